From an optimization exercise on the open Yosys and OpenROAD flow, aimed at small area; shortcuts taken in it are not production practice.
RTL that was checked went through simulation tests only; none was proved equivalent to the original.
The runs stand in the order in which they began. Some may have run side by side, so a run need not build on the results above it, and the first need not be the original design.
Some runs may be left out. An edit can pass the tests and still lose a function that they never use.
No functional check of the RTL was part of runs 1, 2, 6, 7, 10, 13, 14, 20, 25, 26 and 38.
Power is estimated from default activity; no workload was simulated.

`flow/design.v`:
```
`timescale 1ns / 1ps
module ICMP(readmode,sendmode,hardreset,inputdata,typeoficmpin,codein,restofheaderin,clock,outputmessage,outputvalid,restofheaderout,typeoficmpout,codeout);  
input hardreset;
output [31:0]restofheaderout;
reg [31:0] restofheaderout;
 output [7:0] typeoficmpout;
 reg [7:0] typeoficmpout;
input [31:0] inputdata;  
input [31:0] restofheaderin; 
input [7:0] typeoficmpin;  
input [7:0] codein;  
output [7:0] codeout;
reg [7:0] codeout;
input clock;  
input readmode;
input sendmode;
output outputvalid;
output [31:0] outputmessage;  
reg [15:0] checksum;
reg [31:0] outputmessage;  
reg outputvalid;  
parameter SIZE=5;
parameter icmptypecode=5'b00000;
parameter roh=5'b00001;
parameter inpd1=5'b00010;
parameter inpd2=5'b00011;
parameter inpd3=5'b00100;
parameter csgen1=5'b00101;
parameter csgen2=5'b00110;
parameter opmsg1=5'b00111;
parameter opmsg2=5'b01000;
parameter opmsg3=5'b01001;
parameter opmsg4=5'b01010;
parameter opmsg5=5'b01011;
parameter icmptcrd=5'b01100;
parameter rohrd=5'b01101;
parameter d1rd=5'b01110;
parameter d2rd=5'b01111;
parameter d3rd=5'b10000;
parameter ord=5'b10001;
parameter IDLE=5'b11111;
reg [15:0] m0;
reg [31:0] m1;
reg [31:0] m2;
reg [31:0] m3;
reg [31:0] m4;
reg sendtrap;
reg readtrap;
reg [SIZE-1:0] state;  
always @ (posedge clock)
begin
	if (hardreset==1)
		begin
		end
	else
		begin
		end
	end
always @ (posedge clock)
begin
	if (hardreset==1)
		begin
		state<=IDLE;
		end
	else
		begin
			case(state)
			IDLE :   begin
			         if(sendmode&&~readmode)
			         begin
			         sendtrap<=1;
			         state<=icmptypecode;
			         end
			         if(readmode)
			         begin
			         readtrap<=1;
			         state<=icmptcrd;
			         end
			         end
			icmptypecode : state<=roh;
			roh : state<=inpd1;
			inpd1 : state<=inpd2;
			inpd2 : state<=inpd3;
			inpd3 : state<=csgen1;
			csgen1 : state<=csgen2;
			csgen2 : state<=opmsg1;
			opmsg1 : state<=opmsg2;
			opmsg2 : state<=opmsg3;
			opmsg3 : state<=opmsg4;
			opmsg4 : state<=opmsg5;
			opmsg5 : state<=IDLE;
			icmptcrd: state<=rohrd;
			rohrd: state<=d1rd;
			d1rd: state<=d2rd;
			d2rd: state<=d3rd;
			d3rd: state<=ord;
			default : state<=IDLE;
			endcase
		end
	end
always @(posedge clock)
begin
	if(hardreset)
	begin
	sendtrap<=0;
	readtrap<=0;
	m0<=0;
	m1<=0;
	m2<=0;
	m3<=0;
	m4<=0;
	checksum<=0;
	outputmessage<=0;
	outputvalid<=0;
	restofheaderout<=0;
	typeoficmpout<=0;
	codeout<=0;
	end
	else
	begin
	case(state)
	IDLE : begin
	       outputmessage<=0;
	       outputvalid<=0;
	       end
icmptypecode : begin
				m0<={typeoficmpin,codein};
				m1<=restofheaderin;
				m2<=inputdata;
				checksum<=16'b0;
				end
roh :			begin
                m3<=inputdata;
				checksum<=~m0;
				end
inpd1 :         begin
                m4<=inputdata;
                checksum<=checksum+(~(m1[31:16])+(~(m1[15:0])));
                end
inpd2 :         begin
                checksum<=checksum+(~(m2[31:16])+(~(m2[15:0])));
                end
inpd3 :         begin
                checksum<=checksum+(~(m3[31:16])+(~(m3[15:0])));
                end
csgen1 :        begin
                checksum<=checksum+(~(m4[31:16])+(~(m4[15:0])));
                end
csgen2 :        begin
                checksum<=~checksum;
                end
opmsg1 :        begin
                outputmessage<={m0,checksum};
                outputvalid<=1;
                end
opmsg2 :        begin
                outputmessage<=m1;
                end
opmsg3 :        begin
                outputmessage<=m2;
                end
opmsg4 :        begin
                outputmessage<=m3;
                end
opmsg5 :        begin
                outputmessage<=m4;
               sendtrap<=0;
                end
icmptcrd :      	        begin
                            m0<=inputdata[31:16];
                            checksum<=inputdata[15:0];
                            end
rohrd :                     begin
                            m1<=inputdata;
                            typeoficmpout<=m0[15:8];
                            codeout<=m0[7:0];
                            end
d1rd :                  begin
                        m2<=inputdata;
                        restofheaderout<=m1;
                        end
d2rd :                  begin
                        m3<=inputdata;
                        outputmessage<=m2;
                        end
d3rd :                  begin
                        m4<=inputdata;
                        outputmessage<=m3;
                        end
ord :                   begin
                        readtrap<=0;
                        outputmessage<=m4;
                        end
default : begin
end
endcase
end
end
endmodule  
```
`flow/run.sh`:
```
#!/bin/bash
# synth_recipe.tcl (not shown) runs the flow's synth.tcl, then flattens the netlist and writes it again
# the make line also repeats each setting of config.mk as NAME=value (left out here)
make -C /OpenROAD-flow-scripts/flow DESIGN_CONFIG=/design/flow/config.mk WORK_HOME=/design/flow/orfs CLKGATE_MAP_FILE= SYNTH_SCRIPT=/design/flow/synth_recipe.tcl finish
```
`flow/config.mk`:
```
export PLATFORM = sky130hd
export DESIGN_NAME = ICMP
export DESIGN_NICKNAME = ICMP
export VERILOG_FILES = /design/flow/design.v
export SDC_FILE = /design/flow/constraint.sdc
export NUM_CORES = 4
export LEC_CHECK = 0
export CAP_MARGIN = 20
export CORE_MARGIN = 2
export CORE_UTILIZATION = 40
export SLEW_MARGIN = 20
```
`flow/constraint.sdc`:
```
create_clock -name core_clock -period 5.0 [get_ports {clock}]
set_input_delay 1.0000 -clock core_clock [delete_from_list [all_inputs] [get_ports {clock}]]
set_output_delay 1.0000 -clock core_clock [all_outputs]
set_load 0.01 [all_outputs]
```
==> metrics.yaml, run 1 <==
combPwrFrac_pct: 46.3
crit_fanout: 7
multi_input_area_um2: 8424
portBuffers: 164
final_nets: 2107
synth_top_cell_by_area: "dfxtp_1"
drc: 0
swShare_pct: 41.73
syn_avg_cell_area_um2: 7.900
tightest_slew_ns: 1.116
grt_util_met2_pct: 48.24
slew_headroom_pct: 25.40
synth_cells: 1791
grt_use_total_pct: 30.97
min_period_ns: 3.606
core_area_um2: 34710
grt-busiest-layer: "met2"
setup_slack_ns: 1.394
yosysWarnings: 1
areaGrowthSynthToFinish_pct: 21.62
critPathLaunchType: "register"
synthDistinctLibCells: 60
synthArstFlopShare_pct: 0
setup_viol: 0
worstPathCellList: "fa_1 > ha_1 > fa_1 > a211oi_1 > o21bai_1 > a41oi_1 > a21o_1 > xnor2_1 > a22oi_1 > a31oi_1"
initial_utilization_pct: 40.76
p_switching_mw: 3.483
post_cts_buffers: 0
antenna_cells: 0
drive_gt1_share_pct: 5.094
cts_resized: 0
drt_iter0_drc: 1445
synth-edff-count: 0
hold_buffers: 0
synth.top_cell.area_share_pct: 34.81
synth-main-ff-cell: "dfxtp_1"
grt_pass1_wl_um: 84800
p_seq_share_pct: 28.1
p_clk_share_pct: 25.6
critPathKind: "reg -> reg"
grt_pass1_vias: 13420
clk_pin_slew_worst_paths_ns: 0.07
utilization_pct: 49.57
fillerInstances: 3457
synth_fp_nets: 1995
use_met3_pct: 7.400
fmax_mhz: 277.3
dr.pass1.iters: 6
syn_area_um2: 14150
period_share_pct: 72.12
grt_overflow: 0
numClockSinks: 246
max-cap-violations: 0
path_common_cell: "fa_1"
post-dp-hpwl_um: 41620
gp_congestion: 0.9573
hold_viol_final: 0
yosysSeqAreaShare_pct: 34.81
io_pins: 165
die_h_um: 192.1
synthTopCellsByArea: "dfxtp_1, nand2_1, fa_1"
chipWidth_um: 192.1
slew_violations: 0
crit_path_end_kind: "register"
grtUsageMet1_pct: 42.24
p_int_mw: 4.864
clk_path_buf_depth: 3
slowest_delay_ns: 0.56
cts_tree: "yes"
ys_seq_elements: 246
grt_start_max_net_pins: 101
fin_worst_skew_ns: 0.04140
powerDensity_nw_per_um2: 485.1
status: "no timing/DRC/antenna violations"
vias: 13820
grt_setup_unrepaired: "false"
ant_nets: 0
numCtsBuffers: 28
tns_ns: 0
crit_required_ns: 5.41
wirelength_um: 57260
vias_per_cell: 5.810
die_area_um2: 36890
slowest_stage: "dfxtp_1"
h-tree-depth: 1
regArea_um2: 4925
antenna_found_initial: 0
cts_root_buf: "clkbuf_16"
power_leakage_nw: 5.776
dp_slack_ns: 1.461
irDropWorstVdd_uv: 282.6
cp.arrival_ns: 4.01
rows: 68
clock_latency_ns: 0.58
hp-class: "reg -> reg"
routedWlPerCell_um: 24.07
worst paths after layout:
| check | from | slack [ns] | cells after the start | end |
|---|---|---|---|---|
| hold reg to reg | restofheaderout[17] | 0.46 | 2 | restofheaderout[17] |
| setup / recovery | checksum[1] | 1.39 | 10 | checksum[15] |
| setup reg to reg | checksum[1] | 1.39 | 10 | checksum[15] |
| hold / removal | restofheaderout[17] | 0.46 | 2 | restofheaderout[17] |
layout by cell type, fill, tap and decap left out, drive strengths merged, types with 5 or more instances in the layout:
cell type,instances
xnor2,35
ha,56
a311oi,11
o211ai,11
fa,64
inv,132
a211oi,13
buf,24
nand3,15
a222oi,32
or3,6
o22ai,26
o21bai,11
or2,5
nor2,81
clkbuf,46
dfxtp,246
clkdlybuf4s50,163
o21ai,34
o21a,10
nand2,425
nor3,34
a221oi,13
a21oi,231
a21o,11
o221ai,6
a22oi,56
a31oi,48
xor2,22
Yosys cell counts (6+ instances only):
cell	instances
a211oi_1	13
a21o_1	11
a21oi_1	231
a221oi_1	12
a222oi_1	32
a22oi_1	56
a311oi_1	11
a31oi_1	47
buf_1	10
clkbuf_1	89
dfxtp_1	246
fa_1	64
ha_1	56
inv_1	131
nand2_1	425
nand3_1	15
nor2_1	81
nor3_1	34
o211ai_1	11
o21a_1	10
o21ai_0	29
o21bai_1	11
o221ai_1	6
o22ai_1	26
or3_1	6
xnor2_1	35
xor2_1	22
power by group through the flow:
stage	logic, mW	registers (mW)	clock network [mW]
2_1_floorplan	2.76	2.25	0
3_3_place_gp	3.77	2.38	0
3_5_place_dp	3.77	2.38	0
4_1_cts	3.80	2.34	2.17
5_1_grt	4.24	2.37	2.25
6_report	3.87	2.35	2.13
through the flow:
step	hold slack [ns]	cells	total power, mW	area [um^2]
after CTS	0.4551	2379	8.308	17210
after global routing	0.4705	2379	8.852	17210
after floorplan	0.4442	1791	5.004	14150
final	0.4566	2379	8.347	17210
after global placement	0.4463	2328	6.148	16230
after detailed placement	0.4469	2328	6.152	16240
critical path: cells and delay by family (launching register included):
family	cells	cell delay [ns]
AOI/OAI and AO/OA	6	1.57
xor gates and xnor gates	1	0.07
adders and majority gates	3	1.22
DFF	1	0.56
cell families after synthesis:
family / synth area share (%)
fa+ha+maj: 14.01
simple gates: 17.04
flops: 34.81
mux: 0.2830
buf+inv: 6.358
compound gates: 23.97
xor+xnor: 3.528
flip-flops by register name, summed over array words and instances (netlist names):
| signal | count |
|---|---|
| checksum | 16 |
| codeout | 8 |
| m0 | 16 |
| m1 | 32 |
| m2 | 32 |
| m3 | 32 |
| m4 | 32 |
| outputmessage | 32 |
| outputvalid | 1 |
| restofheaderout | 32 |
| state | 5 |
| typeoficmpout | 8 |
layer usage:
metal | part of all wire (%) | vias up
li1 | - | 6453
met1 | 44 | 6664
met2 | 44 | 603
met3 | 8.6 | 101
met4 | 3.7 | 0
met5 | 0 | -
cell type report:
class / count / share of cell area [%]
well taps: 455 / 3.308
clock buffers: 46 / 5.162
repair buffers: 187 / 10.62
flip-flops and latches: 246 / 28.62
multi-input cells: 1308 / 48.96
inverters: 132 / 2.879
clock inverters: 5 / 0.4508
==> inputs of run 2 (changes only) <==
==> flow/design.v (replaced) <==
`timescale 1ns / 1ps
module ICMP(readmode,sendmode,hardreset,inputdata,typeoficmpin,codein,restofheaderin,clock,outputmessage,outputvalid,restofheaderout,typeoficmpout,codeout);
input hardreset;
input [31:0] inputdata;
input [31:0] restofheaderin;
input [7:0] typeoficmpin;
input [7:0] codein;
input clock;
input readmode;
input sendmode;
output [31:0] outputmessage;
output outputvalid;
output reg [31:0] restofheaderout;
output reg [7:0] typeoficmpout;
output reg [7:0] codeout;
reg [3:0] cnt;
reg ms, mr;
reg [31:0] p0, p1, p2, p3, p4;
reg [15:0] acc;
wire idle   = (cnt == 4'd0);
wire s_e1   = ms & (cnt == 4'd1);
wire rot    = ms & (cnt >= 4'd4) & (cnt <= 4'd8);
wire first  = ms & (cnt == 4'd4);
wire ins    = ms & (cnt == 4'd8);
wire swin   = ms & (idle | (cnt >= 4'd9));
wire rwin   = mr & (idle | (cnt >= 4'd5));
always @(posedge clock) begin
  if (hardreset) begin
    cnt <= 4'd0;
    ms <= 1'b0;
    mr <= 1'b0;
  end else if (idle) begin
    mr <= readmode;
    ms <= sendmode & ~readmode;
    cnt <= {3'b000, readmode | sendmode};
  end else if ((ms & (cnt == 4'd12)) | (mr & (cnt == 4'd6))) begin
    cnt <= 4'd0;
  end else begin
    cnt <= cnt + 4'd1;
  end
end
wire [15:0] acc_op = first ? 16'd8 : acc;
wire [15:0] sum = acc_op + p0[31:16] + p0[15:0];
always @(posedge clock) begin
  acc <= sum;
  p4 <= rot ? p0 : inputdata;
  p3 <= s_e1 ? restofheaderin : p4;
  p2 <= s_e1 ? {typeoficmpin, codein, 16'd0} : p3;
  p1 <= p2;
  p0 <= {p1[31:16], ins ? sum : p1[15:0]};
end
always @(posedge clock) begin
  if (hardreset) begin
    restofheaderout <= 32'd0;
    typeoficmpout <= 8'd0;
    codeout <= 8'd0;
  end else begin
    if (mr & (cnt == 4'd2)) begin
      typeoficmpout <= p4[31:24];
      codeout <= p4[23:16];
    end
    if (mr & (cnt == 4'd3))
      restofheaderout <= p4;
  end
end
assign outputvalid = swin;
assign outputmessage = ({32{swin}} & p0) | ({32{rwin}} & p3);
endmodule
==> run 2 against run 1 <==
  * Die area decreased by 41%
  * Critical endpoint is now outputmessage[3]
  * Final area is 37% lower
  * Still clean on timing, DRC and antenna
  * Sequential power fell by 5%
  * Clock skew fell by 0.031 ns
  * Largest cell class is now sequential cells
  * Sequential cell count decreased by 16
  * Via count fell by 59%
  * Sequential share of layout area increased by 14 points
  * Highest routed layer unchanged
  * Core utilization rose by 4.1 points
  * Fmax decreased by 19%
  * Register-to-register slack got worse by 0.42 ns
  * Clock power fell by 17%
==> metrics.yaml, run 2 <==
status: "no timing/DRC/antenna violations"
vias: 5724  # -59%
crit_required_ns: 4.00  # -1.41 ns
slew_headroom_pct: 26.85  # +1.4 points
synth-main-ff-cell: "dfxtp_1"
syn_avg_cell_area_um2: 11.17  # +41%
hp-class: "reg -> reg"
numCtsBuffers: 24  # -14%
grt_setup_unrepaired: "false"
final_cell_mix: "dfxtp_1, clkdlybuf4s50_1, nand2_1"
dr_wl_met2_um: 9355  # -63%
hold-path-endpoint: "p1[3]"
antenna_cells: 0  # unchanged
power_leakage_nw: 4.209  # -27%
antenna_found_initial: 0  # unchanged
slew_violations: 0  # unchanged
h-tree-depth: 1  # unchanged
drc: 0  # unchanged
hold_buffers: 0  # unchanged
critPathLaunchType: "register"
yosys-top-cells-count: "dfxtp_1, nand2_1, mux2_2, a21oi_1, a22o_1"
dp_slack_ns: 0.9463  # -0.5147 ns
cts_root_buf: "clkbuf_16"
rows: 52  # -24%
vias_per_cell: 4.867  # -16%
holdCritStartpoint: "p2[3]"
grt_use_total_pct: 19.22  # -12 points
hold_viol_final: 0  # unchanged
fin_worst_skew_ns: 0.009939  # -0.03146 ns
reg2reg_slack_ns: 0.97  # -0.42 ns
routedWlPerCell_um: 17.64  # -27%
r2r_start: "cnt[0]"
tightest_slew_ns: 1.095  # -0.02175 ns
ys_seq_elements: 230  # -6.5%
synthTopCellsByArea: "dfxtp_1, mux2_2, nand2_1"
layout_commonest_cell: "dfxtp_1"
grt_pass1_wl_um: 32910  # -61%
grt_pass1_vias: 6053  # -55%
yosysWarnings: 1  # unchanged
dr.pass1.iters: 4  # -2
wl_met3_um: 1622  # -67%
wirelength_um: 20750  # -64%
final_nets: 1010  # -52%
powerDensity_nw_per_um2: 544.5  # +12%
numClockSinks: 230  # -6.5%
power_mw: 5.915  # -29%
hold_depth: 0  # -2
synth.top_cell.area_share_pct: 56.00  # +21 points
initial_utilization_pct: 40.63  # -0.13 points
setup_slack_ns: 0.5237  # -0.8702 ns
setup_viol: 0  # unchanged
synthArstFlopShare_pct: 0  # unchanged
gp_congestion: 0.8280  # -14%
synth-edff-count: 0  # unchanged
grt_overflow: 0  # unchanged
clk_pin_slew_worst_paths_ns: 0.06  # about the same
synth_cells: 736  # -59%
slowest_delay_ns: 0.63  # +0.07 ns
portBuffers: 164  # unchanged
chipWidth_um: 147.4  # -23%
crit_path_end_kind: "output pin"
cts_tree: "yes"
synth_top_cell_by_area: "dfxtp_1"
irDropWorstVdd_uv: 248.8  # -12%
grt_start_max_net_pins: 53  # -48%
post-dp-hpwl_um: 15000  # -64%
ant_nets: 0  # unchanged
syn_area_um2: 8222  # -42%
die_area_um2: 21720  # -41%
core_area_um2: 20230  # -42%
rr_worst_depth: 12  # +2
yosysMostFrequentCell: "dfxtp_1"
areaGrowthSynthToFinish_pct: 32.14
slowest_stage: "nor2b_2"
yosysSeqAreaShare_pct: 56.00  # +21 points
die_h_um: 147.4  # -23%
cts_resized: 0  # unchanged
worstPathCellList: "inv_1 > ha_1 > nor2b_1 > a211oi_1 > nor2b_2 > buf_4 > a22o_1 > clkdlybuf4s50_1"
crit_fanout: 18  # +11
drive_gt1_share_pct: 15.34  # +10 points
synthDistinctLibCells: 43  # -28%
wl_met1_um: 9298  # -63%
fmax_mhz: 223.4  # -19%
synth_fp_nets: 855  # -57%
clk_path_buf_depth: 3  # unchanged
period_share_pct: 89.53  # +17 points
clock_latency_ns: 0.50  # -0.08 ns
r2r_end: "p0[12]"
io_pins: 165  # unchanged
critPathKind: "reg -> out"
max-cap-violations: 0  # unchanged
min_period_ns: 4.476  # +0.8702 ns
drt_iter0_drc: 201  # -86%
cp.arrival_ns: 3.48  # -0.53 ns
top_layer: "met4"
tns_ns: 0  # unchanged
post_cts_buffers: 0  # unchanged
run 2: per-stage QoR:
stage	instance area, um^2	hold slack (ns)	utilization, %	instances
finish	10860	0.3192	53.69	1176
CTS	10860	0.3237	53.69	1176
detailed placement	10070	0.3121	49.78	1135
global placement	10070	0.3102	49.78	1135
floorplan	8222	0.3096	-	736
global route	10860	0.3290	53.69	1176
run 2: where the power goes:
group,switching (mW),internal (mW),total (mW)
Combinational,1.00,0.910,1.91
Clock,0.678,1.09,1.76
Sequential,0.132,2.11,2.24
run 2: how the worst max path moves through the flow:
stage / start / endpoint / depth (start not counted)
4_1_cts: cnt[0] / outputmessage[3] / 8
6_report: cnt[0] / outputmessage[3] / 8
3_3_place_gp: cnt[0] / p0[12] / 12
3_5_place_dp: cnt[0] / p0[12] / 12
5_1_grt: cnt[0] / outputmessage[3] / 8
2_1_floorplan: cnt[0] / p0[12] / 13
run 2: area by class of cell:
cell class              count  area, um^2
clock buffers              36       716.9
clock inverters             5       75.07
fillers                  1760        9370
inverters                   8       30.03
multi-input cells         458        3426
flip-flops and latches    230        4604
well taps                 270       337.8
repair buffers            169        1674
run 2: worst max-delay path: cells and delay by family, from the launching register on:
kind | cells | cell delay, ns
AO/OA/AOI/OAI | 2 | 0.34
adder cells (fa/ha/maj) | 1 | 0.25
buffers and inverters | 3 | 1.07
flip-flops | 1 | 0.35
AND/OR/NAND/NOR | 2 | 0.96
run 2: cell families (layout without fill, tap and decap cells):
logic type / count (synthesis) / count (layout) / synth area share, %
flops: 230 / 230 / 56.00
simple gates: 195 / 195 / 10.70
compound gates: 121 / 121 / 9.831
mux: 90 / 90 / 12.36
buf+inv: 48 / 218 / 2.511
fa+ha+maj: 35 / 35 / 6.787
xor+xnor: 17 / 17 / 1.811
run 2: per-layer routing:
metal / vias up / GRT usage, %
met5: - / 0
met2: 186 / 31.00
met4: 0 / 5.577
met3: 30 / 5.093
li1: 2816 / -
met1: 2692 / 25.50
==> inputs of run 3 (changes only) <==
--- a/flow/design.v
+++ b/flow/design.v
@@ -17,9 +17,10 @@
 reg ms, mr;
-reg [31:0] p0, p1, p2, p3, p4;
-reg [15:0] acc;
+reg [15:0] h0, h1, h2, h3, h4;
+reg [15:0] l1, l2, l3, l4;
+reg [15:0] lo;
 wire idle   = (cnt == 4'd0);
 wire s_e1   = ms & (cnt == 4'd1);
-wire rot    = ms & (cnt >= 4'd4) & (cnt <= 4'd8);
+wire rot    = ms & (cnt >= 4'd4);
+wire accum  = ms & (cnt >= 4'd4) & (cnt <= 4'd8);
 wire first  = ms & (cnt == 4'd4);
-wire ins    = ms & (cnt == 4'd8);
 wire swin   = ms & (idle | (cnt >= 4'd9));
@@ -41,11 +42,16 @@
 end
-wire [15:0] acc_op = first ? 16'd8 : acc;
-wire [15:0] sum = acc_op + p0[31:16] + p0[15:0];
+wire [15:0] acc_op = first ? 16'd8 : lo;
+wire [15:0] lo_op  = first ? 16'd0 : l1;
+wire [15:0] sum = acc_op + h0 + lo_op;
 always @(posedge clock) begin
-  acc <= sum;
-  p4 <= rot ? p0 : inputdata;
-  p3 <= s_e1 ? restofheaderin : p4;
-  p2 <= s_e1 ? {typeoficmpin, codein, 16'd0} : p3;
-  p1 <= p2;
-  p0 <= {p1[31:16], ins ? sum : p1[15:0]};
+  h4 <= rot ? h0 : inputdata[31:16];
+  h3 <= s_e1 ? restofheaderin[31:16] : h4;
+  h2 <= s_e1 ? {typeoficmpin, codein} : h3;
+  h1 <= h2;
+  h0 <= h1;
+  l1 <= rot ? l2 : inputdata[15:0];
+  l2 <= l3;
+  l3 <= l4;
+  l4 <= s_e1 ? restofheaderin[15:0] : l1;
+  lo <= accum ? sum : l1;
 end
@@ -58,7 +64,7 @@
     if (mr & (cnt == 4'd2)) begin
-      typeoficmpout <= p4[31:24];
-      codeout <= p4[23:16];
+      typeoficmpout <= h4[15:8];
+      codeout <= h4[7:0];
     end
     if (mr & (cnt == 4'd3))
-      restofheaderout <= p4;
+      restofheaderout <= {h4, l1};
   end
@@ -66,3 +72,3 @@
 assign outputvalid = swin;
-assign outputmessage = ({32{swin}} & p0) | ({32{rwin}} & p3);
+assign outputmessage = ({32{swin}} & {h0, lo}) | ({32{rwin}} & {h3, l4});
 endmodule
==> run 3 against run 2 <==
  * Final area decreased by 2.7%
  * Sequential share of layout area fell by 1.9 points
  * Largest power group unchanged
  * Largest cell class unchanged
  * Combinational power fell by 52%
  * Clock-buffer cell count down 8
==> metrics.yaml, run 3 <==
vias: 5581  # -2.5%
areaGrowthSynthToFinish_pct: 34.67
gp_congestion: 0.9099  # +9.9%
setup_slack_ns: 0.6474  # +0.1236 ns
yosysSeqAreaShare_pct: 54.56  # -1.4 points
chipWidth_um: 144.1  # -2.2%
tightest_slew_ns: 0.9164  # -0.1782 ns
dr.pass1.iters: 4  # unchanged
grt_start_max_net_pins: 53  # unchanged
cp.arrival_ns: 4.75  # +1.27 ns
combPwrFrac_pct: 19.7  # -13 points
drc: 0  # unchanged
max-cap-violations: 0  # unchanged
synthDistinctLibCells: 46  # +7.0%
hold_depth: 0  # unchanged
crit_required_ns: 5.40  # +1.40 ns
grt_setup_unrepaired: "false"
wl_met3_um: 1184  # -27%
synth_fp_nets: 844  # -1.3%
numClockSinks: 214  # -7.0%
reg2reg_slack_ns: 0.65  # -0.32 ns
ant_nets: 0  # unchanged
fillerInstances: 1712  # -2.7%
post-dp-hpwl_um: 14120  # -5.9%
r2r_end: "lo[15]"
cts_resized: 0  # unchanged
ys_seq_elements: 214  # -7.0%
critPathLaunchType: "register"
post_cts_buffers: 0  # unchanged
slowest_stage: "fa_1"
die_area_um2: 20770  # -4.4%
synthArstFlopShare_pct: 0  # unchanged
yosysWarnings: 1  # unchanged
cts_tree: "yes"
drive_gt1_share_pct: 8.909  # -6.4 points
placed_area_um2: 9742  # -3.3%
final_cell_mix: "dfxtp_1, clkdlybuf4s50_1, nand2_1"
crit_start: "cnt[0]"
crit_path_end_kind: "register"
cts_root_buf: "clkbuf_16"
hold_slack_ns: 0.3216  # +0.002430 ns
grt_pass1_wl_um: 30920  # -6.1%
h-tree-depth: 1  # unchanged
powerDensity_nw_per_um2: 445.1  # -18%
final_nets: 1000  # -0.99%
drt_iter0_drc: 215  # +7.0%
r2r_start: "cnt[0]"
status: "no timing/DRC/antenna violations"
slew_headroom_pct: 38.84  # +12 points
worstPathCellList: "inv_1 > ha_1 > nand4_1 > buf_4 > and2_1 > fa_1 > ha_1 > inv_1 > fa_1 > nor2b_1 > o2111ai_1 > nand2_1 > a211oi_2 > xnor2_1 > o21bai_1 > a211o_1"
grt_pass1_vias: 5846  # -3.4%
routedWlPerCell_um: 17.23  # -2.3%
slew_violations: 0  # unchanged
synth-main-ff-cell: "dfxtp_1"
syn_area_um2: 7853  # -4.5%
wl_met1_um: 8879  # -4.5%
vias_per_cell: 4.799  # -1.4%
synth_top_cell_by_area: "dfxtp_1"
largest_register: "restofheaderout"
core_area_um2: 19330  # -4.4%
io_pins: 165  # unchanged
antenna_found_initial: 0  # unchanged
holdCritStartpoint: "h1[1]"
power_leakage_nw: 4.116  # -2.2%
crit_fanout: 18  # unchanged
tns_ns: 0  # unchanged
top_layer: "met4"
yosys-top-cells-count: "dfxtp_1, nand2_1, mux2_1, a21oi_1, a22o_1"
synth.top_cell.area_share_pct: 54.56  # -1.4 points
final_cell_area_um2: 10580  # -2.7%
clk_path_buf_depth: 3  # unchanged
hold-path-endpoint: "h0[1]"
irDropWorstVdd_uv: 246.9  # -0.73%
swShare_pct: 26.56  # -4.1 points
synth-edff-count: 0  # unchanged
hold_viol_final: 0  # unchanged
p_int_mw: 3.457  # -16%
fin_worst_skew_ns: 0.01234  # +0.002400 ns
dp_slack_ns: 0.6883  # -0.2580 ns
antenna_cells: 0  # unchanged
die_h_um: 144.1  # -2.2%
setup_viol: 0  # unchanged
initial_utilization_pct: 40.61  # about the same
hp-class: "reg -> reg"
rows: 51  # -1.9%
min_period_ns: 4.353  # -0.1236 ns
portBuffers: 164  # unchanged
synthTopCellsByArea: "dfxtp_1, mux2_1, nand2_1"
hold_buffers: 0  # unchanged
critPathKind: "reg -> reg"
clock_latency_ns: 0.51  # about the same
clk_pin_slew_worst_paths_ns: 0.07  # about the same
grt_overflow: 0  # unchanged
period_share_pct: 87.05  # -2.5 points
numCtsBuffers: 23  # -4.2%
dr_wl_met2_um: 9452  # +1.0%
p_seq_share_pct: 41.8  # +3.9 points
layout_commonest_cell: "dfxtp_1"
largest_reg_flops: 32
p_clk_share_pct: 38.6  # +8.8 points
yosysMostFrequentCell: "dfxtp_1"
synth_cells: 725  # -1.5%
wirelength_um: 20040  # -3.4%
rr_worst_depth: 16  # +4
syn_avg_cell_area_um2: 10.83  # -3.0%
p_switching_mw: 1.250  # -31%
grt_use_total_pct: 19.32  # +0.092 points
fmax_mhz: 229.7  # +2.8%
slowest_delay_ns: 0.52  # -0.11 ns
run 3: logic make-up (layout without fill, tap and decap cells):
kind of cell | after synthesis | after routing | synth area share (%)
xor+xnor | 15 | 15 | 1.673
simple gates | 186 | 186 | 10.58
flops | 214 | 214 | 54.56
buf+inv | 54 | 227 | 2.964
fa+ha+maj | 35 | 35 | 7.106
mux | 81 | 81 | 11.58
compound gates | 140 | 140 | 11.54
run 3: worst max-delay path by stage:
stage,to,cells after the start,slack [ns]
after floorplan,lo[15],16,1.47
after global placement,lo[15],16,0.85
after detailed placement,lo[15],16,0.69
after CTS,lo[15],16,0.69
after global routing,lo[15],16,0.24
final,lo[15],16,0.65
run 3: final cells by class:
type / count / area, um^2 / area share, %
Sequential cell: 214 / 4284 / 40.51
Clock inverter: 14 / 187.7 / 1.775
Timing Repair Buffer: 172 / 1697 / 16.04
Multi-Input combinational cell: 457 / 3382 / 31.98
Inverter: 13 / 48.80 / 0.4614
Tap cell: 265 / 331.6 / 3.135
Clock buffer: 28 / 644.4 / 6.093
run 3: worst max-delay path: cells and delay by family (launching register included):
family                     cells  cell delay [ns]
AOI/OAI and AO/OA              4             0.63
DFF                            1             0.36
buffers and inverters          3             0.57
adders and majority gates      4             1.38
and+or+nand+nor                4             1.02
xor gates and xnor gates       1             0.27
run 3: per-layer routing:
metal	track usage, %	vias to the layer above
met5	0	-
met4	5.676	0
met3	4.669	40
met2	32.76	146
met1	24.49	2616
li1	-	2779
run 3: power by group through the flow:
| stage | clock, mW | sequential, mW | combinational [mW] |
|---|---|---|---|
| global placement | 0 | 2.00 | 0.912 |
| finish | 1.82 | 1.97 | 0.926 |
| floorplan | 0 | 1.96 | 0.583 |
| CTS | 1.85 | 1.97 | 0.933 |
| global route | 1.92 | 1.98 | 1.01 |
| detailed placement | 0 | 2.01 | 0.924 |
run 3: metrics by stage:
| step | utilization (%) | total power [mW] | cells |
|---|---|---|---|
| final | 54.69 | 4.707 | 1163 |
| after global placement | 50.39 | 2.910 | 1121 |
| after global routing | 54.69 | 4.922 | 1163 |
| after detailed placement | 50.39 | 2.930 | 1121 |
| after floorplan | - | 2.542 | 725 |
| after CTS | 54.69 | 4.754 | 1163 |
==> inputs of run 4 (changes only) <==
--- a/flow/config.mk
+++ b/flow/config.mk
@@ -10,2 +10,5 @@
 export CORE_UTILIZATION = 40
+export CTS_BUF_LIST = sky130_fd_sc_hd__clkbuf_8
+export CTS_CLUSTER_DIAMETER = 60
+export CTS_CLUSTER_SIZE = 20
 export SLEW_MARGIN = 20
==> run 4 against run 3 <==
  * Sequential cell count unchanged
  * Final area decreased by 5.1%
  * Non-clock buffer count unchanged
  * Via count decreased by 0.84%
  * Fmax decreased by 0.25%
  * Clock skew increased by 0.0084 ns
  * Critical path depth unchanged
  * Worst setup slack got worse by 0.011 ns
  * Combinational power about the same
  * Largest power group unchanged
  * Final cell count decreased by 1.5%
  * Die area unchanged
  * Still clean
==> metrics.yaml, run 4 <==
status: "no timing/DRC/antenna violations"
h-tree-depth: 1  # unchanged
die_h_um: 144.1  # unchanged
tightest_slew_ns: 0.9157  # -0.0006945 ns
clk_pin_slew_worst_paths_ns: 0.11  # +0.04 ns
layout_commonest_cell: "dfxtp_1"
numCtsBuffers: 16  # -30%
crit_required_ns: 5.41  # about the same
dr_wl_met2_um: 9510  # +0.61%
post_cts_buffers: 0  # unchanged
cp_num_buf_inv: 3  # unchanged
hold_buffers: 0  # unchanged
fin_worst_skew_ns: 0.02076  # +0.008419 ns
synthArstFlopShare_pct: 0  # unchanged
utilization_pct: 51.93  # -2.8 points
power_leakage_nw: 3.877  # -5.8%
crit_path_end_kind: "register"
numClockSinks: 214  # unchanged
synth_fp_nets: 844  # unchanged
synth.top_cell.area_share_pct: 54.56  # unchanged
post-dp-hpwl_um: 14120  # unchanged
cp.arrival_ns: 4.78  # +0.03 ns
wl_met1_um: 8891  # +0.14%
grt_pass1_vias: 5768  # -1.3%
crit_fanout: 18  # unchanged
setup_viol: 0  # unchanged
synth-edff-count: 0  # unchanged
yosys-top-cells-count: "dfxtp_1, nand2_1, mux2_1, a21oi_1, a22o_1"
drt_iter0_drc: 195  # -9.3%
initial_utilization_pct: 40.61  # unchanged
slowest_stage: "fa_1"
rows: 51  # unchanged
final_cell_mix: "dfxtp_1, clkdlybuf4s50_1, nand2_1"
synth_cells: 725  # unchanged
largest_register: "restofheaderout"
core_area_um2: 19330  # unchanged
top_layer: "met4"
vias_per_cell: 4.829  # +0.63%
holdCritStartpoint: "l3[7]"
irDropWorstVdd_uv: 151.3  # -39%
ant_nets: 0  # unchanged
critPathLaunchType: "register"
yosysSeqAreaShare_pct: 54.56  # unchanged
chipWidth_um: 144.1  # unchanged
path_delay_family: "adder cells"
drive_gt1_share_pct: 6.924  # -2.0 points
grt_pass1_wl_um: 30680  # -0.76%
dr.pass1.iters: 4  # unchanged
fin_cells: 1146  # -1.5%
grt_setup_unrepaired: "false"
reg2reg_slack_ns: 0.64  # about the same
cts_resized: 0  # unchanged
slew_violations: 0  # unchanged
portBuffers: 164  # unchanged
r2r_start: "cnt[0]"
io_pins: 165  # unchanged
syn_avg_cell_area_um2: 10.83  # unchanged
power_mw: 3.800  # -19%
cts_tree: "yes"
ys_seq_elements: 214  # unchanged
routedWlPerCell_um: 17.37  # +0.80%
grt_use_total_pct: 19.16  # -0.16 points
period_share_pct: 87.27  # +0.22 points
synthDistinctLibCells: 46  # unchanged
areaGrowthSynthToFinish_pct: 27.87
final_cell_area_um2: 10040  # -5.1%
wl_met3_um: 1179  # -0.42%
final_nets: 993  # -0.70%
critPathKind: "reg -> reg"
synth_top_cell_by_area: "dfxtp_1"
synth-main-ff-cell: "dfxtp_1"
dp_slack_ns: 0.6883  # unchanged
max-cap-violations: 0  # unchanged
gp_congestion: 0.9099  # unchanged
slew_headroom_pct: 38.88  # +0.046 points
clock_latency_ns: 0.51  # about the same
r2r_end: "lo[15]"
wirelength_um: 19910  # -0.67%
rr_worst_depth: 16  # unchanged
hold_viol_final: 0  # unchanged
hp-class: "reg -> reg"
drc: 0  # unchanged
vias: 5534  # -0.84%
placed_area_um2: 9742  # unchanged
fmax_mhz: 229.2  # -0.25%
tns_ns: 0  # unchanged
min_period_ns: 4.364  # +0.01107 ns
grt_start_max_net_pins: 53  # unchanged
yosysMostFrequentCell: "dfxtp_1"
hold_depth: 0  # unchanged
powerDensity_nw_per_um2: 378.5  # -15%
hold_slack_ns: 0.3353  # +0.01366 ns
worstPathCellList: "inv_1 > ha_1 > nand4_1 > buf_4 > and2_1 > fa_1 > ha_1 > inv_1 > fa_1 > nor2b_1 > o2111ai_1 > nand2_1 > a211oi_2 > xnor2_1 > o21bai_1 > a211o_1"
largest_reg_flops: 32  # unchanged
setup_slack_ns: 0.6363  # -0.01107 ns
dp.cells: 1121  # unchanged
hold-path-endpoint: "l2[7]"
grt_overflow: 0  # unchanged
clk_path_buf_depth: 3  # unchanged
die_area_um2: 20770  # unchanged
slowest_delay_ns: 0.52  # about the same
cts_root_buf: "clkbuf_8"
antenna_cells: 0  # unchanged
yosysWarnings: 1  # unchanged
syn_area_um2: 7853  # unchanged
antenna_found_initial: 0  # unchanged
synthTopCellsByArea: "dfxtp_1, mux2_1, nand2_1"
## run 4: cell counts after synthesis
Identical to the previous run, type by type.
## run 4: how the worst max path moves through the flow
| stage | end | slack (ns) | start | cells after the start |
|---|---|---|---|---|
| 2_1_floorplan | lo[15] | 1.47 | cnt[0] | 16 |
| 5_1_grt | lo[15] | 0.24 | cnt[0] | 16 |
| 4_1_cts | lo[15] | 0.68 | cnt[0] | 16 |
| 6_report | lo[15] | 0.64 | cnt[0] | 16 |
| 3_3_place_gp | lo[15] | 0.85 | cnt[0] | 16 |
| 3_5_place_dp | lo[15] | 0.69 | cnt[0] | 16 |
## run 4: cells by family after synthesis
group / after synthesis / synth area share [%]
DFF: 214 / 54.56
adders and majority gates: 35 / 7.106
AOI/OAI and AO/OA: 140 / 11.54
and+or+nand+nor: 186 / 10.58
muxes: 81 / 11.58
xor gates and xnor gates: 15 / 1.673
buffers and inverters: 54 / 2.964
## run 4: layout make-up
class	instances	area, um^2
repair buffers	172	1697
clock inverters	8	63.81
multi-input cells	457	3382
flip-flops and latches	214	4284
inverters	13	48.80
fillers	1770	9294
clock buffers	17	234.0
well taps	265	331.6
## run 4: where the power goes
group	internal [mW]	switching, mW
clock	0.336	0.577
combinational	0.467	0.459
sequential	1.86	0.103
total	2.66	1.14
## run 4: per-layer routing
layer | track usage [%] | up-vias
met5 | 0 | -
met4 | 4.799 | 0
met1 | 24.45 | 2608
met2 | 32.81 | 147
met3 | 4.503 | 24
li1 | - | 2755
## run 4: worst reg2reg max path, cell delays in order (launching register included)
cell,delay (ns)
dfxtp_1,0.37
inv_1,0.12
ha_1,0.30
nand4_1,0.50
buf_4,0.39
and2_1,0.19
fa_1,0.52
ha_1,0.17
inv_1,0.06
fa_1,0.40
nor2b_1,0.17
o2111ai_1,0.15
nand2_1,0.16
a211oi_2,0.09
xnor2_1,0.27
o21bai_1,0.12
a211o_1,0.29
==> inputs of run 5 (changes only) <==
==> flow/flow/run.sh (new file) <==
#!/bin/bash
# Layout: the standard flow (standard.sh) with two changes:
#  - the port buffers buffer_ports inserts are buf_1 cells
#  - CTS inserts no dummy loads
# make's full output goes to standard.log in the work folder; ORFS's per-step
# logs stay under orfs/logs.
set -euo pipefail
export BUFFER_PORTS_ARGS="-buffer_cell sky130_fd_sc_hd__buf_1"
export CTS_ARGS="-sink_clustering_enable -repair_clock_nets -dont_use_dummy_load"
bash standard.sh > standard.log 2>&1
==> flow/standard.sh (new file) <==
#!/bin/bash
# synth_recipe.tcl (not shown) runs the flow's synth.tcl, then flattens the netlist and writes it again
# the make line also repeats each setting of config.mk as NAME=value (left out here)
make -C /OpenROAD-flow-scripts/flow DESIGN_CONFIG=/design/flow/config.mk WORK_HOME=/design/flow/orfs CLKGATE_MAP_FILE= SYNTH_SCRIPT=/design/flow/synth_recipe.tcl "${@:-finish}"
--- a/flow/config.mk
+++ b/flow/config.mk
@@ -10,5 +10,2 @@
 export CORE_UTILIZATION = 40
-export CTS_BUF_LIST = sky130_fd_sc_hd__clkbuf_8
-export CTS_CLUSTER_DIAMETER = 60
-export CTS_CLUSTER_SIZE = 20
 export SLEW_MARGIN = 20
removed: flow/run.sh
==> run 5 against run 4 <==
  * Critical path type unchanged
  * Clock-buffer cell count rose by 6
  * Highest routed layer unchanged
  * Global-route usage fell by 0.62 points
  * Core utilization decreased by 3.8 points
==> metrics.yaml, run 5 <==
numClockSinks: 214  # unchanged
holdCritStartpoint: "l3[13]"
period_share_pct: 83.69  # -3.6 points
post-dp-hpwl_um: 13590  # -3.7%
numCtsBuffers: 23  # +7
drc: 0  # unchanged
min_period_ns: 4.184  # -0.1793 ns
gp_congestion: 0.8701  # -4.4%
p_seq_share_pct: 47.3  # -4.3 points
cts_root_buf: "clkbuf_16"
vias_per_cell: 4.823  # -0.11%
worstPathCellList: "inv_1 > ha_1 > nand4_1 > buf_4 > and2_1 > fa_1 > ha_1 > a21o_1 > a21o_1 > a21o_1 > a211oi_2 > xnor2_1 > o21bai_1 > a211o_1"
top_layer: "met4"
dr.pass1.iters: 4  # unchanged
chipWidth_um: 144.1  # unchanged
dp_slack_ns: 0.7913  # +0.1030 ns
p_clk_share_pct: 33.6  # +9.6 points
clk_path_buf_depth: 3  # unchanged
clk_pin_slew_worst_paths_ns: 0.06  # -0.05 ns
hold-path-endpoint: "l2[13]"
core_area_um2: 19330  # unchanged
largest_reg_flops: 32  # unchanged
wirelength_um: 19120  # -3.9%
vias: 5518  # -0.29%
areaGrowthSynthToFinish_pct: 18.40
combPwrFrac_pct: 19.1  # -5.3 points
clock_latency_ns: 0.50  # about the same
grt_overflow: 0  # unchanged
grt_setup_unrepaired: "false"
ant_nets: 0  # unchanged
dp.cells: 1121  # unchanged
drt_iter0_drc: 188  # -3.6%
ys_seq_elements: 214  # unchanged
post_cts_buffers: 0  # unchanged
synth-main-ff-cell: "dfxtp_1"
hold_depth: 0  # unchanged
irDropWorstVdd_uv: 237.8  # +57%
synth_top_cell_by_area: "dfxtp_1"
cp.arrival_ns: 4.57  # -0.21 ns
layout_commonest_cell: "dfxtp_1"
synth-edff-count: 0  # unchanged
yosysWarnings: 1  # unchanged
yosysMostFrequentCell: "dfxtp_1"
wl_met3_um: 1252  # +6.2%
yosys-top-cells-count: "dfxtp_1, nand2_1, mux2_1, a21oi_1, a22o_1"
tns_ns: 0  # unchanged
synth_fp_nets: 844  # unchanged
syn_area_um2: 7853  # unchanged
synth_top_family_by_area: "multiplexers"
portBuffers: 164  # unchanged
synthDistinctLibCells: 46  # unchanged
grt_pass1_vias: 5563  # -3.6%
synth_simple_gate_area_share_pct: 10.58  # unchanged
p_switching_mw: 1.148  # +0.81%
grt_use_total_pct: 18.54  # -0.62 points
fin_cells: 1144  # -0.17%
synth_compound_area_share_pct: 11.54  # unchanged
synth_xor_area_share_pct: 1.673  # unchanged
crit_fanout: 17  # -1
synth_mux_area_share_pct: 11.58  # unchanged
antenna_cells: 0  # unchanged
crit_path_end_kind: "register"
slowest_delay_ns: 0.52  # about the same
grt_start_max_net_pins: 40  # -25%
cts_resized: 0  # unchanged
setup_slack_ns: 0.8156  # +0.1793 ns
die_area_um2: 20770  # unchanged
grt_pass1_wl_um: 29510  # -3.8%
reg2reg_slack_ns: 0.82  # +0.18 ns
slew_headroom_pct: 39.25  # +0.37 points
slew_violations: 0  # unchanged
synth_cells: 725  # unchanged
powerDensity_nw_per_um2: 447.1  # +18%
h-tree-depth: 1  # unchanged
r2r_end: "lo[15]"
final_nets: 1000  # +0.70%
largest_register: "restofheaderout"
path_common_cell: "a21o_1"
dr_wl_met2_um: 8925  # -6.2%
status: "no timing/DRC/antenna violations"
fmax_mhz: 239.0  # +4.3%
critPathLaunchType: "register"
critPathKind: "reg -> reg"
power_leakage_nw: 3.593  # -7.3%
swShare_pct: 27.61  # -2.3 points
fin_worst_skew_ns: 0.03537  # +0.01461 ns
initial_utilization_pct: 40.61  # unchanged
io_pins: 165  # unchanged
yosys.area_share.adder_pct: 7.106  # unchanged
hold_viol_final: 0  # unchanged
routedWlPerCell_um: 16.72  # -3.8%
synthArstFlopShare_pct: 0  # unchanged
cts_tree: "yes"
p_int_mw: 3.009  # +13%
rows: 51  # unchanged
final_cell_mix: "dfxtp_1, buf_1, nand2_1"
hp-class: "reg -> reg"
synthTopCellsByArea: "dfxtp_1, mux2_1, nand2_1"
hold_buffers: 0  # unchanged
yosysSeqAreaShare_pct: 54.56  # unchanged
die_h_um: 144.1  # unchanged
syn_avg_cell_area_um2: 10.83  # unchanged
synth.top_cell.area_share_pct: 54.56  # unchanged
crit_required_ns: 5.39  # -0.02 ns
antenna_found_initial: 0  # unchanged
tightest_slew_ns: 0.9102  # -0.005496 ns
rr_worst_depth: 14  # -2
max-cap-violations: 0  # unchanged
wl_met1_um: 8556  # -3.8%
drive_gt1_share_pct: 6.826  # -0.098 points
slowest_stage: "nand4_1"
setup_viol: 0  # unchanged
r2r_start: "cnt[0]"
run 5: cell counts after synthesis:
Identical to the previous run, type by type.
run 5: per-layer routing:
metal  track usage [%]  up-vias
met5                 0        -
met4             4.334        0
met3             4.404       26
met2             31.53      135
met1             23.94     2583
li1                  -     2774
run 5: cells by family after synthesis:
family	Yosys count
AND/OR/NAND/NOR	186
buffers and inverters	54
adder cells (fa/ha/maj)	35
XOR/XNOR	15
multiplexers	81
AO/OA/AOI/OAI	140
flip-flops	214
run 5: layout make-up:
cell class | count | area [um^2]
Clock buffer | 23 | 575.6
Timing Repair Buffer | 172 | 676.9
Tap cell | 265 | 331.6
Inverter | 13 | 48.80
Multi-Input combinational cell | 457 | 3381
Fill cell | 1868 | 10040
Sequential cell | 214 | 4284
run 5: how the worst max path moves through the flow:
stage	endpoint	cells after the start	startpoint
after floorplan	lo[15]	16	cnt[0]
after global placement	lo[15]	14	cnt[0]
after detailed placement	lo[15]	14	cnt[0]
after CTS	lo[15]	14	cnt[0]
after global routing	lo[15]	15	cnt[0]
final	lo[15]	14	cnt[0]
run 5: critical path, delay by kind of cell (launching register included):
family,cells,cell delay [ns]
buffers and inverters,2,0.51
and+or+nand+nor,2,0.71
AOI/OAI and AO/OA,6,1.17
DFF,1,0.35
adders and majority gates,3,1.14
xor gates and xnor gates,1,0.20
run 5: power groups by stage:
stage / Combinational [mW] / Clock [mW] / Sequential [mW]
3_5_place_dp: 0.801 / 0 / 2.00
3_3_place_gp: 0.796 / 0 / 2.00
2_1_floorplan: 0.583 / 0 / 1.96
6_report: 0.794 / 1.40 / 1.96
4_1_cts: 0.806 / 1.44 / 1.97
5_1_grt: 0.894 / 1.50 / 1.98
run 5: stage by stage:
| stage | utilization [%] | hold slack, ns | total power, mW | cell area, um^2 |
|---|---|---|---|---|
| 3_3_place_gp | 45.11 | 0.3097 | 2.796 | 8722 |
| 2_1_floorplan | - | 0.3096 | 2.542 | 7853 |
| 5_1_grt | 48.09 | 0.3232 | 4.377 | 9298 |
| 4_1_cts | 48.09 | 0.3185 | 4.209 | 9298 |
| 3_5_place_dp | 45.11 | 0.3121 | 2.805 | 8722 |
| 6_report | 48.09 | 0.3190 | 4.157 | 9298 |
==> inputs of run 6 (changes only) <==
--- a/flow/design.v
+++ b/flow/design.v
@@ -44,3 +44,14 @@
 wire [15:0] lo_op  = first ? 16'd0 : l1;
-wire [15:0] sum = acc_op + h0 + lo_op;
+wire [15:0] cs_s = acc_op ^ h0 ^ lo_op;
+wire [15:0] cs_c = (acc_op & h0) | (acc_op & lo_op) | (h0 & lo_op);
+wire [15:0] rc_b = {cs_c[14:0], 1'b0};
+wire [16:0] rc_c;
+assign rc_c[0] = 1'b0;
+genvar gi;
+generate
+  for (gi = 0; gi < 16; gi = gi + 1) begin : rca
+    assign rc_c[gi+1] = (cs_s[gi] & rc_b[gi]) | (rc_c[gi] & (cs_s[gi] ^ rc_b[gi]));
+  end
+endgenerate
+wire [15:0] sum = cs_s ^ rc_b ^ rc_c[15:0];
 always @(posedge clock) begin
--- a/flow/flow/run.sh
+++ b/flow/flow/run.sh
@@ -8,3 +8,3 @@
 export BUFFER_PORTS_ARGS="-buffer_cell sky130_fd_sc_hd__buf_1"
-export CTS_ARGS="-sink_clustering_enable -repair_clock_nets -dont_use_dummy_load"
+export CTS_ARGS="-sink_clustering_enable -repair_clock_nets -dont_use_dummy_load -buf_list sky130_fd_sc_hd__clkbuf_16 -sink_clustering_size 30 -sink_clustering_max_diameter 80"
 bash standard.sh > standard.log 2>&1
==> run 6 against run 5 <==
  * Now fails the layout checks on negative setup slack
  * Highest routed layer unchanged
  * Register-to-register slack got worse by 2.4 ns
  * Worst setup slack got worse by 2.4 ns
  * Critical path type unchanged
  * Synthesized cell count fell by 10%
==> metrics.yaml, run 6 <==
grt_pass1_vias: 5189  # -6.7%
yosysWarnings: 1  # unchanged
crit_required_ns: 5.34  # -0.05 ns
hold_buffers: 0  # unchanged
irDropWorstVdd_uv: 202.4  # -15%
rows: 50  # -2.0%
initial_utilization_pct: 41.05  # +0.44 points
synth-main-ff-cell: "dfxtp_1"
critPathLaunchType: "register"
yosys-top-cells-count: "dfxtp_1, nand2_1, mux2_2, a21oi_1, a22o_1"
yosysMostFrequentCell: "dfxtp_1"
io_pins: 165  # unchanged
syn_avg_cell_area_um2: 11.93  # +10%
vias: 5132  # -7.0%
status: "failed layout checks"
ant_nets: 0  # unchanged
drt_iter0_drc: 148  # -21%
die_area_um2: 20520  # -1.2%
cts_root_buf: "clkbuf_16"
hold_viol_final: 0  # unchanged
die_h_um: 143.3  # -0.60%
slowest_stage: "fa_1"
slowest_delay_ns: 0.43  # -0.09 ns
drive_gt1_share_pct: 19.68  # +13 points
tns_ns: -4.729  # -4.729 ns
power_mw: 3.192  # -23%
cp_num_buf_inv: 6  # +4
grt_setup_unrepaired: "true"
fin_cells: 1078  # -5.8%
synth_top_cell_by_area: "dfxtp_1"
synth-edff-count: 0  # unchanged
fmax_mhz: 151.0  # -37%
crit_fanout: 8  # -9
numCtsBuffers: 12  # -48%
max-cap-violations: 0  # unchanged
power_leakage_nw: 3.443  # -4.2%
final_cell_mix: "dfxtp_1, buf_1, nand2_1"
tightest_slew_ns: 0.9894  # +0.07919 ns
slew_violations: 0  # unchanged
dp.cells: 1065  # -5.0%
antenna_found_initial: 0  # unchanged
numClockSinks: 214  # unchanged
critPathKind: "reg -> reg"
layout_commonest_cell: "dfxtp_1"
wirelength_um: 18600  # -2.7%
path_common_cell: "fa_2"
drc: 0  # unchanged
dr.pass1.iters: 4  # unchanged
setup_slack_ns: -1.624  # -2.440 ns
check.faults: "negative setup slack"
powerDensity_nw_per_um2: 352.0  # -21%
clk_pin_slew_worst_paths_ns: 0.11  # +0.05 ns
antenna_cells: 0  # unchanged
synth_fp_nets: 768  # -9.0%
largest_reg_flops: 32  # unchanged
core_area_um2: 18890  # -2.3%
path_delay_family: "adder cells"
cp.arrival_ns: 6.96  # +2.39 ns
clock_latency_ns: 0.47  # -0.03 ns
portBuffers: 164  # unchanged
post-dp-hpwl_um: 13110  # -3.5%
slew_headroom_pct: 33.90  # -5.3 points
routedWlPerCell_um: 17.26  # +3.2%
grt_overflow: 0  # unchanged
clk_path_buf_depth: 3  # unchanged
synth.top_cell.area_share_pct: 55.23  # +0.68 points
final_cell_area_um2: 9069  # -2.5%
setup_viol: 5  # +5
synth_cells: 650  # -10%
gp_congestion: 0.8241  # -5.3%
hp-class: "reg -> reg"
grt_start_max_net_pins: 49  # +23%
h-tree-depth: 1  # unchanged
reg2reg_slack_ns: -1.62  # -2.44 ns
chipWidth_um: 143.3  # -0.60%
utilization_pct: 48.00  # -0.088 points
period_share_pct: 132.5  # +49 points
placed_area_um2: 8737  # +0.17%
dp_slack_ns: -1.678  # -2.469 ns
ys_seq_elements: 214  # unchanged
grt_pass1_wl_um: 28540  # -3.3%
fillerInstances: 1801  # -3.6%
grt_use_total_pct: 18.07  # -0.47 points
crit_path_end_kind: "register"
hold_slack_ns: 0.3127  # -0.006322 ns
largest_register: "restofheaderout"
min_period_ns: 6.624  # +2.440 ns
synthDistinctLibCells: 41  # -11%
syn_area_um2: 7756  # -1.2%
areaGrowthSynthToFinish_pct: 16.92
synthTopCellsByArea: "dfxtp_1, mux2_2, fa_1"
final_nets: 938  # -6.2%
fin_worst_skew_ns: 0.04158  # +0.006216 ns
cts_tree: "yes"
vias_per_cell: 4.761  # -1.3%
yosysSeqAreaShare_pct: 55.23  # +0.68 points
synthArstFlopShare_pct: 0  # unchanged
## run 6: worst paths after layout
check | startpoint | endpoint | cells after the start
worst max-delay path | cnt[1] | lo[15] | 28
worst min register to register | h1[9] | h0[9] | 0
worst min-delay path | h1[9] | h0[9] | 0
worst max register to register | cnt[1] | lo[15] | 28
## run 6: layer usage
metal  share of wire, %  track usage (%)  vias to the layer above
met5                  0                0                        -
met4                1.9            3.509                        0
met3                6.7            4.561                       19
met2                 46            30.50                      139
met1                 45            23.65                     2466
li1                   -                -                     2508
## run 6: repair_timing
| action | CTS | global route |
|---|---|---|
| gates cloned | 0 | 0 |
| gates resized for setup | 4 | 4 |
| setup buffers | 0 | 1 |
| pin swaps | 4 | 1 |
| endpoints found under the setup margin | 6 | 6 |
## run 6: report_power, final
group / internal, mW / switching, mW / total (mW) / leakage [nW]
Combinational: 0.192 / 0.183 / 0.375 / 1.51
Sequential: 1.80 / 0.0580 / 1.86 / 1.79
Clock: 0.432 / 0.523 / 0.955 / 0.148
## run 6: cell families after synthesis
logic type / after synthesis / share of synthesized area (%)
buf+inv: 53 / 4.065
xor+xnor: 3 / 0.5323
mux: 91 / 14.18
compound gates: 96 / 8.179
flops: 214 / 55.23
fa+ha+maj: 34 / 8.195
simple gates: 159 / 9.615
## run 6: worst register-to-register path, delay by kind of cell, from the launching register on
kind | cells | cell delay [ns]
AO/OA/AOI/OAI | 3 | 0.38
XOR/XNOR | 1 | 0.27
adder cells (fa/ha/maj) | 16 | 4.82
buffers and inverters | 6 | 0.42
flip-flops | 1 | 0.34
AND/OR/NAND/NOR | 2 | 0.25
## run 6: layout make-up
| class | count | area, um^2 | share of cell area, % |
|---|---|---|---|
| clock buffers | 12 | 300.3 | 3.311 |
| flip-flops and latches | 214 | 4287 | 47.27 |
| multi-input cells | 383 | 3251 | 35.84 |
| repair buffers | 195 | 853.3 | 9.409 |
| inverters | 14 | 52.55 | 0.5795 |
| well taps | 260 | 325.3 | 3.587 |
==> inputs of run 7 (changes only) <==
--- a/flow/flow/run.sh
+++ b/flow/flow/run.sh
@@ -8,3 +8,3 @@
 export BUFFER_PORTS_ARGS="-buffer_cell sky130_fd_sc_hd__buf_1"
-export CTS_ARGS="-sink_clustering_enable -repair_clock_nets -dont_use_dummy_load -buf_list sky130_fd_sc_hd__clkbuf_16 -sink_clustering_size 30 -sink_clustering_max_diameter 80"
+export CTS_ARGS="-sink_clustering_enable -repair_clock_nets -dont_use_dummy_load -buf_list sky130_fd_sc_hd__clkbuf_8 -sink_clustering_size 18 -sink_clustering_max_diameter 60"
 bash standard.sh > standard.log 2>&1
==> run 7 against run 6 <==
  * The layout still fails its checks (negative setup slack)
  * Sequential share of layout area increased by 0.28 points
  * First-iteration DRC count grew 13%
  * Global-route usage grew 0.32 points
  * Combinational power is essentially flat
  * Highest routed layer unchanged
==> metrics.yaml, run 7 <==
yosysMostFrequentCell: "dfxtp_1"
ys_seq_elements: 214  # unchanged
numClockSinks: 214  # unchanged
fillerInstances: 1805  # +0.22%
slowest_delay_ns: 0.43  # about the same
numCtsBuffers: 18  # +6
slew_violations: 0  # unchanged
crit_required_ns: 5.38  # +0.04 ns
drive_gt1_share_pct: 20.27  # +0.58 points
slew_headroom_pct: 33.63  # -0.27 points
drt_iter0_drc: 167  # +13%
clock_latency_ns: 0.52  # +0.05 ns
wirelength_um: 18690  # +0.46%
grt_pass1_vias: 5252  # +1.2%
clk_pin_slew_worst_paths_ns: 0.11  # about the same
h-tree-depth: 1  # unchanged
use_met3_pct: 5.600  # +1.0 points
hold_viol_final: 0  # unchanged
cts_tree: "yes"
portBuffers: 164  # unchanged
grt_pass1_wl_um: 28870  # +1.2%
synthTopCellsByArea: "dfxtp_1, mux2_2, fa_1"
slowest_stage: "fa_1"
rows: 50  # unchanged
setup_viol: 5  # unchanged
fmax_mhz: 150.9  # about the same
tns_ns: -4.680  # +0.04896 ns
grt_use_total_pct: 18.40  # +0.32 points
yosysWarnings: 1  # unchanged
power_leakage_nw: 3.424  # -0.54%
period_share_pct: 132.5  # about the same
vias: 5131  # -0.019%
setup_slack_ns: -1.627  # -0.003100 ns
post-dp-hpwl_um: 13110  # unchanged
io_pins: 165  # unchanged
synthArstFlopShare_pct: 0  # unchanged
critPathLaunchType: "register"
syn_avg_cell_area_um2: 11.93  # unchanged
vias_per_cell: 4.733  # -0.57%
routedWlPerCell_um: 17.24  # about the same
grt-busiest-layer: "met2"
ant_nets: 0  # unchanged
crit_fanout: 8  # unchanged
yosys-top-cells-count: "dfxtp_1, nand2_1, mux2_2, a21oi_1, a22o_1"
synthDistinctLibCells: 41  # unchanged
drc: 0  # unchanged
synth_top_cell_by_area: "dfxtp_1"
final_nets: 944  # +0.64%
powerDensity_nw_per_um2: 341.6  # -3.0%
grt_start_max_net_pins: 49  # unchanged
yosysSeqAreaShare_pct: 55.23  # unchanged
cp.arrival_ns: 7.01  # +0.05 ns
check.faults: "negative setup slack"
synth-main-ff-cell: "dfxtp_1"
final_cell_mix: "dfxtp_1, buf_1, nand2_1"
grtUsageMet1_pct: 23.58  # -0.070 points
syn_area_um2: 7756  # unchanged
die_area_um2: 20520  # unchanged
layout_commonest_cell: "dfxtp_1"
largest_register: "restofheaderout"
synth.top_cell.area_share_pct: 55.23  # unchanged
max-cap-violations: 0  # unchanged
path_delay_family: "adder cells"
hold_slack_ns: 0.2896  # -0.02311 ns
min_period_ns: 6.627  # +0.003100 ns
synth_cells: 650  # unchanged
core_area_um2: 18890  # unchanged
crit_path_end_kind: "register"
irDropWorstVdd_uv: 236.9  # +17%
dr.pass1.iters: 4  # unchanged
tightest_slew_ns: 0.9934  # +0.003989 ns
grt_overflow: 0  # unchanged
gp_congestion: 0.8241  # unchanged
grt_util_met2_pct: 30.75  # +0.25 points
synth_fp_nets: 768  # unchanged
status: "failed layout checks"
areaGrowthSynthToFinish_pct: 16.24
hold_buffers: 0  # unchanged
largest_reg_flops: 32  # unchanged
path_common_cell: "fa_2"
cp_num_buf_inv: 6  # unchanged
chipWidth_um: 143.3  # unchanged
critPathKind: "reg -> reg"
initial_utilization_pct: 41.05  # unchanged
grt_setup_unrepaired: "true"
dp_slack_ns: -1.678  # unchanged
clk_path_buf_depth: 3  # unchanged
fin_worst_skew_ns: 0.06640  # +0.02482 ns
die_h_um: 143.3  # unchanged
antenna_found_initial: 0  # unchanged
hp-class: "reg -> reg"
cts_root_buf: "clkbuf_8"
synth-edff-count: 0  # unchanged
antenna_cells: 0  # unchanged
-- run 7: cell counts after synthesis --
No cell type changed its count.
-- run 7: repair_timing --
item	in CTS	in global routing
setup buffers	0	1
setup endpoints to repair	6	6
gates resized for setup	4	4
pin swaps	4	1
-- run 7: final timing paths --
kind / start / to / slack [ns] / cells past startpoint
worst max-delay path: cnt[1] / lo[15] / -1.63 / 28
worst min register to register: h1[9] / h0[9] / 0.29 / 0
worst min-delay path: h1[9] / h0[9] / 0.29 / 0
worst max register to register: cnt[1] / lo[15] / -1.63 / 28
-- run 7: per-layer routing --
metal / part of all wire (%) / vias to the layer above
met5: 0 / -
met4: 2.1 / 0
met2: 46 / 150
met1: 45 / 2443
li1: - / 2514
met3: 7.3 / 24
-- run 7: cell type report --
class                   instances  area [um^2]  area share [%]
inverters                      14        52.55          0.5828
well taps                     260        325.3           3.608
multi-input cells             383         3251           36.05
repair buffers                195        853.3           9.464
clock buffers                  18        247.7           2.748
flip-flops and latches        214         4287           47.54
-- run 7: logic make-up (layout without fill, tap and decap cells) --
logic type	after synthesis	count (layout)	share of synthesized area (%)
AO/OA/AOI/OAI	96	96	8.179
XOR/XNOR	3	3	0.5323
adder cells (fa/ha/maj)	34	34	8.195
buffers and inverters	53	227	4.065
flip-flops	214	214	55.23
multiplexers	91	91	14.18
AND/OR/NAND/NOR	159	159	9.615
-- run 7: power breakdown --
group          switching [mW]  internal (mW)
combinational           0.184          0.192
clock                   0.518          0.324
sequential             0.0581           1.80
total                   0.760           2.32
-- run 7: metrics by stage --
step | power [mW] | instance area (um^2) | std cells | util [%]
6_report | 3.080 | 9016 | 1084 | 47.72
5_1_grt | 3.258 | 9016 | 1084 | 47.72
4_1_cts | 3.129 | 8996 | 1083 | 47.62
3_5_place_dp | 2.276 | 8737 | 1065 | 46.25
3_3_place_gp | 2.270 | 8737 | 1065 | 46.25
2_1_floorplan | 2.132 | 7807 | 650 | -
==> inputs of run 8 (changes only) <==
--- a/flow/design.v
+++ b/flow/design.v
@@ -44,14 +44,3 @@
 wire [15:0] lo_op  = first ? 16'd0 : l1;
-wire [15:0] cs_s = acc_op ^ h0 ^ lo_op;
-wire [15:0] cs_c = (acc_op & h0) | (acc_op & lo_op) | (h0 & lo_op);
-wire [15:0] rc_b = {cs_c[14:0], 1'b0};
-wire [16:0] rc_c;
-assign rc_c[0] = 1'b0;
-genvar gi;
-generate
-  for (gi = 0; gi < 16; gi = gi + 1) begin : rca
-    assign rc_c[gi+1] = (cs_s[gi] & rc_b[gi]) | (rc_c[gi] & (cs_s[gi] ^ rc_b[gi]));
-  end
-endgenerate
-wire [15:0] sum = cs_s ^ rc_b ^ rc_c[15:0];
+wire [15:0] sum = acc_op + h0 + lo_op;
 always @(posedge clock) begin
==> flow/flow/run.sh (replaced) <==
#!/bin/bash
# Layout: the standard flow (standard.sh) with these changes:
#  - synthesis is ORFS's synth.tcl run through synth_recipe.tcl as standard.sh
#    does, except that ABC maps the logic with flow/area.abc (area mapping)
#    instead of ORFS's speed script; registers are mapped before ABC runs, so
#    they are the standard synthesis's
#  - the port buffers buffer_ports inserts are buf_1 cells
#  - CTS uses clkbuf_8 with smaller sink clusters and inserts no dummy loads
# make's full output goes to standard.log in the work folder; ORFS's per-step
# logs stay under orfs/logs.
set -euo pipefail
W=$(pwd)
export BUFFER_PORTS_ARGS="-buffer_cell sky130_fd_sc_hd__buf_1"
export CTS_ARGS="-sink_clustering_enable -repair_clock_nets -dont_use_dummy_load -buf_list sky130_fd_sc_hd__clkbuf_8 -sink_clustering_size 18 -sink_clustering_max_diameter 60"
awk -v s="$W/flow/area.abc" '{print} /source .*synth_preamble.tcl/ {print "set abc_args [lreplace $abc_args 1 1 " s "]"}' \
  "$FLOW_HOME/scripts/synth.tcl" > "$W/flow_synth.tcl"
grep -q "lreplace" "$W/flow_synth.tcl"
sed "s#source \$::env(SCRIPTS_DIR)/synth.tcl#source $W/flow_synth.tcl#" "$W/synth_recipe.tcl" > "$W/flow_synth_recipe.tcl"
grep -q "flow_synth.tcl" "$W/flow_synth_recipe.tcl"
sed "s#SYNTH_SCRIPT=$W/synth_recipe.tcl#SYNTH_SCRIPT=$W/flow_synth_recipe.tcl#" "$W/standard.sh" > "$W/flow_standard.sh"
grep -q "flow_synth_recipe.tcl" "$W/flow_standard.sh"
bash "$W/flow_standard.sh" > standard.log 2>&1
==> flow/flow/area.abc (new file) <==
&get -n
&st
&dch
&nf
&st
&syn2
&if -g -K 6
&synch2
&nf
&st
&syn2
&if -g -K 6
&synch2
&nf
&st
&syn2
&if -g -K 6
&synch2
&nf
&st
&syn2
&if -g -K 6
&synch2
&nf
&st
&syn2
&if -g -K 6
&synch2
&nf
&put
buffer -c
topo
stime -c
upsize -c
dnsize -c
==> run 8 against run 7 <==
  * Now clean on timing, DRC and antenna
  * Sequential cell count unchanged
  * Worst setup slack better by 2.4 ns
  * Clock power is 2% lower
  * Sequential share of layout area up 0.29 points
  * Register-to-register slack improved by 2.4 ns
  * Fmax increased by 56%
  * Core utilization is 1.4 points lower
  * Global-route usage rose by 0.075 points
  * First-iteration DRC count increased by 7.8%
  * Critical endpoint unchanged
  * Final area fell by 0.67%
  * Combinational power increased by 110%
  * Clock-buffer cell count shrank 1
==> metrics.yaml, run 8 <==
status: "no timing/DRC/antenna violations"
cp.arrival_ns: 4.61  # -2.40 ns
die_area_um2: 20770  # +1.2%
synth_top_cell_by_area: "dfxtp_1"
hold_viol_final: 0  # unchanged
slew_headroom_pct: 39.15  # +5.5 points
crit_required_ns: 5.37  # about the same
critPathKind: "reg -> reg"
yosysSeqAreaShare_pct: 54.56  # -0.68 points
numClockSinks: 214  # unchanged
setup_viol: 0  # -5
grt_overflow: 0  # unchanged
crit_fanout: 17  # +9
die_h_um: 144.1  # +0.60%
synth_cells: 725  # +12%
synthTopCellsByArea: "dfxtp_1, mux2_1, nand2_1"
clock_latency_ns: 0.52  # about the same
drive_gt1_share_pct: 6.186  # -14 points
rr_worst_depth: 14  # -50%
largest_register: "restofheaderout"
reg2reg_slack_ns: 0.76  # +2.39 ns
syn_area_um2: 7853  # +1.2%
r2r_end: "lo[15]"
tns_ns: 0  # +4.680 ns
r2r_start: "cnt[0]"
routedWlPerCell_um: 16.75  # -2.8%
ys_seq_elements: 214  # unchanged
areaGrowthSynthToFinish_pct: 14.05
period_share_pct: 84.78  # -48 points
vias: 5418  # +5.6%
grt_pass1_vias: 5504  # +4.8%
irDropWorstVdd_uv: 191.1  # -19%
tightest_slew_ns: 0.9118  # -0.08164 ns
drt_iter0_drc: 180  # +7.8%
rows: 51  # +2.0%
gp_congestion: 0.8701  # +5.6%
clk_path_buf_depth: 3  # unchanged
yosys-top-cells-count: "dfxtp_1, nand2_1, mux2_1, a21oi_1, a22o_1"
antenna_cells: 0  # unchanged
antenna_found_initial: 0  # unchanged
min_period_ns: 4.239  # -2.388 ns
portBuffers: 164  # unchanged
cts_tree: "yes"
synthArstFlopShare_pct: 0  # unchanged
layout_commonest_cell: "dfxtp_1"
grt_setup_unrepaired: "false"
h-tree-depth: 1  # unchanged
largest_reg_flops: 32  # unchanged
ant_nets: 0  # unchanged
fin_worst_skew_ns: 0.04024  # -0.02616 ns
dr.pass1.iters: 4  # unchanged
post-dp-hpwl_um: 13590  # +3.7%
yosysMostFrequentCell: "dfxtp_1"
hold_slack_ns: 0.2893  # -0.0002720 ns
wirelength_um: 19060  # +2.0%
syn_avg_cell_area_um2: 10.83  # -9.2%
final_cell_mix: "dfxtp_1, buf_1, nand2_1"
initial_utilization_pct: 40.61  # -0.44 points
cts_resized: 0  # -4
synth.top_cell.area_share_pct: 54.56  # -0.68 points
yosysWarnings: 1  # unchanged
crit_start: "cnt[0]"
crit_path_end_kind: "register"
cts_root_buf: "clkbuf_8"
synth-edff-count: 0  # unchanged
grt_start_max_net_pins: 40  # -18%
cp-endpoint: "lo[15]"
hp-class: "reg -> reg"
grt_use_total_pct: 18.47  # +0.075 points
clk_pin_slew_worst_paths_ns: 0.11  # about the same
synth_fp_nets: 844  # +9.9%
core_area_um2: 19330  # +2.3%
hold_buffers: 0  # unchanged
numCtsBuffers: 17  # -1
drc: 0  # unchanged
powerDensity_nw_per_um2: 400.1  # +17%
max-cap-violations: 0  # unchanged
synth-main-ff-cell: "dfxtp_1"
critPathLaunchType: "register"
utilization_pct: 46.32  # -1.4 points
synthDistinctLibCells: 46  # +12%
final_nets: 994  # +5.3%
grt_pass1_wl_um: 29380  # +1.8%
post_cts_buffers: 0  # unchanged
vias_per_cell: 4.761  # +0.58%
io_pins: 165  # unchanged
slew_violations: 0  # unchanged
chipWidth_um: 144.1  # +0.60%
fmax_mhz: 235.9  # +56%
power_leakage_nw: 3.432  # +0.23%
-- run 8: worst min path at each step --
stage,endpoint,startpoint,cells past startpoint
after floorplan,h0[0],h1[0],0
after global placement,l2[7],l3[7],0
after detailed placement,h0[10],h1[10],0
after CTS,l2[15],l3[15],0
after global routing,l2[15],l3[15],0
final,l2[15],l3[15],0
-- run 8: cell families after synthesis --
kind of cell,count (synthesis),share of synthesized area (%)
adders and majority gates,35,7.106
muxes,81,11.58
AOI/OAI and AO/OA,140,11.54
and+or+nand+nor,186,10.58
xor gates and xnor gates,15,1.673
buffers and inverters,54,2.964
DFF,214,54.56
-- run 8: area by class of cell --
type / count / area (um^2)
Fill cell: 1901 / 10380
Sequential cell: 214 / 4284
Multi-Input combinational cell: 457 / 3381
Timing Repair Buffer: 172 / 676.9
Tap cell: 265 / 331.6
Clock buffer: 17 / 234.0
Inverter: 13 / 48.80
-- run 8: per-stage QoR --
step	worst slack [ns]	area, um^2	instances	power (mW)
6_report	0.7609	8956	1138	3.583
5_1_grt	0.3994	8956	1138	3.796
3_5_place_dp	0.7913	8722	1121	2.805
4_1_cts	0.7618	8956	1138	3.630
2_1_floorplan	1.471	7853	725	2.542
3_3_place_gp	0.9352	8722	1121	2.796
-- run 8: worst max-delay path, cell delays in order (launching register included) --
cell and delay, ns:
dfxtp_1 0.37, inv_1 0.12, ha_1 0.28, nand4_1 0.52, buf_4 0.40, and2_1 0.19
fa_1 0.45, ha_1 0.40, a21o_1 0.19, a21o_1 0.17, a21o_1 0.18, a211oi_2 0.22
xnor2_1 0.20, o21bai_1 0.12, a211o_1 0.29
-- run 8: metal layers --
metal  up-vias  track usage (%)  part of all wire [%]
met3        25            4.205                   5.7
met2       127            31.30                    46
li1       2749                -                     -
met4         0            4.180                   2.1
met1      2517            24.11                    46
met5         -                0                     0
-- run 8: where the power goes --
part	internal [mW]	switching, mW
combinational	0.342	0.450
clock	0.307	0.522
sequential	1.86	0.102
total	2.51	1.07
==> inputs of run 9 (changes only) <==
==> flow/flow/area.abc (replaced) <==
strash
dc2
dch
amap
==> run 9 against run 8 <==
  * Sequential cell count unchanged
  * Final cell count is 7.6% lower
  * Sequential power increased by 3%
  * Synthesized area down 7.2%
  * Core utilization is 1.4 points higher
  * Global-route usage is 2.4 points higher
  * Fmax is 8.1% lower
  * Clock-buffer cell count shrank 1
  * Die area shrank 7.0%
  * Non-clock buffer count is 1 higher
  * Via count is 5.4% higher
  * Critical endpoint unchanged
  * Highest routed layer unchanged
==> metrics.yaml, run 9 <==
synth-main-ff-cell: "dfxtp_1"
cts_tree: "yes"
synth_fp_nets: 752  # -11%
drt_iter0_drc: 250  # +39%
setup_viol: 0  # unchanged
crit_fanout: 7  # -10
final_cell_mix: "dfxtp_1, buf_1, o22a_1"
grt_setup_unrepaired: "false"
routedWlPerCell_um: 19.58  # +17%
vias_per_cell: 5.431  # +14%
critPathKind: "reg -> reg"
layout_commonest_cell: "dfxtp_1"
power_mw: 3.691  # +3.0%
slowest_stage: "fa_1"
dr.pass1.iters: 4  # unchanged
path_common_cell: "nor2_1"
numClockSinks: 214  # unchanged
utilization_pct: 47.74  # +1.4 points
yosysWarnings: 1  # unchanged
synth-edff-count: 0  # unchanged
fmax_mhz: 216.9  # -8.1%
drive_gt1_share_pct: 4.501  # -1.7 points
initial_utilization_pct: 40.70  # +0.091 points
synth.top_cell.area_share_pct: 58.79  # +4.2 points
core_area_um2: 17900  # -7.4%
largest_register: "restofheaderout"
slew_headroom_pct: 29.29  # -9.9 points
slew_violations: 0  # unchanged
clk_pin_slew_worst_paths_ns: 0.11  # about the same
holdCritStartpoint: "h1[9]"
setup_slack_ns: 0.3885  # -0.3724 ns
grt_use_total_pct: 20.85  # +2.4 points
grt_pass1_wl_um: 32110  # +9.3%
post-dp-hpwl_um: 13720  # +0.92%
drc: 0  # unchanged
synthTopCellsByArea: "dfxtp_1, o22a_1, o221a_1"
h-tree-depth: 1  # unchanged
crit_start: "cnt[1]"
wirelength_um: 20580  # +8.0%
syn_avg_cell_area_um2: 11.51  # +6.3%
yosys-top-cells-count: "dfxtp_1, o22a_1, clkinv_1, nor2_1, o221a_1"
die_h_um: 139.0  # -3.6%
crit_required_ns: 5.44  # +0.07 ns
clk_path_buf_depth: 3  # unchanged
synthDistinctLibCells: 25  # -46%
numCtsBuffers: 16  # -1
slowest_delay_ns: 0.43  # -0.09 ns
gp_congestion: 0.8197  # -5.8%
hold_viol_final: 0  # unchanged
die_area_um2: 19310  # -7.0%
yosysMostFrequentCell: "dfxtp_1"
tns_ns: 0  # unchanged
dp_slack_ns: 0.2902  # -0.5011 ns
largest_reg_flops: 32  # unchanged
cp_num_buf_inv: 4  # +2
max-cap-violations: 0  # unchanged
final_nets: 943  # -5.1%
dp.cells: 1035  # -7.7%
io_pins: 165  # unchanged
tightest_slew_ns: 1.061  # +0.1489 ns
synth_cells: 633  # -13%
fin_cells: 1051  # -7.6%
grt_overflow: 0  # unchanged
chipWidth_um: 139.0  # -3.6%
irDropWorstVdd_uv: 224.2  # +17%
ys_seq_elements: 214  # unchanged
antenna_cells: 0  # unchanged
powerDensity_nw_per_um2: 431.9  # +7.9%
portBuffers: 164  # unchanged
synth_top_cell_by_area: "dfxtp_1"
cp.arrival_ns: 5.05  # +0.44 ns
cts_root_buf: "clkbuf_8"
grt_pass1_vias: 5832  # +6.0%
clock_latency_ns: 0.48  # -0.04 ns
hp-class: "reg -> reg"
fin_worst_skew_ns: 0.03070  # -0.009545 ns
syn_area_um2: 7287  # -7.2%
synthArstFlopShare_pct: 0  # unchanged
period_share_pct: 92.23  # +7.4 points
path_delay_family: "compound AO/OA/AOI/OAI gates"
critPathLaunchType: "register"
ant_nets: 0  # unchanged
areaGrowthSynthToFinish_pct: 17.27
rows: 49  # -3.9%
vias: 5708  # +5.4%
power_leakage_nw: 3.144  # -8.4%
min_period_ns: 4.611  # +0.3724 ns
crit_path_end_kind: "register"
grt_start_max_net_pins: 55  # +38%
status: "no timing/DRC/antenna violations"
r2r_start: "cnt[1]"
antenna_found_initial: 0  # unchanged
yosysSeqAreaShare_pct: 58.79  # +4.2 points
==> run 9: cell count changes after synthesis, sizes merged, moves of 11 or more <==
cell    delta
and2      -26
mux2      -79
o221a     +43
a21o      -11
inv       -13
a21oi     -32
buf       -16
o22a      +78
nand2     -99
clkinv    +60
clkbuf    -25
a22o      -17
nor2      +52
==> run 9: area by class of cell <==
class	count	area [um^2]
inverter	60	225.2
tap	229	286.5
clock buffer	16	220.2
timing repair buffer	173	703.2
fill	1714	9356
multi-input combinational	359	2826
sequential	214	4284
==> run 9: timing repair <==
action	CTS	global route
buffers inserted	0	0
hold buffers	0	0
resized for setup	0	4
endpoints found under the setup margin	0	1
==> run 9: layer usage <==
metal / vias to the layer above / GRT usage, % / routed length [um]
met5: - / 0 / 0
li1: 2701 / - / -
met1: 2781 / 27.59 / 8983
met2: 196 / 35.49 / 9931
met3: 30 / 3.626 / 1318
met4: 0 / 5.476 / 349
==> run 9: where the power goes <==
group / switching [mW] / internal (mW) / total [mW]
sequential: 0.106 / 1.90 / 2.01
combinational: 0.529 / 0.350 / 0.879
clock: 0.513 / 0.290 / 0.804
==> run 9: final timing paths <==
kind,to,slack [ns],depth (start not counted)
worst min register to register,h0[9],0.31,0
worst max register to register,lo[15],0.39,29
worst min-delay path,h0[9],0.31,0
worst max-delay path,lo[15],0.39,29
==> run 9: cell families after synthesis <==
kind of cell | share of synthesized area [%]
compound gates | 24.26
fa+ha+maj | 7.658
flops | 58.79
buf+inv | 3.091
simple gates | 6.199
==> run 9: metrics by stage <==
| step | cell area [um^2] | hold WS [ns] |
|---|---|---|
| floorplan | 7295 | 0.3096 |
| global route | 8546 | 0.3076 |
| detailed placement | 8312 | 0.3121 |
| finish | 8546 | 0.3078 |
| global placement | 8284 | 0.3104 |
| CTS | 8532 | 0.3086 |
==> inputs of run 10 (changes only) <==
--- a/flow/design.v
+++ b/flow/design.v
@@ -23,3 +23,2 @@
 wire rot    = ms & (cnt >= 4'd4);
-wire accum  = ms & (cnt >= 4'd4) & (cnt <= 4'd8);
 wire first  = ms & (cnt == 4'd4);
@@ -27,2 +26,4 @@
 wire rwin   = mr & (idle | (cnt >= 4'd5));
+wire lwin   = ms & (cnt == 4'd9);
+wire l4win  = (ms & (idle | (cnt >= 4'd10))) | rwin;
 always @(posedge clock) begin
@@ -55,3 +56,3 @@
   l4 <= s_e1 ? restofheaderin[15:0] : l1;
-  lo <= accum ? sum : l1;
+  lo <= sum;
 end
@@ -72,3 +73,4 @@
 assign outputvalid = swin;
-assign outputmessage = ({32{swin}} & {h0, lo}) | ({32{rwin}} & {h3, l4});
+assign outputmessage = {({16{swin}} & h0) | ({16{rwin}} & h3),
+                        ({16{lwin}} & lo) | ({16{l4win}} & l4)};
 endmodule
==> run 10 against run 9 <==
  * Largest power group unchanged
  * Highest routed layer unchanged
  * First-iteration DRC count decreased by 7.2%
  * Synthesized cell count up 13%
  * Synthesized area is 0.24% higher
  * Clock skew rose by 0.0049 ns
  * Non-clock buffer count up 6
  * Clock-buffer cell count rose by 1
  * Still clean
  * Sequential power hardly changed
  * Sequential share of layout area down 0.46 points
  * Via count shrank 0.42%
==> metrics.yaml, run 10 <==
status: "no timing/DRC/antenna violations"
vias_per_cell: 4.982  # -8.3%
yosysWarnings: 1  # unchanged
grt-busiest-layer: "met2"
reg2reg_slack_ns: 0.34  # -0.05 ns
combPwrFrac_pct: 29.2  # +5.4 points
clk_pin_slew_worst_paths_ns: 0.11  # about the same
dp_slack_ns: 0.03986  # -0.2503 ns
synth-main-ff-cell: "dfxtp_1"
yosys-top-cells-count: "dfxtp_1, nor2_1, clkinv_1, o22a_1, nor3_1"
cts_tree: "yes"
max-cap-violations: 0  # unchanged
slew_headroom_pct: 31.87  # +2.6 points
tightest_slew_ns: 1.021  # -0.04006 ns
dr.pass1.iters: 6  # +2
die_h_um: 139.1  # +0.12%
drc: 0  # unchanged
hold_viol_final: 0  # unchanged
wirelength_um: 19680  # -4.4%
die_area_um2: 19360  # +0.24%
min_period_ns: 4.659  # +0.04717 ns
portBuffers: 164  # unchanged
hp-class: "reg -> reg"
period_share_pct: 93.17  # +0.94 points
core_area_um2: 17960  # +0.34%
grt_start_max_net_pins: 53  # -3.6%
clk_path_buf_depth: 3  # unchanged
power_leakage_nw: 3.310  # +5.3%
slowest_delay_ns: 0.45  # +0.02 ns
crit_path_end_kind: "register"
crit_fanout: 7  # unchanged
areaGrowthSynthToFinish_pct: 18.11
drive_gt1_share_pct: 4.830  # +0.33 points
drt_iter0_drc: 232  # -7.2%
synth_top_cell_by_area: "dfxtp_1"
syn_area_um2: 7305  # +0.24%
grt_use_total_pct: 19.97  # -0.88 points
ys_seq_elements: 214  # unchanged
path_common_cell: "nor2_1"
syn_avg_cell_area_um2: 10.22  # -11%
cp.arrival_ns: 5.09  # +0.04 ns
regArea_um2: 4285  # about the same
critPathLaunchType: "register"
slowest_stage: "fa_1"
use_met3_pct: 3.557  # -0.069 points
grtUsageMet1_pct: 27.65  # +0.058 points
cts_root_buf: "clkbuf_8"
numClockSinks: 214  # unchanged
synthDistinctLibCells: 26  # +4.0%
numCtsBuffers: 17  # +1
crit_required_ns: 5.44  # about the same
utilization_pct: 48.03  # +0.29 points
final_nets: 1032  # +9.4%
p_int_mw: 2.756  # +8.4%
synth-edff-count: 0  # unchanged
fillerInstances: 1784  # +4.1%
fin_worst_skew_ns: 0.03564  # +0.004946 ns
io_pins: 165  # unchanged
tns_ns: 0  # unchanged
irDropWorstVdd_uv: 213.7  # -4.7%
critPathKind: "reg -> reg"
slew_violations: 0  # unchanged
hold_buffers: 0  # unchanged
grt_pass1_wl_um: 30030  # -6.5%
setup_slack_ns: 0.3414  # -0.04717 ns
synth_fp_nets: 834  # +11%
rows: 49  # unchanged
powerDensity_nw_per_um2: 471.1  # +9.1%
largest_register: "restofheaderout"
swShare_pct: 32.19  # +1.1 points
antenna_found_initial: 1  # +1
setup_viol: 0  # unchanged
ant_nets: 0  # unchanged
grt_util_met2_pct: 33.39  # -2.1 points
chipWidth_um: 139.1  # +0.12%
vias: 5684  # -0.42%
clock_latency_ns: 0.50  # +0.02 ns
yosysMostFrequentCell: "dfxtp_1"
grt_overflow: 0  # unchanged
synthArstFlopShare_pct: 0  # unchanged
grt_setup_unrepaired: "false"
grt_pass1_vias: 5424  # -7.0%
gp_congestion: 0.8651  # +5.5%
largest_reg_flops: 32  # unchanged
p_switching_mw: 1.308  # +14%
synth.top_cell.area_share_pct: 58.65  # -0.14 points
final_cell_mix: "dfxtp_1, buf_1, nor2_1"
initial_utilization_pct: 40.66  # -0.041 points
routedWlPerCell_um: 17.24  # -12%
multi_input_area_um2: 2770  # -2.0%
p_seq_share_pct: 50.2  # -4.2 points
synthTopCellsByArea: "dfxtp_1, o22a_1, nor2_1"
h-tree-depth: 1  # unchanged
layout_commonest_cell: "dfxtp_1"
synth_cells: 715  # +13%
post-dp-hpwl_um: 12900  # -5.9%
yosysSeqAreaShare_pct: 58.65  # -0.14 points
p_clk_share_pct: 20.6  # -1.2 points
fmax_mhz: 214.7  # -1.0%
==> run 10: cell count changes after synthesis, sizes merged, moves of 8 or more <==
cell	before	now
o221a	43	0
a22o	15	0
nor3	8	53
nand3	0	8
a32o	0	10
o22ai	3	19
o21ai	28	6
nand2	28	15
clkinv	60	75
nor2	60	148
==> run 10: layout make-up <==
type	count	share of cell area, %
Tap cell	229	3.321
Antenna cell	1	0.02901
Timing Repair Buffer	179	8.861
Sequential cell	214	49.67
Clock buffer	17	2.712
Multi-Input combinational cell	426	32.11
Inverter	75	3.292
==> run 10: power by group through the flow <==
stage / clock network (mW) / logic, mW / registers [mW]
3_5_place_dp: 0 / 1.19 / 2.08
2_1_floorplan: 0 / 0.895 / 2.05
3_3_place_gp: 0 / 1.17 / 2.08
6_report: 0.838 / 1.19 / 2.04
5_1_grt: 0.928 / 1.38 / 2.07
4_1_cts: 0.870 / 1.20 / 2.04
==> run 10: path summary, 6_finish.rpt <==
kind,cells past startpoint,startpoint,endpoint
worst min-delay path,0,h1[10],h0[10]
worst max register to register,29,cnt[1],lo[15]
worst max-delay path,29,cnt[1],lo[15]
worst min register to register,0,h1[10],h0[10]
==> run 10: critical path: cells and delay by family, from the launching register on <==
family | cells | cell delay (ns)
AO/OA/AOI/OAI | 7 | 1.10
adder cells (fa/ha/maj) | 4 | 1.25
buffers and inverters | 4 | 0.36
flip-flops | 1 | 0.35
AND/OR/NAND/NOR | 14 | 1.53
==> run 10: what timing repair did <==
item,CTS,global route
gates cloned,0,0
gates resized for setup,1,9
setup endpoints to repair,1,1
hold endpoints to repair,0,0
buffers inserted,0,1
pin swaps,0,1
==> run 10: cells by family (layout without fill, tap and decap cells) <==
family | count (synthesis) | in the layout | synth area share (%)
other | 0 | 1 | 0
DFF | 214 | 214 | 58.65
and+or+nand+nor | 244 | 244 | 14.27
AOI/OAI and AO/OA | 147 | 147 | 15.59
adders and majority gates | 35 | 35 | 7.640
buffers and inverters | 75 | 271 | 3.854
==> run 10: metrics by stage <==
step | hold WS, ns | std cells | area (um^2) | power [mW]
3_3_place_gp | 0.3097 | 1120 | 8322 | 3.250
3_5_place_dp | 0.3121 | 1120 | 8322 | 3.270
4_1_cts | 0.2867 | 1137 | 8557 | 4.109
5_1_grt | 0.2772 | 1140 | 8625 | 4.369
6_report | 0.2862 | 1141 | 8627 | 4.064
2_1_floorplan | 0.3096 | 715 | 7310 | 2.943
==> run 10: metal layers <==
layer  vias up  part of all wire, %
met5         -                    0
met4         0                  1.6
met3        23                  5.1
met2       157                   45
met1      2652                   48
li1       2852                    -
==> inputs of run 11 (changes only) <==
--- a/flow/design.v
+++ b/flow/design.v
@@ -23,2 +23,3 @@
 wire rot    = ms & (cnt >= 4'd4);
+wire accum  = ms & (cnt >= 4'd4) & (cnt <= 4'd8);
 wire first  = ms & (cnt == 4'd4);
@@ -26,4 +27,2 @@
 wire rwin   = mr & (idle | (cnt >= 4'd5));
-wire lwin   = ms & (cnt == 4'd9);
-wire l4win  = (ms & (idle | (cnt >= 4'd10))) | rwin;
 always @(posedge clock) begin
@@ -56,3 +55,3 @@
   l4 <= s_e1 ? restofheaderin[15:0] : l1;
-  lo <= sum;
+  lo <= accum ? sum : l1;
 end
@@ -73,4 +72,3 @@
 assign outputvalid = swin;
-assign outputmessage = {({16{swin}} & h0) | ({16{rwin}} & h3),
-                        ({16{lwin}} & lo) | ({16{l4win}} & l4)};
+assign outputmessage = ({32{swin}} & {h0, lo}) | ({32{rwin}} & {h3, l4});
 endmodule
--- a/flow/flow/run.sh
+++ b/flow/flow/run.sh
@@ -13,3 +13,3 @@
 export BUFFER_PORTS_ARGS="-buffer_cell sky130_fd_sc_hd__buf_1"
-export CTS_ARGS="-sink_clustering_enable -repair_clock_nets -dont_use_dummy_load -buf_list sky130_fd_sc_hd__clkbuf_8 -sink_clustering_size 18 -sink_clustering_max_diameter 60"
+export CTS_ARGS="-sink_clustering_enable -repair_clock_nets -dont_use_dummy_load -buf_list sky130_fd_sc_hd__clkbuf_4 -sink_clustering_size 10 -sink_clustering_max_diameter 40"
 awk -v s="$W/flow/area.abc" '{print} /source .*synth_preamble.tcl/ {print "set abc_args [lreplace $abc_args 1 1 " s "]"}' \
==> run 11 against run 10 <==
  * Largest power group unchanged
  * Via count rose by 1.9%
  * Die area fell by 0.24%
  * First-iteration DRC count rose by 9.5%
  * Final area is 0.71% lower
  * Register-to-register slack improved by 0.02 ns
  * Still clean on timing, DRC and antenna
  * Highest routed layer unchanged
  * Largest cell class unchanged
==> metrics.yaml, run 11 <==
hold_viol_final: 0  # unchanged
final_nets: 957  # -7.3%
tns_ns: 0  # unchanged
r2r_start: "cnt[0]"
largest_register: "restofheaderout"
grt_use_total_pct: 20.96  # +0.99 points
fin_worst_skew_ns: 0.05792  # +0.02228 ns
post-dp-hpwl_um: 13720  # +6.3%
final_cell_mix: "dfxtp_1, buf_1, o22a_1"
areaGrowthSynthToFinish_pct: 17.55
synthArstFlopShare_pct: 0  # unchanged
dr.pass1.iters: 4  # -2
tightest_slew_ns: 1.085  # +0.06441 ns
synthDistinctLibCells: 25  # -3.8%
hold_buffers: 0  # unchanged
dp_slack_ns: 0.2902  # +0.2503 ns
vias: 5790  # +1.9%
yosys-top-cells-count: "dfxtp_1, o22a_1, clkinv_1, nor2_1, o221a_1"
slew_headroom_pct: 27.66  # -4.2 points
hold_depth: 0  # unchanged
drc: 0  # unchanged
fillerInstances: 1705  # -4.4%
dp.cells: 1035  # -7.6%
rows: 49  # unchanged
r2r_end: "lo[15]"
crit_required_ns: 5.52  # +0.08 ns
combPwrFrac_pct: 24.0  # -5.2 points
yosysWarnings: 1  # unchanged
synth_cells: 633  # -11%
cts_root_buf: "clkbuf_4"
power_leakage_nw: 3.170  # -4.2%
core_area_um2: 17900  # -0.34%
largest_reg_flops: 32  # unchanged
reg2reg_slack_ns: 0.36  # +0.02 ns
critPathLaunchType: "register"
cp.arrival_ns: 5.16  # +0.07 ns
drive_gt1_share_pct: 6.459  # +1.6 points
syn_area_um2: 7287  # -0.24%
clk_pin_slew_worst_paths_ns: 0.11  # about the same
clock_latency_ns: 0.64  # +0.14 ns
period_share_pct: 92.85  # -0.32 points
hold-path-endpoint: "h0[5]"
grt_setup_unrepaired: "false"
yosysMostFrequentCell: "dfxtp_1"
holdCritStartpoint: "h1[5]"
irDropWorstVdd_uv: 211.7  # -0.93%
crit_path_end_kind: "register"
max-cap-violations: 0  # unchanged
powerDensity_nw_per_um2: 430.8  # -8.5%
die_h_um: 139.0  # -0.12%
p_switching_mw: 1.167  # -11%
p_int_mw: 2.523  # -8.4%
clk_path_buf_depth: 3  # unchanged
grt_start_max_net_pins: 55  # +3.8%
portBuffers: 164  # unchanged
drt_iter0_drc: 254  # +9.5%
synth.top_cell.area_share_pct: 58.79  # +0.14 points
ant_nets: 0  # unchanged
setup_viol: 0  # unchanged
p_clk_share_pct: 21.5  # +0.9 points
power_mw: 3.690  # -9.2%
gp_congestion: 0.8197  # -5.2%
numClockSinks: 214  # unchanged
wirelength_um: 20670  # +5.0%
layout_commonest_cell: "dfxtp_1"
rr_worst_depth: 27  # -6.9%
syn_avg_cell_area_um2: 11.51  # +13%
slew_violations: 0  # unchanged
fin_cells: 1066  # -6.6%
ys_seq_elements: 214  # unchanged
io_pins: 165  # unchanged
synth-main-ff-cell: "dfxtp_1"
chipWidth_um: 139.0  # -0.12%
fmax_mhz: 215.4  # +0.35%
synthTopCellsByArea: "dfxtp_1, o22a_1, o221a_1"
swShare_pct: 31.62  # -0.57 points
grt_pass1_vias: 5935  # +9.4%
grt_pass1_wl_um: 32310  # +7.6%
hp-class: "reg -> reg"
critPathKind: "reg -> reg"
synth-edff-count: 0  # unchanged
grt_overflow: 0  # unchanged
initial_utilization_pct: 40.70  # +0.041 points
vias_per_cell: 5.432  # +9.0%
p_seq_share_pct: 54.4  # +4.2 points
cts_tree: "yes"
yosysSeqAreaShare_pct: 58.79  # +0.14 points
setup_slack_ns: 0.3576  # +0.01622 ns
status: "no timing/DRC/antenna violations"
min_period_ns: 4.642  # -0.01621 ns
synth_fp_nets: 752  # -9.8%
antenna_found_initial: 1  # unchanged
die_area_um2: 19310  # -0.24%
routedWlPerCell_um: 19.39  # +12%
h-tree-depth: 1  # unchanged
crit_fanout: 22  # +15
numCtsBuffers: 29  # +12
synth_top_cell_by_area: "dfxtp_1"
-- run 11: area by class of cell --
type                    count  area [um^2]  share of cell area (%)
flip-flops and latches    214         4284                   50.01
multi-input cells         359         2839                   33.14
repair buffers            174        710.7                   8.297
well taps                 229        286.5                   3.345
inverters                  60        225.2                   2.629
clock buffers              29        217.7                   2.542
diodes                      1        2.502                 0.02921
-- run 11: power groups by stage --
stage	Clock [mW]	Combinational (mW)	Sequential, mW
6_report	0.795	0.887	2.01
5_1_grt	0.887	0.996	2.03
2_1_floorplan	0	0.586	2.02
3_3_place_gp	0	0.847	2.04
3_5_place_dp	0	0.871	2.05
4_1_cts	0.823	0.876	2.01
-- run 11: timing repair --
action / in CTS / in global routing
resized for setup: 0 / 8
setup endpoints to repair: 0 / 1
setup buffers: 0 / 1
-- run 11: layer usage --
metal	global-route usage, %	vias to the layer above	routed length [um]
li1	-	2740	-
met1	27.24	2819	9072
met2	35.18	185	9780
met3	4.316	46	1263
met4	6.699	0	550
met5	0	-	0
-- run 11: how the worst max path moves through the flow --
stage	cells after the start	end	from	slack, ns
after global routing	29	lo[15]	cnt[0]	0.0006
after floorplan	29	lo[15]	cnt[0]	0.38
after global placement	29	lo[15]	cnt[0]	0.47
after detailed placement	29	lo[15]	cnt[0]	0.29
final	27	lo[15]	cnt[0]	0.36
after CTS	29	lo[15]	cnt[0]	0.18
-- run 11: per-stage QoR --
stage | cell area, um^2 | hold WS (ns) | util (%)
global placement | 8284 | 0.3104 | 46.27
detailed placement | 8312 | 0.3121 | 46.43
floorplan | 7295 | 0.3096 | -
finish | 8566 | 0.2924 | 47.85
CTS | 8529 | 0.2929 | 47.64
global route | 8566 | 0.3065 | 47.85
-- run 11: logic make-up (layout without fill, tap and decap cells) --
logic type | after synthesis | after routing | share of synthesized area (%)
adder cells (fa/ha/maj) | 35 | 35 | 7.658
other | 0 | 1 | 0
buffers and inverters | 60 | 263 | 3.091
flip-flops | 214 | 214 | 58.79
AND/OR/NAND/NOR | 109 | 109 | 6.199
AO/OA/AOI/OAI | 215 | 215 | 24.26
-- run 11: worst max-delay path: stages, from the launching register on --
cell and delay [ns]:
dfxtp_1 0.36, inv_2 0.12, ha_4 0.16, nand2_1 0.10
nor2_4 0.23, buf_4 0.30, nor2_1 0.09, fa_1 0.46
ha_1 0.33, clkinv_1 0.06, nor2_1 0.05, nor2_1 0.09
nor2_1 0.06, o21a_1 0.17, nor2_1 0.09, nor2_1 0.06
o21a_1 0.17, nor2_1 0.12, nor2_1 0.07, nor2_1 0.10
nor2_1 0.05, nor2_1 0.15, clkinv_1 0.12, a221oi_2 0.28
nor2_1 0.09, o21a_1 0.18, o311a_1 0.33, a21oi_1 0.11
==> inputs of run 12 (changes only) <==
--- a/flow/flow/run.sh
+++ b/flow/flow/run.sh
@@ -13,3 +13,3 @@
 export BUFFER_PORTS_ARGS="-buffer_cell sky130_fd_sc_hd__buf_1"
-export CTS_ARGS="-sink_clustering_enable -repair_clock_nets -dont_use_dummy_load -buf_list sky130_fd_sc_hd__clkbuf_4 -sink_clustering_size 10 -sink_clustering_max_diameter 40"
+export CTS_ARGS="-sink_clustering_enable -repair_clock_nets -dont_use_dummy_load -buf_list sky130_fd_sc_hd__clkbuf_16 -sink_clustering_size 30 -sink_clustering_max_diameter 80"
 awk -v s="$W/flow/area.abc" '{print} /source .*synth_preamble.tcl/ {print "set abc_args [lreplace $abc_args 1 1 " s "]"}' \
==> run 12 against run 11 <==
  * Still clean
  * Critical path depth up 2
  * Hold slack gained 0.0066 ns
  * Register-to-register slack better by 0.03 ns
  * Clock skew is 0.011 ns lower
  * Sequential cell count did not move
  * First-iteration DRC count grew 3.5%
  * Worst setup slack better by 0.033 ns
  * Largest power group unchanged
==> metrics.yaml, run 12 <==
hold-path-endpoint: "h0[11]"
layout_commonest_cell: "dfxtp_1"
critPathLaunchType: "register"
initial_utilization_pct: 40.70  # unchanged
syn_area_um2: 7287  # unchanged
chipWidth_um: 139.0  # unchanged
gp_congestion: 0.8197  # unchanged
numCtsBuffers: 12  # -59%
dr.pass1.iters: 5  # +1
synth_compound_area_share_pct: 24.26  # unchanged
status: "no timing/DRC/antenna violations"
routedWlPerCell_um: 19.51  # +0.63%
slew_headroom_pct: 28.43  # +0.77 points
final_cell_mix: "dfxtp_1, buf_1, o22a_1"
synth_top_family_by_area: "compound AO/OA/AOI/OAI gates"
clock_latency_ns: 0.47  # -0.17 ns
clk_pin_slew_worst_paths_ns: 0.10  # about the same
drive_gt1_share_pct: 4.034  # -2.4 points
numClockSinks: 214  # unchanged
reg2reg_slack_ns: 0.39  # +0.03 ns
synthTopCellsByArea: "dfxtp_1, o22a_1, o221a_1"
period_share_pct: 92.19  # -0.65 points
hp-class: "reg -> reg"
cp.arrival_ns: 5.02  # -0.14 ns
yosysMostFrequentCell: "dfxtp_1"
path_common_cell: "nor2_1"
hold_buffers: 0  # unchanged
drt_iter0_drc: 263  # +3.5%
slowest_delay_ns: 0.43  # -0.03 ns
grt_pass1_vias: 5797  # -2.3%
holdCritStartpoint: "h1[11]"
fillerInstances: 1698  # -0.41%
fin_worst_skew_ns: 0.04652  # -0.01140 ns
yosys-top-cells-count: "dfxtp_1, o22a_1, clkinv_1, nor2_1, o221a_1"
synth-edff-count: 0  # unchanged
synth_fp_nets: 752  # unchanged
r2r_end: "lo[15]"
post-dp-hpwl_um: 13720  # unchanged
clk_path_buf_depth: 3  # unchanged
power_leakage_nw: 3.177  # +0.22%
synthDistinctLibCells: 25  # unchanged
ant_nets: 0  # unchanged
rr_worst_depth: 29  # +7.4%
post_cts_buffers: 0  # unchanged
grt_overflow: 0  # unchanged
synth_simple_gate_area_share_pct: 6.198  # unchanged
h-tree-depth: 1  # unchanged
die_h_um: 139.0  # unchanged
min_period_ns: 4.610  # -0.03272 ns
rows: 49  # unchanged
setup_viol: 0  # unchanged
critPathKind: "reg -> reg"
synth_cells: 633  # unchanged
r2r_start: "cnt[1]"
largest_reg_flops: 32  # unchanged
synth.top_cell.area_share_pct: 58.79  # unchanged
crit_fanout: 7  # -68%
grt_use_total_pct: 20.72  # -0.24 points
irDropWorstVdd_uv: 309.8  # +46%
slew_violations: 0  # unchanged
hold_viol_final: 0  # unchanged
max-cap-violations: 0  # unchanged
final_nets: 939  # -1.9%
tns_ns: 0  # unchanged
vias: 5690  # -1.7%
areaGrowthSynthToFinish_pct: 18.37
wirelength_um: 20430  # -1.2%
dp_slack_ns: 0.2902  # unchanged
synth_xor_area_share_pct: 0  # unchanged
setup_slack_ns: 0.3903  # +0.03272 ns
core_area_um2: 17900  # unchanged
synthArstFlopShare_pct: 0  # unchanged
crit_path_end_kind: "register"
yosysWarnings: 1  # unchanged
synth-main-ff-cell: "dfxtp_1"
vias_per_cell: 5.435  # about the same
grt_pass1_wl_um: 31870  # -1.3%
die_area_um2: 19310  # unchanged
portBuffers: 164  # unchanged
hold_depth: 0  # unchanged
antenna_found_initial: 0  # -1
power_mw: 3.831  # +3.8%
largest_register: "restofheaderout"
cts_root_buf: "clkbuf_16"
tightest_slew_ns: 1.074  # -0.01151 ns
antenna_cells: 0  # -1
io_pins: 165  # unchanged
crit_required_ns: 5.41  # -0.11 ns
synth_top_cell_by_area: "dfxtp_1"
fmax_mhz: 216.9  # +0.71%
yosysSeqAreaShare_pct: 58.79  # unchanged
grt_setup_unrepaired: "false"
synth_mux_area_share_pct: 0  # unchanged
ys_seq_elements: 214  # unchanged
powerDensity_nw_per_um2: 444.1  # +3.1%
slowest_stage: "fa_1"
syn_avg_cell_area_um2: 11.51  # unchanged
drc: 0  # unchanged
yosys.area_share.adder_pct: 7.658  # unchanged
cts_tree: "yes"
grt_start_max_net_pins: 55  # unchanged
-- run 12: cell counts after synthesis --
Identical to the previous run, type by type.
-- run 12: what timing repair did --
item | in CTS | in global routing
hold endpoints to repair | 0 | 0
gates resized for setup | 0 | 4
setup endpoints to repair | 0 | 2
-- run 12: metal layers --
layer | up-vias | track usage [%] | routed length (um) | share of wire [%]
li1 | 2692 | - | - | -
met1 | 2777 | 27.42 | 8956 | 44
met2 | 186 | 35.21 | 9796 | 48
met3 | 35 | 3.764 | 1206 | 5.9
met4 | 0 | 5.316 | 466 | 2.3
met5 | - | 0 | 0 | 0
-- run 12: area by class of cell --
class / count / area, um^2 / area share (%)
sequential: 214 / 4284 / 49.67
clock buffer: 12 / 300.3 / 3.481
tap: 229 / 286.5 / 3.322
timing repair buffer: 173 / 703.2 / 8.152
inverter: 60 / 225.2 / 2.611
multi-input combinational: 359 / 2826 / 32.77
-- run 12: logic make-up after synthesis --
group                      after synthesis
and+or+nand+nor                        109
buffers and inverters                   60
AOI/OAI and AO/OA                      215
adders and majority gates               35
DFF                                    214
-- run 12: worst max-delay path by stage --
stage            from     end  slack [ns]  depth (start not counted)
6_report       cnt[1]  lo[15]        0.39                         29
3_5_place_dp   cnt[0]  lo[15]        0.29                         29
4_1_cts        cnt[0]  lo[15]        0.25                         29
5_1_grt        cnt[0]  lo[15]       0.007                         31
3_3_place_gp   cnt[0]  lo[15]        0.47                         29
2_1_floorplan  cnt[0]  lo[15]        0.38                         29
-- run 12: through the flow --
step | hold slack, ns | area (um^2) | std cells | util [%]
floorplan | 0.3096 | 7295 | 633 | -
global placement | 0.3104 | 8284 | 1034 | 46.27
detailed placement | 0.3121 | 8312 | 1035 | 46.43
CTS | 0.3041 | 8612 | 1047 | 48.11
global route | 0.3029 | 8626 | 1047 | 48.18
finish | 0.2990 | 8626 | 1047 | 48.18
-- run 12: critical path, delay by kind of cell (launching register included) --
kind / cells / cell delay (ns)
compound gates: 7 / 1.37
flops: 1 / 0.37
buf+inv: 4 / 0.39
fa+ha+maj: 4 / 1.10
simple gates: 14 / 1.34
-- run 12: power breakdown --
group / total [mW] / leakage [nW] / switching, mW / internal, mW
Sequential: 2.01 / 1.79 / 0.107 / 1.90
Clock: 0.944 / 0.148 / 0.512 / 0.432
Combinational: 0.878 / 1.24 / 0.528 / 0.350
==> inputs of run 13 (changes only) <==
--- a/flow/design.v
+++ b/flow/design.v
@@ -23,3 +23,2 @@
 wire rot    = ms & (cnt >= 4'd4);
-wire accum  = ms & (cnt >= 4'd4) & (cnt <= 4'd8);
 wire first  = ms & (cnt == 4'd4);
@@ -27,2 +26,4 @@
 wire rwin   = mr & (idle | (cnt >= 4'd5));
+wire lwin   = ms & (cnt == 4'd9);
+wire l4win  = (ms & (idle | (cnt >= 4'd10))) | rwin;
 always @(posedge clock) begin
@@ -55,3 +56,3 @@
   l4 <= s_e1 ? restofheaderin[15:0] : l1;
-  lo <= accum ? sum : l1;
+  lo <= sum;
 end
@@ -72,3 +73,4 @@
 assign outputvalid = swin;
-assign outputmessage = ({32{swin}} & {h0, lo}) | ({32{rwin}} & {h3, l4});
+assign outputmessage = {({16{swin}} & h0) | ({16{rwin}} & h3),
+                        ({16{lwin}} & lo) | ({16{l4win}} & l4)};
 endmodule
--- a/flow/flow/run.sh
+++ b/flow/flow/run.sh
@@ -13,3 +13,3 @@
 export BUFFER_PORTS_ARGS="-buffer_cell sky130_fd_sc_hd__buf_1"
-export CTS_ARGS="-sink_clustering_enable -repair_clock_nets -dont_use_dummy_load -buf_list sky130_fd_sc_hd__clkbuf_16 -sink_clustering_size 30 -sink_clustering_max_diameter 80"
+export CTS_ARGS="-sink_clustering_enable -repair_clock_nets -dont_use_dummy_load -buf_list sky130_fd_sc_hd__clkbuf_8 -sink_clustering_size 18 -sink_clustering_max_diameter 60"
 awk -v s="$W/flow/area.abc" '{print} /source .*synth_preamble.tcl/ {print "set abc_args [lreplace $abc_args 1 1 " s "]"}' \
==> flow/flow/area.abc (replaced) <==
strash
dc2
dc2
dch -f
amap
==> run 13 against run 12 <==
  * Non-clock buffer count is 8 higher
  * Total power is 13% higher
  * Clock-buffer cell count rose by 5
  * Clock skew is 0.0030 ns higher
  * Critical path type unchanged
  * Critical endpoint unchanged
  * Highest routed layer unchanged
==> metrics.yaml, run 13 <==
status: "no timing/DRC/antenna violations"
slowest_delay_ns: 0.47  # +0.04 ns
synthTopCellsByArea: "dfxtp_1, o22a_1, o221a_1"
tightest_slew_ns: 1.012  # -0.06194 ns
slew_violations: 0  # unchanged
ant_nets: 0  # unchanged
vias: 5563  # -2.2%
areaGrowthSynthToFinish_pct: 18.37  # about the same
fmax_mhz: 214.8  # -0.97%
grt_use_total_pct: 20.07  # -0.65 points
ys_seq_elements: 214  # unchanged
critPathLaunchType: "register"
hold_viol_final: 0  # unchanged
numClockSinks: 214  # unchanged
syn_area_um2: 7233  # -0.74%
clk_pin_slew_worst_paths_ns: 0.10  # about the same
period_share_pct: 93.10  # +0.91 points
power_leakage_nw: 3.194  # +0.53%
setup_viol: 0  # unchanged
antenna_found_initial: 0  # unchanged
crit_path_end_kind: "register"
chipWidth_um: 138.5  # -0.36%
crit_fanout: 7  # unchanged
antenna_cells: 0  # unchanged
dr_wl_met2_um: 9448  # -3.6%
p_int_mw: 2.874  # +7.0%
clock_latency_ns: 0.50  # +0.03 ns
cp_num_buf_inv: 1  # -3
core_area_um2: 17840  # -0.34%
yosysMostFrequentCell: "dfxtp_1"
drt_iter0_drc: 288  # +9.5%
post-dp-hpwl_um: 13310  # -3.0%
gp_congestion: 0.8650  # +5.5%
wl_met3_um: 1290  # +7.0%
top_layer: "met4"
synth_cells: 632  # -0.16%
portBuffers: 164  # unchanged
fin_worst_skew_ns: 0.04957  # +0.003048 ns
dp_slack_ns: 0.1201  # -0.1701 ns
p_switching_mw: 1.472  # +28%
synth.top_cell.area_share_pct: 59.23  # +0.44 points
drive_gt1_share_pct: 5.904  # +1.9 points
layout_commonest_cell: "dfxtp_1"
slowest_stage: "fa_1"
critPathKind: "reg -> reg"
synthArstFlopShare_pct: 0  # unchanged
dr.pass1.iters: 5  # unchanged
cp.arrival_ns: 5.05  # +0.03 ns
path_common_cell: "nor2_1"
routedWlPerCell_um: 18.67  # -4.3%
final_nets: 951  # +1.3%
yosysSeqAreaShare_pct: 59.23  # +0.44 points
p_clk_share_pct: 18.9  # -5.7 points
rows: 49  # unchanged
numCtsBuffers: 17  # +5
grt_pass1_wl_um: 31040  # -2.6%
min_period_ns: 4.655  # +0.04526 ns
wl_met1_um: 8536  # -4.7%
synthDistinctLibCells: 27  # +8.0%
die_area_um2: 19170  # -0.72%
crit_required_ns: 5.39  # -0.02 ns
p_seq_share_pct: 48.9  # -3.6 points
synth_fp_nets: 751  # -0.13%
irDropWorstVdd_uv: 248.5  # -20%
wirelength_um: 19780  # -3.2%
drc: 0  # unchanged
synth-main-ff-cell: "dfxtp_1"
slew_headroom_pct: 32.46  # +4.0 points
utilization_pct: 47.99  # -0.19 points
synth-edff-count: 0  # unchanged
setup_slack_ns: 0.3450  # -0.04526 ns
largest_register: "restofheaderout"
die_h_um: 138.5  # -0.36%
largest_reg_flops: 32  # unchanged
h-tree-depth: 1  # unchanged
powerDensity_nw_per_um2: 507.6  # +14%
path_delay_family: "simple AND/OR/NAND/NOR gates"
swShare_pct: 33.87  # +3.9 points
cts_root_buf: "clkbuf_8"
grt_pass1_vias: 5942  # +2.5%
vias_per_cell: 5.253  # -3.3%
synth_top_cell_by_area: "dfxtp_1"
hp-class: "reg -> reg"
grt_overflow: 0  # unchanged
cts_tree: "yes"
clk_path_buf_depth: 3  # unchanged
yosysWarnings: 1  # unchanged
syn_avg_cell_area_um2: 11.44  # -0.58%
io_pins: 165  # unchanged
grt_start_max_net_pins: 51  # -7.3%
initial_utilization_pct: 40.54  # -0.16 points
yosys-top-cells-count: "dfxtp_1, clkinv_1, o22a_1, nor2_1, o221a_1"
max-cap-violations: 0  # unchanged
final_cell_mix: "dfxtp_1, buf_1, o22a_1"
combPwrFrac_pct: 32.2  # +9.3 points
hold_buffers: 0  # unchanged
-- run 13: cell type report --
cell class | count | area [um^2]
multi-input cells | 345 | 2726
fillers | 1689 | 9279
clock buffers | 17 | 234.0
well taps | 229 | 286.5
repair buffers | 181 | 750.7
inverters | 73 | 277.8
flip-flops and latches | 214 | 4287
-- run 13: logic make-up after synthesis --
group                    Yosys count  share of synthesized area [%]
flip-flops                       214                          59.23
AO/OA/AOI/OAI                    196                          22.51
AND/OR/NAND/NOR                  114                          6.764
buffers and inverters             73                          3.788
adder cells (fa/ha/maj)           35                          7.715
-- run 13: power groups by stage --
stage          sequential (mW)  clock [mW]  combinational [mW]
2_1_floorplan             2.12           0               0.994
3_3_place_gp              2.16           0                1.34
3_5_place_dp              2.17           0                1.39
4_1_cts                   2.13       0.861                1.40
5_1_grt                   2.15       0.919                1.60
6_report                  2.13       0.820                1.40
-- run 13: final timing paths --
kind,startpoint,end,slack (ns),depth (start not counted)
setup / recovery,cnt[0],lo[15],0.35,26
hold / removal,h2[14],h1[14],0.29,0
setup reg to reg,cnt[0],lo[15],0.35,26
hold reg to reg,h2[14],h1[14],0.29,0
-- run 13: repair_timing --
| item | 4_1_cts | 5_1_grt |
|---|---|---|
| setup buffers | 0 | 5 |
| setup endpoints to repair | 0 | 2 |
| gates resized for setup | 0 | 13 |
-- run 13: per-stage QoR --
stage | setup TNS (ns) | std cells | power [mW] | hold WS [ns] | cell area [um^2]
finish | 0 | 1059 | 4.346 | 0.2914 | 8562
global route | -0.04135 | 1059 | 4.672 | 0.2907 | 8562
CTS | 0 | 1054 | 4.388 | 0.2944 | 8491
detailed placement | 0 | 1037 | 3.558 | 0.3121 | 8257
global placement | 0 | 1037 | 3.495 | 0.3101 | 8257
floorplan | 0 | 632 | 3.113 | 0.3096 | 7241
-- run 13: per-layer routing --
layer	up-vias	GRT usage (%)
met5	-	0
met4	0	6.713
met3	35	4.157
met2	166	34.37
met1	2685	25.39
li1	2677	-
==> inputs of run 14 (changes only) <==
--- a/flow/design.v
+++ b/flow/design.v
@@ -23,3 +23,3 @@
 wire rot    = ms & (cnt >= 4'd4);
-wire first  = ms & (cnt == 4'd4);
+wire first  = ms & (cnt == 4'd5);
 wire swin   = ms & (idle | (cnt >= 4'd9));
@@ -43,5 +43,4 @@
 end
-wire [15:0] acc_op = first ? 16'd8 : lo;
-wire [15:0] lo_op  = first ? 16'd0 : l1;
-wire [15:0] sum = acc_op + h0 + lo_op;
+wire [15:0] acc_op = first ? h4 : lo;
+wire [15:0] sum = acc_op + h0 + l1 + 16'd2;
 always @(posedge clock) begin
==> run 14 against run 13 <==
  * Sequential share of layout area increased by 0.29 points
  * Combinational power barely moved
  * Die area decreased by 0.38%
  * Clock-buffer cell count is 1 lower
  * Largest power group unchanged
==> metrics.yaml, run 14 <==
r2r_end: "lo[15]"
vias: 5435  # -2.3%
max-cap-violations: 0  # unchanged
slew_violations: 0  # unchanged
slowest_stage: "fa_1"
antenna_cells: 0  # unchanged
synthDistinctLibCells: 26  # -3.7%
ys_seq_elements: 214  # unchanged
r2r_start: "cnt[1]"
final_nets: 948  # -0.32%
rr_worst_depth: 28  # +7.7%
portBuffers: 164  # unchanged
die_h_um: 138.2  # -0.19%
synth-main-ff-cell: "dfxtp_1"
h-tree-depth: 1  # unchanged
cts_tree: "yes"
slew_headroom_pct: 30.09  # -2.4 points
critPathKind: "reg -> reg"
reg2reg_slack_ns: 0.50  # +0.15 ns
min_period_ns: 4.504  # -0.1509 ns
initial_utilization_pct: 40.38  # -0.16 points
grt_start_max_net_pins: 53  # +3.9%
dp.cells: 1038  # +0.096%
largest_reg_flops: 32  # unchanged
core_area_um2: 17840  # unchanged
post-dp-hpwl_um: 12560  # -5.6%
synth_top_cell_by_area: "dfxtp_1"
powerDensity_nw_per_um2: 504.2  # -0.67%
slowest_delay_ns: 0.50  # +0.03 ns
antenna_found_initial: 0  # unchanged
synth.top_cell.area_share_pct: 59.47  # +0.24 points
hp-class: "reg -> reg"
synthTopCellsByArea: "dfxtp_1, o22a_1, o221a_1"
layout_commonest_cell: "dfxtp_1"
crit_fanout: 4  # -3
syn_area_um2: 7204  # -0.40%
die_area_um2: 19100  # -0.38%
yosysWarnings: 1  # unchanged
fin_worst_skew_ns: 0.05355  # +0.003980 ns
period_share_pct: 90.08  # -3.0 points
fmax_mhz: 222.0  # +3.4%
largest_register: "restofheaderout"
chipWidth_um: 138.2  # -0.19%
hold_viol_final: 0  # unchanged
holdCritStartpoint: "l4[14]"
setup_viol: 0  # unchanged
cts_root_buf: "clkbuf_8"
fin_cells: 1057  # -0.19%
gp_congestion: 0.8175  # -5.5%
power_leakage_nw: 3.161  # -1.0%
hold_depth: 0  # unchanged
numClockSinks: 214  # unchanged
utilization_pct: 47.69  # -0.30 points
wirelength_um: 19280  # -2.5%
synth_fp_nets: 752  # +0.13%
synth-edff-count: 0  # unchanged
fillerInstances: 1719  # +1.8%
irDropWorstVdd_uv: 289.0  # +16%
status: "no timing/DRC/antenna violations"
final_cell_mix: "dfxtp_1, buf_1, clkinv_1"
drc: 0  # unchanged
drive_gt1_share_pct: 5.314  # -0.59 points
synthArstFlopShare_pct: 0  # unchanged
synth_cells: 634  # +0.32%
tightest_slew_ns: 1.047  # +0.03557 ns
yosys-top-cells-count: "dfxtp_1, clkinv_1, o22a_1, nor2_1, a21oi_1"
yosysMostFrequentCell: "dfxtp_1"
clock_latency_ns: 0.52  # +0.02 ns
dr.pass1.iters: 4  # -1
clk_path_buf_depth: 3  # unchanged
grt_use_total_pct: 19.34  # -0.73 points
grt_overflow: 0  # unchanged
crit_path_end_kind: "register"
clk_pin_slew_worst_paths_ns: 0.10  # about the same
vias_per_cell: 5.142  # -2.1%
hold_buffers: 0  # unchanged
ant_nets: 0  # unchanged
cp.arrival_ns: 4.92  # -0.13 ns
grt_pass1_vias: 5352  # -9.9%
yosysSeqAreaShare_pct: 59.47  # +0.24 points
critPathLaunchType: "register"
hold-path-endpoint: "l3[14]"
routedWlPerCell_um: 18.24  # -2.3%
rows: 49  # unchanged
grt_pass1_wl_um: 29330  # -5.5%
syn_avg_cell_area_um2: 11.36  # -0.71%
path_common_cell: "nor2_1"
multi_input_area_um2: 2711  # -0.55%
regArea_um2: 4284  # about the same
areaGrowthSynthToFinish_pct: 18.10
numCtsBuffers: 16  # -1
crit_required_ns: 5.41  # +0.02 ns
io_pins: 165  # unchanged
drt_iter0_drc: 298  # +3.5%
-- run 14: cell count changes in the layout (fill, tap and decap cells not counted), sizes merged, moves of 3 or more --
cell / change
a21oi: +16
a22o: +11
a32o: -11
nor2b: -10
nand2: -8
nor2: +4
o22ai: +4
buf: -3
nand3: -3
-- run 14: area by class of cell --
type / count / area share (%)
clock buffers: 16 / 2.588
inverters: 75 / 3.353
multi-input cells: 345 / 31.87
flip-flops and latches: 214 / 50.35
well taps: 229 / 3.368
repair buffers: 178 / 8.471
-- run 14: cell families (layout without fill, tap and decap cells) --
logic type / Yosys count / count (layout) / synth area share (%)
AOI/OAI and AO/OA: 217 / 217 / 23.91
DFF: 214 / 214 / 59.47
and+or+nand+nor: 94 / 94 / 5.245
buffers and inverters: 75 / 269 / 3.908
adders and majority gates: 34 / 34 / 7.468
-- run 14: worst max-delay path by stage --
stage / startpoint / to / slack, ns / cells past startpoint
after floorplan: cnt[1] / lo[15] / 0.36 / 28
after global placement: cnt[0] / lo[15] / 0.36 / 27
after detailed placement: cnt[1] / lo[15] / 0.18 / 28
after CTS: cnt[1] / lo[15] / 0.16 / 28
after global routing: cnt[1] / lo[15] / -0.02 / 29
final: cnt[1] / lo[15] / 0.50 / 28
-- run 14: what timing repair did --
action	4_1_cts	5_1_grt
setup endpoints to repair	0	2
gates resized for setup	0	7
buffers inserted	0	3
-- run 14: through the flow --
stage	power (mW)	TNS, ns	hold WS [ns]	area [um^2]	setup WS, ns
after CTS	4.325	0	0.3278	8466	0.1583
after detailed placement	3.524	0	0.3121	8245	0.1846
after global routing	4.594	-0.02117	0.3321	8508	-0.02117
after global placement	3.511	0	0.3099	8245	0.3557
after floorplan	3.095	0	0.3096	7204	0.3643
final	4.290	0	0.3280	8508	0.4960
-- run 14: where the power goes --
part / total, mW / switching (mW) / internal (mW) / leakage (nW)
Clock: 0.808 / 0.518 / 0.290 / 0.115
Sequential: 2.10 / 0.124 / 1.97 / 1.79
Combinational: 1.38 / 0.795 / 0.588 / 1.26
-- run 14: critical path: cells and delay by family (launching register included) --
family	cells	cell delay [ns]
AO/OA/AOI/OAI	9	1.38
AND/OR/NAND/NOR	12	1.19
adder cells (fa/ha/maj)	3	1.05
buffers and inverters	4	0.42
flip-flops	1	0.35
-- run 14: per-layer routing --
layer | GRT usage (%) | share of wire [%] | up-vias
li1 | - | - | 2684
met1 | 27.38 | 47 | 2564
met2 | 31.19 | 45 | 162
met3 | 3.741 | 5.5 | 25
met4 | 3.813 | 1.8 | 0
met5 | 0 | 0 | -
==> inputs of run 15 (changes only) <==
--- a/flow/design.v
+++ b/flow/design.v
@@ -23,3 +23,3 @@
 wire rot    = ms & (cnt >= 4'd4);
-wire first  = ms & (cnt == 4'd5);
+wire hsel   = (cnt <= 4'd5);
 wire swin   = ms & (idle | (cnt >= 4'd9));
@@ -43,6 +43,9 @@
 end
-wire [15:0] acc_op = first ? h4 : lo;
-wire [15:0] sum = acc_op + h0 + l1 + 16'd2;
+wire [15:0] h4_d = rot ? h0 : inputdata[31:16];
+wire [15:0] l1_d = rot ? l2 : inputdata[15:0];
+wire [15:0] acc_op = s_e1 ? l1_d : lo;
+wire [15:0] add_op = hsel ? h4_d : l1_d;
+wire [15:0] sum = acc_op + add_op + 16'd1;
 always @(posedge clock) begin
-  h4 <= rot ? h0 : inputdata[31:16];
+  h4 <= h4_d;
   h3 <= s_e1 ? restofheaderin[31:16] : h4;
@@ -51,3 +54,3 @@
   h0 <= h1;
-  l1 <= rot ? l2 : inputdata[15:0];
+  l1 <= l1_d;
   l2 <= l3;
==> run 15 against run 14 <==
  * Global-route usage is 2.8 points higher
  * Hold slack better by 0.0011 ns
  * Total power is 7.4% lower
  * Die area down 3.0%
  * Critical path depth rose by 2
  * Largest cell class unchanged
  * Register-to-register slack about the same
  * Synthesized cell count is 0.95% lower
  * Worst setup slack worse by 0.011 ns
  * Final area decreased by 2.0%
  * Critical path type unchanged
  * Clock skew is 0.0087 ns lower
==> metrics.yaml, run 15 <==
io_pins: 165  # unchanged
path_common_cell: "nor2_1"
fmax_mhz: 221.5  # -0.24%
post_cts_buffers: 0  # unchanged
hp-class: "reg -> reg"
drive_gt1_share_pct: 6.780  # +1.5 points
cp.arrival_ns: 4.95  # +0.03 ns
core_area_um2: 17180  # -3.7%
portBuffers: 164  # unchanged
slew_violations: 0  # unchanged
slew_headroom_pct: 38.07  # +8.0 points
fin_worst_skew_ns: 0.04480  # -0.008749 ns
numClockSinks: 214  # unchanged
slowest_delay_ns: 0.39  # -0.11 ns
die_h_um: 136.1  # -1.5%
grt_pass1_wl_um: 31600  # +7.7%
placed_area_um2: 8108  # -1.7%
p_clk_share_pct: 20.2  # +1.4 points
p_int_mw: 2.701  # -5.3%
multi_input_area_um2: 2444  # -9.9%
swShare_pct: 32.01  # -1.5 points
irDropWorstVdd_uv: 234.2  # -19%
final_nets: 933  # -1.6%
grt_overflow: 0  # unchanged
synthArstFlopShare_pct: 0  # unchanged
layout_commonest_cell: "dfxtp_1"
vias_per_cell: 5.448  # +6.0%
synth-main-ff-cell: "dfxtp_1"
gp_congestion: 0.8654  # +5.9%
power_mw: 3.973  # -7.4%
yosysMostFrequentCell: "dfxtp_1"
syn_avg_cell_area_um2: 11.12  # -2.1%
slowest_stage: "dfxtp_2"
critPathLaunchType: "register"
p_seq_share_pct: 52.2  # +3.3 points
regArea_um2: 4288  # about the same
yosys-top-cells-count: "dfxtp_1, clkinv_1, o22ai_1, o22a_1, nor2_1"
clk_pin_slew_worst_paths_ns: 0.11  # about the same
powerDensity_nw_per_um2: 476.7  # -5.5%
final_cell_area_um2: 8334  # -2.0%
post-dp-hpwl_um: 14020  # +12%
areaGrowthSynthToFinish_pct: 19.33
period_share_pct: 90.30  # +0.22 points
largest_register: "restofheaderout"
synth-edff-count: 0  # unchanged
synth_fp_nets: 733  # -2.5%
numCtsBuffers: 16  # unchanged
synthDistinctLibCells: 25  # -3.8%
antenna_found_initial: 0  # unchanged
fillerInstances: 1653  # -3.8%
antenna_cells: 0  # unchanged
clk_path_buf_depth: 3  # unchanged
combPwrFrac_pct: 27.5  # -4.7 points
ys_seq_elements: 214  # unchanged
synthTopCellsByArea: "dfxtp_1, o22ai_1, o22a_1"
dr.pass1.iters: 4  # unchanged
path_delay_family: "compound AO/OA/AOI/OAI gates"
yosysWarnings: 1  # unchanged
drt_iter0_drc: 348  # +17%
hold_viol_final: 0  # unchanged
setup_viol: 0  # unchanged
grt_pass1_vias: 5914  # +11%
crit_fanout: 11  # +7
crit_required_ns: 5.44  # +0.03 ns
max-cap-violations: 0  # unchanged
routedWlPerCell_um: 19.77  # +8.4%
clock_latency_ns: 0.51  # about the same
final_cell_mix: "dfxtp_1, buf_1, clkinv_1"
crit_path_end_kind: "register"
vias: 5726  # +5.4%
synth_top_cell_by_area: "dfxtp_1"
grt_start_max_net_pins: 35  # -34%
p_switching_mw: 1.272  # -11%
yosysSeqAreaShare_pct: 61.34  # +1.9 points
status: "no timing/DRC/antenna violations"
drc: 0  # unchanged
power_leakage_nw: 3.083  # -2.5%
largest_reg_flops: 32  # unchanged
die_area_um2: 18530  # -3.0%
rows: 48  # -2.0%
cts_tree: "yes"
min_period_ns: 4.515  # +0.01100 ns
wirelength_um: 20780  # +7.8%
syn_area_um2: 6984  # -3.1%
cts_root_buf: "clkbuf_8"
ant_nets: 0  # unchanged
synth.top_cell.area_share_pct: 61.34  # +1.9 points
cp_num_buf_inv: 5  # +1
h-tree-depth: 1  # unchanged
initial_utilization_pct: 40.66  # +0.28 points
critPathKind: "reg -> reg"
synth_cells: 628  # -0.95%
grt_use_total_pct: 22.12  # +2.8 points
chipWidth_um: 136.1  # -1.5%
tightest_slew_ns: 0.9259  # -0.1212 ns
-- run 15: cell families after synthesis --
| kind of cell | count (synthesis) | synth area share [%] |
|---|---|---|
| AND/OR/NAND/NOR | 70 | 4.156 |
| adder cells (fa/ha/maj) | 21 | 3.870 |
| flip-flops | 214 | 61.34 |
| buffers and inverters | 91 | 4.891 |
| AO/OA/AOI/OAI | 232 | 25.74 |
-- run 15: repair_timing --
| item | 4_1_cts | 5_1_grt |
|---|---|---|
| hold buffers | 0 | 0 |
| gates resized for setup | 0 | 2 |
| endpoints found under the setup margin | 0 | 1 |
-- run 15: area by class of cell --
cell class / instances / area share (%)
tap: 225 / 3.378
clock buffer: 16 / 2.642
inverter: 91 / 4.159
sequential: 214 / 51.45
timing repair buffer: 182 / 9.053
multi-input combinational: 323 / 29.32
-- run 15: routing by layer --
metal | track usage, % | vias to the layer above | share of wire, %
li1 | - | 2706 | -
met1 | 28.99 | 2755 | 44
met2 | 36.68 | 228 | 47
met3 | 3.654 | 37 | 6.9
met4 | 8.218 | 0 | 2.5
met5 | 0 | - | 0
-- run 15: worst paths after layout --
| kind | end | cells past startpoint | slack [ns] | from |
|---|---|---|---|---|
| setup reg to reg | lo[14] | 30 | 0.48 | cnt[0] |
| setup / recovery | lo[14] | 30 | 0.48 | cnt[0] |
| hold / removal | h1[14] | 0 | 0.33 | h2[14] |
| hold reg to reg | h1[14] | 0 | 0.33 | h2[14] |
-- run 15: power groups by stage --
| stage | sequential [mW] | combinational, mW | clock (mW) |
|---|---|---|---|
| 3_3_place_gp | 2.10 | 1.05 | 0 |
| 6_report | 2.08 | 1.09 | 0.804 |
| 2_1_floorplan | 2.09 | 0.735 | 0 |
| 3_5_place_dp | 2.11 | 1.08 | 0 |
| 5_1_grt | 2.10 | 1.21 | 0.888 |
| 4_1_cts | 2.08 | 1.09 | 0.832 |
-- run 15: through the flow --
step,TNS (ns),setup WS [ns],std cells,hold WS [ns],util (%)
after floorplan,-8.841,-1.497,628,0.3096,-
after global placement,0,0.6269,1035,0.3104,47.20
after detailed placement,0,0.4475,1035,0.3121,47.20
after CTS,0,0.4915,1051,0.3284,48.48
after global routing,-0.004548,-0.004548,1051,0.3386,48.52
final,0,0.4850,1051,0.3291,48.52
==> inputs of run 16 (changes only) <==
--- a/flow/flow/run.sh
+++ b/flow/flow/run.sh
@@ -13,2 +13,3 @@
 export BUFFER_PORTS_ARGS="-buffer_cell sky130_fd_sc_hd__buf_1"
+export REMOVE_ABC_BUFFERS=1
 export CTS_ARGS="-sink_clustering_enable -repair_clock_nets -dont_use_dummy_load -buf_list sky130_fd_sc_hd__clkbuf_8 -sink_clustering_size 18 -sink_clustering_max_diameter 60"
==> run 16 against run 15 <==
  * Final area stayed put
  * Non-clock buffer count grew 5
  * Final cell count is 0.48% higher
  * First-iteration DRC count is 20% lower
  * Die area is the same
  * Critical path depth down 2
  * Via count decreased by 1.4%
  * Sequential share of layout area about the same
  * Critical path type unchanged
  * Largest power group unchanged
==> metrics.yaml, run 16 <==
areaGrowthSynthToFinish_pct: 19.33  # unchanged
dp.cells: 1033  # -0.19%
fin_cells: 1056  # +0.48%
r2r_start: "cnt[0]"
slew_headroom_pct: 35.26  # -2.8 points
core_area_um2: 17180  # unchanged
io_pins: 165  # unchanged
utilization_pct: 48.52  # unchanged
cts_tree: "yes"
combPwrFrac_pct: 27.0  # -0.5 points
grt_pass1_wl_um: 30710  # -2.8%
largest_reg_flops: 32  # unchanged
slew_violations: 0  # unchanged
h-tree-depth: 1  # unchanged
drive_gt1_share_pct: 6.017  # -0.76 points
grt_pass1_vias: 5743  # -2.9%
numCtsBuffers: 16  # unchanged
syn_area_um2: 6984  # unchanged
vias: 5648  # -1.4%
cp.arrival_ns: 5.04  # +0.09 ns
antenna_found_initial: 0  # unchanged
use_met3_pct: 4.325  # +0.67 points
rr_worst_depth: 28  # -6.7%
die_area_um2: 18530  # unchanged
clock_latency_ns: 0.50  # about the same
largest_register: "restofheaderout"
slowest_delay_ns: 0.42  # +0.03 ns
status: "no timing/DRC/antenna violations"
tns_ns: 0  # unchanged
yosysSeqAreaShare_pct: 61.34  # unchanged
clk_path_buf_depth: 3  # unchanged
synth.top_cell.area_share_pct: 61.34  # unchanged
grt_overflow: 0  # unchanged
hold_buffers: 0  # unchanged
tightest_slew_ns: 0.9679  # +0.04201 ns
swShare_pct: 31.86  # -0.15 points
grt_use_total_pct: 21.43  # -0.69 points
yosysMostFrequentCell: "dfxtp_1"
ys_seq_elements: 214  # unchanged
p_switching_mw: 1.257  # -1.2%
initial_utilization_pct: 40.66  # unchanged
p_seq_share_pct: 52.5  # +0.3 points
antenna_cells: 0  # unchanged
syn_avg_cell_area_um2: 11.12  # unchanged
critPathKind: "reg -> reg"
regArea_um2: 4284  # about the same
hold_viol_final: 0  # unchanged
crit_path_end_kind: "register"
fillerInstances: 1692  # +2.4%
numClockSinks: 214  # unchanged
yosysWarnings: 1  # unchanged
post-dp-hpwl_um: 13830  # -1.3%
critPathLaunchType: "register"
synth-edff-count: 0  # unchanged
chipWidth_um: 136.1  # unchanged
irDropWorstVdd_uv: 201.1  # -14%
layout_commonest_cell: "dfxtp_1"
drc: 0  # unchanged
synth_top_cell_by_area: "dfxtp_1"
synthTopCellsByArea: "dfxtp_1, o22ai_1, o22a_1"
synthDistinctLibCells: 25  # unchanged
min_period_ns: 4.635  # +0.1204 ns
fmax_mhz: 215.7  # -2.6%
period_share_pct: 92.71  # +2.4 points
routedWlPerCell_um: 19.31  # -2.3%
grtUsageMet1_pct: 27.75  # -1.2 points
power_leakage_nw: 3.102  # +0.61%
powerDensity_nw_per_um2: 473.4  # -0.70%
drt_iter0_drc: 279  # -20%
yosys-top-cells-count: "dfxtp_1, clkinv_1, o22ai_1, o22a_1, nor2_1"
multi_input_area_um2: 2415  # -1.2%
p_int_mw: 2.688  # -0.47%
clk_pin_slew_worst_paths_ns: 0.12  # about the same
die_h_um: 136.1  # unchanged
hp-class: "reg -> reg"
crit_fanout: 4  # -7
synth_cells: 628  # unchanged
final_nets: 938  # +0.54%
vias_per_cell: 5.348  # -1.8%
fin_worst_skew_ns: 0.02472  # -0.02008 ns
grt_start_max_net_pins: 39  # +11%
grt_util_met2_pct: 35.87  # -0.81 points
cp_num_buf_inv: 4  # -1
wirelength_um: 20390  # -1.9%
portBuffers: 164  # unchanged
synthArstFlopShare_pct: 0  # unchanged
grt-busiest-layer: "met2"
reg2reg_slack_ns: 0.36  # -0.12 ns
p_clk_share_pct: 20.5  # +0.3 points
hold-path-endpoint: "h0[10]"
grt_setup_unrepaired: "true"
rows: 48  # unchanged
cts_root_buf: "clkbuf_8"
path_delay_family: "compound AO/OA/AOI/OAI gates"
max-cap-violations: 0  # unchanged
crit_required_ns: 5.41  # -0.03 ns
r2r_end: "lo[14]"
ant_nets: 0  # unchanged
gp_congestion: 0.9081  # +4.9%
final_cell_mix: "dfxtp_1, buf_1, clkinv_1"
path_common_cell: "nor2_1"
synth-main-ff-cell: "dfxtp_1"
dr.pass1.iters: 4  # unchanged
holdCritStartpoint: "h1[10]"
setup_viol: 0  # unchanged
slowest_stage: "fa_1"
hold_depth: 0  # unchanged
[run 16: cell counts after synthesis]
Identical to the previous run, type by type.
[run 16: worst register-to-register path: cells and delay by family, from the launching register on]
kind                     cells  cell delay (ns)
AO/OA/AOI/OAI               10             1.49
adder cells (fa/ha/maj)      3             0.84
buffers and inverters        4             0.47
flip-flops                   1             0.41
AND/OR/NAND/NOR             11             1.33
[run 16: how the worst max path moves through the flow]
| stage | from | endpoint | slack, ns | cells past startpoint |
|---|---|---|---|---|
| 2_1_floorplan | cnt[1] | lo[14] | -4.96 | 27 |
| 3_3_place_gp | inputdata[0] | lo[14] | 0.54 | 24 |
| 6_report | cnt[0] | lo[14] | 0.36 | 28 |
| 5_1_grt | cnt[0] | lo[14] | -0.05 | 29 |
| 4_1_cts | ms | lo[14] | 0.32 | 25 |
| 3_5_place_dp | ms | lo[14] | 0.33 | 25 |
[run 16: logic make-up (layout without fill, tap and decap cells)]
family / Yosys count / count (layout) / share of synthesized area (%)
and+or+nand+nor: 70 / 70 / 4.156
AOI/OAI and AO/OA: 232 / 232 / 25.74
buffers and inverters: 91 / 294 / 4.891
DFF: 214 / 214 / 61.34
adders and majority gates: 21 / 21 / 3.870
[run 16: power by group through the flow]
stage	Combinational (mW)	Clock [mW]	Sequential, mW
floorplan	0.719	0	2.09
global placement	1.03	0	2.11
detailed placement	1.05	0	2.11
CTS	1.06	0.834	2.07
global route	1.19	0.896	2.10
finish	1.06	0.809	2.07
[run 16: cell type report]
type	instances	share of cell area, %
Timing Repair Buffer	187	9.503
Sequential cell	214	51.40
Tap cell	225	3.378
Clock buffer	16	2.642
Multi-Input combinational cell	323	28.97
Inverter	91	4.098
[run 16: routing by layer]
layer,vias to the layer above,share of wire [%]
li1,2710,-
met1,2720,44
met2,182,47
met3,36,6.5
met4,0,2.4
met5,-,0
[run 16: timing repair]
action,in CTS,in global routing
setup endpoints to repair,0,2
setup buffers,0,7
gates resized for setup,0,3
[run 16: stage by stage]
stage                     hold slack, ns  total power [mW]  area (um^2)  setup WS, ns
after floorplan                   0.3096             2.804         6984        -4.959
after global placement            0.3104             3.137         8049        0.5443
after detailed placement          0.3121             3.163         8049        0.3343
after CTS                         0.3152             3.967         8269        0.3162
after global routing              0.3139             4.179         8334      -0.05046
final                             0.3115             3.945         8334        0.3645
==> inputs of run 17 (changes only) <==
--- a/flow/flow/run.sh
+++ b/flow/flow/run.sh
@@ -13,3 +13,2 @@
 export BUFFER_PORTS_ARGS="-buffer_cell sky130_fd_sc_hd__buf_1"
-export REMOVE_ABC_BUFFERS=1
 export CTS_ARGS="-sink_clustering_enable -repair_clock_nets -dont_use_dummy_load -buf_list sky130_fd_sc_hd__clkbuf_8 -sink_clustering_size 18 -sink_clustering_max_diameter 60"
--- a/flow/config.mk
+++ b/flow/config.mk
@@ -7,5 +7,5 @@
 export LEC_CHECK = 0
-export CAP_MARGIN = 20
+export CAP_MARGIN = 5
 export CORE_MARGIN = 2
 export CORE_UTILIZATION = 40
-export SLEW_MARGIN = 20
+export SLEW_MARGIN = 5
==> run 17 against run 16 <==
  * Largest cell class unchanged
  * Synthesized cell count unchanged
  * Global-route usage up 0.69 points
  * Largest power group unchanged
  * Core utilization unchanged
  * Die area unchanged
  * First-iteration DRC count up 25%
  * Synthesized area unchanged
  * Still clean on timing, DRC and antenna
  * Clock skew up 0.020 ns
  * Sequential share of layout area about the same
==> metrics.yaml, run 17 <==
status: "no timing/DRC/antenna violations"
io_pins: 165  # unchanged
grt_pass1_vias: 5914  # +3.0%
hp-class: "reg -> reg"
yosysSeqAreaShare_pct: 61.34  # unchanged
yosysWarnings: 1  # unchanged
clk_path_buf_depth: 3  # unchanged
clock_latency_ns: 0.51  # about the same
vias: 5726  # +1.4%
rows: 48  # unchanged
crit_fanout: 11  # +7
irDropWorstVdd_uv: 234.2  # +16%
synth-edff-count: 0  # unchanged
synth_top_cell_by_area: "dfxtp_1"
yosys-top-cells-count: "dfxtp_1, clkinv_1, o22ai_1, o22a_1, nor2_1"
p_seq_share_pct: 52.2  # -0.3 points
p_clk_share_pct: 20.2  # -0.3 points
drc: 0  # unchanged
crit_required_ns: 5.44  # +0.03 ns
p_int_mw: 2.701  # +0.47%
critPathLaunchType: "register"
final_nets: 933  # -0.53%
tns_ns: 0  # unchanged
fin_worst_skew_ns: 0.04480  # +0.02008 ns
placed_area_um2: 8108  # +0.73%
fmax_mhz: 221.5  # +2.7%
final_cell_mix: "dfxtp_1, buf_1, clkinv_1"
path_common_cell: "nor2_1"
holdCritStartpoint: "h2[14]"
p_switching_mw: 1.272  # +1.2%
largest_reg_flops: 32  # unchanged
min_period_ns: 4.515  # -0.1204 ns
regArea_um2: 4288  # about the same
synth.top_cell.area_share_pct: 61.34  # unchanged
grt_start_max_net_pins: 35  # -10%
die_h_um: 136.1  # unchanged
die_area_um2: 18530  # unchanged
largest_register: "restofheaderout"
areaGrowthSynthToFinish_pct: 19.33  # unchanged
fillerInstances: 1653  # -2.3%
synth_fp_nets: 733
crit_start: "cnt[0]"
dp_slack_ns: 0.4475  # +0.1133 ns
cp.arrival_ns: 4.95  # -0.09 ns
fin_cells: 1051  # -0.47%
h-tree-depth: 1  # unchanged
synthTopCellsByArea: "dfxtp_1, o22ai_1, o22a_1"
synth-main-ff-cell: "dfxtp_1"
syn_area_um2: 6984  # unchanged
grt_use_total_pct: 22.12  # +0.69 points
critPathKind: "reg -> reg"
dr.pass1.iters: 4  # unchanged
slew_headroom_pct: 38.07  # +2.8 points
antenna_found_initial: 0  # unchanged
clk_pin_slew_worst_paths_ns: 0.11  # about the same
tightest_slew_ns: 0.9259  # -0.04201 ns
chipWidth_um: 136.1  # unchanged
layout_commonest_cell: "dfxtp_1"
slowest_delay_ns: 0.39  # -0.03 ns
hold_slack_ns: 0.3291  # +0.01753 ns
r2r_start: "cnt[0]"
portBuffers: 164  # unchanged
syn_avg_cell_area_um2: 11.12  # unchanged
ant_nets: 0  # unchanged
powerDensity_nw_per_um2: 476.7  # +0.70%
dp.cells: 1035  # +0.19%
wirelength_um: 20780  # +1.9%
slew_violations: 0  # unchanged
hold_buffers: 0  # unchanged
numCtsBuffers: 16  # unchanged
crit_path_end_kind: "register"
cts_root_buf: "clkbuf_8"
numClockSinks: 214  # unchanged
swShare_pct: 32.01  # +0.15 points
vias_per_cell: 5.448  # +1.9%
synth_cells: 628  # unchanged
combPwrFrac_pct: 27.5  # +0.5 points
setup_slack_ns: 0.4850  # +0.1204 ns
initial_utilization_pct: 40.66  # unchanged
power_leakage_nw: 3.083  # -0.61%
final_cell_area_um2: 8334  # unchanged
cts_tree: "yes"
drive_gt1_share_pct: 6.780  # +0.76 points
post-dp-hpwl_um: 14020  # +1.4%
grt_overflow: 0  # unchanged
yosysMostFrequentCell: "dfxtp_1"
core_area_um2: 17180  # unchanged
gp_congestion: 0.8654  # -4.7%
hold_viol_final: 0  # unchanged
synthDistinctLibCells: 25  # unchanged
routedWlPerCell_um: 19.77  # +2.4%
synthArstFlopShare_pct: 0  # unchanged
period_share_pct: 90.30  # -2.4 points
antenna_cells: 0  # unchanged
ys_seq_elements: 214  # unchanged
multi_input_area_um2: 2444  # +1.2%
grt_pass1_wl_um: 31600  # +2.9%
setup_viol: 0  # unchanged
slowest_stage: "dfxtp_2"
drt_iter0_drc: 348  # +25%
max-cap-violations: 0  # unchanged
[run 17: cell counts after synthesis]
Identical to the previous run, type by type.
[run 17: logic make-up (layout without fill, tap and decap cells)]
group / count (synthesis) / in the layout / share of synthesized area (%)
AND/OR/NAND/NOR: 70 / 70 / 4.156
adder cells (fa/ha/maj): 21 / 21 / 3.870
flip-flops: 214 / 214 / 61.34
buffers and inverters: 91 / 289 / 4.891
AO/OA/AOI/OAI: 232 / 232 / 25.74
[run 17: worst max-delay path, delay by kind of cell, from the launching register on]
kind                       cells  cell delay (ns)
buffers and inverters          5             0.52
DFF                            1             0.39
AOI/OAI and AO/OA             10             1.47
and+or+nand+nor               12             1.28
adders and majority gates      3             0.79
[run 17: stage by stage]
stage	power, mW	util [%]
global route	4.205	48.52
finish	3.973	48.52
global placement	3.157	47.20
CTS	3.996	48.48
detailed placement	3.196	47.20
floorplan	2.824	-
[run 17: timing repair]
action,in CTS,in global routing
resized for setup,0,2
setup endpoints to repair,0,1
buffers inserted,0,0
[run 17: cell type report]
class                           instances  share of cell area (%)
Clock buffer                           16                   2.642
Inverter                               91                   4.159
Multi-Input combinational cell        323                   29.32
Sequential cell                       214                   51.45
Tap cell                              225                   3.378
Timing Repair Buffer                  182                   9.053
[run 17: layer usage]
layer  wire [um]  part of all wire [%]  GRT usage, %
met1        9117                    44         28.99
met2        9709                    47         36.68
met3        1434                   6.9         3.654
met4         517                   2.5         8.218
met5           0                     0             0
[run 17: path summary, 6_finish.rpt]
check	slack, ns	cells past startpoint	to
setup / recovery	0.48	30	lo[14]
setup reg to reg	0.48	30	lo[14]
hold reg to reg	0.33	0	h1[14]
hold / removal	0.33	0	h1[14]
[run 17: power groups by stage]
stage,Sequential [mW],Combinational (mW),Clock (mW)
3_5_place_dp,2.11,1.08,0
2_1_floorplan,2.09,0.735,0
3_3_place_gp,2.10,1.05,0
5_1_grt,2.10,1.21,0.888
6_report,2.08,1.09,0.804
4_1_cts,2.08,1.09,0.832
==> inputs of run 18 (changes only) <==
--- a/flow/config.mk
+++ b/flow/config.mk
@@ -7,5 +7,5 @@
 export LEC_CHECK = 0
-export CAP_MARGIN = 5
+export CAP_MARGIN = 20
 export CORE_MARGIN = 2
-export CORE_UTILIZATION = 40
-export SLEW_MARGIN = 5
+export CORE_UTILIZATION = 75
+export SLEW_MARGIN = 20
==> run 18 against run 17 <==
  * Final cell count fell by 11%
  * Clock skew decreased by 0.021 ns
  * Core utilization rose by 41 points
  * Synthesized cell count unchanged
  * Wire length down 6.0%
  * Via count grew 4.7%
  * Die area decreased by 46%
==> metrics.yaml, run 18 <==
status: "no timing/DRC/antenna violations"
h-tree-depth: 1  # unchanged
fillerInstances: 441  # -73%
holdCritStartpoint: "l3[9]"
drt_iter0_drc: 355  # +2.0%
power_leakage_nw: 3.071  # -0.39%
yosysSeqAreaShare_pct: 61.34  # unchanged
tns_ns: 0  # unchanged
die_h_um: 100.5  # -26%
power_mw: 3.960  # -0.33%
layout_commonest_cell: "dfxtp_1"
cp.arrival_ns: 4.96  # about the same
routedWlPerCell_um: 20.90  # +5.7%
synth_top_family_by_area: "compound AO/OA/AOI/OAI gates"
clk_path_buf_depth: 3  # unchanged
yosys.area_share.adder_pct: 3.870  # unchanged
synth-edff-count: 0  # unchanged
largest_register: "restofheaderout"
final_cell_mix: "dfxtp_1, buf_1, clkinv_1"
setup_viol: 0  # unchanged
post-dp-hpwl_um: 13290  # -5.2%
initial_utilization_pct: 76.31  # +36 points
final_nets: 931  # -0.21%
ys_seq_elements: 214  # unchanged
areaGrowthSynthToFinish_pct: 16.97
grt_overflow: 0  # unchanged
hold_buffers: 0  # unchanged
yosysMostFrequentCell: "dfxtp_1"
critPathLaunchType: "register"
slew_headroom_pct: 43.37  # +5.3 points
vias: 5995  # +4.7%
synth.top_cell.area_share_pct: 61.34  # unchanged
slowest_delay_ns: 0.39  # about the same
core_area_um2: 9153  # -47%
numClockSinks: 214  # unchanged
yosysWarnings: 1  # unchanged
crit_required_ns: 5.37  # -0.07 ns
cts_root_buf: "clkbuf_8"
critPathKind: "reg -> reg"
utilization_pct: 89.26  # +41 points
antenna_cells: 0  # unchanged
synthDistinctLibCells: 25  # unchanged
wirelength_um: 19540  # -6.0%
grt_use_total_pct: 38.27  # +16 points
slew_violations: 0  # unchanged
drc: 0  # unchanged
synthArstFlopShare_pct: 0  # unchanged
synth_top_cell_by_area: "dfxtp_1"
synth_fp_nets: 733  # unchanged
slowest_stage: "dfxtp_2"
numCtsBuffers: 15  # -1
fin_worst_skew_ns: 0.02419  # -0.02062 ns
gp_congestion: 0.9649  # +11%
grt_start_max_net_pins: 33  # -5.7%
synth_simple_gate_area_share_pct: 4.156  # unchanged
max-cap-violations: 0  # unchanged
path_common_cell: "nand2_1"
hp-class: "reg -> reg"
cts_tree: "yes"
synth_cells: 628  # unchanged
grt_pass1_vias: 6118  # +3.4%
crit_start: "cnt[0]"
die_area_um2: 10100  # -46%
fmax_mhz: 217.8  # -1.7%
dr.pass1.iters: 6  # +2
crit_path_end_kind: "register"
vias_per_cell: 6.412  # +18%
portBuffers: 164  # unchanged
ant_nets: 0  # unchanged
antenna_found_initial: 0  # unchanged
tightest_slew_ns: 0.8471  # -0.07884 ns
synth_xor_area_share_pct: 0  # unchanged
syn_area_um2: 6984  # unchanged
min_period_ns: 4.592  # +0.07658 ns
clk_pin_slew_worst_paths_ns: 0.11  # about the same
powerDensity_nw_per_um2: 484.7  # +1.7%
synthTopCellsByArea: "dfxtp_1, o22ai_1, o22a_1"
io_pins: 165  # unchanged
syn_avg_cell_area_um2: 11.12  # unchanged
synth_mux_area_share_pct: 0  # unchanged
grt_setup_unrepaired: "false"
crit_fanout: 15  # +4
synth-main-ff-cell: "dfxtp_1"
period_share_pct: 91.83  # +1.5 points
synth_compound_area_share_pct: 25.74  # unchanged
hold_viol_final: 0  # unchanged
irDropWorstVdd_uv: 403.9  # +72%
clock_latency_ns: 0.49  # -0.02 ns
largest_reg_flops: 32  # unchanged
r2r_start: "cnt[0]"
chipWidth_um: 100.5  # -26%
grt_pass1_wl_um: 30090  # -4.8%
yosys-top-cells-count: "dfxtp_1, clkinv_1, o22ai_1, o22a_1, nor2_1"
drive_gt1_share_pct: 6.796  # +0.016 points
hold_slack_ns: 0.3222  # -0.006862 ns
rows: 35  # -27%
==> run 18: cell types whose count changed in the layout (fill, tap and decap cells not counted) <==
| cell | delta |
|---|---|
| buf_4 | -1 |
| clkinv_1 | -1 |
| a211oi_4 | -1 |
| o22ai_2 | +1 |
| clkbuf_8 | -1 |
| a211oi_2 | +1 |
| inv_2 | +1 |
| o22ai_1 | -1 |
==> run 18: worst paths after layout <==
kind | to | slack [ns] | cells past startpoint
max | lo[15] | 0.41 | 31
min | l2[9] | 0.32 | 0
max reg2reg | lo[15] | 0.41 | 31
min reg2reg | l2[9] | 0.32 | 0
==> run 18: cell type report <==
type                       instances  area [um^2]  share of cell area [%]
multi-input combinational        323         2442                   29.90
tap                              111        138.9                   1.700
clock buffer                      15        206.4                   2.527
inverter                          91        346.6                   4.243
timing repair buffer             181        747.0                   9.144
sequential                       214         4288                   52.49
==> run 18: through the flow <==
stage,instances,instance area [um^2],setup slack [ns]
floorplan,628,7033,-1.497
global placement,919,7943,0.5918
detailed placement,919,7943,0.3524
CTS,934,8149,0.2855
global route,935,8169,0.03435
finish,935,8169,0.4084
==> run 18: what timing repair did <==
action | 4_1_cts | 5_1_grt
setup endpoints to repair | 0 | 2
buffers inserted | 0 | 1
hold endpoints to repair | 0 | 0
gates resized for setup | 0 | 3
==> run 18: critical path: cells and delay by family, from the launching register on <==
kind | cells | cell delay [ns]
adder cells (fa/ha/maj) | 2 | 0.50
AND/OR/NAND/NOR | 13 | 1.05
AO/OA/AOI/OAI | 11 | 1.82
flip-flops | 1 | 0.39
buffers and inverters | 5 | 0.70
==> run 18: where the power goes <==
part	switching (mW)	total [mW]	internal, mW
clock	0.491	0.764	0.273
sequential	0.118	2.09	1.97
combinational	0.661	1.11	0.449
total	1.27	3.96	2.69
==> run 18: metal layers <==
metal,GRT usage (%),part of all wire (%)
met1,45.63,38
met2,68.15,50
met3,6.449,8.0
met4,16.54,3.7
met5,0,0
==> run 18: logic make-up after synthesis <==
kind of cell / after synthesis
AO/OA/AOI/OAI: 232
adder cells (fa/ha/maj): 21
AND/OR/NAND/NOR: 70
flip-flops: 214
buffers and inverters: 91
==> inputs of run 19 (changes only) <==
--- a/flow/config.mk
+++ b/flow/config.mk
@@ -9,3 +9,3 @@
 export CORE_MARGIN = 2
-export CORE_UTILIZATION = 75
+export CORE_UTILIZATION = 60
 export SLEW_MARGIN = 20
==> run 19 against run 18 <==
  * Critical path type unchanged
  * Register-to-register slack better by 0.19 ns
  * Critical endpoint is now lo[14]
  * Sequential cell count is the same
  * Wire length shrank 0.95%
  * Die area grew 24%
  * Final area is 0.58% higher
  * Non-clock buffer count unchanged
  * Global-route usage decreased by 7.8 points
==> metrics.yaml, run 19 <==
hold_buffers: 0  # unchanged
syn_area_um2: 6984  # unchanged
cts_root_buf: "clkbuf_8"
cp-endpoint: "lo[14]"
synth_cells: 628  # unchanged
cts_tree: "yes"
antenna_cells: 0  # unchanged
gp_congestion: 0.8763  # -9.2%
rows: 39  # +11%
r2r_start: "cnt[0]"
synth_top_cell_by_area: "dfxtp_1"
ys_seq_elements: 214  # unchanged
hold_viol_final: 0  # unchanged
final_nets: 931  # unchanged
crit_required_ns: 5.40  # +0.03 ns
status: "no timing/DRC/antenna violations"
cp.arrival_ns: 4.81  # -0.15 ns
wirelength_um: 19360  # -0.95%
grt_pass1_vias: 5840  # -4.5%
p_clk_share_pct: 19.7  # +0.4 points
yosysWarnings: 1  # unchanged
slowest_stage: "dfxtp_2"
core_area_um2: 11370  # +24%
slew_violations: 0  # unchanged
p_int_mw: 2.687  # -0.11%
post_cts_buffers: 0  # unchanged
p_switching_mw: 1.251  # -1.5%
numClockSinks: 214  # unchanged
grt_pass1_wl_um: 30440  # +1.1%
die_area_um2: 12520  # +24%
combPwrFrac_pct: 27.6  # -0.4 points
antenna_found_initial: 0  # unchanged
slowest_delay_ns: 0.37  # -0.02 ns
grt_start_max_net_pins: 49  # +48%
yosys-top-cells-count: "dfxtp_1, clkinv_1, o22ai_1, o22a_1, nor2_1"
synth.top_cell.area_share_pct: 61.34  # unchanged
synth-main-ff-cell: "dfxtp_1"
final_cell_area_um2: 8217  # +0.58%
min_period_ns: 4.405  # -0.1866 ns
syn_avg_cell_area_um2: 11.12  # unchanged
placed_area_um2: 8010  # +0.85%
fin_cells: 967  # +3.4%
yosys.area_share.adder_pct: 3.870  # unchanged
grt_overflow: 0  # unchanged
yosysMostFrequentCell: "dfxtp_1"
drc: 0  # unchanged
dr.pass1.iters: 7  # +1
fillerInstances: 896  # +100%
rr_worst_depth: 28  # -9.7%
layout_commonest_cell: "dfxtp_1"
crit_fanout: 16  # +1
powerDensity_nw_per_um2: 479.3  # -1.1%
critPathLaunchType: "register"
drt_iter0_drc: 406  # +14%
portBuffers: 164  # unchanged
drive_gt1_share_pct: 6.432  # -0.36 points
largest_register: "restofheaderout"
post-dp-hpwl_um: 12710  # -4.3%
critPathKind: "reg -> reg"
dp.cells: 952  # +3.6%
grt_use_total_pct: 30.42  # -7.8 points
power_mw: 3.938  # -0.55%
grt_setup_unrepaired: "false"
synth_simple_gate_area_share_pct: 4.156  # unchanged
initial_utilization_pct: 61.43  # -15 points
power_leakage_nw: 3.076  # +0.17%
synth_top_family_by_area: "compound AO/OA/AOI/OAI gates"
vias_per_cell: 5.941  # -7.3%
routedWlPerCell_um: 20.02  # -4.2%
synth-edff-count: 0  # unchanged
h-tree-depth: 1  # unchanged
cts_resized: 0  # unchanged
slew_headroom_pct: 40.98  # -2.4 points
synth_mux_area_share_pct: 0  # unchanged
die_h_um: 111.9  # +11%
irDropWorstVdd_uv: 350.8  # -13%
final_cell_mix: "dfxtp_1, buf_1, clkinv_1"
tightest_slew_ns: 0.8829  # +0.03579 ns
r2r_end: "lo[14]"
path_common_cell: "nor2_1"
vias: 5745  # -4.2%
synthTopCellsByArea: "dfxtp_1, o22ai_1, o22a_1"
setup_viol: 0  # unchanged
synth_fp_nets: 733  # unchanged
fmax_mhz: 227.0  # +4.2%
yosysSeqAreaShare_pct: 61.34  # unchanged
max-cap-violations: 0  # unchanged
io_pins: 165  # unchanged
synthDistinctLibCells: 25  # unchanged
synth_xor_area_share_pct: 0  # unchanged
crit_path_end_kind: "register"
largest_reg_flops: 32  # unchanged
fin_worst_skew_ns: 0.05398  # +0.02980 ns
synthArstFlopShare_pct: 0  # unchanged
swShare_pct: 31.76  # -0.30 points
crit_start: "cnt[0]"
period_share_pct: 88.10  # -3.7 points
p_seq_share_pct: 52.7  # about the same
chipWidth_um: 111.9  # +11%
reg2reg_slack_ns: 0.60  # +0.19 ns
clk_path_buf_depth: 3  # unchanged
regArea_um2: 4288  # unchanged
clock_latency_ns: 0.51  # +0.02 ns
clk_pin_slew_worst_paths_ns: 0.12  # about the same
multi_input_area_um2: 2434  # -0.36%
synth_compound_area_share_pct: 25.74  # unchanged
ant_nets: 0  # unchanged
numCtsBuffers: 15  # unchanged
holdCritStartpoint: "h2[2]"
areaGrowthSynthToFinish_pct: 17.65
hp-class: "reg -> reg"
## run 19: changes by cell type in the layout (fill, tap and decap cells not counted), sizes merged
| cell | before | now |
|---|---|---|
| clkinv | 89 | 90 |
| inv | 2 | 1 |
## run 19: how the worst min path moves through the flow
stage,endpoint,cells after the start
global route,h1[2],0
CTS,l2[15],0
global placement,h1[8],0
floorplan,h0[0],0
detailed placement,h1[14],0
finish,h1[2],0
## run 19: cell type report
| type | count | area share [%] |
|---|---|---|
| flip-flops and latches | 214 | 52.19 |
| multi-input cells | 323 | 29.62 |
| repair buffers | 181 | 9.289 |
| inverters | 91 | 4.218 |
| clock buffers | 15 | 2.513 |
| well taps | 143 | 2.178 |
## run 19: power groups by stage
| stage | logic (mW) | clock network, mW | registers (mW) |
|---|---|---|---|
| after CTS | 1.08 | 0.788 | 2.08 |
| after global routing | 1.20 | 0.841 | 2.10 |
| after detailed placement | 1.07 | 0 | 2.11 |
| after global placement | 1.03 | 0 | 2.10 |
| after floorplan | 0.735 | 0 | 2.09 |
| final | 1.09 | 0.777 | 2.08 |
## run 19: layer usage
metal / share of wire, % / GRT usage, % / routed length, um
met2: 47 / 51.39 / 9153
met4: 2.5 / 10.53 / 490
met1: 43 / 39.96 / 8415
met5: 0 / 0 / 0
met3: 6.7 / 4.790 / 1296
## run 19: critical path: cells and delay by family, from the launching register on
kind,cells,cell delay (ns)
buffers and inverters,4,0.45
AND/OR/NAND/NOR,11,1.11
AO/OA/AOI/OAI,10,1.64
flip-flops,1,0.37
adder cells (fa/ha/maj),3,0.73
## run 19: cells by family (layout without fill, tap and decap cells)
logic type               count (synthesis)  in the layout
AO/OA/AOI/OAI                          232            232
flip-flops                             214            214
buffers and inverters                   91            287
AND/OR/NAND/NOR                         70             70
adder cells (fa/ha/maj)                 21             21
## run 19: per-stage QoR
step	hold slack [ns]	TNS (ns)	utilization, %	worst slack, ns
after floorplan	0.3096	-8.841	-	-1.497
after global placement	0.3102	0	70.21	0.6499
after detailed placement	0.3128	0	70.45	0.5361
after CTS	0.2970	0	72.27	0.6195
after global routing	0.2923	0	72.27	0.2103
final	0.2857	0	72.27	0.5950
==> inputs of run 20 (changes only) <==
--- a/flow/design.v
+++ b/flow/design.v
@@ -18,4 +18,7 @@
 reg [15:0] h0, h1, h2, h3, h4;
-reg [15:0] l1, l2, l3, l4;
-reg [15:0] lo;
+reg [15:0] l1, l2, l3;
+reg [15:0] l4_n;    
+reg [15:0] lo_n;    
+wire [15:0] l4 = ~l4_n;
+wire [15:0] lo = ~lo_n;
 wire idle   = (cnt == 4'd0);
@@ -57,4 +60,4 @@
   l3 <= l4;
-  l4 <= s_e1 ? restofheaderin[15:0] : l1;
-  lo <= sum;
+  l4_n <= ~(s_e1 ? restofheaderin[15:0] : l1);
+  lo_n <= ~sum;
 end
==> run 20 against run 19 <==
  * Still clean
  * Clock power is 1% lower
  * Register-to-register slack worse by 0.15 ns
  * Synthesized cell count shrank 2.1%
  * Total power fell by 1.7%
  * Final cell count shrank 1.1%
  * Die area down 1.2%
  * Critical path type unchanged
  * Largest cell class unchanged
==> metrics.yaml, run 20 <==
grt_use_total_pct: 29.78  # -0.64 points
initial_utilization_pct: 60.95  # -0.48 points
slew_violations: 0  # unchanged
path_common_cell: "nor2_1"
crit_fanout: 20  # +4
clk_path_buf_depth: 3  # unchanged
hold_viol_final: 0  # unchanged
largest_register: "restofheaderout"
clk_pin_slew_worst_paths_ns: 0.11  # about the same
rows: 39  # unchanged
numClockSinks: 214  # unchanged
vias_per_cell: 5.946  # about the same
powerDensity_nw_per_um2: 472.9  # -1.3%
yosys.area_share.adder_pct: 4.098  # +0.23 points
critPathLaunchType: "register"
setup_slack_ns: 0.4436  # -0.1515 ns
ys_seq_elements: 214  # unchanged
layout_commonest_cell: "dfxtp_1"
rr_worst_depth: 28  # unchanged
synth_simple_gate_area_share_pct: 4.587  # +0.43 points
synth_cells: 615  # -2.1%
post-dp-hpwl_um: 12500  # -1.7%
crit_required_ns: 5.38  # -0.02 ns
drc: 0  # unchanged
fmax_mhz: 219.5  # -3.3%
clock_latency_ns: 0.49  # -0.02 ns
crit_path_end_kind: "register"
synth_mux_area_share_pct: 0  # unchanged
core_area_um2: 11320  # -0.43%
status: "no timing/DRC/antenna violations"
drt_iter0_drc: 473  # +17%
critPathKind: "reg -> reg"
portBuffers: 164  # unchanged
yosys-top-cells-count: "dfxtp_1, o22ai_1, clkinv_1, nor2_1, o22a_1"
chipWidth_um: 111.2  # -0.58%
antenna_cells: 0  # unchanged
io_pins: 165  # unchanged
fin_cells: 956  # -1.1%
cp-endpoint: "lo_n[15]"
tightest_slew_ns: 0.9977  # +0.1148 ns
crit_start: "ms"
fin_worst_skew_ns: 0.03159  # -0.02240 ns
fillerInstances: 896  # unchanged
period_share_pct: 91.13  # +3.0 points
drive_gt1_share_pct: 7.503  # +1.1 points
grt_pass1_vias: 5723  # -2.0%
synth_xor_area_share_pct: 0  # unchanged
synth_fp_nets: 721  # -1.6%
cp.arrival_ns: 4.94  # +0.13 ns
dp.cells: 937  # -1.6%
ant_nets: 0  # unchanged
antenna_found_initial: 0  # unchanged
die_area_um2: 12370  # -1.2%
final_nets: 921  # -1.1%
cp_num_buf_inv: 4  # unchanged
final_cell_mix: "dfxtp_1, buf_1, o22ai_1"
grt_pass1_wl_um: 29850  # -1.9%
syn_avg_cell_area_um2: 11.22  # +0.89%
slowest_stage: "dfxtp_1"
max-cap-violations: 0  # unchanged
r2r_end: "lo_n[15]"
synth-edff-count: 0  # unchanged
slew_headroom_pct: 33.29  # -7.7 points
r2r_start: "ms"
path_delay_family: "simple AND/OR/NAND/NOR gates"
yosysWarnings: 1  # unchanged
syn_area_um2: 6900  # -1.2%
hp-class: "reg -> reg"
synth_top_family_by_area: "compound AO/OA/AOI/OAI gates"
cp_num_cells: 28  # unchanged
dp_slack_ns: 0.1999  # -0.3362 ns
reg2reg_slack_ns: 0.44  # -0.15 ns
grt_setup_unrepaired: "false"
cts_root_buf: "clkbuf_8"
slowest_delay_ns: 0.37  # about the same
die_h_um: 111.2  # -0.58%
synth-main-ff-cell: "dfxtp_1"
vias: 5684  # -1.1%
grt_start_max_net_pins: 53  # +8.2%
wirelength_um: 18830  # -2.7%
synth.top_cell.area_share_pct: 62.09  # +0.75 points
synth_top_cell_by_area: "dfxtp_1"
yosysSeqAreaShare_pct: 62.09  # +0.75 points
routedWlPerCell_um: 19.69  # -1.6%
synth_compound_area_share_pct: 25.26  # -0.49 points
irDropWorstVdd_uv: 313.0  # -11%
gp_congestion: 0.9312  # +6.3%
synthTopCellsByArea: "dfxtp_1, o22ai_1, o221a_1"
h-tree-depth: 1  # unchanged
numCtsBuffers: 15  # unchanged
areaGrowthSynthToFinish_pct: 18.64
synthDistinctLibCells: 26  # +4.0%
yosysMostFrequentCell: "dfxtp_1"
cts_tree: "yes"
grt_overflow: 0  # unchanged
min_period_ns: 4.556  # +0.1515 ns
power_leakage_nw: 3.088  # +0.36%
synthArstFlopShare_pct: 0  # unchanged
setup_viol: 0  # unchanged
largest_reg_flops: 32  # unchanged
dr.pass1.iters: 7  # unchanged
[run 20: routing by layer]
layer	vias to the layer above	wire, um	track usage (%)
li1	2681	-	-
met1	2702	8036	39.57
met2	267	8944	50.85
met3	34	1413	5.249
met4	0	430	7.325
met5	-	0	0
[run 20: cell families (layout without fill, tap and decap cells)]
family,Yosys count,after routing
AO/OA/AOI/OAI,231,231
flip-flops,214,214
adder cells (fa/ha/maj),22,22
AND/OR/NAND/NOR,75,75
buffers and inverters,73,271
[run 20: through the flow]
stage	power, mW	hold slack, ns	cell area, um^2	utilization [%]	TNS (ns)
after floorplan	2.773	0.3096	6934	-	-9.128
after global placement	3.066	0.3099	7855	69.39	0
after detailed placement	3.106	0.3121	7884	69.64	0
after CTS	3.854	0.3310	8090	71.46	0
after global routing	4.083	0.3395	8187	72.31	0
final	3.871	0.3324	8187	72.31	0
[run 20: worst min path at each step]
stage / startpoint / end / slack, ns / depth (start not counted)
floorplan: h1[0] / h0[0] / 0.31 / 0
global placement: h2[12] / h1[12] / 0.31 / 0
detailed placement: h2[9] / h1[9] / 0.31 / 0
CTS: h1[6] / h0[6] / 0.33 / 0
global route: h1[13] / h0[13] / 0.34 / 0
finish: h1[6] / h0[6] / 0.33 / 0
[run 20: final cells by class]
cell class	instances	area (um^2)	share of cell area, %
repair inverters	1	5.005	0.06113
repair buffers	182	770.7	9.415
clock buffers	15	206.4	2.522
well taps	143	178.9	2.186
flip-flops and latches	214	4289	52.39
inverters	73	282.8	3.454
multi-input cells	328	2454	29.97
[run 20: what timing repair did]
| action | CTS | global route |
|---|---|---|
| setup buffers | 0 | 3 |
| resized for setup | 0 | 16 |
| endpoints found under the setup margin | 0 | 3 |
| hold buffers | 0 | 0 |
[run 20: power by group]
| group | switching [mW] | leakage, nW | internal (mW) |
|---|---|---|---|
| clock network | 0.493 | 0.108 | 0.273 |
| registers | 0.131 | 1.79 | 1.97 |
| logic | 0.584 | 1.19 | 0.425 |
[run 20: worst reg2reg max path, delay by kind of cell (launching register included)]
kind	cells	cell delay, ns
buffers and inverters	4	0.94
AND/OR/NAND/NOR	14	1.53
adder cells (fa/ha/maj)	1	0.26
AO/OA/AOI/OAI	9	1.37
flip-flops	1	0.37
==> inputs of run 21 (changes only) <==
--- a/flow/design.v
+++ b/flow/design.v
@@ -18,4 +18,6 @@
 reg [15:0] h0, h1, h2, h3, h4;
-reg [15:0] l1, l2, l3;
-reg [15:0] l4_n;    
+reg [15:0] l1;
+reg [15:0] l2_n, l3_n, l4_n;    
+wire [15:0] l2 = ~l2_n;
+wire [15:0] l3 = ~l3_n;
 reg [15:0] lo_n;    
@@ -58,4 +60,4 @@
   l1 <= l1_d;
-  l2 <= l3;
-  l3 <= l4;
+  l2_n <= l3_n;
+  l3_n <= l4_n;
   l4_n <= ~(s_e1 ? restofheaderin[15:0] : l1);
==> run 21 against run 20 <==
  * Critical endpoint unchanged
  * Sequential share of layout area rose by 0.65 points
  * Still clean on timing, DRC and antenna
  * Hold slack got worse by 0.032 ns
  * Combinational power fell by 4%
==> metrics.yaml, run 21 <==
yosysMostFrequentCell: "dfxtp_1"
multi_input_area_um2: 2422  # -1.3%
grt_pass1_wl_um: 28060  # -6.0%
synth.top_cell.area_share_pct: 62.40  # +0.32 points
grt_use_total_pct: 28.22  # -1.6 points
cp.arrival_ns: 5.09  # +0.15 ns
grt_pass1_vias: 5577  # -2.6%
final_cell_mix: "dfxtp_1, buf_1, o22ai_1"
hold_buffers: 0  # unchanged
vias: 5622  # -1.1%
irDropWorstVdd_uv: 369.8  # +18%
ant_nets: 0  # unchanged
hold_slack_ns: 0.2999  # -0.03247 ns
p_clk_share_pct: 19.8  # about the same
status: "no timing/DRC/antenna violations"
synth_cells: 610  # -0.81%
clk_path_buf_depth: 3  # unchanged
fmax_mhz: 215.0  # -2.0%
power_leakage_nw: 3.105  # +0.57%
critPathKind: "reg -> reg"
yosys-top-cells-count: "dfxtp_1, o22ai_1, clkinv_1, nor2_1"
setup_viol: 0  # unchanged
cts_root_buf: "clkbuf_8"
drive_gt1_share_pct: 6.180  # -1.3 points
grt_overflow: 0  # unchanged
synth_top_cell_by_area: "dfxtp_1"
post-dp-hpwl_um: 12120  # -3.0%
cts_tree: "yes"
rows: 39  # unchanged
gp_congestion: 0.8756  # -6.0%
critPathLaunchType: "register"
regArea_um2: 4287  # about the same
chipWidth_um: 111.0  # -0.24%
period_share_pct: 93.02  # +1.9 points
die_h_um: 111.0  # -0.24%
combPwrFrac_pct: 25.4  # -0.7 points
clk_pin_slew_worst_paths_ns: 0.11  # about the same
initial_utilization_pct: 60.91  # about the same
power_mw: 3.825  # -1.2%
fin_worst_skew_ns: 0.05770  # +0.02611 ns
slowest_stage: "dfxtp_1"
numCtsBuffers: 15  # unchanged
path_delay_family: "compound AO/OA/AOI/OAI gates"
drt_iter0_drc: 351  # -26%
slowest_delay_ns: 0.40  # +0.03 ns
synth_fp_nets: 716  # -0.69%
p_switching_mw: 1.176  # -2.7%
synth-main-ff-cell: "dfxtp_1"
wirelength_um: 17930  # -4.7%
largest_register: "restofheaderout"
p_int_mw: 2.648  # -0.54%
drc: 0  # unchanged
io_pins: 165  # unchanged
setup_slack_ns: 0.3490  # -0.09451 ns
areaGrowthSynthToFinish_pct: 17.71
crit_path_end_kind: "register"
tightest_slew_ns: 0.9755  # -0.02216 ns
die_area_um2: 12310  # -0.48%
cp_num_cells: 30  # +7.1%
synthArstFlopShare_pct: 0  # unchanged
crit_fanout: 8  # -60%
h-tree-depth: 1  # unchanged
max-cap-violations: 0  # unchanged
yosysWarnings: 1  # unchanged
largest_reg_flops: 32  # unchanged
slew_violations: 0  # unchanged
synthDistinctLibCells: 27  # +3.8%
layout_commonest_cell: "dfxtp_1"
portBuffers: 164  # unchanged
syn_area_um2: 6865  # -0.51%
numClockSinks: 214  # unchanged
synth-edff-count: 0  # unchanged
clock_latency_ns: 0.50  # about the same
final_nets: 917  # -0.43%
syn_avg_cell_area_um2: 11.25  # +0.31%
cp_num_buf_inv: 4  # unchanged
hold_viol_final: 0  # unchanged
grt_start_max_net_pins: 37  # -30%
routedWlPerCell_um: 18.84  # -4.3%
dp_slack_ns: 0.2512  # +0.05134 ns
tns_ns: 0  # unchanged
hold_depth: 0  # unchanged
antenna_found_initial: 0  # unchanged
antenna_cells: 0  # unchanged
hp-class: "reg -> reg"
path_common_cell: "nor2_1"
yosysSeqAreaShare_pct: 62.40  # +0.32 points
min_period_ns: 4.651  # +0.09451 ns
rr_worst_depth: 30  # +7.1%
swShare_pct: 30.75  # -0.46 points
vias_per_cell: 5.905  # -0.68%
crit_required_ns: 5.44  # +0.06 ns
p_seq_share_pct: 54.8  # +0.6 points
slew_headroom_pct: 34.77  # +1.5 points
core_area_um2: 11270  # -0.43%
ys_seq_elements: 214  # unchanged
fillerInstances: 899  # +0.33%
dr.pass1.iters: 4  # -3
synthTopCellsByArea: "dfxtp_1, o22ai_1, o221a_1"
powerDensity_nw_per_um2: 473.3  # about the same
==> run 21: what timing repair did <==
| action | 4_1_cts | 5_1_grt |
|---|---|---|
| buffers inserted | 0 | 4 |
| setup endpoints to repair | 0 | 2 |
| resized for setup | 0 | 4 |
==> run 21: metrics by stage <==
stage	utilization (%)	instance area, um^2	cells
5_1_grt	71.70	8082	952
3_3_place_gp	69.45	7829	933
2_1_floorplan	-	6903	610
3_5_place_dp	69.45	7829	933
4_1_cts	71.28	8035	948
6_report	71.70	8082	952
==> run 21: layout make-up <==
cell class              count  share of cell area, %
flip-flops and latches    214                  53.04
multi-input cells         339                  29.97
repair buffers            184                  9.475
inverters                  57                  2.740
clock buffers              15                  2.555
well taps                 143                  2.214
==> run 21: cells by family after synthesis <==
kind of cell	synth area share (%)
AO/OA/AOI/OAI	25.42
adder cells (fa/ha/maj)	4.119
buffers and inverters	3.117
flip-flops	62.40
AND/OR/NAND/NOR	4.939
==> run 21: path summary, 6_finish.rpt <==
check	startpoint	end	slack, ns
max reg2reg	ms	lo_n[15]	0.35
min reg2reg	l4_n[12]	l3_n[12]	0.30
max	ms	lo_n[15]	0.35
min	l4_n[12]	l3_n[12]	0.30
==> run 21: worst reg2reg max path: cells and delay by family, from the launching register on <==
kind	cells	cell delay, ns
compound gates	11	1.75
fa+ha+maj	1	0.31
simple gates	14	1.49
flops	1	0.40
buf+inv	4	0.69
==> run 21: power by group through the flow <==
stage	Clock (mW)	Sequential, mW	Combinational (mW)
floorplan	0	2.10	0.668
global placement	0	2.13	0.924
detailed placement	0	2.13	0.956
CTS	0.774	2.09	0.963
global route	0.838	2.12	1.08
finish	0.759	2.10	0.971
==> run 21: layer usage <==
metal	GRT usage, %	part of all wire [%]	vias up
met1	36.58	42	2701
met4	8.667	2.4	0
met3	4.975	7.0	33
li1	-	-	2672
met5	0	0	-
met2	48.43	48	216
==> inputs of run 22 (changes only) <==
--- a/flow/config.mk
+++ b/flow/config.mk
@@ -9,3 +9,4 @@
 export CORE_MARGIN = 2
-export CORE_UTILIZATION = 60
+export CORE_UTILIZATION = 70
+export PLACE_DENSITY = 0.8
 export SLEW_MARGIN = 20
==> run 22 against run 21 <==
  * Total power is 0.53% higher
  * Die area is 14% lower
  * Fmax is 2.1% higher
  * Wire length is 2.8% higher
  * Synthesized cell count stayed put
  * Hold slack better by 0.015 ns
  * Clock power is 0.9% higher
  * Via count is 3.3% higher
  * Combinational power is 0.4% higher
  * Critical path type unchanged
  * Largest power group unchanged
==> metrics.yaml, run 22 <==
status: "no timing/DRC/antenna violations"
cp.arrival_ns: 5.00  # -0.09 ns
numCtsBuffers: 15  # unchanged
holdCritStartpoint: "l3_n[6]"
vias_per_cell: 6.176  # +4.6%
synth.top_cell.area_share_pct: 62.40  # unchanged
power_leakage_nw: 3.094  # -0.35%
combPwrFrac_pct: 25.3  # about the same
max-cap-violations: 0  # unchanged
synthTopCellsByArea: "dfxtp_1, o22ai_1, o221a_1"
synth_top_family_by_area: "compound AO/OA/AOI/OAI gates"
path_common_cell: "nor2_1"
core_area_um2: 9639  # -14%
p_switching_mw: 1.197  # +1.8%
irDropWorstVdd_uv: 326.3  # -12%
h-tree-depth: 1  # unchanged
gp_congestion: 0.8768  # +0.14%
grt_start_max_net_pins: 61  # +65%
cp_num_buf_inv: 4  # unchanged
yosysMostFrequentCell: "dfxtp_1"
p_seq_share_pct: 54.7  # about the same
min_period_ns: 4.557  # -0.09420 ns
synth_fp_nets: 716  # unchanged
vias: 5805  # +3.3%
synth-edff-count: 0  # unchanged
dr.pass1.iters: 6  # +2
yosysWarnings: 1  # unchanged
grt_overflow: 0  # unchanged
r2r_end: "lo_n[15]"
synth_cells: 610  # unchanged
rows: 36  # -7.7%
synth_mux_area_share_pct: 0  # unchanged
grt_use_total_pct: 33.11  # +4.9 points
synth-main-ff-cell: "dfxtp_1"
ant_nets: 0  # unchanged
hp-class: "reg -> reg"
dp.cells: 921  # -1.3%
portBuffers: 164  # unchanged
syn_avg_cell_area_um2: 11.25  # unchanged
path_delay_family: "compound AO/OA/AOI/OAI gates"
slowest_delay_ns: 0.39  # about the same
cts_tree: "yes"
powerDensity_nw_per_um2: 477.8  # +0.96%
crit_path_end_kind: "register"
initial_utilization_pct: 71.22  # +10 points
synthArstFlopShare_pct: 0  # unchanged
clk_pin_slew_worst_paths_ns: 0.11  # about the same
antenna_cells: 0  # unchanged
grt-busiest-layer: "met2"
slew_headroom_pct: 40.28  # +5.5 points
grt_util_met2_pct: 57.34  # +8.9 points
p_clk_share_pct: 19.9  # about the same
hold_depth: 0  # unchanged
layout_commonest_cell: "dfxtp_1"
clock_latency_ns: 0.50  # about the same
synthDistinctLibCells: 27  # unchanged
tightest_slew_ns: 0.8931  # -0.08241 ns
fmax_mhz: 219.5  # +2.1%
p_int_mw: 2.648  # about the same
hold_viol_final: 0  # unchanged
numClockSinks: 214  # unchanged
final_cell_mix: "dfxtp_1, buf_1, o22ai_1"
yosys.area_share.adder_pct: 4.119  # unchanged
fin_cells: 940  # -1.3%
slew_violations: 0  # unchanged
synth_top_cell_by_area: "dfxtp_1"
largest_reg_flops: 32  # unchanged
slowest_stage: "dfxtp_1"
post-dp-hpwl_um: 12110  # about the same
io_pins: 165  # unchanged
placed_area_um2: 7801  # -0.35%
cts_root_buf: "clkbuf_8"
r2r_start: "ms"
grt_pass1_wl_um: 27330  # -2.6%
grt_pass1_vias: 5518  # -1.1%
grtUsageMet1_pct: 40.85  # +4.3 points
wirelength_um: 18430  # +2.8%
hold_slack_ns: 0.3153  # +0.01539 ns
final_nets: 915  # -0.22%
setup_viol: 0  # unchanged
areaGrowthSynthToFinish_pct: 17.22
critPathKind: "reg -> reg"
chipWidth_um: 103.0  # -7.2%
rr_worst_depth: 30  # unchanged
crit_required_ns: 5.44  # about the same
clk_path_buf_depth: 3  # unchanged
syn_area_um2: 6865  # unchanged
critPathLaunchType: "register"
synth_xor_area_share_pct: 0  # unchanged
swShare_pct: 31.14  # +0.38 points
synth_compound_area_share_pct: 25.42  # unchanged
final_cell_area_um2: 8048  # -0.42%
use_met3_pct: 6.915  # +1.9 points
drt_iter0_drc: 346  # -1.4%
hold-path-endpoint: "l2_n[6]"
ys_seq_elements: 214  # unchanged
drive_gt1_share_pct: 5.948  # -0.23 points
yosys-top-cells-count: "dfxtp_1, o22ai_1, clkinv_1, nor2_1"
largest_register: "restofheaderout"
crit_fanout: 7  # -1
period_share_pct: 91.14  # -1.9 points
routedWlPerCell_um: 19.61  # +4.1%
yosysSeqAreaShare_pct: 62.40  # unchanged
hold_buffers: 0  # unchanged
synth_simple_gate_area_share_pct: 4.939  # unchanged
die_h_um: 103.0  # -7.2%
antenna_found_initial: 0  # unchanged
fin_worst_skew_ns: 0.04516  # -0.01254 ns
crit_start: "ms"
reg2reg_slack_ns: 0.44  # +0.09 ns
drc: 0  # unchanged
die_area_um2: 10620  # -14%
==> run 22: changes by cell type in the layout (fill, tap and decap cells not counted), sizes merged <==
cell,change
buf,-2
inv,+1
clkinv,-1
==> run 22: repair_timing <==
item                                   4_1_cts  5_1_grt
endpoints found under the hold margin        0        0
setup buffers                                0        4
setup endpoints to repair                    0        1
gates resized for setup                      0        3
==> run 22: power by group through the flow <==
stage               Sequential, mW  Clock (mW)  Combinational [mW]
floorplan                     2.10           0               0.668
global placement              2.12           0               0.923
detailed placement            2.13           0               0.953
CTS                           2.10       0.765               0.966
global route                  2.12       0.827                1.07
finish                        2.10       0.766               0.975
==> run 22: how the worst max path moves through the flow <==
stage | endpoint | depth (start not counted)
final | lo_n[15] | 30
after global routing | lo_n[15] | 30
after CTS | lo_n[15] | 30
after detailed placement | lo_n[15] | 30
after global placement | lo_n[15] | 30
after floorplan | lo_n[15] | 29
==> run 22: layout make-up <==
class / instances / area, um^2
inverters: 57 / 221.5
fillers: 574 / 1592
flip-flops and latches: 214 / 4287
well taps: 133 / 166.4
clock buffers: 15 / 206.4
multi-input cells: 339 / 2416
repair buffers: 182 / 750.7
==> run 22: per-stage QoR <==
stage	power (mW)	worst slack, ns	util [%]	setup TNS [ns]
CTS	3.831	0.3276	83.07	0
finish	3.845	0.4432	83.49	0
detailed placement	3.088	0.3058	80.93	0
global route	4.025	-0.01352	83.49	-0.01352
global placement	3.045	0.4681	80.93	0
floorplan	2.764	-1.585	-	-9.096
==> run 22: cells by family (layout without fill, tap and decap cells) <==
logic type,Yosys count,in the layout
compound gates,233,233
fa+ha+maj,22,22
buf+inv,57,254
flops,214,214
simple gates,84,84
==> run 22: per-layer routing <==
| metal | wire [um] | vias to the layer above |
|---|---|---|
| met1 | 7316 | 2792 |
| li1 | - | 2671 |
| met3 | 1434 | 52 |
| met2 | 9125 | 290 |
| met4 | 557 | 0 |
| met5 | 0 | - |
==> inputs of run 23 (changes only) <==
--- a/flow/design.v
+++ b/flow/design.v
@@ -15,4 +15,6 @@
 output reg [7:0] codeout;
-reg [3:0] cnt;
-reg ms, mr;
+reg [4:0] st;
+wire ms = ~st[4];
+wire mr = st[4];
+wire [3:0] cnt = st[3:0];
 reg [15:0] h0, h1, h2, h3, h4;
@@ -25,24 +27,17 @@
 wire [15:0] lo = ~lo_n;
-wire idle   = (cnt == 4'd0);
-wire s_e1   = ms & (cnt == 4'd1);
+wire idle   = (st == 5'd0) | (st == 5'd13) | (st == 5'd23);
+wire s_e1   = (st == 5'd1);
 wire rot    = ms & (cnt >= 4'd4);
 wire hsel   = (cnt <= 4'd5);
-wire swin   = ms & (idle | (cnt >= 4'd9));
-wire rwin   = mr & (idle | (cnt >= 4'd5));
-wire lwin   = ms & (cnt == 4'd9);
-wire l4win  = (ms & (idle | (cnt >= 4'd10))) | rwin;
+wire swin   = ms & (cnt >= 4'd9);
+wire rwin   = mr & (cnt >= 4'd5);
+wire lwin   = (st == 5'd9);
+wire l4win  = (ms & (cnt >= 4'd10)) | rwin;
 always @(posedge clock) begin
-  if (hardreset) begin
-    cnt <= 4'd0;
-    ms <= 1'b0;
-    mr <= 1'b0;
-  end else if (idle) begin
-    mr <= readmode;
-    ms <= sendmode & ~readmode;
-    cnt <= {3'b000, readmode | sendmode};
-  end else if ((ms & (cnt == 4'd12)) | (mr & (cnt == 4'd6))) begin
-    cnt <= 4'd0;
-  end else begin
-    cnt <= cnt + 4'd1;
-  end
+  if (hardreset)
+    st <= 5'd0;
+  else if (idle)
+    st <= readmode ? 5'd17 : (sendmode ? 5'd1 : 5'd0);
+  else
+    st <= st + 5'd1;
 end
==> run 23 against run 22 <==
  * Worst setup slack got worse by 0.023 ns
  * Critical path type unchanged
  * Via count is 0.91% lower
  * Clock power fell by 0.5%
==> metrics.yaml, run 23 <==
status: "no timing/DRC/antenna violations"
crit_path_end_kind: "register"
largest_reg_flops: 32  # unchanged
power_mw: 4.019  # +4.5%
synth_cells: 602  # -1.3%
dp_slack_ns: 0.05794  # -0.2479 ns
holdCritStartpoint: "l3_n[5]"
vias: 5752  # -0.91%
hold_depth: 0  # unchanged
hp-class: "reg -> reg"
hold_viol_final: 0  # unchanged
slowest_stage: "dfxtp_4"
critPathLaunchType: "register"
chipWidth_um: 102.7  # -0.28%
r2r_start: "st[0]"
hold_buffers: 0  # unchanged
antenna_found_initial: 0  # unchanged
largest_register: "restofheaderout"
slowest_delay_ns: 0.40  # about the same
max-cap-violations: 0  # unchanged
cts_tree: "yes"
die_h_um: 102.7  # -0.28%
path_common_cell: "nor2_1"
period_share_pct: 91.60  # +0.47 points
min_period_ns: 4.580  # +0.02344 ns
post-dp-hpwl_um: 12510  # +3.3%
final_cell_area_um2: 8055  # about the same
ant_nets: 0  # unchanged
p_seq_share_pct: 57.8  # +3.1 points
clock_latency_ns: 0.48  # -0.02 ns
h-tree-depth: 1  # unchanged
yosysSeqAreaShare_pct: 62.47  # +0.073 points
p_switching_mw: 1.223  # +2.2%
vias_per_cell: 6.192  # +0.26%
yosysWarnings: 1  # unchanged
gp_congestion: 0.9601  # +9.5%
syn_avg_cell_area_um2: 11.34  # +0.74%
critPathKind: "reg -> reg"
cp.arrival_ns: 5.00  # about the same
powerDensity_nw_per_um2: 499.0  # +4.4%
synthDistinctLibCells: 24  # -11%
synth-edff-count: 0  # unchanged
hold-path-endpoint: "l2_n[5]"
r2r_end: "lo_n[15]"
setup_slack_ns: 0.4198  # -0.02343 ns
tightest_slew_ns: 0.9138  # +0.02070 ns
synthArstFlopShare_pct: 0  # unchanged
wirelength_um: 18900  # +2.5%
rr_worst_depth: 28  # -6.7%
core_area_um2: 9639  # unchanged
grt_pass1_wl_um: 28430  # +4.0%
p_clk_share_pct: 19.0  # -0.9 points
dr.pass1.iters: 5  # -1
slew_violations: 0  # unchanged
final_nets: 904  # -1.2%
routedWlPerCell_um: 20.34  # +3.7%
synth.top_cell.area_share_pct: 62.47  # +0.073 points
swShare_pct: 30.43  # -0.70 points
setup_viol: 0  # unchanged
grt_start_max_net_pins: 36  # -41%
synth-main-ff-cell: "dfxtp_1"
fmax_mhz: 218.3  # -0.51%
clk_path_buf_depth: 3  # unchanged
synth_fp_nets: 708  # -1.1%
die_area_um2: 10560  # -0.56%
fin_worst_skew_ns: 0.02084  # -0.02432 ns
final_cell_mix: "dfxtp_1, buf_1, o22ai_1"
clk_pin_slew_worst_paths_ns: 0.11  # about the same
yosys-top-cells-count: "dfxtp_1, o22ai_1, clkinv_1, nor2_1, o22a_1"
syn_area_um2: 6825  # -0.58%
grt_use_total_pct: 34.98  # +1.9 points
crit_required_ns: 5.42  # -0.02 ns
synthTopCellsByArea: "dfxtp_1, o22ai_1, o221a_1"
irDropWorstVdd_uv: 372.5  # +14%
placed_area_um2: 7792  # -0.11%
crit_start: "st[0]"
synth_top_cell_by_area: "dfxtp_1"
combPwrFrac_pct: 23.3  # -2.0 points
reg2reg_slack_ns: 0.42  # -0.02 ns
slew_headroom_pct: 38.91  # -1.4 points
crit_fanout: 11  # +4
numClockSinks: 213  # -0.47%
io_pins: 165  # unchanged
areaGrowthSynthToFinish_pct: 18.02
hold_slack_ns: 0.3224  # +0.007114 ns
ys_seq_elements: 213  # -0.47%
drive_gt1_share_pct: 6.784  # +0.84 points
drc: 0  # unchanged
path_delay_family: "compound AO/OA/AOI/OAI gates"
rows: 36  # unchanged
numCtsBuffers: 15  # unchanged
drt_iter0_drc: 296  # -14%
initial_utilization_pct: 70.81  # -0.42 points
grt_overflow: 0  # unchanged
cts_root_buf: "clkbuf_8"
grt_setup_unrepaired: "false"
antenna_cells: 0  # unchanged
portBuffers: 164  # unchanged
p_int_mw: 2.796  # +5.6%
cp_num_buf_inv: 2  # -2
layout_commonest_cell: "dfxtp_1"
power_leakage_nw: 3.092  # about the same
grt_pass1_vias: 5679  # +2.9%
yosysMostFrequentCell: "dfxtp_1"
[run 23: routing by layer]
layer	global-route usage, %	part of all wire, %	up-vias
met4	13.77	2.9	0
met3	7.254	8.9	47
li1	-	-	2648
met2	59.93	49	323
met1	43.61	39	2734
met5	0	0	-
[run 23: stage by stage]
stage,instances,util [%],TNS (ns)
floorplan,602,-,-9.205
global placement,914,80.75,0
detailed placement,914,80.84,0
CTS,929,82.98,0
global route,929,83.57,0
finish,929,83.57,0
[run 23: cells by family after synthesis]
kind of cell,Yosys count,synth area share (%)
compound gates,233,25.66
buf+inv,55,3.025
fa+ha+maj,22,4.143
flops,213,62.47
simple gates,79,4.693
[run 23: power groups by stage]
stage	Combinational [mW]	Clock, mW	Sequential (mW)
global route	1.03	0.831	2.36
detailed placement	0.899	0	2.35
finish	0.935	0.762	2.32
CTS	0.913	0.765	2.32
global placement	0.852	0	2.33
floorplan	0.657	0	2.29
[run 23: layout make-up]
cell class	instances	area, um^2
Tap cell	133	166.4
Clock buffer	15	206.4
Inverter	55	227.7
Sequential cell	213	4272
Timing Repair Buffer	179	728.2
Multi-Input combinational cell	334	2455
Fill cell	579	1584
[run 23: worst max path at each step]
| stage | end | slack [ns] | depth (start not counted) |
|---|---|---|---|
| 3_5_place_dp | lo_n[15] | 0.06 | 30 |
| 5_1_grt | lo_n[15] | 0.04 | 29 |
| 2_1_floorplan | lo_n[15] | -1.60 | 30 |
| 3_3_place_gp | lo_n[15] | 0.47 | 29 |
| 6_report | lo_n[15] | 0.42 | 28 |
| 4_1_cts | lo_n[15] | 0.03 | 30 |
[run 23: what timing repair did]
item / CTS / global route
hold endpoints to repair: 0 / 0
gates resized for setup: 0 / 16
endpoints found under the setup margin: 0 / 3
setup buffers: 0 / 0
[run 23: worst register-to-register path: cells and delay by family, from the launching register on]
family / cells / cell delay (ns)
flops: 1 / 0.40
fa+ha+maj: 2 / 0.55
compound gates: 11 / 1.87
buf+inv: 2 / 0.35
simple gates: 13 / 1.35
==> inputs of run 24 (changes only) <==
--- a/flow/config.mk
+++ b/flow/config.mk
@@ -10,2 +10,3 @@
 export CORE_UTILIZATION = 70
+export GPL_TIMING_DRIVEN = 0
 export PLACE_DENSITY = 0.8
==> run 24 against run 23 <==
  * Hold slack got worse by 0.0048 ns
  * Largest cell class unchanged
  * Largest power group unchanged
  * Global-route usage increased by 0.50 points
  * Final cell count increased by 0.54%
==> metrics.yaml, run 24 <==
portBuffers: 164  # unchanged
status: "no timing/DRC/antenna violations"
fmax_mhz: 209.6  # -4.0%
fin_worst_skew_ns: 0.03354  # +0.01270 ns
powerDensity_nw_per_um2: 498.0  # -0.19%
path_common_cell: "nor2_1"
gp_congestion: 0.8821  # -8.1%
critPathLaunchType: "register"
antenna_cells: 0  # unchanged
antenna_found_initial: 0  # unchanged
numCtsBuffers: 15  # unchanged
crit_required_ns: 5.44  # +0.02 ns
largest_register: "restofheaderout"
dr_wl_met2_um: 9918  # +6.7%
crit_path_end_kind: "register"
drive_gt1_share_pct: 7.740  # +0.96 points
hold_buffers: 0  # unchanged
routedWlPerCell_um: 21.27  # +4.5%
combPwrFrac_pct: 24.5  # +1.2 points
final_nets: 909  # +0.55%
grt_pass1_vias: 5738  # +1.0%
grt_start_max_net_pins: 47  # +31%
grt_use_total_pct: 35.48  # +0.50 points
slew_headroom_pct: 27.55  # -11 points
reg2reg_slack_ns: 0.23  # -0.19 ns
min_period_ns: 4.770  # +0.1897 ns
holdCritStartpoint: "l3_n[3]"
synth-main-ff-cell: "dfxtp_1"
slowest_delay_ns: 0.41  # about the same
synthTopCellsByArea: "dfxtp_1, o22ai_1, o221a_1"
p_seq_share_pct: 56.8  # -1.0 points
initial_utilization_pct: 70.81  # unchanged
wl_met1_um: 7391  # about the same
synthArstFlopShare_pct: 0  # unchanged
p_int_mw: 2.840  # +1.6%
synthDistinctLibCells: 24  # unchanged
tightest_slew_ns: 1.087  # +0.1729 ns
slew_violations: 0  # unchanged
dp.cells: 908  # -0.66%
ys_seq_elements: 213  # unchanged
layout_commonest_cell: "dfxtp_1"
vias_per_cell: 6.345  # +2.5%
swShare_pct: 30.55  # +0.11 points
crit_fanout: 16  # +5
r2r_start: "st[0]"
yosysMostFrequentCell: "dfxtp_1"
cp.arrival_ns: 5.21  # +0.21 ns
final_cell_area_um2: 8212  # +1.9%
largest_reg_flops: 32  # unchanged
grt_overflow: 0  # unchanged
p_switching_mw: 1.249  # +2.1%
hp-class: "reg -> reg"
synth_fp_nets: 708  # unchanged
syn_area_um2: 6825  # unchanged
r2r_end: "lo_n[15]"
clock_latency_ns: 0.50  # +0.02 ns
rows: 36  # unchanged
yosysSeqAreaShare_pct: 62.47  # unchanged
h-tree-depth: 1  # unchanged
grt_pass1_wl_um: 28660  # +0.80%
top_layer: "met4"
wl_met3_um: 1875  # +12%
numClockSinks: 213  # unchanged
die_area_um2: 10560  # unchanged
path_delay_family: "compound AO/OA/AOI/OAI gates"
yosysWarnings: 1  # unchanged
setup_viol: 0  # unchanged
rr_worst_depth: 31  # +11%
synth_cells: 602  # unchanged
core_area_um2: 9639  # unchanged
vias: 5926  # +3.0%
cts_root_buf: "clkbuf_8"
cp_num_buf_inv: 4  # +2
hold_depth: 0  # unchanged
max-cap-violations: 0  # unchanged
final_cell_mix: "dfxtp_1, buf_1, o22ai_1"
die_h_um: 102.7  # unchanged
chipWidth_um: 102.7  # unchanged
placed_area_um2: 7848  # +0.71%
irDropWorstVdd_uv: 347.5  # -6.7%
synth.top_cell.area_share_pct: 62.47  # unchanged
ant_nets: 0  # unchanged
drc: 0  # unchanged
cts_tree: "yes"
syn_avg_cell_area_um2: 11.34  # unchanged
clk_path_buf_depth: 3  # unchanged
period_share_pct: 95.40  # +3.8 points
power_leakage_nw: 3.153  # +2.0%
synth_top_cell_by_area: "dfxtp_1"
post-dp-hpwl_um: 12640  # +1.0%
fin_cells: 934  # +0.54%
clk_pin_slew_worst_paths_ns: 0.11  # about the same
synth-edff-count: 0  # unchanged
hold_viol_final: 0  # unchanged
areaGrowthSynthToFinish_pct: 20.31
yosys-top-cells-count: "dfxtp_1, o22ai_1, clkinv_1, nor2_1, o22a_1"
wirelength_um: 19870  # +5.1%
critPathKind: "reg -> reg"
hold-path-endpoint: "l2_n[3]"
slowest_stage: "dfxtp_2"
tns_ns: 0  # unchanged
dr.pass1.iters: 7  # +2
drt_iter0_drc: 373  # +26%
fillerInstances: 569  # -1.7%
p_clk_share_pct: 18.6  # -0.4 points
io_pins: 165  # unchanged
run 24: worst max-delay path by stage:
| stage | startpoint | to | slack, ns | cells past startpoint |
|---|---|---|---|---|
| after CTS | st[3] | lo_n[15] | 0.03 | 31 |
| after global routing | st[2] | lo_n[15] | -0.09 | 30 |
| after floorplan | st[1] | lo_n[15] | -1.60 | 30 |
| final | st[0] | lo_n[15] | 0.23 | 31 |
| after global placement | st[1] | lo_n[15] | -4.14 | 30 |
| after detailed placement | st[2] | lo_n[15] | -0.62 | 30 |
run 24: what timing repair did:
action / 4_1_cts / 5_1_grt
gates resized for setup: 8 / 12
setup endpoints to repair: 3 / 3
setup buffers: 1 / 8
cloned: 0 / 2
pin swaps: 1 / 4
run 24: logic make-up (layout without fill, tap and decap cells):
family	count (synthesis)	in the layout	synth area share [%]
simple gates	79	79	4.693
flops	213	213	62.47
buf+inv	55	254	3.025
fa+ha+maj	22	22	4.143
compound gates	233	233	25.66
run 24: through the flow:
| stage | setup slack (ns) | hold WS, ns | utilization, % | power [mW] |
|---|---|---|---|---|
| 6_report | 0.2301 | 0.3176 | 85.19 | 4.090 |
| 5_1_grt | -0.08764 | 0.3280 | 85.19 | 4.273 |
| 4_1_cts | 0.02857 | 0.3301 | 83.97 | 4.035 |
| 3_5_place_dp | -0.6197 | 0.3121 | 81.41 | 3.283 |
| 3_3_place_gp | -4.137 | 0.3098 | 79.41 | 3.148 |
| 2_1_floorplan | -1.595 | 0.3096 | - | 2.943 |
run 24: metal layers:
metal / global-route usage, % / up-vias
li1: - / 2661
met1: 43.30 / 2832
met2: 61.04 / 378
met3: 6.644 / 55
met4: 16.60 / 0
met5: 0 / -
run 24: area by class of cell:
type | instances | area, um^2 | share of cell area [%]
Sequential cell | 213 | 4269 | 51.99
Multi-Input combinational cell | 334 | 2466 | 30.03
Timing Repair Buffer | 182 | 837.1 | 10.19
Inverter | 55 | 249.0 | 3.032
Clock buffer | 15 | 206.4 | 2.514
Tap cell | 133 | 166.4 | 2.027
Timing Repair inverter | 2 | 17.52 | 0.2133
run 24: power groups by stage:
stage	clock network [mW]	logic (mW)	registers, mW
2_1_floorplan	0	0.657	2.29
3_3_place_gp	0	0.832	2.32
3_5_place_dp	0	0.939	2.34
4_1_cts	0.767	0.955	2.31
5_1_grt	0.822	1.09	2.36
6_report	0.762	1.00	2.32
==> inputs of run 25 (changes only) <==
--- a/flow/design.v
+++ b/flow/design.v
@@ -28,4 +28,8 @@
 wire idle   = (st == 5'd0) | (st == 5'd13) | (st == 5'd23);
-wire s_e1   = (st == 5'd1);
-wire rot    = ms & (cnt >= 4'd4);
+wire sel_h3 = (st == 5'd1);
+wire sel_l4 = (cnt == 4'd1);
+wire sel_h2 = (st <= 5'd1);
+wire sel_a  = (cnt <= 4'd1);
+wire rot_h  = ms & (cnt >= 4'd4) & (cnt <= 4'd8);
+wire rot_l  = ms & (cnt >= 4'd4);
 wire hsel   = (cnt <= 4'd5);
@@ -43,5 +47,5 @@
 end
-wire [15:0] h4_d = rot ? h0 : inputdata[31:16];
-wire [15:0] l1_d = rot ? l2 : inputdata[15:0];
-wire [15:0] acc_op = s_e1 ? l1_d : lo;
+wire [15:0] h4_d = rot_h ? h0 : inputdata[31:16];
+wire [15:0] l1_d = rot_l ? l2 : inputdata[15:0];
+wire [15:0] acc_op = sel_a ? l1_d : lo;
 wire [15:0] add_op = hsel ? h4_d : l1_d;
@@ -50,4 +54,4 @@
   h4 <= h4_d;
-  h3 <= s_e1 ? restofheaderin[31:16] : h4;
-  h2 <= s_e1 ? {typeoficmpin, codein} : h3;
+  h3 <= sel_h3 ? restofheaderin[31:16] : h4;
+  h2 <= sel_h2 ? {typeoficmpin, codein} : h3;
   h1 <= h2;
@@ -57,3 +61,3 @@
   l3_n <= l4_n;
-  l4_n <= ~(s_e1 ? restofheaderin[15:0] : l1);
+  l4_n <= ~(sel_l4 ? restofheaderin[15:0] : l1);
   lo_n <= ~sum;
--- a/flow/flow/run.sh
+++ b/flow/flow/run.sh
@@ -13,2 +13,3 @@
 export BUFFER_PORTS_ARGS="-buffer_cell sky130_fd_sc_hd__buf_1"
+export REMOVE_ABC_BUFFERS=1
 export CTS_ARGS="-sink_clustering_enable -repair_clock_nets -dont_use_dummy_load -buf_list sky130_fd_sc_hd__clkbuf_8 -sink_clustering_size 18 -sink_clustering_max_diameter 60"
--- a/flow/config.mk
+++ b/flow/config.mk
@@ -10,3 +10,2 @@
 export CORE_UTILIZATION = 70
-export GPL_TIMING_DRIVEN = 0
 export PLACE_DENSITY = 0.8
==> run 25 against run 24 <==
  * Clock skew down 0.0078 ns
  * Final area shrank 2.0%
  * Register-to-register slack hardly changed
  * Critical path depth is 2 lower
  * Largest cell class unchanged
==> metrics.yaml, run 25 <==
status: "no timing/DRC/antenna violations"
crit_fanout: 10  # -6
synth_compound_area_share_pct: 25.69  # about the same
synthTopCellsByArea: "dfxtp_1, o22ai_1, o221a_1"
chipWidth_um: 102.9  # +0.16%
slowest_stage: "fa_1"
crit_path_end_kind: "register"
layout_commonest_cell: "dfxtp_1"
largest_reg_flops: 32  # unchanged
core_area_um2: 9639  # unchanged
critPathLaunchType: "register"
yosysMostFrequentCell: "dfxtp_1"
synth-main-ff-cell: "dfxtp_1"
wirelength_um: 19060  # -4.1%
slew_violations: 0  # unchanged
tightest_slew_ns: 0.9334  # -0.1533 ns
hp-class: "reg -> reg"
clk_pin_slew_worst_paths_ns: 0.12  # about the same
slew_headroom_pct: 37.70  # +10 points
syn_area_um2: 6848  # +0.33%
vias: 5831  # -1.6%
final_cell_mix: "dfxtp_1, buf_1, o22ai_1"
crit_required_ns: 5.42  # -0.02 ns
yosysSeqAreaShare_pct: 62.27  # -0.21 points
final_nets: 913  # +0.44%
largest_register: "restofheaderout"
powerDensity_nw_per_um2: 586.5  # +18%
syn_avg_cell_area_um2: 11.24  # -0.82%
cp_num_buf_inv: 3  # -1
cts_tree: "yes"
synth_top_cell_by_area: "dfxtp_1"
slowest_delay_ns: 0.41  # about the same
gp_congestion: 1.001  # +13%
critPathKind: "reg -> reg"
hold_viol_final: 0  # unchanged
max-cap-violations: 0  # unchanged
drc: 0  # unchanged
dp.cells: 924  # +1.8%
rows: 36  # unchanged
grt_pass1_wl_um: 28330  # -1.2%
clk_path_buf_depth: 3  # unchanged
synth-edff-count: 0  # unchanged
synth_mux_area_share_pct: 0  # unchanged
ant_nets: 0  # unchanged
cp.arrival_ns: 5.17  # -0.04 ns
period_share_pct: 95.17  # -0.23 points
numClockSinks: 213  # unchanged
h-tree-depth: 1  # unchanged
vias_per_cell: 6.210  # -2.1%
synth_simple_gate_area_share_pct: 4.970  # +0.28 points
ys_seq_elements: 213  # unchanged
post-dp-hpwl_um: 12720  # +0.62%
power_mw: 4.722  # +15%
fmax_mhz: 210.2  # +0.24%
fin_cells: 939  # +0.54%
initial_utilization_pct: 71.04  # +0.23 points
yosys.area_share.adder_pct: 3.947  # -0.20 points
routedWlPerCell_um: 20.29  # -4.6%
setup_viol: 0  # unchanged
drt_iter0_drc: 430  # +15%
synthDistinctLibCells: 26  # +8.3%
cts_root_buf: "clkbuf_8"
min_period_ns: 4.758  # -0.01149 ns
die_area_um2: 10590  # +0.31%
antenna_cells: 0  # unchanged
io_pins: 165  # unchanged
yosysWarnings: 1  # unchanged
synth_xor_area_share_pct: 0  # unchanged
yosys-top-cells-count: "dfxtp_1, o22ai_1, clkinv_1, nor2_1, o22a_1"
grt_start_max_net_pins: 34  # -28%
synth.top_cell.area_share_pct: 62.27  # -0.21 points
path_delay_family: "compound AO/OA/AOI/OAI gates"
portBuffers: 164  # unchanged
dr.pass1.iters: 5  # -2
grt_pass1_vias: 5718  # -0.35%
drive_gt1_share_pct: 6.452  # -1.3 points
grt_use_total_pct: 35.13  # -0.35 points
post_cts_buffers: 0  # -1
clock_latency_ns: 0.49  # about the same
antenna_found_initial: 0  # unchanged
synth_cells: 609  # +1.2%
synth_top_family_by_area: "compound AO/OA/AOI/OAI gates"
areaGrowthSynthToFinish_pct: 17.58
numCtsBuffers: 15  # unchanged
synthArstFlopShare_pct: 0  # unchanged
fin_worst_skew_ns: 0.02576  # -0.007773 ns
power_leakage_nw: 3.108  # -1.4%
die_h_um: 102.9  # +0.16%
grt_overflow: 0  # unchanged
irDropWorstVdd_uv: 394.8  # +14%
hold_buffers: 0  # unchanged
-- run 25: where the power goes --
group          internal [mW]  switching (mW)
Combinational          0.572           0.831
Clock                  0.273           0.494
Sequential              2.29           0.266
-- run 25: final cells by class --
class / count / area (um^2)
Fill cell: 588 / 1588
Inverter: 57 / 230.2
Multi-Input combinational cell: 339 / 2424
Clock buffer: 15 / 206.4
Sequential cell: 213 / 4267
Timing Repair Buffer: 182 / 758.2
Tap cell: 133 / 166.4
-- run 25: worst paths after layout --
kind | from | to | slack, ns | depth (start not counted)
hold / removal | h2[1] | h1[1] | 0.32 | 0
setup reg to reg | st[1] | lo_n[14] | 0.24 | 29
hold reg to reg | h2[1] | h1[1] | 0.32 | 0
setup / recovery | st[1] | lo_n[14] | 0.24 | 29
-- run 25: metal layers --
layer / track usage [%] / routed length (um) / part of all wire [%]
met5: 0 / 0 / 0
met4: 13.06 / 535 / 2.8
met3: 5.966 / 1577 / 8.3
met2: 59.24 / 9464 / 50
met1: 45.72 / 7478 / 39
-- run 25: metrics by stage --
step           setup slack (ns)  util (%)  instance area (um^2)  TNS [ns]  hold WS [ns]
5_1_grt                -0.05870     83.53                  8051  -0.05870        0.3302
3_5_place_dp            0.03679     80.84                  7792         0        0.3121
3_3_place_gp             0.2717     80.66                  7775         0        0.3103
2_1_floorplan           -0.6583         -                  6848    -1.873        0.3096
4_1_cts                 0.06437     83.02                  8003         0        0.3221
6_report                 0.2416     83.53                  8051         0        0.3230
-- run 25: cells by family after synthesis --
logic type	count (synthesis)
compound gates	235
fa+ha+maj	21
buf+inv	57
flops	213
simple gates	83
-- run 25: timing repair --
item	CTS	global route
gates cloned	0	0
setup endpoints to repair	1	3
gates resized for setup	3	14
==> inputs of run 26 (changes only) <==
--- a/flow/flow/run.sh
+++ b/flow/flow/run.sh
@@ -13,3 +13,2 @@
 export BUFFER_PORTS_ARGS="-buffer_cell sky130_fd_sc_hd__buf_1"
-export REMOVE_ABC_BUFFERS=1
 export CTS_ARGS="-sink_clustering_enable -repair_clock_nets -dont_use_dummy_load -buf_list sky130_fd_sc_hd__clkbuf_8 -sink_clustering_size 18 -sink_clustering_max_diameter 60"
==> run 26 against run 25 <==
  * Final area up 0.48%
  * Synthesized cell count unchanged
  * Total power down 0.55%
  * Global-route usage down 0.74 points
  * Clock skew up 0.0016 ns
  * Via count up 0.62%
  * Sequential power about the same
  * Fmax up 2.8%
  * Critical path type unchanged
==> metrics.yaml, run 26 <==
gp_congestion: 0.8687  # -13%
dp_slack_ns: 0.1144  # +0.07760 ns
yosysMostFrequentCell: "dfxtp_1"
tightest_slew_ns: 0.9391  # +0.005687 ns
synthArstFlopShare_pct: 0  # unchanged
largest_register: "restofheaderout"
holdCritStartpoint: "l3_n[7]"
vias_per_cell: 6.248  # +0.62%
r2r_start: "st[1]"
wirelength_um: 18710  # -1.8%
synth-edff-count: 0  # unchanged
portBuffers: 164  # unchanged
post-dp-hpwl_um: 12790  # +0.59%
hold_depth: 0  # unchanged
clk_path_buf_depth: 3  # unchanged
irDropWorstVdd_uv: 379.3  # -3.9%
drc: 0  # unchanged
slowest_stage: "dfxtp_2"
hold_buffers: 0  # unchanged
grt_overflow: 0  # unchanged
final_nets: 913  # unchanged
grt_use_total_pct: 34.39  # -0.74 points
yosys-top-cells-count: "dfxtp_1, o22ai_1, clkinv_1, nor2_1, o22a_1"
numCtsBuffers: 15  # unchanged
reg2reg_slack_ns: 0.37  # +0.13 ns
initial_utilization_pct: 71.04  # unchanged
synth_fp_nets: 714
fmax_mhz: 216.0  # +2.8%
r2r_end: "lo_n[15]"
areaGrowthSynthToFinish_pct: 18.14
rows: 36  # unchanged
cts_resized: 0  # -3
powerDensity_nw_per_um2: 580.5  # -1.0%
antenna_found_initial: 0  # unchanged
synth_cells: 609  # unchanged
yosysWarnings: 1  # unchanged
hold_viol_final: 0  # unchanged
grt_pass1_vias: 5571  # -2.6%
slowest_delay_ns: 0.37  # -0.04 ns
period_share_pct: 92.60  # -2.6 points
critPathLaunchType: "register"
crit_required_ns: 5.42  # about the same
slew_violations: 0  # unchanged
die_area_um2: 10590  # unchanged
final_cell_mix: "dfxtp_1, buf_1, o22ai_1"
min_period_ns: 4.630  # -0.1282 ns
hp-class: "reg -> reg"
synthDistinctLibCells: 26  # unchanged
crit_fanout: 8  # -2
synth.top_cell.area_share_pct: 62.27  # unchanged
setup_slack_ns: 0.3698  # +0.1282 ns
rr_worst_depth: 30  # +3.4%
antenna_cells: 0  # unchanged
fillerInstances: 562  # -4.4%
synth-main-ff-cell: "dfxtp_1"
max-cap-violations: 0  # unchanged
ys_seq_elements: 213  # unchanged
synthTopCellsByArea: "dfxtp_1, o22ai_1, o221a_1"
critPathKind: "reg -> reg"
clk_pin_slew_worst_paths_ns: 0.10  # -0.02 ns
drive_gt1_share_pct: 6.700  # +0.25 points
setup_viol: 0  # unchanged
ant_nets: 0  # unchanged
yosysSeqAreaShare_pct: 62.27  # unchanged
drt_iter0_drc: 432  # +0.47%
chipWidth_um: 102.9  # unchanged
h-tree-depth: 1  # unchanged
hold-path-endpoint: "l2_n[7]"
layout_commonest_cell: "dfxtp_1"
numClockSinks: 213  # unchanged
syn_avg_cell_area_um2: 11.24  # unchanged
post_cts_buffers: 0  # unchanged
power_leakage_nw: 3.109  # about the same
cts_root_buf: "clkbuf_8"
crit_path_end_kind: "register"
slew_headroom_pct: 37.39  # -0.31 points
cp_num_buf_inv: 4  # +1
die_h_um: 102.9  # unchanged
grt_pass1_wl_um: 28010  # -1.1%
routedWlPerCell_um: 19.93  # -1.8%
vias: 5867  # +0.62%
hold_slack_ns: 0.3258  # +0.002808 ns
syn_area_um2: 6848  # unchanged
dr.pass1.iters: 5  # unchanged
fin_worst_skew_ns: 0.02731  # +0.001552 ns
path_delay_family: "compound AO/OA/AOI/OAI gates"
status: "no timing/DRC/antenna violations"
tns_ns: 0  # unchanged
cts_tree: "yes"
clock_latency_ns: 0.49  # about the same
core_area_um2: 9639  # unchanged
largest_reg_flops: 32  # unchanged
io_pins: 165  # unchanged
grt_start_max_net_pins: 33  # -2.9%
cp.arrival_ns: 5.05  # -0.12 ns
path_common_cell: "nor2_1"
synth_top_cell_by_area: "dfxtp_1"
[run 26: how the worst max path moves through the flow]
| stage | slack, ns | to | from | cells after the start |
|---|---|---|---|---|
| floorplan | 0.12 | lo_n[15] | st[1] | 30 |
| global placement | 0.43 | lo_n[15] | st[3] | 32 |
| detailed placement | 0.11 | lo_n[15] | st[3] | 32 |
| CTS | 0.08 | lo_n[15] | st[3] | 32 |
| global route | -0.001 | lo_n[15] | st[1] | 31 |
| finish | 0.37 | lo_n[15] | st[1] | 30 |
[run 26: report_power, final]
| part | total, mW | switching [mW] | internal (mW) |
|---|---|---|---|
| combinational | 1.39 | 0.817 | 0.578 |
| sequential | 2.55 | 0.261 | 2.29 |
| clock | 0.754 | 0.481 | 0.273 |
[run 26: area by class of cell]
type / instances / area, um^2 / share of cell area, %
flip-flops and latches: 213 / 4270 / 52.78
inverters: 57 / 214.0 / 2.645
repair buffers: 182 / 789.5 / 9.759
well taps: 133 / 166.4 / 2.057
clock buffers: 15 / 206.4 / 2.552
multi-input cells: 339 / 2444 / 30.20
[run 26: per-layer routing]
layer / vias to the layer above / wire length (um) / global-route usage (%)
met5: - / 0 / 0
met4: 0 / 743 / 14.78
met3: 67 / 2003 / 5.695
met2: 390 / 8896 / 57.14
met1: 2735 / 7066 / 44.68
li1: 2675 / - / -
[run 26: kinds of logic (layout without fill, tap and decap cells)]
| family | after synthesis | count (layout) | share of synthesized area (%) |
|---|---|---|---|
| AO/OA/AOI/OAI | 235 | 235 | 25.69 |
| adder cells (fa/ha/maj) | 21 | 21 | 3.947 |
| buffers and inverters | 57 | 254 | 3.124 |
| flip-flops | 213 | 213 | 62.27 |
| AND/OR/NAND/NOR | 83 | 83 | 4.970 |
[run 26: stage by stage]
stage / power (mW) / util [%] / std cells / cell area [um^2]
after global routing: 4.950 / 83.93 / 939 / 8090
final: 4.697 / 83.93 / 939 / 8090
after floorplan: 3.421 / - / 609 / 6852
after CTS: 4.656 / 83.27 / 939 / 8026
after detailed placement: 3.919 / 81.13 / 924 / 7820
after global placement: 3.837 / 80.69 / 922 / 7777
[run 26: worst reg2reg max path: cells and delay by family (launching register included)]
family                     cells  cell delay, ns
AOI/OAI and AO/OA             10            1.75
adders and majority gates      2            0.54
buffers and inverters          4            0.44
DFF                            1            0.37
and+or+nand+nor               14            1.45
==> inputs of run 27 (changes only) <==
--- a/flow/design.v
+++ b/flow/design.v
@@ -15,6 +15,4 @@
 output reg [7:0] codeout;
-reg [4:0] st;
-wire ms = ~st[4];
-wire mr = st[4];
-wire [3:0] cnt = st[3:0];
+reg [3:0] cnt;
+reg ms, mr;
 reg [15:0] h0, h1, h2, h3, h4;
@@ -27,25 +25,28 @@
 wire [15:0] lo = ~lo_n;
-wire idle   = (st == 5'd0) | (st == 5'd13) | (st == 5'd23);
-wire sel_h3 = (st == 5'd1);
-wire sel_l4 = (cnt == 4'd1);
-wire sel_h2 = (st <= 5'd1);
-wire sel_a  = (cnt <= 4'd1);
-wire rot_h  = ms & (cnt >= 4'd4) & (cnt <= 4'd8);
-wire rot_l  = ms & (cnt >= 4'd4);
+wire idle   = (cnt == 4'd0);
+wire s_e1   = ms & (cnt == 4'd1);
+wire rot    = ms & (cnt >= 4'd4);
 wire hsel   = (cnt <= 4'd5);
-wire swin   = ms & (cnt >= 4'd9);
-wire rwin   = mr & (cnt >= 4'd5);
-wire lwin   = (st == 5'd9);
-wire l4win  = (ms & (cnt >= 4'd10)) | rwin;
+wire swin   = ms & (idle | (cnt >= 4'd9));
+wire rwin   = mr & (idle | (cnt >= 4'd5));
+wire lwin   = ms & (cnt == 4'd9);
+wire l4win  = (ms & (idle | (cnt >= 4'd10))) | rwin;
 always @(posedge clock) begin
-  if (hardreset)
-    st <= 5'd0;
-  else if (idle)
-    st <= readmode ? 5'd17 : (sendmode ? 5'd1 : 5'd0);
-  else
-    st <= st + 5'd1;
+  if (hardreset) begin
+    cnt <= 4'd0;
+    ms <= 1'b0;
+    mr <= 1'b0;
+  end else if (idle) begin
+    mr <= readmode;
+    ms <= sendmode & ~readmode;
+    cnt <= {3'b000, readmode | sendmode};
+  end else if ((ms & (cnt == 4'd12)) | (mr & (cnt == 4'd6))) begin
+    cnt <= 4'd0;
+  end else begin
+    cnt <= cnt + 4'd1;
+  end
 end
-wire [15:0] h4_d = rot_h ? h0 : inputdata[31:16];
-wire [15:0] l1_d = rot_l ? l2 : inputdata[15:0];
-wire [15:0] acc_op = sel_a ? l1_d : lo;
+wire [15:0] h4_d = rot ? h0 : inputdata[31:16];
+wire [15:0] l1_d = rot ? l2 : inputdata[15:0];
+wire [15:0] acc_op = s_e1 ? l1_d : lo;
 wire [15:0] add_op = hsel ? h4_d : l1_d;
@@ -54,4 +55,4 @@
   h4 <= h4_d;
-  h3 <= sel_h3 ? restofheaderin[31:16] : h4;
-  h2 <= sel_h2 ? {typeoficmpin, codein} : h3;
+  h3 <= s_e1 ? restofheaderin[31:16] : h4;
+  h2 <= s_e1 ? {typeoficmpin, codein} : h3;
   h1 <= h2;
@@ -61,3 +62,3 @@
   l3_n <= l4_n;
-  l4_n <= ~(sel_l4 ? restofheaderin[15:0] : l1);
+  l4_n <= ~(s_e1 ? restofheaderin[15:0] : l1);
   lo_n <= ~sum;
--- a/flow/flow/run.sh
+++ b/flow/flow/run.sh
@@ -13,2 +13,3 @@
 export BUFFER_PORTS_ARGS="-buffer_cell sky130_fd_sc_hd__buf_1"
+export REMOVE_ABC_BUFFERS=1
 export CTS_ARGS="-sink_clustering_enable -repair_clock_nets -dont_use_dummy_load -buf_list sky130_fd_sc_hd__clkbuf_8 -sink_clustering_size 18 -sink_clustering_max_diameter 60"
==> run 27 against run 26 <==
  * Still clean
  * Sequential share of layout area is 0.44 points higher
  * Register-to-register slack about the same
  * Total power decreased by 18%
  * Via count decreased by 2.1%
  * Wire length shrank 2.6%
  * Critical path depth shrank 1
  * Fmax grew 0.20%
  * Clock-buffer cell count unchanged
  * Die area increased by 0.25%
  * Sequential power fell by 18%
  * Global-route usage fell by 1.3 points
  * Clock power barely moved
  * Largest cell class unchanged
  * Highest routed layer unchanged
==> metrics.yaml, run 27 <==
status: "no timing/DRC/antenna violations"
cts_root_buf: "clkbuf_8"
crit_required_ns: 5.42  # about the same
numClockSinks: 214  # +0.47%
core_area_um2: 9639  # unchanged
synthTopCellsByArea: "dfxtp_1, o22ai_1, o221a_1"
numCtsBuffers: 15  # unchanged
synth-edff-count: 0  # unchanged
die_h_um: 103.0  # +0.13%
drc: 0  # unchanged
syn_area_um2: 6865  # +0.26%
slew_headroom_pct: 33.27  # -4.1 points
vias: 5746  # -2.1%
dr.pass1.iters: 5  # unchanged
fin_worst_skew_ns: 0.01432  # -0.01299 ns
routedWlPerCell_um: 19.34  # -2.9%
vias_per_cell: 6.100  # -2.4%
synthDistinctLibCells: 27  # +3.8%
yosysSeqAreaShare_pct: 62.40  # +0.13 points
grt_pass1_vias: 5488  # -1.5%
largest_register: "restofheaderout"
dp_slack_ns: 0.2211  # +0.1067 ns
final_nets: 917  # +0.44%
grt_pass1_wl_um: 27080  # -3.3%
io_pins: 165  # unchanged
antenna_cells: 0  # unchanged
crit_fanout: 15  # +7
post-dp-hpwl_um: 12380  # -3.2%
synth-main-ff-cell: "dfxtp_1"
layout_commonest_cell: "dfxtp_1"
slowest_delay_ns: 0.44  # +0.07 ns
max-cap-violations: 0  # unchanged
path_common_cell: "nor2_1"
drive_gt1_share_pct: 6.304  # -0.40 points
antenna_found_initial: 0  # unchanged
grt_use_total_pct: 33.08  # -1.3 points
ant_nets: 0  # unchanged
period_share_pct: 92.42  # -0.18 points
yosysWarnings: 1  # unchanged
slowest_stage: "dfxtp_1"
setup_viol: 0  # unchanged
yosysMostFrequentCell: "dfxtp_1"
syn_avg_cell_area_um2: 11.25  # about the same
gp_congestion: 0.8689  # about the same
powerDensity_nw_per_um2: 475.6  # -18%
critPathLaunchType: "register"
synth_top_cell_by_area: "dfxtp_1"
tightest_slew_ns: 1.001  # +0.06175 ns
initial_utilization_pct: 71.22  # +0.18 points
die_area_um2: 10620  # +0.25%
slew_violations: 0  # unchanged
final_cell_mix: "dfxtp_1, buf_1, o22ai_1"
fillerInstances: 577  # +2.7%
drt_iter0_drc: 286  # -34%
synth.top_cell.area_share_pct: 62.40  # +0.13 points
yosys-top-cells-count: "dfxtp_1, o22ai_1, clkinv_1, nor2_1"
synth_cells: 610  # +0.16%
cts_tree: "yes"
ys_seq_elements: 214  # +0.47%
chipWidth_um: 103.0  # +0.13%
wirelength_um: 18220  # -2.6%
hp-class: "reg -> reg"
critPathKind: "reg -> reg"
h-tree-depth: 1  # unchanged
rows: 36  # unchanged
synthArstFlopShare_pct: 0  # unchanged
fmax_mhz: 216.4  # +0.20%
clk_path_buf_depth: 3  # unchanged
clk_pin_slew_worst_paths_ns: 0.10  # about the same
hold_viol_final: 0  # unchanged
crit_path_end_kind: "register"
min_period_ns: 4.621  # -0.009049 ns
clock_latency_ns: 0.48  # about the same
grt_overflow: 0  # unchanged
setup_slack_ns: 0.3788  # +0.009049 ns
portBuffers: 164  # unchanged
cp.arrival_ns: 5.04  # about the same
tns_ns: 0  # unchanged
areaGrowthSynthToFinish_pct: 17.31
power_leakage_nw: 3.098  # -0.34%
grt_start_max_net_pins: 44  # +33%
largest_reg_flops: 32  # unchanged
irDropWorstVdd_uv: 319.4  # -16%
run 27: metrics by stage:
stage / hold slack [ns] / area [um^2] / power (mW) / std cells / utilization [%]
2_1_floorplan: 0.3096 / 6865 / 2.753 / 610 / -
6_report: 0.3225 / 8054 / 3.830 / 942 / 83.55
3_3_place_gp: 0.3096 / 7776 / 3.033 / 922 / 80.67
3_5_place_dp: 0.3132 / 7776 / 3.082 / 922 / 80.67
4_1_cts: 0.3259 / 7983 / 3.814 / 937 / 82.81
5_1_grt: 0.3385 / 8054 / 4.022 / 942 / 83.55
run 27: what timing repair did:
action                     in CTS  in global routing
setup buffers                   0                  5
hold buffers                    0                  0
resized for setup               0                 13
setup endpoints to repair       0                  4
run 27: worst max-delay path: cells and delay by family, from the launching register on:
family                     cells  cell delay [ns]
and+or+nand+nor               16             1.75
AOI/OAI and AO/OA              9             1.50
buffers and inverters          3             0.58
DFF                            1             0.44
adders and majority gates      1             0.29
run 27: worst paths after layout:
kind / startpoint / endpoint / slack (ns) / depth (start not counted)
max: cnt[2] / lo_n[15] / 0.38 / 29
min: l3_n[12] / l2_n[12] / 0.32 / 0
max reg2reg: cnt[2] / lo_n[15] / 0.38 / 29
min reg2reg: l3_n[12] / l2_n[12] / 0.32 / 0
run 27: logic make-up after synthesis:
family / after synthesis / synth area share, %
simple gates: 84 / 4.939
fa+ha+maj: 22 / 4.119
flops: 214 / 62.40
buf+inv: 57 / 3.117
compound gates: 233 / 25.42
run 27: area by class of cell:
cell class	instances	area, um^2	area share, %
clock buffers	15	206.4	2.563
inverters	57	217.7	2.703
multi-input cells	339	2411	29.94
flip-flops and latches	214	4287	53.22
well taps	133	166.4	2.066
repair buffers	184	765.7	9.508
run 27: power breakdown:
| group | switching [mW] | internal, mW |
|---|---|---|
| Combinational | 0.574 | 0.407 |
| Sequential | 0.129 | 1.97 |
| Clock | 0.480 | 0.272 |
run 27: per-layer routing:
| metal | vias to the layer above | global-route usage [%] | wire length [um] |
|---|---|---|---|
| li1 | 2677 | - | - |
| met1 | 2749 | 42.01 | 7353 |
| met2 | 277 | 56.84 | 8983 |
| met3 | 43 | 5.627 | 1410 |
| met4 | 0 | 12.35 | 471 |
| met5 | - | 0 | 0 |
==> inputs of run 28 (changes only) <==
--- a/flow/design.v
+++ b/flow/design.v
@@ -15,4 +15,6 @@
 output reg [7:0] codeout;
-reg [3:0] cnt;
-reg ms, mr;
+reg [4:0] st;
+wire ms = ~st[4];
+wire mr = st[4];
+wire [3:0] cnt = st[3:0];
 reg [15:0] h0, h1, h2, h3, h4;
@@ -25,24 +27,17 @@
 wire [15:0] lo = ~lo_n;
-wire idle   = (cnt == 4'd0);
-wire s_e1   = ms & (cnt == 4'd1);
+wire idle   = (st == 5'd0) | (st == 5'd13) | (st == 5'd23);
+wire s_e1   = (st == 5'd1);
 wire rot    = ms & (cnt >= 4'd4);
 wire hsel   = (cnt <= 4'd5);
-wire swin   = ms & (idle | (cnt >= 4'd9));
-wire rwin   = mr & (idle | (cnt >= 4'd5));
-wire lwin   = ms & (cnt == 4'd9);
-wire l4win  = (ms & (idle | (cnt >= 4'd10))) | rwin;
+wire swin   = ms & (cnt >= 4'd9);
+wire rwin   = mr & (cnt >= 4'd5);
+wire lwin   = (st == 5'd9);
+wire l4win  = (ms & (cnt >= 4'd10)) | rwin;
 always @(posedge clock) begin
-  if (hardreset) begin
-    cnt <= 4'd0;
-    ms <= 1'b0;
-    mr <= 1'b0;
-  end else if (idle) begin
-    mr <= readmode;
-    ms <= sendmode & ~readmode;
-    cnt <= {3'b000, readmode | sendmode};
-  end else if ((ms & (cnt == 4'd12)) | (mr & (cnt == 4'd6))) begin
-    cnt <= 4'd0;
-  end else begin
-    cnt <= cnt + 4'd1;
-  end
+  if (hardreset)
+    st <= 5'd0;
+  else if (idle)
+    st <= readmode ? 5'd17 : (sendmode ? 5'd1 : 5'd0);
+  else
+    st <= st + 5'd1;
 end
==> run 28 against run 27 <==
  * Still clean on timing, DRC and antenna
  * Sequential share of layout area about the same
  * Global-route usage up 0.47 points
  * Synthesized area down 0.58%
  * Via count down 1.3%
  * Critical path type unchanged
  * Critical endpoint unchanged
==> metrics.yaml, run 28 <==
final_nets: 906  # -1.2%
drive_gt1_share_pct: 5.890  # -0.41 points
yosysSeqAreaShare_pct: 62.47  # +0.073 points
holdCritStartpoint: "l3_n[4]"
fmax_mhz: 216.3  # about the same
routedWlPerCell_um: 19.54  # +1.0%
yosysMostFrequentCell: "dfxtp_1"
die_h_um: 102.7  # -0.28%
cts_root_buf: "clkbuf_8"
hold_viol_final: 0  # unchanged
utilization_pct: 83.20  # -0.35 points
max-cap-violations: 0  # unchanged
rows: 36  # unchanged
synth-edff-count: 0  # unchanged
fin_cells: 931  # -1.2%
layout_commonest_cell: "dfxtp_1"
min_period_ns: 4.623  # +0.001803 ns
period_share_pct: 92.46  # about the same
chipWidth_um: 102.7  # -0.28%
crit_required_ns: 5.40  # -0.02 ns
gp_congestion: 0.9306  # +7.1%
areaGrowthSynthToFinish_pct: 17.51
synthDistinctLibCells: 24  # -11%
crit_path_end_kind: "register"
slowest_stage: "dfxtp_1"
rr_worst_depth: 30  # +3.4%
hp-class: "reg -> reg"
critPathKind: "reg -> reg"
antenna_cells: 0  # unchanged
largest_register: "restofheaderout"
final_cell_mix: "dfxtp_1, buf_1, o22ai_1"
post-dp-hpwl_um: 12160  # -1.8%
critPathLaunchType: "register"
core_area_um2: 9639  # unchanged
drt_iter0_drc: 299  # +4.5%
tightest_slew_ns: 1.065  # +0.06452 ns
largest_reg_flops: 32  # unchanged
setup_viol: 0  # unchanged
slew_violations: 0  # unchanged
cp.arrival_ns: 5.02  # -0.02 ns
dp.cells: 914  # -0.87%
power_leakage_nw: 3.093  # -0.15%
fin_worst_skew_ns: 0.06540  # +0.05107 ns
synth_top_cell_by_area: "dfxtp_1"
dr.pass1.iters: 6  # +1
syn_area_um2: 6825  # -0.58%
drc: 0  # unchanged
portBuffers: 164  # unchanged
synth_cells: 602  # -1.3%
cts_tree: "yes"
yosys-top-cells-count: "dfxtp_1, o22ai_1, clkinv_1, nor2_1, o22a_1"
vias: 5672  # -1.3%
synthArstFlopShare_pct: 0  # unchanged
status: "no timing/DRC/antenna violations"
hold_buffers: 0  # unchanged
grt_use_total_pct: 33.55  # +0.47 points
r2r_start: "st[3]"
numCtsBuffers: 15  # unchanged
slew_headroom_pct: 28.80  # -4.5 points
path_common_cell: "nor2_1"
ys_seq_elements: 213  # -0.47%
clk_path_buf_depth: 3  # unchanged
slowest_delay_ns: 0.42  # -0.02 ns
numClockSinks: 213  # -0.47%
io_pins: 165  # unchanged
initial_utilization_pct: 70.81  # -0.42 points
hold_depth: 0  # unchanged
tns_ns: 0  # unchanged
grt_overflow: 0  # unchanged
die_area_um2: 10560  # -0.56%
grt_pass1_wl_um: 27610  # +1.9%
irDropWorstVdd_uv: 363.9  # +14%
hold-path-endpoint: "l2_n[4]"
h-tree-depth: 1  # unchanged
power_mw: 3.995  # +4.3%
r2r_end: "lo_n[15]"
synthTopCellsByArea: "dfxtp_1, o22ai_1, o221a_1"
reg2reg_slack_ns: 0.38  # about the same
grt_start_max_net_pins: 38  # -14%
clk_pin_slew_worst_paths_ns: 0.11  # about the same
antenna_found_initial: 0  # unchanged
synth-main-ff-cell: "dfxtp_1"
grt_pass1_vias: 5674  # +3.4%
vias_per_cell: 6.092  # -0.12%
clock_latency_ns: 0.51  # +0.03 ns
yosysWarnings: 1  # unchanged
synth.top_cell.area_share_pct: 62.47  # +0.073 points
ant_nets: 0  # unchanged
powerDensity_nw_per_um2: 498.1  # +4.7%
crit_fanout: 9  # -6
syn_avg_cell_area_um2: 11.34  # +0.74%
wirelength_um: 18190  # -0.15%
-- run 28: kinds of logic (layout without fill, tap and decap cells) --
group           count (synthesis)  after routing  synth area share, %
compound gates                233            233                25.66
flops                         213            213                62.47
simple gates                   79             79                4.693
buf+inv                        55            251                3.025
fa+ha+maj                      22             22                4.143
-- run 28: critical path, delay by kind of cell (launching register included) --
kind | cells | cell delay [ns]
AO/OA/AOI/OAI | 11 | 1.74
flip-flops | 1 | 0.42
adder cells (fa/ha/maj) | 1 | 0.30
buffers and inverters | 3 | 0.52
AND/OR/NAND/NOR | 15 | 1.51
-- run 28: worst max-delay path by stage --
stage / from / to / slack, ns / cells past startpoint
3_3_place_gp: st[2] / lo_n[15] / 0.45 / 29
4_1_cts: st[2] / lo_n[15] / 0.1 / 29
6_report: st[3] / lo_n[15] / 0.38 / 30
5_1_grt: st[3] / lo_n[15] / -0.08 / 30
3_5_place_dp: st[2] / lo_n[15] / 0.18 / 29
2_1_floorplan: st[1] / lo_n[15] / -4.96 / 30
-- run 28: cell type report --
class | instances | area, um^2
multi-input combinational | 334 | 2414
fill | 628 | 1619
clock buffer | 15 | 206.4
inverter | 55 | 212.7
sequential | 213 | 4265
timing repair buffer | 181 | 755.7
tap | 133 | 166.4
-- run 28: layer usage --
metal / vias up / routed length (um) / GRT usage [%]
li1: 2653 / - / -
met1: 2719 / 7308 / 42.86
met2: 254 / 8981 / 57.67
met3: 46 / 1481 / 6.305
met4: 0 / 420 / 11.44
met5: - / 0 / 0
-- run 28: power breakdown --
group,internal (mW),switching [mW],leakage [nW]
combinational,0.404,0.513,1.21
clock,0.272,0.493,0.108
sequential,2.12,0.191,1.78
total,2.80,1.20,3.09
-- run 28: through the flow --
stage	hold slack (ns)	setup WS, ns	instance area (um^2)
after CTS	0.2849	0.09628	7948
after global placement	0.3097	0.4484	7741
after global routing	0.2993	-0.08189	8020
after detailed placement	0.3136	0.1849	7741
after floorplan	0.3096	-4.961	6825
final	0.2763	0.3770	8020
-- run 28: timing repair --
action	in CTS	in global routing
endpoints found under the setup margin	0	3
buffers inserted	0	2
hold endpoints to repair	0	0
gates resized for setup	0	20
==> inputs of run 29 (changes only) <==
--- a/flow/flow/run.sh
+++ b/flow/flow/run.sh
@@ -6,2 +6,4 @@
 #    they are the standard synthesis's
+#  - the floorplan step removes synthesis buffers (REMOVE_ABC_BUFFERS=1)
+#    instead of running repair_timing on wire-load estimates
 #  - the port buffers buffer_ports inserts are buf_1 cells
==> run 29 against run 28 <==
  * Clock-buffer cell count unchanged
  * Die area stayed put
  * Non-clock buffer count unchanged
  * Sequential share of layout area unchanged
  * Sequential cell count did not move
  * Fmax is the same
  * Core utilization stayed put
  * Via count unchanged
  * Final cell count unchanged
  * First-iteration DRC count is the same
==> metrics.yaml, run 29 <==
numClockSinks: 213  # unchanged
chipWidth_um: 102.7  # unchanged
cts_tree: "yes"
irDropWorstVdd_uv: 363.9  # unchanged
syn_avg_cell_area_um2: 11.34  # unchanged
die_h_um: 102.7  # unchanged
synthArstFlopShare_pct: 0  # unchanged
crit_required_ns: 5.40  # about the same
grt_pass1_vias: 5674  # unchanged
slew_violations: 0  # unchanged
grt_start_max_net_pins: 38  # unchanged
dr.pass1.iters: 6  # unchanged
crit_path_end_kind: "register"
die_area_um2: 10560  # unchanged
critPathKind: "reg -> reg"
ys_seq_elements: 213  # unchanged
gp_congestion: 0.9306  # unchanged
fin_worst_skew_ns: 0.06540  # unchanged
layout_commonest_cell: "dfxtp_1"
critPathLaunchType: "register"
period_share_pct: 92.46  # unchanged
dp_slack_ns: 0.1849  # unchanged
setup_viol: 0  # unchanged
min_period_ns: 4.623  # unchanged
hp-class: "reg -> reg"
power_leakage_nw: 3.093  # unchanged
post-dp-hpwl_um: 12160  # unchanged
crit_fanout: 9  # unchanged
synthTopCellsByArea: "dfxtp_1, o22ai_1, o221a_1"
slowest_delay_ns: 0.42  # about the same
synth_xor_area_share_pct: 0  # unchanged
max-cap-violations: 0  # unchanged
antenna_cells: 0  # unchanged
cp.arrival_ns: 5.02  # about the same
synth-main-ff-cell: "dfxtp_1"
wirelength_um: 18190  # unchanged
cts_root_buf: "clkbuf_8"
clk_path_buf_depth: 3  # unchanged
synthDistinctLibCells: 24  # unchanged
tightest_slew_ns: 1.065  # unchanged
final_nets: 906  # unchanged
yosysWarnings: 1  # unchanged
fillerInstances: 628  # unchanged
path_common_cell: "nor2_1"
h-tree-depth: 1  # unchanged
slowest_stage: "dfxtp_1"
synth_mux_area_share_pct: 0  # unchanged
grt_use_total_pct: 33.55  # unchanged
yosysMostFrequentCell: "dfxtp_1"
portBuffers: 164  # unchanged
synth_cells: 602  # unchanged
grt_overflow: 0  # unchanged
rows: 36  # unchanged
synth-edff-count: 0  # unchanged
yosys.area_share.adder_pct: 4.143  # unchanged
vias_per_cell: 6.092  # unchanged
drc: 0  # unchanged
synth.top_cell.area_share_pct: 62.47  # unchanged
grt_pass1_wl_um: 27610  # unchanged
ant_nets: 0  # unchanged
setup_slack_ns: 0.3770  # unchanged
antenna_found_initial: 0  # unchanged
hold_depth: 0  # unchanged
io_pins: 165  # unchanged
drt_iter0_drc: 299  # unchanged
vias: 5672  # unchanged
final_cell_mix: "dfxtp_1, buf_1, o22ai_1"
synth_simple_gate_area_share_pct: 4.693  # unchanged
synth_top_cell_by_area: "dfxtp_1"
clk_pin_slew_worst_paths_ns: 0.11  # about the same
powerDensity_nw_per_um2: 498.1  # unchanged
largest_reg_flops: 32  # unchanged
areaGrowthSynthToFinish_pct: 17.51  # unchanged
synth_compound_area_share_pct: 25.66  # unchanged
slew_headroom_pct: 28.80  # unchanged
drive_gt1_share_pct: 5.890  # unchanged
yosysSeqAreaShare_pct: 62.47  # unchanged
status: "no timing/DRC/antenna violations"
core_area_um2: 9639  # unchanged
hold_viol_final: 0  # unchanged
routedWlPerCell_um: 19.54  # unchanged
rr_worst_depth: 30  # unchanged
yosys-top-cells-count: "dfxtp_1, o22ai_1, clkinv_1, nor2_1, o22a_1"
syn_area_um2: 6825  # unchanged
hold_buffers: 0  # unchanged
numCtsBuffers: 15  # unchanged
fmax_mhz: 216.3  # unchanged
final_cell_area_um2: 8020  # unchanged
placed_area_um2: 7741  # unchanged
initial_utilization_pct: 70.81  # unchanged
clock_latency_ns: 0.51  # about the same
synth_top_family_by_area: "compound AO/OA/AOI/OAI gates"
largest_register: "restofheaderout"
## run 29: cell counts after synthesis
Identical to the previous run, type by type.
## run 29: critical path, delay by kind of cell (launching register included)
family,cells,cell delay [ns]
AOI/OAI and AO/OA,11,1.74
adders and majority gates,1,0.30
buffers and inverters,3,0.52
DFF,1,0.42
and+or+nand+nor,15,1.51
## run 29: cell families after synthesis
group           count (synthesis)
simple gates                   79
compound gates                233
fa+ha+maj                      22
buf+inv                        55
flops                         213
## run 29: cell type report
cell class / instances / area [um^2] / share of cell area, %
clock buffers: 15 / 206.4 / 2.574
flip-flops and latches: 213 / 4265 / 53.18
inverters: 55 / 212.7 / 2.652
multi-input cells: 334 / 2414 / 30.09
repair buffers: 181 / 755.7 / 9.423
well taps: 133 / 166.4 / 2.075
## run 29: where the power goes
group          internal (mW)  total [mW]  leakage, nW  switching [mW]
logic                  0.404       0.917         1.21           0.513
clock network          0.272       0.765        0.108           0.493
registers               2.12        2.31         1.78           0.191
## run 29: path summary, 6_finish.rpt
path	from	to	slack (ns)
hold reg to reg	l3_n[4]	l2_n[4]	0.28
setup reg to reg	st[3]	lo_n[15]	0.38
setup / recovery	st[3]	lo_n[15]	0.38
hold / removal	l3_n[4]	l2_n[4]	0.28
## run 29: per-stage QoR
step	cells	TNS (ns)	util, %	total power, mW	hold slack (ns)
global placement	914	0	80.31	3.166	0.3097
CTS	929	0	82.45	3.957	0.2849
detailed placement	914	0	80.31	3.216	0.3136
global route	931	-0.08189	83.20	4.213	0.2993
finish	931	0	83.20	3.995	0.2763
floorplan	602	-165.89	-	2.936	0.3096
## run 29: timing repair
action / CTS / global route
buffers inserted: 0 / 2
gates resized for setup: 0 / 20
endpoints found under the setup margin: 0 / 3
## run 29: metal layers
metal	part of all wire (%)	routed length, um	global-route usage (%)
met2	49	8981	57.67
met1	40	7308	42.86
met4	2.3	420	11.44
met3	8.1	1481	6.305
met5	0	0	0
==> inputs of run 30 (changes only) <==
--- a/flow/config.mk
+++ b/flow/config.mk
@@ -9,4 +9,4 @@
 export CORE_MARGIN = 2
-export CORE_UTILIZATION = 70
-export PLACE_DENSITY = 0.8
+export CORE_UTILIZATION = 80
+export PLACE_DENSITY = 0.9
 export SLEW_MARGIN = 20
==> run 30 against run 29 <==
  * The flow now stops in clock tree synthesis (4_1_cts)
  * Synthesized area unchanged
  * Synthesized cell count unchanged
==> metrics.yaml, run 30 <==
cts_resized: 35  # +35
hold_buffers: 0  # unchanged
rows: 33  # -8.3%
chipWidth_um: 96.37  # -6.2%
placed_area_um2: 7696  # -0.58%
status: "aborted with a tool error"
post_cts_buffers: 6  # +6
h-tree-depth: 1  # unchanged
syn_avg_cell_area_um2: 11.34  # unchanged
synth_cells: 602  # unchanged
haltStage: "clock tree synthesis (4_1_cts)"
gp_congestion: 1.023  # +9.9%
initial_utilization_pct: 82.65  # +12 points
io_pins: 165  # unchanged
synth-main-ff-cell: "dfxtp_1"
yosysSeqAreaShare_pct: 62.47  # unchanged
clk_path_buf_depth: 3  # unchanged
ys_seq_elements: 213  # unchanged
synthTopCellsByArea: "dfxtp_1, o22ai_1, o221a_1"
yosysWarnings: 1  # unchanged
dp.cells: 885  # -3.2%
numCtsBuffers: 15  # unchanged
syn_area_um2: 6825  # unchanged
synthArstFlopShare_pct: 0  # unchanged
synth.top_cell.area_share_pct: 62.47  # unchanged
synthDistinctLibCells: 24  # unchanged
die_h_um: 96.37  # -6.2%
tool.error: "[ERROR DPL-0033] detailed placement checks failed during check placement."
portBuffers: 164  # unchanged
yosysMostFrequentCell: "dfxtp_1"
yosys-top-cells-count: "dfxtp_1, o22ai_1, clkinv_1, nor2_1, o22a_1"
cts_root_buf: "clkbuf_8"
synth-edff-count: 0  # unchanged
post-dp-hpwl_um: 14060  # +16%
numClockSinks: 213  # unchanged
synth_top_cell_by_area: "dfxtp_1"
-- run 30: cell counts after synthesis --
Identical to the previous run, type by type.
-- run 30: worst min-delay path by stage --
stage | endpoint | slack [ns]
detailed placement | l2_n[4] | 0.31
floorplan | h0[0] | 0.31
global placement | h1[12] | 0.31
-- run 30: power by group through the flow --
stage               Clock [mW]  Sequential (mW)  Combinational, mW
detailed placement           0             2.36              0.919
global placement             0             2.32              0.834
floorplan                    0             2.28              0.654
-- run 30: stage by stage --
stage	utilization, %	hold WS, ns	power, mW	worst slack [ns]
floorplan	-	0.3096	2.936	-4.961
global placement	93.20	0.3097	3.154	0.5299
detailed placement	93.20	0.3121	3.277	0.1348
-- run 30: cell families after synthesis --
group	synth area share [%]
and+or+nand+nor	4.693
AOI/OAI and AO/OA	25.66
DFF	62.47
buffers and inverters	3.025
adders and majority gates	4.143
==> inputs of run 31 (changes only) <==
--- a/flow/flow/run.sh
+++ b/flow/flow/run.sh
@@ -16,3 +16,3 @@
 export REMOVE_ABC_BUFFERS=1
-export CTS_ARGS="-sink_clustering_enable -repair_clock_nets -dont_use_dummy_load -buf_list sky130_fd_sc_hd__clkbuf_8 -sink_clustering_size 18 -sink_clustering_max_diameter 60"
+export CTS_ARGS="-sink_clustering_enable -repair_clock_nets -dont_use_dummy_load -buf_list sky130_fd_sc_hd__clkbuf_8 -sink_clustering_size 20 -sink_clustering_max_diameter 45"
 awk -v s="$W/flow/area.abc" '{print} /source .*synth_preamble.tcl/ {print "set abc_args [lreplace $abc_args 1 1 " s "]"}' \
--- a/flow/config.mk
+++ b/flow/config.mk
@@ -9,4 +9,4 @@
 export CORE_MARGIN = 2
-export CORE_UTILIZATION = 80
-export PLACE_DENSITY = 0.9
+export CORE_UTILIZATION = 70
+export PLACE_DENSITY = 0.8
 export SLEW_MARGIN = 20
==> run 31 against run 30 <==
  * Now clean on timing, DRC and antenna
  * Synthesized cell count unchanged
  * Synthesized area is the same
==> metrics.yaml, run 31 <==
status: "no timing/DRC/antenna violations"
holdCritStartpoint: "l3_n[4]"
power_leakage_nw: 3.105
ys_seq_elements: 213  # unchanged
antenna_cells: 0
portBuffers: 164  # unchanged
post-dp-hpwl_um: 12160  # -14%
areaGrowthSynthToFinish_pct: 17.84
clk_pin_slew_worst_paths_ns: 0.12
reg2reg_slack_ns: 0.42
yosysSeqAreaShare_pct: 62.47  # unchanged
r2r_end: "lo_n[15]"
hp-class: "reg -> reg"
h-tree-depth: 1  # unchanged
dr_wl_met2_um: 9199
rows: 36  # +9.1%
yosysMostFrequentCell: "dfxtp_1"
tns_ns: 0
fin_worst_skew_ns: 0.08546
period_share_pct: 91.52
syn_avg_cell_area_um2: 11.34  # unchanged
synthTopCellsByArea: "dfxtp_1, o22ai_1, o221a_1"
min_period_ns: 4.576
largest_reg_flops: 32
slew_violations: 0
layout_commonest_cell: "dfxtp_1"
synth_cells: 602  # unchanged
clk_path_buf_depth: 3  # unchanged
crit_required_ns: 5.40
path_common_cell: "nor2_1"
vias_per_cell: 6.094
die_h_um: 102.7  # +6.6%
hold_viol_final: 0
chipWidth_um: 102.7  # +6.6%
drive_gt1_share_pct: 6.250
synthDistinctLibCells: 24  # unchanged
critPathLaunchType: "register"
top_layer: "met4"
numCtsBuffers: 16  # +1
crit_path_end_kind: "register"
grt_overflow: 0
slew_headroom_pct: 29.19
powerDensity_nw_per_um2: 501.2
core_area_um2: 9639
slowest_stage: "dfxtp_1"
gp_congestion: 0.9306  # -9.0%
grt_pass1_vias: 5705
final_nets: 908
wl_met1_um: 7382
tightest_slew_ns: 1.060
yosysWarnings: 1  # unchanged
wirelength_um: 18630
synth_top_cell_by_area: "dfxtp_1"
hold-path-endpoint: "l2_n[4]"
synth-edff-count: 0  # unchanged
setup_viol: 0
fmax_mhz: 218.5
final_cell_mix: "dfxtp_1, buf_1, o22ai_1"
antenna_found_initial: 0
rr_worst_depth: 30
crit_fanout: 9
cts_tree: "yes"
synth.top_cell.area_share_pct: 62.47  # unchanged
ant_nets: 0
slowest_delay_ns: 0.43
synth-main-ff-cell: "dfxtp_1"
clock_latency_ns: 0.51
critPathKind: "reg -> reg"
die_area_um2: 10560
power_mw: 4.031
synthArstFlopShare_pct: 0  # unchanged
dr.pass1.iters: 5
drc: 0
io_pins: 165  # unchanged
max-cap-violations: 0
numClockSinks: 213  # unchanged
largest_register: "restofheaderout"
hold_depth: 0
irDropWorstVdd_uv: 334.1
cts_root_buf: "clkbuf_8"
initial_utilization_pct: 70.81  # -12 points
routedWlPerCell_um: 19.96
grt_use_total_pct: 34.05
yosys-top-cells-count: "dfxtp_1, o22ai_1, clkinv_1, nor2_1, o22a_1"
r2r_start: "st[3]"
vias: 5686
wl_met3_um: 1571
grt_pass1_wl_um: 27880
grt_start_max_net_pins: 38
drt_iter0_drc: 311
cp.arrival_ns: 4.97
syn_area_um2: 6825  # unchanged
-- run 31: cell counts after synthesis --
Identical to the previous run, type by type.
-- run 31: cell families after synthesis --
group / Yosys count / synth area share (%)
DFF: 213 / 62.47
adders and majority gates: 22 / 4.143
buffers and inverters: 55 / 3.025
AOI/OAI and AO/OA: 233 / 25.66
and+or+nand+nor: 79 / 4.693
-- run 31: worst max-delay path by stage --
stage | from | endpoint | slack (ns) | cells after the start
floorplan | st[1] | lo_n[15] | -4.96 | 30
global route | st[3] | lo_n[15] | -0.07 | 30
CTS | st[2] | lo_n[15] | 0.08 | 29
detailed placement | st[2] | lo_n[15] | 0.18 | 29
global placement | st[2] | lo_n[15] | 0.45 | 29
finish | st[3] | lo_n[15] | 0.42 | 30
-- run 31: critical path, delay by kind of cell (launching register included) --
kind                       cells  cell delay, ns
DFF                            1            0.43
and+or+nand+nor               15            1.50
AOI/OAI and AO/OA             11            1.73
buffers and inverters          3            0.49
adders and majority gates      1            0.30
-- run 31: per-stage QoR --
stage	hold WS, ns	cells	util (%)	instance area, um^2	setup WS (ns)
after floorplan	0.3096	602	-	6825	-4.961
after global placement	0.3097	914	80.31	7741	0.4484
after detailed placement	0.3136	914	80.31	7741	0.1849
after CTS	0.2809	930	82.59	7961	0.08213
after global routing	0.2817	933	83.44	8043	-0.07221
final	0.2806	933	83.44	8043	0.4240
-- run 31: power by group --
part / internal [mW] / switching (mW) / leakage (nW)
Clock: 0.290 / 0.501 / 0.115
Sequential: 2.12 / 0.192 / 1.78
Combinational: 0.405 / 0.520 / 1.21
-- run 31: final cells by class --
cell class | count | area [um^2]
Clock buffer | 16 | 220.2
Sequential cell | 213 | 4267
Tap cell | 133 | 166.4
Fill cell | 622 | 1597
Multi-Input combinational cell | 334 | 2414
Inverter | 55 | 212.7
Timing Repair Buffer | 182 | 763.2
-- run 31: routing by layer --
layer	vias up	GRT usage, %
li1	2653	-
met1	2701	43.39
met2	295	58.02
met3	37	6.780
met4	0	12.25
met5	-	0
-- run 31: timing repair --
| action | CTS | global route |
|---|---|---|
| resized for setup | 0 | 22 |
| hold endpoints to repair | 0 | 0 |
| setup buffers | 0 | 3 |
| endpoints found under the setup margin | 0 | 3 |
| hold buffers | 0 | 0 |
==> inputs of run 32 (changes only) <==
--- a/flow/flow/run.sh
+++ b/flow/flow/run.sh
@@ -16,3 +16,3 @@
 export REMOVE_ABC_BUFFERS=1
-export CTS_ARGS="-sink_clustering_enable -repair_clock_nets -dont_use_dummy_load -buf_list sky130_fd_sc_hd__clkbuf_8 -sink_clustering_size 20 -sink_clustering_max_diameter 45"
+export CTS_ARGS="-sink_clustering_enable -repair_clock_nets -dont_use_dummy_load -buf_list sky130_fd_sc_hd__clkbuf_8 -sink_clustering_size 18 -sink_clustering_max_diameter 60"
 awk -v s="$W/flow/area.abc" '{print} /source .*synth_preamble.tcl/ {print "set abc_args [lreplace $abc_args 1 1 " s "]"}' \
--- a/flow/config.mk
+++ b/flow/config.mk
@@ -10,3 +10,3 @@
 export CORE_UTILIZATION = 70
-export PLACE_DENSITY = 0.8
+export PLACE_DENSITY = 0.9
 export SLEW_MARGIN = 20
==> run 32 against run 31 <==
  * Still clean
  * Final area grew 1.1%
  * Total power up 1.5%
  * First-iteration DRC count increased by 14%
  * Synthesized area did not move
  * Clock-buffer cell count fell by 1
  * Combinational power is 7.7% higher
  * Wire length rose by 5.6%
  * Worst setup slack worse by 0.10 ns
  * Hold slack gained 0.042 ns
  * Core utilization is 0.95 points higher
  * Fmax down 2.2%
  * Clock skew fell by 0.039 ns
  * Largest cell class unchanged
  * Highest routed layer unchanged
==> metrics.yaml, run 32 <==
grt_start_max_net_pins: 64  # +68%
synth_cells: 602  # unchanged
vias: 5899  # +3.7%
grt_pass1_wl_um: 28540  # +2.4%
drc: 0  # unchanged
layout_commonest_cell: "dfxtp_1"
largest_register: "restofheaderout"
hp-class: "reg -> reg"
initial_utilization_pct: 70.81  # unchanged
ant_nets: 0  # unchanged
chipWidth_um: 102.7  # unchanged
power_mw: 4.092  # +1.5%
portBuffers: 164  # unchanged
vias_per_cell: 6.269  # +2.9%
crit_fanout: 16  # +7
core_area_um2: 9639  # unchanged
critPathLaunchType: "register"
largest_reg_flops: 32  # unchanged
slew_violations: 0  # unchanged
power_leakage_nw: 3.160  # +1.8%
drt_iter0_drc: 355  # +14%
synthDistinctLibCells: 24  # unchanged
cts_root_buf: "clkbuf_8"
slew_headroom_pct: 36.75  # +7.6 points
h-tree-depth: 1  # unchanged
numCtsBuffers: 15  # -1
period_share_pct: 93.61  # +2.1 points
clk_pin_slew_worst_paths_ns: 0.11  # about the same
yosysWarnings: 1  # unchanged
slowest_delay_ns: 0.35  # -0.08 ns
min_period_ns: 4.681  # +0.1047 ns
synth-main-ff-cell: "dfxtp_1"
grt_overflow: 0  # unchanged
tns_ns: 0  # unchanged
wirelength_um: 19680  # +5.6%
synthArstFlopShare_pct: 0  # unchanged
tightest_slew_ns: 0.9461  # -0.1136 ns
powerDensity_nw_per_um2: 503.1  # +0.38%
post-dp-hpwl_um: 12220  # +0.48%
synth-edff-count: 0  # unchanged
grt_pass1_vias: 5819  # +2.0%
die_area_um2: 10560  # unchanged
antenna_found_initial: 0  # unchanged
cp.arrival_ns: 5.08  # +0.11 ns
rows: 36  # unchanged
path_common_cell: "nor2_1"
synth_top_cell_by_area: "dfxtp_1"
status: "no timing/DRC/antenna violations"
hold_viol_final: 0  # unchanged
syn_avg_cell_area_um2: 11.34  # unchanged
yosysSeqAreaShare_pct: 62.47  # unchanged
dr.pass1.iters: 5  # unchanged
fin_worst_skew_ns: 0.04611  # -0.03936 ns
cts_tree: "yes"
syn_area_um2: 6825  # unchanged
routedWlPerCell_um: 20.91  # +4.7%
areaGrowthSynthToFinish_pct: 19.18
max-cap-violations: 0  # unchanged
final_cell_mix: "dfxtp_1, buf_1, o22ai_1"
fmax_mhz: 213.6  # -2.2%
critPathKind: "reg -> reg"
irDropWorstVdd_uv: 386.0  # +16%
ys_seq_elements: 213  # unchanged
crit_required_ns: 5.40  # about the same
gp_congestion: 0.9174  # -1.4%
clock_latency_ns: 0.50  # about the same
synthTopCellsByArea: "dfxtp_1, o22ai_1, o221a_1"
setup_viol: 0  # unchanged
crit_path_end_kind: "register"
drive_gt1_share_pct: 7.673  # +1.4 points
final_nets: 916  # +0.88%
grt_use_total_pct: 34.48  # +0.43 points
hold_buffers: 0  # unchanged
slowest_stage: "dfxtp_1"
clk_path_buf_depth: 3  # unchanged
numClockSinks: 213  # unchanged
io_pins: 165  # unchanged
hold_depth: 0  # unchanged
synth.top_cell.area_share_pct: 62.47  # unchanged
rr_worst_depth: 31  # +3.3%
die_h_um: 102.7  # unchanged
antenna_cells: 0  # unchanged
yosys-top-cells-count: "dfxtp_1, o22ai_1, clkinv_1, nor2_1, o22a_1"
yosysMostFrequentCell: "dfxtp_1"
## run 32: kinds of logic after synthesis
kind of cell    after synthesis  share of synthesized area [%]
compound gates              233                          25.66
fa+ha+maj                    22                          4.143
buf+inv                      55                          3.025
flops                       213                          62.47
simple gates                 79                          4.693
## run 32: area by class of cell
| type | count | area, um^2 |
|---|---|---|
| inverters | 55 | 216.5 |
| repair buffers | 191 | 863.3 |
| well taps | 133 | 166.4 |
| clock buffers | 15 | 206.4 |
| fillers | 544 | 1505 |
| multi-input cells | 334 | 2416 |
| flip-flops and latches | 213 | 4265 |
## run 32: per-layer routing
metal	GRT usage [%]	share of wire [%]	wire length, um
met1	44.44	38	7555
met2	59.28	48	9509
met3	6.169	11	2134
met4	11.23	2.4	477
met5	0	0	0
## run 32: report_power, final
part / switching (mW) / leakage, nW / internal [mW] / total, mW
Sequential: 0.201 / 1.78 / 2.12 / 2.32
Clock: 0.500 / 0.108 / 0.273 / 0.773
Combinational: 0.557 / 1.27 / 0.439 / 0.996
Total: 1.26 / 3.16 / 2.83 / 4.09
## run 32: worst paths after layout
check        start  endpoint  slack, ns
min reg2reg  h2[9]     h1[9]       0.32
max reg2reg  st[1]  lo_n[15]       0.32
max          st[1]  lo_n[15]       0.32
min          h2[9]     h1[9]       0.32
## run 32: what timing repair did
item | in CTS | in global routing
buffers inserted | 0 | 10
endpoints found under the setup margin | 0 | 2
gates resized for setup | 0 | 24
## run 32: worst max-delay path, delay by kind of cell, from the launching register on
family	cells	cell delay [ns]
simple gates	14	1.53
flops	1	0.35
fa+ha+maj	2	0.58
compound gates	10	1.49
buf+inv	5	0.62
## run 32: stage by stage
step	area [um^2]	cells	setup WS (ns)	utilization [%]	hold slack, ns
6_report	8134	941	0.3194	84.38	0.3227
4_1_cts	7961	929	0.2427	82.59	0.3315
3_5_place_dp	7755	914	0.3186	80.45	0.3121
3_3_place_gp	7754	914	0.4851	80.44	0.3095
5_1_grt	8134	941	-0.09939	84.38	0.3347
2_1_floorplan	6825	602	-4.961	-	0.3096
==> inputs of run 33 (changes only) <==
--- a/flow/flow/run.sh
+++ b/flow/flow/run.sh
@@ -16,3 +16,3 @@
 export REMOVE_ABC_BUFFERS=1
-export CTS_ARGS="-sink_clustering_enable -repair_clock_nets -dont_use_dummy_load -buf_list sky130_fd_sc_hd__clkbuf_8 -sink_clustering_size 18 -sink_clustering_max_diameter 60"
+export CTS_ARGS="-sink_clustering_enable -repair_clock_nets -dont_use_dummy_load -buf_list \"sky130_fd_sc_hd__clkbuf_4 sky130_fd_sc_hd__clkbuf_8\" -sink_clustering_size 18 -sink_clustering_max_diameter 60"
 awk -v s="$W/flow/area.abc" '{print} /source .*synth_preamble.tcl/ {print "set abc_args [lreplace $abc_args 1 1 " s "]"}' \
--- a/flow/config.mk
+++ b/flow/config.mk
@@ -10,3 +10,3 @@
 export CORE_UTILIZATION = 70
-export PLACE_DENSITY = 0.9
+export PLACE_DENSITY = 0.8
 export SLEW_MARGIN = 20
==> run 33 against run 32 <==
  * Critical endpoint unchanged
  * Core utilization fell by 1.2 points
  * Highest routed layer unchanged
  * Hold slack got worse by 0.046 ns
  * Clock-buffer cell count did not move
  * Critical path type unchanged
  * Fmax rose by 1.2%
==> metrics.yaml, run 33 <==
portBuffers: 164  # unchanged
synth-edff-count: 0  # unchanged
powerDensity_nw_per_um2: 498.1  # -0.99%
cp.arrival_ns: 5.02  # -0.06 ns
grt_use_total_pct: 33.55  # -0.92 points
regArea_um2: 4265  # unchanged
largest_register: "restofheaderout"
grt_pass1_wl_um: 27610  # -3.3%
synth_cells: 602  # unchanged
setup_viol: 0  # unchanged
final_nets: 906  # -1.1%
slew_violations: 0  # unchanged
utilization_pct: 83.20  # -1.2 points
min_period_ns: 4.623  # -0.05762 ns
tightest_slew_ns: 1.065  # +0.1193 ns
final_cell_mix: "dfxtp_1, buf_1, o22ai_1"
h-tree-depth: 1  # unchanged
antenna_found_initial: 0  # unchanged
fmax_mhz: 216.3  # +1.2%
die_h_um: 102.7  # unchanged
path_common_cell: "nor2_1"
synth.top_cell.area_share_pct: 62.47  # unchanged
synth_top_cell_by_area: "dfxtp_1"
period_share_pct: 92.46  # -1.2 points
status: "no timing/DRC/antenna violations"
crit_fanout: 9  # -7
holdCritStartpoint: "l3_n[4]"
numClockSinks: 213  # unchanged
reg2reg_slack_ns: 0.38  # +0.06 ns
fin_worst_skew_ns: 0.06540  # +0.01929 ns
syn_avg_cell_area_um2: 11.34  # unchanged
drive_gt1_share_pct: 5.890  # -1.8 points
synthDistinctLibCells: 24  # unchanged
antenna_cells: 0  # unchanged
vias: 5672  # -3.8%
io_pins: 165  # unchanged
routedWlPerCell_um: 19.54  # -6.6%
crit_required_ns: 5.40  # about the same
cp_num_buf_inv: 3  # -2
yosys-top-cells-count: "dfxtp_1, o22ai_1, clkinv_1, nor2_1, o22a_1"
syn_area_um2: 6825  # unchanged
dp.cells: 914  # unchanged
numCtsBuffers: 15  # unchanged
clk_path_buf_depth: 3  # unchanged
vias_per_cell: 6.092  # -2.8%
path_delay_family: "compound AO/OA/AOI/OAI gates"
yosysWarnings: 1  # unchanged
wirelength_um: 18190  # -7.6%
slew_headroom_pct: 28.80  # -7.9 points
largest_reg_flops: 32  # unchanged
synthTopCellsByArea: "dfxtp_1, o22ai_1, o221a_1"
dr.pass1.iters: 6  # +1
initial_utilization_pct: 70.81  # unchanged
grt_start_max_net_pins: 38  # -41%
final_cell_area_um2: 8020  # -1.4%
multi_input_area_um2: 2414  # -0.10%
clock_latency_ns: 0.51  # about the same
gp_congestion: 0.9306  # +1.4%
slowest_stage: "dfxtp_1"
fillerInstances: 628  # +15%
layout_commonest_cell: "dfxtp_1"
r2r_start: "st[3]"
drt_iter0_drc: 299  # -16%
irDropWorstVdd_uv: 363.9  # -5.7%
drc: 0  # unchanged
synthArstFlopShare_pct: 0  # unchanged
areaGrowthSynthToFinish_pct: 17.51
yosysSeqAreaShare_pct: 62.47  # unchanged
post-dp-hpwl_um: 12160  # -0.48%
critPathKind: "reg -> reg"
power_leakage_nw: 3.093  # -2.1%
synth-main-ff-cell: "dfxtp_1"
grt_overflow: 0  # unchanged
critPathLaunchType: "register"
placed_area_um2: 7741  # -0.18%
chipWidth_um: 102.7  # unchanged
cts_root_buf: "clkbuf_8"
rows: 36  # unchanged
grt_pass1_vias: 5674  # -2.5%
slowest_delay_ns: 0.42  # +0.07 ns
fin_cells: 931  # -1.1%
ant_nets: 0  # unchanged
crit_start: "st[3]"
max-cap-violations: 0  # unchanged
core_area_um2: 9639  # unchanged
tns_ns: 0  # unchanged
clk_pin_slew_worst_paths_ns: 0.11  # about the same
crit_path_end_kind: "register"
yosysMostFrequentCell: "dfxtp_1"
hold_viol_final: 0  # unchanged
hp-class: "reg -> reg"
die_area_um2: 10560  # unchanged
cts_tree: "yes"
ys_seq_elements: 213  # unchanged
power_mw: 3.995  # -2.4%
-- run 33: cell count changes in the layout (fill, tap and decap cells not counted), moves of 2 or more --
cell,delta
buf_4,-6
buf_6,-2
clkinv_1,+2
o21ai_2,-2
-- run 33: what timing repair did --
item                                    CTS  global route
resized for setup                         0            20
buffers inserted                          0             2
hold buffers                              0             0
endpoints found under the setup margin    0             3
-- run 33: through the flow --
step / setup slack (ns) / hold slack [ns]
2_1_floorplan: -4.961 / 0.3096
3_3_place_gp: 0.4484 / 0.3097
3_5_place_dp: 0.1849 / 0.3136
4_1_cts: 0.09628 / 0.2849
5_1_grt: -0.08189 / 0.2993
6_report: 0.3770 / 0.2763
-- run 33: path summary, 6_finish.rpt --
check	endpoint	depth (start not counted)
worst max-delay path	lo_n[15]	30
worst min-delay path	l2_n[4]	0
worst max register to register	lo_n[15]	30
worst min register to register	l2_n[4]	0
-- run 33: routing by layer --
layer	share of wire [%]	vias to the layer above	GRT usage [%]
met5	0	-	0
met1	40	2719	42.86
met3	8.1	46	6.305
li1	-	2653	-
met4	2.3	0	11.44
met2	49	254	57.67
-- run 33: final cells by class --
class	instances	share of cell area [%]
inverter	55	2.652
timing repair buffer	181	9.423
tap	133	2.075
clock buffer	15	2.574
multi-input combinational	334	30.09
sequential	213	53.18
-- run 33: logic make-up (layout without fill, tap and decap cells) --
logic type / after synthesis / in the layout / synth area share, %
AOI/OAI and AO/OA: 233 / 233 / 25.66
adders and majority gates: 22 / 22 / 4.143
buffers and inverters: 55 / 251 / 3.025
DFF: 213 / 213 / 62.47
and+or+nand+nor: 79 / 79 / 4.693
-- run 33: worst register-to-register path: cells and delay by family (launching register included) --
kind / cells / cell delay [ns]
flops: 1 / 0.42
compound gates: 11 / 1.74
buf+inv: 3 / 0.52
fa+ha+maj: 1 / 0.30
simple gates: 15 / 1.52
-- run 33: report_power, final --
part	internal (mW)	leakage [nW]	switching, mW
Combinational	0.404	1.21	0.513
Sequential	2.12	1.78	0.191
Clock	0.272	0.108	0.493
==> inputs of run 34 (changes only) <==
--- a/flow/flow/run.sh
+++ b/flow/flow/run.sh
@@ -16,3 +16,3 @@
 export REMOVE_ABC_BUFFERS=1
-export CTS_ARGS="-sink_clustering_enable -repair_clock_nets -dont_use_dummy_load -buf_list \"sky130_fd_sc_hd__clkbuf_4 sky130_fd_sc_hd__clkbuf_8\" -sink_clustering_size 18 -sink_clustering_max_diameter 60"
+export CTS_ARGS="-sink_clustering_enable -repair_clock_nets -dont_use_dummy_load -buf_list sky130_fd_sc_hd__clkbuf_8 -sink_clustering_size 18 -sink_clustering_max_diameter 60"
 awk -v s="$W/flow/area.abc" '{print} /source .*synth_preamble.tcl/ {print "set abc_args [lreplace $abc_args 1 1 " s "]"}' \
--- a/flow/config.mk
+++ b/flow/config.mk
@@ -11,2 +11,3 @@
 export PLACE_DENSITY = 0.8
+export SETUP_SLACK_MARGIN = -0.15
 export SLEW_MARGIN = 20
==> run 34 against run 33 <==
  * Still clean
  * Core utilization is 0.091 points lower
  * Critical path depth unchanged
  * Non-clock buffer count unchanged
  * Global-route usage did not move
  * Die area did not move
  * Fmax down 1.3%
  * Final area is 0.11% lower
  * Largest cell class unchanged
  * Highest routed layer unchanged
==> metrics.yaml, run 34 <==
slew_headroom_pct: 29.14  # +0.34 points
synthTopCellsByArea: "dfxtp_1, o22ai_1, o221a_1"
vias_per_cell: 6.112  # +0.32%
irDropWorstVdd_uv: 363.7  # about the same
crit_path_end_kind: "register"
dp.cells: 914  # unchanged
post-dp-hpwl_um: 12160  # unchanged
status: "no timing/DRC/antenna violations"
utilization_pct: 83.11  # -0.091 points
areaGrowthSynthToFinish_pct: 17.38
multi_input_area_um2: 2406  # -0.31%
initial_utilization_pct: 70.81  # unchanged
die_area_um2: 10560  # unchanged
rows: 36  # unchanged
grt_overflow: 0  # unchanged
portBuffers: 164  # unchanged
cp-endpoint: "lo_n[15]"
die_h_um: 102.7  # unchanged
power_leakage_nw: 3.085  # -0.27%
h-tree-depth: 1  # unchanged
clk_path_buf_depth: 3  # unchanged
crit_fanout: 9  # unchanged
max-cap-violations: 0  # unchanged
yosysSeqAreaShare_pct: 62.47  # unchanged
power_mw: 3.987  # -0.19%
setup_viol: 0  # unchanged
min_period_ns: 4.683  # +0.06049 ns
path_delay_family: "compound AO/OA/AOI/OAI gates"
synth_top_cell_by_area: "dfxtp_1"
tightest_slew_ns: 1.060  # -0.005070 ns
synthArstFlopShare_pct: 0  # unchanged
rr_worst_depth: 30  # unchanged
reg2reg_slack_ns: 0.32  # -0.06 ns
setup_slack_ns: 0.3165  # -0.06049 ns
yosysWarnings: 1  # unchanged
crit_start: "st[2]"
synth-edff-count: 0  # unchanged
hold_buffers: 0  # unchanged
antenna_found_initial: 0  # unchanged
dp_slack_ns: 0.1849  # unchanged
grt_pass1_vias: 5674  # unchanged
grt_use_total_pct: 33.55  # unchanged
wirelength_um: 18160  # -0.20%
syn_area_um2: 6825  # unchanged
r2r_end: "lo_n[15]"
fmax_mhz: 213.5  # -1.3%
core_area_um2: 9639  # unchanged
synthDistinctLibCells: 24  # unchanged
grt_pass1_wl_um: 27610  # unchanged
io_pins: 165  # unchanged
cp_num_buf_inv: 3  # unchanged
hold_viol_final: 0  # unchanged
yosys-top-cells-count: "dfxtp_1, o22ai_1, clkinv_1, nor2_1, o22a_1"
final_cell_mix: "dfxtp_1, buf_1, o22ai_1"
drc: 0  # unchanged
crit_required_ns: 5.40  # about the same
syn_avg_cell_area_um2: 11.34  # unchanged
drt_iter0_drc: 286  # -4.3%
clock_latency_ns: 0.51  # about the same
dr.pass1.iters: 5  # -1
cp_num_cells: 30  # unchanged
gp_congestion: 0.9306  # unchanged
routedWlPerCell_um: 19.50  # -0.20%
yosysMostFrequentCell: "dfxtp_1"
cts_root_buf: "clkbuf_8"
final_nets: 906  # unchanged
chipWidth_um: 102.7  # unchanged
slew_violations: 0  # unchanged
period_share_pct: 93.67  # +1.2 points
layout_commonest_cell: "dfxtp_1"
r2r_start: "st[2]"
numClockSinks: 213  # unchanged
hp-class: "reg -> reg"
cts_tree: "yes"
clk_pin_slew_worst_paths_ns: 0.11  # about the same
synth.top_cell.area_share_pct: 62.47  # unchanged
drive_gt1_share_pct: 5.388  # -0.50 points
slowest_stage: "dfxtp_1"
fin_worst_skew_ns: 0.06287  # -0.002531 ns
path_common_cell: "nor2_1"
ys_seq_elements: 213  # unchanged
critPathKind: "reg -> reg"
antenna_cells: 0  # unchanged
vias: 5690  # +0.32%
ant_nets: 0  # unchanged
synth_cells: 602  # unchanged
critPathLaunchType: "register"
fin_cells: 931  # unchanged
powerDensity_nw_per_um2: 497.7  # about the same
cp.arrival_ns: 5.08  # +0.06 ns
regArea_um2: 4264  # about the same
largest_register: "restofheaderout"
grt_start_max_net_pins: 38  # unchanged
fillerInstances: 631  # +0.48%
synth-main-ff-cell: "dfxtp_1"
slowest_delay_ns: 0.46  # +0.04 ns
numCtsBuffers: 15  # unchanged
largest_reg_flops: 32  # unchanged
-- run 34: logic make-up (layout without fill, tap and decap cells) --
| group | after synthesis | after routing | share of synthesized area [%] |
|---|---|---|---|
| AND/OR/NAND/NOR | 79 | 79 | 4.693 |
| buffers and inverters | 55 | 251 | 3.025 |
| flip-flops | 213 | 213 | 62.47 |
| adder cells (fa/ha/maj) | 22 | 22 | 4.143 |
| AO/OA/AOI/OAI | 233 | 233 | 25.66 |
-- run 34: repair_timing --
| action | in CTS | in global routing |
|---|---|---|
| gates resized for setup | 0 | 14 |
| buffers inserted | 0 | 2 |
| setup endpoints to repair | 0 | 1 |
-- run 34: worst min path at each step --
stage / startpoint / endpoint / slack, ns / cells after the start
2_1_floorplan: h1[0] / h0[0] / 0.31 / 0
3_3_place_gp: l3_n[2] / l2_n[2] / 0.31 / 0
3_5_place_dp: h2[6] / h1[6] / 0.31 / 0
4_1_cts: l3_n[4] / l2_n[4] / 0.28 / 0
5_1_grt: l3_n[4] / l2_n[4] / 0.30 / 0
6_report: l3_n[4] / l2_n[4] / 0.28 / 0
-- run 34: per-stage QoR --
step	setup TNS, ns	hold slack (ns)	cell area, um^2
after floorplan	-165.89	0.3096	6825
after global placement	0	0.3097	7741
after detailed placement	0	0.3136	7741
after CTS	0	0.2849	7948
after global routing	-0.1770	0.2993	8011
final	0	0.2788	8011
-- run 34: area by class of cell --
cell class | count | area share [%]
Sequential cell | 213 | 53.23
Timing Repair Buffer | 181 | 9.433
Multi-Input combinational cell | 334 | 30.03
Clock buffer | 15 | 2.577
Inverter | 55 | 2.655
Tap cell | 133 | 2.077
-- run 34: power by group --
part,switching [mW],leakage (nW),internal (mW)
Combinational,0.512,1.20,0.400
Clock,0.491,0.108,0.272
Sequential,0.190,1.78,2.12
-- run 34: layer usage --
metal  global-route usage (%)  up-vias  share of wire, %
met5                        0        -                 0
met4                    11.44        0               2.3
met3                    6.305       39               8.1
met2                    57.67      273                49
met1                    42.86     2729                41
li1                         -     2649                 -
==> inputs of run 35 (changes only) <==
--- a/flow/config.mk
+++ b/flow/config.mk
@@ -11,3 +11,3 @@
 export PLACE_DENSITY = 0.8
-export SETUP_SLACK_MARGIN = -0.15
+export SETUP_SLACK_MARGIN = -0.3
 export SLEW_MARGIN = 20
==> run 35 against run 34 <==
  * Core utilization fell by 0.36 points
  * First-iteration DRC count fell by 5.6%
  * Final cell count fell by 0.21%
  * Global-route usage did not move
  * Critical endpoint unchanged
==> metrics.yaml, run 35 <==
hold_buffers: 0  # unchanged
cts_tree: "yes"
layout_commonest_cell: "dfxtp_1"
crit_path_end_kind: "register"
slew_violations: 0  # unchanged
status: "no timing/DRC/antenna violations"
fmax_mhz: 208.5  # -2.4%
yosys.area_share.adder_pct: 4.143  # unchanged
hp-class: "reg -> reg"
synth-edff-count: 0  # unchanged
yosysMostFrequentCell: "dfxtp_1"
post_cts_buffers: 0  # unchanged
irDropWorstVdd_uv: 364.4  # +0.18%
final_nets: 904  # -0.22%
rows: 36  # unchanged
synth.top_cell.area_share_pct: 62.47  # unchanged
dp_slack_ns: 0.1849  # unchanged
synth_compound_area_share_pct: 25.66  # unchanged
dp.cells: 914  # unchanged
grtUsageMet1_pct: 42.86  # unchanged
max-cap-violations: 0  # unchanged
cts_resized: 0  # unchanged
synthDistinctLibCells: 24  # unchanged
post-dp-hpwl_um: 12160  # unchanged
grt_overflow: 0  # unchanged
grt_pass1_wl_um: 27610  # unchanged
min_period_ns: 4.797  # +0.1130 ns
yosysSeqAreaShare_pct: 62.47  # unchanged
initial_utilization_pct: 70.81  # unchanged
tns_ns: 0  # unchanged
setup_viol: 0  # unchanged
tightest_slew_ns: 1.056  # -0.004023 ns
setup_slack_ns: 0.2035  # -0.1130 ns
largest_register: "restofheaderout"
fin_worst_skew_ns: 0.05771  # -0.005156 ns
clk_pin_slew_worst_paths_ns: 0.11  # about the same
die_area_um2: 10560  # unchanged
power_mw: 3.974  # -0.33%
chipWidth_um: 102.7  # unchanged
routedWlPerCell_um: 19.50  # about the same
grt-busiest-layer: "met2"
h-tree-depth: 1  # unchanged
synth_simple_gate_area_share_pct: 4.693  # unchanged
path_common_cell: "nor2_1"
yosys-top-cells-count: "dfxtp_1, o22ai_1, clkinv_1, nor2_1, o22a_1"
drive_gt1_share_pct: 4.899  # -0.49 points
power_leakage_nw: 3.070  # -0.48%
core_area_um2: 9639  # unchanged
syn_avg_cell_area_um2: 11.34  # unchanged
crit_fanout: 37  # +28
grt_use_total_pct: 33.55  # unchanged
ys_seq_elements: 213  # unchanged
grt_util_met2_pct: 57.67  # unchanged
clock_latency_ns: 0.51  # about the same
final_cell_area_um2: 7976  # -0.44%
drt_iter0_drc: 270  # -5.6%
clk_path_buf_depth: 3  # unchanged
synth-main-ff-cell: "dfxtp_1"
grt_start_max_net_pins: 38  # unchanged
wirelength_um: 18120  # -0.19%
synth_mux_area_share_pct: 0  # unchanged
numClockSinks: 213  # unchanged
cts_root_buf: "clkbuf_8"
largest_reg_flops: 32  # unchanged
period_share_pct: 95.93  # +2.3 points
critPathKind: "reg -> reg"
io_pins: 165  # unchanged
drc: 0  # unchanged
gp_congestion: 0.9306  # unchanged
grt_pass1_vias: 5674  # unchanged
synthArstFlopShare_pct: 0  # unchanged
ant_nets: 0  # unchanged
synthTopCellsByArea: "dfxtp_1, o22ai_1, o221a_1"
antenna_found_initial: 0  # unchanged
powerDensity_nw_per_um2: 498.3  # +0.11%
syn_area_um2: 6825  # unchanged
dr.pass1.iters: 6  # +1
fillerInstances: 640  # +1.4%
slew_headroom_pct: 29.41  # +0.27 points
areaGrowthSynthToFinish_pct: 16.87
die_h_um: 102.7  # unchanged
numCtsBuffers: 15  # unchanged
vias: 5664  # -0.46%
crit_required_ns: 5.40  # about the same
fin_cells: 929  # -0.21%
slowest_stage: "dfxtp_1"
final_cell_mix: "dfxtp_1, buf_1, o22ai_1"
synth_top_family_by_area: "compound AO/OA/AOI/OAI gates"
slowest_delay_ns: 0.38  # -0.08 ns
synth_xor_area_share_pct: 0  # unchanged
antenna_cells: 0  # unchanged
use_met3_pct: 6.305  # unchanged
hold_viol_final: 0  # unchanged
critPathLaunchType: "register"
vias_per_cell: 6.097  # -0.24%
placed_area_um2: 7741  # unchanged
synth_cells: 602  # unchanged
portBuffers: 164  # unchanged
yosysWarnings: 1  # unchanged
cp.arrival_ns: 5.20  # +0.12 ns
synth_top_cell_by_area: "dfxtp_1"
run 35: stage by stage:
stage          hold slack, ns  util (%)
2_1_floorplan          0.3096         -
3_3_place_gp           0.3097     80.31
3_5_place_dp           0.3136     80.31
4_1_cts                0.2849     82.45
5_1_grt                0.2993     82.75
6_report               0.2800     82.75
run 35: cell type report:
class,instances,area (um^2),area share [%]
well taps,133,166.4,2.086
flip-flops and latches,213,4264,53.46
repair buffers,179,732.0,9.176
multi-input cells,334,2397,30.05
clock buffers,15,206.4,2.588
inverters,55,210.2,2.635
run 35: cells by family (layout without fill, tap and decap cells):
logic type	after synthesis	count (layout)
AND/OR/NAND/NOR	79	79
AO/OA/AOI/OAI	233	233
buffers and inverters	55	249
adder cells (fa/ha/maj)	22	22
flip-flops	213	213
run 35: routing by layer:
metal | wire length (um) | vias up
met5 | 0 | -
met4 | 450 | 0
met3 | 1588 | 45
met2 | 8923 | 269
met1 | 7157 | 2704
li1 | - | 2646
run 35: critical path: cells and delay by family (launching register included):
kind,cells,cell delay [ns]
and+or+nand+nor,15,1.86
AOI/OAI and AO/OA,10,1.49
buffers and inverters,3,0.62
DFF,1,0.38
adders and majority gates,1,0.32
run 35: final timing paths:
check	slack, ns	end	depth (start not counted)	startpoint
max	0.20	lo_n[15]	29	st[2]
min	0.28	l2_n[4]	0	l3_n[4]
max reg2reg	0.20	lo_n[15]	29	st[2]
min reg2reg	0.28	l2_n[4]	0	l3_n[4]
run 35: where the power goes:
| group | internal [mW] | switching, mW | leakage, nW |
|---|---|---|---|
| clock | 0.272 | 0.492 | 0.108 |
| sequential | 2.12 | 0.188 | 1.78 |
| combinational | 0.392 | 0.508 | 1.18 |
| total | 2.79 | 1.19 | 3.07 |
==> inputs of run 36 (changes only) <==
--- a/flow/design.v
+++ b/flow/design.v
@@ -15,6 +15,12 @@
 output reg [7:0] codeout;
+localparam [4:0] I   = 5'b00000,
+                 S1  = 5'b01001, S2  = 5'b01010, S3  = 5'b01011,
+                 S4  = 5'b11000, S5  = 5'b11001, S6  = 5'b10000,
+                 S7  = 5'b10001, S8  = 5'b10010, S9  = 5'b10100,
+                 S10 = 5'b10101, S11 = 5'b10110, S12 = 5'b10111,
+                 S13 = 5'b11100,
+                 R1  = 5'b00001, R2  = 5'b00010, R3  = 5'b00011,
+                 R4  = 5'b00100, R5  = 5'b00101, R6  = 5'b00110,
+                 R7  = 5'b00111;
 reg [4:0] st;
-wire ms = ~st[4];
-wire mr = st[4];
-wire [3:0] cnt = st[3:0];
 reg [15:0] h0, h1, h2, h3, h4;
@@ -27,17 +33,22 @@
 wire [15:0] lo = ~lo_n;
-wire idle   = (st == 5'd0) | (st == 5'd13) | (st == 5'd23);
-wire s_e1   = (st == 5'd1);
-wire rot    = ms & (cnt >= 4'd4);
-wire hsel   = (cnt <= 4'd5);
-wire swin   = ms & (cnt >= 4'd9);
-wire rwin   = mr & (cnt >= 4'd5);
-wire lwin   = (st == 5'd9);
-wire l4win  = (ms & (cnt >= 4'd10)) | rwin;
+wire idle   = (st == I) | (st == S13) | (st == R7);
+wire s_e1   = (st == S1);
+wire rot    = st[4];
+wire hsel   = st[3];
+wire swin   = st[4] & st[2];                            
+wire rwin   = (st == R5) | (st == R6) | (st == R7);
+wire lwin   = (st == S9);
+wire l4win  = (st == S10) | (st == S11) | (st == S12) | (st == S13) | rwin;
 always @(posedge clock) begin
   if (hardreset)
-    st <= 5'd0;
-  else if (idle)
-    st <= readmode ? 5'd17 : (sendmode ? 5'd1 : 5'd0);
+    st <= I;
   else
-    st <= st + 5'd1;
+    case (st)
+      S1: st <= S2;   S2: st <= S3;   S3: st <= S4;   S4: st <= S5;
+      S5: st <= S6;   S6: st <= S7;   S7: st <= S8;   S8: st <= S9;
+      S9: st <= S10;  S10: st <= S11; S11: st <= S12; S12: st <= S13;
+      R1: st <= R2;   R2: st <= R3;   R3: st <= R4;   R4: st <= R5;
+      R5: st <= R6;   R6: st <= R7;
+      default: st <= readmode ? R1 : (sendmode ? S1 : I);    
+    endcase
 end
@@ -66,3 +77,3 @@
   end else begin
-    if (mr & (cnt == 4'd2)) begin
+    if (st == R2) begin
       typeoficmpout <= h4[15:8];
@@ -70,3 +81,3 @@
     end
-    if (mr & (cnt == 4'd3))
+    if (st == R3)
       restofheaderout <= {h4, l1};
--- a/flow/config.mk
+++ b/flow/config.mk
@@ -11,3 +11,2 @@
 export PLACE_DENSITY = 0.8
-export SETUP_SLACK_MARGIN = -0.3
 export SLEW_MARGIN = 20
==> run 36 against run 35 <==
  * Clock skew decreased by 0.017 ns
  * Sequential share of layout area decreased by 0.18 points
  * Core utilization increased by 0.30 points
  * Final cell count increased by 0.75%
  * Sequential cell count unchanged
  * Critical path type unchanged
  * Critical endpoint unchanged
  * Largest cell class unchanged
  * Largest power group unchanged
  * Highest routed layer unchanged
==> metrics.yaml, run 36 <==
clock_latency_ns: 0.50  # about the same
chipWidth_um: 102.8  # about the same
antenna_cells: 0  # unchanged
synthDistinctLibCells: 28  # +17%
grt_pass1_wl_um: 27640  # +0.13%
grt_setup_unrepaired: "false"
synthTopCellsByArea: "dfxtp_1, o22ai_1, o221a_1"
post_cts_buffers: 0  # unchanged
vias_per_cell: 6.174  # +1.3%
crit_path_end_kind: "register"
synth-edff-count: 0  # unchanged
core_area_um2: 9639  # unchanged
ant_nets: 0  # unchanged
cp-endpoint: "lo_n[15]"
die_area_um2: 10580  # +0.20%
numClockSinks: 213  # unchanged
crit_start: "st[4]"
reg2reg_slack_ns: 0.42  # +0.22 ns
hold_viol_final: 0  # unchanged
r2r_end: "lo_n[15]"
hold_slack_ns: 0.3230  # +0.04302 ns
synthArstFlopShare_pct: 0  # unchanged
gp_congestion: 0.9373  # +0.72%
post-dp-hpwl_um: 11860  # -2.5%
synth_top_cell_by_area: "dfxtp_1"
setup_slack_ns: 0.4226  # +0.2192 ns
largest_reg_flops: 32  # unchanged
grt_pass1_vias: 5730  # +0.99%
numCtsBuffers: 15  # unchanged
synth.top_cell.area_share_pct: 62.35  # -0.13 points
dp_slack_ns: 0.09538  # -0.08952 ns
wirelength_um: 18090  # -0.18%
die_h_um: 102.8  # about the same
vias: 5779  # +2.0%
areaGrowthSynthToFinish_pct: 17.05
drc: 0  # unchanged
min_period_ns: 4.577  # -0.2192 ns
cts_root_buf: "clkbuf_8"
irDropWorstVdd_uv: 324.4  # -11%
h-tree-depth: 1  # unchanged
r2r_start: "st[4]"
period_share_pct: 91.55  # -4.4 points
rr_worst_depth: 27  # -6.9%
crit_required_ns: 5.39  # about the same
status: "no timing/DRC/antenna violations"
drive_gt1_share_pct: 5.106  # +0.21 points
fin_worst_skew_ns: 0.04086  # -0.01685 ns
crit_fanout: 16  # -57%
hp-class: "reg -> reg"
ys_seq_elements: 213  # unchanged
grt_use_total_pct: 33.49  # -0.067 points
yosysSeqAreaShare_pct: 62.35  # -0.13 points
syn_avg_cell_area_um2: 11.25  # -0.79%
slew_headroom_pct: 50.76  # +21 points
yosysMostFrequentCell: "dfxtp_1"
powerDensity_nw_per_um2: 423.9  # -15%
synth_cells: 608  # +1.0%
synth-main-ff-cell: "dfxtp_1"
power_leakage_nw: 3.061  # -0.29%
cp.arrival_ns: 4.97  # -0.23 ns
routedWlPerCell_um: 19.32  # -0.92%
setup_viol: 0  # unchanged
critPathKind: "reg -> reg"
initial_utilization_pct: 70.95  # +0.14 points
hold_depth: 0  # unchanged
yosys-top-cells-count: "dfxtp_1, o22ai_1, clkinv_1, nor2_1, o22a_1"
cts_tree: "yes"
tightest_slew_ns: 0.7369  # -0.3194 ns
grt_start_max_net_pins: 50  # +32%
antenna_found_initial: 0  # unchanged
clk_pin_slew_worst_paths_ns: 0.11  # about the same
fmax_mhz: 218.5  # +4.8%
drt_iter0_drc: 311  # +15%
io_pins: 165  # unchanged
dr.pass1.iters: 5  # -1
rows: 36  # unchanged
syn_area_um2: 6839  # +0.20%
grt_overflow: 0  # unchanged
final_cell_mix: "dfxtp_1, buf_1, o22ai_1"
clk_path_buf_depth: 3  # unchanged
portBuffers: 164  # unchanged
layout_commonest_cell: "dfxtp_1"
critPathLaunchType: "register"
final_nets: 906  # +0.22%
yosysWarnings: 1  # unchanged
largest_register: "restofheaderout"
max-cap-violations: 0  # unchanged
slew_violations: 0  # unchanged
run 36: critical path: stages, from the launching register on:
cell	delay [ns]
dfxtp_2	0.50
inv_4	0.11
buf_4	0.21
o21ai_0	0.31
clkinv_1	0.17
o22ai_1	0.19
ha_1	0.31
a21oi_1	0.21
nor2_1	0.08
o21a_1	0.17
nor2_1	0.14
nor2_1	0.08
o21a_1	0.17
nor2_1	0.12
nor2_1	0.07
o21a_1	0.16
nor2_1	0.11
nor2_1	0.07
o21a_1	0.16
nor2_1	0.15
nor2_1	0.09
o21a_1	0.18
nor2_1	0.12
nor2_1	0.07
o21a_1	0.17
or2_0	0.22
nand2_1	0.07
o21ai_0	0.07
run 36: per-stage QoR:
step	power (mW)	instances	instance area, um^2	util (%)	TNS (ns)
finish	3.393	936	8005	83.05	0
global route	3.547	936	8005	83.05	0
CTS	3.364	936	7953	82.50	0
detailed placement	2.633	921	7746	80.36	0
global placement	2.591	921	7746	80.36	0
floorplan	2.448	608	6839	-	-6.887
run 36: logic make-up (layout without fill, tap and decap cells):
family,count (synthesis),after routing,synth area share (%)
and+or+nand+nor,91,91,5.434
buffers and inverters,53,248,2.909
AOI/OAI and AO/OA,234,234,26.09
adders and majority gates,17,17,3.220
DFF,213,213,62.35
run 36: layout make-up:
class | count | area, um^2
Multi-Input combinational cell | 342 | 2412
Timing Repair Buffer | 180 | 750.7
Sequential cell | 213 | 4265
Fill cell | 609 | 1634
Tap cell | 133 | 166.4
Inverter | 53 | 203.9
Clock buffer | 15 | 206.4
run 36: routing by layer:
metal	share of wire (%)	global-route usage, %	routed length, um	vias up
li1	-	-	-	2686
met1	40	42.60	7271	2791
met2	49	57.32	8951	253
met3	7.6	6.508	1382	49
met4	2.7	11.94	482	0
met5	0	0	0	-
run 36: how the worst min path moves through the flow:
stage	slack, ns	from	to
final	0.32	l3_n[12]	l2_n[12]
after global routing	0.32	l3_n[5]	l2_n[5]
after CTS	0.33	l3_n[12]	l2_n[12]
after detailed placement	0.31	h2[13]	h1[13]
after global placement	0.31	h1[12]	h0[12]
after floorplan	0.31	h1[0]	h0[0]
run 36: report_power, final:
part / internal, mW / leakage (nW) / switching (mW) / total [mW]
registers: 1.88 / 1.78 / 0.101 / 1.98
logic: 0.292 / 1.17 / 0.352 / 0.644
clock network: 0.273 / 0.108 / 0.492 / 0.765
run 36: repair_timing:
item                       4_1_cts  5_1_grt
resized for setup                0       14
setup endpoints to repair        0        3
hold buffers                     0        0
==> inputs of run 37 (changes only) <==
--- a/flow/config.mk
+++ b/flow/config.mk
@@ -11,2 +11,3 @@
 export PLACE_DENSITY = 0.8
+export SETUP_SLACK_MARGIN = -0.3
 export SLEW_MARGIN = 20
==> run 37 against run 36 <==
  * Critical path depth increased by 1
  * Still clean on timing, DRC and antenna
  * Via count is 0.52% lower
  * Largest power group unchanged
  * Largest cell class unchanged
  * Register-to-register slack lost 0.18 ns
==> metrics.yaml, run 37 <==
status: "no timing/DRC/antenna violations"
p_clk_share_pct: 22.6  # about the same
slew_headroom_pct: 50.57  # -0.18 points
core_area_um2: 9639  # unchanged
grt_pass1_wl_um: 27640  # unchanged
dp.cells: 921  # unchanged
crit_fanout: 31  # +15
clk_pin_slew_worst_paths_ns: 0.11  # about the same
numClockSinks: 213  # unchanged
dp_slack_ns: 0.09538  # unchanged
tightest_slew_ns: 0.7403  # +0.003447 ns
grt_start_max_net_pins: 50  # unchanged
clock_latency_ns: 0.49  # about the same
routedWlPerCell_um: 19.15  # -0.90%
setup_slack_ns: 0.2431  # -0.1795 ns
swShare_pct: 27.69  # -0.15 points
cts_tree: "yes"
initial_utilization_pct: 70.95  # unchanged
critPathKind: "reg -> reg"
irDropWorstVdd_uv: 325.4  # +0.29%
rows: 36  # unchanged
numCtsBuffers: 15  # unchanged
synth-main-ff-cell: "dfxtp_1"
synthArstFlopShare_pct: 0  # unchanged
io_pins: 165  # unchanged
wirelength_um: 17930  # -0.90%
drc: 0  # unchanged
syn_avg_cell_area_um2: 11.25  # unchanged
fin_cells: 936  # unchanged
slowest_delay_ns: 0.43  # -0.07 ns
hp-class: "reg -> reg"
fin_worst_skew_ns: 0.03566  # -0.005201 ns
synth_cells: 608  # unchanged
die_area_um2: 10580  # unchanged
holdCritStartpoint: "l3_n[12]"
drt_iter0_drc: 283  # -9.0%
p_int_mw: 2.444  # -0.19%
p_seq_share_pct: 58.6  # about the same
yosysWarnings: 1  # unchanged
synth_top_cell_by_area: "dfxtp_1"
fmax_mhz: 210.2  # -3.8%
grt_use_total_pct: 33.49  # unchanged
period_share_pct: 95.14  # +3.6 points
syn_area_um2: 6839  # unchanged
antenna_cells: 0  # unchanged
grtUsageMet1_pct: 42.60  # unchanged
min_period_ns: 4.757  # +0.1795 ns
synthDistinctLibCells: 28  # unchanged
yosysSeqAreaShare_pct: 62.35  # unchanged
power_leakage_nw: 3.047  # -0.45%
slowest_stage: "nor4_2"
synth.top_cell.area_share_pct: 62.35  # unchanged
gp_congestion: 0.9373  # unchanged
h-tree-depth: 1  # unchanged
layout_commonest_cell: "dfxtp_1"
cts_root_buf: "clkbuf_8"
final_cell_mix: "dfxtp_1, buf_1, o22ai_1"
clk_path_buf_depth: 3  # unchanged
power_mw: 3.380  # -0.39%
hold_viol_final: 0  # unchanged
hold_buffers: 0  # unchanged
use_met3_pct: 6.508  # unchanged
die_h_um: 102.8  # unchanged
yosys-top-cells-count: "dfxtp_1, o22ai_1, clkinv_1, nor2_1, o22a_1"
critPathLaunchType: "register"
r2r_start: "st[0]"
tns_ns: 0  # unchanged
grt_overflow: 0  # unchanged
chipWidth_um: 102.8  # unchanged
portBuffers: 164  # unchanged
crit_required_ns: 5.39  # about the same
yosysMostFrequentCell: "dfxtp_1"
path_common_cell: "nor2_1"
grt_pass1_vias: 5730  # unchanged
p_switching_mw: 0.9360  # -0.92%
synth-edff-count: 0  # unchanged
vias_per_cell: 6.142  # -0.52%
post-dp-hpwl_um: 11860  # unchanged
dr.pass1.iters: 6  # +1
cp.arrival_ns: 5.15  # +0.18 ns
antenna_found_initial: 0  # unchanged
ant_nets: 0  # unchanged
max-cap-violations: 0  # unchanged
combPwrFrac_pct: 18.8  # -0.2 points
ys_seq_elements: 213  # unchanged
slew_violations: 0  # unchanged
areaGrowthSynthToFinish_pct: 16.37
crit_path_end_kind: "register"
crit_start: "st[0]"
setup_viol: 0  # unchanged
largest_register: "restofheaderout"
largest_reg_flops: 32  # unchanged
powerDensity_nw_per_um2: 424.7  # +0.19%
multi_input_area_um2: 2387  # -1.0%
vias: 5749  # -0.52%
grt_util_met2_pct: 57.32  # unchanged
post_cts_buffers: 0  # unchanged
final_nets: 906  # unchanged
fillerInstances: 626  # +2.8%
grt-busiest-layer: "met2"
regArea_um2: 4264  # about the same
synthTopCellsByArea: "dfxtp_1, o22ai_1, o221a_1"
drive_gt1_share_pct: 4.608  # -0.50 points
## run 37: cell counts after synthesis
Identical to the previous run, type by type.
## run 37: what timing repair did
action                                  in CTS  in global routing
endpoints found under the setup margin       0                  1
endpoints found under the hold margin        0                  0
gates resized for setup                      0                  2
## run 37: power groups by stage
stage,Combinational (mW),Sequential (mW),Clock [mW]
6_report,0.634,1.98,0.764
5_1_grt,0.718,2.00,0.822
4_1_cts,0.625,1.98,0.759
3_5_place_dp,0.617,2.02,0
3_3_place_gp,0.583,2.01,0
2_1_floorplan,0.459,1.99,0
## run 37: worst max-delay path, delay by kind of cell, from the launching register on
family	cells	cell delay, ns
AOI/OAI and AO/OA	8	1.22
adders and majority gates	1	0.31
DFF	1	0.39
buffers and inverters	4	0.81
and+or+nand+nor	15	1.95
## run 37: cell families after synthesis
logic type / share of synthesized area (%)
simple gates: 5.434
buf+inv: 2.909
fa+ha+maj: 3.220
compound gates: 26.09
flops: 62.35
## run 37: cell type report
type                       instances  share of cell area (%)
clock buffer                      15                   2.594
inverter                          53                   2.500
timing repair buffer             180                   9.244
tap                              133                   2.091
sequential                       213                   53.58
multi-input combinational        342                   30.00
## run 37: final timing paths
check | slack, ns | end | cells after the start
worst min-delay path | 0.32 | l2_n[12] | 0
worst max register to register | 0.24 | lo_n[15] | 28
worst min register to register | 0.32 | l2_n[12] | 0
worst max-delay path | 0.24 | lo_n[15] | 28
## run 37: routing by layer
layer	share of wire, %	up-vias
met1	40	2767
met2	50	248
met4	2.7	0
met5	0	-
met3	7.5	52
li1	-	2682
## run 37: per-stage QoR
stage               hold WS, ns  util, %  cell area, um^2
CTS                      0.3283    82.50             7953
global placement         0.3100    80.36             7746
floorplan                0.3096        -             6839
finish                   0.3211    82.57             7959
global route             0.3234    82.57             7959
detailed placement       0.3121    80.36             7746
==> inputs of run 38 (changes only) <==
--- a/flow/design.v
+++ b/flow/design.v
@@ -15,11 +15,2 @@
 output reg [7:0] codeout;
-localparam [4:0] I   = 5'b00000,
-                 S1  = 5'b01001, S2  = 5'b01010, S3  = 5'b01011,
-                 S4  = 5'b11000, S5  = 5'b11001, S6  = 5'b10000,
-                 S7  = 5'b10001, S8  = 5'b10010, S9  = 5'b10100,
-                 S10 = 5'b10101, S11 = 5'b10110, S12 = 5'b10111,
-                 S13 = 5'b11100,
-                 R1  = 5'b00001, R2  = 5'b00010, R3  = 5'b00011,
-                 R4  = 5'b00100, R5  = 5'b00101, R6  = 5'b00110,
-                 R7  = 5'b00111;
 reg [4:0] st;
@@ -33,22 +24,17 @@
 wire [15:0] lo = ~lo_n;
-wire idle   = (st == I) | (st == S13) | (st == R7);
-wire s_e1   = (st == S1);
+wire idle   = (st == 5'd0) | (st == 5'd25) | (st == 5'd7);
+wire s_e1   = (st == 5'd13);
 wire rot    = st[4];
-wire hsel   = st[3];
-wire swin   = st[4] & st[2];                            
-wire rwin   = (st == R5) | (st == R6) | (st == R7);
-wire lwin   = (st == S9);
-wire l4win  = (st == S10) | (st == S11) | (st == S12) | (st == S13) | rwin;
+wire hsel   = (st <= 5'd17);
+wire swin   = (st >= 5'd21);
+wire rwin   = (st >= 5'd5) & (st <= 5'd7);
+wire lwin   = (st == 5'd21);
+wire l4win  = (st >= 5'd22) | rwin;
 always @(posedge clock) begin
   if (hardreset)
-    st <= I;
+    st <= 5'd0;
+  else if (idle)
+    st <= readmode ? 5'd1 : (sendmode ? 5'd13 : 5'd0);
   else
-    case (st)
-      S1: st <= S2;   S2: st <= S3;   S3: st <= S4;   S4: st <= S5;
-      S5: st <= S6;   S6: st <= S7;   S7: st <= S8;   S8: st <= S9;
-      S9: st <= S10;  S10: st <= S11; S11: st <= S12; S12: st <= S13;
-      R1: st <= R2;   R2: st <= R3;   R3: st <= R4;   R4: st <= R5;
-      R5: st <= R6;   R6: st <= R7;
-      default: st <= readmode ? R1 : (sendmode ? S1 : I);    
-    endcase
+    st <= st + 5'd1;
 end
@@ -77,3 +63,3 @@
   end else begin
-    if (st == R2) begin
+    if (st == 5'd2) begin
       typeoficmpout <= h4[15:8];
@@ -81,3 +67,3 @@
     end
-    if (st == R3)
+    if (st == 5'd3)
       restofheaderout <= {h4, l1};
==> run 38 against run 37 <==
  * Critical path depth up 2
  * Still clean
  * Clock power about the same
  * Global-route usage hardly changed
  * Wire length increased by 4.4%
  * Largest cell class unchanged
  * Combinational power up 9.1%
  * Via count increased by 0.80%
  * Clock-buffer cell count is the same
  * Total power up 1.7%
==> metrics.yaml, run 38 <==
critPathLaunchType: "register"
hold-path-endpoint: "h1[7]"
antenna_found_initial: 0  # unchanged
io_pins: 165  # unchanged
combPwrFrac_pct: 20.1  # +1.3 points
powerDensity_nw_per_um2: 430.8  # +1.4%
setup_viol: 0  # unchanged
rows: 35  # -2.8%
routedWlPerCell_um: 20.27  # +5.9%
synth-edff-count: 0  # unchanged
post_cts_buffers: 0  # unchanged
crit_start: "st[1]"
hp-class: "reg -> reg"
initial_utilization_pct: 73.01  # +2.1 points
hold_buffers: 0  # unchanged
power_leakage_nw: 3.056  # +0.28%
yosys-top-cells-count: "dfxtp_1, o22ai_1, clkinv_1, nor2_1, o22a_1"
p_seq_share_pct: 57.5  # -1.1 points
r2r_start: "st[1]"
synth_cells: 599  # -1.5%
die_h_um: 102.6  # -0.20%
drc: 0  # unchanged
path_common_cell: "nor2_1"
cp.arrival_ns: 5.18  # +0.03 ns
hold_viol_final: 0  # unchanged
period_share_pct: 96.32  # +1.2 points
rr_worst_depth: 30  # +7.1%
core_area_um2: 9328  # -3.2%
fin_worst_skew_ns: 0.02335  # -0.01231 ns
cts_root_buf: "clkbuf_8"
slowest_stage: "nor3_2"
drt_iter0_drc: 368  # +30%
irDropWorstVdd_uv: 390.3  # +20%
chipWidth_um: 102.6  # -0.20%
status: "no timing/DRC/antenna violations"
post-dp-hpwl_um: 12220  # +3.1%
h-tree-depth: 1  # unchanged
areaGrowthSynthToFinish_pct: 17.12
regArea_um2: 4265  # about the same
layout_commonest_cell: "dfxtp_1"
synthDistinctLibCells: 25  # -11%
reg2reg_slack_ns: 0.18  # -0.06 ns
dp_slack_ns: 0.2483  # +0.1529 ns
utilization_pct: 85.51  # +2.9 points
vias: 5795  # +0.80%
syn_avg_cell_area_um2: 11.37  # +1.1%
tightest_slew_ns: 0.9129  # +0.1726 ns
slowest_delay_ns: 0.37  # -0.06 ns
ys_seq_elements: 213  # unchanged
multi_input_area_um2: 2375  # -0.52%
min_period_ns: 4.816  # +0.05913 ns
dr.pass1.iters: 6  # unchanged
setup_slack_ns: 0.1840  # -0.05913 ns
p_int_mw: 2.454  # +0.40%
grt_pass1_vias: 5714  # -0.28%
largest_register: "restofheaderout"
yosysSeqAreaShare_pct: 62.61  # +0.26 points
gp_congestion: 0.8466  # -9.7%
r2r_end: "lo_n[15]"
portBuffers: 164  # unchanged
die_area_um2: 10530  # -0.41%
clock_latency_ns: 0.48  # about the same
fmax_mhz: 207.6  # -1.2%
p_switching_mw: 0.9824  # +5.0%
swShare_pct: 28.59  # +0.90 points
vias_per_cell: 6.278  # +2.2%
syn_area_um2: 6810  # -0.42%
largest_reg_flops: 32  # unchanged
hold_depth: 0  # unchanged
crit_required_ns: 5.37  # -0.02 ns
power_mw: 3.436  # +1.7%
synthTopCellsByArea: "dfxtp_1, o22ai_1, o221a_1"
fillerInstances: 522  # -17%
holdCritStartpoint: "h2[7]"
grt_overflow: 0  # unchanged
synthArstFlopShare_pct: 0  # unchanged
synth.top_cell.area_share_pct: 62.61  # +0.26 points
ant_nets: 0  # unchanged
synth_top_cell_by_area: "dfxtp_1"
slew_headroom_pct: 38.96  # -12 points
drive_gt1_share_pct: 4.786  # +0.18 points
crit_fanout: 17  # -45%
critPathKind: "reg -> reg"
grt_start_max_net_pins: 67  # +34%
cts_tree: "yes"
antenna_cells: 0  # unchanged
max-cap-violations: 0  # unchanged
wirelength_um: 18710  # +4.4%
p_clk_share_pct: 22.3  # -0.3 points
grt_pass1_wl_um: 27820  # +0.65%
final_nets: 901  # -0.55%
numClockSinks: 213  # unchanged
slew_violations: 0  # unchanged
clk_path_buf_depth: 3  # unchanged
yosysMostFrequentCell: "dfxtp_1"
yosysWarnings: 1  # unchanged
crit_path_end_kind: "register"
final_cell_mix: "dfxtp_1, buf_1, o22ai_1"
numCtsBuffers: 15  # unchanged
clk_pin_slew_worst_paths_ns: 0.11  # about the same
grt_use_total_pct: 33.45  # -0.038 points
synth-main-ff-cell: "dfxtp_1"
run 38: worst max path at each step:
stage	end	slack (ns)	depth (start not counted)
after global routing	lo_n[15]	-0.30	30
after global placement	lo_n[15]	0.37	29
after floorplan	lo_n[15]	-5.21	30
after detailed placement	lo_n[15]	0.25	29
final	lo_n[15]	0.18	30
after CTS	lo_n[15]	0.22	30
run 38: critical path: cells and delay by family, from the launching register on:
kind	cells	cell delay, ns
adders and majority gates	2	0.47
and+or+nand+nor	14	1.74
buffers and inverters	4	0.53
DFF	1	0.36
AOI/OAI and AO/OA	10	1.59
run 38: timing repair:
action / CTS / global route
endpoints found under the hold margin: 0 / 0
resized for setup: 0 / 4
endpoints found under the setup margin: 0 / 1
run 38: metal layers:
metal | global-route usage, % | wire [um] | vias to the layer above
met5 | 0 | 0 | -
met1 | 43.27 | 7171 | 2748
met4 | 10.67 | 624 | 0
met2 | 57.97 | 9042 | 338
met3 | 5.085 | 1873 | 63
li1 | - | - | 2646
run 38: final cells by class:
class,instances,area share [%]
flip-flops and latches,213,53.47
clock buffers,15,2.588
well taps,129,2.024
multi-input cells,336,29.77
inverters,50,2.400
repair buffers,180,9.741
run 38: logic make-up (layout without fill, tap and decap cells):
| group | after synthesis | in the layout | share of synthesized area [%] |
|---|---|---|---|
| flip-flops | 213 | 213 | 62.61 |
| AND/OR/NAND/NOR | 82 | 82 | 5.016 |
| XOR/XNOR | 1 | 1 | 0.1286 |
| AO/OA/AOI/OAI | 232 | 232 | 25.52 |
| buffers and inverters | 50 | 245 | 2.756 |
| adder cells (fa/ha/maj) | 21 | 21 | 3.968 |
run 38: power by group through the flow:
stage | combinational, mW | sequential (mW) | clock (mW)
floorplan | 0.479 | 1.99 | 0
global placement | 0.636 | 2.00 | 0
detailed placement | 0.669 | 2.01 | 0
CTS | 0.676 | 1.97 | 0.761
global route | 0.780 | 1.99 | 0.829
finish | 0.692 | 1.98 | 0.767
run 38: through the flow:
| step | area (um^2) | setup TNS, ns | hold slack, ns | std cells |
|---|---|---|---|---|
| floorplan | 6810 | -168.90 | 0.3096 | 599 |
| global placement | 7715 | 0 | 0.3098 | 906 |
| detailed placement | 7715 | 0 | 0.3121 | 906 |
| CTS | 7921 | 0 | 0.3307 | 921 |
| global route | 7976 | -0.3038 | 0.3358 | 923 |
| finish | 7976 | 0 | 0.3297 | 923 |

-- re-timing with driven ports --
In the flow no input, the clock included, has a driving cell. The finished layouts below were timed again as built, in two steps.
Step 1 sets driving cells, clkbuf_16 on the clock port and buf_2 on the other inputs (assumed; they add their load-dependent delay and slew).
Step 2 moves the port delays by t, midway between the first and last clock arrival at a register: inputs arrive t later, outputs are due t later. That takes back most of the time a late clock gives input paths.
Slacks: ideal ports / drivers / drivers and shift; pairs: ideal ports / drivers.
run | t, ns | slack for setup (ns) | worst setup path at the end | slew at the worst register clock pin (ns)
run 1 | 0.611 | 1.394 / 1.394 / 1.394 | register to register | 0.07 / 0.07
run 2 | 0.540 | 0.524 / 0.480 / 0.969 | register to register | 0.06 / 0.06
run 3 | 0.545 | 0.647 / 0.647 / 0.647 | register to register | 0.07 / 0.07
run 4 | 0.542 | 0.636 / 0.636 / 0.636 | register to register | 0.12 / 0.12
run 5 | 0.530 | 0.816 / 0.816 / 0.816 | register to register | 0.06 / 0.06
run 6 | 0.496 | -1.624 / -1.624 / -1.624 | register to register | 0.11 / 0.11
run 7 | 0.526 | -1.627 / -1.627 / -1.627 | register to register | 0.11 / 0.11
run 8 | 0.537 | 0.761 / 0.761 / 0.761 | register to register | 0.11 / 0.11
run 9 | 0.516 | 0.389 / 0.389 / 0.389 | register to register | 0.11 / 0.11
run 10 | 0.523 | 0.341 / 0.341 / 0.341 | register to register | 0.11 / 0.11
run 11 | 0.655 | 0.358 / 0.358 / 0.358 | register to register | 0.11 / 0.11
run 12 | 0.490 | 0.390 / 0.390 / 0.390 | register to register | 0.11 / 0.11
run 13 | 0.512 | 0.345 / 0.345 / 0.345 | register to register | 0.11 / 0.11
run 14 | 0.532 | 0.496 / 0.496 / 0.496 | register to register | 0.11 / 0.11
run 15 | 0.522 | 0.485 / 0.485 / 0.461 | input to register | 0.11 / 0.11
run 16 | 0.524 | 0.365 / 0.365 / 0.365 | register to register | 0.12 / 0.12
run 17 | 0.522 | 0.485 / 0.485 / 0.461 | input to register | 0.11 / 0.11
run 18 | 0.512 | 0.408 / 0.408 / 0.408 | register to register | 0.12 / 0.12
run 19 | 0.518 | 0.595 / 0.595 / 0.532 | input to register | 0.12 / 0.12
run 20 | 0.514 | 0.444 / 0.444 / 0.418 | input to register | 0.11 / 0.11
run 21 | 0.507 | 0.349 / 0.349 / 0.349 | register to register | 0.11 / 0.11
run 22 | 0.517 | 0.443 / 0.443 / 0.421 | input to register | 0.11 / 0.11
run 23 | 0.504 | 0.420 / 0.420 / 0.270 | input to register | 0.11 / 0.11
run 24 | 0.521 | 0.230 / 0.230 / 0.145 | input to register | 0.11 / 0.11
run 25 | 0.516 | 0.242 / 0.242 / 0.242 | register to register | 0.12 / 0.12
run 26 | 0.514 | 0.370 / 0.370 / 0.248 | input to register | 0.11 / 0.11
run 27 | 0.509 | 0.379 / 0.379 / 0.335 | input to register | 0.11 / 0.11
run 28 | 0.510 | 0.377 / 0.377 / 0.253 | input to register | 0.11 / 0.11
run 29 | 0.510 | 0.377 / 0.377 / 0.253 | input to register | 0.11 / 0.11
run 31 | 0.510 | 0.424 / 0.424 / 0.288 | input to register | 0.12 / 0.12
run 32 | 0.518 | 0.319 / 0.319 / 0.319 | input to register | 0.11 / 0.11
run 33 | 0.510 | 0.377 / 0.377 / 0.253 | input to register | 0.11 / 0.11
run 34 | 0.510 | 0.317 / 0.317 / 0.289 | input to register | 0.11 / 0.11
run 35 | 0.512 | 0.203 / 0.203 / 0.203 | register to register | 0.11 / 0.11
run 36 | 0.514 | 0.423 / 0.423 / 0.207 | input to register | 0.11 / 0.11
run 37 | 0.512 | 0.243 / 0.243 / 0.181 | input to register | 0.11 / 0.11
run 38 | 0.505 | 0.184 / 0.184 / 0.124 | input to register | 0.11 / 0.11
For run 36, which loses most, drivers alone change the setup slack by 0.000 ns; drivers and shift together by -0.216 ns.
